Source: an optimization exercise on an open RTL-to-GDS flow (aim: small area, a short achievable clock period and few clock cycles per item). Production flows keep margins and buffers that such runs may drop. At most, simulation tests tie the RTL to the original design; equivalence was not proved. The runs stand in the order in which they began. Some may have run side by side, so a run need not build on the results above it, and the first need not be the original design. Not every run is shown, and edits may drop behaviour that the tests do not exercise. For runs 2 to 10, 15 to 17, 22 to 27, 30, 36 and 37, only the layout was checked, not whether the RTL still works. Power figures rest on the tool's default switching activity, not on a simulated workload.

[flow/run.sh]
#!/bin/bash
# synth_recipe.tcl (not shown) runs the flow's synth.tcl, then flattens the netlist and writes it again
# the make line also repeats each setting of config.mk as NAME=value (left out here)
make -C /OpenROAD-flow-scripts/flow DESIGN_CONFIG=/design/flow/config.mk WORK_HOME=/design/flow/orfs CLKGATE_MAP_FILE= SYNTH_SCRIPT=/design/flow/synth_recipe.tcl finish
[flow/config.mk]
export PLATFORM = sky130hd
export DESIGN_NAME = madd_pipeline
export DESIGN_NICKNAME = madd_pipeline
export VERILOG_FILES = /design/flow/design.v
export SDC_FILE = /design/flow/constraint.sdc
export NUM_CORES = 4
export LEC_CHECK = 0
export CAP_MARGIN = 20
export CORE_MARGIN = 2
export CORE_UTILIZATION = 40
export SLEW_MARGIN = 20
[flow/constraint.sdc]
create_clock -name core_clock -period 7.5 [get_ports {clk}]
set_input_delay 1.5000 -clock core_clock [delete_from_list [all_inputs] [get_ports {clk}]]
set_output_delay 1.5000 -clock core_clock [all_outputs]
set_load 0.01 [all_outputs]
[flow/design.v]
`default_nettype none
module multiply_stage #(parameter data_width = 16, parameter n_blocks = 256, parameter full_width = 2 * data_width + 8, parameter n_channels = 16)
	(
		input wire clk,
		input wire reset,
		input wire enable,
		input  wire in_valid,
		output wire in_ready,
		output reg out_valid,
		input wire out_ready,
		input wire [$clog2(n_blocks) - 1 : 0] block_in,
		output reg [$clog2(n_blocks) - 1 : 0] block_out,
		input wire [4:0] shift_in,
		output reg [4:0] shift_out,
		input wire shift_disable_in,
		output reg shift_disable_out,
		input wire signedness_in,
		output reg signedness_out,
		input wire saturate_disable_in,
		output reg saturate_disable_out,
		input wire signed [	data_width - 1 : 0] arg_a_in,
		input wire signed [	data_width - 1 : 0] arg_b_in,
		output reg signed [full_width - 1 : 0] product_out,
		input wire signed [data_width - 1 : 0] arg_c_in,
		output reg signed [data_width - 1 : 0] arg_c_out,
		input wire [ch_addr_w - 1 : 0] dest_in,
		output reg [ch_addr_w - 1 : 0] dest_out,
		input wire [4 - 1 : 0] commit_id_in,
		output reg [4 - 1 : 0] commit_id_out,
		input wire commit_flag_in,
		output reg commit_flag_out
	);
	localparam ch_addr_w = $clog2(n_channels);
	assign in_ready = ~out_valid | out_ready;
	wire take_in  = in_ready & in_valid;
	wire take_out = out_valid & out_ready;
	wire signed [full_width - 1 : 0] product_signed   = $signed(arg_a_in)   * $signed(arg_b_in);
	wire 	    [full_width - 1 : 0] product_unsigned = $unsigned(arg_a_in) * $unsigned(arg_b_in);
	always @(posedge clk) begin
		out_valid <= out_valid;
		block_out <= block_out;
		shift_out <= shift_out;
		shift_disable_out <= shift_disable_out;
		signedness_out <= signedness_out;
		saturate_disable_out <= saturate_disable_out;
		product_out <= product_out;
		arg_c_out <= arg_c_out;
		dest_out <= dest_out;
		commit_id_out <= commit_id_out;
		commit_flag_out <= commit_flag_out;
		if (reset) begin
			out_valid 	<= 0;
		end else if (enable) begin
			if (take_in) begin
				out_valid <= 1;
				block_out <= block_in;
				shift_out 			 <= shift_in;
				shift_disable_out 	 <= shift_disable_in;
				saturate_disable_out <= saturate_disable_in;
				signedness_out 		 <= signedness_in;
				product_out 		 <= signedness_in ? product_signed : product_unsigned;
				arg_c_out 			 <= arg_c_in;
				dest_out 			 <= dest_in;
				commit_id_out		 <= commit_id_in;
				commit_flag_out 	 <= commit_flag_in;
			end else if (take_out) begin
				out_valid <= 0;
			end
		end
	end
endmodule
module shift_stage_1 #(parameter data_width = 16, parameter n_blocks = 256, parameter full_width = 2 * data_width + 8, parameter n_channels = 16, parameter bit shift_type = 0)
	(
		input wire clk,
		input wire reset,
		input wire enable,
		input  wire in_valid,
		output wire in_ready,
		output reg out_valid,
		input wire out_ready,
		input wire [$clog2(n_blocks) - 1 : 0] block_in,
		output reg [$clog2(n_blocks) - 1 : 0] block_out,
		input wire [4:0] shift_in,
		output reg [4:0] shift_out,
		input wire shift_disable_in,
		output reg shift_disable_out,
		input wire signedness_in,
		output reg signedness_out,
		input wire saturate_disable_in,
		output reg saturate_disable_out,
		input wire signed [full_width - 1 : 0] product_in,
		output reg signed [full_width - 1 : 0] product_out,
		output reg rounding_bit,
		input wire signed [data_width - 1 : 0] arg_c_in,
		output reg signed [data_width - 1 : 0] arg_c_out,
		input wire [ch_addr_w - 1 : 0] dest_in,
		output reg [ch_addr_w - 1 : 0] dest_out,
		input wire [4 - 1 : 0] commit_id_in,
		output reg [4 - 1 : 0] commit_id_out,
		input wire commit_flag_in,
		output reg commit_flag_out
	);
	localparam ch_addr_w = $clog2(n_channels);
	assign in_ready = ~out_valid | out_ready;
	wire take_in  = in_ready & in_valid;
	wire take_out = out_valid & out_ready;
	wire signed [full_width - 1 : 0] sh1;
	wire signed [full_width - 1 : 0] sh2;
	generate
		if (shift_type == 1) begin
			assign sh1 = shift_in[3] ? (product_in << 8) : product_in;
			assign sh2 = shift_in[2] ? (sh1 << 4) : sh1;
		end else begin
			assign sh1 = shift_in[3] ? (product_in >>> 8) : product_in;
			assign sh2 = shift_in[2] ? (sh1 >>> 4) : sh1;
		end
	endgenerate
	always @(posedge clk) begin
		if (reset) begin
			out_valid 	<= 0;
			block_out 			 <= 0;
			shift_out 			 <= 0;
			shift_disable_out 	 <= 0;
			signedness_out 		 <= 0;
			saturate_disable_out <= 0;
			product_out 		 <= 0;
			rounding_bit 		 <= 0;
			arg_c_out 			 <= 0;
			dest_out 			 <= 0;
			commit_id_out 		 <= 0;
			commit_flag_out 	 <= 0;
		end else if (enable) begin
			if (take_in) begin
				out_valid <= 1;
				block_out <= block_in;
				saturate_disable_out 	<= saturate_disable_in;
				signedness_out 			<= signedness_in;
				rounding_bit <= (shift_in == 0) ? 0 : (product_in[shift_in - 1] & ~shift_disable_in);
				if (shift_in > 15) 		   product_out <= 0;
				else if (shift_disable_in) product_out <= product_in;
				else 					   product_out <= sh2;
				shift_disable_out <= shift_disable_in;
				shift_out <= shift_in;
				arg_c_out 		<= arg_c_in;
				dest_out 		<= dest_in;
				commit_id_out	<= commit_id_in;
				commit_flag_out <= commit_flag_in;
			end else if (take_out) begin
				out_valid <= 0;
			end
		end
	end
endmodule
module shift_stage_2 #(parameter data_width = 16, parameter n_blocks = 256, parameter full_width = 2 * data_width + 8, parameter n_channels = 16, parameter bit shift_type = 0)
	(
		input wire clk,
		input wire reset,
		input wire enable,
		input  wire in_valid,
		output wire in_ready,
		output reg out_valid,
		input wire out_ready,
		input wire [$clog2(n_blocks) - 1 : 0] block_in,
		output reg [$clog2(n_blocks) - 1 : 0] block_out,
		input wire [4:0] shift_in,
		input wire shift_disable_in,
		input wire signedness_in,
		output reg signedness_out,
		input wire saturate_disable_in,
		output reg saturate_disable_out,
		input wire signed [full_width - 1 : 0] product_in,
		output reg signed [full_width - 1 : 0] product_out,
		input wire rounding_bit,
		input wire signed [data_width - 1 : 0] arg_c_in,
		output reg signed [data_width - 1 : 0] arg_c_out,
		input wire [ch_addr_w - 1 : 0] dest_in,
		output reg [ch_addr_w - 1 : 0] dest_out,
		input wire [4 - 1 : 0] commit_id_in,
		output reg [4 - 1 : 0] commit_id_out,
		input wire commit_flag_in,
		output reg commit_flag_out
	);
	localparam ch_addr_w = $clog2(n_channels);
	assign in_ready = ~out_valid | out_ready;
	wire take_in  = in_ready & in_valid;
	wire take_out = out_valid & out_ready;
	wire signed [full_width - 1 : 0] sh1;
	wire signed [full_width - 1 : 0] sh2;
	generate
		if (shift_type == 1) begin
			assign sh1 = shift_in[1] ? (product_in << 2) : product_in;
			assign sh2 = shift_in[0] ? (sh1 << 1) : sh1;
		end else begin
			assign sh1 = shift_in[1] ? (product_in >>> 2) : product_in;
			assign sh2 = shift_in[0] ? (sh1 >>> 1) : sh1;
		end
	endgenerate
	always @(posedge clk) begin
		if (reset) begin
			out_valid 	<= 0;
		end else if (enable) begin
			if (take_in) begin
				out_valid <= 1;
				block_out <= block_in;
				saturate_disable_out 	<= saturate_disable_in;
				signedness_out 			<= signedness_in;
				if (shift_disable_in)
					product_out <= product_in;
				else
					product_out <= sh2 + rounding_bit;
				arg_c_out 		<= arg_c_in;
				dest_out 		<= dest_in;
				commit_id_out	<= commit_id_in;
				commit_flag_out <= commit_flag_in;
			end else if (take_out) begin
				out_valid <= 0;
			end
		end
	end
endmodule
module add_stage #(parameter data_width = 16, parameter n_blocks = 256, parameter full_width = 2 * data_width + 8, parameter n_channels = 16)
	(
		input wire clk,
		input wire reset,
		input wire enable,
		input wire [$clog2(n_blocks) - 1 : 0] block_in,
		output reg [$clog2(n_blocks) - 1 : 0] block_out,
		input  wire in_valid,
		output wire in_ready,
		output reg out_valid,
		input wire out_ready,
		input wire saturate_disable_in,
		output reg saturate_disable_out,
		input wire signedness_in,
		input wire signed [full_width - 1 : 0] product_in,
		input wire signed [data_width - 1 : 0] arg_c_in,
		output reg signed [full_width - 1 : 0] result_out,
		input wire [ch_addr_w - 1 : 0] dest_in,
		output reg [ch_addr_w - 1 : 0] dest_out,
		input wire [4 - 1 : 0] commit_id_in,
		output reg [4 - 1 : 0] commit_id_out,
		input wire commit_flag_in,
		output reg commit_flag_out
	);
	localparam ch_addr_w = $clog2(n_channels);
	assign in_ready = ~out_valid | out_ready;
	wire take_in  =  in_ready & in_valid;
	wire take_out = out_valid & out_ready;
	wire signed [full_width - 1 : 0] arg_c_ext = {{(full_width - data_width){signedness_in & arg_c_in[data_width-1]}}, arg_c_in};
	wire signed [full_width - 1 : 0] result = product_in + arg_c_ext;
	always @(posedge clk) begin
		if (reset) begin
			out_valid 	<= 0;
		end else if (enable) begin
			if (take_in) begin
				out_valid <= 1;
				block_out <= block_in;
				saturate_disable_out 	<= saturate_disable_in;
				result_out		<= result;
				dest_out 		<= dest_in;
				commit_id_out	<= commit_id_in;
				commit_flag_out <= commit_flag_in;
			end else if (take_out) begin
				out_valid <= 0;
			end
		end
	end
endmodule
module saturate_stage #(parameter data_width = 16, parameter n_blocks = 256, parameter full_width = 2 * data_width + 8, parameter n_channels = 16)
	(
		input wire clk,
		input wire reset,
		input wire enable,
		input  wire in_valid,
		output wire in_ready,
		input wire [$clog2(n_blocks) - 1 : 0] block_in,
		output reg [$clog2(n_blocks) - 1 : 0] block_out,
		input wire saturate_disable_in,
		input wire signed [full_width - 1 : 0] result_in,
		output reg signed [full_width - 1 : 0] result_out,
		input wire [ch_addr_w - 1 : 0] dest_in,
		output reg [ch_addr_w - 1 : 0] dest_out,
		output reg out_valid,
		input wire out_ready,
		input wire [4 - 1 : 0] commit_id_in,
		output reg [4 - 1 : 0] commit_id_out,
		input wire commit_flag_in,
		output reg commit_flag_out
	);
	localparam ch_addr_w = $clog2(n_channels);
	assign in_ready = ~out_valid | out_ready;
	wire take_in  =  in_ready & in_valid;
	wire take_out = out_valid & out_ready;
	localparam signed [full_width - 1 : 0] sat_max = ( 1 << (data_width - 1)) - 1;
	localparam signed [full_width - 1 : 0] sat_min = (-1 << (data_width - 1));
	wire signed [full_width - 1 : 0] result_in_sat = (result_in > sat_max) ? sat_max : ((result_in < sat_min) ? sat_min : result_in);
	always @(posedge clk) begin
		if (reset) begin
			out_valid <= 0;
			block_out <= 0;
			result_out <= 0;
			dest_out <= 0;
			out_valid <= 0;
			commit_id_out <= 0;
			commit_flag_out <= 0;
		end else if (enable) begin
			if (take_in) begin
				out_valid <= 1;
				result_out <= (saturate_disable_in) ? result_in : result_in_sat;
				dest_out 	  	<= dest_in;
				block_out 	  	<= block_in;
				commit_id_out 	<= commit_id_in;
				commit_flag_out <= commit_flag_in;
			end else if (take_out) begin
				out_valid <= 0;
			end
		end
	end
endmodule
module mac_pipeline #(parameter data_width = 16, parameter n_blocks = 256, parameter full_width = 2 * data_width + 8, parameter n_channels = 16, parameter bit shift_type = 0)
	(
		input wire clk,
		input wire reset,
		input wire enable,
		input  wire in_valid,
		output wire in_ready,
		output wire out_valid,
		input  wire out_ready,
		input  wire [$clog2(n_blocks) - 1 : 0] block_in,
		output wire [$clog2(n_blocks) - 1 : 0] block_out,
		input  wire [4:0] shift,
		input  wire shift_disable,
		input  wire signedness_in,
		output wire signedness_out,
		input  wire saturate_disable_in,
		output wire saturate_disable_out,
		input  wire signed [data_width - 1 : 0] arg_a_in,
		input  wire signed [data_width - 1 : 0] arg_b_in,
		input  wire signed [data_width - 1 : 0] arg_c_in,
		output wire signed [data_width - 1 : 0] arg_c_out,
		output wire signed [full_width - 1 : 0] result_out,
		input  wire [ch_addr_w - 1 : 0] dest_in,
		output wire [ch_addr_w - 1 : 0] dest_out,
		input  wire [4 - 1 : 0] commit_id_in,
		output wire [4 - 1 : 0] commit_id_out,
		input  wire commit_flag_in,
		output wire commit_flag_out
	);
	localparam ch_addr_w = $clog2(n_channels);
	wire out_valid_muls;
	wire [$clog2(n_blocks) - 1 : 0] block_out_muls;
	wire [4:0] shift_out_muls;
	wire shift_disable_out_muls;
	wire saturate_disable_out_muls;
	wire signedness_out_muls;
	wire accumulator_needed_out_muls;
	wire subtract_out_muls;
	wire signed [data_width - 1 : 0] arg_a_out_muls;
	wire signed [data_width - 1 : 0] arg_b_out_muls;
	wire signed [data_width - 1 : 0] arg_c_out_muls;
	wire signed [full_width - 1 : 0] product_out_muls;
	wire signed [full_width - 1 : 0] accumulator_out_muls;
	wire [ch_addr_w - 1 : 0] dest_out_muls;
	wire writes_accumulator_out_muls;
	wire [4 - 1 : 0] commit_id_out_muls;
	wire commit_flag_out_muls;
	multiply_stage #(.data_width(data_width), .n_blocks(n_blocks), .full_width(full_width), .n_channels(n_channels)) multiply_stage
		(
			.clk(clk),
			.reset(reset),
			.enable(enable),
			.in_valid(in_valid),
			.in_ready(in_ready),
			.out_valid(out_valid_muls),
			.out_ready(in_ready_sh1),
			.block_in(block_in),
			.block_out(block_out_muls),
			.shift_in(shift),
			.shift_out(shift_out_muls),
			.shift_disable_in(shift_disable),
			.shift_disable_out(shift_disable_out_muls),
			.signedness_in(signedness_in),
			.signedness_out(signedness_out_muls),
			.saturate_disable_in(saturate_disable_in),
			.saturate_disable_out(saturate_disable_out_muls),
			.arg_a_in(arg_a_in),
			.arg_b_in(arg_b_in),
			.arg_c_in(arg_c_in),
			.product_out(product_out_muls),
			.arg_c_out(arg_c_out_muls),
			.dest_in(dest_in),
			.dest_out(dest_out_muls),
			.commit_id_in(commit_id_in),
			.commit_id_out(commit_id_out_muls),
			.commit_flag_in(commit_flag_in),
			.commit_flag_out(commit_flag_out_muls)
		);
	wire in_ready_sh1;
	wire out_valid_sh1;
	wire [$clog2(n_blocks) - 1 : 0] block_out_sh1;
	wire [4:0] shift_out_sh1;
	wire shift_disable_out_sh1;
	wire saturate_disable_out_sh1;
	wire signedness_out_sh1;
	wire accumulator_needed_out_sh1;
	wire subtract_out_sh1;
	wire signed [data_width - 1 : 0] arg_a_out_sh1;
	wire signed [data_width - 1 : 0] arg_b_out_sh1;
	wire signed [data_width - 1 : 0] arg_c_out_sh1;
	wire signed [full_width - 1 : 0] result_out_sh1;
	wire signed [full_width - 1 : 0] accumulator_out_sh1;
	wire [ch_addr_w - 1 : 0] dest_out_sh1;
	wire writes_accumulator_out_sh1;
	wire [4 - 1 : 0] commit_id_out_sh1;
	wire commit_flag_out_sh1;
	wire rounding_bit;
	shift_stage_1 #(.data_width(data_width), .n_blocks(n_blocks), .full_width(full_width), .shift_type(shift_type)) shift_1
		(
			.clk(clk),
			.reset(reset),
			.enable(enable),
			.in_valid(out_valid_muls),
			.in_ready(in_ready_sh1),
			.out_valid(out_valid_sh1),
			.out_ready(in_ready_sh2),
			.block_in(block_out_muls),
			.block_out(block_out_sh1),
			.shift_in(shift_out_muls),
			.shift_out(shift_out_sh1),
			.shift_disable_in(shift_disable_out_muls),
			.shift_disable_out(shift_disable_out_sh1),
			.saturate_disable_in(saturate_disable_out_muls),
			.saturate_disable_out(saturate_disable_out_sh1),
			.signedness_in(signedness_out_muls),
			.signedness_out(signedness_out_sh1),
			.product_in(product_out_muls),
			.product_out(result_out_sh1),
			.rounding_bit(rounding_bit),
			.arg_c_in(arg_c_out_muls),
			.arg_c_out(arg_c_out_sh1),
			.dest_in(dest_out_muls),
			.dest_out(dest_out_sh1),
			.commit_id_in(commit_id_out_muls),
			.commit_id_out(commit_id_out_sh1),
			.commit_flag_in(commit_flag_out_muls),
			.commit_flag_out(commit_flag_out_sh1)
		);
	wire in_ready_sh2;
	shift_stage_2 #(.data_width(data_width), .n_blocks(n_blocks), .full_width(full_width), .shift_type(shift_type)) shift_2
		(
			.clk(clk),
			.reset(reset),
			.enable(enable),
			.in_valid(out_valid_sh1),
			.in_ready(in_ready_sh2),
			.out_valid(out_valid),
			.out_ready(out_ready),
			.block_in(block_out_sh1),
			.block_out(block_out),
			.shift_in(shift_out_sh1),
			.shift_disable_in(shift_disable_out_sh1),
			.saturate_disable_in(saturate_disable_out_sh1),
			.saturate_disable_out(saturate_disable_out),
			.signedness_in(signedness_out_sh1),
			.signedness_out(signedness_out),
			.product_in(result_out_sh1),
			.product_out(result_out),
			.rounding_bit(rounding_bit),
			.arg_c_in(arg_c_out_sh1),
			.arg_c_out(arg_c_out),
			.dest_in(dest_out_sh1),
			.dest_out(dest_out),
			.commit_id_in(commit_id_out_sh1),
			.commit_id_out(commit_id_out),
			.commit_flag_in(commit_flag_out_sh1),
			.commit_flag_out(commit_flag_out)
		);
endmodule
module madd_pipeline #(parameter data_width = 16, parameter n_blocks = 256, parameter full_width = 2 * data_width + 8, parameter n_channels = 16)
	(
		input wire clk,
		input wire reset,
		input wire enable,
		input  wire in_valid,
		output wire in_ready,
		output wire out_valid,
		input  wire out_ready,
		input  wire [$clog2(n_blocks) - 1 : 0] block_in,
		output wire [$clog2(n_blocks) - 1 : 0] block_out,
		input wire [4:0] shift,
		input wire shift_disable,
		input wire signedness,
		input wire saturate_disable,
		input wire signed [data_width - 1 : 0] arg_a_in,
		input wire signed [data_width - 1 : 0] arg_b_in,
		input wire signed [data_width - 1 : 0] arg_c_in,
		output wire signed [full_width - 1 : 0] result_out,
		input  wire [ch_addr_w - 1 : 0] dest_in,
		output wire [ch_addr_w - 1 : 0] dest_out,
		input  wire [4 - 1 : 0] commit_id_in,
		output wire [4 - 1 : 0] commit_id_out,
		input wire commit_flag_in,
		output wire commit_flag_out
	);
	localparam ch_addr_w = $clog2(n_channels);
	wire [$clog2(n_blocks) - 1 : 0] block_out_mac;
	wire in_ready_mac;
	wire out_valid_mac;
	wire signedness_out_mac;
	wire saturate_disable_out_mac;
	wire signed [data_width - 1 : 0] arg_c_out_mac;
	wire signed [full_width - 1 : 0] accumulator_out_mac;
	wire signed [full_width - 1 : 0] result_out_mac;
	wire [4 - 1 : 0] commit_id_out_mac;
	wire [ch_addr_w - 1 : 0] dest_out_mac;
	wire commit_flag_out_mac;
	mac_pipeline #(.data_width(data_width), .n_blocks(n_blocks), .full_width(full_width), .n_channels(n_channels)) madd_main
	(
		.clk(clk),
		.reset(reset),
		.enable(enable),
		.in_valid(in_valid),
		.in_ready(in_ready),
		.out_valid(out_valid_mac),
		.out_ready(in_ready_add),
		.block_in(block_in),
		.block_out(block_out_mac),
		.shift(data_width - shift - 1),
		.shift_disable(shift_disable),
		.signedness_in(signedness),
		.signedness_out(signedness_out_mac),
		.saturate_disable_in(saturate_disable),
		.saturate_disable_out(saturate_disable_out_mac),
		.arg_a_in(arg_a_in),
		.arg_b_in(arg_b_in),
		.arg_c_in(arg_c_in),
		.arg_c_out(arg_c_out_mac),
		.result_out(result_out_mac),
		.dest_in(dest_in),
		.dest_out(dest_out_mac),
		.commit_id_in(commit_id_in),
		.commit_id_out(commit_id_out_mac),
		.commit_flag_in(commit_flag_in),
		.commit_flag_out(commit_flag_out_mac)
	);
	wire [$clog2(n_blocks) - 1 : 0] block_out_add;
	wire saturate_disable_out_add;
	wire in_ready_add;
	wire out_valid_add;
	wire [full_width - 1 : 0] result_out_add;
	wire [ch_addr_w - 1 : 0] dest_out_add;
	wire [4 - 1 : 0] commit_id_out_add;
	wire commit_flag_out_add;
	add_stage #(.data_width(data_width), .n_blocks(n_blocks), .full_width(full_width), .n_channels(n_channels)) add_stage
		(
			.clk(clk),
			.reset(reset),
			.enable(enable),
			.in_valid(out_valid_mac),
			.in_ready(in_ready_add),
			.out_valid(out_valid_add),
			.out_ready(in_ready_sats),
			.block_in(block_out_mac),
			.block_out(block_out_add),
			.signedness_in(signedness_out_mac),
			.saturate_disable_in(saturate_disable_out_mac),
			.saturate_disable_out(saturate_disable_out_add),
			.product_in(result_out_mac),
			.arg_c_in(arg_c_out_mac),
			.dest_in(dest_out_mac),
			.dest_out(dest_out_add),
			.result_out(result_out_add),
			.commit_id_in(commit_id_out_mac),
			.commit_id_out(commit_id_out_add),
			.commit_flag_in(commit_flag_out_mac),
			.commit_flag_out(commit_flag_out_add)
		);
	wire in_ready_sats;
	saturate_stage #(.data_width(data_width), .n_blocks(n_blocks), .full_width(full_width), .n_channels(n_channels)) saturate_stage
		(
			.clk(clk),
			.reset(reset),
			.enable(enable),
			.in_valid(out_valid_add),
			.in_ready(in_ready_sats),
			.out_valid(out_valid),
			.out_ready(out_ready),
			.block_in(block_out_add),
			.block_out(block_out),
			.saturate_disable_in(saturate_disable_out_add),
			.dest_in(dest_out_add),
			.dest_out(dest_out),
			.result_in(result_out_add),
			.result_out(result_out),
			.commit_id_in(commit_id_out_add),
			.commit_id_out(commit_id_out),
			.commit_flag_in(commit_flag_out_add),
			.commit_flag_out(commit_flag_out)
		);
endmodule
`default_nettype wire
==> impl_metrics.csv, run 1 <==
group,metric,value,unit
timing,max_slew_margin,0.275,
timing,setup_tns,0,ps
die,die_y,284,um
critical_path,r2r_end,"add_stage.result_out[38]",
critical_path,cpPeakStageDelay,570,ps
timing,hold_violations,0,
grt,grt_pass1_wl,120000,um
critical_path,cp_max_fo,7,
die,die_x,284,um
clocking,cts-buffers-inserted,36,
worst_hold_path,hold_start,"madd_main.shift_2.commit_flag_out",
finish,final_layout_size_suffix_gt1_frac,0.108,
clocking,root_buffer,"clkbuf_16",
timing,fmax,136,MHz
logic_synthesis,synthesis.nets,3874,
worst_hold_path,min_to,"add_stage.commit_flag_out",
timing,min_period_over_period,0.978,
timing,setup_ws,168,ps
logic_synthesis,syn_avg_cell_area,9.67,sq um
die,io_pins,137,
logic_synthesis,synth_top_area_share,0.235,
finish,seq_area,8940,sq um
finish,fin_nets,4157,
worst_hold_path,holdPathStages,0,
critical_path,worstPathArrival,7580,ps
logic_synthesis,ys_ff_latch,343,
drt,routed_wl,72000,um
finish,area_delta_synth_final,17.2,%
logic_synthesis,synth_area_leader_cell,"fa_1",
critical_path,slowest_stage,"fa_1",
placed_design,hpwl,58500,um
finish,fin_cells,4583,
die,core-area,77300,sq um
logic_synthesis,synth_ff_type,"edfxtp_1",
critical_path,cp.required,7750,ps
timing,worstMarginPinSlew,1090,ps
drt,num_vias,22569,
timing,slew_viol_final,0,
logic_synthesis,syn_inst,3232,
clocking,clkTransAtPathRegs,60,ps
die,dieArea,80400,sq um
clocking,insertion_delay,530,ps
clocking,cts_tree,"done",
timing,clock_skew,19.0,ps
logic_synthesis,ys_seq_area_frac,0.286,
drt,drt-pass1-iter-count,8,
die,start_util,0.404,
clocking,htreeDepth,2,
drt,drt_iter0_markers,1198,
grt,overflow,0,
worst_hold_path,min_path_type,"flop to flop",
timing,period_minus_slack,7330,ps
logic_synthesis,async_reset_ff_frac,0,
timing,setup_viol,0,
critical_path,critical_path.cell_chain,"clkdlybuf4s50_1 > buf_12 > and2_1 > fa_1 > inv_1 > fa_1 > fa_1 > inv_1 > fa_1 > fa_1 > inv_1 > fa_1 > inv_1 > ha_1 > a22o_1 > or4_1 > a21oi_2 > o21ai_2 > and4_1 > a211oi_1 > buf_4 > xor2_1 > o221ai_1",
clocking,cts_hold_buffers,0,
critical_path,crit_top_cell,"fa_1",
finish,final_cell_mix,"inv_1 (502), nand2_1 (410), fa_1 (366), a21oi_1 (245), buf_4 (232)",
finish,fillers,7419,
logic_synthesis,synth.distinct_cells,79,
drt,postRouteAntennaNets,0,
job,drv_cap,0,
finish,final_common_cell,"inv_1",
critical_path,rrSetupSlack,3520,ps
grt,groute.usage.overall,0.180,
grt,grt_pass1_vias,23330,
logic_synthesis,ys_warn_count,6,
grt,grt_max_degree,80,
critical_path,r2r_cells,11,
drt,vias_per_cell,4.92,
clocking,post-cts-setup-buffer-count,0,
placed_design,place.gp.congestion,0.848,
critical_path,startpoint_type,"input pin",
grt,grt_antenna_before_repair,1,
critical_path,r2r-start,"madd_main.shift_2.arg_c_out[15]",
critical_path,cp-end-kind,"flop",
clocking,clockBufferDepth,3,
placed_design,dp_slack,-631,ps
critical_path,worstSetupPathType,"input pin to flop",
logic_synthesis,synth_edf_count,207,
drt,drc,0,
logic_synthesis,synthTopCellsByArea,"fa_1 (24%), edfxtp_1 (20%), dfxtp_1 (8.7%), ha_1 (7.9%), inv_1 (6.0%)",
clocking,cts_sinks,343,
logic_synthesis,syn_area,31200,sq um
outcome,outcome,"finished clean",
drt,wl_per_cell,15.7,um
placed_design,dp.cells,4516,
die,rows,102,
finish,multiInputGateArea,20000,sq um
placed_design,io_buffers,136,
[worst max path at each step]
stage,slack [ps],from,to
2_1_floorplan,40,arg_b_in[15],madd_main.multiply_stage.product_out[29]
3_3_place_gp,-530,arg_b_in[4],madd_main.multiply_stage.product_out[31]
3_5_place_dp,-630,arg_a_in[14],madd_main.multiply_stage.product_out[31]
4_1_cts,50,arg_b_in[4],madd_main.multiply_stage.product_out[29]
5_1_grt,-20,arg_a_in[13],madd_main.multiply_stage.product_out[29]
6_report,170,arg_a_in[13],madd_main.multiply_stage.product_out[29]
[flip-flops by register name, summed over array words and instances (netlist names), 5 cells and up]
register / flops
add_stage.result_out: 40
madd_main.multiply_stage.arg_c_out: 16
add_stage.block_out: 8
saturate_stage.result_out: 40
madd_main.shift_1.product_out: 35
madd_main.shift_2.arg_c_out: 16
madd_main.multiply_stage.shift_out: 5
madd_main.shift_1.block_out: 8
saturate_stage.block_out: 8
madd_main.shift_2.product_out: 40
madd_main.multiply_stage.block_out: 8
madd_main.shift_2.block_out: 8
madd_main.shift_1.arg_c_out: 16
madd_main.multiply_stage.product_out: 33
[cell usage after synthesis, types with 8 or more instances]
cell and number:
and2_1 119, o21bai_1 14, nand4_1 24, nand2b_1 32
ha_1 197, xor2_1 44, nand2_1 411, nor2_1 170
o221ai_1 22, o21ai_0 131, a211oi_1 20, mux4_2 30
fa_1 367, a21o_1 40, clkbuf_1 122, a31oi_1 9
inv_1 502, mux2i_1 52, nor2b_1 8, xnor2_1 80
edfxtp_1 207, and3_1 15, a21oi_1 251, nand3_1 30
nor3_1 47, nor4_1 12, dfxtp_1 136, o211ai_1 15
[metal layers]
layer / share of wire / up-vias / wire length (um) / GRT usage
li1: - / 11232 / - / -
met1: 0.47 / 10877 / 33800 / 0.242
met2: 0.48 / 378 / 34700 / 0.313
met3: 0.031 / 82 / 2200 / 0.0182
met4: 0.019 / 0 / 1380 / 0.0402
met5: 0 / - / 0 / 0
[repair_timing]
action / in CTS / in global routing
setup endpoints to repair: 2 / 12
gates resized for setup: 2 / 26
pin swaps: 0 / 8
[critical path, delay by kind of cell]
family | cells | cell delay (ps)
compound gates | 5 | 770
xor+xnor | 1 | 170
fa+ha+maj | 7 | 3330
buf+inv | 7 | 1000
simple gates | 3 | 820
[through the flow]
stage	cell area (sq um)	util	hold slack (ps)
3_5_place_dp	35400	0.457	405
3_3_place_gp	35400	0.457	400
4_1_cts	36500	0.472	417
2_1_floorplan	31200	-	400
6_report	36600	0.473	414
5_1_grt	36600	0.473	425
[cells by family after synthesis]
group,share of synthesized area
simple gates,0.134
compound gates,0.107
fa+ha+maj,0.314
flops,0.286
mux,0.0455
xor+xnor,0.0348
buf+inv,0.0789
[layout make-up]
| cell class | instances | area share |
|---|---|---|
| multi-input combinational | 2249 | 0.546 |
| inverter | 503 | 0.0516 |
| antenna | 1 | 0.0000684 |
| clock buffer | 54 | 0.0281 |
| timing repair buffer | 382 | 0.0922 |
| clock inverter | 11 | 0.00215 |
| sequential | 343 | 0.244 |
| tap | 1040 | 0.0355 |
Testbench counts, summed over its fixed seeds: cycles 24,040, items 24,000.
Power of run 1 is not shown: the default activity estimate is doubtful for this run.
==> run 2, diff against run 1 <==
==> flow/design.v (replaced) <==
`default_nettype none
module madd_pipeline #(parameter data_width = 16, parameter n_blocks = 256, parameter full_width = 2 * data_width + 8, parameter n_channels = 16)
	(
		input wire clk,
		input wire reset,
		input wire enable,
		input  wire in_valid,
		output wire in_ready,
		output wire out_valid,
		input  wire out_ready,
		input  wire [$clog2(n_blocks) - 1 : 0] block_in,
		output wire [$clog2(n_blocks) - 1 : 0] block_out,
		input wire [4:0] shift,
		input wire shift_disable,
		input wire signedness,
		input wire saturate_disable,
		input wire signed [data_width - 1 : 0] arg_a_in,
		input wire signed [data_width - 1 : 0] arg_b_in,
		input wire signed [data_width - 1 : 0] arg_c_in,
		output wire signed [full_width - 1 : 0] result_out,
		input  wire [ch_addr_w - 1 : 0] dest_in,
		output wire [ch_addr_w - 1 : 0] dest_out,
		input  wire [4 - 1 : 0] commit_id_in,
		output wire [4 - 1 : 0] commit_id_out,
		input wire commit_flag_in,
		output wire commit_flag_out
	);
	localparam ch_addr_w = $clog2(n_channels);
	wire [3:0] s4  = ~shift[3:0];
	wire       big = shift[4];
	wire [3:0] sa  = (shift_disable | big) ? 4'd0 : s4;
	wire [16:0] a_ext = {signedness & arg_a_in[15], arg_a_in};
	wire [16:0] b_ext = {signedness & arg_b_in[15], arg_b_in};
	wire [33:0] c_ext = {{18{signedness & arg_c_in[15]}}, arg_c_in};
	wire [33:0] c_sh = c_ext << sa;
	wire [33:0] rnd  = (sa == 4'd0) ? 34'd0 : (34'd1 << (sa - 4'd1));
	wire [33:0] crow = big ? 34'd0 : (c_sh | rnd);
	wire pp1;
	wire pp2;
	wire pp3;
	wire pp4;
	wire pp5;
	wire pp6;
	wire pp7;
	wire pp8;
	wire pp9;
	wire pp10;
	wire pp11;
	wire pp12;
	wire pp13;
	wire pp14;
	wire pp15;
	wire pp16;
	wire pp17;
	wire pp18;
	wire pp19;
	wire pp20;
	wire pp21;
	wire pp22;
	wire pp23;
	wire pp24;
	wire pp25;
	wire pp26;
	wire pp27;
	wire pp28;
	wire pp29;
	wire pp30;
	wire pp31;
	wire pp32;
	wire pp33;
	wire pp34;
	wire pp35;
	wire pp36;
	wire pp37;
	wire pp38;
	wire pp39;
	wire pp40;
	wire pp41;
	wire pp42;
	wire pp43;
	wire pp44;
	wire pp45;
	wire pp46;
	wire pp47;
	wire pp48;
	wire pp49;
	wire pp50;
	wire pp51;
	wire pp52;
	wire pp53;
	wire pp54;
	wire pp55;
	wire pp56;
	wire pp57;
	wire pp58;
	wire pp59;
	wire pp60;
	wire pp61;
	wire pp62;
	wire pp63;
	wire pp64;
	wire pp65;
	wire pp66;
	wire pp67;
	wire pp68;
	wire pp69;
	wire pp70;
	wire pp71;
	wire pp72;
	wire pp73;
	wire pp74;
	wire pp75;
	wire pp76;
	wire pp77;
	wire pp78;
	wire pp79;
	wire pp80;
	wire pp81;
	wire pp82;
	wire pp83;
	wire pp84;
	wire pp85;
	wire pp86;
	wire pp87;
	wire pp88;
	wire pp89;
	wire pp90;
	wire pp91;
	wire pp92;
	wire pp93;
	wire pp94;
	wire pp95;
	wire pp96;
	wire pp97;
	wire pp98;
	wire pp99;
	wire pp100;
	wire pp101;
	wire pp102;
	wire pp103;
	wire pp104;
	wire pp105;
	wire pp106;
	wire pp107;
	wire pp108;
	wire pp109;
	wire pp110;
	wire pp111;
	wire pp112;
	wire pp113;
	wire pp114;
	wire pp115;
	wire pp116;
	wire pp117;
	wire pp118;
	wire pp119;
	wire pp120;
	wire pp121;
	wire pp122;
	wire pp123;
	wire pp124;
	wire pp125;
	wire pp126;
	wire pp127;
	wire pp128;
	wire pp129;
	wire pp130;
	wire pp131;
	wire pp132;
	wire pp133;
	wire pp134;
	wire pp135;
	wire pp136;
	wire pp137;
	wire pp138;
	wire pp139;
	wire pp140;
	wire pp141;
	wire pp142;
	wire pp143;
	wire pp144;
	wire pp145;
	wire pp146;
	wire pp147;
	wire pp148;
	wire pp149;
	wire pp150;
	wire pp151;
	wire pp152;
	wire pp153;
	wire pp154;
	wire pp155;
	wire pp156;
	wire pp157;
	wire pp158;
	wire pp159;
	wire pp160;
	wire pp161;
	wire pp162;
	wire s163;
	wire c164;
	wire s165;
	wire c166;
	wire s167;
	wire c168;
	wire s169;
	wire c170;
	wire s171;
	wire c172;
	wire s173;
	wire c174;
	wire s175;
	wire c176;
	wire s177;
	wire c178;
	wire s179;
	wire c180;
	wire s181;
	wire c182;
	wire s183;
	wire c184;
	wire s185;
	wire c186;
	wire s187;
	wire c188;
	wire s189;
	wire c190;
	wire s191;
	wire c192;
	wire s193;
	wire c194;
	wire s195;
	wire c196;
	wire s197;
	wire c198;
	wire s199;
	wire c200;
	wire s201;
	wire c202;
	wire s203;
	wire c204;
	wire s205;
	wire c206;
	wire s207;
	wire c208;
	wire s209;
	wire c210;
	wire s211;
	wire c212;
	wire s213;
	wire c214;
	wire s215;
	wire c216;
	wire s217;
	wire c218;
	wire s219;
	wire c220;
	wire s221;
	wire c222;
	wire s223;
	wire c224;
	wire s225;
	wire c226;
	wire s227;
	wire c228;
	wire s229;
	wire c230;
	wire s231;
	wire c232;
	wire s233;
	wire c234;
	wire s235;
	wire c236;
	wire s237;
	wire c238;
	wire s239;
	wire c240;
	wire s241;
	wire c242;
	wire s243;
	wire c244;
	wire s245;
	wire c246;
	wire s247;
	wire c248;
	wire s249;
	wire c250;
	wire s251;
	wire c252;
	wire s253;
	wire c254;
	wire s255;
	wire c256;
	wire s257;
	wire c258;
	wire s259;
	wire c260;
	wire s261;
	wire c262;
	wire s263;
	wire c264;
	wire s265;
	wire c266;
	wire s267;
	wire c268;
	wire s269;
	wire c270;
	wire s271;
	wire c272;
	wire s273;
	wire c274;
	wire s275;
	wire c276;
	wire s277;
	wire c278;
	wire s279;
	wire c280;
	wire s281;
	wire c282;
	wire s283;
	wire c284;
	wire s285;
	wire c286;
	wire s287;
	wire c288;
	wire s289;
	wire c290;
	wire s291;
	wire c292;
	wire s293;
	wire c294;
	wire s295;
	wire c296;
	wire s297;
	wire c298;
	wire s299;
	wire c300;
	wire s301;
	wire c302;
	wire s303;
	wire c304;
	wire s305;
	wire c306;
	wire s307;
	wire c308;
	wire s309;
	wire c310;
	wire s311;
	wire c312;
	wire s313;
	wire c314;
	wire s315;
	wire c316;
	wire s317;
	wire c318;
	wire s319;
	wire c320;
	wire s321;
	wire c322;
	wire s323;
	wire c324;
	wire s325;
	wire c326;
	wire s327;
	wire c328;
	wire s329;
	wire c330;
	wire s331;
	wire c332;
	wire s333;
	wire c334;
	wire s335;
	wire c336;
	wire s337;
	wire c338;
	wire s339;
	wire c340;
	wire s341;
	wire c342;
	wire s343;
	wire c344;
	wire s345;
	wire c346;
	wire s347;
	wire c348;
	wire s349;
	wire c350;
	wire s351;
	wire c352;
	wire s353;
	wire c354;
	wire s355;
	wire c356;
	wire s357;
	wire c358;
	wire s359;
	wire c360;
	wire s361;
	wire c362;
	wire s363;
	wire c364;
	wire s365;
	wire c366;
	wire s367;
	wire c368;
	wire s369;
	wire c370;
	wire s371;
	wire c372;
	wire s373;
	wire c374;
	wire s375;
	wire c376;
	wire s377;
	wire c378;
	wire s379;
	wire c380;
	wire s381;
	wire c382;
	wire s383;
	wire c384;
	wire s385;
	wire c386;
	wire s387;
	wire c388;
	wire s389;
	wire c390;
	wire s391;
	wire c392;
	wire s393;
	wire c394;
	wire s395;
	wire c396;
	wire s397;
	wire c398;
	wire s399;
	wire c400;
	wire s401;
	wire c402;
	wire s403;
	wire c404;
	wire s405;
	wire c406;
	wire s407;
	wire c408;
	wire s409;
	wire c410;
	wire s411;
	wire c412;
	wire s413;
	wire c414;
	wire s415;
	wire c416;
	wire s417;
	wire c418;
	wire s419;
	wire c420;
	wire s421;
	wire c422;
	wire s423;
	wire c424;
	wire s425;
	wire c426;
	wire s427;
	wire c428;
	wire s429;
	wire c430;
	wire s431;
	wire c432;
	wire s433;
	wire c434;
	wire s435;
	wire c436;
	wire s437;
	wire c438;
	wire s439;
	wire c440;
	wire s441;
	wire c442;
	wire s443;
	wire c444;
	wire s445;
	wire c446;
	wire s447;
	wire c448;
	wire s449;
	wire c450;
	wire s451;
	wire c452;
	wire s453;
	wire c454;
	wire s455;
	wire c456;
	wire s457;
	wire c458;
	wire s459;
	wire c460;
	wire s461;
	wire c462;
	wire s463;
	wire c464;
	wire s465;
	wire c466;
	wire s467;
	wire c468;
	wire s469;
	wire c470;
	wire s471;
	wire c472;
	wire s473;
	wire c474;
	wire s475;
	wire c476;
	wire s477;
	wire c478;
	wire s479;
	wire c480;
	wire s481;
	wire c482;
	wire s483;
	wire c484;
	wire s485;
	wire c486;
	wire s487;
	wire c488;
	wire s489;
	wire c490;
	wire s491;
	wire c492;
	wire s493;
	wire c494;
	wire s495;
	wire c496;
	wire s497;
	wire c498;
	wire s499;
	wire c500;
	wire s501;
	wire c502;
	wire bneg0 = b_ext[1];
	wire bone0 = b_ext[0] ^ 1'b0;
	wire btwo0 = (b_ext[1] & ~b_ext[0] & ~1'b0) | (~b_ext[1] & b_ext[0] & 1'b0);
	assign pp1 = (((bone0 & a_ext[0]) | (btwo0 & 1'b0)) ^ bneg0);
	assign pp2 = (((bone0 & a_ext[1]) | (btwo0 & a_ext[0])) ^ bneg0);
	assign pp3 = (((bone0 & a_ext[2]) | (btwo0 & a_ext[1])) ^ bneg0);
	assign pp4 = (((bone0 & a_ext[3]) | (btwo0 & a_ext[2])) ^ bneg0);
	assign pp5 = (((bone0 & a_ext[4]) | (btwo0 & a_ext[3])) ^ bneg0);
	assign pp6 = (((bone0 & a_ext[5]) | (btwo0 & a_ext[4])) ^ bneg0);
	assign pp7 = (((bone0 & a_ext[6]) | (btwo0 & a_ext[5])) ^ bneg0);
	assign pp8 = (((bone0 & a_ext[7]) | (btwo0 & a_ext[6])) ^ bneg0);
	assign pp9 = (((bone0 & a_ext[8]) | (btwo0 & a_ext[7])) ^ bneg0);
	assign pp10 = (((bone0 & a_ext[9]) | (btwo0 & a_ext[8])) ^ bneg0);
	assign pp11 = (((bone0 & a_ext[10]) | (btwo0 & a_ext[9])) ^ bneg0);
	assign pp12 = (((bone0 & a_ext[11]) | (btwo0 & a_ext[10])) ^ bneg0);
	assign pp13 = (((bone0 & a_ext[12]) | (btwo0 & a_ext[11])) ^ bneg0);
	assign pp14 = (((bone0 & a_ext[13]) | (btwo0 & a_ext[12])) ^ bneg0);
	assign pp15 = (((bone0 & a_ext[14]) | (btwo0 & a_ext[13])) ^ bneg0);
	assign pp16 = (((bone0 & a_ext[15]) | (btwo0 & a_ext[14])) ^ bneg0);
	assign pp17 = (((bone0 & a_ext[16]) | (btwo0 & a_ext[15])) ^ bneg0);
	assign pp18 = ~(((bone0 & a_ext[16]) | (btwo0 & a_ext[16])) ^ bneg0);
	wire bneg1 = b_ext[3];
	wire bone1 = b_ext[2] ^ b_ext[1];
	wire btwo1 = (b_ext[3] & ~b_ext[2] & ~b_ext[1]) | (~b_ext[3] & b_ext[2] & b_ext[1]);
	assign pp19 = (((bone1 & a_ext[0]) | (btwo1 & 1'b0)) ^ bneg1);
	assign pp20 = (((bone1 & a_ext[1]) | (btwo1 & a_ext[0])) ^ bneg1);
	assign pp21 = (((bone1 & a_ext[2]) | (btwo1 & a_ext[1])) ^ bneg1);
	assign pp22 = (((bone1 & a_ext[3]) | (btwo1 & a_ext[2])) ^ bneg1);
	assign pp23 = (((bone1 & a_ext[4]) | (btwo1 & a_ext[3])) ^ bneg1);
	assign pp24 = (((bone1 & a_ext[5]) | (btwo1 & a_ext[4])) ^ bneg1);
	assign pp25 = (((bone1 & a_ext[6]) | (btwo1 & a_ext[5])) ^ bneg1);
	assign pp26 = (((bone1 & a_ext[7]) | (btwo1 & a_ext[6])) ^ bneg1);
	assign pp27 = (((bone1 & a_ext[8]) | (btwo1 & a_ext[7])) ^ bneg1);
	assign pp28 = (((bone1 & a_ext[9]) | (btwo1 & a_ext[8])) ^ bneg1);
	assign pp29 = (((bone1 & a_ext[10]) | (btwo1 & a_ext[9])) ^ bneg1);
	assign pp30 = (((bone1 & a_ext[11]) | (btwo1 & a_ext[10])) ^ bneg1);
	assign pp31 = (((bone1 & a_ext[12]) | (btwo1 & a_ext[11])) ^ bneg1);
	assign pp32 = (((bone1 & a_ext[13]) | (btwo1 & a_ext[12])) ^ bneg1);
	assign pp33 = (((bone1 & a_ext[14]) | (btwo1 & a_ext[13])) ^ bneg1);
	assign pp34 = (((bone1 & a_ext[15]) | (btwo1 & a_ext[14])) ^ bneg1);
	assign pp35 = (((bone1 & a_ext[16]) | (btwo1 & a_ext[15])) ^ bneg1);
	assign pp36 = ~(((bone1 & a_ext[16]) | (btwo1 & a_ext[16])) ^ bneg1);
	wire bneg2 = b_ext[5];
	wire bone2 = b_ext[4] ^ b_ext[3];
	wire btwo2 = (b_ext[5] & ~b_ext[4] & ~b_ext[3]) | (~b_ext[5] & b_ext[4] & b_ext[3]);
	assign pp37 = (((bone2 & a_ext[0]) | (btwo2 & 1'b0)) ^ bneg2);
	assign pp38 = (((bone2 & a_ext[1]) | (btwo2 & a_ext[0])) ^ bneg2);
	assign pp39 = (((bone2 & a_ext[2]) | (btwo2 & a_ext[1])) ^ bneg2);
	assign pp40 = (((bone2 & a_ext[3]) | (btwo2 & a_ext[2])) ^ bneg2);
	assign pp41 = (((bone2 & a_ext[4]) | (btwo2 & a_ext[3])) ^ bneg2);
	assign pp42 = (((bone2 & a_ext[5]) | (btwo2 & a_ext[4])) ^ bneg2);
	assign pp43 = (((bone2 & a_ext[6]) | (btwo2 & a_ext[5])) ^ bneg2);
	assign pp44 = (((bone2 & a_ext[7]) | (btwo2 & a_ext[6])) ^ bneg2);
	assign pp45 = (((bone2 & a_ext[8]) | (btwo2 & a_ext[7])) ^ bneg2);
	assign pp46 = (((bone2 & a_ext[9]) | (btwo2 & a_ext[8])) ^ bneg2);
	assign pp47 = (((bone2 & a_ext[10]) | (btwo2 & a_ext[9])) ^ bneg2);
	assign pp48 = (((bone2 & a_ext[11]) | (btwo2 & a_ext[10])) ^ bneg2);
	assign pp49 = (((bone2 & a_ext[12]) | (btwo2 & a_ext[11])) ^ bneg2);
	assign pp50 = (((bone2 & a_ext[13]) | (btwo2 & a_ext[12])) ^ bneg2);
	assign pp51 = (((bone2 & a_ext[14]) | (btwo2 & a_ext[13])) ^ bneg2);
	assign pp52 = (((bone2 & a_ext[15]) | (btwo2 & a_ext[14])) ^ bneg2);
	assign pp53 = (((bone2 & a_ext[16]) | (btwo2 & a_ext[15])) ^ bneg2);
	assign pp54 = ~(((bone2 & a_ext[16]) | (btwo2 & a_ext[16])) ^ bneg2);
	wire bneg3 = b_ext[7];
	wire bone3 = b_ext[6] ^ b_ext[5];
	wire btwo3 = (b_ext[7] & ~b_ext[6] & ~b_ext[5]) | (~b_ext[7] & b_ext[6] & b_ext[5]);
	assign pp55 = (((bone3 & a_ext[0]) | (btwo3 & 1'b0)) ^ bneg3);
	assign pp56 = (((bone3 & a_ext[1]) | (btwo3 & a_ext[0])) ^ bneg3);
	assign pp57 = (((bone3 & a_ext[2]) | (btwo3 & a_ext[1])) ^ bneg3);
	assign pp58 = (((bone3 & a_ext[3]) | (btwo3 & a_ext[2])) ^ bneg3);
	assign pp59 = (((bone3 & a_ext[4]) | (btwo3 & a_ext[3])) ^ bneg3);
	assign pp60 = (((bone3 & a_ext[5]) | (btwo3 & a_ext[4])) ^ bneg3);
	assign pp61 = (((bone3 & a_ext[6]) | (btwo3 & a_ext[5])) ^ bneg3);
	assign pp62 = (((bone3 & a_ext[7]) | (btwo3 & a_ext[6])) ^ bneg3);
	assign pp63 = (((bone3 & a_ext[8]) | (btwo3 & a_ext[7])) ^ bneg3);
	assign pp64 = (((bone3 & a_ext[9]) | (btwo3 & a_ext[8])) ^ bneg3);
	assign pp65 = (((bone3 & a_ext[10]) | (btwo3 & a_ext[9])) ^ bneg3);
	assign pp66 = (((bone3 & a_ext[11]) | (btwo3 & a_ext[10])) ^ bneg3);
	assign pp67 = (((bone3 & a_ext[12]) | (btwo3 & a_ext[11])) ^ bneg3);
	assign pp68 = (((bone3 & a_ext[13]) | (btwo3 & a_ext[12])) ^ bneg3);
	assign pp69 = (((bone3 & a_ext[14]) | (btwo3 & a_ext[13])) ^ bneg3);
	assign pp70 = (((bone3 & a_ext[15]) | (btwo3 & a_ext[14])) ^ bneg3);
	assign pp71 = (((bone3 & a_ext[16]) | (btwo3 & a_ext[15])) ^ bneg3);
	assign pp72 = ~(((bone3 & a_ext[16]) | (btwo3 & a_ext[16])) ^ bneg3);
	wire bneg4 = b_ext[9];
	wire bone4 = b_ext[8] ^ b_ext[7];
	wire btwo4 = (b_ext[9] & ~b_ext[8] & ~b_ext[7]) | (~b_ext[9] & b_ext[8] & b_ext[7]);
	assign pp73 = (((bone4 & a_ext[0]) | (btwo4 & 1'b0)) ^ bneg4);
	assign pp74 = (((bone4 & a_ext[1]) | (btwo4 & a_ext[0])) ^ bneg4);
	assign pp75 = (((bone4 & a_ext[2]) | (btwo4 & a_ext[1])) ^ bneg4);
	assign pp76 = (((bone4 & a_ext[3]) | (btwo4 & a_ext[2])) ^ bneg4);
	assign pp77 = (((bone4 & a_ext[4]) | (btwo4 & a_ext[3])) ^ bneg4);
	assign pp78 = (((bone4 & a_ext[5]) | (btwo4 & a_ext[4])) ^ bneg4);
	assign pp79 = (((bone4 & a_ext[6]) | (btwo4 & a_ext[5])) ^ bneg4);
	assign pp80 = (((bone4 & a_ext[7]) | (btwo4 & a_ext[6])) ^ bneg4);
	assign pp81 = (((bone4 & a_ext[8]) | (btwo4 & a_ext[7])) ^ bneg4);
	assign pp82 = (((bone4 & a_ext[9]) | (btwo4 & a_ext[8])) ^ bneg4);
	assign pp83 = (((bone4 & a_ext[10]) | (btwo4 & a_ext[9])) ^ bneg4);
	assign pp84 = (((bone4 & a_ext[11]) | (btwo4 & a_ext[10])) ^ bneg4);
	assign pp85 = (((bone4 & a_ext[12]) | (btwo4 & a_ext[11])) ^ bneg4);
	assign pp86 = (((bone4 & a_ext[13]) | (btwo4 & a_ext[12])) ^ bneg4);
	assign pp87 = (((bone4 & a_ext[14]) | (btwo4 & a_ext[13])) ^ bneg4);
	assign pp88 = (((bone4 & a_ext[15]) | (btwo4 & a_ext[14])) ^ bneg4);
	assign pp89 = (((bone4 & a_ext[16]) | (btwo4 & a_ext[15])) ^ bneg4);
	assign pp90 = ~(((bone4 & a_ext[16]) | (btwo4 & a_ext[16])) ^ bneg4);
	wire bneg5 = b_ext[11];
	wire bone5 = b_ext[10] ^ b_ext[9];
	wire btwo5 = (b_ext[11] & ~b_ext[10] & ~b_ext[9]) | (~b_ext[11] & b_ext[10] & b_ext[9]);
	assign pp91 = (((bone5 & a_ext[0]) | (btwo5 & 1'b0)) ^ bneg5);
	assign pp92 = (((bone5 & a_ext[1]) | (btwo5 & a_ext[0])) ^ bneg5);
	assign pp93 = (((bone5 & a_ext[2]) | (btwo5 & a_ext[1])) ^ bneg5);
	assign pp94 = (((bone5 & a_ext[3]) | (btwo5 & a_ext[2])) ^ bneg5);
	assign pp95 = (((bone5 & a_ext[4]) | (btwo5 & a_ext[3])) ^ bneg5);
	assign pp96 = (((bone5 & a_ext[5]) | (btwo5 & a_ext[4])) ^ bneg5);
	assign pp97 = (((bone5 & a_ext[6]) | (btwo5 & a_ext[5])) ^ bneg5);
	assign pp98 = (((bone5 & a_ext[7]) | (btwo5 & a_ext[6])) ^ bneg5);
	assign pp99 = (((bone5 & a_ext[8]) | (btwo5 & a_ext[7])) ^ bneg5);
	assign pp100 = (((bone5 & a_ext[9]) | (btwo5 & a_ext[8])) ^ bneg5);
	assign pp101 = (((bone5 & a_ext[10]) | (btwo5 & a_ext[9])) ^ bneg5);
	assign pp102 = (((bone5 & a_ext[11]) | (btwo5 & a_ext[10])) ^ bneg5);
	assign pp103 = (((bone5 & a_ext[12]) | (btwo5 & a_ext[11])) ^ bneg5);
	assign pp104 = (((bone5 & a_ext[13]) | (btwo5 & a_ext[12])) ^ bneg5);
	assign pp105 = (((bone5 & a_ext[14]) | (btwo5 & a_ext[13])) ^ bneg5);
	assign pp106 = (((bone5 & a_ext[15]) | (btwo5 & a_ext[14])) ^ bneg5);
	assign pp107 = (((bone5 & a_ext[16]) | (btwo5 & a_ext[15])) ^ bneg5);
	assign pp108 = ~(((bone5 & a_ext[16]) | (btwo5 & a_ext[16])) ^ bneg5);
	wire bneg6 = b_ext[13];
	wire bone6 = b_ext[12] ^ b_ext[11];
	wire btwo6 = (b_ext[13] & ~b_ext[12] & ~b_ext[11]) | (~b_ext[13] & b_ext[12] & b_ext[11]);
	assign pp109 = (((bone6 & a_ext[0]) | (btwo6 & 1'b0)) ^ bneg6);
	assign pp110 = (((bone6 & a_ext[1]) | (btwo6 & a_ext[0])) ^ bneg6);
	assign pp111 = (((bone6 & a_ext[2]) | (btwo6 & a_ext[1])) ^ bneg6);
	assign pp112 = (((bone6 & a_ext[3]) | (btwo6 & a_ext[2])) ^ bneg6);
	assign pp113 = (((bone6 & a_ext[4]) | (btwo6 & a_ext[3])) ^ bneg6);
	assign pp114 = (((bone6 & a_ext[5]) | (btwo6 & a_ext[4])) ^ bneg6);
	assign pp115 = (((bone6 & a_ext[6]) | (btwo6 & a_ext[5])) ^ bneg6);
	assign pp116 = (((bone6 & a_ext[7]) | (btwo6 & a_ext[6])) ^ bneg6);
	assign pp117 = (((bone6 & a_ext[8]) | (btwo6 & a_ext[7])) ^ bneg6);
	assign pp118 = (((bone6 & a_ext[9]) | (btwo6 & a_ext[8])) ^ bneg6);
	assign pp119 = (((bone6 & a_ext[10]) | (btwo6 & a_ext[9])) ^ bneg6);
	assign pp120 = (((bone6 & a_ext[11]) | (btwo6 & a_ext[10])) ^ bneg6);
	assign pp121 = (((bone6 & a_ext[12]) | (btwo6 & a_ext[11])) ^ bneg6);
	assign pp122 = (((bone6 & a_ext[13]) | (btwo6 & a_ext[12])) ^ bneg6);
	assign pp123 = (((bone6 & a_ext[14]) | (btwo6 & a_ext[13])) ^ bneg6);
	assign pp124 = (((bone6 & a_ext[15]) | (btwo6 & a_ext[14])) ^ bneg6);
	assign pp125 = (((bone6 & a_ext[16]) | (btwo6 & a_ext[15])) ^ bneg6);
	assign pp126 = ~(((bone6 & a_ext[16]) | (btwo6 & a_ext[16])) ^ bneg6);
	wire bneg7 = b_ext[15];
	wire bone7 = b_ext[14] ^ b_ext[13];
	wire btwo7 = (b_ext[15] & ~b_ext[14] & ~b_ext[13]) | (~b_ext[15] & b_ext[14] & b_ext[13]);
	assign pp127 = (((bone7 & a_ext[0]) | (btwo7 & 1'b0)) ^ bneg7);
	assign pp128 = (((bone7 & a_ext[1]) | (btwo7 & a_ext[0])) ^ bneg7);
	assign pp129 = (((bone7 & a_ext[2]) | (btwo7 & a_ext[1])) ^ bneg7);
	assign pp130 = (((bone7 & a_ext[3]) | (btwo7 & a_ext[2])) ^ bneg7);
	assign pp131 = (((bone7 & a_ext[4]) | (btwo7 & a_ext[3])) ^ bneg7);
	assign pp132 = (((bone7 & a_ext[5]) | (btwo7 & a_ext[4])) ^ bneg7);
	assign pp133 = (((bone7 & a_ext[6]) | (btwo7 & a_ext[5])) ^ bneg7);
	assign pp134 = (((bone7 & a_ext[7]) | (btwo7 & a_ext[6])) ^ bneg7);
	assign pp135 = (((bone7 & a_ext[8]) | (btwo7 & a_ext[7])) ^ bneg7);
	assign pp136 = (((bone7 & a_ext[9]) | (btwo7 & a_ext[8])) ^ bneg7);
	assign pp137 = (((bone7 & a_ext[10]) | (btwo7 & a_ext[9])) ^ bneg7);
	assign pp138 = (((bone7 & a_ext[11]) | (btwo7 & a_ext[10])) ^ bneg7);
	assign pp139 = (((bone7 & a_ext[12]) | (btwo7 & a_ext[11])) ^ bneg7);
	assign pp140 = (((bone7 & a_ext[13]) | (btwo7 & a_ext[12])) ^ bneg7);
	assign pp141 = (((bone7 & a_ext[14]) | (btwo7 & a_ext[13])) ^ bneg7);
	assign pp142 = (((bone7 & a_ext[15]) | (btwo7 & a_ext[14])) ^ bneg7);
	assign pp143 = (((bone7 & a_ext[16]) | (btwo7 & a_ext[15])) ^ bneg7);
	assign pp144 = ~(((bone7 & a_ext[16]) | (btwo7 & a_ext[16])) ^ bneg7);
	wire bneg8 = b_ext[16];
	wire bone8 = b_ext[16] ^ b_ext[15];
	wire btwo8 = (b_ext[16] & ~b_ext[16] & ~b_ext[15]) | (~b_ext[16] & b_ext[16] & b_ext[15]);
	assign pp145 = (((bone8 & a_ext[0]) | (btwo8 & 1'b0)) ^ bneg8);
	assign pp146 = (((bone8 & a_ext[1]) | (btwo8 & a_ext[0])) ^ bneg8);
	assign pp147 = (((bone8 & a_ext[2]) | (btwo8 & a_ext[1])) ^ bneg8);
	assign pp148 = (((bone8 & a_ext[3]) | (btwo8 & a_ext[2])) ^ bneg8);
	assign pp149 = (((bone8 & a_ext[4]) | (btwo8 & a_ext[3])) ^ bneg8);
	assign pp150 = (((bone8 & a_ext[5]) | (btwo8 & a_ext[4])) ^ bneg8);
	assign pp151 = (((bone8 & a_ext[6]) | (btwo8 & a_ext[5])) ^ bneg8);
	assign pp152 = (((bone8 & a_ext[7]) | (btwo8 & a_ext[6])) ^ bneg8);
	assign pp153 = (((bone8 & a_ext[8]) | (btwo8 & a_ext[7])) ^ bneg8);
	assign pp154 = (((bone8 & a_ext[9]) | (btwo8 & a_ext[8])) ^ bneg8);
	assign pp155 = (((bone8 & a_ext[10]) | (btwo8 & a_ext[9])) ^ bneg8);
	assign pp156 = (((bone8 & a_ext[11]) | (btwo8 & a_ext[10])) ^ bneg8);
	assign pp157 = (((bone8 & a_ext[12]) | (btwo8 & a_ext[11])) ^ bneg8);
	assign pp158 = (((bone8 & a_ext[13]) | (btwo8 & a_ext[12])) ^ bneg8);
	assign pp159 = (((bone8 & a_ext[14]) | (btwo8 & a_ext[13])) ^ bneg8);
	assign pp160 = (((bone8 & a_ext[15]) | (btwo8 & a_ext[14])) ^ bneg8);
	assign pp161 = (((bone8 & a_ext[16]) | (btwo8 & a_ext[15])) ^ bneg8);
	assign pp162 = ~(((bone8 & a_ext[16]) | (btwo8 & a_ext[16])) ^ bneg8);
	assign s163 = bneg7 ^ pp111;
	assign c164 = bneg7 & pp111;
	assign s165 = pp112 ^ pp128;
	assign c166 = pp112 & pp128;
	assign s167 = bneg8 ^ pp113 ^ pp129;
	assign c168 = (bneg8 & pp113) | (bneg8 & pp129) | (pp113 & pp129);
	assign s169 = pp145 ^ pp17;
	assign c170 = pp145 & pp17;
	assign s171 = 1'b1 ^ pp114 ^ pp130;
	assign c172 = (1'b1 & pp114) | (1'b1 & pp130) | (pp114 & pp130);
	assign s173 = pp146 ^ pp18 ^ pp34;
	assign c174 = (pp146 & pp18) | (pp146 & pp34) | (pp18 & pp34);
	assign s175 = 1'b1 ^ pp115 ^ pp131;
	assign c176 = (1'b1 & pp115) | (1'b1 & pp131) | (pp115 & pp131);
	assign s177 = pp147 ^ pp35;
	assign c178 = pp147 & pp35;
	assign s179 = pp100 ^ pp116 ^ pp132;
	assign c180 = (pp100 & pp116) | (pp100 & pp132) | (pp116 & pp132);
	assign s181 = 1'b1 ^ pp101;
	assign c182 = 1'b1 & pp101;
	assign s183 = bneg4 ^ pp25;
	assign c184 = bneg4 & pp25;
	assign s185 = pp10 ^ pp26;
	assign c186 = pp10 & pp26;
	assign s187 = bneg5 ^ pp11 ^ pp27;
	assign c188 = (bneg5 & pp11) | (bneg5 & pp27) | (pp11 & pp27);
	assign s189 = pp43 ^ pp59;
	assign c190 = pp43 & pp59;
	assign s191 = pp12 ^ pp28 ^ pp44;
	assign c192 = (pp12 & pp28) | (pp12 & pp44) | (pp28 & pp44);
	assign s193 = pp60 ^ pp76;
	assign c194 = pp60 & pp76;
	assign s195 = bneg6 ^ pp109 ^ pp13;
	assign c196 = (bneg6 & pp109) | (bneg6 & pp13) | (pp109 & pp13);
	assign s197 = pp29 ^ pp45 ^ pp61;
	assign c198 = (pp29 & pp45) | (pp29 & pp61) | (pp45 & pp61);
	assign s199 = pp77 ^ pp93;
	assign c200 = pp77 & pp93;
	assign s201 = pp110 ^ pp14 ^ pp30;
	assign c202 = (pp110 & pp14) | (pp110 & pp30) | (pp14 & pp30);
	assign s203 = pp46 ^ pp62 ^ pp78;
	assign c204 = (pp46 & pp62) | (pp46 & pp78) | (pp62 & pp78);
	assign s205 = pp94 ^ crow[13];
	assign c206 = pp94 & crow[13];
	assign s207 = pp127 ^ pp15 ^ pp31;
	assign c208 = (pp127 & pp15) | (pp127 & pp31) | (pp15 & pp31);
	assign s209 = pp47 ^ pp63 ^ pp79;
	assign c210 = (pp47 & pp63) | (pp47 & pp79) | (pp63 & pp79);
	assign s211 = pp95 ^ crow[14] ^ s163;
	assign c212 = (pp95 & crow[14]) | (pp95 & s163) | (crow[14] & s163);
	assign s213 = pp16 ^ pp32 ^ pp48;
	assign c214 = (pp16 & pp32) | (pp16 & pp48) | (pp32 & pp48);
	assign s215 = pp64 ^ pp80 ^ pp96;
	assign c216 = (pp64 & pp80) | (pp64 & pp96) | (pp80 & pp96);
	assign s217 = c164 ^ crow[15] ^ s165;
	assign c218 = (c164 & crow[15]) | (c164 & s165) | (crow[15] & s165);
	assign s219 = pp33 ^ pp49 ^ pp65;
	assign c220 = (pp33 & pp49) | (pp33 & pp65) | (pp49 & pp65);
	assign s221 = pp81 ^ pp97 ^ c166;
	assign c222 = (pp81 & pp97) | (pp81 & c166) | (pp97 & c166);
	assign s223 = crow[16] ^ s169 ^ s167;
	assign c224 = (crow[16] & s169) | (crow[16] & s167) | (s169 & s167);
	assign s225 = pp50 ^ pp66 ^ pp82;
	assign c226 = (pp50 & pp66) | (pp50 & pp82) | (pp66 & pp82);
	assign s227 = pp98 ^ c170 ^ crow[17];
	assign c228 = (pp98 & c170) | (pp98 & crow[17]) | (c170 & crow[17]);
	assign s229 = c168 ^ s171 ^ s173;
	assign c230 = (c168 & s171) | (c168 & s173) | (s171 & s173);
	assign s231 = pp51 ^ pp67 ^ pp83;
	assign c232 = (pp51 & pp67) | (pp51 & pp83) | (pp67 & pp83);
	assign s233 = pp99 ^ crow[18] ^ s177;
	assign c234 = (pp99 & crow[18]) | (pp99 & s177) | (crow[18] & s177);
	assign s235 = c172 ^ c174 ^ s175;
	assign c236 = (c172 & c174) | (c172 & s175) | (c174 & s175);
	assign s237 = pp148 ^ pp36 ^ pp52;
	assign c238 = (pp148 & pp36) | (pp148 & pp52) | (pp36 & pp52);
	assign s239 = pp68 ^ pp84 ^ c178;
	assign c240 = (pp68 & pp84) | (pp68 & c178) | (pp84 & c178);
	assign s241 = crow[19] ^ c176 ^ s179;
	assign c242 = (crow[19] & c176) | (crow[19] & s179) | (c176 & s179);
	assign s243 = pp117 ^ pp133 ^ pp149;
	assign c244 = (pp117 & pp133) | (pp117 & pp149) | (pp133 & pp149);
	assign s245 = pp53 ^ pp69 ^ pp85;
	assign c246 = (pp53 & pp69) | (pp53 & pp85) | (pp69 & pp85);
	assign s247 = crow[20] ^ s181 ^ c180;
	assign c248 = (crow[20] & s181) | (crow[20] & c180) | (s181 & c180);
	assign s249 = pp102 ^ pp118 ^ pp134;
	assign c250 = (pp102 & pp118) | (pp102 & pp134) | (pp118 & pp134);
	assign s251 = pp150 ^ pp54 ^ pp70;
	assign c252 = (pp150 & pp54) | (pp150 & pp70) | (pp54 & pp70);
	assign s253 = pp86 ^ c182 ^ crow[21];
	assign c254 = (pp86 & c182) | (pp86 & crow[21]) | (c182 & crow[21]);
	assign s255 = 1'b1 ^ pp103 ^ pp119;
	assign c256 = (1'b1 & pp103) | (1'b1 & pp119) | (pp103 & pp119);
	assign s257 = pp135 ^ pp151 ^ pp71;
	assign c258 = (pp135 & pp151) | (pp135 & pp71) | (pp151 & pp71);
	assign s259 = pp87 ^ crow[22];
	assign c260 = pp87 & crow[22];
	assign s261 = pp104 ^ pp120 ^ pp136;
	assign c262 = (pp104 & pp120) | (pp104 & pp136) | (pp120 & pp136);
	assign s263 = pp152 ^ pp72 ^ pp88;
	assign c264 = (pp152 & pp72) | (pp152 & pp88) | (pp72 & pp88);
	assign s265 = 1'b1 ^ pp105 ^ pp121;
	assign c266 = (1'b1 & pp105) | (1'b1 & pp121) | (pp105 & pp121);
	assign s267 = pp137 ^ pp153;
	assign c268 = pp137 & pp153;
	assign s269 = pp106 ^ pp122 ^ pp138;
	assign c270 = (pp106 & pp122) | (pp106 & pp138) | (pp122 & pp138);
	assign s271 = 1'b1 ^ pp107;
	assign c272 = 1'b1 & pp107;
	assign s273 = bneg2 ^ pp21;
	assign c274 = bneg2 & pp21;
	assign s275 = pp22 ^ pp38;
	assign c276 = pp22 & pp38;
	assign s277 = bneg3 ^ pp23 ^ pp39;
	assign c278 = (bneg3 & pp23) | (bneg3 & pp39) | (pp23 & pp39);
	assign s279 = pp55 ^ pp7;
	assign c280 = pp55 & pp7;
	assign s281 = pp24 ^ pp40 ^ pp56;
	assign c282 = (pp24 & pp40) | (pp24 & pp56) | (pp40 & pp56);
	assign s283 = pp8 ^ crow[7];
	assign c284 = pp8 & crow[7];
	assign s285 = pp41 ^ pp57 ^ pp73;
	assign c286 = (pp41 & pp57) | (pp41 & pp73) | (pp57 & pp73);
	assign s287 = pp9 ^ crow[8] ^ s183;
	assign c288 = (pp9 & crow[8]) | (pp9 & s183) | (crow[8] & s183);
	assign s289 = pp42 ^ pp58 ^ pp74;
	assign c290 = (pp42 & pp58) | (pp42 & pp74) | (pp58 & pp74);
	assign s291 = c184 ^ crow[9] ^ s185;
	assign c292 = (c184 & crow[9]) | (c184 & s185) | (crow[9] & s185);
	assign s293 = pp75 ^ pp91 ^ c186;
	assign c294 = (pp75 & pp91) | (pp75 & c186) | (pp91 & c186);
	assign s295 = crow[10] ^ s189 ^ s187;
	assign c296 = (crow[10] & s189) | (crow[10] & s187) | (s189 & s187);
	assign s297 = pp92 ^ c190 ^ crow[11];
	assign c298 = (pp92 & c190) | (pp92 & crow[11]) | (c190 & crow[11]);
	assign s299 = s193 ^ c188 ^ s191;
	assign c300 = (s193 & c188) | (s193 & s191) | (c188 & s191);
	assign s301 = c194 ^ crow[12] ^ s199;
	assign c302 = (c194 & crow[12]) | (c194 & s199) | (crow[12] & s199);
	assign s303 = c192 ^ s195 ^ s197;
	assign c304 = (c192 & s195) | (c192 & s197) | (s195 & s197);
	assign s305 = c200 ^ c196 ^ c198;
	assign c306 = (c200 & c196) | (c200 & c198) | (c196 & c198);
	assign s307 = s201 ^ s203 ^ s205;
	assign c308 = (s201 & s203) | (s201 & s205) | (s203 & s205);
	assign s309 = c202 ^ c204 ^ s207;
	assign c310 = (c202 & c204) | (c202 & s207) | (c204 & s207);
	assign s311 = s209 ^ c206 ^ s211;
	assign c312 = (s209 & c206) | (s209 & s211) | (c206 & s211);
	assign s313 = c208 ^ c210 ^ s213;
	assign c314 = (c208 & c210) | (c208 & s213) | (c210 & s213);
	assign s315 = s215 ^ c212 ^ s217;
	assign c316 = (s215 & c212) | (s215 & s217) | (c212 & s217);
	assign s317 = c214 ^ c216 ^ s219;
	assign c318 = (c214 & c216) | (c214 & s219) | (c216 & s219);
	assign s319 = c218 ^ s221 ^ s223;
	assign c320 = (c218 & s221) | (c218 & s223) | (s221 & s223);
	assign s321 = c220 ^ s225 ^ c222;
	assign c322 = (c220 & s225) | (c220 & c222) | (s225 & c222);
	assign s323 = s227 ^ c224 ^ s229;
	assign c324 = (s227 & c224) | (s227 & s229) | (c224 & s229);
	assign s325 = c226 ^ s231 ^ c228;
	assign c326 = (c226 & s231) | (c226 & c228) | (s231 & c228);
	assign s327 = s233 ^ c230 ^ s235;
	assign c328 = (s233 & c230) | (s233 & s235) | (c230 & s235);
	assign s329 = c232 ^ s237 ^ c234;
	assign c330 = (c232 & s237) | (c232 & c234) | (s237 & c234);
	assign s331 = s239 ^ c236 ^ s241;
	assign c332 = (s239 & c236) | (s239 & s241) | (c236 & s241);
	assign s333 = c238 ^ s243 ^ s245;
	assign c334 = (c238 & s243) | (c238 & s245) | (s243 & s245);
	assign s335 = c240 ^ c242 ^ s247;
	assign c336 = (c240 & c242) | (c240 & s247) | (c242 & s247);
	assign s337 = c244 ^ c246 ^ s249;
	assign c338 = (c244 & c246) | (c244 & s249) | (c246 & s249);
	assign s339 = s251 ^ s253 ^ c248;
	assign c340 = (s251 & s253) | (s251 & c248) | (s253 & c248);
	assign s341 = c250 ^ c252 ^ s255;
	assign c342 = (c250 & c252) | (c250 & s255) | (c252 & s255);
	assign s343 = s257 ^ s259 ^ c254;
	assign c344 = (s257 & s259) | (s257 & c254) | (s259 & c254);
	assign s345 = crow[23] ^ c256 ^ c258;
	assign c346 = (crow[23] & c256) | (crow[23] & c258) | (c256 & c258);
	assign s347 = s261 ^ s263 ^ c260;
	assign c348 = (s261 & s263) | (s261 & c260) | (s263 & c260);
	assign s349 = pp89 ^ crow[24] ^ s267;
	assign c350 = (pp89 & crow[24]) | (pp89 & s267) | (crow[24] & s267);
	assign s351 = c262 ^ c264 ^ s265;
	assign c352 = (c262 & c264) | (c262 & s265) | (c264 & s265);
	assign s353 = pp154 ^ pp90 ^ c268;
	assign c354 = (pp154 & pp90) | (pp154 & c268) | (pp90 & c268);
	assign s355 = crow[25] ^ c266 ^ s269;
	assign c356 = (crow[25] & c266) | (crow[25] & s269) | (c266 & s269);
	assign s357 = pp123 ^ pp139 ^ pp155;
	assign c358 = (pp123 & pp139) | (pp123 & pp155) | (pp139 & pp155);
	assign s359 = crow[26] ^ s271 ^ c270;
	assign c360 = (crow[26] & s271) | (crow[26] & c270) | (s271 & c270);
	assign s361 = pp108 ^ pp124 ^ pp140;
	assign c362 = (pp108 & pp124) | (pp108 & pp140) | (pp124 & pp140);
	assign s363 = pp156 ^ c272 ^ crow[27];
	assign c364 = (pp156 & c272) | (pp156 & crow[27]) | (c272 & crow[27]);
	assign s365 = 1'b1 ^ pp125 ^ pp141;
	assign c366 = (1'b1 & pp125) | (1'b1 & pp141) | (pp125 & pp141);
	assign s367 = pp157 ^ crow[28];
	assign c368 = pp157 & crow[28];
	assign s369 = pp126 ^ pp142 ^ pp158;
	assign c370 = (pp126 & pp142) | (pp126 & pp158) | (pp142 & pp158);
	assign s371 = 1'b1 ^ pp143;
	assign c372 = 1'b1 & pp143;
	assign s373 = bneg1 ^ pp19;
	assign c374 = bneg1 & pp19;
	assign s375 = pp20 ^ pp4;
	assign c376 = pp20 & pp4;
	assign s377 = pp37 ^ pp5 ^ crow[4];
	assign c378 = (pp37 & pp5) | (pp37 & crow[4]) | (pp5 & crow[4]);
	assign s379 = pp6 ^ c274 ^ crow[5];
	assign c380 = (pp6 & c274) | (pp6 & crow[5]) | (c274 & crow[5]);
	assign s381 = c276 ^ crow[6] ^ s279;
	assign c382 = (c276 & crow[6]) | (c276 & s279) | (crow[6] & s279);
	assign s383 = c280 ^ c278 ^ s281;
	assign c384 = (c280 & c278) | (c280 & s281) | (c278 & s281);
	assign s385 = c282 ^ s285 ^ c284;
	assign c386 = (c282 & s285) | (c282 & c284) | (s285 & c284);
	assign s387 = c286 ^ s289 ^ c288;
	assign c388 = (c286 & s289) | (c286 & c288) | (s289 & c288);
	assign s389 = c290 ^ c292 ^ s293;
	assign c390 = (c290 & c292) | (c290 & s293) | (c292 & s293);
	assign s391 = c294 ^ s297 ^ c296;
	assign c392 = (c294 & s297) | (c294 & c296) | (s297 & c296);
	assign s393 = c298 ^ s301 ^ c300;
	assign c394 = (c298 & s301) | (c298 & c300) | (s301 & c300);
	assign s395 = c302 ^ c304 ^ s305;
	assign c396 = (c302 & c304) | (c302 & s305) | (c304 & s305);
	assign s397 = c306 ^ s309 ^ c308;
	assign c398 = (c306 & s309) | (c306 & c308) | (s309 & c308);
	assign s399 = c310 ^ s313 ^ c312;
	assign c400 = (c310 & s313) | (c310 & c312) | (s313 & c312);
	assign s401 = c314 ^ s317 ^ c316;
	assign c402 = (c314 & s317) | (c314 & c316) | (s317 & c316);
	assign s403 = c318 ^ s321 ^ c320;
	assign c404 = (c318 & s321) | (c318 & c320) | (s321 & c320);
	assign s405 = c322 ^ s325 ^ c324;
	assign c406 = (c322 & s325) | (c322 & c324) | (s325 & c324);
	assign s407 = c326 ^ s329 ^ c328;
	assign c408 = (c326 & s329) | (c326 & c328) | (s329 & c328);
	assign s409 = s333 ^ c330 ^ c332;
	assign c410 = (s333 & c330) | (s333 & c332) | (c330 & c332);
	assign s411 = c334 ^ s337 ^ s339;
	assign c412 = (c334 & s337) | (c334 & s339) | (s337 & s339);
	assign s413 = c338 ^ s341 ^ s343;
	assign c414 = (c338 & s341) | (c338 & s343) | (s341 & s343);
	assign s415 = c342 ^ s345 ^ s347;
	assign c416 = (c342 & s345) | (c342 & s347) | (s345 & s347);
	assign s417 = s349 ^ c346 ^ s351;
	assign c418 = (s349 & c346) | (s349 & s351) | (c346 & s351);
	assign s419 = c350 ^ s353 ^ c352;
	assign c420 = (c350 & s353) | (c350 & c352) | (s353 & c352);
	assign s421 = s357 ^ c354 ^ c356;
	assign c422 = (s357 & c354) | (s357 & c356) | (c354 & c356);
	assign s423 = c358 ^ s361 ^ s363;
	assign c424 = (c358 & s361) | (c358 & s363) | (s361 & s363);
	assign s425 = c362 ^ s365 ^ s367;
	assign c426 = (c362 & s365) | (c362 & s367) | (s365 & s367);
	assign s427 = crow[29] ^ c366 ^ s369;
	assign c428 = (crow[29] & c366) | (crow[29] & s369) | (c366 & s369);
	assign s429 = pp159 ^ crow[30] ^ s371;
	assign c430 = (pp159 & crow[30]) | (pp159 & s371) | (crow[30] & s371);
	assign s431 = pp144 ^ pp160 ^ c372;
	assign c432 = (pp144 & pp160) | (pp144 & c372) | (pp160 & c372);
	assign s433 = 1'b1 ^ pp161;
	assign c434 = 1'b1 & pp161;
	assign s435 = bneg0 ^ pp1;
	assign c436 = bneg0 & pp1;
	assign s437 = pp2 ^ crow[1];
	assign c438 = pp2 & crow[1];
	assign s439 = pp3 ^ crow[2] ^ s373;
	assign c440 = (pp3 & crow[2]) | (pp3 & s373) | (crow[2] & s373);
	assign s441 = c374 ^ crow[3] ^ s375;
	assign c442 = (c374 & crow[3]) | (c374 & s375) | (crow[3] & s375);
	assign s443 = c376 ^ s273 ^ s377;
	assign c444 = (c376 & s273) | (c376 & s377) | (s273 & s377);
	assign s445 = s275 ^ c378 ^ s379;
	assign c446 = (s275 & c378) | (s275 & s379) | (c378 & s379);
	assign s447 = s277 ^ c380 ^ s381;
	assign c448 = (s277 & c380) | (s277 & s381) | (c380 & s381);
	assign s449 = s283 ^ c382 ^ s383;
	assign c450 = (s283 & c382) | (s283 & s383) | (c382 & s383);
	assign s451 = s287 ^ c384 ^ s385;
	assign c452 = (s287 & c384) | (s287 & s385) | (c384 & s385);
	assign s453 = s291 ^ c386 ^ s387;
	assign c454 = (s291 & c386) | (s291 & s387) | (c386 & s387);
	assign s455 = s295 ^ c388 ^ s389;
	assign c456 = (s295 & c388) | (s295 & s389) | (c388 & s389);
	assign s457 = s299 ^ c390 ^ s391;
	assign c458 = (s299 & c390) | (s299 & s391) | (c390 & s391);
	assign s459 = s303 ^ c392 ^ s393;
	assign c460 = (s303 & c392) | (s303 & s393) | (c392 & s393);
	assign s461 = s307 ^ c394 ^ s395;
	assign c462 = (s307 & c394) | (s307 & s395) | (c394 & s395);
	assign s463 = s311 ^ c396 ^ s397;
	assign c464 = (s311 & c396) | (s311 & s397) | (c396 & s397);
	assign s465 = s315 ^ c398 ^ s399;
	assign c466 = (s315 & c398) | (s315 & s399) | (c398 & s399);
	assign s467 = s319 ^ c400 ^ s401;
	assign c468 = (s319 & c400) | (s319 & s401) | (c400 & s401);
	assign s469 = s323 ^ c402 ^ s403;
	assign c470 = (s323 & c402) | (s323 & s403) | (c402 & s403);
	assign s471 = s327 ^ c404 ^ s405;
	assign c472 = (s327 & c404) | (s327 & s405) | (c404 & s405);
	assign s473 = s331 ^ c406 ^ s407;
	assign c474 = (s331 & c406) | (s331 & s407) | (c406 & s407);
	assign s475 = s335 ^ c408 ^ s409;
	assign c476 = (s335 & c408) | (s335 & s409) | (c408 & s409);
	assign s477 = c336 ^ c410 ^ s411;
	assign c478 = (c336 & c410) | (c336 & s411) | (c410 & s411);
	assign s479 = c340 ^ s413 ^ c412;
	assign c480 = (c340 & s413) | (c340 & c412) | (s413 & c412);
	assign s481 = c344 ^ s415 ^ c414;
	assign c482 = (c344 & s415) | (c344 & c414) | (s415 & c414);
	assign s483 = c348 ^ s417 ^ c416;
	assign c484 = (c348 & s417) | (c348 & c416) | (s417 & c416);
	assign s485 = s355 ^ s419 ^ c418;
	assign c486 = (s355 & s419) | (s355 & c418) | (s419 & c418);
	assign s487 = s359 ^ c420 ^ s421;
	assign c488 = (s359 & c420) | (s359 & s421) | (c420 & s421);
	assign s489 = c360 ^ s423 ^ c422;
	assign c490 = (c360 & s423) | (c360 & c422) | (s423 & c422);
	assign s491 = c364 ^ s425 ^ c424;
	assign c492 = (c364 & s425) | (c364 & c424) | (s425 & c424);
	assign s493 = c368 ^ s427 ^ c426;
	assign c494 = (c368 & s427) | (c368 & c426) | (s427 & c426);
	assign s495 = c370 ^ s429 ^ c428;
	assign c496 = (c370 & s429) | (c370 & c428) | (s429 & c428);
	assign s497 = crow[31] ^ c430 ^ s431;
	assign c498 = (crow[31] & c430) | (crow[31] & s431) | (c430 & s431);
	assign s499 = crow[32] ^ s433 ^ c432;
	assign c500 = (crow[32] & s433) | (crow[32] & c432) | (s433 & c432);
	assign s501 = pp162 ^ c434 ^ crow[33];
	assign c502 = (pp162 & c434) | (pp162 & crow[33]) | (c434 & crow[33]);
	wire [33:0] row0 = {s501, c498, s497, s495, s493, s491, c488, c486, s485, s483, s481, c478, c476, c474, c472, c470, c468, c466, c464, c462, c460, c458, c456, c454, c452, c450, c448, c446, c444, c442, c440, c438, c436, crow[0]};
	wire [33:0] row1 = {c500, s499, c496, c494, c492, c490, s489, s487, c484, c482, c480, s479, s477, s475, s473, s471, s469, s467, s465, s463, s461, s459, s457, s455, s453, s451, s449, s447, s445, s443, s441, s439, s437, s435};
	wire [17:0] sum_lo = row0[16:0] + row1[16:0];
	reg        v_q;
	reg [3:0]  sh_q;
	reg        big_q, rb_en_q, satd_q, sg_q;
	reg [15:0] c_q;
	reg [7:0]  block_q;
	reg [3:0]  dest_q, cid_q;
	reg        cf_q;
	reg [17:0] lo_q;
	reg [33:17] h0_q;
	reg [33:17] h1_q;
	assign in_ready  = ~v_q | out_ready;
	assign out_valid = v_q;
	wire take_in  = in_valid & in_ready;
	wire take_out = v_q & out_ready;
	always @(posedge clk) begin
		if (reset)
			v_q <= 1'b0;
		else if (enable) begin
			if (take_in)
				v_q <= 1'b1;
			else if (take_out)
				v_q <= 1'b0;
		end
	end
	always @(posedge clk) begin
		if (enable & take_in) begin
			lo_q <= sum_lo;
			h0_q <= row0[33:17];
			h1_q <= row1[33:17];
			sh_q    <= (shift_disable & ~big) ? 4'd0 : s4;
			big_q   <= big;
			rb_en_q <= big & ~shift_disable;
			satd_q  <= saturate_disable;
			sg_q    <= signedness;
			c_q     <= arg_c_in;
			block_q <= block_in;
			dest_q  <= dest_in;
			cid_q   <= commit_id_in;
			cf_q    <= commit_flag_in;
		end
	end
	wire [33:0] x = {h0_q + h1_q + lo_q[17], lo_q[16:0]};
	wire signed [33:0] y = $signed(x) >>> sh_q;
	wire [32:0] xd = x[33:1] ^ x[32:0];
	reg  [32:0] ovf_mask;
	integer k;
	always @(*)
		for (k = 0; k < 33; k = k + 1)
			ovf_mask[k] = (k >= 15 + sh_q);
	wire ovf_y = |(xd & ovf_mask);
	wire [17:0] c18   = {{2{sg_q & c_q[15]}}, c_q};
	wire [17:0] c18p  = c18 + 18'd1;
	wire [17:0] r_big = (rb_en_q & y[15]) ? c18p : c18;
	wire ovf_big = ~r_big[17] & (r_big[16] | r_big[15]);
	wire        neg = big_q ? r_big[17] : x[33];
	wire        ovf = big_q ? ovf_big : ovf_y;
	wire [15:0] lo  = big_q ? r_big[15:0] : y[15:0];
	wire [23:0] hi  = big_q ? {{22{r_big[17]}}, r_big[17:16]} : {{6{y[33]}}, y[33:16]};
	assign result_out = satd_q ? {hi, lo} :
	                    ovf    ? {{25{neg}}, {15{~neg}}} :
	                             {{24{lo[15]}}, lo};
	assign block_out       = block_q;
	assign dest_out        = dest_q;
	assign commit_id_out   = cid_q;
	assign commit_flag_out = cf_q;
endmodule
`default_nettype wire
--- a/flow/config.mk
+++ b/flow/config.mk
@@ -6,4 +6,5 @@
 export NUM_CORES = 4
 export LEC_CHECK = 0
+export ABC_AREA = 1
 export CAP_MARGIN = 20
 export CORE_MARGIN = 2
==> impl_metrics.csv, run 2 <==
group,metric,value,unit
critical_path,startpoint_type,"input pin",
die,io_pins,137,
job,drv_cap,0,
die,dieArea,40300,sq um
clocking,cts_hold_buffers,0,
timing,fmax,143,MHz
clocking,cts_sinks,94,
logic_synthesis,synthTopCellsByCount,"nand2_1 (438), inv_1 (309), o21ai_0 (159)",
clocking,cts_tree,"done",
finish,n_antenna_cell,0,
clocking,clkTransAtPathRegs,60,ps
logic_synthesis,synth_top_area_share,0.182,
worst_hold_path,min_path_type,"flop to flop",
clocking,cts-buffers-inserted,9,
logic_synthesis,synth_area_leader_cell,"fa_1",
finish,fin_nets,2443,
clocking,post-cts-setup-buffer-count,0,
grt,gr-max-usage-layer,"met2",
clocking,cts_resized,0,
finish,finalInstanceArea,17700,sq um
drt,routed_wl,48000,um
die,rows,72,
timing,clock_skew,11.2,ps
logic_synthesis,synth.distinct_cells,55,
clocking,insertion_delay,350,ps
grt,gr-usage-met2,0.410,
clocking,root_buffer,"clkbuf_16",
logic_synthesis,syn_inst,2074,
grt,overflow,0,
logic_synthesis,ys_ff_latch,94,
logic_synthesis,async_reset_ff_frac,0,
worst_hold_path,holdPathStages,2,
grt,grt_pass1_wl,77100,um
critical_path,cp_num_buf_inv,7,
grt,met3_usage,0.0221,
critical_path,cp-end-kind,"flop",
logic_synthesis,synthesis.nets,2355,
timing,rsz0062_at_grt,"false",
timing,hold_violations,0,
finish,area_delta_synth_final,14.1,%
logic_synthesis,synth_ff_type,"edfxtp_1",
logic_synthesis,syn_area,15500,sq um
timing,setup_tns,0,ps
clocking,htreeDepth,3,
timing,worstMarginPinSlew,942,ps
critical_path,r2r_cells,4,
logic_synthesis,ys_seq_area_frac,0.181,
critical_path,worstSetupPathDepth,23,
die,core-area,38500,sq um
critical_path,cp_max_fo,27,
drt,wl_per_cell,17.9,um
placed_design,hpwl,39200,um
critical_path,slowest_stage,"fa_1",
critical_path,cpPeakStageDelay,560,ps
timing,max_slew_margin,0.371,
outcome,outcome,"finished clean",
grt,grt_antenna_before_repair,0,
grt,grtUsageMet1,0.316,
finish,final_layout_size_suffix_gt1_frac,0.0683,
power,cellLeakagePower,8.22,nW
drt,drt-pass1-iter-count,5,
grt,grt_max_degree,77,
drt,postRouteAntennaNets,0,
finish,largestRegisters,"lo_q (18), h0_q (17), h1_q (17)",
placed_design,io_buffers,136,
grt,groute.usage.overall,0.238,
timing,period_minus_slack,6980,ps
timing,min_period_over_period,0.930,
logic_synthesis,ys_warn_count,1,
logic_synthesis,yosysMostFrequentCell,"nand2_1",
grt,grt_pass1_vias,14385,
timing,setup_viol,0,
die,start_util,0.403,
power,p_per_area,364,nW/um^2
critical_path,worstSetupPathType,"input pin to flop",
critical_path,cp.required,7580,ps
placed_design,placedInstanceArea,17400,sq um
finish,regMostFlops,"lo_q",
finish,final_common_cell,"nand2_1",
finish,post-route-util,0.460,
placed_design,place.gp.congestion,0.948,
critical_path,critical_path.cell_chain,"clkdlybuf4s50_1 > nor2_1 > inv_1 > nor2_1 > clkinv_1 > a22oi_1 > o21ai_0 > o21ai_0 > o21ai_0 > fa_1 > inv_1 > fa_1 > inv_1 > fa_1 > inv_1 > fa_1 > inv_1 > ha_1 > a21oi_1 > o21ai_0 > a21oi_1 > o21ai_0 > xor2_1",
finish,largest_register_ff_count,18,
die,die_x,201,um
power,peakVddDrop,340,uV
drt,drt_iter0_markers,1078,
drt,vias_per_cell,5.32,
clocking,clockBufferDepth,2,
critical_path,worstPathArrival,7060,ps
finish,final_cell_mix,"nand2_1 (438), inv_1 (308), o21ai_0 (159), xor2_1 (157), fa_1 (141)",
drt,drc,0,
critical_path,crit_family,"adder cells",
logic_synthesis,syn_avg_cell_area,7.47,sq um
logic_synthesis,synthTopCellsByArea,"fa_1 (18%), edfxtp_1 (18%), nand2_1 (11%), xor2_1 (8.9%), inv_1 (7.5%)",
logic_synthesis,synth_edf_count,93,
drt,num_vias,14292,
timing,whs,492,ps
placed_design,dp.cells,2669,
die,die_y,201,um
finish,fin_cells,2684,
timing,slew_viol_final,0,
run 2: cell count changes after synthesis, moves of 95 or more:
cell,delta
a21oi_1,-184
inv_1,-193
edfxtp_1,-114
xor2_1,+113
o22ai_1,+132
ha_1,-135
and2_1,-116
nor2_1,-95
fa_1,-226
dfxtp_1,-135
run 2: stage by stage:
step	setup slack (ps)	power, mW
CTS	678	6.41
global placement	478	5.87
floorplan	1350	4.59
detailed placement	340	5.96
global route	272	7.13
finish	522	6.43
run 2: cell type report:
| type | instances | area [sq um] |
|---|---|---|
| fillers | 3856 | 20800 |
| multi-input cells | 1533 | 10900 |
| flip-flops and latches | 94 | 2810 |
| repair buffers | 188 | 1750 |
| inverters | 336 | 1270 |
| well taps | 518 | 648 |
| clock buffers | 9 | 225 |
| clock inverters | 6 | 46.3 |
run 2: final timing paths:
path / end / from / slack (ps)
setup / recovery: lo_q[16] / shift[4] / 520
hold / removal: v_q / v_q / 490
setup reg to reg: sh_q[2] / v_q / 5490
hold reg to reg: v_q / v_q / 490
run 2: power by group:
part           internal [mW]  switching, mW
clock network          0.225          0.193
registers              0.945         0.0746
logic                   1.95           3.05
total                   3.12           3.31
run 2: per-layer routing:
metal,vias to the layer above,part of all wire
met5,-,0
met4,0,0.031
met3,83,0.055
met2,454,0.48
met1,6802,0.43
li1,6953,-
run 2: logic make-up (layout without fill, tap and decap cells):
logic type / count (synthesis) / in the layout / synth area share
AND/OR/NAND/NOR: 719 / 719 / 0.208
adder cells (fa/ha/maj): 203 / 203 / 0.232
multiplexers: 15 / 15 / 0.00969
XOR/XNOR: 173 / 173 / 0.0992
buffers and inverters: 447 / 539 / 0.113
AO/OA/AOI/OAI: 423 / 423 / 0.156
flip-flops: 94 / 94 / 0.181
run 2: worst register-to-register path: cells and delay by family, from the launching register on:
kind / cells / cell delay, ps
buffers and inverters: 2 / 990
DFF: 1 / 320
and+or+nand+nor: 2 / 230
==> run 3, diff against run 2 <==
--- a/flow/design.v
+++ b/flow/design.v
@@ -1069,5 +1069,4 @@
 	wire [33:0] row0 = {s501, c498, s497, s495, s493, s491, c488, c486, s485, s483, s481, c478, c476, c474, c472, c470, c468, c466, c464, c462, c460, c458, c456, c454, c452, c450, c448, c446, c444, c442, c440, c438, c436, crow[0]};
 	wire [33:0] row1 = {c500, s499, c496, c494, c492, c490, s489, s487, c484, c482, c480, s479, s477, s475, s473, s471, s469, s467, s465, s463, s461, s459, s457, s455, s453, s451, s449, s447, s445, s443, s441, s439, s437, s435};
-	wire [17:0] sum_lo = row0[16:0] + row1[16:0];
 	reg        v_q;
 	reg [3:0]  sh_q;
@@ -1077,7 +1076,6 @@
 	reg [3:0]  dest_q, cid_q;
 	reg        cf_q;
-	reg [17:0] lo_q;
-	reg [33:17] h0_q;
-	reg [33:17] h1_q;
+	reg [33:0] r0_q;
+	reg [33:0] r1_q;
 	assign in_ready  = ~v_q | out_ready;
 	assign out_valid = v_q;
@@ -1096,7 +1094,6 @@
 	always @(posedge clk) begin
 		if (enable & take_in) begin
-			lo_q <= sum_lo;
-			h0_q <= row0[33:17];
-			h1_q <= row1[33:17];
+			r0_q <= row0;
+			r1_q <= row1;
 			sh_q    <= (shift_disable & ~big) ? 4'd0 : s4;
 			big_q   <= big;
@@ -1111,5 +1108,5 @@
 		end
 	end
-	wire [33:0] x = {h0_q + h1_q + lo_q[17], lo_q[16:0]};
+	wire [33:0] x = r0_q + r1_q;
 	wire signed [33:0] y = $signed(x) >>> sh_q;
 	wire [32:0] xd = x[33:1] ^ x[32:0];
==> impl_metrics.csv, run 3 <==
group,metric,value,unit
drt,num_vias,15698,
timing,setup_tns,0,ps
clocking,clkTransAtPathRegs,70,ps
critical_path,worstSetupPathDepth,25,
critical_path,r2r-start,"v_q",
clocking,cts_sinks,110,
placed_design,dp_slack,1220,ps
grt,overflow,0,
outcome,outcome,"finished clean",
logic_synthesis,synth.distinct_cells,52,
die,die_x,208,um
logic_synthesis,ys_ff_latch,110,
drt,dr_wl_met2,26100,um
critical_path,worstSetupPathType,"flop to output pin",
grt,groute.usage.overall,0.252,
finish,largestRegisters,"r0_q (34), r1_q (34), c_q (16)",
power,p_per_area,329,nW/um^2
power,peakVddDrop,145,uV
critical_path,crit_top_cell,"nand2_1",
placed_design,place.gp.congestion,0.942,
logic_synthesis,ys_warn_count,1,
clocking,cts_tree,"done",
logic_synthesis,synth_top_area_share,0.196,
timing,min_period_over_period,0.865,
timing,worstMarginPinSlew,1010,ps
power,cellLeakagePower,9.06,nW
grt,grt_pass1_vias,15357,
critical_path,cpPeakStageDelay,580,ps
placed_design,io_buffers,136,
timing,setup_ws,1020,ps
critical_path,cp_num_buf_inv,4,
logic_synthesis,synthTopCellsByCount,"nand2_1 (605), inv_1 (414), o21ai_0 (149)",
critical_path,cp-end-kind,"output pin",
critical_path,crit_start,"r0_q[0]",
worst_hold_path,hold_start,"v_q",
timing,period_minus_slack,6480,ps
critical_path,cp.required,6000,ps
drt,wl_met3,2740,um
finish,fin_cells,2959,
job,drv_cap,0,
timing,fmax,154,MHz
drt,postRouteAntennaNets,0,
drt,vias_per_cell,5.31,
drt,drt_iter0_markers,1306,
die,rows,74,
drt,dr.max_layer_used,"met4",
drt,m1WireLength,23800,um
logic_synthesis,yosysMostFrequentCell,"nand2_1",
placed_design,placedInstanceArea,18500,sq um
timing,whs,489,ps
critical_path,worstPathArrival,4980,ps
die,start_util,0.407,
finish,finalInstanceArea,18800,sq um
logic_synthesis,synth_edf_count,109,
clocking,post-cts-setup-buffer-count,0,
finish,final_cell_mix,"nand2_1 (605), inv_1 (413), o21ai_0 (149), xor2_1 (148), fa_1 (139)",
logic_synthesis,syn_inst,2352,
die,dieArea,43300,sq um
timing,max_slew_margin,0.328,
placed_design,hpwl,44400,um
finish,final_layout_size_suffix_gt1_frac,0.0396,
finish,n_antenna_cell,0,
timing,setup_viol,0,
grt,grt_pass1_wl,85500,um
critical_path,startpoint_type,"flop",
clocking,cts_hold_buffers,0,
logic_synthesis,synth_ff_type,"edfxtp_1",
clocking,insertion_delay,380,ps
finish,final_common_cell,"nand2_1",
die,die_y,208,um
logic_synthesis,synth_area_leader_cell,"edfxtp_1",
die,io_pins,137,
drt,routed_wl,54300,um
clocking,cts-buffers-inserted,9,
clocking,clockBufferDepth,2,
logic_synthesis,syn_avg_cell_area,7.09,sq um
clocking,htreeDepth,3,
placed_design,dp.cells,2943,
grt,grt_antenna_before_repair,0,
timing,hold_violations,0,
timing,slew_viol_final,0,
finish,post-route-util,0.459,
clocking,root_buffer,"clkbuf_16",
logic_synthesis,synthTopCellsByArea,"edfxtp_1 (20%), fa_1 (17%), nand2_1 (14%), inv_1 (9.3%), xor2_1 (7.8%)",
worst_hold_path,holdPathStages,2,
drt,wl_per_cell,18.3,um
timing,clock_skew,7.43,ps
worst_hold_path,min_path_type,"flop to flop",
critical_path,cp_max_fo,18,
critical_path,r2r_cells,4,
drt,drc,0,
power,total_power,6.20,mW
logic_synthesis,syn_area,16700,sq um
clocking,cts_resized,0,
drt,drt-pass1-iter-count,6,
logic_synthesis,ys_seq_area_frac,0.198,
die,core-area,41000,sq um
finish,area_delta_synth_final,13.0,%
timing,rsz0062_at_grt,"false",
grt,grt_max_degree,61,
critical_path,slowest_stage,"clkdlybuf4s50_1",
finish,fin_nets,2703,
logic_synthesis,async_reset_ff_frac,0,
critical_path,crit_family,"simple AND/OR/NAND/NOR gates",
logic_synthesis,synthesis.nets,2633,
==> run 3: power breakdown <==
| part | total [mW] | internal [mW] | switching (mW) | leakage (nW) |
|---|---|---|---|---|
| Combinational | 4.61 | 1.61 | 3.00 | 7.86 |
| Clock | 0.560 | 0.329 | 0.230 | 0.168 |
| Sequential | 1.03 | 0.981 | 0.0492 | 1.03 |
==> run 3: path summary, 6_finish.rpt <==
check / endpoint / slack (ps)
worst max-delay path: result_out[39] / 1020
worst min-delay path: v_q / 490
worst max register to register: r0_q[0] / 5290
worst min register to register: v_q / 490
==> run 3: cells by family (layout without fill, tap and decap cells) <==
group,after synthesis,after routing,share of synthesized area
AO/OA/AOI/OAI,414,414,0.143
XOR/XNOR,157,157,0.0829
adder cells (fa/ha/maj),203,203,0.215
buffers and inverters,541,616,0.124
flip-flops,110,110,0.198
multiplexers,8,8,0.00495
AND/OR/NAND/NOR,919,919,0.232
==> run 3: worst min-delay path, stage by stage (launching register included) <==
cell and delay (ps):
dfxtp_1 330, nand2_1 70, a21oi_1 50
==> run 3: metal layers <==
metal / vias up / global-route usage
li1: 7683 / -
met1: 7409 / 0.334
met2: 526 / 0.431
met3: 80 / 0.0273
met4: 0 / 0.0821
met5: - / 0
==> run 3: layout make-up <==
type / instances / area [sq um]
well taps: 532 / 666
flip-flops and latches: 110 / 3290
clock buffers: 10 / 229
repair buffers: 168 / 1600
clock inverters: 6 / 116
inverters: 432 / 1620
multi-input cells: 1701 / 11300
fillers: 4268 / 22200
==> run 4, diff against run 3 <==
--- a/flow/config.mk
+++ b/flow/config.mk
@@ -10,3 +10,4 @@
 export CORE_MARGIN = 2
 export CORE_UTILIZATION = 40
+export SETUP_SLACK_MARGIN = 1.0
 export SLEW_MARGIN = 20
==> impl_metrics.csv, run 4 <==
group,metric,value,unit
grt,grt_pass1_wl,85500,um
timing,fmax,164,MHz
grt,grt_max_degree,61,
critical_path,worstSetupPathType,"flop to output pin",
drt,postRouteAntennaNets,0,
timing,slew_viol_final,0,
placed_design,place.gp.congestion,0.942,
clocking,cts_tree,"done",
placed_design,dp_slack,1220,ps
finish,largestRegisters,"r0_q (34), r1_q (34), c_q (16)",
timing,whs,489,ps
clocking,cts-buffers-inserted,9,
power,p_per_area,329,nW/um^2
drt,drt-pass1-iter-count,6,
drt,wl_met3,2850,um
logic_synthesis,synthTopCellsByCount,"nand2_1 (605), inv_1 (414), o21ai_0 (149)",
drt,dr_wl_met2,26100,um
finish,fillers,4261,
worst_hold_path,hold_start,"v_q",
finish,finalInstanceArea,18900,sq um
logic_synthesis,ys_warn_count,1,
logic_synthesis,syn_avg_cell_area,7.09,sq um
critical_path,rrSetupSlack,5290,ps
clocking,clockBufferDepth,2,
logic_synthesis,synthTopCellsByArea,"edfxtp_1 (20%), fa_1 (17%), nand2_1 (14%), inv_1 (9.3%), xor2_1 (7.8%)",
logic_synthesis,synth.distinct_cells,52,
finish,final_layout_size_suffix_gt1_frac,0.0415,
grt,grt_antenna_before_repair,0,
timing,max_slew_margin,0.329,
die,die_x,208,um
critical_path,r2r_end,"r0_q[0]",
grt,grt_pass1_vias,15357,
logic_synthesis,synth_edf_count,109,
timing,clock_skew,9.27,ps
drt,drc,0,
job,drv_cap,0,
finish,final_cell_mix,"nand2_1 (604), inv_1 (413), o21ai_0 (149), xor2_1 (148), fa_1 (139)",
power,total_power,6.21,mW
drt,num_vias,15731,
drt,routed_wl,54200,um
clocking,clkTransAtPathRegs,70,ps
critical_path,r2r-start,"v_q",
drt,m1WireLength,23700,um
logic_synthesis,yosysMostFrequentCell,"nand2_1",
grt,groute.usage.overall,0.252,
die,start_util,0.407,
clocking,cts_sinks,110,
die,core-area,41000,sq um
critical_path,r2r_cells,4,
placed_design,dp.cells,2943,
logic_synthesis,syn_inst,2352,
critical_path,startpoint_type,"flop",
outcome,outcome,"finished clean",
power,cellLeakagePower,9.08,nW
placed_design,io_buffers,136,
logic_synthesis,synth_area_leader_cell,"edfxtp_1",
finish,area_delta_synth_final,13.3,%
power,peakVddDrop,144,uV
placed_design,hpwl,44400,um
logic_synthesis,async_reset_ff_frac,0,
grt,overflow,0,
clocking,insertion_delay,380,ps
worst_hold_path,min_to,"v_q",
die,dieArea,43300,sq um
logic_synthesis,synth_top_area_share,0.196,
timing,period_minus_slack,6110,ps
logic_synthesis,synthesis.nets,2633,
finish,fin_cells,2963,
timing,setup_ws,1390,ps
die,die_y,208,um
finish,n_antenna_cell,0,
die,io_pins,137,
clocking,htreeDepth,3,
timing,rsz0062_at_grt,"false",
timing,hold_violations,0,
drt,drt_iter0_markers,1425,
timing,setup_viol,0,
finish,fin_nets,2707,
logic_synthesis,synth_ff_type,"edfxtp_1",
drt,dr.max_layer_used,"met4",
logic_synthesis,syn_area,16700,sq um
logic_synthesis,ys_seq_area_frac,0.198,
critical_path,worstPathArrival,4610,ps
critical_path,cp_max_fo,16,
timing,worstMarginPinSlew,1000,ps
critical_path,cp-end-kind,"output pin",
placed_design,placedInstanceArea,18500,sq um
worst_hold_path,holdPathStages,2,
finish,final_common_cell,"nand2_1",
clocking,root_buffer,"clkbuf_16",
timing,min_period_over_period,0.814,
drt,vias_per_cell,5.31,
timing,setup_tns,0,ps
logic_synthesis,ys_ff_latch,110,
die,rows,74,
finish,post-route-util,0.461,
drt,wl_per_cell,18.3,um
worst_hold_path,min_path_type,"flop to flop",
critical_path,cp.required,6000,ps
[run 4: cell counts after synthesis]
Identical to the previous run, type by type.
[run 4: report_power, final]
group	switching, mW	internal (mW)	total (mW)
clock	0.230	0.329	0.560
sequential	0.0491	0.981	1.03
combinational	3.00	1.62	4.62
total	3.28	2.93	6.21
[run 4: critical path, stage by stage (launching register included)]
cell             delay [ps]
edfxtp_1                410
ha_1                    240
inv_1                    70
fa_1                    400
inv_1                   120
nand3_1                  70
nand2_1                 130
nand2_1                  70
nand2_1                 130
nand3_1                 120
nand2_1                 120
nand4_1                 120
nand3_1                 100
nand2_1                 180
xor2_1                  220
nor2_1                  170
nand2_1                  70
nor2_1                   90
nand3_1                 130
nand2_1                 150
nand2_4                 100
nand2_2                 230
o21ai_0                 150
nand2_1                  90
clkdlybuf4s50_1         550
[run 4: worst max-delay path by stage]
stage	startpoint	endpoint	cells after the start
after floorplan	arg_b_in[13]	r1_q[17]	13
after global placement	arg_b_in[13]	r1_q[17]	14
after detailed placement	arg_b_in[13]	r1_q[20]	15
after CTS	r0_q[0]	result_out[36]	25
after global routing	r0_q[0]	result_out[25]	26
final	r0_q[0]	result_out[11]	24
[run 4: cells by family (layout without fill, tap and decap cells)]
| group | count (synthesis) | in the layout | share of synthesized area |
|---|---|---|---|
| compound gates | 414 | 414 | 0.143 |
| flops | 110 | 110 | 0.198 |
| xor+xnor | 157 | 157 | 0.0829 |
| buf+inv | 541 | 620 | 0.124 |
| fa+ha+maj | 203 | 203 | 0.215 |
| simple gates | 919 | 919 | 0.232 |
| mux | 8 | 8 | 0.00495 |
[run 4: what timing repair did]
action / in CTS / in global routing
setup buffers: 0 / 4
hold buffers: 0 / 0
endpoints found under the setup margin: 0 / 31
resized for setup: 0 / 3
[run 4: area by class of cell]
cell class                 instances  area (sq um)  area share
clock buffer                      10           229      0.0121
timing repair buffer             172          1640      0.0870
inverter                         432          1620      0.0860
multi-input combinational       1701         11300       0.599
clock inverter                     6           116     0.00616
tap                              532           666      0.0352
sequential                       110          3290       0.174
[run 4: routing by layer]
layer	up-vias	track usage
met5	-	0
met4	0	0.0821
met3	78	0.0273
met2	530	0.431
met1	7438	0.334
li1	7685	-
==> run 5, diff against run 4 <==
--- a/flow/config.mk
+++ b/flow/config.mk
@@ -10,4 +10,4 @@
 export CORE_MARGIN = 2
 export CORE_UTILIZATION = 40
-export SETUP_SLACK_MARGIN = 1.0
+export SETUP_SLACK_MARGIN = 2.0
 export SLEW_MARGIN = 20
==> impl_metrics.csv, run 5 <==
group,metric,value,unit
outcome,outcome,"finished clean",
drt,drt_iter0_markers,1179,
placed_design,dp.cells,2943,
critical_path,rrSetupSlack,5280,ps
drt,drt-pass1-iter-count,8,
drt,wl_per_cell,18.6,um
placed_design,placedInstanceArea,18500,sq um
power,peakVddDrop,160,uV
finish,fillers,4154,
worst_hold_path,min_path_type,"flop to flop",
timing,setup_ws,2050,ps
placed_design,dp_slack,1220,ps
finish,n_antenna_cell,0,
die,start_util,0.407,
critical_path,r2r_end,"r0_q[0]",
drt,vias_per_cell,5.33,
grt,grt_antenna_before_repair,0,
finish,area_delta_synth_final,20.0,%
die,rows,74,
critical_path,r2r_cells,4,
power,cellLeakagePower,9.46,nW
power,total_power,6.69,mW
die,core-area,41000,sq um
critical_path,crit_start,"arg_a_in[14]",
logic_synthesis,synth.distinct_cells,52,
placed_design,hpwl,44400,um
finish,final_cell_mix,"nand2_1 (564), inv_1 (405), xor2_1 (146), o22ai_1 (138), fa_1 (138)",
timing,hold_violations,0,
logic_synthesis,ys_seq_area_frac,0.198,
logic_synthesis,ys_warn_count,1,
critical_path,cp_max_fo,17,
die,dieArea,43300,sq um
logic_synthesis,synth_edf_count,109,
finish,finalInstanceArea,20000,sq um
die,die_x,208,um
logic_synthesis,synthTopCellsByCount,"nand2_1 (605), inv_1 (414), o21ai_0 (149)",
drt,routed_wl,55900,um
logic_synthesis,ys_ff_latch,110,
finish,fin_nets,2744,
drt,num_vias,15998,
logic_synthesis,synth_top_area_share,0.196,
clocking,clockBufferDepth,2,
critical_path,worstPathArrival,5560,ps
timing,worstMarginPinSlew,1020,ps
timing,min_period_over_period,0.726,
timing,clock_skew,7.74,ps
drt,postRouteAntennaNets,0,
finish,final_layout_size_suffix_gt1_frac,0.130,
clocking,cts-buffers-inserted,9,
clocking,cts_tree,"done",
die,io_pins,137,
finish,seq_area,3290,sq um
logic_synthesis,synth_ff_type,"edfxtp_1",
timing,setup_viol,0,
timing,setup_tns,0,ps
clocking,clkTransAtPathRegs,70,ps
finish,multiInputGateArea,12100,sq um
critical_path,startpoint_type,"input pin",
critical_path,r2r-start,"v_q",
job,drv_cap,0,
logic_synthesis,yosysMostFrequentCell,"nand2_1",
finish,post-route-util,0.488,
finish,fin_cells,3000,
drt,drc,0,
critical_path,cp.required,7610,ps
timing,rsz0062_at_grt,"true",
logic_synthesis,syn_inst,2352,
placed_design,place.gp.congestion,0.942,
timing,period_minus_slack,5450,ps
grt,overflow,0,
worst_hold_path,hold_start,"v_q",
timing,max_slew_margin,0.320,
clocking,root_buffer,"clkbuf_16",
grt,groute.usage.overall,0.255,
grt,grt_pass1_wl,86500,um
worst_hold_path,min_to,"v_q",
logic_synthesis,async_reset_ff_frac,0,
critical_path,cp-end-kind,"flop",
logic_synthesis,syn_area,16700,sq um
grt,grt_max_degree,61,
critical_path,worstSetupPathType,"input pin to flop",
clocking,cts_hold_buffers,0,
logic_synthesis,synth_area_leader_cell,"edfxtp_1",
logic_synthesis,synthesis.nets,2633,
finish,final_common_cell,"nand2_1",
logic_synthesis,synthTopCellsByArea,"edfxtp_1 (20%), fa_1 (17%), nand2_1 (14%), inv_1 (9.3%), xor2_1 (7.8%)",
worst_hold_path,holdPathStages,2,
power,p_per_area,334,nW/um^2
clocking,htreeDepth,3,
clocking,insertion_delay,380,ps
grt,grt_pass1_vias,15512,
timing,slew_viol_final,0,
finish,largestRegisters,"r0_q (34), r1_q (34), c_q (16)",
placed_design,io_buffers,136,
die,die_y,208,um
logic_synthesis,syn_avg_cell_area,7.09,sq um
clocking,cts_sinks,110,
timing,whs,487,ps
timing,fmax,184,MHz
[run 5: cell count changes in the layout (fill, tap and decap cells not counted), sizes merged]
cell / delta
clkdlybuf4s15: +2
inv: -4
clkdlybuf4s50: -50
nand3: +1
clkinvlp: +8
clkbuf: +25
nand2: +1
dlygate4sd2: +1
dlymetal6s2s: +6
buf: +48
clkinv: -1
[run 5: worst max-delay path by stage]
stage	end	slack (ps)	depth (start not counted)
after CTS	result_out[36]	1780	24
final	r1_q[18]	2050	12
after global routing	result_out[18]	1890	26
after detailed placement	r1_q[20]	1220	15
after floorplan	r1_q[17]	2000	13
after global placement	r1_q[17]	1280	14
[run 5: kinds of logic (layout without fill, tap and decap cells)]
| kind of cell | count (synthesis) | count (layout) | synth area share |
|---|---|---|---|
| XOR/XNOR | 157 | 157 | 0.0829 |
| buffers and inverters | 541 | 655 | 0.124 |
| AO/OA/AOI/OAI | 414 | 414 | 0.143 |
| AND/OR/NAND/NOR | 919 | 921 | 0.232 |
| adder cells (fa/ha/maj) | 203 | 203 | 0.215 |
| multiplexers | 8 | 8 | 0.00495 |
| flip-flops | 110 | 110 | 0.198 |
[run 5: layout make-up]
type / instances / share of cell area
clock buffer: 10 / 0.0114
clock inverter: 6 / 0.00581
inverter: 432 / 0.0823
multi-input combinational: 1703 / 0.607
sequential: 110 / 0.165
tap: 532 / 0.0333
timing repair buffer: 204 / 0.0951
timing repair inverter: 3 / 0.000875
[run 5: timing repair]
action,in CTS,in global routing
pin swaps,11,30
gates resized for setup,91,300
buffers inserted,17,18
gates cloned,3,3
setup endpoints to repair,65,61
[run 5: layer usage]
layer  share of wire  vias to the layer above  global-route usage
li1                -                     7779                   -
met1            0.44                     7651               0.337
met2            0.48                      484               0.440
met3           0.047                       84              0.0270
met4           0.032                        0              0.0816
met5               0                        -                   0
[run 5: critical path, cell delays in order]
cell and delay [ps]:
clkdlybuf4s50_1 460, clkinv_1 530, o22ai_1 380, xor2_1 300
fa_1 510, fa_1 500, inv_1 50, fa_1 350
inv_1 70, fa_1 400, inv_1 80, fa_1 420
[run 5: power breakdown]
part           internal [mW]  switching, mW
clock                  0.329          0.229
sequential             0.983         0.0702
combinational           1.84           3.24
==> run 6, diff against run 5 <==
--- a/flow/config.mk
+++ b/flow/config.mk
@@ -10,4 +10,4 @@
 export CORE_MARGIN = 2
 export CORE_UTILIZATION = 40
-export SETUP_SLACK_MARGIN = 2.0
+export SETUP_SLACK_MARGIN = 3.0
 export SLEW_MARGIN = 20
==> impl_metrics.csv, run 6 <==
group,metric,value,unit
logic_synthesis,synth-adder-area-share,0.215,
placed_design,io_buffers,136,
logic_synthesis,yosysMostFrequentCell,"nand2_1",
logic_synthesis,synth.distinct_cells,52,
critical_path,cp.required,6000,ps
timing,max_slew_margin,0.336,
timing,min_period_over_period,0.703,
worst_hold_path,min_path_type,"flop to flop",
finish,final_common_cell,"nand2_1",
logic_synthesis,synthXorXnorAreaFrac,0.0829,
die,die_y,208,um
drt,dr.max_layer_used,"met5",
clocking,cts-buffers-inserted,9,
timing,whs,487,ps
power,clock_power_share,0.067,
critical_path,startpoint_type,"flop",
placed_design,dp.cells,2931,
die,start_util,0.407,
drt,postRouteAntennaNets,0,
die,core-area,41000,sq um
drt,dr_wl_met2,29900,um
drt,drt-pass1-iter-count,5,
outcome,outcome,"finished clean",
logic_synthesis,synth_top_family_by_area,"simple AND/OR/NAND/NOR gates",
logic_synthesis,ys_seq_area_frac,0.198,
drt,wl_met3,3900,um
timing,setup_tns,0,ps
drt,routed_wl,63500,um
logic_synthesis,synth_top_area_share,0.196,
die,io_pins,137,
power,cellLeakagePower,10.8,nW
clocking,htreeDepth,3,
logic_synthesis,ys_ff_latch,110,
finish,fin_nets,2925,
drt,drc,0,
critical_path,worstPathArrival,3770,ps
logic_synthesis,syn_inst,2352,
logic_synthesis,yosys.area_share.simple,0.232,
grt,groute.usage.overall,0.282,
grt,overflow,0,
critical_path,cp_max_fo,7,
drt,num_vias,17513,
power,peakVddDrop,189,uV
critical_path,cp-end-kind,"output pin",
logic_synthesis,ys_warn_count,1,
logic_synthesis,syn_area,16700,sq um
power,p_seq_frac,0.145,
clocking,cts_hold_buffers,0,
drt,m1WireLength,25600,um
die,dieArea,43300,sq um
clocking,cts_tree,"done",
logic_synthesis,synth_area_leader_cell,"edfxtp_1",
finish,largestRegisters,"r0_q (34), r1_q (34), c_q (16)",
timing,rsz0062_at_grt,"true",
placed_design,hpwl,44400,um
logic_synthesis,synthTopCellsByArea,"edfxtp_1 (20%), fa_1 (17%), nand2_1 (14%), inv_1 (9.3%), xor2_1 (7.8%)",
drt,drt_iter0_markers,1606,
die,rows,74,
grt,grt_max_degree,59,
power,power_switching,3.93,mW
logic_synthesis,synth_edf_count,109,
timing,slew_viol_final,0,
power,p_per_area,315,nW/um^2
logic_synthesis,synthTopCellsByCount,"nand2_1 (605), inv_1 (414), o21ai_0 (149)",
finish,fillers,3687,
power,total_power,7.50,mW
logic_synthesis,synthesis.nets,2633,
grt,grt_pass1_wl,95500,um
timing,clock_skew,6.45,ps
finish,area_delta_synth_final,42.6,%
power,power_frac_comb,0.788,
clocking,clkTransAtPathRegs,70,ps
finish,final_layout_size_suffix_gt1_frac,0.325,
clocking,cts_sinks,110,
finish,final_cell_mix,"nand2_1 (462), inv_1 (348), buf_4 (178), xor2_1 (134)",
job,drv_cap,0,
clocking,root_buffer,"clkbuf_16",
grt,grt_antenna_before_repair,2,
clocking,insertion_delay,360,ps
timing,setup_viol,0,
logic_synthesis,synthMuxAreaShare,0.00495,
drt,wl_per_cell,20.0,um
timing,period_minus_slack,5270,ps
logic_synthesis,synth_ff_type,"edfxtp_1",
timing,fmax,190,MHz
logic_synthesis,synth_compound_area_frac,0.143,
placed_design,placedInstanceArea,18700,sq um
logic_synthesis,syn_avg_cell_area,7.09,sq um
logic_synthesis,async_reset_ff_frac,0,
drt,vias_per_cell,5.50,
worst_hold_path,holdPathStages,2,
finish,finalInstanceArea,23800,sq um
placed_design,place.gp.congestion,0.940,
timing,worstMarginPinSlew,996,ps
timing,hold_violations,0,
power,netSwitchingFraction,0.525,
clocking,clockBufferDepth,2,
grt,grt_pass1_vias,17153,
die,die_x,208,um
critical_path,r2r_cells,4,
finish,fin_cells,3182,
power,p_int,3.56,mW
critical_path,worstSetupPathType,"flop to output pin",
## run 6: cell counts after synthesis
No cell type changed its count.
## run 6: layout make-up
type | instances | area (sq um) | area share
antenna | 1 | 2.50 | 0.000105
clock buffer | 9 | 225 | 0.00947
clock inverter | 7 | 80.1 | 0.00337
inverter | 432 | 1770 | 0.0744
multi-input combinational | 1705 | 14000 | 0.587
sequential | 110 | 3290 | 0.138
tap | 532 | 666 | 0.0280
timing repair buffer | 382 | 3750 | 0.158
timing repair inverter | 4 | 28.8 | 0.00121
## run 6: path summary, 6_finish.rpt
kind / from / end / slack (ps)
max reg2reg: v_q / c_q[13] / 5290
max: r0_q[22] / result_out[38] / 2230
min reg2reg: v_q / v_q / 490
min: v_q / v_q / 490
## run 6: what timing repair did
item                                    CTS  global route
cloned                                   10             2
gates resized for setup                 682           341
hold endpoints to repair                  0             0
endpoints found under the setup margin   94            77
buffers inserted                        152            70
pin swaps                               119           170
## run 6: kinds of logic after synthesis
kind of cell | after synthesis
adder cells (fa/ha/maj) | 203
AND/OR/NAND/NOR | 919
flip-flops | 110
buffers and inverters | 541
XOR/XNOR | 157
AO/OA/AOI/OAI | 414
multiplexers | 8
## run 6: power by group through the flow
| stage | Clock [mW] | Sequential [mW] | Combinational (mW) |
|---|---|---|---|
| 2_1_floorplan | 0 | 1.03 | 3.24 |
| 4_1_cts | 0.513 | 1.07 | 5.17 |
| 6_report | 0.500 | 1.09 | 5.91 |
| 5_1_grt | 0.535 | 1.10 | 6.54 |
| 3_5_place_dp | 0 | 1.05 | 4.62 |
| 3_3_place_gp | 0 | 1.04 | 4.54 |
## run 6: per-layer routing
metal / up-vias / GRT usage
li1: 8148 / -
met1: 8371 / 0.356
met2: 769 / 0.477
met3: 223 / 0.0315
met4: 2 / 0.147
met5: - / 0
## run 6: worst max-delay path: stages (launching register included)
cell      delay [ps]
edfxtp_1         440
ha_4             340
nand2_2           90
nor2_2           170
inv_1             90
nor3_2           180
nand2_2           80
nand4_1          190
buf_4            170
nand2_2           70
xor2_1           160
o21ai_0           90
nand4_1          140
nor2_2           170
nand3_2          130
nand2_2          110
nand2_4           80
buf_6            120
nand2_4           50
nand3_4          130
buf_12           210
nand2_8           80
buf_6            110
## run 6: through the flow
stage               utilization  setup WS (ps)
floorplan                     -           2700
global placement          0.457           1270
detailed placement        0.457           1190
CTS                       0.536           2190
global route              0.580           2030
finish                    0.580           2230
==> run 7, diff against run 6 <==
==> flow/flow/run.sh (new file) <==
#!/bin/bash
# Own layout flow: the standard flow (standard.sh, unchanged synthesis),
# with the port buffers that buffer_ports inserts made plain sky130 buffers
# (buffer_ports otherwise picks clkdlybuf4s50_1, a slow 10 um2 delay cell).
# The full output of the flow goes to flow_standard.log in this folder.
set -euo pipefail
cd "$(dirname "$0")/.."
EXTRA=()
if [[ -f flow/extra.mk ]]; then
  while IFS= read -r line; do
    [[ -z "$line" || "$line" == \#* ]] && continue
    EXTRA+=("$line")
  done < flow/extra.mk
fi
bash standard.sh "BUFFER_PORTS_ARGS=-buffer_cell sky130_fd_sc_hd__buf_2" ${EXTRA[@]+"${EXTRA[@]}"} finish > flow_standard.log 2>&1
==> flow/standard.sh (new file) <==
#!/bin/bash
# synth_recipe.tcl (not shown) runs the flow's synth.tcl, then flattens the netlist and writes it again
# the make line also repeats each setting of config.mk as NAME=value (left out here)
make -C /OpenROAD-flow-scripts/flow DESIGN_CONFIG=/design/flow/config.mk WORK_HOME=/design/flow/orfs CLKGATE_MAP_FILE= SYNTH_SCRIPT=/design/flow/synth_recipe.tcl "${@:-finish}"
--- a/flow/config.mk
+++ b/flow/config.mk
@@ -10,4 +10,4 @@
 export CORE_MARGIN = 2
 export CORE_UTILIZATION = 40
-export SETUP_SLACK_MARGIN = 3.0
+export SETUP_SLACK_MARGIN = 2.0
 export SLEW_MARGIN = 20
removed: flow/run.sh
==> impl_metrics.csv, run 7 <==
group,metric,value,unit
power,peakVddDrop,158,uV
critical_path,rrSetupSlack,5300,ps
clocking,clkTransAtPathRegs,70,ps
grt,gr-usage-met2,0.406,
critical_path,cp.required,7620,ps
logic_synthesis,synth_ff_type,"edfxtp_1",
critical_path,r2r_cells,4,
critical_path,cp_max_fo,12,
drt,wl_per_cell,18.1,um
power,cellLeakagePower,9.14,nW
clocking,htreeDepth,3,
clocking,clockBufferDepth,2,
power,power_switching,3.34,mW
logic_synthesis,synth_area_leader_cell,"edfxtp_1",
critical_path,worstPathArrival,5440,ps
die,dieArea,43300,sq um
drt,drt-pass1-iter-count,6,
clocking,cts_sinks,110,
logic_synthesis,syn_avg_cell_area,7.09,sq um
finish,area_delta_synth_final,11.8,%
placed_design,dp_slack,1450,ps
power,p_per_area,334,nW/um^2
logic_synthesis,ys_seq_area_frac,0.198,
logic_synthesis,synthTopCellsByCount,"nand2_1 (605), inv_1 (414), o21ai_0 (149)",
logic_synthesis,synthesis.nets,2633,
grt,grt_pass1_vias,15153,
logic_synthesis,syn_inst,2352,
finish,largestRegisters,"r0_q (34), r1_q (34), c_q (16)",
critical_path,r2r-start,"v_q",
power,netSwitchingFraction,0.537,
finish,fin_nets,2709,
power,clock_power_share,0.077,
drt,vias_per_cell,5.34,
timing,rsz0062_at_grt,"false",
finish,final_layout_size_suffix_gt1_frac,0.129,
grt,grt_pass1_wl,83900,um
logic_synthesis,ys_ff_latch,110,
critical_path,cp-end-kind,"flop",
clocking,cts-buffers-inserted,9,
placed_design,io_buffers,136,
worst_hold_path,holdPathStages,2,
finish,fin_cells,2965,
die,die_x,208,um
logic_synthesis,yosysMostFrequentCell,"nand2_1",
clocking,cts_hold_buffers,0,
timing,hold_violations,0,
logic_synthesis,async_reset_ff_frac,0,
grt,overflow,0,
timing,setup_tns,0,ps
power,p_int,2.88,mW
grt,grt_antenna_before_repair,0,
logic_synthesis,synth_edf_count,109,
drt,num_vias,15841,
worst_hold_path,min_path_type,"flop to flop",
timing,min_period_over_period,0.710,
drt,drt_iter0_markers,1462,
die,rows,74,
job,drv_cap,0,
logic_synthesis,syn_area,16700,sq um
logic_synthesis,synth_top_area_share,0.196,
grt,groute.usage.overall,0.247,
timing,setup_viol,0,
timing,setup_ws,2170,ps
outcome,outcome,"finished clean",
drt,drc,0,
clocking,insertion_delay,370,ps
die,io_pins,137,
clocking,cts_tree,"done",
critical_path,startpoint_type,"input pin",
power,p_seq_frac,0.168,
drt,routed_wl,53700,um
logic_synthesis,synth.distinct_cells,52,
die,core-area,41000,sq um
timing,fmax,188,MHz
timing,worstMarginPinSlew,974,ps
finish,fillers,4278,
grt,met3_usage,0.0287,
drt,postRouteAntennaNets,0,
timing,max_slew_margin,0.350,
placed_design,hpwl,43100,um
finish,final_cell_mix,"nand2_1 (588), inv_1 (411), o21ai_0 (149), xor2_1 (147)",
placed_design,dp.cells,2934,
worst_hold_path,min_to,"v_q",
clocking,root_buffer,"clkbuf_16",
timing,clock_skew,7.20,ps
critical_path,worstSetupPathType,"input pin to flop",
logic_synthesis,synthTopCellsByArea,"edfxtp_1 (20%), fa_1 (17%), nand2_1 (14%), inv_1 (9.3%), xor2_1 (7.8%)",
finish,final_common_cell,"nand2_1",
grt,grt_max_degree,66,
grt,grtUsageMet1,0.331,
grt,gr-max-usage-layer,"met2",
die,start_util,0.407,
timing,period_minus_slack,5330,ps
power,power_frac_comb,0.755,
critical_path,r2r_end,"sh_q[0]",
timing,slew_viol_final,0,
placed_design,place.gp.congestion,0.949,
worst_hold_path,hold_start,"v_q",
logic_synthesis,ys_warn_count,1,
die,die_y,208,um
-- run 7: cell count changes in the layout (fill, tap and decap cells not counted), moves of 33 or more --
cell             previous run  this run
fa_1                       99       138
buf_6                      59         1
inv_2                      48         6
o21ai_0                   100       149
fa_2                       40         1
buf_2                      20       135
nand3_1                    74       107
buf_4                     178        30
inv_1                     348       411
o22ai_1                   103       138
nand2_4                    49         1
clkdlybuf4s50_1            56         0
nand2_1                   462       588
nand2_2                   109        34
-- run 7: layout make-up --
type	instances	area (sq um)	share of cell area
Clock buffer	9	225	0.0121
Sequential cell	110	3290	0.177
Inverter	432	1640	0.0879
Timing Repair Buffer	174	1070	0.0577
Clock inverter	6	61.3	0.00329
Tap cell	532	666	0.0357
Antenna cell	1	2.50	0.000134
Multi-Input combinational cell	1701	11700	0.627
-- run 7: worst max path at each step --
stage / startpoint / end / slack, ps / cells after the start
3_5_place_dp: arg_b_in[13] / r1_q[17] / 1450 / 12
2_1_floorplan: arg_b_in[13] / r1_q[17] / 2000 / 13
4_1_cts: r1_q[0] / result_out[25] / 2020 / 27
5_1_grt: r0_q[7] / result_out[25] / 1970 / 24
6_report: signedness / r1_q[18] / 2170 / 13
3_3_place_gp: arg_b_in[13] / r1_q[17] / 1510 / 12
-- run 7: stage by stage --
step | power (mW) | utilization | area, sq um | hold WS, ps
after floorplan | 4.21 | - | 16700 | 488
after global placement | 5.43 | 0.433 | 17700 | 459
after detailed placement | 5.50 | 0.433 | 17700 | 469
after CTS | 6.02 | 0.442 | 18100 | 478
after global routing | 6.99 | 0.454 | 18600 | 520
final | 6.22 | 0.454 | 18600 | 478
-- run 7: logic make-up (layout without fill, tap and decap cells) --
| group | count (synthesis) | after routing | synth area share |
|---|---|---|---|
| compound gates | 414 | 414 | 0.143 |
| xor+xnor | 157 | 157 | 0.0829 |
| fa+ha+maj | 203 | 203 | 0.215 |
| buf+inv | 541 | 621 | 0.124 |
| flops | 110 | 110 | 0.198 |
| mux | 8 | 8 | 0.00495 |
| other cells | 0 | 1 | 0 |
| simple gates | 919 | 919 | 0.232 |
-- run 7: repair_timing --
action                                  in CTS  in global routing
pin swaps                                    2                  6
gates cloned                                 0                  3
endpoints found under the setup margin      45                 45
resized for setup                           14                 93
buffers inserted                             5                  7
-- run 7: power groups by stage --
stage | clock network, mW | registers, mW | logic (mW)
after floorplan | 0 | 1.03 | 3.18
after global placement | 0 | 1.04 | 4.39
after detailed placement | 0 | 1.04 | 4.46
after CTS | 0.496 | 1.03 | 4.50
after global routing | 0.519 | 1.06 | 5.41
final | 0.481 | 1.04 | 4.70
-- run 7: critical path: stages --
cell	delay, ps
buf_2	260
nand2_1	410
inv_1	510
a21oi_1	160
a21oi_1	260
fa_1	490
fa_1	490
inv_1	50
fa_1	350
inv_1	80
fa_1	400
inv_1	80
fa_1	400
-- run 7: routing by layer --
metal	wire length, um	vias to the layer above
met4	2140	0
li1	-	7697
met2	25000	581
met5	0	-
met3	3070	104
met1	23500	7459
==> run 8, diff against run 7 <==
--- a/flow/design.v
+++ b/flow/design.v
@@ -33,7 +33,7 @@
 	wire [16:0] b_ext = {signedness & arg_b_in[15], arg_b_in};
 	wire [33:0] c_ext = {{18{signedness & arg_c_in[15]}}, arg_c_in};
-	wire [33:0] c_sh = c_ext << sa;
-	wire [33:0] rnd  = (sa == 4'd0) ? 34'd0 : (34'd1 << (sa - 4'd1));
-	wire [33:0] crow = big ? 34'd0 : (c_sh | rnd);
+	wire [33:0] c_sh  = c_ext << sa;
+	wire [33:0] rnd   = (sa == 4'd0) ? 34'd0 : (34'd1 << (sa - 4'd1));
+	wire [33:0] crow  = big ? 34'd0 : (c_sh | rnd);
 	wire pp1;
 	wire pp2;
@@ -1067,6 +1067,7 @@
 	assign s501 = pp162 ^ c434 ^ crow[33];
 	assign c502 = (pp162 & c434) | (pp162 & crow[33]) | (c434 & crow[33]);
-	wire [33:0] row0 = {s501, c498, s497, s495, s493, s491, c488, c486, s485, s483, s481, c478, c476, c474, c472, c470, c468, c466, c464, c462, c460, c458, c456, c454, c452, c450, c448, c446, c444, c442, c440, c438, c436, crow[0]};
-	wire [33:0] row1 = {c500, s499, c496, c494, c492, c490, s489, s487, c484, c482, c480, s479, s477, s475, s473, s471, s469, s467, s465, s463, s461, s459, s457, s455, s453, s451, s449, s447, s445, s443, s441, s439, s437, s435};
+	wire [33:0] row0 = {s501, s499, s497, s495, s493, s491, c488, c486, s485, s483, s481, c478, c476, c474, c472, c470, c468, c466, c464, c462, c460, c458, c456, c454, c452, c450, c448, c446, c444, c442, c440, c438, c436, crow[0]};
+	wire [33:0] row1 = {c500, c498, c496, c494, c492, c490, s489, s487, c484, c482, c480, s479, s477, s475, s473, s471, s469, s467, s465, s463, s461, s459, s457, s455, s453, s451, s449, s447, s445, s443, s441, s439, s437, s435};
+	wire [10:0] sum_lo = row0[9:0] + row1[9:0];
 	reg        v_q;
 	reg [3:0]  sh_q;
@@ -1076,6 +1077,7 @@
 	reg [3:0]  dest_q, cid_q;
 	reg        cf_q;
-	reg [33:0] r0_q;
-	reg [33:0] r1_q;
+	reg [10:0] lo_q;
+	reg [33:10] h0_q;
+	reg [33:10] h1_q;
 	assign in_ready  = ~v_q | out_ready;
 	assign out_valid = v_q;
@@ -1094,6 +1096,7 @@
 	always @(posedge clk) begin
 		if (enable & take_in) begin
-			r0_q <= row0;
-			r1_q <= row1;
+			lo_q <= sum_lo;
+			h0_q <= row0[33:10];
+			h1_q <= row1[33:10];
 			sh_q    <= (shift_disable & ~big) ? 4'd0 : s4;
 			big_q   <= big;
@@ -1108,5 +1111,5 @@
 		end
 	end
-	wire [33:0] x = r0_q + r1_q;
+	wire [33:0] x = {h0_q + h1_q + lo_q[10], lo_q[9:0]};
 	wire signed [33:0] y = $signed(x) >>> sh_q;
 	wire [32:0] xd = x[33:1] ^ x[32:0];
==> impl_metrics.csv, run 8 <==
group,metric,value,unit
outcome,outcome,"finished clean",
power,p_per_area,347,nW/um^2
drt,wl_met3,2410,um
placed_design,io_buffers,136,
logic_synthesis,synth_ff_type,"edfxtp_1",
critical_path,startpoint_type,"input pin",
clocking,htreeDepth,3,
clocking,cts_tree,"done",
die,io_pins,137,
drt,wl_per_cell,17.8,um
grt,overflow,0,
drt,drt_iter0_markers,1042,
logic_synthesis,ys_ff_latch,101,
worst_hold_path,min_path_type,"flop to flop",
logic_synthesis,synthesis.nets,2446,
clocking,cts-buffers-inserted,9,
timing,hold_violations,0,
finish,area_delta_synth_final,12.0,%
drt,m1WireLength,22300,um
finish,final_layout_size_suffix_gt1_frac,0.126,
logic_synthesis,synthTopCellsByArea,"edfxtp_1 (19%), fa_1 (18%), nand2_1 (12%), xor2_1 (8.8%), inv_1 (7.9%)",
die,start_util,0.406,
clocking,insertion_delay,370,ps
timing,worstMarginPinSlew,942,ps
timing,slew_viol_final,0,
die,die_x,202,um
logic_synthesis,syn_avg_cell_area,7.27,sq um
die,core-area,38700,sq um
timing,setup_viol,0,
die,rows,72,
timing,max_slew_margin,0.372,
drt,num_vias,14640,
clocking,root_buffer,"clkbuf_16",
timing,setup_tns,0,ps
clocking,clockBufferDepth,2,
grt,grt_antenna_before_repair,0,
finish,post-route-util,0.455,
logic_synthesis,synth_top_area_share,0.191,
timing,fmax,187,MHz
clocking,clkTransAtPathRegs,70,ps
grt,grt_pass1_vias,13935,
critical_path,cp-end-kind,"flop",
logic_synthesis,synthTopCellsByCount,"nand2_1 (516), inv_1 (332), xor2_1 (158)",
finish,final_common_cell,"nand2_1",
logic_synthesis,synth_area_leader_cell,"edfxtp_1",
drt,vias_per_cell,5.30,
finish,largestRegisters,"h0_q (24), h1_q (24), c_q (16)",
drt,postRouteAntennaNets,0,
power,cellLeakagePower,8.45,nW
finish,fin_nets,2521,
timing,rsz0062_at_grt,"true",
critical_path,worstPathArrival,5460,ps
drt,drc,0,
grt,grt_pass1_wl,76700,um
clocking,cts_sinks,101,
logic_synthesis,ys_seq_area_frac,0.192,
job,drv_cap,0,
logic_synthesis,syn_area,15700,sq um
logic_synthesis,synth_edf_count,100,
worst_hold_path,holdPathStages,2,
grt,groute.usage.overall,0.237,
placed_design,dp_slack,1500,ps
critical_path,cp_max_fo,13,
timing,setup_ws,2150,ps
drt,drt-pass1-iter-count,5,
finish,n_antenna_cell,0,
logic_synthesis,syn_inst,2165,
die,dieArea,40900,sq um
finish,final_cell_mix,"nand2_1 (495), inv_1 (329), xor2_1 (157), o22ai_1 (139), fa_1 (139)",
drt,routed_wl,49100,um
timing,min_period_over_period,0.713,
die,die_y,202,um
timing,clock_skew,10.6,ps
critical_path,r2r_cells,4,
critical_path,worstSetupPathType,"input pin to flop",
logic_synthesis,async_reset_ff_frac,0,
drt,dr.max_layer_used,"met4",
placed_design,hpwl,39200,um
logic_synthesis,synth.distinct_cells,50,
placed_design,place.gp.congestion,0.937,
critical_path,cp.required,7610,ps
timing,period_minus_slack,5350,ps
power,peakVddDrop,179,uV
logic_synthesis,ys_warn_count,1,
grt,grt_max_degree,75,
logic_synthesis,yosysMostFrequentCell,"nand2_1",
drt,dr_wl_met2,23100,um
[run 8: cell count changes after synthesis, moves of 6 or more]
| cell | before | now |
|---|---|---|
| nand2_1 | 605 | 516 |
| xnor2_1 | 8 | 15 |
| nor2_1 | 117 | 107 |
| inv_1 | 414 | 332 |
| edfxtp_1 | 109 | 100 |
| nand2_2 | 18 | 5 |
| nand4_1 | 18 | 12 |
| nor3_1 | 12 | 20 |
| xor2_1 | 148 | 158 |
| o211ai_1 | 22 | 11 |
[run 8: cell type report]
cell class                 count  area (sq um)
fill                        4070         21100
multi-input combinational   1607         11400
sequential                   101          3020
inverter                     349          1320
timing repair buffer         172           991
tap                          518           648
clock buffer                   9           225
clock inverter                 7          68.8
[run 8: timing repair]
item | in CTS | in global routing
endpoints found under the setup margin | 45 | 57
setup buffers | 5 | 13
pin swaps | 5 | 14
cloned | 3 | 3
gates resized for setup | 19 | 86
hold endpoints to repair | 0 | 0
hold buffers | 0 | 0
[run 8: metrics by stage]
step           total power, mW  area [sq um]  std cells  hold WS [ps]
2_1_floorplan             4.19         15700       2165           488
3_3_place_gp              5.37         16700       2723           456
3_5_place_dp              5.45         16700       2723           462
4_1_cts                   5.95         17200       2747           473
5_1_grt                   6.82         17600       2763           495
6_report                  6.11         17600       2763           468
[run 8: where the power goes]
| part | internal [mW] | switching [mW] |
|---|---|---|
| registers | 0.948 | 0.0796 |
| logic | 1.68 | 2.95 |
| clock network | 0.234 | 0.223 |
| total | 2.86 | 3.25 |
[run 8: final timing paths]
check	start	to	slack, ps
setup / recovery	arg_b_in[7]	lo_q[9]	2150
hold / removal	v_q	v_q	470
setup reg to reg	v_q	c_q[9]	5410
hold reg to reg	v_q	v_q	470
[run 8: per-layer routing]
layer | vias up | GRT usage
li1 | 7182 | -
met1 | 6964 | 0.328
met2 | 425 | 0.398
met3 | 69 | 0.0216
met4 | 0 | 0.0594
met5 | - | 0
[run 8: worst max-delay path, stage by stage]
cell and delay [ps]:
buf_2 320, inv_1 410, o21ai_2 370, buf_4 260
o22ai_1 100, xor2_1 210, fa_1 460, fa_1 540
fa_1 440, ha_1 300, inv_1 80, nor2_1 50
nor2_1 130, nor2_1 50, nor2_1 120, xnor2_1 80
[run 8: logic make-up (layout without fill, tap and decap cells)]
logic type | Yosys count | after routing | synth area share
AND/OR/NAND/NOR | 812 | 818 | 0.216
buffers and inverters | 463 | 537 | 0.113
AO/OA/AOI/OAI | 403 | 403 | 0.146
adder cells (fa/ha/maj) | 203 | 203 | 0.229
XOR/XNOR | 175 | 175 | 0.0984
flip-flops | 101 | 101 | 0.192
multiplexers | 8 | 8 | 0.00517
==> run 9, diff against run 8 <==
--- a/flow/design.v
+++ b/flow/design.v
@@ -1069,5 +1069,4 @@
 	wire [33:0] row0 = {s501, s499, s497, s495, s493, s491, c488, c486, s485, s483, s481, c478, c476, c474, c472, c470, c468, c466, c464, c462, c460, c458, c456, c454, c452, c450, c448, c446, c444, c442, c440, c438, c436, crow[0]};
 	wire [33:0] row1 = {c500, c498, c496, c494, c492, c490, s489, s487, c484, c482, c480, s479, s477, s475, s473, s471, s469, s467, s465, s463, s461, s459, s457, s455, s453, s451, s449, s447, s445, s443, s441, s439, s437, s435};
-	wire [10:0] sum_lo = row0[9:0] + row1[9:0];
 	reg        v_q;
 	reg [3:0]  sh_q;
@@ -1077,7 +1076,6 @@
 	reg [3:0]  dest_q, cid_q;
 	reg        cf_q;
-	reg [10:0] lo_q;
-	reg [33:10] h0_q;
-	reg [33:10] h1_q;
+	reg [33:0] r0_q;
+	reg [33:0] r1_q;
 	assign in_ready  = ~v_q | out_ready;
 	assign out_valid = v_q;
@@ -1096,7 +1094,6 @@
 	always @(posedge clk) begin
 		if (enable & take_in) begin
-			lo_q <= sum_lo;
-			h0_q <= row0[33:10];
-			h1_q <= row1[33:10];
+			r0_q <= row0;
+			r1_q <= row1;
 			sh_q    <= (shift_disable & ~big) ? 4'd0 : s4;
 			big_q   <= big;
@@ -1111,5 +1108,5 @@
 		end
 	end
-	wire [33:0] x = {h0_q + h1_q + lo_q[10], lo_q[9:0]};
+	wire [33:0] x = r0_q + r1_q;
 	wire signed [33:0] y = $signed(x) >>> sh_q;
 	wire [32:0] xd = x[33:1] ^ x[32:0];
--- a/flow/config.mk
+++ b/flow/config.mk
@@ -10,4 +10,4 @@
 export CORE_MARGIN = 2
 export CORE_UTILIZATION = 40
-export SETUP_SLACK_MARGIN = 2.0
+export SETUP_SLACK_MARGIN = 2.5
 export SLEW_MARGIN = 20
==> impl_metrics.csv, run 9 <==
group,metric,value,unit
logic_synthesis,async_reset_ff_frac,0,
logic_synthesis,synth_area_leader_cell,"edfxtp_1",
clocking,cts-buffers-inserted,9,
grt,overflow,0,
timing,hold_violations,0,
power,cellLeakagePower,10.0,nW
drt,drt_iter0_markers,1418,
die,io_pins,137,
die,die_y,208,um
logic_synthesis,syn_area,16700,sq um
placed_design,hpwl,43300,um
outcome,outcome,"finished clean",
logic_synthesis,ys_ff_latch,110,
critical_path,crit_family,"simple AND/OR/NAND/NOR gates",
drt,postRouteAntennaNets,0,
clocking,clockBufferDepth,2,
logic_synthesis,synth.distinct_cells,52,
drt,dr.max_layer_used,"met4",
logic_synthesis,synthTopCellsByCount,"nand2_1 (605), inv_1 (414), o21ai_0 (149)",
die,core-area,41000,sq um
timing,period_minus_slack,5220,ps
logic_synthesis,syn_avg_cell_area,7.09,sq um
logic_synthesis,synthesis.nets,2633,
clocking,cts_tree,"done",
die,start_util,0.407,
die,die_x,208,um
finish,area_delta_synth_final,26.2,%
finish,fin_cells,3064,
critical_path,cp.required,6000,ps
timing,max_slew_margin,0.328,
finish,final_layout_size_suffix_gt1_frac,0.242,
grt,grt_antenna_before_repair,0,
finish,finalInstanceArea,21000,sq um
clocking,htreeDepth,3,
timing,setup_tns,0,ps
grt,grt_pass1_vias,16286,
placed_design,io_buffers,136,
grt,grt_pass1_wl,89200,um
logic_synthesis,synth_edf_count,109,
timing,setup_ws,2280,ps
finish,fin_nets,2808,
clocking,insertion_delay,390,ps
critical_path,worstPathArrival,3720,ps
drt,num_vias,16744,
timing,setup_viol,0,
critical_path,slowest_stage,"edfxtp_1",
critical_path,cpPeakStageDelay,400,ps
clocking,root_buffer,"clkbuf_16",
placed_design,place.gp.congestion,0.962,
drt,drc,0,
finish,fillers,3990,
critical_path,worstSetupPathType,"flop to output pin",
logic_synthesis,ys_warn_count,1,
logic_synthesis,yosysMostFrequentCell,"nand2_1",
placed_design,dp_slack,1430,ps
critical_path,cp-end-kind,"output pin",
critical_path,cp_max_fo,7,
drt,drt-pass1-iter-count,5,
power,p_per_area,350,nW/um^2
timing,fmax,192,MHz
finish,largestRegisters,"r0_q (34), r1_q (34), c_q (16)",
power,peakVddDrop,210,uV
grt,grt_max_degree,66,
job,drv_cap,0,
timing,rsz0062_at_grt,"true",
drt,m1WireLength,24300,um
drt,vias_per_cell,5.46,
placed_design,placedInstanceArea,17700,sq um
finish,post-route-util,0.513,
finish,n_antenna_cell,0,
clocking,clkTransAtPathRegs,70,ps
grt,groute.usage.overall,0.262,
timing,worstMarginPinSlew,1010,ps
drt,wl_met3,3450,um
finish,final_common_cell,"nand2_1",
timing,slew_viol_final,0,
drt,wl_per_cell,18.9,um
worst_hold_path,min_path_type,"flop to flop",
timing,clock_skew,22.6,ps
logic_synthesis,syn_inst,2352,
logic_synthesis,ys_seq_area_frac,0.198,
placed_design,dp.cells,2927,
critical_path,startpoint_type,"flop",
critical_path,cp_num_buf_inv,4,
clocking,cts_sinks,110,
finish,final_cell_mix,"nand2_1 (502), inv_1 (391), xor2_1 (144), fa_1 (137), o22ai_1 (134)",
logic_synthesis,synthTopCellsByArea,"edfxtp_1 (20%), fa_1 (17%), nand2_1 (14%), inv_1 (9.3%), xor2_1 (7.8%)",
die,rows,74,
die,dieArea,43300,sq um
drt,routed_wl,58000,um
critical_path,crit_top_cell,"nand2_4",
drt,dr_wl_met2,27400,um
logic_synthesis,synth_ff_type,"edfxtp_1",
timing,min_period_over_period,0.696,
logic_synthesis,synth_top_area_share,0.196,
[run 9: cell types whose count changed after synthesis, moves of 9 or more]
cell      change
edfxtp_1      +9
inv_1        +82
nand2_1      +89
nand2_2      +13
nor2_1       +10
o211ai_1     +11
xor2_1       -10
[run 9: path summary, 6_finish.rpt]
path / startpoint / end / slack, ps / depth (start not counted)
worst min-delay path: v_q / v_q / 470 / 2
worst min register to register: v_q / v_q / 470 / 2
worst max-delay path: r1_q[0] / result_out[26] / 2280 / 25
worst max register to register: v_q / r0_q[27] / 5300 / 4
[run 9: timing repair]
action,CTS,global route
gates resized for setup,256,220
gates cloned,8,4
buffers inserted,47,62
hold buffers,0,0
endpoints found under the setup margin,73,63
pin swaps,39,85
[run 9: cells by family (layout without fill, tap and decap cells)]
kind of cell / count (synthesis) / count (layout) / synth area share
and+or+nand+nor: 919 / 921 / 0.232
xor gates and xnor gates: 157 / 157 / 0.0829
AOI/OAI and AO/OA: 414 / 414 / 0.143
muxes: 8 / 8 / 0.00495
adders and majority gates: 203 / 203 / 0.215
buffers and inverters: 541 / 719 / 0.124
DFF: 110 / 110 / 0.198
[run 9: worst min-delay path, stage by stage, from the launching register on]
cell	delay (ps)
dfxtp_1	320
nand2_1	60
a21oi_1	50
[run 9: cell type report]
class | count | area, sq um | share of cell area
repair buffers | 268 | 2080 | 0.0990
repair inverters | 3 | 21.3 | 0.00101
clock inverters | 6 | 92.6 | 0.00440
flip-flops and latches | 110 | 3290 | 0.157
clock buffers | 10 | 229 | 0.0109
multi-input cells | 1703 | 13000 | 0.616
inverters | 432 | 1690 | 0.0802
well taps | 532 | 666 | 0.0316
[run 9: metrics by stage]
stage | hold slack (ps) | total power [mW]
finish | 468 | 7.35
global route | 496 | 8.04
floorplan | 488 | 4.21
detailed placement | 460 | 5.54
global placement | 456 | 5.45
CTS | 473 | 6.69
[run 9: power breakdown]
group	internal [mW]	total, mW	leakage (nW)	switching, mW
Combinational	2.19	5.72	8.82	3.53
Sequential	0.988	1.10	1.03	0.116
Clock	0.296	0.533	0.157	0.237
[run 9: per-layer routing]
layer	global-route usage	vias to the layer above
met3	0.0264	159
met1	0.340	7968
li1	-	7915
met5	0	-
met4	0.118	0
met2	0.441	702
==> run 10, diff against run 9 <==
--- a/flow/design.v
+++ b/flow/design.v
@@ -1069,4 +1069,66 @@
 	wire [33:0] row0 = {s501, s499, s497, s495, s493, s491, c488, c486, s485, s483, s481, c478, c476, c474, c472, c470, c468, c466, c464, c462, c460, c458, c456, c454, c452, c450, c448, c446, c444, c442, c440, c438, c436, crow[0]};
 	wire [33:0] row1 = {c500, c498, c496, c494, c492, c490, s489, s487, c484, c482, c480, s479, s477, s475, s473, s471, s469, s467, s465, s463, s461, s459, s457, s455, s453, s451, s449, s447, s445, s443, s441, s439, s437, s435};
+	wire [10:0] sum_lo;
+	wire [9:0] fl_p, fl_g;
+	assign fl_p[0] = row0[0] ^ row1[0];
+	assign fl_g[0] = row0[0] & row1[0];
+	assign fl_p[1] = row0[1] ^ row1[1];
+	assign fl_g[1] = row0[1] & row1[1];
+	assign fl_p[2] = row0[2] ^ row1[2];
+	assign fl_g[2] = row0[2] & row1[2];
+	assign fl_p[3] = row0[3] ^ row1[3];
+	assign fl_g[3] = row0[3] & row1[3];
+	assign fl_p[4] = row0[4] ^ row1[4];
+	assign fl_g[4] = row0[4] & row1[4];
+	assign fl_p[5] = row0[5] ^ row1[5];
+	assign fl_g[5] = row0[5] & row1[5];
+	assign fl_p[6] = row0[6] ^ row1[6];
+	assign fl_g[6] = row0[6] & row1[6];
+	assign fl_p[7] = row0[7] ^ row1[7];
+	assign fl_g[7] = row0[7] & row1[7];
+	assign fl_p[8] = row0[8] ^ row1[8];
+	assign fl_g[8] = row0[8] & row1[8];
+	assign fl_p[9] = row0[9] ^ row1[9];
+	assign fl_g[9] = row0[9] & row1[9];
+	wire fl_G1 = fl_g[1] | (fl_p[1] & fl_g[0]);
+	wire fl_P1 = fl_p[1] & fl_p[0];
+	wire fl_G2 = fl_g[3] | (fl_p[3] & fl_g[2]);
+	wire fl_P2 = fl_p[3] & fl_p[2];
+	wire fl_G3 = fl_g[5] | (fl_p[5] & fl_g[4]);
+	wire fl_P3 = fl_p[5] & fl_p[4];
+	wire fl_G4 = fl_g[7] | (fl_p[7] & fl_g[6]);
+	wire fl_P4 = fl_p[7] & fl_p[6];
+	wire fl_G5 = fl_g[9] | (fl_p[9] & fl_g[8]);
+	wire fl_P5 = fl_p[9] & fl_p[8];
+	wire fl_G6 = fl_G2 | (fl_P2 & fl_G1);
+	wire fl_P6 = fl_P2 & fl_P1;
+	wire fl_G7 = fl_G4 | (fl_P4 & fl_G3);
+	wire fl_P7 = fl_P4 & fl_P3;
+	wire fl_G8 = fl_G7 | (fl_P7 & fl_G6);
+	wire fl_P8 = fl_P7 & fl_P6;
+	wire fl_G9 = fl_G3 | (fl_P3 & fl_G6);
+	wire fl_P9 = fl_P3 & fl_P6;
+	wire fl_G10 = fl_G5 | (fl_P5 & fl_G8);
+	wire fl_P10 = fl_P5 & fl_P8;
+	wire fl_G11 = fl_g[2] | (fl_p[2] & fl_G1);
+	wire fl_P11 = fl_p[2] & fl_P1;
+	wire fl_G12 = fl_g[4] | (fl_p[4] & fl_G6);
+	wire fl_P12 = fl_p[4] & fl_P6;
+	wire fl_G13 = fl_g[6] | (fl_p[6] & fl_G9);
+	wire fl_P13 = fl_p[6] & fl_P9;
+	wire fl_G14 = fl_g[8] | (fl_p[8] & fl_G8);
+	wire fl_P14 = fl_p[8] & fl_P8;
+	assign sum_lo[0] = fl_p[0];
+	assign sum_lo[1] = fl_p[1] ^ fl_g[0];
+	assign sum_lo[2] = fl_p[2] ^ fl_G1;
+	assign sum_lo[3] = fl_p[3] ^ fl_G11;
+	assign sum_lo[4] = fl_p[4] ^ fl_G6;
+	assign sum_lo[5] = fl_p[5] ^ fl_G12;
+	assign sum_lo[6] = fl_p[6] ^ fl_G9;
+	assign sum_lo[7] = fl_p[7] ^ fl_G13;
+	assign sum_lo[8] = fl_p[8] ^ fl_G8;
+	assign sum_lo[9] = fl_p[9] ^ fl_G14;
+	wire fl_cout = fl_G10;
+	assign sum_lo[10] = fl_cout;
 	reg        v_q;
 	reg [3:0]  sh_q;
@@ -1076,6 +1138,7 @@
 	reg [3:0]  dest_q, cid_q;
 	reg        cf_q;
-	reg [33:0] r0_q;
-	reg [33:0] r1_q;
+	reg [10:0] lo_q;
+	reg [33:10] h0_q;
+	reg [33:10] h1_q;
 	assign in_ready  = ~v_q | out_ready;
 	assign out_valid = v_q;
@@ -1094,6 +1157,7 @@
 	always @(posedge clk) begin
 		if (enable & take_in) begin
-			r0_q <= row0;
-			r1_q <= row1;
+			lo_q <= sum_lo;
+			h0_q <= row0[33:10];
+			h1_q <= row1[33:10];
 			sh_q    <= (shift_disable & ~big) ? 4'd0 : s4;
 			big_q   <= big;
@@ -1108,5 +1172,163 @@
 		end
 	end
-	wire [33:0] x = r0_q + r1_q;
+	wire [23:0] xh;
+	wire [23:0] fh_p, fh_g;
+	assign fh_p[0] = h0_q[10] ^ h1_q[10];
+	assign fh_g[0] = h0_q[10] & h1_q[10];
+	assign fh_p[1] = h0_q[11] ^ h1_q[11];
+	assign fh_g[1] = h0_q[11] & h1_q[11];
+	assign fh_p[2] = h0_q[12] ^ h1_q[12];
+	assign fh_g[2] = h0_q[12] & h1_q[12];
+	assign fh_p[3] = h0_q[13] ^ h1_q[13];
+	assign fh_g[3] = h0_q[13] & h1_q[13];
+	assign fh_p[4] = h0_q[14] ^ h1_q[14];
+	assign fh_g[4] = h0_q[14] & h1_q[14];
+	assign fh_p[5] = h0_q[15] ^ h1_q[15];
+	assign fh_g[5] = h0_q[15] & h1_q[15];
+	assign fh_p[6] = h0_q[16] ^ h1_q[16];
+	assign fh_g[6] = h0_q[16] & h1_q[16];
+	assign fh_p[7] = h0_q[17] ^ h1_q[17];
+	assign fh_g[7] = h0_q[17] & h1_q[17];
+	assign fh_p[8] = h0_q[18] ^ h1_q[18];
+	assign fh_g[8] = h0_q[18] & h1_q[18];
+	assign fh_p[9] = h0_q[19] ^ h1_q[19];
+	assign fh_g[9] = h0_q[19] & h1_q[19];
+	assign fh_p[10] = h0_q[20] ^ h1_q[20];
+	assign fh_g[10] = h0_q[20] & h1_q[20];
+	assign fh_p[11] = h0_q[21] ^ h1_q[21];
+	assign fh_g[11] = h0_q[21] & h1_q[21];
+	assign fh_p[12] = h0_q[22] ^ h1_q[22];
+	assign fh_g[12] = h0_q[22] & h1_q[22];
+	assign fh_p[13] = h0_q[23] ^ h1_q[23];
+	assign fh_g[13] = h0_q[23] & h1_q[23];
+	assign fh_p[14] = h0_q[24] ^ h1_q[24];
+	assign fh_g[14] = h0_q[24] & h1_q[24];
+	assign fh_p[15] = h0_q[25] ^ h1_q[25];
+	assign fh_g[15] = h0_q[25] & h1_q[25];
+	assign fh_p[16] = h0_q[26] ^ h1_q[26];
+	assign fh_g[16] = h0_q[26] & h1_q[26];
+	assign fh_p[17] = h0_q[27] ^ h1_q[27];
+	assign fh_g[17] = h0_q[27] & h1_q[27];
+	assign fh_p[18] = h0_q[28] ^ h1_q[28];
+	assign fh_g[18] = h0_q[28] & h1_q[28];
+	assign fh_p[19] = h0_q[29] ^ h1_q[29];
+	assign fh_g[19] = h0_q[29] & h1_q[29];
+	assign fh_p[20] = h0_q[30] ^ h1_q[30];
+	assign fh_g[20] = h0_q[30] & h1_q[30];
+	assign fh_p[21] = h0_q[31] ^ h1_q[31];
+	assign fh_g[21] = h0_q[31] & h1_q[31];
+	assign fh_p[22] = h0_q[32] ^ h1_q[32];
+	assign fh_g[22] = h0_q[32] & h1_q[32];
+	assign fh_p[23] = h0_q[33] ^ h1_q[33];
+	assign fh_g[23] = h0_q[33] & h1_q[33];
+	wire fh_g0c = fh_g[0] | (fh_p[0] & lo_q[10]);
+	wire fh_G1 = fh_g[1] | (fh_p[1] & fh_g0c);
+	wire fh_P1 = fh_p[1] & fh_p[0];
+	wire fh_G2 = fh_g[3] | (fh_p[3] & fh_g[2]);
+	wire fh_P2 = fh_p[3] & fh_p[2];
+	wire fh_G3 = fh_g[5] | (fh_p[5] & fh_g[4]);
+	wire fh_P3 = fh_p[5] & fh_p[4];
+	wire fh_G4 = fh_g[7] | (fh_p[7] & fh_g[6]);
+	wire fh_P4 = fh_p[7] & fh_p[6];
+	wire fh_G5 = fh_g[9] | (fh_p[9] & fh_g[8]);
+	wire fh_P5 = fh_p[9] & fh_p[8];
+	wire fh_G6 = fh_g[11] | (fh_p[11] & fh_g[10]);
+	wire fh_P6 = fh_p[11] & fh_p[10];
+	wire fh_G7 = fh_g[13] | (fh_p[13] & fh_g[12]);
+	wire fh_P7 = fh_p[13] & fh_p[12];
+	wire fh_G8 = fh_g[15] | (fh_p[15] & fh_g[14]);
+	wire fh_P8 = fh_p[15] & fh_p[14];
+	wire fh_G9 = fh_g[17] | (fh_p[17] & fh_g[16]);
+	wire fh_P9 = fh_p[17] & fh_p[16];
+	wire fh_G10 = fh_g[19] | (fh_p[19] & fh_g[18]);
+	wire fh_P10 = fh_p[19] & fh_p[18];
+	wire fh_G11 = fh_g[21] | (fh_p[21] & fh_g[20]);
+	wire fh_P11 = fh_p[21] & fh_p[20];
+	wire fh_G12 = fh_g[23] | (fh_p[23] & fh_g[22]);
+	wire fh_P12 = fh_p[23] & fh_p[22];
+	wire fh_G13 = fh_G2 | (fh_P2 & fh_G1);
+	wire fh_P13 = fh_P2 & fh_P1;
+	wire fh_G14 = fh_G4 | (fh_P4 & fh_G3);
+	wire fh_P14 = fh_P4 & fh_P3;
+	wire fh_G15 = fh_G6 | (fh_P6 & fh_G5);
+	wire fh_P15 = fh_P6 & fh_P5;
+	wire fh_G16 = fh_G8 | (fh_P8 & fh_G7);
+	wire fh_P16 = fh_P8 & fh_P7;
+	wire fh_G17 = fh_G10 | (fh_P10 & fh_G9);
+	wire fh_P17 = fh_P10 & fh_P9;
+	wire fh_G18 = fh_G12 | (fh_P12 & fh_G11);
+	wire fh_P18 = fh_P12 & fh_P11;
+	wire fh_G19 = fh_G14 | (fh_P14 & fh_G13);
+	wire fh_P19 = fh_P14 & fh_P13;
+	wire fh_G20 = fh_G16 | (fh_P16 & fh_G15);
+	wire fh_P20 = fh_P16 & fh_P15;
+	wire fh_G21 = fh_G18 | (fh_P18 & fh_G17);
+	wire fh_P21 = fh_P18 & fh_P17;
+	wire fh_G22 = fh_G20 | (fh_P20 & fh_G19);
+	wire fh_P22 = fh_P20 & fh_P19;
+	wire fh_G23 = fh_G21 | (fh_P21 & fh_G22);
+	wire fh_P23 = fh_P21 & fh_P22;
+	wire fh_G24 = fh_G15 | (fh_P15 & fh_G19);
+	wire fh_P24 = fh_P15 & fh_P19;
+	wire fh_G25 = fh_G17 | (fh_P17 & fh_G22);
+	wire fh_P25 = fh_P17 & fh_P22;
+	wire fh_G26 = fh_G3 | (fh_P3 & fh_G13);
+	wire fh_P26 = fh_P3 & fh_P13;
+	wire fh_G27 = fh_G5 | (fh_P5 & fh_G19);
+	wire fh_P27 = fh_P5 & fh_P19;
+	wire fh_G28 = fh_G7 | (fh_P7 & fh_G24);
+	wire fh_P28 = fh_P7 & fh_P24;
+	wire fh_G29 = fh_G9 | (fh_P9 & fh_G22);
+	wire fh_P29 = fh_P9 & fh_P22;
+	wire fh_G30 = fh_G11 | (fh_P11 & fh_G25);
+	wire fh_P30 = fh_P11 & fh_P25;
+	wire fh_G31 = fh_g[2] | (fh_p[2] & fh_G1);
+	wire fh_P31 = fh_p[2] & fh_P1;
+	wire fh_G32 = fh_g[4] | (fh_p[4] & fh_G13);
+	wire fh_P32 = fh_p[4] & fh_P13;
+	wire fh_G33 = fh_g[6] | (fh_p[6] & fh_G26);
+	wire fh_P33 = fh_p[6] & fh_P26;
+	wire fh_G34 = fh_g[8] | (fh_p[8] & fh_G19);
+	wire fh_P34 = fh_p[8] & fh_P19;
+	wire fh_G35 = fh_g[10] | (fh_p[10] & fh_G27);
+	wire fh_P35 = fh_p[10] & fh_P27;
+	wire fh_G36 = fh_g[12] | (fh_p[12] & fh_G24);
+	wire fh_P36 = fh_p[12] & fh_P24;
+	wire fh_G37 = fh_g[14] | (fh_p[14] & fh_G28);
+	wire fh_P37 = fh_p[14] & fh_P28;
+	wire fh_G38 = fh_g[16] | (fh_p[16] & fh_G22);
+	wire fh_P38 = fh_p[16] & fh_P22;
+	wire fh_G39 = fh_g[18] | (fh_p[18] & fh_G29);
+	wire fh_P39 = fh_p[18] & fh_P29;
+	wire fh_G40 = fh_g[20] | (fh_p[20] & fh_G25);
+	wire fh_P40 = fh_p[20] & fh_P25;
+	wire fh_G41 = fh_g[22] | (fh_p[22] & fh_G30);
+	wire fh_P41 = fh_p[22] & fh_P30;
+	assign xh[0] = fh_p[0] ^ lo_q[10];
+	assign xh[1] = fh_p[1] ^ fh_g0c;
+	assign xh[2] = fh_p[2] ^ fh_G1;
+	assign xh[3] = fh_p[3] ^ fh_G31;
+	assign xh[4] = fh_p[4] ^ fh_G13;
+	assign xh[5] = fh_p[5] ^ fh_G32;
+	assign xh[6] = fh_p[6] ^ fh_G26;
+	assign xh[7] = fh_p[7] ^ fh_G33;
+	assign xh[8] = fh_p[8] ^ fh_G19;
+	assign xh[9] = fh_p[9] ^ fh_G34;
+	assign xh[10] = fh_p[10] ^ fh_G27;
+	assign xh[11] = fh_p[11] ^ fh_G35;
+	assign xh[12] = fh_p[12] ^ fh_G24;
+	assign xh[13] = fh_p[13] ^ fh_G36;
+	assign xh[14] = fh_p[14] ^ fh_G28;
+	assign xh[15] = fh_p[15] ^ fh_G37;
+	assign xh[16] = fh_p[16] ^ fh_G22;
+	assign xh[17] = fh_p[17] ^ fh_G38;
+	assign xh[18] = fh_p[18] ^ fh_G29;
+	assign xh[19] = fh_p[19] ^ fh_G39;
+	assign xh[20] = fh_p[20] ^ fh_G25;
+	assign xh[21] = fh_p[21] ^ fh_G40;
+	assign xh[22] = fh_p[22] ^ fh_G30;
+	assign xh[23] = fh_p[23] ^ fh_G41;
+	wire fh_cout = fh_G23;
+	wire [33:0] x = {xh, lo_q[9:0]};
 	wire signed [33:0] y = $signed(x) >>> sh_q;
 	wire [32:0] xd = x[33:1] ^ x[32:0];
--- a/flow/config.mk
+++ b/flow/config.mk
@@ -10,4 +10,4 @@
 export CORE_MARGIN = 2
 export CORE_UTILIZATION = 40
-export SETUP_SLACK_MARGIN = 2.5
+export SETUP_SLACK_MARGIN = 2.0
 export SLEW_MARGIN = 20
==> impl_metrics.csv, run 10 <==
group,metric,value,unit
outcome,outcome,"finished clean",
logic_synthesis,ys_ff_latch,101,
worst_hold_path,min_path_type,"flop to flop",
die,dieArea,40400,sq um
finish,largestRegisters,"h0_q (24), h1_q (24), c_q (16)",
critical_path,worstPathArrival,4760,ps
placed_design,dp.cells,2620,
critical_path,cp_max_fo,7,
grt,grt_max_degree,73,
logic_synthesis,synth.distinct_cells,46,
logic_synthesis,syn_area,15500,sq um
clocking,root_buffer,"clkbuf_16",
die,die_x,201,um
timing,setup_viol,0,
logic_synthesis,synth_top_area_share,0.201,
power,peakVddDrop,151,uV
logic_synthesis,synthTopCellsByArea,"fa_1 (20%), edfxtp_1 (19%), nand2_1 (11%), xor2_1 (8.9%), inv_1 (8.0%)",
finish,fin_nets,2440,
grt,grt_pass1_vias,13799,
grt,grtUsageMet1,0.316,
placed_design,placedInstanceArea,16500,sq um
drt,wl_per_cell,18.3,um
grt,overflow,0,
die,core-area,38500,sq um
grt,gr-max-usage-layer,"met2",
power,p_per_area,332,nW/um^2
die,die_y,201,um
timing,clock_skew,7.64,ps
logic_synthesis,ys_warn_count,1,
drt,routed_wl,48900,um
grt,groute.usage.overall,0.241,
logic_synthesis,synth_edf_count,100,
critical_path,cpPeakStageDelay,560,ps
grt,grt_antenna_before_repair,0,
die,rows,72,
timing,period_minus_slack,6260,ps
timing,slew_viol_final,0,
clocking,cts-buffers-inserted,9,
drt,postRouteAntennaNets,0,
finish,fin_cells,2670,
drt,drc,0,
logic_synthesis,synthTopCellsByCount,"nand2_1 (448), inv_1 (331), o21ai_0 (168)",
clocking,cts_sinks,101,
critical_path,cp.required,6000,ps
timing,rsz0062_at_grt,"true",
power,cellLeakagePower,8.37,nW
finish,final_common_cell,"nand2_1",
clocking,insertion_delay,370,ps
logic_synthesis,syn_inst,2062,
timing,min_period_over_period,0.834,
placed_design,io_buffers,136,
clocking,cts_hold_buffers,0,
critical_path,slowest_stage,"fa_2",
finish,final_layout_size_suffix_gt1_frac,0.140,
finish,n_antenna_cell,0,
timing,hold_violations,0,
clocking,clkTransAtPathRegs,70,ps
die,start_util,0.403,
die,io_pins,137,
timing,setup_tns,0,ps
clocking,cts_tree,"done",
clocking,clockBufferDepth,2,
grt,met3_usage,0.0263,
logic_synthesis,syn_avg_cell_area,7.52,sq um
logic_synthesis,synth_area_leader_cell,"fa_1",
timing,max_slew_margin,0.365,
drt,vias_per_cell,5.32,
logic_synthesis,async_reset_ff_frac,0,
clocking,htreeDepth,3,
finish,final_cell_mix,"nand2_1 (437), inv_1 (319), o21ai_0 (162), xor2_1 (157), fa_1 (152)",
critical_path,worstSetupPathType,"flop to output pin",
critical_path,cp-end-kind,"output pin",
timing,fmax,160,MHz
grt,grt_pass1_wl,76400,um
logic_synthesis,synth_ff_type,"edfxtp_1",
placed_design,place.gp.congestion,0.939,
drt,drt-pass1-iter-count,6,
logic_synthesis,synthesis.nets,2355,
logic_synthesis,yosysMostFrequentCell,"nand2_1",
power,total_power,5.79,mW
job,drv_cap,0,
placed_design,hpwl,37600,um
drt,drt_iter0_markers,1160,
drt,num_vias,14213,
critical_path,startpoint_type,"flop",
finish,area_delta_synth_final,12.5,%
logic_synthesis,ys_seq_area_frac,0.195,
finish,finalInstanceArea,17400,sq um
placed_design,dp_slack,892,ps
timing,setup_ws,1240,ps
timing,worstMarginPinSlew,952,ps
grt,gr-usage-met2,0.405,
-- run 10: kinds of logic (layout without fill, tap and decap cells) --
kind of cell / Yosys count / after routing / synth area share
AO/OA/AOI/OAI: 418 / 418 / 0.151
XOR/XNOR: 164 / 164 / 0.0926
adder cells (fa/ha/maj): 215 / 215 / 0.249
buffers and inverters: 470 / 556 / 0.119
flip-flops: 101 / 101 / 0.195
multiplexers: 9 / 9 / 0.00581
AND/OR/NAND/NOR: 685 / 689 / 0.187
-- run 10: final cells by class --
class / instances / area (sq um)
repair buffers: 181 / 1130
clock inverters: 7 / 72.6
multi-input cells: 1495 / 11000
well taps: 518 / 648
repair inverters: 4 / 20.0
flip-flops and latches: 101 / 3020
fillers: 3875 / 21000
inverters: 355 / 1360
clock buffers: 9 / 225
-- run 10: through the flow --
step	hold WS, ps	utilization
3_3_place_gp	457	0.429
6_report	483	0.454
4_1_cts	491	0.446
3_5_place_dp	480	0.429
2_1_floorplan	488	-
5_1_grt	518	0.454
-- run 10: where the power goes --
| part | switching [mW] | internal (mW) | total (mW) |
|---|---|---|---|
| Clock | 0.219 | 0.260 | 0.479 |
| Combinational | 2.64 | 1.63 | 4.28 |
| Sequential | 0.0842 | 0.949 | 1.03 |
-- run 10: path summary, 6_finish.rpt --
kind                  from             end  slack, ps  cells past startpoint
setup / recovery  lo_q[10]  result_out[35]       1240                     27
hold / removal         v_q             v_q        480                      2
setup reg to reg       v_q          c_q[3]       5390                      4
hold reg to reg        v_q             v_q        480                      2
-- run 10: what timing repair did --
action	4_1_cts	5_1_grt
pin swaps	24	23
endpoints found under the setup margin	47	45
buffers inserted	9	17
gates cloned	5	3
gates resized for setup	60	38
-- run 10: layer usage --
| metal | part of all wire | vias up | routed length [um] |
|---|---|---|---|
| met1 | 0.43 | 6746 | 21000 |
| met2 | 0.48 | 563 | 23500 |
| met3 | 0.052 | 81 | 2570 |
| met5 | 0 | - | 0 |
| met4 | 0.038 | 0 | 1870 |
| li1 | - | 6823 | - |
-- run 10: worst max-delay path: cells and delay by family (launching register included) --
kind            cells  cell delay [ps]
xor+xnor            1              160
fa+ha+maj           3             1100
buf+inv             5              360
compound gates      6              810
flops               1              360
simple gates       12             1590
==> run 11, diff against run 10 <==
--- a/flow/design.v
+++ b/flow/design.v
@@ -1091,43 +1091,65 @@
 	assign fl_p[9] = row0[9] ^ row1[9];
 	assign fl_g[9] = row0[9] & row1[9];
-	wire fl_G1 = fl_g[1] | (fl_p[1] & fl_g[0]);
-	wire fl_P1 = fl_p[1] & fl_p[0];
-	wire fl_G2 = fl_g[3] | (fl_p[3] & fl_g[2]);
-	wire fl_P2 = fl_p[3] & fl_p[2];
-	wire fl_G3 = fl_g[5] | (fl_p[5] & fl_g[4]);
-	wire fl_P3 = fl_p[5] & fl_p[4];
-	wire fl_G4 = fl_g[7] | (fl_p[7] & fl_g[6]);
-	wire fl_P4 = fl_p[7] & fl_p[6];
-	wire fl_G5 = fl_g[9] | (fl_p[9] & fl_g[8]);
-	wire fl_P5 = fl_p[9] & fl_p[8];
-	wire fl_G6 = fl_G2 | (fl_P2 & fl_G1);
-	wire fl_P6 = fl_P2 & fl_P1;
-	wire fl_G7 = fl_G4 | (fl_P4 & fl_G3);
-	wire fl_P7 = fl_P4 & fl_P3;
-	wire fl_G8 = fl_G7 | (fl_P7 & fl_G6);
-	wire fl_P8 = fl_P7 & fl_P6;
-	wire fl_G9 = fl_G3 | (fl_P3 & fl_G6);
-	wire fl_P9 = fl_P3 & fl_P6;
-	wire fl_G10 = fl_G5 | (fl_P5 & fl_G8);
-	wire fl_P10 = fl_P5 & fl_P8;
-	wire fl_G11 = fl_g[2] | (fl_p[2] & fl_G1);
-	wire fl_P11 = fl_p[2] & fl_P1;
-	wire fl_G12 = fl_g[4] | (fl_p[4] & fl_G6);
-	wire fl_P12 = fl_p[4] & fl_P6;
-	wire fl_G13 = fl_g[6] | (fl_p[6] & fl_G9);
-	wire fl_P13 = fl_p[6] & fl_P9;
-	wire fl_G14 = fl_g[8] | (fl_p[8] & fl_G8);
-	wire fl_P14 = fl_p[8] & fl_P8;
+	wire fl_G1 = fl_g[9] | (fl_p[9] & fl_g[8]);
+	wire fl_P1 = fl_p[9] & fl_p[8];
+	wire fl_G2 = fl_g[8] | (fl_p[8] & fl_g[7]);
+	wire fl_P2 = fl_p[8] & fl_p[7];
+	wire fl_G3 = fl_g[7] | (fl_p[7] & fl_g[6]);
+	wire fl_P3 = fl_p[7] & fl_p[6];
+	wire fl_G4 = fl_g[6] | (fl_p[6] & fl_g[5]);
+	wire fl_P4 = fl_p[6] & fl_p[5];
+	wire fl_G5 = fl_g[5] | (fl_p[5] & fl_g[4]);
+	wire fl_P5 = fl_p[5] & fl_p[4];
+	wire fl_G6 = fl_g[4] | (fl_p[4] & fl_g[3]);
+	wire fl_P6 = fl_p[4] & fl_p[3];
+	wire fl_G7 = fl_g[3] | (fl_p[3] & fl_g[2]);
+	wire fl_P7 = fl_p[3] & fl_p[2];
+	wire fl_G8 = fl_g[2] | (fl_p[2] & fl_g[1]);
+	wire fl_P8 = fl_p[2] & fl_p[1];
+	wire fl_G9 = fl_g[1] | (fl_p[1] & fl_g[0]);
+	wire fl_P9 = fl_p[1] & fl_p[0];
+	wire fl_G10 = fl_G1 | (fl_P1 & fl_G3);
+	wire fl_P10 = fl_P1 & fl_P3;
+	wire fl_G11 = fl_G2 | (fl_P2 & fl_G4);
+	wire fl_P11 = fl_P2 & fl_P4;
+	wire fl_G12 = fl_G3 | (fl_P3 & fl_G5);
+	wire fl_P12 = fl_P3 & fl_P5;
+	wire fl_G13 = fl_G4 | (fl_P4 & fl_G6);
+	wire fl_P13 = fl_P4 & fl_P6;
+	wire fl_G14 = fl_G5 | (fl_P5 & fl_G7);
+	wire fl_P14 = fl_P5 & fl_P7;
+	wire fl_G15 = fl_G6 | (fl_P6 & fl_G8);
+	wire fl_P15 = fl_P6 & fl_P8;
+	wire fl_G16 = fl_G7 | (fl_P7 & fl_G9);
+	wire fl_P16 = fl_P7 & fl_P9;
+	wire fl_G17 = fl_G8 | (fl_P8 & fl_g[0]);
+	wire fl_P17 = fl_P8 & fl_p[0];
+	wire fl_G18 = fl_G10 | (fl_P10 & fl_G14);
+	wire fl_P18 = fl_P10 & fl_P14;
+	wire fl_G19 = fl_G11 | (fl_P11 & fl_G15);
+	wire fl_P19 = fl_P11 & fl_P15;
+	wire fl_G20 = fl_G12 | (fl_P12 & fl_G16);
+	wire fl_P20 = fl_P12 & fl_P16;
+	wire fl_G21 = fl_G13 | (fl_P13 & fl_G17);
+	wire fl_P21 = fl_P13 & fl_P17;
+	wire fl_G22 = fl_G14 | (fl_P14 & fl_G9);
+	wire fl_P22 = fl_P14 & fl_P9;
+	wire fl_G23 = fl_G15 | (fl_P15 & fl_g[0]);
+	wire fl_P23 = fl_P15 & fl_p[0];
+	wire fl_G24 = fl_G18 | (fl_P18 & fl_G9);
+	wire fl_P24 = fl_P18 & fl_P9;
+	wire fl_G25 = fl_G19 | (fl_P19 & fl_g[0]);
+	wire fl_P25 = fl_P19 & fl_p[0];
 	assign sum_lo[0] = fl_p[0];
 	assign sum_lo[1] = fl_p[1] ^ fl_g[0];
-	assign sum_lo[2] = fl_p[2] ^ fl_G1;
-	assign sum_lo[3] = fl_p[3] ^ fl_G11;
-	assign sum_lo[4] = fl_p[4] ^ fl_G6;
-	assign sum_lo[5] = fl_p[5] ^ fl_G12;
-	assign sum_lo[6] = fl_p[6] ^ fl_G9;
-	assign sum_lo[7] = fl_p[7] ^ fl_G13;
-	assign sum_lo[8] = fl_p[8] ^ fl_G8;
-	assign sum_lo[9] = fl_p[9] ^ fl_G14;
-	wire fl_cout = fl_G10;
+	assign sum_lo[2] = fl_p[2] ^ fl_G9;
+	assign sum_lo[3] = fl_p[3] ^ fl_G17;
+	assign sum_lo[4] = fl_p[4] ^ fl_G16;
+	assign sum_lo[5] = fl_p[5] ^ fl_G23;
+	assign sum_lo[6] = fl_p[6] ^ fl_G22;
+	assign sum_lo[7] = fl_p[7] ^ fl_G21;
+	assign sum_lo[8] = fl_p[8] ^ fl_G20;
+	assign sum_lo[9] = fl_p[9] ^ fl_G25;
+	wire fl_cout = fl_G24;
 	assign sum_lo[10] = fl_cout;
 	reg        v_q;
@@ -1223,111 +1245,207 @@
 	assign fh_g[23] = h0_q[33] & h1_q[33];
 	wire fh_g0c = fh_g[0] | (fh_p[0] & lo_q[10]);
-	wire fh_G1 = fh_g[1] | (fh_p[1] & fh_g0c);
-	wire fh_P1 = fh_p[1] & fh_p[0];
-	wire fh_G2 = fh_g[3] | (fh_p[3] & fh_g[2]);
-	wire fh_P2 = fh_p[3] & fh_p[2];
-	wire fh_G3 = fh_g[5] | (fh_p[5] & fh_g[4]);
-	wire fh_P3 = fh_p[5] & fh_p[4];
-	wire fh_G4 = fh_g[7] | (fh_p[7] & fh_g[6]);
-	wire fh_P4 = fh_p[7] & fh_p[6];
-	wire fh_G5 = fh_g[9] | (fh_p[9] & fh_g[8]);
-	wire fh_P5 = fh_p[9] & fh_p[8];
-	wire fh_G6 = fh_g[11] | (fh_p[11] & fh_g[10]);
-	wire fh_P6 = fh_p[11] & fh_p[10];
-	wire fh_G7 = fh_g[13] | (fh_p[13] & fh_g[12]);
-	wire fh_P7 = fh_p[13] & fh_p[12];
-	wire fh_G8 = fh_g[15] | (fh_p[15] & fh_g[14]);
-	wire fh_P8 = fh_p[15] & fh_p[14];
-	wire fh_G9 = fh_g[17] | (fh_p[17] & fh_g[16]);
-	wire fh_P9 = fh_p[17] & fh_p[16];
-	wire fh_G10 = fh_g[19] | (fh_p[19] & fh_g[18]);
-	wire fh_P10 = fh_p[19] & fh_p[18];
-	wire fh_G11 = fh_g[21] | (fh_p[21] & fh_g[20]);
-	wire fh_P11 = fh_p[21] & fh_p[20];
-	wire fh_G12 = fh_g[23] | (fh_p[23] & fh_g[22]);
-	wire fh_P12 = fh_p[23] & fh_p[22];
-	wire fh_G13 = fh_G2 | (fh_P2 & fh_G1);
-	wire fh_P13 = fh_P2 & fh_P1;
-	wire fh_G14 = fh_G4 | (fh_P4 & fh_G3);
-	wire fh_P14 = fh_P4 & fh_P3;
-	wire fh_G15 = fh_G6 | (fh_P6 & fh_G5);
-	wire fh_P15 = fh_P6 & fh_P5;
-	wire fh_G16 = fh_G8 | (fh_P8 & fh_G7);
-	wire fh_P16 = fh_P8 & fh_P7;
-	wire fh_G17 = fh_G10 | (fh_P10 & fh_G9);
-	wire fh_P17 = fh_P10 & fh_P9;
-	wire fh_G18 = fh_G12 | (fh_P12 & fh_G11);
-	wire fh_P18 = fh_P12 & fh_P11;
-	wire fh_G19 = fh_G14 | (fh_P14 & fh_G13);
-	wire fh_P19 = fh_P14 & fh_P13;
-	wire fh_G20 = fh_G16 | (fh_P16 & fh_G15);
-	wire fh_P20 = fh_P16 & fh_P15;
-	wire fh_G21 = fh_G18 | (fh_P18 & fh_G17);
-	wire fh_P21 = fh_P18 & fh_P17;
-	wire fh_G22 = fh_G20 | (fh_P20 & fh_G19);
-	wire fh_P22 = fh_P20 & fh_P19;
-	wire fh_G23 = fh_G21 | (fh_P21 & fh_G22);
-	wire fh_P23 = fh_P21 & fh_P22;
-	wire fh_G24 = fh_G15 | (fh_P15 & fh_G19);
-	wire fh_P24 = fh_P15 & fh_P19;
-	wire fh_G25 = fh_G17 | (fh_P17 & fh_G22);
-	wire fh_P25 = fh_P17 & fh_P22;
-	wire fh_G26 = fh_G3 | (fh_P3 & fh_G13);
-	wire fh_P26 = fh_P3 & fh_P13;
-	wire fh_G27 = fh_G5 | (fh_P5 & fh_G19);
-	wire fh_P27 = fh_P5 & fh_P19;
-	wire fh_G28 = fh_G7 | (fh_P7 & fh_G24);
-	wire fh_P28 = fh_P7 & fh_P24;
-	wire fh_G29 = fh_G9 | (fh_P9 & fh_G22);
-	wire fh_P29 = fh_P9 & fh_P22;
-	wire fh_G30 = fh_G11 | (fh_P11 & fh_G25);
-	wire fh_P30 = fh_P11 & fh_P25;
-	wire fh_G31 = fh_g[2] | (fh_p[2] & fh_G1);
-	wire fh_P31 = fh_p[2] & fh_P1;
-	wire fh_G32 = fh_g[4] | (fh_p[4] & fh_G13);
-	wire fh_P32 = fh_p[4] & fh_P13;
-	wire fh_G33 = fh_g[6] | (fh_p[6] & fh_G26);
-	wire fh_P33 = fh_p[6] & fh_P26;
-	wire fh_G34 = fh_g[8] | (fh_p[8] & fh_G19);
-	wire fh_P34 = fh_p[8] & fh_P19;
-	wire fh_G35 = fh_g[10] | (fh_p[10] & fh_G27);
-	wire fh_P35 = fh_p[10] & fh_P27;
-	wire fh_G36 = fh_g[12] | (fh_p[12] & fh_G24);
-	wire fh_P36 = fh_p[12] & fh_P24;
-	wire fh_G37 = fh_g[14] | (fh_p[14] & fh_G28);
-	wire fh_P37 = fh_p[14] & fh_P28;
-	wire fh_G38 = fh_g[16] | (fh_p[16] & fh_G22);
-	wire fh_P38 = fh_p[16] & fh_P22;
-	wire fh_G39 = fh_g[18] | (fh_p[18] & fh_G29);
-	wire fh_P39 = fh_p[18] & fh_P29;
-	wire fh_G40 = fh_g[20] | (fh_p[20] & fh_G25);
-	wire fh_P40 = fh_p[20] & fh_P25;
-	wire fh_G41 = fh_g[22] | (fh_p[22] & fh_G30);
-	wire fh_P41 = fh_p[22] & fh_P30;
+	wire fh_G1 = fh_g[23] | (fh_p[23] & fh_g[22]);
+	wire fh_P1 = fh_p[23] & fh_p[22];
+	wire fh_G2 = fh_g[22] | (fh_p[22] & fh_g[21]);
+	wire fh_P2 = fh_p[22] & fh_p[21];
+	wire fh_G3 = fh_g[21] | (fh_p[21] & fh_g[20]);
+	wire fh_P3 = fh_p[21] & fh_p[20];
+	wire fh_G4 = fh_g[20] | (fh_p[20] & fh_g[19]);
+	wire fh_P4 = fh_p[20] & fh_p[19];
+	wire fh_G5 = fh_g[19] | (fh_p[19] & fh_g[18]);
+	wire fh_P5 = fh_p[19] & fh_p[18];
+	wire fh_G6 = fh_g[18] | (fh_p[18] & fh_g[17]);
+	wire fh_P6 = fh_p[18] & fh_p[17];
+	wire fh_G7 = fh_g[17] | (fh_p[17] & fh_g[16]);
+	wire fh_P7 = fh_p[17] & fh_p[16];
+	wire fh_G8 = fh_g[16] | (fh_p[16] & fh_g[15]);
+	wire fh_P8 = fh_p[16] & fh_p[15];
+	wire fh_G9 = fh_g[15] | (fh_p[15] & fh_g[14]);
+	wire fh_P9 = fh_p[15] & fh_p[14];
+	wire fh_G10 = fh_g[14] | (fh_p[14] & fh_g[13]);
+	wire fh_P10 = fh_p[14] & fh_p[13];
+	wire fh_G11 = fh_g[13] | (fh_p[13] & fh_g[12]);
+	wire fh_P11 = fh_p[13] & fh_p[12];
+	wire fh_G12 = fh_g[12] | (fh_p[12] & fh_g[11]);
+	wire fh_P12 = fh_p[12] & fh_p[11];
+	wire fh_G13 = fh_g[11] | (fh_p[11] & fh_g[10]);
+	wire fh_P13 = fh_p[11] & fh_p[10];
+	wire fh_G14 = fh_g[10] | (fh_p[10] & fh_g[9]);
+	wire fh_P14 = fh_p[10] & fh_p[9];
+	wire fh_G15 = fh_g[9] | (fh_p[9] & fh_g[8]);
+	wire fh_P15 = fh_p[9] & fh_p[8];
+	wire fh_G16 = fh_g[8] | (fh_p[8] & fh_g[7]);
+	wire fh_P16 = fh_p[8] & fh_p[7];
+	wire fh_G17 = fh_g[7] | (fh_p[7] & fh_g[6]);
+	wire fh_P17 = fh_p[7] & fh_p[6];
+	wire fh_G18 = fh_g[6] | (fh_p[6] & fh_g[5]);
+	wire fh_P18 = fh_p[6] & fh_p[5];
+	wire fh_G19 = fh_g[5] | (fh_p[5] & fh_g[4]);
+	wire fh_P19 = fh_p[5] & fh_p[4];
+	wire fh_G20 = fh_g[4] | (fh_p[4] & fh_g[3]);
+	wire fh_P20 = fh_p[4] & fh_p[3];
+	wire fh_G21 = fh_g[3] | (fh_p[3] & fh_g[2]);
+	wire fh_P21 = fh_p[3] & fh_p[2];
+	wire fh_G22 = fh_g[2] | (fh_p[2] & fh_g[1]);
+	wire fh_P22 = fh_p[2] & fh_p[1];
+	wire fh_G23 = fh_g[1] | (fh_p[1] & fh_g0c);
+	wire fh_P23 = fh_p[1] & fh_p[0];
+	wire fh_G24 = fh_G1 | (fh_P1 & fh_G3);
+	wire fh_P24 = fh_P1 & fh_P3;
+	wire fh_G25 = fh_G2 | (fh_P2 & fh_G4);
+	wire fh_P25 = fh_P2 & fh_P4;
+	wire fh_G26 = fh_G3 | (fh_P3 & fh_G5);
+	wire fh_P26 = fh_P3 & fh_P5;
+	wire fh_G27 = fh_G4 | (fh_P4 & fh_G6);
+	wire fh_P27 = fh_P4 & fh_P6;
+	wire fh_G28 = fh_G5 | (fh_P5 & fh_G7);
+	wire fh_P28 = fh_P5 & fh_P7;
+	wire fh_G29 = fh_G6 | (fh_P6 & fh_G8);
+	wire fh_P29 = fh_P6 & fh_P8;
+	wire fh_G30 = fh_G7 | (fh_P7 & fh_G9);
+	wire fh_P30 = fh_P7 & fh_P9;
+	wire fh_G31 = fh_G8 | (fh_P8 & fh_G10);
+	wire fh_P31 = fh_P8 & fh_P10;
+	wire fh_G32 = fh_G9 | (fh_P9 & fh_G11);
+	wire fh_P32 = fh_P9 & fh_P11;
+	wire fh_G33 = fh_G10 | (fh_P10 & fh_G12);
+	wire fh_P33 = fh_P10 & fh_P12;
+	wire fh_G34 = fh_G11 | (fh_P11 & fh_G13);
+	wire fh_P34 = fh_P11 & fh_P13;
+	wire fh_G35 = fh_G12 | (fh_P12 & fh_G14);
+	wire fh_P35 = fh_P12 & fh_P14;
+	wire fh_G36 = fh_G13 | (fh_P13 & fh_G15);
+	wire fh_P36 = fh_P13 & fh_P15;
+	wire fh_G37 = fh_G14 | (fh_P14 & fh_G16);
+	wire fh_P37 = fh_P14 & fh_P16;
+	wire fh_G38 = fh_G15 | (fh_P15 & fh_G17);
+	wire fh_P38 = fh_P15 & fh_P17;
+	wire fh_G39 = fh_G16 | (fh_P16 & fh_G18);
+	wire fh_P39 = fh_P16 & fh_P18;
+	wire fh_G40 = fh_G17 | (fh_P17 & fh_G19);
+	wire fh_P40 = fh_P17 & fh_P19;
+	wire fh_G41 = fh_G18 | (fh_P18 & fh_G20);
+	wire fh_P41 = fh_P18 & fh_P20;
+	wire fh_G42 = fh_G19 | (fh_P19 & fh_G21);
+	wire fh_P42 = fh_P19 & fh_P21;
+	wire fh_G43 = fh_G20 | (fh_P20 & fh_G22);
+	wire fh_P43 = fh_P20 & fh_P22;
+	wire fh_G44 = fh_G21 | (fh_P21 & fh_G23);
+	wire fh_P44 = fh_P21 & fh_P23;
+	wire fh_G45 = fh_G22 | (fh_P22 & fh_g0c);
+	wire fh_P45 = fh_P22 & fh_p[0];
+	wire fh_G46 = fh_G24 | (fh_P24 & fh_G28);
+	wire fh_P46 = fh_P24 & fh_P28;
+	wire fh_G47 = fh_G25 | (fh_P25 & fh_G29);
+	wire fh_P47 = fh_P25 & fh_P29;
+	wire fh_G48 = fh_G26 | (fh_P26 & fh_G30);
+	wire fh_P48 = fh_P26 & fh_P30;
+	wire fh_G49 = fh_G27 | (fh_P27 & fh_G31);
+	wire fh_P49 = fh_P27 & fh_P31;
+	wire fh_G50 = fh_G28 | (fh_P28 & fh_G32);
+	wire fh_P50 = fh_P28 & fh_P32;
+	wire fh_G51 = fh_G29 | (fh_P29 & fh_G33);
+	wire fh_P51 = fh_P29 & fh_P33;
+	wire fh_G52 = fh_G30 | (fh_P30 & fh_G34);
+	wire fh_P52 = fh_P30 & fh_P34;
+	wire fh_G53 = fh_G31 | (fh_P31 & fh_G35);
+	wire fh_P53 = fh_P31 & fh_P35;
+	wire fh_G54 = fh_G32 | (fh_P32 & fh_G36);
+	wire fh_P54 = fh_P32 & fh_P36;
+	wire fh_G55 = fh_G33 | (fh_P33 & fh_G37);
+	wire fh_P55 = fh_P33 & fh_P37;
+	wire fh_G56 = fh_G34 | (fh_P34 & fh_G38);
+	wire fh_P56 = fh_P34 & fh_P38;
+	wire fh_G57 = fh_G35 | (fh_P35 & fh_G39);
+	wire fh_P57 = fh_P35 & fh_P39;
+	wire fh_G58 = fh_G36 | (fh_P36 & fh_G40);
+	wire fh_P58 = fh_P36 & fh_P40;
+	wire fh_G59 = fh_G37 | (fh_P37 & fh_G41);
+	wire fh_P59 = fh_P37 & fh_P41;
+	wire fh_G60 = fh_G38 | (fh_P38 & fh_G42);
+	wire fh_P60 = fh_P38 & fh_P42;
+	wire fh_G61 = fh_G39 | (fh_P39 & fh_G43);
+	wire fh_P61 = fh_P39 & fh_P43;
+	wire fh_G62 = fh_G40 | (fh_P40 & fh_G44);
+	wire fh_P62 = fh_P40 & fh_P44;
+	wire fh_G63 = fh_G41 | (fh_P41 & fh_G45);
+	wire fh_P63 = fh_P41 & fh_P45;
+	wire fh_G64 = fh_G42 | (fh_P42 & fh_G23);
+	wire fh_P64 = fh_P42 & fh_P23;
+	wire fh_G65 = fh_G43 | (fh_P43 & fh_g0c);
+	wire fh_P65 = fh_P43 & fh_p[0];
+	wire fh_G66 = fh_G46 | (fh_P46 & fh_G54);
+	wire fh_P66 = fh_P46 & fh_P54;
+	wire fh_G67 = fh_G47 | (fh_P47 & fh_G55);
+	wire fh_P67 = fh_P47 & fh_P55;
+	wire fh_G68 = fh_G48 | (fh_P48 & fh_G56);
+	wire fh_P68 = fh_P48 & fh_P56;
+	wire fh_G69 = fh_G49 | (fh_P49 & fh_G57);
+	wire fh_P69 = fh_P49 & fh_P57;
+	wire fh_G70 = fh_G50 | (fh_P50 & fh_G58);
+	wire fh_P70 = fh_P50 & fh_P58;
+	wire fh_G71 = fh_G51 | (fh_P51 & fh_G59);
+	wire fh_P71 = fh_P51 & fh_P59;
+	wire fh_G72 = fh_G52 | (fh_P52 & fh_G60);
+	wire fh_P72 = fh_P52 & fh_P60;
+	wire fh_G73 = fh_G53 | (fh_P53 & fh_G61);
+	wire fh_P73 = fh_P53 & fh_P61;
+	wire fh_G74 = fh_G54 | (fh_P54 & fh_G62);
+	wire fh_P74 = fh_P54 & fh_P62;
+	wire fh_G75 = fh_G55 | (fh_P55 & fh_G63);
+	wire fh_P75 = fh_P55 & fh_P63;
+	wire fh_G76 = fh_G56 | (fh_P56 & fh_G64);
+	wire fh_P76 = fh_P56 & fh_P64;
+	wire fh_G77 = fh_G57 | (fh_P57 & fh_G65);
+	wire fh_P77 = fh_P57 & fh_P65;
+	wire fh_G78 = fh_G58 | (fh_P58 & fh_G44);
+	wire fh_P78 = fh_P58 & fh_P44;
+	wire fh_G79 = fh_G59 | (fh_P59 & fh_G45);
+	wire fh_P79 = fh_P59 & fh_P45;
+	wire fh_G80 = fh_G60 | (fh_P60 & fh_G23);
+	wire fh_P80 = fh_P60 & fh_P23;
+	wire fh_G81 = fh_G61 | (fh_P61 & fh_g0c);
+	wire fh_P81 = fh_P61 & fh_p[0];
+	wire fh_G82 = fh_G66 | (fh_P66 & fh_G62);
+	wire fh_P82 = fh_P66 & fh_P62;
+	wire fh_G83 = fh_G67 | (fh_P67 & fh_G63);
+	wire fh_P83 = fh_P67 & fh_P63;
+	wire fh_G84 = fh_G68 | (fh_P68 & fh_G64);
+	wire fh_P84 = fh_P68 & fh_P64;
+	wire fh_G85 = fh_G69 | (fh_P69 & fh_G65);
+	wire fh_P85 = fh_P69 & fh_P65;
+	wire fh_G86 = fh_G70 | (fh_P70 & fh_G44);
+	wire fh_P86 = fh_P70 & fh_P44;
+	wire fh_G87 = fh_G71 | (fh_P71 & fh_G45);
+	wire fh_P87 = fh_P71 & fh_P45;
+	wire fh_G88 = fh_G72 | (fh_P72 & fh_G23);
+	wire fh_P88 = fh_P72 & fh_P23;
+	wire fh_G89 = fh_G73 | (fh_P73 & fh_g0c);
+	wire fh_P89 = fh_P73 & fh_p[0];
 	assign xh[0] = fh_p[0] ^ lo_q[10];
 	assign xh[1] = fh_p[1] ^ fh_g0c;
-	assign xh[2] = fh_p[2] ^ fh_G1;
-	assign xh[3] = fh_p[3] ^ fh_G31;
-	assign xh[4] = fh_p[4] ^ fh_G13;
-	assign xh[5] = fh_p[5] ^ fh_G32;
-	assign xh[6] = fh_p[6] ^ fh_G26;
-	assign xh[7] = fh_p[7] ^ fh_G33;
-	assign xh[8] = fh_p[8] ^ fh_G19;
-	assign xh[9] = fh_p[9] ^ fh_G34;
-	assign xh[10] = fh_p[10] ^ fh_G27;
-	assign xh[11] = fh_p[11] ^ fh_G35;
-	assign xh[12] = fh_p[12] ^ fh_G24;
-	assign xh[13] = fh_p[13] ^ fh_G36;
-	assign xh[14] = fh_p[14] ^ fh_G28;
-	assign xh[15] = fh_p[15] ^ fh_G37;
-	assign xh[16] = fh_p[16] ^ fh_G22;
-	assign xh[17] = fh_p[17] ^ fh_G38;
-	assign xh[18] = fh_p[18] ^ fh_G29;
-	assign xh[19] = fh_p[19] ^ fh_G39;
-	assign xh[20] = fh_p[20] ^ fh_G25;
-	assign xh[21] = fh_p[21] ^ fh_G40;
-	assign xh[22] = fh_p[22] ^ fh_G30;
-	assign xh[23] = fh_p[23] ^ fh_G41;
-	wire fh_cout = fh_G23;
+	assign xh[2] = fh_p[2] ^ fh_G23;
+	assign xh[3] = fh_p[3] ^ fh_G45;
+	assign xh[4] = fh_p[4] ^ fh_G44;
+	assign xh[5] = fh_p[5] ^ fh_G65;
+	assign xh[6] = fh_p[6] ^ fh_G64;
+	assign xh[7] = fh_p[7] ^ fh_G63;
+	assign xh[8] = fh_p[8] ^ fh_G62;
+	assign xh[9] = fh_p[9] ^ fh_G81;
+	assign xh[10] = fh_p[10] ^ fh_G80;
+	assign xh[11] = fh_p[11] ^ fh_G79;
+	assign xh[12] = fh_p[12] ^ fh_G78;
+	assign xh[13] = fh_p[13] ^ fh_G77;
+	assign xh[14] = fh_p[14] ^ fh_G76;
+	assign xh[15] = fh_p[15] ^ fh_G75;
+	assign xh[16] = fh_p[16] ^ fh_G74;
+	assign xh[17] = fh_p[17] ^ fh_G89;
+	assign xh[18] = fh_p[18] ^ fh_G88;
+	assign xh[19] = fh_p[19] ^ fh_G87;
+	assign xh[20] = fh_p[20] ^ fh_G86;
+	assign xh[21] = fh_p[21] ^ fh_G85;
+	assign xh[22] = fh_p[22] ^ fh_G84;
+	assign xh[23] = fh_p[23] ^ fh_G83;
+	wire fh_cout = fh_G82;
 	wire [33:0] x = {xh, lo_q[9:0]};
 	wire signed [33:0] y = $signed(x) >>> sh_q;
==> impl_metrics.csv, run 11 <==
group,metric,value,unit
outcome,outcome,"finished clean",
clocking,cts-buffers-inserted,9,
logic_synthesis,yosysMostFrequentCell,"nand2_1",
critical_path,cp-end-kind,"flop",
die,start_util,0.403,
critical_path,worstSetupPathType,"input pin to flop",
drt,drt-pass1-iter-count,6,
timing,min_period_over_period,0.703,
logic_synthesis,synthMuxAreaShare,0.00441,
logic_synthesis,ys_warn_count,1,
logic_synthesis,synth_compound_area_frac,0.151,
timing,setup_ws,2230,ps
placed_design,place.gp.congestion,0.923,
critical_path,cp.required,7600,ps
timing,period_minus_slack,5270,ps
timing,worstMarginPinSlew,986,ps
finish,fin_cells,2787,
clocking,clkTransAtPathRegs,70,ps
critical_path,critical_path.cell_chain,"buf_2 > nand2_1 > inv_1 > o21ai_0 > fa_1 > inv_1 > fa_1 > inv_1 > fa_1 > inv_1 > fa_1 > inv_1 > fa_1",
logic_synthesis,syn_inst,2180,
critical_path,cp_max_fo,16,
logic_synthesis,synth_ff_type,"edfxtp_1",
logic_synthesis,syn_area,15900,sq um
placed_design,dp_slack,1470,ps
clocking,cts_tree,"done",
grt,groute.usage.overall,0.245,
drt,drc,0,
logic_synthesis,syn_avg_cell_area,7.29,sq um
drt,dr.max_layer_used,"met4",
finish,n_antenna_cell,0,
drt,vias_per_cell,5.33,
die,io_pins,137,
die,die_y,203,um
critical_path,cpPeakStageDelay,530,ps
critical_path,slowest_stage,"inv_1",
die,dieArea,41300,sq um
logic_synthesis,ys_ff_latch,101,
logic_synthesis,async_reset_ff_frac,0,
logic_synthesis,synth_top_area_share,0.189,
die,core-area,39500,sq um
critical_path,startpoint_type,"input pin",
drt,drt_iter0_markers,1347,
clocking,clockBufferDepth,2,
job,drv_cap,0,
logic_synthesis,synthTopCellsByArea,"edfxtp_1 (19%), fa_1 (18%), nand2_1 (12%), xor2_1 (8.4%), inv_1 (8.0%)",
placed_design,hpwl,40700,um
logic_synthesis,synth_area_leader_cell,"edfxtp_1",
clocking,root_buffer,"clkbuf_16",
logic_synthesis,synth_edf_count,100,
logic_synthesis,synthesis.nets,2461,
critical_path,worstPathArrival,5370,ps
logic_synthesis,ys_seq_area_frac,0.190,
grt,grt_antenna_before_repair,0,
timing,setup_tns,0,ps
power,total_power,6.27,mW
finish,final_layout_size_suffix_gt1_frac,0.137,
power,p_per_area,352,nW/um^2
grt,grt_max_degree,66,
placed_design,io_buffers,136,
clocking,insertion_delay,360,ps
placed_design,dp.cells,2751,
logic_synthesis,synth_top_family_by_area,"adder cells",
drt,num_vias,14855,
drt,postRouteAntennaNets,0,
worst_hold_path,min_path_type,"flop to flop",
drt,routed_wl,50500,um
timing,slew_viol_final,0,
clocking,cts_hold_buffers,0,
die,die_x,203,um
timing,hold_violations,0,
logic_synthesis,synth-adder-area-share,0.226,
die,rows,73,
drt,wl_per_cell,18.1,um
drt,m1WireLength,23200,um
logic_synthesis,synth.distinct_cells,50,
logic_synthesis,synthXorXnorAreaFrac,0.0925,
finish,area_delta_synth_final,12.0,%
logic_synthesis,yosys.area_share.simple,0.221,
clocking,htreeDepth,3,
timing,setup_viol,0,
clocking,cts_sinks,101,
finish,largestRegisters,"h0_q (24), h1_q (24), c_q (16)",
timing,fmax,190,MHz
timing,rsz0062_at_grt,"false",
grt,grt_pass1_wl,79700,um
power,cellLeakagePower,8.58,nW
finish,fillers,4088,
critical_path,cp_num_buf_inv,6,
finish,fin_nets,2538,
logic_synthesis,synthTopCellsByCount,"nand2_1 (516), inv_1 (339), o21ai_0 (170)",
power,peakVddDrop,224,uV
critical_path,crit_family,"adder cells",
drt,dr_wl_met2,23700,um
timing,max_slew_margin,0.342,
grt,grt_pass1_vias,14635,
finish,final_common_cell,"nand2_1",
drt,wl_met3,2440,um
finish,final_cell_mix,"nand2_1 (499), inv_1 (333), o21ai_0 (161), xor2_1 (150), o22ai_1 (140)",
grt,overflow,0,
timing,clock_skew,8.89,ps
[run 11: changes by cell type in the layout (fill, tap and decap cells not counted), sizes merged, moves of 9 or more]
cell	change
fa	-15
nand2	+67
nor2	+9
nand3	+9
nor3	+18
[run 11: path summary, 6_finish.rpt]
kind / depth (start not counted) / endpoint / from / slack [ps]
worst max-delay path: 13 / h1_q[18] / signedness / 2230
worst min-delay path: 2 / v_q / v_q / 470
worst max register to register: 4 / sh_q[3] / v_q / 5390
worst min register to register: 2 / v_q / v_q / 470
[run 11: through the flow]
step	instance area, sq um	utilization	hold slack [ps]
finish	17800	0.451	472
global route	17800	0.451	506
CTS	17400	0.441	477
detailed placement	16900	0.429	466
global placement	16900	0.429	456
floorplan	15900	-	488
[run 11: final cells by class]
type | instances | area (sq um) | area share
clock inverter | 7 | 81.3 | 0.00457
clock buffer | 9 | 225 | 0.0127
tap | 525 | 657 | 0.0369
multi-input combinational | 1611 | 11400 | 0.642
timing repair inverter | 1 | 7.51 | 0.000422
inverter | 359 | 1370 | 0.0768
sequential | 101 | 3020 | 0.170
timing repair buffer | 174 | 1010 | 0.0569
[run 11: cells by family after synthesis]
family,Yosys count
and+or+nand+nor,810
buffers and inverters,469
AOI/OAI and AO/OA,423
adders and majority gates,203
xor gates and xnor gates,167
DFF,101
muxes,7
[run 11: worst min-delay path: stages, from the launching register on]
cell and delay, ps:
dfxtp_1 320, nand2_1 60, a21oi_1 50
[run 11: routing by layer]
layer | vias to the layer above | GRT usage
li1 | 7239 | -
met1 | 7058 | 0.344
met2 | 493 | 0.406
met3 | 65 | 0.0155
met4 | 0 | 0.0764
met5 | - | 0
[run 11: what timing repair did]
item,4_1_cts,5_1_grt
endpoints found under the setup margin,48,56
setup buffers,8,9
cloned,1,2
resized for setup,16,80
pin swaps,4,19
[run 11: report_power, final]
group          switching [mW]  total [mW]  internal [mW]
logic                    3.02        4.76           1.74
clock network           0.226       0.490          0.264
registers              0.0741        1.02          0.948
total                    3.32        6.27           2.95
Testbench counts for the RTL of run 11, summed over its fixed seeds: cycles 24,008, items 24,000.
==> run 12, diff against run 11 <==
--- a/flow/config.mk
+++ b/flow/config.mk
@@ -9,5 +9,5 @@
 export CAP_MARGIN = 20
 export CORE_MARGIN = 2
-export CORE_UTILIZATION = 40
+export CORE_UTILIZATION = 60
 export SETUP_SLACK_MARGIN = 2.0
 export SLEW_MARGIN = 20
==> impl_metrics.csv, run 12 <==
group,metric,value,unit
outcome,outcome,"finished clean",
job,drv_cap,0,
critical_path,worstPathArrival,5450,ps
worst_hold_path,hold_start,"v_q",
timing,setup_tns,0,ps
finish,largestRegisters,"h0_q (24), h1_q (24), c_q (16)",
logic_synthesis,syn_avg_cell_area,7.29,sq um
finish,final_common_cell,"nand2_1",
clocking,htreeDepth,3,
clocking,cts-buffers-inserted,9,
power,p_int,2.90,mW
timing,period_minus_slack,5370,ps
finish,final_cell_mix,"nand2_1 (508), inv_1 (330), o21ai_0 (163), xor2_1 (150)",
grt,grt_max_degree,81,
clocking,clkTransAtPathRegs,90,ps
power,netSwitchingFraction,0.528,
logic_synthesis,ys_ff_latch,101,
logic_synthesis,async_reset_ff_frac,0,
critical_path,r2r_end,"c_q[14]",
grt,grt_pass1_wl,76600,um
clocking,cts_sinks,101,
power,power_switching,3.24,mW
drt,num_vias,15404,
critical_path,cp.required,7580,ps
timing,clock_skew,21.2,ps
power,total_power,6.14,mW
critical_path,cp_max_fo,16,
critical_path,worstSetupPathType,"input pin to flop",
drt,vias_per_cell,5.90,
grt,grt_pass1_vias,14315,
timing,hold_violations,0,
finish,fin_nets,2554,
timing,setup_viol,0,
finish,area_delta_synth_final,10.4,%
timing,min_period_over_period,0.716,
drt,routed_wl,49300,um
worst_hold_path,holdPathStages,2,
critical_path,startpoint_type,"input pin",
clocking,clockBufferDepth,2,
finish,final_layout_size_suffix_gt1_frac,0.135,
drt,wl_per_cell,18.8,um
logic_synthesis,syn_inst,2180,
drt,drc,0,
die,io_pins,137,
logic_synthesis,synthesis.nets,2461,
drt,postRouteAntennaNets,0,
logic_synthesis,synth_ff_type,"edfxtp_1",
placed_design,place.gp.congestion,1.00,
logic_synthesis,syn_area,15900,sq um
timing,fmax,186,MHz
power,power_frac_comb,0.749,
die,start_util,0.610,
placed_design,io_buffers,136,
critical_path,cp-end-kind,"flop",
power,clock_power_share,0.084,
logic_synthesis,yosysMostFrequentCell,"nand2_1",
logic_synthesis,synthTopCellsByArea,"edfxtp_1 (19%), fa_1 (18%), nand2_1 (12%), xor2_1 (8.4%), inv_1 (8.0%)",
power,cellLeakagePower,8.61,nW
worst_hold_path,min_path_type,"flop to flop",
timing,worstMarginPinSlew,988,ps
timing,slew_viol_final,0,
critical_path,r2r-start,"v_q",
power,p_per_area,350,nW/um^2
timing,rsz0062_at_grt,"true",
critical_path,r2r_cells,4,
die,die_y,167,um
logic_synthesis,synth_area_leader_cell,"edfxtp_1",
worst_hold_path,min_to,"v_q",
logic_synthesis,synth.distinct_cells,50,
power,p_seq_frac,0.167,
drt,drt_iter0_markers,1703,
logic_synthesis,synth_edf_count,100,
die,dieArea,27800,sq um
finish,n_antenna_cell,0,
critical_path,rrSetupSlack,5400,ps
die,die_x,167,um
logic_synthesis,synthTopCellsByCount,"nand2_1 (516), inv_1 (339), o21ai_0 (170)",
logic_synthesis,ys_warn_count,1,
grt,groute.usage.overall,0.347,
die,core-area,26100,sq um
power,peakVddDrop,178,uV
grt,grt_antenna_before_repair,0,
grt,overflow,0,
clocking,cts_tree,"done",
logic_synthesis,synth_top_area_share,0.189,
clocking,cts_hold_buffers,0,
die,rows,59,
drt,drt-pass1-iter-count,9,
clocking,root_buffer,"clkbuf_16",
timing,max_slew_margin,0.341,
placed_design,hpwl,38100,um
clocking,insertion_delay,360,ps
logic_synthesis,ys_seq_area_frac,0.190,
-- run 12: changes by cell type in the layout (fill, tap and decap cells not counted), moves of 4 or more --
cell / before / now
buf_4: 33 / 45
nand2_1: 499 / 508
nand2_2: 32 / 27
nand2_4: 8 / 4
nand3_1: 84 / 89
nand3_2: 15 / 19
nand3_4: 16 / 7
-- run 12: final cells by class --
class | count | area (sq um)
clock buffers | 9 | 225
clock inverters | 7 | 103
fillers | 2347 | 8510
inverters | 359 | 1380
multi-input cells | 1611 | 11200
flip-flops and latches | 101 | 3020
well taps | 335 | 419
repair buffers | 189 | 1150
repair inverters | 2 | 12.5
-- run 12: how the worst max path moves through the flow --
stage                       startpoint              to  depth (start not counted)
after floorplan            arg_b_in[3]        h1_q[18]                         15
after global placement    arg_b_in[15]        h1_q[17]                         13
after detailed placement      shift[4]        h1_q[18]                         19
after CTS                      sh_q[2]  result_out[24]                         22
after global routing          h1_q[10]  result_out[16]                         27
final                       signedness        h1_q[18]                         13
-- run 12: routing by layer --
metal,up-vias,share of wire,GRT usage
li1,7261,-,-
met1,7141,0.42,0.485
met2,859,0.45,0.545
met3,143,0.088,0.0518
met4,0,0.046,0.142
met5,-,0,0
-- run 12: power by group through the flow --
stage               Clock [mW]  Combinational (mW)  Sequential, mW
floorplan                    0                3.18            1.01
global placement             0                4.18            1.03
detailed placement           0                4.32            1.03
CTS                      0.520                4.39            1.02
global route             0.543                5.17            1.03
finish                   0.517                4.60            1.02
-- run 12: through the flow --
stage               hold slack, ps   util  instance area [sq um]  cells  setup WS [ps]
floorplan                      488      -                  15900   2180           2060
CTS                            475  0.656                  17100   2585           2000
global route                   532  0.673                  17500   2613           1980
finish                         477  0.673                  17500   2613           2130
detailed placement             462  0.639                  16700   2558           1570
global placement               453  0.639                  16700   2558           1620
-- run 12: cells by family after synthesis --
| group | Yosys count | share of synthesized area |
|---|---|---|
| muxes | 7 | 0.00441 |
| and+or+nand+nor | 810 | 0.221 |
| buffers and inverters | 469 | 0.114 |
| xor gates and xnor gates | 167 | 0.0925 |
| DFF | 101 | 0.190 |
| adders and majority gates | 203 | 0.226 |
| AOI/OAI and AO/OA | 423 | 0.151 |
-- run 12: what timing repair did --
item                                    in CTS  in global routing
buffers inserted                             9                 26
pin swaps                                    4                 12
endpoints found under the setup margin      47                 54
endpoints found under the hold margin        0                  0
gates resized for setup                      7                 59
cloned                                       2                  2
-- run 12: critical path: stages --
cell	delay [ps]
buf_2	280
nand2_1	390
inv_1	600
o21ai_0	210
fa_1	540
inv_1	50
fa_1	470
inv_1	50
fa_1	350
inv_1	80
fa_1	400
inv_1	80
fa_1	420
==> run 13, diff against run 12 <==
==> flow/flow/extra.mk (new file) <==
SYNTH_ARGS=-noabc
--- a/flow/config.mk
+++ b/flow/config.mk
@@ -9,5 +9,5 @@
 export CAP_MARGIN = 20
 export CORE_MARGIN = 2
-export CORE_UTILIZATION = 60
+export CORE_UTILIZATION = 40
 export SETUP_SLACK_MARGIN = 2.0
 export SLEW_MARGIN = 20
==> impl_metrics.csv, run 13 <==
group,metric,value,unit
outcome,outcome,"finished clean",
critical_path,startpoint_type,"flop",
placed_design,hpwl,38200,um
clocking,cts_hold_buffers,0,
finish,n_antenna_cell,0,
logic_synthesis,yosys.area_share.simple,0.214,
logic_synthesis,synthTopCellsByCount,"nand2_1 (466), xor2_1 (176), inv_1 (173)",
logic_synthesis,ys_seq_area_frac,0.196,
die,rows,71,
worst_hold_path,min_path_type,"flop to flop",
power,cellLeakagePower,7.93,nW
finish,fillers,3849,
timing,hold_violations,0,
grt,gr-max-usage-layer,"met2",
timing,max_slew_margin,0.369,
grt,grt_max_degree,71,
job,drv_cap,0,
logic_synthesis,syn_area,15400,sq um
logic_synthesis,synth_area_leader_cell,"edfxtp_1",
timing,slew_viol_final,0,
logic_synthesis,synth_edf_count,100,
drt,routed_wl,48800,um
timing,rsz0062_at_grt,"true",
die,die_y,200,um
die,core-area,37800,sq um
critical_path,worstSetupPathType,"flop to output pin",
drt,wl_per_cell,18.8,um
logic_synthesis,yosysMostFrequentCell,"nand2_1",
critical_path,critical_path.cell_chain,"fa_2 > fa_2 > nand3_2 > nand3_4 > nand3_2 > nand2_4 > nand2_2 > nand3b_1 > nand3_2 > nand3_2 > nand3_4 > nand3_4 > buf_6 > nand4_1 > nand2_1 > inv_2 > nand2_2 > nand2_4 > nand2_4 > nand2_4 > nand3_4 > clkbuf_16 > nand2_4 > buf_6",
logic_synthesis,synth_ff_type,"edfxtp_1",
finish,final_cell_mix,"nand2_1 (444), inv_1 (171), xor2_1 (171), o21ai_0 (147), fa_1 (140)",
timing,fmax,184,MHz
logic_synthesis,synth_top_family_by_area,"adder cells",
drt,drt_iter0_markers,1174,
logic_synthesis,syn_avg_cell_area,7.73,sq um
logic_synthesis,synthesis.nets,2279,
logic_synthesis,async_reset_ff_frac,0,
placed_design,io_buffers,136,
logic_synthesis,synthXorXnorAreaFrac,0.110,
finish,final_layout_size_suffix_gt1_frac,0.159,
finish,seq_area,3020,sq um
logic_synthesis,synthTopCellsByArea,"edfxtp_1 (19%), fa_1 (18%), nand2_1 (11%), xor2_1 (10%), o22ai_1 (5.4%)",
critical_path,cpPeakStageDelay,460,ps
drt,drc,0,
finish,fin_nets,2370,
clocking,clockBufferDepth,2,
clocking,cts_tree,"done",
drt,vias_per_cell,5.48,
logic_synthesis,synth_top_area_share,0.195,
timing,min_period_over_period,0.724,
die,start_util,0.407,
power,peakVddDrop,188,uV
grt,met3_usage,0.0203,
timing,period_minus_slack,5430,ps
clocking,root_buffer,"clkbuf_16",
finish,area_delta_synth_final,14.6,%
critical_path,worstPathArrival,3930,ps
grt,grtUsageMet1,0.334,
die,die_x,200,um
die,io_pins,137,
power,total_power,6.45,mW
critical_path,crit_top_cell,"nand2_4",
critical_path,cp_num_buf_inv,4,
logic_synthesis,ys_warn_count,1,
finish,final_common_cell,"nand2_1",
critical_path,cp_max_fo,6,
critical_path,slowest_stage,"fa_2",
critical_path,cp.required,6000,ps
logic_synthesis,ys_ff_latch,101,
clocking,clkTransAtPathRegs,70,ps
clocking,insertion_delay,380,ps
logic_synthesis,synth-adder-area-share,0.238,
logic_synthesis,synth_compound_area_frac,0.151,
timing,worstMarginPinSlew,946,ps
grt,gr-usage-met2,0.396,
finish,multiInputGateArea,11600,sq um
grt,groute.usage.overall,0.238,
critical_path,cp-end-kind,"output pin",
logic_synthesis,synth.distinct_cells,55,
logic_synthesis,syn_inst,1993,
timing,clock_skew,19.7,ps
grt,grt_pass1_wl,76400,um
clocking,cts-buffers-inserted,9,
timing,setup_viol,0,
drt,drt-pass1-iter-count,7,
grt,grt_antenna_before_repair,0,
power,p_per_area,365,nW/um^2
clocking,cts_sinks,101,
timing,setup_tns,0,ps
logic_synthesis,synthMuxAreaShare,0.0131,
placed_design,place.gp.congestion,0.947,
drt,postRouteAntennaNets,0,
grt,grt_pass1_vias,13639,
finish,largestRegisters,"h0_q (24), h1_q (24), c_q (16)",
drt,num_vias,14241,
die,dieArea,40100,sq um
grt,overflow,0,
clocking,htreeDepth,3,
critical_path,crit_family,"simple AND/OR/NAND/NOR gates",
-- run 13: changes by cell type after synthesis, moves of 12 or more --
cell | previous run | this run
inv_1 | 339 | 173
mux2i_1 | 7 | 19
nand2_1 | 516 | 466
nor2_1 | 94 | 113
o21ai_0 | 170 | 153
xor2_1 | 152 | 176
-- run 13: per-stage QoR --
stage / cell area (sq um) / std cells / worst slack (ps) / util / hold slack [ps]
global placement: 16500 / 2558 / 1250 / 0.435 / 512
detailed placement: 16500 / 2558 / 1090 / 0.435 / 534
finish: 17700 / 2600 / 2070 / 0.467 / 535
global route: 17700 / 2600 / 1860 / 0.467 / 567
CTS: 17000 / 2582 / 2000 / 0.449 / 545
floorplan: 15400 / 1993 / 2010 / - / 513
-- run 13: per-layer routing --
metal  routed length [um]  part of all wire
met3                 2460             0.050
met2                23100              0.47
met4                 1060             0.022
met5                    0                 0
met1                22200              0.45
-- run 13: report_power, final --
part	internal [mW]	switching, mW
logic	1.88	3.04
registers	0.962	0.0776
clock network	0.264	0.225
-- run 13: cells by family (layout without fill, tap and decap cells) --
family,after synthesis,after routing
xor+xnor,190,190
fa+ha+maj,208,208
flops,101,101
buf+inv,310,405
compound gates,403,403
mux,20,20
simple gates,761,762
-- run 13: what timing repair did --
item / in CTS / in global routing
pin swaps: 5 / 18
gates resized for setup: 32 / 114
gates cloned: 1 / 3
buffers inserted: 7 / 15
endpoints found under the setup margin: 74 / 55
-- run 13: final timing paths --
| path | end | slack [ps] | from | depth (start not counted) |
|---|---|---|---|---|
| worst max register to register | sh_q[2] | 5390 | v_q | 3 |
| worst min register to register | v_q | 540 | v_q | 2 |
| worst max-delay path | result_out[23] | 2070 | h0_q[10] | 24 |
| worst min-delay path | v_q | 540 | v_q | 2 |
-- run 13: final cells by class --
cell class	count	area share
multi-input combinational	1583	0.659
inverter	208	0.0459
timing repair buffer	180	0.0700
clock inverter	7	0.00475
clock buffer	9	0.0128
sequential	101	0.171
timing repair inverter	1	0.000283
tap	511	0.0362
-- run 13: worst register-to-register path: stages (launching register included) --
cell and delay [ps]:
dfxtp_1 360, a21oi_4 150, buf_4 370, buf_4 760
==> run 14, diff against run 13 <==
==> flow/flow/run.sh (replaced) <==
#!/bin/bash
# Own layout flow: the standard flow (standard.sh) with a few extra ORFS
# make variables, read one per line from flow/extra.mk. By default the port
# buffers that buffer_ports inserts are plain buf_2 cells (buffer_ports
# otherwise picks clkdlybuf4s50_1, a slow 10 um2 delay cell).
# The full output of the flow goes to flow_standard.log in this folder; each
# ORFS step keeps its own log under orfs/logs/.
set -euo pipefail
cd "$(dirname "$0")/.."
EXTRA=()
PORTBUF="BUFFER_PORTS_ARGS=-buffer_cell sky130_fd_sc_hd__buf_2"
if [[ -f flow/extra.mk ]]; then
  while IFS= read -r line; do
    [[ -z "$line" || "$line" == \#* ]] && continue
    if [[ "$line" == BUFFER_PORTS_ARGS=* ]]; then PORTBUF="$line"; continue; fi
    EXTRA+=("$line")
  done < flow/extra.mk
fi
bash standard.sh "$PORTBUF" ${EXTRA[@]+"${EXTRA[@]}"} finish > flow_standard.log 2>&1
--- a/flow/config.mk
+++ b/flow/config.mk
@@ -10,4 +10,5 @@
 export CORE_MARGIN = 2
 export CORE_UTILIZATION = 40
+export CTS_BUF_LIST = sky130_fd_sc_hd__clkbuf_4 sky130_fd_sc_hd__clkbuf_8
 export SETUP_SLACK_MARGIN = 2.0
 export SLEW_MARGIN = 20
removed: flow/flow/extra.mk
==> impl_metrics.csv, run 14 <==
group,metric,value,unit
logic_synthesis,syn_inst,2180,
clocking,clockBufferDepth,2,
clocking,root_buffer,"clkbuf_8",
clocking,cts_tree,"done",
logic_synthesis,yosysMostFrequentCell,"nand2_1",
drt,drc,0,
drt,wl_per_cell,18.1,um
die,die_x,203,um
clocking,htreeDepth,3,
logic_synthesis,ys_seq_area_frac,0.190,
logic_synthesis,synthTopCellsByArea,"edfxtp_1 (19%), fa_1 (18%), nand2_1 (12%), xor2_1 (8.4%), inv_1 (8.0%)",
placed_design,place.gp.congestion,0.923,
die,dieArea,41300,sq um
power,cellLeakagePower,8.58,nW
finish,area_delta_synth_final,12.4,%
clocking,cts_hold_buffers,0,
timing,min_period_over_period,0.717,
drt,num_vias,14796,
placed_design,dp.cells,2751,
clocking,insertion_delay,410,ps
critical_path,cp_max_fo,6,
power,p_per_area,348,nW/um^2
timing,fmax,186,MHz
critical_path,cp-end-kind,"output pin",
logic_synthesis,synth_ff_type,"edfxtp_1",
logic_synthesis,synth.distinct_cells,50,
placed_design,hpwl,40700,um
drt,drt-pass1-iter-count,6,
worst_hold_path,holdPathStages,2,
clocking,cts-buffers-inserted,9,
timing,worstMarginPinSlew,969,ps
die,start_util,0.403,
logic_synthesis,ys_warn_count,1,
timing,setup_viol,0,
drt,drt_iter0_markers,1272,
timing,rsz0062_at_grt,"true",
worst_hold_path,min_path_type,"flop to flop",
critical_path,cp.required,6000,ps
finish,largestRegisters,"h0_q (24), h1_q (24), c_q (16)",
finish,final_common_cell,"nand2_1",
logic_synthesis,syn_area,15900,sq um
critical_path,startpoint_type,"flop",
finish,fillers,4082,
die,rows,73,
critical_path,r2r_cells,4,
finish,fin_nets,2539,
logic_synthesis,synth_edf_count,100,
outcome,outcome,"finished clean",
critical_path,worstPathArrival,3880,ps
placed_design,io_buffers,136,
logic_synthesis,async_reset_ff_frac,0,
timing,setup_tns,0,ps
die,core-area,39500,sq um
clocking,cts_sinks,101,
finish,seq_area,3020,sq um
finish,fin_cells,2788,
logic_synthesis,synth_top_area_share,0.189,
logic_synthesis,ys_ff_latch,101,
timing,hold_violations,0,
power,peakVddDrop,179,uV
logic_synthesis,syn_avg_cell_area,7.29,sq um
drt,vias_per_cell,5.31,
finish,multiInputGateArea,11500,sq um
drt,postRouteAntennaNets,0,
finish,final_layout_size_suffix_gt1_frac,0.141,
grt,grt_max_degree,66,
finish,n_antenna_cell,0,
timing,period_minus_slack,5380,ps
die,io_pins,137,
grt,grt_antenna_before_repair,0,
job,drv_cap,0,
logic_synthesis,synthesis.nets,2461,
grt,groute.usage.overall,0.245,
logic_synthesis,synth_area_leader_cell,"edfxtp_1",
timing,clock_skew,15.0,ps
clocking,clkTransAtPathRegs,100,ps
grt,overflow,0,
finish,final_cell_mix,"nand2_1 (491), inv_1 (333), o21ai_0 (160), xor2_1 (150), o22ai_1 (140)",
critical_path,worstSetupPathType,"flop to output pin",
grt,grt_pass1_wl,79500,um
grt,grt_pass1_vias,14608,
die,die_y,203,um
logic_synthesis,synthTopCellsByCount,"nand2_1 (516), inv_1 (339), o21ai_0 (170)",
drt,routed_wl,50400,um
timing,slew_viol_final,0,
timing,max_slew_margin,0.353,
run 14: logic make-up after synthesis:
kind of cell | count (synthesis) | synth area share
compound gates | 423 | 0.151
fa+ha+maj | 203 | 0.226
mux | 7 | 0.00441
simple gates | 810 | 0.221
buf+inv | 469 | 0.114
flops | 101 | 0.190
xor+xnor | 167 | 0.0925
run 14: area by class of cell:
type	count	area share
multi-input combinational	1611	0.642
sequential	101	0.169
inverter	359	0.0765
timing repair buffer	175	0.0635
tap	525	0.0368
clock buffer	9	0.00693
clock inverter	7	0.00455
timing repair inverter	1	0.000280
run 14: power breakdown:
group          switching, mW  internal, mW  leakage [nW]
clock network          0.210         0.160         0.106
registers             0.0738         0.948         0.946
logic                   3.05          1.78          7.53
total                   3.33          2.88          8.58
run 14: worst max-delay path, cell delays in order (launching register included):
cell and delay [ps]:
edfxtp_1 440, fa_2 430, inv_2 70, fa_2 210, inv_2 50, nand3_2 80, nand3_4 130, buf_6 160
xor2_4 160, xnor2_1 170, o21ai_1 80, a21oi_1 140, nand3b_1 100, nor2_2 130, nand2_1 70, nor2_1 130
nand3_2 150, nand2_2 130, nand2_4 100, nand2_4 90, nand3_4 110, clkbuf_16 190, nand2_2 60, buf_6 100
run 14: path summary, 6_finish.rpt:
check,from,to,slack (ps)
worst max-delay path,lo_q[10],result_out[25],2120
worst min-delay path,v_q,v_q,480
worst max register to register,v_q,h0_q[12],5390
worst min register to register,v_q,v_q,480
run 14: timing repair:
| item | in CTS | in global routing |
|---|---|---|
| pin swaps | 5 | 26 |
| setup buffers | 8 | 10 |
| gates resized for setup | 17 | 112 |
| gates cloned | 1 | 2 |
| setup endpoints to repair | 45 | 52 |
run 14: metal layers:
metal / vias to the layer above / track usage / part of all wire
li1: 7251 / - / -
met1: 6999 / 0.344 / 0.46
met2: 482 / 0.405 / 0.47
met3: 64 / 0.0155 / 0.047
met4: 0 / 0.0740 / 0.022
met5: - / 0 / 0
run 14: metrics by stage:
stage          setup slack (ps)  cell area [sq um]  power [mW]  hold WS [ps]  utilization
2_1_floorplan              2060              15900        4.19           488            -
6_report                   2120              17900        6.21           476        0.453
5_1_grt                    1910              17900        6.91           511        0.453
3_3_place_gp               1540              16900        5.37           456        0.429
3_5_place_dp               1470              16900        5.47           466        0.429
4_1_cts                    2030              17300        5.91           482        0.438
--- run 15: outline of the changes from run 14 ---
flow/design.v: 1475 -> 1455 lines; modules unchanged: 0
  madd_pipeline: edited, 1473 -> 1453 lines, shown in part
==> module madd_pipeline as of run 15, first 31 of 1453 lines <==
module madd_pipeline #(parameter data_width = 16, parameter n_blocks = 256, parameter full_width = 2 * data_width + 8, parameter n_channels = 16)
	(
		input wire clk,
		input wire reset,
		input wire enable,
		input  wire in_valid,
		output wire in_ready,
		output wire out_valid,
		input  wire out_ready,
		input  wire [$clog2(n_blocks) - 1 : 0] block_in,
		output wire [$clog2(n_blocks) - 1 : 0] block_out,
		input wire [4:0] shift,
		input wire shift_disable,
		input wire signedness,
		input wire saturate_disable,
		input wire signed [data_width - 1 : 0] arg_a_in,
		input wire signed [data_width - 1 : 0] arg_b_in,
		input wire signed [data_width - 1 : 0] arg_c_in,
		output wire signed [full_width - 1 : 0] result_out,
		input  wire [ch_addr_w - 1 : 0] dest_in,
		output wire [ch_addr_w - 1 : 0] dest_out,
		input  wire [4 - 1 : 0] commit_id_in,
		output wire [4 - 1 : 0] commit_id_out,
		input wire commit_flag_in,
		output wire commit_flag_out
	);
	localparam ch_addr_w = $clog2(n_channels);
	wire [3:0] s4  = ~shift[3:0];
	wire       big = shift[4];
	wire [3:0] sa  = (shift_disable | big) ? 4'd0 : s4;
	wire [16:0] a_ext = {signedness & arg_a_in[15], arg_a_in};
--- a/flow/config.mk
+++ b/flow/config.mk
@@ -10,5 +10,4 @@
 export CORE_MARGIN = 2
 export CORE_UTILIZATION = 40
-export CTS_BUF_LIST = sky130_fd_sc_hd__clkbuf_4 sky130_fd_sc_hd__clkbuf_8
 export SETUP_SLACK_MARGIN = 2.0
 export SLEW_MARGIN = 20
==> impl_metrics.csv, run 15 <==
group,metric,value,unit
finish,largestRegisters,"h0_q (24), h1_q (24), c_q (16)",
clocking,cts_tree,"done",
critical_path,crit_start,"arg_b_in[9]",
finish,fin_cells,2754,
placed_design,io_buffers,136,
power,power_switching,3.16,mW
timing,worstMarginPinSlew,951,ps
logic_synthesis,yosysMostFrequentCell,"nand2_1",
placed_design,place.gp.congestion,0.963,
critical_path,r2r-start,"v_q",
timing,min_period_over_period,0.716,
critical_path,worstSetupPathType,"input pin to flop",
worst_hold_path,min_path_type,"flop to flop",
critical_path,slowest_stage,"o21ai_4",
power,p_seq_frac,0.169,
logic_synthesis,synthesis.nets,2420,
clocking,root_buffer,"clkbuf_16",
logic_synthesis,syn_area,15500,sq um
logic_synthesis,async_reset_ff_frac,0,
finish,multiInputGateArea,11200,sq um
timing,setup_ws,2130,ps
critical_path,worstPathArrival,5480,ps
logic_synthesis,syn_avg_cell_area,7.26,sq um
drt,wl_per_cell,18.0,um
logic_synthesis,synth_edf_count,100,
drt,drt_iter0_markers,1038,
power,peakVddDrop,196,uV
logic_synthesis,synthTopCellsByCount,"nand2_1 (500), inv_1 (338), o21ai_0 (165)",
timing,rsz0062_at_grt,"false",
power,clock_power_share,0.081,
clocking,cts-buffers-inserted,9,
logic_synthesis,syn_inst,2142,
critical_path,cpPeakStageDelay,600,ps
logic_synthesis,ys_seq_area_frac,0.194,
finish,area_delta_synth_final,13.2,%
timing,setup_tns,0,ps
outcome,outcome,"finished clean",
critical_path,cp_max_fo,16,
timing,period_minus_slack,5370,ps
timing,fmax,186,MHz
critical_path,cp.required,7600,ps
critical_path,crit_top_cell,"fa_1",
placed_design,hpwl,39400,um
drt,vias_per_cell,5.29,
timing,max_slew_margin,0.365,
clocking,cts_hold_buffers,0,
finish,final_common_cell,"nand2_1",
job,drv_cap,0,
grt,grt_antenna_before_repair,1,
clocking,clockBufferDepth,2,
grt,grt_pass1_wl,76800,um
power,power_frac_comb,0.750,
grt,grt_max_degree,71,
clocking,htreeDepth,3,
clocking,insertion_delay,370,ps
logic_synthesis,synth_top_area_share,0.193,
clocking,cts_sinks,101,
logic_synthesis,synth_area_leader_cell,"edfxtp_1",
logic_synthesis,synth.distinct_cells,51,
die,die_x,201,um
logic_synthesis,ys_warn_count,1,
timing,setup_viol,0,
drt,drt-pass1-iter-count,7,
timing,slew_viol_final,0,
power,cellLeakagePower,8.49,nW
grt,groute.usage.overall,0.240,
worst_hold_path,hold_start,"v_q",
drt,routed_wl,49600,um
clocking,clkTransAtPathRegs,70,ps
timing,hold_violations,0,
finish,fillers,3901,
power,p_int,2.85,mW
placed_design,dp.cells,2705,
grt,overflow,0,
finish,seq_area,3020,sq um
logic_synthesis,ys_ff_latch,101,
drt,drc,0,
finish,final_cell_mix,"nand2_1 (489), inv_1 (331), o21ai_0 (157), xor2_1 (151), o22ai_1 (140)",
die,rows,72,
grt,grt_pass1_vias,13937,
die,start_util,0.404,
finish,fin_nets,2509,
logic_synthesis,synthTopCellsByArea,"edfxtp_1 (19%), fa_1 (18%), nand2_1 (12%), xor2_1 (8.7%), inv_1 (8.2%)",
power,total_power,6.01,mW
timing,clock_skew,11.6,ps
logic_synthesis,synth_ff_type,"edfxtp_1",
critical_path,startpoint_type,"input pin",
die,die_y,201,um
die,core-area,38500,sq um
drt,num_vias,14572,
placed_design,dp_slack,1330,ps
drt,postRouteAntennaNets,0,
finish,final_layout_size_suffix_gt1_frac,0.132,
die,io_pins,137,
critical_path,cp-end-kind,"flop",
critical_path,critical_path.cell_chain,"buf_2 > clkinv_1 > o21ai_4 > o22ai_1 > xor2_1 > fa_1 > inv_1 > fa_1 > inv_1 > fa_1 > inv_1 > fa_1",
power,netSwitchingFraction,0.526,
die,dieArea,40500,sq um
finish,n_antenna_cell,0,
power,p_per_area,342,nW/um^2
## run 15: cell count changes after synthesis, sizes merged, moves of 4 or more
cell / change
nand2: -30
nor2: +15
nand3: +11
nor3: -9
o21ai: -8
buf: -6
xnor2: -6
nand3b: -5
nand4: -5
clkinv: +4
## run 15: layout make-up
type / instances / area share
Multi-Input combinational cell: 1582 / 0.636
Sequential cell: 101 / 0.172
Inverter: 360 / 0.0788
Timing Repair Buffer: 176 / 0.0588
Tap cell: 518 / 0.0368
Clock buffer: 9 / 0.0128
Clock inverter: 7 / 0.00455
Timing Repair inverter: 1 / 0.000284
## run 15: per-stage QoR
| stage | hold slack, ps | instance area, sq um | util |
|---|---|---|---|
| 2_1_floorplan | 488 | 15600 | - |
| 3_3_place_gp | 454 | 16500 | 0.430 |
| 3_5_place_dp | 485 | 16500 | 0.430 |
| 4_1_cts | 495 | 17100 | 0.443 |
| 5_1_grt | 540 | 17600 | 0.458 |
| 6_report | 492 | 17600 | 0.458 |
## run 15: kinds of logic (layout without fill, tap and decap cells)
kind of cell    after synthesis  after routing  share of synthesized area
compound gates              417            417                      0.152
mux                           7              7                    0.00451
buf+inv                     464            553                      0.115
simple gates                789            794                      0.212
xor+xnor                    164            164                     0.0933
fa+ha+maj                   200            200                      0.229
flops                       101            101                      0.194
## run 15: critical path: cells and delay by family
kind / cells / cell delay (ps)
xor gates and xnor gates: 1 / 190
AOI/OAI and AO/OA: 2 / 750
adders and majority gates: 4 / 1980
buffers and inverters: 5 / 1030
## run 15: timing repair
item                                   in CTS  in global routing
endpoints found under the hold margin       0                  0
buffers inserted                            7                 19
gates resized for setup                    30                 86
cloned                                      1                  6
setup endpoints to repair                  60                 58
pin swaps                                   5                 12
## run 15: final timing paths
check                           endpoint  slack (ps)  depth (start not counted)
worst max register to register    c_q[0]        5410                          4
worst min register to register       v_q         490                          2
worst min-delay path                 v_q         490                          2
worst max-delay path            h1_q[23]        2130                         12
## run 15: per-layer routing
layer	part of all wire	vias up	GRT usage
met5	0.00026	-	0
met4	0.024	2	0.0722
met2	0.47	437	0.398
met1	0.46	6911	0.331
met3	0.047	77	0.0245
li1	-	7145	-
## run 15: power by group through the flow
stage          Clock [mW]  Combinational [mW]  Sequential (mW)
6_report            0.486                4.51             1.02
3_3_place_gp            0                4.19             1.03
4_1_cts             0.497                4.35             1.02
2_1_floorplan           0                3.09             1.00
3_5_place_dp            0                4.27             1.03
5_1_grt             0.520                5.16             1.03
## Run 16: large edit since run 15, in outline
flow/design.v: 1455 -> 1366 lines; modules unchanged: 0
  madd_pipeline: edited, 1453 -> 1364 lines, shown in part
==> module madd_pipeline as of run 16, first 44 of 1364 lines <==
module madd_pipeline #(parameter data_width = 16, parameter n_blocks = 256, parameter full_width = 2 * data_width + 8, parameter n_channels = 16)
	(
		input wire clk,
		input wire reset,
		input wire enable,
		input  wire in_valid,
		output wire in_ready,
		output wire out_valid,
		input  wire out_ready,
		input  wire [$clog2(n_blocks) - 1 : 0] block_in,
		output wire [$clog2(n_blocks) - 1 : 0] block_out,
		input wire [4:0] shift,
		input wire shift_disable,
		input wire signedness,
		input wire saturate_disable,
		input wire signed [data_width - 1 : 0] arg_a_in,
		input wire signed [data_width - 1 : 0] arg_b_in,
		input wire signed [data_width - 1 : 0] arg_c_in,
		output wire signed [full_width - 1 : 0] result_out,
		input  wire [ch_addr_w - 1 : 0] dest_in,
		output wire [ch_addr_w - 1 : 0] dest_out,
		input  wire [4 - 1 : 0] commit_id_in,
		output wire [4 - 1 : 0] commit_id_out,
		input wire commit_flag_in,
		output wire commit_flag_out
	);
	localparam ch_addr_w = $clog2(n_channels);
	wire [3:0] s4  = ~shift[3:0];
	wire       big = shift[4];
	wire [3:0] sa  = (shift_disable | big) ? 4'd0 : s4;
	wire [16:0] a_ext = {signedness & arg_a_in[15], arg_a_in};
	wire [16:0] b_ext = {signedness & arg_b_in[15], arg_b_in};
	wire [14:0] crow = (sa == 4'd0) ? 15'd0 : (15'd1 << (sa - 4'd1));
	wire pp1;
	wire pp2;
	wire pp3;
	wire pp4;
	wire pp5;
	wire pp6;
	wire pp7;
	wire pp8;
	wire pp9;
	wire pp10;
	wire pp11;
==> impl_metrics.csv, run 16 <==
group,metric,value,unit
outcome,outcome,"finished clean",
power,total_power,5.62,mW
die,rows,71,
die,die_y,199,um
die,io_pins,137,
grt,grt_antenna_before_repair,0,
timing,clock_skew,7.27,ps
clocking,htreeDepth,3,
clocking,cts-buffers-inserted,9,
placed_design,place.gp.congestion,0.981,
finish,finalInstanceArea,18700,sq um
grt,groute.usage.overall,0.242,
grt,grt_max_degree,65,
logic_synthesis,async_reset_ff_frac,0,
finish,multiInputGateArea,12200,sq um
drt,vias_per_cell,5.35,
drt,drt-pass1-iter-count,5,
logic_synthesis,syn_area,15300,sq um
drt,postRouteAntennaNets,0,
finish,final_layout_size_suffix_gt1_frac,0.241,
critical_path,cp_max_fo,38,
logic_synthesis,synthXorXnorAreaFrac,0.0964,
clocking,clockBufferDepth,2,
timing,hold_violations,0,
finish,regMostFlops,"h1_q",
logic_synthesis,ys_seq_area_frac,0.192,
power,cellLeakagePower,8.96,nW
die,dieArea,39700,sq um
die,start_util,0.406,
worst_hold_path,min_path_type,"flop to flop",
logic_synthesis,yosys.area_share.simple,0.247,
logic_synthesis,ys_ff_latch,98,
drt,wl_per_cell,17.5,um
timing,period_minus_slack,6480,ps
finish,n_antenna_cell,0,
finish,largest_register_ff_count,23,
logic_synthesis,synth_top_area_share,0.191,
drt,drt_iter0_markers,1035,
clocking,cts_sinks,98,
logic_synthesis,synth_edf_count,97,
placed_design,hpwl,37400,um
die,core-area,37600,sq um
finish,final_common_cell,"nand2_1",
clocking,cts_hold_buffers,0,
critical_path,worstSetupPathType,"flop to output pin",
critical_path,r2r_cells,4,
finish,largestRegisters,"h1_q (23), h0_q (22), c_q (16)",
timing,worstMarginPinSlew,1270,ps
timing,fmax,154,MHz
finish,final_cell_mix,"nand2_1 (431), inv_1 (330), xor2_1 (160), o22ai_1 (128)",
clocking,root_buffer,"clkbuf_16",
clocking,cts_tree,"done",
die,die_x,199,um
timing,slew_viol_final,0,
finish,fin_nets,2548,
logic_synthesis,synth.distinct_cells,44,
grt,grt_pass1_wl,75100,um
critical_path,cp-end-kind,"output pin",
logic_synthesis,synthTopCellsByArea,"edfxtp_1 (19%), fa_1 (17%), nand2_1 (13%), xor2_1 (9.4%), inv_1 (8.3%)",
grt,grt_pass1_vias,14310,
finish,seq_area,2930,sq um
critical_path,worstPathArrival,4980,ps
critical_path,r2r_end,"c_q[15]",
critical_path,startpoint_type,"flop",
critical_path,r2r-start,"v_q",
logic_synthesis,yosysMostFrequentCell,"nand2_1",
power,p_per_area,300,nW/um^2
finish,fillers,3693,
logic_synthesis,synthTopCellsByCount,"nand2_1 (546), inv_1 (339), xor2_1 (163)",
clocking,clkTransAtPathRegs,70,ps
job,drv_cap,0,
finish,area_delta_synth_final,22.8,%
logic_synthesis,syn_avg_cell_area,7.20,sq um
logic_synthesis,synth_ff_type,"edfxtp_1",
power,peakVddDrop,123,uV
logic_synthesis,synthesis.nets,2409,
critical_path,cp.required,6000,ps
logic_synthesis,synthMuxAreaShare,0.00328,
timing,rsz0062_at_grt,"true",
timing,whs,474,ps
logic_synthesis,syn_inst,2120,
logic_synthesis,synth-adder-area-share,0.235,
critical_path,crit_start,"sh_q[0]",
drt,num_vias,14848,
grt,overflow,0,
clocking,insertion_delay,360,ps
timing,max_slew_margin,0.153,
placed_design,io_buffers,136,
timing,setup_viol,0,
drt,drc,0,
critical_path,cp-endpoint,"result_out[5]",
logic_synthesis,synth_top_family_by_area,"simple AND/OR/NAND/NOR gates",
logic_synthesis,ys_warn_count,1,
placed_design,placedInstanceArea,16500,sq um
logic_synthesis,synth_compound_area_frac,0.113,
timing,setup_tns,0,ps
logic_synthesis,synth_area_leader_cell,"edfxtp_1",
timing,min_period_over_period,0.865,
drt,routed_wl,48500,um
critical_path,rrSetupSlack,5480,ps
[run 16: what timing repair did]
item | CTS | global route
setup buffers | 31 | 21
cloned | 3 | 1
endpoints found under the setup margin | 42 | 42
endpoints found under the hold margin | 0 | 0
gates resized for setup | 198 | 191
pin swaps | 68 | 75
[run 16: worst min path at each step]
stage / from / endpoint / slack, ps / cells after the start
6_report: v_q / v_q / 470 / 2
5_1_grt: v_q / v_q / 520 / 2
4_1_cts: v_q / v_q / 480 / 2
3_5_place_dp: v_q / v_q / 470 / 2
3_3_place_gp: v_q / v_q / 460 / 2
2_1_floorplan: v_q / v_q / 490 / 2
[run 16: layout make-up]
class,count,share of cell area
tap,511,0.0341
clock buffer,9,0.0120
multi-input combinational,1578,0.650
clock inverter,6,0.00361
timing repair buffer,208,0.0697
inverter,362,0.0739
sequential,98,0.157
timing repair inverter,2,0.000601
[run 16: through the flow]
step / setup WS [ps] / instances / utilization
after floorplan: 2010 / 2120 / -
after global placement: 1120 / 2703 / 0.438
after detailed placement: 1060 / 2703 / 0.438
after CTS: 1040 / 2752 / 0.472
after global routing: 754 / 2774 / 0.499
final: 1020 / 2774 / 0.499
[run 16: cells by family after synthesis]
group,Yosys count
and+or+nand+nor,892
buffers and inverters,446
adders and majority gates,211
DFF,98
xor gates and xnor gates,167
muxes,5
AOI/OAI and AO/OA,301
[run 16: critical path, stage by stage (launching register included)]
cell and delay (ps):
edfxtp_1 320, buf_4 400, clkinvlp_2 780, nand3_1 450, nand3_4 130, nand3_4 110, nand3_4 90, nand3_4 100
nand2_4 60, ha_4 160, fa_2 440, nand3_2 110, nand3_4 100, nand2_4 80, nand2_4 80, nand2_4 90
nand3_4 80, nand2_2 100, nand2_4 70, nor2_4 80, nand2_1 70, nor2_2 120, nand3_4 140, nand3_4 170
nand2_2 90, nand2_2 80, buf_6 100
[run 16: per-layer routing]
layer | vias to the layer above | global-route usage | part of all wire
met1 | 7016 | 0.312 | 0.43
met5 | - | 0 | 0
li1 | 7112 | - | -
met2 | 609 | 0.410 | 0.47
met3 | 111 | 0.0334 | 0.065
met4 | 0 | 0.0934 | 0.035
[run 16: power breakdown]
part	total (mW)	internal (mW)	switching, mW
Sequential	0.919	0.872	0.0473
Clock	0.471	0.258	0.213
Combinational	4.23	1.62	2.61
Total	5.62	2.75	2.87
==> run 17: too many edits to list; what changed since run 16 <==
flow/design.v: 1366 -> 1457 lines; modules unchanged: 0
  madd_pipeline: edited, 1364 -> 1455 lines, shown in part
==> module madd_pipeline, changes in run 17, first 63 of 720 lines <==
@@ -31,5 +31,8 @@
 	wire [16:0] a_ext = {signedness & arg_a_in[15], arg_a_in};
 	wire [16:0] b_ext = {signedness & arg_b_in[15], arg_b_in};
-	wire [14:0] crow = (sa == 4'd0) ? 15'd0 : (15'd1 << (sa - 4'd1));
+	wire [33:0] c_ext = {{18{signedness & arg_c_in[15]}}, arg_c_in};
+	wire [33:0] c_sh  = c_ext << sa;
+	wire [33:0] rnd   = (sa == 4'd0) ? 34'd0 : (34'd1 << (sa - 4'd1));
+	wire [33:0] crow  = big ? 34'd0 : (c_sh | rnd);
 	wire pp1;
 	wire pp2;
@@ -487,4 +490,42 @@
 	wire s454;
 	wire c455;
+	wire s456;
+	wire c457;
+	wire s458;
+	wire c459;
+	wire s460;
+	wire c461;
+	wire s462;
+	wire c463;
+	wire s464;
+	wire c465;
+	wire s466;
+	wire c467;
+	wire s468;
+	wire c469;
+	wire s470;
+	wire c471;
+	wire s472;
+	wire c473;
+	wire s474;
+	wire c475;
+	wire s476;
+	wire c477;
+	wire s478;
+	wire c479;
+	wire s480;
+	wire c481;
+	wire s482;
+	wire c483;
+	wire s484;
+	wire c485;
+	wire s486;
+	wire c487;
+	wire s488;
+	wire c489;
+	wire s490;
+	wire c491;
+	wire s492;
+	wire c493;
 	wire bneg0 = b_ext[1];
 	wire bone0 = b_ext[0] ^ 1'b0;
@@ -673,300 +714,338 @@
 	assign pp160 = arg_a_in[14] & row8_en;
 	assign pp161 = arg_a_in[15] & row8_en;
-	assign s162 = bneg7 ^ crow[14];
-	assign c163 = bneg7 & crow[14];
-	assign s164 = bneg4 ^ crow[8];
-	assign c165 = bneg4 & crow[8];
-	assign s166 = crow[9] ^ pp10;
-	assign c167 = crow[9] & pp10;
-	assign s168 = bneg5 ^ crow[10] ^ pp11;
==> impl_metrics.csv, run 17 <==
group,metric,value,unit
power,power_switching,3.09,mW
worst_hold_path,min_to,"v_q",
finish,final_layout_size_suffix_gt1_frac,0.134,
grt,overflow,0,
logic_synthesis,ys_warn_count,1,
finish,final_cell_mix,"nand2_1 (470), inv_1 (333), xor2_1 (151), o21ai_0 (140)",
grt,grt_max_degree,65,
timing,rsz0062_at_grt,"true",
timing,slew_viol_final,0,
critical_path,r2r-start,"v_q",
grt,groute.usage.overall,0.236,
logic_synthesis,yosysMostFrequentCell,"nand2_1",
logic_synthesis,synth_area_leader_cell,"edfxtp_1",
timing,clock_skew,19.6,ps
drt,vias_per_cell,5.22,
critical_path,slowest_stage,"edfxtp_1",
logic_synthesis,synthXorXnorAreaFrac,0.0946,
logic_synthesis,synth_edf_count,100,
clocking,cts_sinks,101,
critical_path,r2r_end,"c_q[12]",
die,rows,71,
logic_synthesis,syn_avg_cell_area,7.33,sq um
finish,multiInputGateArea,10900,sq um
die,io_pins,137,
placed_design,placedInstanceArea,16300,sq um
power,peakVddDrop,176,uV
die,dieArea,40000,sq um
placed_design,io_buffers,136,
critical_path,crit_top_cell,"nand3_4",
drt,postRouteAntennaNets,0,
critical_path,startpoint_type,"flop",
logic_synthesis,syn_area,15400,sq um
logic_synthesis,ys_seq_area_frac,0.197,
timing,setup_tns,0,ps
die,start_util,0.407,
logic_synthesis,yosys.area_share.simple,0.207,
power,clock_power_share,0.077,
finish,area_delta_synth_final,12.4,%
logic_synthesis,synthTopCellsByArea,"edfxtp_1 (20%), fa_1 (18%), nand2_1 (12%), xor2_1 (8.7%), inv_1 (8.3%)",
clocking,cts_hold_buffers,0,
logic_synthesis,synth.distinct_cells,48,
power,netSwitchingFraction,0.527,
timing,period_minus_slack,5320,ps
die,die_y,200,um
clocking,clkTransAtPathRegs,70,ps
job,drv_cap,0,
clocking,clockBufferDepth,2,
timing,hold_violations,0,
worst_hold_path,min_path_type,"flop to flop",
power,cellLeakagePower,8.26,nW
clocking,cts-buffers-inserted,9,
grt,grt_pass1_wl,73100,um
power,total_power,5.87,mW
critical_path,cp-end-kind,"output pin",
drt,wl_per_cell,17.5,um
finish,final_common_cell,"nand2_1",
timing,worstMarginPinSlew,1150,ps
logic_synthesis,ys_ff_latch,101,
placed_design,hpwl,38100,um
critical_path,worstPathArrival,3820,ps
finish,n_antenna_cell,0,
logic_synthesis,synthTopCellsByCount,"nand2_1 (482), inv_1 (340), o21ai_0 (156)",
drt,num_vias,14044,
power,p_int,2.77,mW
timing,min_period_over_period,0.709,
critical_path,cp_max_fo,6,
critical_path,cpPeakStageDelay,420,ps
power,p_seq_frac,0.171,
logic_synthesis,synth_top_family_by_area,"adder cells",
finish,fillers,3849,
grt,grt_pass1_vias,13404,
finish,post-route-util,0.457,
clocking,insertion_delay,370,ps
clocking,htreeDepth,3,
finish,finalInstanceArea,17200,sq um
power,power_frac_comb,0.753,
finish,largestRegisters,"h0_q (24), h1_q (24), c_q (16)",
drt,drt_iter0_markers,1113,
logic_synthesis,synth_compound_area_frac,0.145,
logic_synthesis,syn_inst,2094,
worst_hold_path,hold_start,"v_q",
logic_synthesis,async_reset_ff_frac,0,
grt,grt_antenna_before_repair,0,
drt,drt-pass1-iter-count,6,
logic_synthesis,synthesis.nets,2369,
finish,fin_nets,2452,
critical_path,critical_path.cell_chain,"inv_2 > fa_2 > inv_2 > fa_2 > nand3_2 > nand3_4 > nand2_2 > nand2_4 > nand3_4 > nand2_2 > nand2_2 > nand3_2 > nand3_4 > nand3_4 > nand3_4 > nand3_4 > o21ai_4 > nor2_4 > a21oi_4 > clkinv_4 > nand2_4 > o21ai_0 > buf_2",
clocking,cts_tree,"done",
critical_path,worstSetupPathType,"flop to output pin",
clocking,root_buffer,"clkbuf_16",
outcome,outcome,"finished clean",
finish,seq_area,3020,sq um
logic_synthesis,synthMuxAreaShare,0.00848,
logic_synthesis,synth_top_area_share,0.196,
placed_design,place.gp.congestion,0.984,
timing,max_slew_margin,0.231,
logic_synthesis,synth_ff_type,"edfxtp_1",
drt,routed_wl,47200,um
timing,fmax,188,MHz
critical_path,r2r_cells,4,
power,p_per_area,340,nW/um^2
critical_path,cp.required,6000,ps
logic_synthesis,synth-adder-area-share,0.230,
die,core-area,37800,sq um
die,die_x,200,um
timing,setup_viol,0,
worst_hold_path,holdPathStages,2,
critical_path,rrSetupSlack,5420,ps
drt,drc,0,
## run 17: cell types whose count changed in the layout (fill, tap and decap cells not counted), sizes merged, moves of 10 or more
cell,change
buf,-36
ha,-29
nor2,-12
o21ai,+77
o22ai,+12
a21oi,-10
xor2,-10
fa,+15
nand3,-46
clkinv,-10
nand2,-61
## run 17: cell families after synthesis
| kind of cell | Yosys count |
|---|---|
| buffers and inverters | 470 |
| adder cells (fa/ha/maj) | 197 |
| AND/OR/NAND/NOR | 757 |
| flip-flops | 101 |
| multiplexers | 13 |
| XOR/XNOR | 165 |
| AO/OA/AOI/OAI | 391 |
## run 17: metal layers
metal  vias to the layer above  GRT usage  share of wire  wire, um
met5                         -          0              0         0
met4                         0     0.0842          0.035      1640
met3                        87     0.0267          0.054      2560
met2                       435      0.389           0.46     21600
met1                      6598      0.322           0.45     21400
li1                       6924          -              -         -
## run 17: critical path: cells and delay by family (launching register included)
family          cells  cell delay (ps)
compound gates      3              500
buf+inv             4              490
flops               1              420
fa+ha+maj           2              590
simple gates       14             1450
## run 17: stage by stage
step                worst slack, ps  instances  hold slack, ps
floorplan                      2060       2094             488
global placement               1400       2647             453
detailed placement             1390       2647             463
CTS                            2030       2669             472
global route                   1960       2693             517
finish                         2180       2693             472
## run 17: final cells by class
type | count | area share
inverters | 362 | 0.0807
multi-input cells | 1527 | 0.633
well taps | 511 | 0.0371
flip-flops and latches | 101 | 0.175
repair inverters | 2 | 0.000725
clock buffers | 9 | 0.0131
clock inverters | 7 | 0.00326
repair buffers | 174 | 0.0564
## run 17: worst max path at each step
stage | from | to | cells past startpoint
6_report | lo_q[10] | result_out[28] | 23
5_1_grt | h0_q[19] | result_out[29] | 20
4_1_cts | lo_q[10] | result_out[16] | 22
3_5_place_dp | arg_b_in[15] | h1_q[19] | 14
3_3_place_gp | arg_b_in[15] | h1_q[19] | 14
2_1_floorplan | arg_b_in[13] | h1_q[19] | 15
## run 17: repair_timing
| action | 4_1_cts | 5_1_grt |
|---|---|---|
| pin swaps | 5 | 18 |
| cloned | 2 | 4 |
| buffers inserted | 4 | 20 |
| endpoints found under the setup margin | 49 | 56 |
| gates resized for setup | 17 | 87 |
| hold endpoints to repair | 0 | 0 |
## run 17: power by group through the flow
stage	logic, mW	registers, mW	clock network, mW
finish	4.42	1.00	0.450
global route	5.06	1.01	0.478
CTS	4.18	1.00	0.459
detailed placement	4.11	1.01	0
global placement	4.03	1.01	0
floorplan	3.05	0.991	0
--- run 18: outline of the changes from run 17 ---
flow/design.v: 1457 -> 1449 lines; modules unchanged: 0
  madd_pipeline: edited, 1455 -> 1447 lines, not shown
==> flow/flow/extra.mk (new file) <==
SYNTH_ARGS=-noabc
==> impl_metrics.csv, run 18 <==
group,metric,value,unit
clocking,cts-buffers-inserted,9,
logic_synthesis,synth-adder-area-share,0.246,
clocking,htreeDepth,3,
worst_hold_path,holdPathStages,2,
finish,fin_nets,2287,
critical_path,startpoint_type,"input pin",
critical_path,worstSetupPathType,"input pin to flop",
logic_synthesis,synth_edf_count,96,
logic_synthesis,synth_top_area_share,0.198,
timing,period_minus_slack,5370,ps
logic_synthesis,syn_inst,1886,
power,cellLeakagePower,7.70,nW
critical_path,r2r_end,"sh_q[1]",
drt,wl_per_cell,18.2,um
die,die_y,195,um
die,rows,69,
critical_path,cp-end-kind,"flop",
critical_path,r2r_cells,4,
clocking,cts_tree,"done",
die,dieArea,38000,sq um
worst_hold_path,hold_start,"v_q",
logic_synthesis,synthXorXnorAreaFrac,0.101,
critical_path,worstPathArrival,5490,ps
logic_synthesis,syn_avg_cell_area,7.74,sq um
clocking,cts_sinks,97,
clocking,clkTransAtPathRegs,70,ps
grt,grt_pass1_vias,13094,
placed_design,place.gp.congestion,0.940,
power,peakVddDrop,216,uV
finish,n_antenna_cell,0,
finish,final_cell_mix,"nand2_1 (402), inv_1 (165), xor2_1 (154), fa_1 (138), o22ai_1 (133)",
finish,post-route-util,0.476,
grt,grt_max_degree,75,
clocking,insertion_delay,360,ps
logic_synthesis,synth_top_family_by_area,"adder cells",
logic_synthesis,syn_area,14600,sq um
critical_path,r2r-start,"v_q",
placed_design,hpwl,35100,um
logic_synthesis,async_reset_ff_frac,0,
timing,min_period_over_period,0.716,
placed_design,io_buffers,136,
grt,overflow,0,
logic_synthesis,synth_area_leader_cell,"edfxtp_1",
grt,grt_pass1_wl,70900,um
logic_synthesis,synth_compound_area_frac,0.152,
finish,final_layout_size_suffix_gt1_frac,0.179,
critical_path,rrSetupSlack,5510,ps
drt,num_vias,13597,
logic_synthesis,yosysMostFrequentCell,"nand2_1",
drt,drc,0,
timing,rsz0062_at_grt,"true",
die,io_pins,137,
clocking,root_buffer,"clkbuf_16",
grt,groute.usage.overall,0.233,
job,drv_cap,0,
timing,max_slew_margin,0.309,
logic_synthesis,yosys.area_share.simple,0.208,
logic_synthesis,ys_ff_latch,97,
timing,setup_tns,0,ps
die,die_x,195,um
outcome,outcome,"finished clean",
logic_synthesis,synthMuxAreaShare,0.0137,
finish,area_delta_synth_final,16.7,%
timing,setup_viol,0,
logic_synthesis,synthTopCellsByCount,"nand2_1 (432), inv_1 (172), xor2_1 (160)",
timing,fmax,186,MHz
clocking,clockBufferDepth,2,
power,p_per_area,362,nW/um^2
drt,routed_wl,44900,um
timing,slew_viol_final,0,
logic_synthesis,synthTopCellsByArea,"edfxtp_1 (20%), fa_1 (19%), nand2_1 (11%), xor2_1 (9.6%), o22ai_1 (5.7%)",
grt,grt_antenna_before_repair,0,
drt,postRouteAntennaNets,0,
logic_synthesis,ys_warn_count,1,
drt,drt-pass1-iter-count,7,
critical_path,cp_max_fo,8,
logic_synthesis,synth.distinct_cells,52,
timing,clock_skew,9.09,ps
timing,worstMarginPinSlew,1030,ps
critical_path,cp.required,7620,ps
worst_hold_path,min_to,"v_q",
logic_synthesis,ys_seq_area_frac,0.199,
worst_hold_path,min_path_type,"flop to flop",
drt,drt_iter0_markers,1134,
finish,largestRegisters,"h0_q (20), h1_q (20), c_q (16)",
finish,final_common_cell,"nand2_1",
timing,hold_violations,0,
drt,vias_per_cell,5.50,
die,start_util,0.408,
logic_synthesis,synthesis.nets,2166,
die,core-area,35700,sq um
logic_synthesis,synth_ff_type,"edfxtp_1",
run 18: worst max path at each step:
stage,start,end,slack [ps]
final,shift[4],lo_q[14],2130
after global placement,shift[4],lo_q[14],1180
after detailed placement,shift[4],lo_q[14],1060
after global routing,shift[4],lo_q[14],1900
after floorplan,arg_b_in[7],lo_q[14],1950
after CTS,shift[4],lo_q[14],1990
run 18: cells by family after synthesis:
logic type / count (synthesis)
AOI/OAI and AO/OA: 388
xor gates and xnor gates: 166
adders and majority gates: 202
buffers and inverters: 302
DFF: 97
muxes: 20
and+or+nand+nor: 711
run 18: cell type report:
| type | count | area (sq um) |
|---|---|---|
| fill | 3579 | 18700 |
| multi-input combinational | 1491 | 11100 |
| sequential | 97 | 2900 |
| timing repair buffer | 210 | 1350 |
| inverter | 198 | 782 |
| tap | 461 | 577 |
| clock buffer | 9 | 225 |
| clock inverter | 7 | 47.5 |
run 18: through the flow:
step / hold WS (ps) / cell area [sq um] / total power, mW / std cells / worst slack [ps]
final: 475 / 17000 / 6.17 / 2473 / 2130
after detailed placement: 475 / 15700 / 5.32 / 2408 / 1060
after global routing: 541 / 17000 / 6.87 / 2473 / 1900
after floorplan: 488 / 14700 / 4.20 / 1886 / 1950
after global placement: 453 / 15700 / 5.24 / 2408 / 1180
after CTS: 485 / 16200 / 5.81 / 2438 / 1990
run 18: repair_timing:
item	4_1_cts	5_1_grt
pin swaps	3	30
setup endpoints to repair	55	44
cloned	2	2
resized for setup	26	136
endpoints found under the hold margin	0	0
hold buffers	0	0
setup buffers	12	33
run 18: report_power, final:
part	internal (mW)	total (mW)	switching [mW]	leakage, nW
Clock	0.224	0.421	0.198	0.134
Sequential	0.949	1.01	0.0578	0.908
Combinational	1.86	4.74	2.88	6.65
run 18: worst max-delay path, stage by stage:
cell,delay [ps]
buf_2,170
nor2_2,140
inv_2,90
nor2_4,160
clkinvlp_4,190
ha_4,220
xor2_4,150
nand2_1,140
nor3_2,210
nand2_1,90
o21ai_1,130
ha_1,210
fa_1,430
fa_1,450
ha_1,320
inv_1,110
nor2_1,60
o21ai_1,130
nand2_1,100
nand2_1,70
nand2_1,60
a21oi_2,170
o21bai_1,80
nand2_1,60
nand2_1,40
run 18: per-layer routing:
layer  vias to the layer above  GRT usage  wire [um]
li1                       6542          -          -
met1                      6509      0.321      20100
met2                       484      0.386      21200
met3                        62     0.0245       2450
met4                         0     0.0777       1130
met5                         -          0          0
Testbench counts for the RTL of run 18, summed over its fixed seeds: cycles 24,008, items 24,000.
==> run 19, diff against run 18 <==
--- a/flow/config.mk
+++ b/flow/config.mk
@@ -9,5 +9,5 @@
 export CAP_MARGIN = 20
 export CORE_MARGIN = 2
-export CORE_UTILIZATION = 40
+export CORE_UTILIZATION = 42
 export SETUP_SLACK_MARGIN = 2.0
 export SLEW_MARGIN = 20
removed: flow/flow/extra.mk
==> impl_metrics.csv, run 19 <==
group,metric,value,unit
critical_path,worstSetupPathType,"input pin to flop",
logic_synthesis,syn_inst,2048,
logic_synthesis,syn_area,15100,sq um
placed_design,place.gp.congestion,0.932,
finish,area_delta_synth_final,12.5,%
clocking,htreeDepth,3,
finish,finalInstanceArea,17000,sq um
worst_hold_path,min_path_type,"flop to flop",
timing,fmax,188,MHz
grt,grt_pass1_vias,13257,
clocking,cts_sinks,97,
clocking,clockBufferDepth,2,
critical_path,critical_path.cell_chain,"buf_2 > inv_2 > o21ai_1 > buf_4 > o22ai_1 > xor2_1 > fa_1 > inv_1 > fa_1 > inv_1 > fa_1 > inv_1 > fa_1 > inv_1 > fa_1",
drt,drt-pass1-iter-count,5,
grt,grt_antenna_before_repair,1,
placed_design,dp_slack,1270,ps
logic_synthesis,synth_top_area_share,0.191,
logic_synthesis,ys_ff_latch,97,
power,total_power,6.20,mW
logic_synthesis,syn_avg_cell_area,7.37,sq um
drt,drt_iter0_markers,1058,
timing,hold_violations,0,
die,io_pins,137,
finish,final_cell_mix,"nand2_1 (459), inv_1 (341), xor2_1 (150), o22ai_1 (145), fa_1 (138)",
job,drv_cap,0,
timing,max_slew_margin,0.379,
grt,grt_max_degree,71,
finish,fin_nets,2424,
critical_path,cp_num_buf_inv,7,
critical_path,startpoint_type,"input pin",
logic_synthesis,ys_warn_count,1,
logic_synthesis,synth_ff_type,"edfxtp_1",
power,p_seq_frac,0.160,
drt,routed_wl,45000,um
logic_synthesis,synthTopCellsByCount,"nand2_1 (469), inv_1 (350), xor2_1 (151)",
critical_path,cp-end-kind,"flop",
power,cellLeakagePower,8.24,nW
timing,period_minus_slack,5320,ps
critical_path,cpPeakStageDelay,520,ps
grt,grt_pass1_wl,71600,um
logic_synthesis,yosysMostFrequentCell,"nand2_1",
clocking,cts_tree,"done",
finish,final_common_cell,"nand2_1",
timing,rsz0062_at_grt,"true",
timing,setup_viol,0,
drt,wl_per_cell,17.2,um
critical_path,worstPathArrival,5400,ps
placed_design,placedInstanceArea,16200,sq um
finish,largestRegisters,"h0_q (20), h1_q (20), c_q (16)",
finish,n_antenna_cell,0,
die,rows,69,
placed_design,io_buffers,136,
logic_synthesis,synthMuxAreaShare,0.00530,
timing,setup_ws,2180,ps
grt,overflow,0,
die,die_y,194,um
timing,worstMarginPinSlew,930,ps
finish,final_layout_size_suffix_gt1_frac,0.139,
grt,groute.usage.overall,0.238,
logic_synthesis,synth_compound_area_frac,0.146,
drt,postRouteAntennaNets,0,
logic_synthesis,synth_area_leader_cell,"edfxtp_1",
clocking,cts-buffers-inserted,9,
drt,drc,0,
die,core-area,35500,sq um
clocking,root_buffer,"clkbuf_16",
power,p_int,2.99,mW
critical_path,crit_family,"adder cells",
critical_path,cp.required,7580,ps
power,clock_power_share,0.075,
placed_design,hpwl,36700,um
outcome,outcome,"finished clean",
critical_path,cp_max_fo,15,
logic_synthesis,synth-adder-area-share,0.233,
power,p_per_area,365,nW/um^2
logic_synthesis,yosys.area_share.simple,0.206,
timing,slew_viol_final,0,
power,power_frac_comb,0.765,
power,netSwitchingFraction,0.517,
drt,num_vias,13970,
timing,setup_tns,0,ps
timing,whs,477,ps
die,dieArea,37500,sq um
clocking,insertion_delay,340,ps
timing,clock_skew,5.98,ps
logic_synthesis,ys_seq_area_frac,0.192,
die,die_x,194,um
critical_path,crit_top_cell,"fa_1",
die,start_util,0.426,
logic_synthesis,synth_top_family_by_area,"adder cells",
drt,vias_per_cell,5.34,
clocking,clkTransAtPathRegs,70,ps
logic_synthesis,synthXorXnorAreaFrac,0.0955,
power,peakVddDrop,277,uV
logic_synthesis,async_reset_ff_frac,0,
logic_synthesis,synth.distinct_cells,52,
logic_synthesis,synthesis.nets,2323,
logic_synthesis,synthTopCellsByArea,"edfxtp_1 (19%), fa_1 (19%), nand2_1 (12%), xor2_1 (8.8%), inv_1 (8.7%)",
power,power_switching,3.21,mW
critical_path,slowest_stage,"fa_1",
logic_synthesis,synth_edf_count,96,
timing,min_period_over_period,0.710,
[run 19: metrics by stage]
step | instances | util
3_3_place_gp | 2568 | 0.456
4_1_cts | 2591 | 0.467
3_5_place_dp | 2568 | 0.456
6_report | 2615 | 0.479
5_1_grt | 2615 | 0.479
2_1_floorplan | 2048 | -
[run 19: layout make-up]
class | count | area [sq um]
multi-input combinational | 1475 | 10600
tap | 461 | 577
clock buffer | 9 | 225
timing repair buffer | 187 | 1110
sequential | 97 | 2900
clock inverter | 7 | 77.6
fill | 3548 | 18500
inverter | 379 | 1490
[run 19: path summary, 6_finish.rpt]
path | startpoint | to | slack (ps) | cells after the start
hold / removal | v_q | v_q | 480 | 2
setup / recovery | arg_b_in[13] | h1_q[19] | 2180 | 15
setup reg to reg | v_q | c_q[8] | 5450 | 4
hold reg to reg | v_q | v_q | 480 | 2
[run 19: cell families after synthesis]
| group | count (synthesis) |
|---|---|
| and+or+nand+nor | 723 |
| buffers and inverters | 477 |
| AOI/OAI and AO/OA | 383 |
| adders and majority gates | 197 |
| xor gates and xnor gates | 163 |
| DFF | 97 |
| muxes | 8 |
[run 19: what timing repair did]
| item | in CTS | in global routing |
|---|---|---|
| hold endpoints to repair | 0 | 0 |
| pin swaps | 3 | 9 |
| endpoints found under the setup margin | 40 | 46 |
| gates resized for setup | 14 | 60 |
| setup buffers | 6 | 23 |
| hold buffers | 0 | 0 |
| gates cloned | 1 | 1 |
[run 19: per-layer routing]
metal | global-route usage | share of wire | up-vias
met5 | 0 | 0.00016 | -
met4 | 0.0707 | 0.023 | 2
met3 | 0.0173 | 0.053 | 68
met2 | 0.390 | 0.47 | 468
met1 | 0.337 | 0.46 | 6614
li1 | - | - | 6818
[run 19: power groups by stage]
| stage | clock, mW | sequential [mW] | combinational [mW] |
|---|---|---|---|
| after floorplan | 0 | 0.987 | 3.27 |
| after global placement | 0 | 1.00 | 4.41 |
| after detailed placement | 0 | 1.00 | 4.48 |
| after CTS | 0.477 | 0.993 | 4.53 |
| after global routing | 0.496 | 1.01 | 5.43 |
| final | 0.465 | 0.991 | 4.74 |
[run 19: worst min-delay path, cell delays in order, from the launching register on]
cell     delay (ps)
dfxtp_1         320
nand2_1          70
a21oi_1          50
==> run 20, diff against run 19 <==
--- a/flow/config.mk
+++ b/flow/config.mk
@@ -9,5 +9,5 @@
 export CAP_MARGIN = 20
 export CORE_MARGIN = 2
-export CORE_UTILIZATION = 42
+export CORE_UTILIZATION = 40
 export SETUP_SLACK_MARGIN = 2.0
 export SLEW_MARGIN = 20
==> impl_metrics.csv, run 20 <==
group,metric,value,unit
logic_synthesis,syn_inst,2048,
finish,multiInputGateArea,10600,sq um
finish,seq_area,2900,sq um
finish,final_common_cell,"nand2_1",
finish,fin_nets,2415,
clocking,cts-buffers-inserted,9,
grt,overflow,0,
clocking,cts_sinks,97,
grt,grt_pass1_vias,13352,
finish,final_cell_mix,"nand2_1 (460), inv_1 (340), xor2_1 (150), o22ai_1 (143), fa_1 (138)",
critical_path,r2r_end,"c_q[7]",
power,p_per_area,359,nW/um^2
placed_design,place.gp.congestion,0.948,
timing,fmax,186,MHz
die,start_util,0.404,
timing,hold_violations,0,
logic_synthesis,ys_seq_area_frac,0.192,
die,dieArea,39300,sq um
grt,met3_usage,0.0242,
timing,setup_viol,0,
timing,worstMarginPinSlew,953,ps
grt,gr-usage-met2,0.393,
clocking,htreeDepth,3,
timing,slew_viol_final,0,
timing,rsz0062_at_grt,"true",
timing,setup_ws,2120,ps
finish,area_delta_synth_final,12.7,%
critical_path,cp.required,7600,ps
critical_path,worstSetupPathType,"input pin to flop",
clocking,cts_tree,"done",
logic_synthesis,synthesis.nets,2323,
grt,grt_pass1_wl,72300,um
clocking,root_buffer,"clkbuf_16",
worst_hold_path,holdPathStages,2,
logic_synthesis,synth.distinct_cells,52,
power,total_power,6.10,mW
timing,setup_tns,0,ps
die,die_y,198,um
die,die_x,198,um
logic_synthesis,synthTopCellsByArea,"edfxtp_1 (19%), fa_1 (19%), nand2_1 (12%), xor2_1 (8.8%), inv_1 (8.7%)",
worst_hold_path,hold_start,"v_q",
critical_path,cp_max_fo,13,
timing,min_period_over_period,0.717,
placed_design,dp.cells,2616,
finish,fillers,3835,
critical_path,startpoint_type,"input pin",
grt,grt_antenna_before_repair,0,
drt,postRouteAntennaNets,0,
power,peakVddDrop,259,uV
drt,vias_per_cell,5.24,
logic_synthesis,synth_edf_count,96,
die,io_pins,137,
finish,largestRegisters,"h0_q (20), h1_q (20), c_q (16)",
logic_synthesis,synthTopCellsByCount,"nand2_1 (469), inv_1 (350), xor2_1 (151)",
placed_design,dp_slack,950,ps
grt,grt_max_degree,73,
critical_path,worstPathArrival,5480,ps
critical_path,r2r-start,"v_q",
critical_path,r2r_cells,4,
finish,final_layout_size_suffix_gt1_frac,0.137,
timing,period_minus_slack,5380,ps
clocking,clockBufferDepth,2,
logic_synthesis,synth_ff_type,"edfxtp_1",
worst_hold_path,min_to,"v_q",
logic_synthesis,ys_ff_latch,97,
logic_synthesis,syn_area,15100,sq um
die,rows,71,
logic_synthesis,yosysMostFrequentCell,"nand2_1",
placed_design,io_buffers,136,
logic_synthesis,ys_warn_count,1,
drt,drt_iter0_markers,1055,
grt,gr-max-usage-layer,"met2",
grt,groute.usage.overall,0.234,
drt,drt-pass1-iter-count,5,
outcome,outcome,"finished clean",
finish,fin_cells,2656,
finish,n_antenna_cell,0,
logic_synthesis,async_reset_ff_frac,0,
worst_hold_path,min_path_type,"flop to flop",
drt,routed_wl,45800,um
drt,num_vias,13907,
grt,grtUsageMet1,0.322,
clocking,insertion_delay,350,ps
clocking,clkTransAtPathRegs,60,ps
critical_path,rrSetupSlack,5440,ps
power,cellLeakagePower,8.22,nW
die,core-area,37400,sq um
placed_design,hpwl,36700,um
logic_synthesis,synth_area_leader_cell,"edfxtp_1",
drt,drc,0,
job,drv_cap,0,
critical_path,cp-end-kind,"flop",
timing,clock_skew,8.39,ps
timing,whs,480,ps
drt,wl_per_cell,17.2,um
logic_synthesis,syn_avg_cell_area,7.37,sq um
logic_synthesis,synth_top_area_share,0.191,
timing,max_slew_margin,0.364,
-- run 20: cell counts after synthesis --
Identical to the previous run, type by type.
-- run 20: through the flow --
stage	util	cell area, sq um
floorplan	-	15200
global placement	0.434	16200
detailed placement	0.434	16200
CTS	0.448	16700
global route	0.455	17000
finish	0.455	17000
-- run 20: worst max-delay path, stage by stage --
cell and delay [ps]:
buf_8 140, inv_1 70, buf_6 190, nand2_1 130, o21ai_4 120, buf_6 190
o22ai_1 90, xor2_1 190, fa_1 500, fa_1 500, inv_1 60, fa_1 450
ha_1 340, inv_2 90, o21ai_1 100, a21oi_1 170, o21ai_1 110, nand2_1 70
nand2_1 60, a21oi_2 160, o21bai_1 80, a21o_1 150
-- run 20: how the worst max path moves through the flow --
stage                   from  endpoint  cells past startpoint
2_1_floorplan    arg_b_in[1]  lo_q[13]                     20
3_3_place_gp    arg_b_in[11]  lo_q[13]                     19
3_5_place_dp   shift_disable  lo_q[14]                     26
4_1_cts          arg_b_in[7]  lo_q[14]                     22
5_1_grt        shift_disable  lo_q[14]                     26
6_report         arg_b_in[7]  lo_q[14]                     22
-- run 20: cells by family after synthesis --
family,count (synthesis),share of synthesized area
xor gates and xnor gates,163,0.0955
AOI/OAI and AO/OA,383,0.146
muxes,8,0.00530
adders and majority gates,197,0.233
DFF,97,0.192
and+or+nand+nor,723,0.206
buffers and inverters,477,0.122
-- run 20: per-layer routing --
metal,vias to the layer above,part of all wire
li1,6797,-
met1,6570,0.45
met2,458,0.47
met3,82,0.057
met4,0,0.024
met5,-,0
-- run 20: what timing repair did --
item,CTS,global route
endpoints found under the setup margin,64,45
resized for setup,25,56
buffers inserted,13,10
gates cloned,1,0
pin swaps,5,9
hold buffers,0,0
-- run 20: cell type report --
type / instances / share of cell area
inverters: 379 / 0.0869
well taps: 511 / 0.0376
repair buffers: 178 / 0.0623
clock inverters: 7 / 0.00581
clock buffers: 9 / 0.0132
multi-input cells: 1475 / 0.624
flip-flops and latches: 97 / 0.171
-- run 20: power breakdown --
group / switching (mW) / internal, mW / leakage (nW)
Sequential: 0.0545 / 0.936 / 0.908
Combinational: 2.90 / 1.71 / 7.15
Clock: 0.203 / 0.295 / 0.157
==> run 21, diff against run 20 <==
==> flow/flow/extra.mk (new file) <==
BUFFER_PORTS_ARGS=-buffer_cell sky130_fd_sc_hd__buf_1
==> impl_metrics.csv, run 21 <==
group,metric,value,unit
outcome,outcome,"finished clean",
finish,fin_cells,2686,
clocking,clkTransAtPathRegs,70,ps
logic_synthesis,async_reset_ff_frac,0,
logic_synthesis,ys_ff_latch,97,
logic_synthesis,synthTopCellsByCount,"nand2_1 (469), inv_1 (350), xor2_1 (151)",
critical_path,cp_num_buf_inv,2,
logic_synthesis,syn_area,15100,sq um
critical_path,cp.required,7610,ps
logic_synthesis,synth_area_leader_cell,"edfxtp_1",
timing,slew_viol_final,0,
timing,setup_tns,0,ps
finish,area_delta_synth_final,12.9,%
die,dieArea,39300,sq um
finish,post-route-util,0.456,
logic_synthesis,yosysMostFrequentCell,"nand2_1",
clocking,root_buffer,"clkbuf_16",
die,die_y,198,um
timing,rsz0062_at_grt,"false",
timing,clock_skew,9.20,ps
critical_path,crit_family,"adder cells",
drt,wl_per_cell,16.8,um
placed_design,hpwl,36600,um
power,cellLeakagePower,8.02,nW
grt,groute.usage.overall,0.231,
finish,n_antenna_cell,0,
critical_path,startpoint_type,"input pin",
finish,fin_nets,2445,
logic_synthesis,syn_inst,2048,
drt,vias_per_cell,5.20,
timing,max_slew_margin,0.381,
finish,final_layout_size_suffix_gt1_frac,0.0933,
timing,whs,487,ps
job,drv_cap,0,
critical_path,slowest_stage,"fa_1",
grt,grt_pass1_vias,13389,
logic_synthesis,ys_warn_count,1,
critical_path,worstSetupPathType,"input pin to flop",
grt,grt_pass1_wl,71300,um
critical_path,cpPeakStageDelay,510,ps
logic_synthesis,synthesis.nets,2323,
timing,setup_viol,0,
logic_synthesis,synth_ff_type,"edfxtp_1",
drt,routed_wl,45200,um
die,rows,71,
finish,largestRegisters,"h0_q (20), h1_q (20), c_q (16)",
timing,hold_violations,0,
logic_synthesis,synth_edf_count,96,
placed_design,io_buffers,136,
clocking,cts-buffers-inserted,9,
clocking,cts_tree,"done",
grt,overflow,0,
clocking,clockBufferDepth,2,
power,p_per_area,357,nW/um^2
critical_path,cp_max_fo,16,
power,total_power,6.08,mW
clocking,insertion_delay,360,ps
drt,drt_iter0_markers,877,
finish,final_common_cell,"nand2_1",
placed_design,dp.cells,2630,
die,start_util,0.404,
drt,num_vias,13964,
placed_design,place.gp.congestion,0.941,
grt,grt_max_degree,72,
logic_synthesis,syn_avg_cell_area,7.37,sq um
drt,drc,0,
finish,final_cell_mix,"nand2_1 (457), inv_1 (345), xor2_1 (150), o22ai_1 (144), fa_1 (138)",
logic_synthesis,synthTopCellsByArea,"edfxtp_1 (19%), fa_1 (19%), nand2_1 (12%), xor2_1 (8.8%), inv_1 (8.7%)",
clocking,cts_sinks,97,
die,core-area,37400,sq um
grt,grt_antenna_before_repair,0,
timing,period_minus_slack,5360,ps
placed_design,placedInstanceArea,16200,sq um
timing,worstMarginPinSlew,928,ps
power,peakVddDrop,248,uV
drt,drt-pass1-iter-count,5,
timing,fmax,187,MHz
clocking,htreeDepth,3,
worst_hold_path,min_path_type,"flop to flop",
die,die_x,198,um
die,io_pins,137,
timing,setup_ws,2140,ps
critical_path,critical_path.cell_chain,"buf_1 > inv_1 > o22ai_1 > xor2_1 > ha_1 > fa_1 > fa_1 > ha_1 > a21oi_1 > o21ai_1 > a21oi_1 > o21ai_1 > a21oi_1 > o21ai_1 > nand2_1 > nand2_1 > a21oi_2 > o21bai_1 > a21o_1",
finish,finalInstanceArea,17000,sq um
logic_synthesis,ys_seq_area_frac,0.192,
logic_synthesis,synth_top_area_share,0.191,
critical_path,worstPathArrival,5470,ps
critical_path,cp-end-kind,"flop",
logic_synthesis,synth.distinct_cells,52,
placed_design,dp_slack,1000,ps
clocking,cts_hold_buffers,0,
timing,min_period_over_period,0.714,
drt,postRouteAntennaNets,0,
==> run 21: cell counts after synthesis <==
Identical to the previous run, type by type.
==> run 21: what timing repair did <==
action / 4_1_cts / 5_1_grt
pin swaps: 5 / 10
resized for setup: 22 / 71
setup endpoints to repair: 44 / 43
buffers inserted: 9 / 30
cloned: 1 / 0
==> run 21: final cells by class <==
| class | count | area, sq um |
|---|---|---|
| Fill cell | 3810 | 20400 |
| Clock buffer | 9 | 225 |
| Tap cell | 511 | 639 |
| Clock inverter | 7 | 68.8 |
| Sequential cell | 97 | 2900 |
| Inverter | 379 | 1460 |
| Multi-Input combinational cell | 1475 | 10600 |
| Timing Repair Buffer | 208 | 1110 |
==> run 21: worst paths after layout <==
check                    from  endpoint  slack, ps  depth (start not counted)
setup / recovery  arg_a_in[2]  lo_q[14]       2140                         19
hold / removal            v_q       v_q        490                          2
setup reg to reg          v_q    c_q[3]       5420                          4
hold reg to reg           v_q       v_q        490                          2
==> run 21: layer usage <==
metal | global-route usage | part of all wire | up-vias
li1 | - | - | 6851
met1 | 0.314 | 0.45 | 6575
met2 | 0.379 | 0.47 | 467
met3 | 0.0264 | 0.058 | 71
met4 | 0.0813 | 0.028 | 0
met5 | 0 | 0 | -
==> run 21: power breakdown <==
part | switching [mW] | internal [mW]
registers | 0.0547 | 0.936
clock network | 0.201 | 0.258
logic | 2.90 | 1.73
==> run 21: cells by family (layout without fill, tap and decap cells) <==
| family | after synthesis | count (layout) | synth area share |
|---|---|---|---|
| simple gates | 723 | 724 | 0.206 |
| mux | 8 | 8 | 0.00530 |
| xor+xnor | 163 | 163 | 0.0955 |
| buf+inv | 477 | 603 | 0.122 |
| fa+ha+maj | 197 | 197 | 0.233 |
| flops | 97 | 97 | 0.192 |
| compound gates | 383 | 383 | 0.146 |
==> run 21: worst min-delay path: stages, from the launching register on <==
cell	delay, ps
dfxtp_1	330
nand2_1	70
a21oi_1	50
==> run 22, diff against run 21 <==
--- a/flow/design.v
+++ b/flow/design.v
@@ -32,8 +32,9 @@
 	wire [16:0] a_ext = {signedness & arg_a_in[15], arg_a_in};
 	wire [16:0] b_ext = {signedness & arg_b_in[15], arg_b_in};
-	wire [33:0] c_ext = {{18{signedness & arg_c_in[15]}}, arg_c_in};
+	wire [15:0]   c_g   = arg_c_in & {16{~big}};
+	wire [33:0] c_ext = {{18{signedness & c_g[15]}}, c_g};
 	wire [33:0] c_sh  = c_ext << sa;
 	wire [33:0] rnd   = (sa == 4'd0) ? 34'd0 : (34'd1 << (sa - 4'd1));
-	wire [33:0] crow  = big ? 34'd0 : (c_sh | rnd);
+	wire [33:0] crow  = c_sh | rnd;
 	wire pp1;
 	wire pp2;
removed: flow/flow/extra.mk
==> impl_metrics.csv, run 22 <==
group,metric,value,unit
timing,hold_violations,0,
grt,overflow,0,
drt,vias_per_cell,5.22,
logic_synthesis,synth_top_family_by_area,"adder cells",
timing,min_period_over_period,0.714,
logic_synthesis,synth_compound_area_frac,0.150,
drt,drt-pass1-iter-count,5,
clocking,root_buffer,"clkbuf_16",
placed_design,place.gp.congestion,0.969,
placed_design,placedInstanceArea,16300,sq um
power,peakVddDrop,271,uV
power,power_switching,3.22,mW
grt,grt_antenna_before_repair,0,
power,p_int,2.97,mW
finish,largestRegisters,"h0_q (20), h1_q (20), c_q (16)",
critical_path,cp_max_fo,15,
grt,grt_pass1_vias,13445,
placed_design,hpwl,37400,um
timing,slew_viol_final,0,
critical_path,slowest_stage,"fa_1",
logic_synthesis,synth.distinct_cells,50,
timing,fmax,187,MHz
logic_synthesis,ys_warn_count,1,
die,start_util,0.406,
finish,seq_area,2900,sq um
power,cellLeakagePower,8.35,nW
drt,postRouteAntennaNets,0,
power,netSwitchingFraction,0.520,
die,die_x,199,um
die,core-area,37600,sq um
clocking,insertion_delay,370,ps
finish,post-route-util,0.462,
die,die_y,199,um
finish,n_antenna_cell,0,
logic_synthesis,synth_top_area_share,0.189,
finish,final_layout_size_suffix_gt1_frac,0.158,
critical_path,crit_start,"shift[4]",
logic_synthesis,syn_inst,2066,
critical_path,crit_top_cell,"inv_1",
logic_synthesis,synthTopCellsByArea,"edfxtp_1 (19%), fa_1 (19%), nand2_1 (11%), xor2_1 (9.1%), inv_1 (8.0%)",
timing,rsz0062_at_grt,"true",
drt,drc,0,
drt,wl_per_cell,17.2,um
logic_synthesis,synthXorXnorAreaFrac,0.0964,
grt,groute.usage.overall,0.233,
placed_design,dp.cells,2620,
clocking,htreeDepth,3,
job,drv_cap,0,
critical_path,cpPeakStageDelay,530,ps
timing,clock_skew,16.3,ps
logic_synthesis,syn_area,15200,sq um
grt,grt_max_degree,80,
critical_path,cp-end-kind,"flop",
logic_synthesis,synthesis.nets,2341,
timing,worstMarginPinSlew,999,ps
logic_synthesis,async_reset_ff_frac,0,
placed_design,io_buffers,136,
critical_path,cp_num_buf_inv,9,
outcome,outcome,"finished clean",
drt,drt_iter0_markers,1121,
critical_path,cp.required,7610,ps
power,power_frac_comb,0.767,
finish,final_common_cell,"nand2_1",
logic_synthesis,synth_edf_count,96,
finish,finalInstanceArea,17300,sq um
clocking,cts-buffers-inserted,9,
logic_synthesis,syn_avg_cell_area,7.38,sq um
timing,setup_tns,0,ps
worst_hold_path,hold_start,"v_q",
critical_path,critical_path.cell_chain,"buf_4 > nor2_2 > inv_2 > nor2_2 > buf_6 > clkinvlp_4 > buf_4 > a21oi_1 > o21ai_0 > nand2_1 > nand2_1 > o21ai_1 > fa_1 > inv_1 > fa_1 > inv_1 > fa_1 > inv_1 > ha_1 > inv_1 > nor3_2 > nand3_1 > nand2_1 > xor2_1",
critical_path,worstSetupPathType,"input pin to flop",
logic_synthesis,yosys.area_share.simple,0.199,
drt,num_vias,14064,
die,dieArea,39700,sq um
critical_path,r2r-start,"v_q",
worst_hold_path,min_path_type,"flop to flop",
critical_path,startpoint_type,"input pin",
die,rows,71,
finish,multiInputGateArea,10900,sq um
grt,grt_pass1_wl,72200,um
logic_synthesis,synth_area_leader_cell,"edfxtp_1",
finish,area_delta_synth_final,13.8,%
power,clock_power_share,0.073,
logic_synthesis,yosysMostFrequentCell,"nand2_1",
finish,fillers,3779,
critical_path,crit_family,"adder cells",
die,io_pins,137,
logic_synthesis,ys_seq_area_frac,0.190,
clocking,cts_tree,"done",
clocking,clkTransAtPathRegs,70,ps
logic_synthesis,ys_ff_latch,97,
logic_synthesis,synthTopCellsByCount,"nand2_1 (432), inv_1 (325), o21ai_0 (161)",
finish,final_cell_mix,"nand2_1 (419), inv_1 (312), xor2_1 (157), o21ai_0 (150), fa_1 (137)",
critical_path,worstPathArrival,5460,ps
drt,routed_wl,46300,um
finish,fin_nets,2453,
finish,fin_cells,2694,
logic_synthesis,synth-adder-area-share,0.231,
power,p_seq_frac,0.160,
timing,setup_viol,0,
clocking,cts_sinks,97,
clocking,clockBufferDepth,2,
logic_synthesis,synthMuxAreaShare,0.0151,
logic_synthesis,synth_ff_type,"edfxtp_1",
power,p_per_area,357,nW/um^2
timing,period_minus_slack,5350,ps
timing,max_slew_margin,0.333,
run 22: changes by cell type in the layout (fill, tap and decap cells not counted), moves of 14 or more:
cell / previous run / this run
buf_2: 1 / 130
buf_1: 127 / 0
nand2_1: 457 / 419
inv_1: 345 / 312
a21oi_1: 49 / 80
o21ai_0: 122 / 150
nor2_1: 86 / 106
mux2i_1: 8 / 23
o22ai_1: 144 / 129
clkinvlp_4: 4 / 18
run 22: worst min-delay path: cells and delay by family, from the launching register on:
family / cells / cell delay, ps
DFF: 1 / 330
AOI/OAI and AO/OA: 1 / 60
and+or+nand+nor: 1 / 70
run 22: power groups by stage:
stage / clock [mW] / sequential, mW / combinational (mW)
CTS: 0.463 / 0.994 / 4.56
detailed placement: 0 / 1.01 / 4.49
global placement: 0 / 1.00 / 4.41
finish: 0.449 / 0.992 / 4.75
floorplan: 0 / 0.991 / 3.34
global route: 0.479 / 1.01 / 5.44
run 22: cell type report:
| class | count | share of cell area |
|---|---|---|
| Clock buffer | 9 | 0.0130 |
| Clock inverter | 7 | 0.00353 |
| Inverter | 349 | 0.0788 |
| Multi-Input combinational cell | 1512 | 0.627 |
| Sequential cell | 97 | 0.167 |
| Tap cell | 511 | 0.0369 |
| Timing Repair Buffer | 206 | 0.0718 |
| Timing Repair inverter | 3 | 0.00130 |
run 22: logic make-up (layout without fill, tap and decap cells):
family                     after synthesis  after routing
xor gates and xnor gates               167            167
buffers and inverters                  460            574
muxes                                   23             23
DFF                                     97             97
adders and majority gates              197            197
and+or+nand+nor                        714            717
AOI/OAI and AO/OA                      408            408
run 22: timing repair:
item                                    CTS  global route
hold buffers                              0             0
cloned                                    4             3
pin swaps                                 8            17
endpoints found under the setup margin   54            51
resized for setup                        22            74
buffers inserted                         16            35
run 22: worst paths after layout:
path                   end  slack (ps)  depth (start not counted)
setup / recovery  lo_q[13]        2150                         24
setup reg to reg    c_q[5]        5460                          4
hold reg to reg        v_q         500                          2
hold / removal         v_q         500                          2
run 22: metal layers:
| metal | share of wire | up-vias | wire length [um] | track usage |
|---|---|---|---|---|
| li1 | - | 6900 | - | - |
| met1 | 0.44 | 6646 | 20600 | 0.309 |
| met2 | 0.48 | 448 | 22100 | 0.397 |
| met3 | 0.052 | 70 | 2430 | 0.0275 |
| met4 | 0.027 | 0 | 1230 | 0.0724 |
| met5 | 0 | - | 0 | 0 |
run 22: through the flow:
stage / hold slack, ps / worst slack (ps) / power (mW)
2_1_floorplan: 488 / 1960 / 4.33
3_3_place_gp: 453 / 1350 / 5.41
3_5_place_dp: 490 / 1250 / 5.49
4_1_cts: 499 / 1940 / 6.02
5_1_grt: 527 / 1920 / 6.92
6_report: 500 / 2150 / 6.19
==> run 23, diff against run 22 <==
--- a/flow/config.mk
+++ b/flow/config.mk
@@ -10,4 +10,4 @@
 export CORE_MARGIN = 2
 export CORE_UTILIZATION = 40
-export SETUP_SLACK_MARGIN = 2.0
+export SETUP_SLACK_MARGIN = 2.2
 export SLEW_MARGIN = 20
==> impl_metrics.csv, run 23 <==
group,metric,value,unit
drt,drc,0,
critical_path,worstSetupPathType,"input pin to flop",
drt,vias_per_cell,5.32,
die,start_util,0.406,
power,total_power,6.77,mW
clocking,root_buffer,"clkbuf_16",
grt,groute.usage.overall,0.239,
placed_design,placedInstanceArea,16300,sq um
timing,hold_violations,0,
die,die_x,199,um
logic_synthesis,ys_seq_area_frac,0.190,
clocking,cts_sinks,97,
critical_path,r2r_cells,4,
drt,postRouteAntennaNets,0,
outcome,outcome,"finished clean",
logic_synthesis,synthesis.nets,2341,
logic_synthesis,synth_ff_type,"edfxtp_1",
placed_design,io_buffers,136,
job,drv_cap,0,
finish,fin_nets,2483,
critical_path,worstPathArrival,5340,ps
logic_synthesis,ys_warn_count,1,
timing,period_minus_slack,5240,ps
logic_synthesis,syn_inst,2066,
logic_synthesis,synth_area_leader_cell,"edfxtp_1",
critical_path,worstSetupPathDepth,23,
logic_synthesis,ys_ff_latch,97,
drt,wl_per_cell,17.5,um
clocking,cts-buffers-inserted,9,
drt,num_vias,14500,
drt,dr.max_layer_used,"met4",
power,power_frac_comb,0.786,
finish,multiInputGateArea,11200,sq um
timing,clock_skew,8.77,ps
critical_path,crit_top_cell,"inv_2",
critical_path,slowest_stage,"fa_2",
timing,fmax,191,MHz
logic_synthesis,synthTopCellsByCount,"nand2_1 (432), inv_1 (325), o21ai_0 (161)",
finish,post-route-util,0.480,
logic_synthesis,synth_top_area_share,0.189,
critical_path,cp-end-kind,"flop",
logic_synthesis,synthMuxAreaShare,0.0151,
finish,final_common_cell,"nand2_1",
timing,min_period_over_period,0.698,
timing,setup_tns,0,ps
clocking,insertion_delay,360,ps
drt,wl_met3,2470,um
grt,grt_max_degree,70,
critical_path,crit_family,"adder cells",
critical_path,cp_max_fo,7,
logic_synthesis,synth_compound_area_frac,0.150,
timing,setup_viol,0,
critical_path,r2r_end,"sh_q[2]",
grt,grt_antenna_before_repair,0,
drt,routed_wl,47700,um
critical_path,cp-endpoint,"lo_q[13]",
timing,whs,476,ps
placed_design,hpwl,37500,um
power,peakVddDrop,271,uV
clocking,clkTransAtPathRegs,70,ps
grt,grt_pass1_vias,13774,
logic_synthesis,synth.distinct_cells,50,
logic_synthesis,syn_area,15200,sq um
logic_synthesis,syn_avg_cell_area,7.38,sq um
timing,slew_viol_final,0,
die,io_pins,137,
critical_path,critical_path.cell_chain,"buf_12 > nor2_4 > inv_2 > nor2_2 > buf_6 > clkinvlp_4 > buf_6 > o21ai_2 > o21ai_1 > mux2i_1 > mux2i_1 > o32ai_2 > ha_2 > inv_2 > fa_1 > inv_2 > fa_2 > ha_4 > a21oi_2 > o21ai_2 > a21oi_1 > nand2_1 > xor2_1",
logic_synthesis,synth_edf_count,96,
finish,final_cell_mix,"nand2_1 (395), inv_1 (298), xor2_1 (157), o21ai_0 (141), fa_1 (136)",
die,core-area,37600,sq um
worst_hold_path,min_path_type,"flop to flop",
clocking,clockBufferDepth,2,
drt,m1WireLength,20700,um
finish,area_delta_synth_final,18.2,%
die,die_y,199,um
critical_path,rrSetupSlack,5410,ps
logic_synthesis,synth_top_family_by_area,"adder cells",
finish,final_layout_size_suffix_gt1_frac,0.203,
power,clock_power_share,0.066,
critical_path,cp_num_buf_inv,7,
logic_synthesis,synthTopCellsByArea,"edfxtp_1 (19%), fa_1 (19%), nand2_1 (11%), xor2_1 (9.1%), inv_1 (8.0%)",
grt,overflow,0,
critical_path,r2r-start,"v_q",
clocking,htreeDepth,3,
timing,max_slew_margin,0.305,
logic_synthesis,synth-adder-area-share,0.231,
power,netSwitchingFraction,0.514,
finish,seq_area,2900,sq um
placed_design,place.gp.congestion,0.922,
power,power_switching,3.48,mW
critical_path,startpoint_type,"input pin",
grt,grt_pass1_wl,74100,um
drt,dr_wl_met2,23100,um
logic_synthesis,yosys.area_share.simple,0.199,
die,dieArea,39700,sq um
power,p_seq_frac,0.148,
power,cellLeakagePower,8.56,nW
power,p_per_area,375,nW/um^2
critical_path,cp.required,7600,ps
clocking,cts_tree,"done",
timing,worstMarginPinSlew,1040,ps
critical_path,crit_start,"shift[4]",
timing,rsz0062_at_grt,"true",
finish,largestRegisters,"h0_q (20), h1_q (20), c_q (16)",
finish,n_antenna_cell,0,
drt,drt_iter0_markers,1153,
logic_synthesis,async_reset_ff_frac,0,
finish,fillers,3739,
critical_path,cpPeakStageDelay,560,ps
finish,finalInstanceArea,18000,sq um
logic_synthesis,yosysMostFrequentCell,"nand2_1",
power,p_int,3.29,mW
drt,drt-pass1-iter-count,6,
logic_synthesis,synthXorXnorAreaFrac,0.0964,
clocking,cts_hold_buffers,0,
die,rows,71,
-- run 23: cell counts after synthesis --
No cell type changed its count.
-- run 23: area by class of cell --
cell class,instances,area share
well taps,511,0.0355
clock inverters,7,0.00326
repair buffers,233,0.0867
repair inverters,5,0.00167
inverters,349,0.0763
multi-input cells,1513,0.623
clock buffers,9,0.0125
flip-flops and latches,97,0.161
-- run 23: worst min-delay path by stage --
| stage | from | end | cells past startpoint |
|---|---|---|---|
| after floorplan | v_q | v_q | 2 |
| after global placement | v_q | v_q | 2 |
| after detailed placement | v_q | v_q | 2 |
| after CTS | v_q | v_q | 2 |
| after global routing | v_q | v_q | 2 |
| final | v_q | v_q | 2 |
-- run 23: timing repair --
item,CTS,global route
gates resized for setup,46,158
cloned,3,6
setup endpoints to repair,64,62
setup buffers,37,41
pin swaps,17,51
-- run 23: logic make-up after synthesis --
logic type / after synthesis
adders and majority gates: 197
muxes: 23
and+or+nand+nor: 714
AOI/OAI and AO/OA: 408
xor gates and xnor gates: 167
buffers and inverters: 460
DFF: 97
-- run 23: metrics by stage --
step                instances  setup WS (ps)
finish                   2724           2260
global route             2724           2080
CTS                      2677           2200
detailed placement       2621           1350
global placement         2621           1370
floorplan                2066           2130
-- run 23: worst reg2reg max path, stage by stage (launching register included) --
cell,delay [ps]
dfxtp_1,320
nand2_1,110
nand3_1,110
clkinv_2,350
buf_4,730
-- run 23: power groups by stage --
stage               combinational (mW)  clock, mW  sequential, mW
finish                            5.32      0.449            1.00
global route                      6.03      0.480            1.02
CTS                               4.73      0.459           0.999
detailed placement                4.56          0            1.01
global placement                  4.44          0            1.01
floorplan                         3.38          0           0.991
-- run 23: per-layer routing --
metal / GRT usage / up-vias
met3: 0.0209 / 84
met4: 0.0774 / 0
met5: 0 / -
met1: 0.322 / 6963
li1: - / 6986
met2: 0.407 / 467
--- run 24: outline of the changes from run 23 ---
flow/design.v: 1450 -> 1456 lines; modules unchanged: 0
  madd_pipeline: edited, 1448 -> 1454 lines, shown in part
==> module madd_pipeline, changes in run 24, first 22 of 674 lines <==
@@ -31,9 +31,8 @@
 	wire [16:0] a_ext = {signedness & arg_a_in[15], arg_a_in};
 	wire [16:0] b_ext = {signedness & arg_b_in[15], arg_b_in};
-	wire [15:0]   c_g   = arg_c_in & {16{~big}};
-	wire [33:0] c_ext = {{18{signedness & c_g[15]}}, c_g};
+	wire [33:0] c_ext = {{18{signedness & arg_c_in[15]}}, arg_c_in};
 	wire [33:0] c_sh  = c_ext << sa;
 	wire [33:0] rnd   = (sa == 4'd0) ? 34'd0 : (34'd1 << (sa - 4'd1));
-	wire [33:0] crow  = c_sh | rnd;
+	wire [33:0] crow  = big ? 34'd0 : (c_sh | rnd);
 	wire pp1;
 	wire pp2;
@@ -1049,6 +1048,6 @@
 	wire [33:0] row0 = {s492, s490, s488, s486, s484, c481, c479, s478, s476, s474, c471, c469, c467, c465, c463, c461, c459, c457, c455, c453, c451, c449, c447, c445, c443, c441, c439, c437, c435, c433, c431, c429, c427, s426};
 	wire [33:0] row1 = {c491, c489, c487, c485, c483, s482, s480, c477, c475, c473, s472, s470, s468, s466, s464, s462, s460, s458, s456, s454, s452, s450, s448, s446, s444, s442, s440, s438, s436, s434, s432, s430, s428, crow[0]};
-	wire [14:0] sum_lo;
-	wire [13:0] fl_p, fl_g;
+	wire [10:0] sum_lo;
+	wire [9:0] fl_p, fl_g;
 	assign fl_p[0] = row0[0] ^ row1[0];
 	assign fl_g[0] = row0[0] & row1[0];
@@ -1071,110 +1070,66 @@
--- a/flow/config.mk
+++ b/flow/config.mk
@@ -10,4 +10,4 @@
 export CORE_MARGIN = 2
 export CORE_UTILIZATION = 40
-export SETUP_SLACK_MARGIN = 2.2
+export SETUP_SLACK_MARGIN = 2.0
 export SLEW_MARGIN = 20
==> impl_metrics.csv, run 24 <==
group,metric,value,unit
outcome,outcome,"finished clean",
power,p_per_area,349,nW/um^2
die,dieArea,40100,sq um
placed_design,place.gp.congestion,0.941,
timing,rsz0062_at_grt,"true",
grt,grt_antenna_before_repair,0,
drt,wl_per_cell,17.1,um
drt,drt_iter0_markers,972,
drt,drt-pass1-iter-count,7,
grt,grt_max_degree,74,
power,cellLeakagePower,8.38,nW
critical_path,crit_top_cell,"nand2_1",
clocking,insertion_delay,370,ps
die,rows,71,
critical_path,cp.required,6000,ps
drt,num_vias,14203,
timing,period_minus_slack,5330,ps
finish,n_antenna_cell,0,
grt,grt_pass1_vias,13632,
power,peakVddDrop,191,uV
critical_path,worstPathArrival,3830,ps
clocking,clkTransAtPathRegs,70,ps
finish,area_delta_synth_final,12.8,%
placed_design,dp.cells,2681,
clocking,clockBufferDepth,2,
clocking,root_buffer,"clkbuf_16",
critical_path,worstSetupPathType,"flop to output pin",
finish,fin_cells,2728,
logic_synthesis,ys_ff_latch,101,
finish,final_layout_size_suffix_gt1_frac,0.132,
logic_synthesis,yosysMostFrequentCell,"nand2_1",
critical_path,cp_max_fo,7,
timing,setup_ws,2170,ps
drt,postRouteAntennaNets,0,
timing,min_period_over_period,0.711,
clocking,htreeDepth,3,
timing,setup_tns,0,ps
logic_synthesis,async_reset_ff_frac,0,
drt,drc,0,
finish,seq_area,3020,sq um
timing,worstMarginPinSlew,1080,ps
logic_synthesis,synth.distinct_cells,47,
finish,final_cell_mix,"nand2_1 (501), inv_1 (350), xor2_1 (155), o21ai_0 (148), fa_1 (140)",
logic_synthesis,synthesis.nets,2398,
grt,groute.usage.overall,0.229,
logic_synthesis,syn_avg_cell_area,7.26,sq um
critical_path,startpoint_type,"flop",
logic_synthesis,synth_top_area_share,0.195,
logic_synthesis,syn_area,15400,sq um
worst_hold_path,min_path_type,"flop to flop",
placed_design,dp_slack,1450,ps
die,io_pins,137,
logic_synthesis,ys_seq_area_frac,0.196,
timing,clock_skew,6.61,ps
die,core-area,37800,sq um
logic_synthesis,syn_inst,2123,
timing,hold_violations,0,
finish,final_common_cell,"nand2_1",
finish,fillers,3971,
grt,overflow,0,
drt,routed_wl,46800,um
finish,fin_nets,2487,
finish,largestRegisters,"h0_q (24), h1_q (24), c_q (16)",
die,start_util,0.407,
logic_synthesis,synth_area_leader_cell,"edfxtp_1",
die,die_x,200,um
critical_path,cpPeakStageDelay,430,ps
logic_synthesis,synthTopCellsByCount,"nand2_1 (509), inv_1 (353), xor2_1 (158)",
finish,post-route-util,0.459,
critical_path,rrSetupSlack,5400,ps
finish,multiInputGateArea,11000,sq um
clocking,cts-buffers-inserted,9,
timing,fmax,188,MHz
timing,slew_viol_final,0,
timing,max_slew_margin,0.281,
logic_synthesis,synth_ff_type,"edfxtp_1",
placed_design,hpwl,37500,um
logic_synthesis,synth_edf_count,100,
job,drv_cap,0,
critical_path,cp_num_buf_inv,2,
clocking,cts_sinks,101,
placed_design,io_buffers,136,
clocking,cts_tree,"done",
critical_path,critical_path.cell_chain,"ha_4 > nand2_1 > nand2_1 > nand3_1 > nand2_1 > nand3_1 > nand2_2 > nand2_1 > nand3_1 > nand3_1 > nand3_2 > nand3_2 > nand3_4 > nand3_4 > o21ai_4 > nor2_4 > a21oi_4 > buf_12 > nand3_2 > nand2_1 > buf_2",
timing,setup_viol,0,
critical_path,cp-end-kind,"output pin",
critical_path,slowest_stage,"edfxtp_1",
critical_path,crit_family,"simple AND/OR/NAND/NOR gates",
grt,grt_pass1_wl,73800,um
die,die_y,200,um
drt,vias_per_cell,5.21,
logic_synthesis,ys_warn_count,1,
logic_synthesis,synthTopCellsByArea,"edfxtp_1 (19%), fa_1 (18%), nand2_1 (12%), xor2_1 (9.0%), inv_1 (8.6%)",
run 24: worst paths after layout:
path	start	depth (start not counted)	end
hold / removal	v_q	2	v_q
setup reg to reg	v_q	4	c_q[1]
setup / recovery	h0_q[10]	21	result_out[3]
hold reg to reg	v_q	2	v_q
run 24: layout make-up:
cell class,instances,share of cell area
clock inverter,7,0.00374
inverter,372,0.0811
tap,511,0.0368
clock buffer,9,0.0130
timing repair inverter,2,0.000720
timing repair buffer,180,0.0592
multi-input combinational,1546,0.632
sequential,101,0.174
run 24: logic make-up (layout without fill, tap and decap cells):
kind of cell | count (synthesis) | after routing | synth area share
adders and majority gates | 197 | 197 | 0.228
and+or+nand+nor | 773 | 776 | 0.206
muxes | 10 | 10 | 0.00650
buffers and inverters | 479 | 570 | 0.120
DFF | 101 | 101 | 0.196
xor gates and xnor gates | 173 | 173 | 0.0998
AOI/OAI and AO/OA | 390 | 390 | 0.144
run 24: worst reg2reg max path, stage by stage, from the launching register on:
cell and delay, ps:
dfxtp_1 320, nand2_1 90, nand3_1 130, inv_4 310, buf_4 790
run 24: stage by stage:
stage	power [mW]	area, sq um	hold WS [ps]
after floorplan	4.06	15400	488
after global placement	5.14	16400	453
after detailed placement	5.25	16400	465
after CTS	5.75	16800	476
after global routing	6.76	17400	513
final	6.06	17400	474
run 24: power breakdown:
| group | switching, mW | internal (mW) | total, mW |
|---|---|---|---|
| Combinational | 2.84 | 1.72 | 4.56 |
| Sequential | 0.0853 | 0.944 | 1.03 |
| Clock | 0.237 | 0.234 | 0.471 |
| Total | 3.16 | 2.90 | 6.06 |
run 24: timing repair:
action,CTS,global route
setup endpoints to repair,44,57
buffers inserted,0,25
pin swaps,0,11
resized for setup,7,79
gates cloned,1,5
hold buffers,0,0
run 24: routing by layer:
metal / global-route usage / routed length [um]
met3: 0.0265 / 2560
met1: 0.309 / 20900
met5: 0 / 0
met4: 0.0516 / 673
met2: 0.394 / 22600
## Run 25: large edit since run 24, in outline
flow/design.v: 1456 -> 1452 lines; modules unchanged: 0
  madd_pipeline: edited, 1454 -> 1450 lines, not shown
==> impl_metrics.csv, run 25 <==
group,metric,value,unit
clocking,htreeDepth,3,
timing,hold_violations,0,
die,die_x,200,um
die,die_y,200,um
die,dieArea,39900,sq um
clocking,cts_sinks,99,
logic_synthesis,synth_area_leader_cell,"edfxtp_1",
critical_path,cp.required,7600,ps
placed_design,place.gp.congestion,0.957,
clocking,root_buffer,"clkbuf_16",
logic_synthesis,synth_compound_area_frac,0.158,
drt,drt-pass1-iter-count,7,
logic_synthesis,synthXorXnorAreaFrac,0.0929,
grt,grt_antenna_before_repair,0,
worst_hold_path,min_path_type,"flop to flop",
timing,whs,496,ps
logic_synthesis,ys_warn_count,1,
clocking,cts_tree,"done",
timing,setup_viol,0,
drt,drc,0,
finish,n_antenna_cell,0,
power,peakVddDrop,152,uV
clocking,clockBufferDepth,2,
drt,drt_iter0_markers,973,
power,cellLeakagePower,8.16,nW
logic_synthesis,yosysMostFrequentCell,"nand2_1",
logic_synthesis,synth-adder-area-share,0.231,
job,drv_cap,0,
die,io_pins,137,
clocking,insertion_delay,370,ps
critical_path,worstSetupPathType,"input pin to flop",
finish,final_common_cell,"nand2_1",
finish,fin_nets,2459,
grt,groute.usage.overall,0.236,
finish,post-route-util,0.458,
timing,period_minus_slack,5380,ps
critical_path,critical_path.cell_chain,"buf_2 > nor2_1 > inv_1 > nor2_1 > buf_6 > clkinvlp_4 > ha_2 > inv_1 > nor3_1 > o311ai_1 > fa_1 > inv_1 > fa_1 > fa_1 > ha_1 > inv_1 > o21bai_1 > and2_1 > nor2_1 > xor2_1",
critical_path,startpoint_type,"input pin",
timing,clock_skew,12.1,ps
logic_synthesis,syn_inst,2091,
critical_path,cpPeakStageDelay,440,ps
timing,slew_viol_final,0,
clocking,cts-buffers-inserted,9,
logic_synthesis,ys_seq_area_frac,0.193,
critical_path,cp_max_fo,23,
drt,postRouteAntennaNets,0,
logic_synthesis,synth_ff_type,"edfxtp_1",
placed_design,io_buffers,136,
drt,num_vias,14208,
finish,final_layout_size_suffix_gt1_frac,0.139,
finish,area_delta_synth_final,12.4,%
critical_path,slowest_stage,"fa_1",
critical_path,worstPathArrival,5480,ps
power,total_power,5.92,mW
die,rows,71,
finish,largestRegisters,"h0_q (22), h1_q (22), c_q (16)",
logic_synthesis,synthTopCellsByArea,"edfxtp_1 (19%), fa_1 (18%), nand2_1 (11%), xor2_1 (8.7%), inv_1 (8.2%)",
logic_synthesis,synthMuxAreaShare,0.00588,
drt,vias_per_cell,5.27,
logic_synthesis,synth_edf_count,98,
drt,routed_wl,46900,um
critical_path,crit_top_cell,"inv_1",
logic_synthesis,synth_top_area_share,0.192,
logic_synthesis,syn_avg_cell_area,7.33,sq um
critical_path,cp-end-kind,"flop",
timing,max_slew_margin,0.413,
logic_synthesis,async_reset_ff_frac,0,
grt,grt_pass1_wl,73300,um
logic_synthesis,synth.distinct_cells,52,
clocking,clkTransAtPathRegs,60,ps
timing,worstMarginPinSlew,879,ps
timing,setup_tns,0,ps
grt,overflow,0,
grt,grt_max_degree,71,
drt,wl_per_cell,17.4,um
logic_synthesis,ys_ff_latch,99,
grt,grt_pass1_vias,13705,
logic_synthesis,synthTopCellsByCount,"nand2_1 (461), inv_1 (335), o21ai_0 (168)",
timing,fmax,186,MHz
logic_synthesis,syn_area,15300,sq um
logic_synthesis,synth_top_family_by_area,"adder cells",
placed_design,hpwl,37600,um
finish,final_cell_mix,"nand2_1 (450), inv_1 (328), o21ai_0 (165), xor2_1 (151), fa_1 (140)",
outcome,outcome,"finished clean",
logic_synthesis,yosys.area_share.simple,0.201,
timing,min_period_over_period,0.717,
power,p_per_area,344,nW/um^2
die,core-area,37700,sq um
timing,rsz0062_at_grt,"true",
logic_synthesis,synthesis.nets,2368,
die,start_util,0.407,
-- run 25: metal layers --
metal,share of wire,GRT usage,wire length [um]
met5,0,0,0
met4,0.026,0.0818,1240
met3,0.062,0.0291,2890
met2,0.47,0.398,22200
met1,0.44,0.313,20600
-- run 25: kinds of logic after synthesis --
| family | Yosys count |
|---|---|
| simple gates | 728 |
| buf+inv | 468 |
| compound gates | 427 |
| fa+ha+maj | 199 |
| xor+xnor | 161 |
| flops | 99 |
| mux | 9 |
-- run 25: layout make-up --
type / instances / area, sq um
Timing Repair inverter: 3 / 17.5
Multi-Input combinational cell: 1525 / 10900
Inverter: 360 / 1400
Clock inverter: 6 / 48.8
Clock buffer: 10 / 229
Tap cell: 511 / 639
Timing Repair Buffer: 184 / 1070
Sequential cell: 99 / 2960
Fill cell: 3920 / 20400
-- run 25: path summary, 6_finish.rpt --
kind,depth (start not counted),slack (ps),from,end
worst max-delay path,20,2120,shift_disable,lo_q[11]
worst min-delay path,2,500,v_q,v_q
worst max register to register,4,5430,v_q,c_q[9]
worst min register to register,2,500,v_q,v_q
-- run 25: power breakdown --
group	leakage, nW	internal [mW]	switching (mW)	total, mW
Combinational	7.10	1.66	2.82	4.48
Clock	0.126	0.228	0.208	0.436
Sequential	0.927	0.938	0.0695	1.01
Total	8.16	2.83	3.10	5.92
-- run 25: worst max-delay path: cells and delay by family --
family | cells | cell delay (ps)
adders and majority gates | 5 | 1960
xor gates and xnor gates | 1 | 140
and+or+nand+nor | 5 | 710
buffers and inverters | 7 | 840
AOI/OAI and AO/OA | 2 | 320
-- run 25: repair_timing --
item	CTS	global route
setup endpoints to repair	42	54
hold buffers	0	0
gates resized for setup	12	73
pin swaps	2	6
buffers inserted	3	18
cloned	0	4
-- run 25: stage by stage --
stage	cells	area [sq um]	setup slack, ps
3_3_place_gp	2657	16400	1270
2_1_floorplan	2091	15400	2000
3_5_place_dp	2657	16400	1200
6_report	2698	17200	2120
5_1_grt	2698	17200	1870
4_1_cts	2676	16800	1890
==> run 26: too many edits to list; what changed since run 25 <==
flow/design.v: 1452 -> 1504 lines; modules unchanged: 0
  madd_pipeline: edited, 1450 -> 1502 lines, shown in part
==> module madd_pipeline, changes in run 26, first 28 of 752 lines <==
@@ -1048,110 +1048,4 @@
 	wire [33:0] row0 = {s492, s490, s488, s486, s484, c481, c479, s478, s476, s474, c471, c469, c467, c465, c463, c461, c459, c457, c455, c453, c451, c449, c447, c445, c443, c441, c439, c437, c435, c433, c431, c429, c427, s426};
 	wire [33:0] row1 = {c491, c489, c487, c485, c483, s482, s480, c477, c475, c473, s472, s470, s468, s466, s464, s462, s460, s458, s456, s454, s452, s450, s448, s446, s444, s442, s440, s438, s436, s434, s432, s430, s428, crow[0]};
-	wire [12:0] sum_lo;
-	wire [11:0] fl_p, fl_g;
-	assign fl_p[0] = row0[0] ^ row1[0];
-	assign fl_g[0] = row0[0] & row1[0];
-	assign fl_p[1] = row0[1] ^ row1[1];
-	assign fl_g[1] = row0[1] & row1[1];
-	assign fl_p[2] = row0[2] ^ row1[2];
-	assign fl_g[2] = row0[2] & row1[2];
-	assign fl_p[3] = row0[3] ^ row1[3];
-	assign fl_g[3] = row0[3] & row1[3];
-	assign fl_p[4] = row0[4] ^ row1[4];
-	assign fl_g[4] = row0[4] & row1[4];
-	assign fl_p[5] = row0[5] ^ row1[5];
-	assign fl_g[5] = row0[5] & row1[5];
-	assign fl_p[6] = row0[6] ^ row1[6];
-	assign fl_g[6] = row0[6] & row1[6];
-	assign fl_p[7] = row0[7] ^ row1[7];
-	assign fl_g[7] = row0[7] & row1[7];
-	assign fl_p[8] = row0[8] ^ row1[8];
-	assign fl_g[8] = row0[8] & row1[8];
-	assign fl_p[9] = row0[9] ^ row1[9];
-	assign fl_g[9] = row0[9] & row1[9];
-	assign fl_p[10] = row0[10] ^ row1[10];
-	assign fl_g[10] = row0[10] & row1[10];
-	assign fl_p[11] = row0[11] ^ row1[11];
==> impl_metrics.csv, run 26 <==
group,metric,value,unit
critical_path,worstPathArrival,5470,ps
logic_synthesis,synth_edf_count,109,
finish,fillers,4166,
job,drv_cap,0,
logic_synthesis,synthTopCellsByCount,"nand2_1 (631), inv_1 (386), o21ai_0 (155)",
critical_path,r2r_cells,4,
power,total_power,6.02,mW
critical_path,rrSetupSlack,5280,ps
die,die_y,207,um
grt,overflow,0,
die,rows,74,
placed_design,io_buffers,136,
drt,drt-pass1-iter-count,6,
critical_path,cp.required,7610,ps
clocking,cts-buffers-inserted,9,
timing,whs,473,ps
timing,clock_skew,11.8,ps
critical_path,worstSetupPathType,"input pin to flop",
power,cellLeakagePower,9.05,nW
finish,largestRegisters,"r0_q (34), r1_q (34), c_q (16)",
finish,final_layout_size_suffix_gt1_frac,0.129,
logic_synthesis,synth.distinct_cells,46,
timing,setup_ws,2130,ps
die,dieArea,42900,sq um
power,peakVddDrop,151,uV
grt,grt_antenna_before_repair,0,
finish,final_cell_mix,"nand2_1 (616), inv_1 (383), o21ai_0 (150), xor2_1 (145), o22ai_1 (142)",
placed_design,dp_slack,1430,ps
grt,groute.usage.overall,0.237,
timing,setup_tns,0,ps
finish,final_common_cell,"nand2_1",
drt,drt_iter0_markers,999,
drt,routed_wl,52200,um
clocking,cts_tree,"done",
logic_synthesis,synthTopCellsByArea,"edfxtp_1 (20%), fa_1 (17%), nand2_1 (14%), inv_1 (8.8%), xor2_1 (7.7%)",
logic_synthesis,syn_inst,2335,
clocking,cts_sinks,110,
logic_synthesis,yosysMostFrequentCell,"nand2_1",
clocking,insertion_delay,370,ps
clocking,root_buffer,"clkbuf_16",
die,start_util,0.405,
drt,wl_per_cell,17.7,um
drt,postRouteAntennaNets,0,
logic_synthesis,synth_ff_type,"edfxtp_1",
timing,period_minus_slack,5370,ps
logic_synthesis,ys_warn_count,1,
critical_path,cp_max_fo,17,
worst_hold_path,min_path_type,"flop to flop",
critical_path,r2r-start,"v_q",
finish,n_antenna_cell,0,
die,io_pins,137,
critical_path,r2r_end,"c_q[10]",
logic_synthesis,synth_top_area_share,0.198,
timing,max_slew_margin,0.316,
timing,worstMarginPinSlew,1020,ps
grt,grt_max_degree,65,
placed_design,hpwl,42300,um
worst_hold_path,min_to,"v_q",
critical_path,startpoint_type,"input pin",
logic_synthesis,ys_ff_latch,110,
timing,fmax,186,MHz
clocking,clockBufferDepth,2,
worst_hold_path,holdPathStages,2,
logic_synthesis,ys_seq_area_frac,0.199,
logic_synthesis,synthesis.nets,2609,
timing,slew_viol_final,0,
timing,setup_viol,0,
drt,drc,0,
logic_synthesis,async_reset_ff_frac,0,
timing,min_period_over_period,0.715,
worst_hold_path,hold_start,"v_q",
logic_synthesis,synth_area_leader_cell,"edfxtp_1",
timing,rsz0062_at_grt,"true",
outcome,outcome,"finished clean",
finish,fin_nets,2693,
drt,vias_per_cell,5.25,
critical_path,cp-end-kind,"flop",
grt,grt_pass1_vias,14871,
die,core-area,40800,sq um
clocking,htreeDepth,3,
drt,num_vias,15512,
logic_synthesis,syn_avg_cell_area,7.07,sq um
power,p_per_area,328,nW/um^2
finish,post-route-util,0.450,
timing,hold_violations,0,
die,die_x,207,um
finish,area_delta_synth_final,11.3,%
logic_synthesis,syn_area,16500,sq um
placed_design,place.gp.congestion,0.934,
grt,grt_pass1_wl,80900,um
clocking,clkTransAtPathRegs,80,ps
run 26: cells by family (layout without fill, tap and decap cells):
| group | after synthesis | after routing | share of synthesized area |
|---|---|---|---|
| multiplexers | 13 | 13 | 0.00788 |
| AO/OA/AOI/OAI | 383 | 383 | 0.132 |
| XOR/XNOR | 160 | 160 | 0.0848 |
| buffers and inverters | 528 | 612 | 0.123 |
| AND/OR/NAND/NOR | 945 | 949 | 0.241 |
| adder cells (fa/ha/maj) | 196 | 196 | 0.212 |
| flip-flops | 110 | 110 | 0.199 |
run 26: what timing repair did:
| action | 4_1_cts | 5_1_grt |
|---|---|---|
| pin swaps | 4 | 20 |
| setup buffers | 3 | 17 |
| resized for setup | 12 | 72 |
| gates cloned | 1 | 5 |
| hold buffers | 0 | 0 |
| setup endpoints to repair | 48 | 60 |
run 26: cell type report:
class | count | area [sq um] | area share
inverters | 420 | 1600 | 0.0869
repair buffers | 175 | 1000 | 0.0545
multi-input cells | 1701 | 11500 | 0.627
repair inverters | 2 | 10.0 | 0.000544
well taps | 532 | 666 | 0.0362
flip-flops and latches | 110 | 3290 | 0.179
clock inverters | 6 | 71.3 | 0.00388
clock buffers | 9 | 225 | 0.0123
run 26: worst max-delay path, stage by stage:
cell,delay (ps)
buf_2,340
nor2_1,160
inv_1,80
nand2_1,360
o22ai_1,350
xor2_1,290
fa_1,480
fa_1,530
inv_1,60
fa_1,400
inv_1,80
fa_1,380
inv_1,90
fa_1,380
run 26: metrics by stage:
step / cell area (sq um) / cells
CTS: 17900 / 2933
detailed placement: 17500 / 2914
global placement: 17500 / 2914
finish: 18400 / 2955
floorplan: 16500 / 2335
global route: 18400 / 2955
run 26: per-layer routing:
metal | vias up | track usage | wire length (um)
met5 | - | 0 | 0
met4 | 0 | 0.0943 | 2050
met3 | 91 | 0.0248 | 2710
met2 | 545 | 0.403 | 25100
met1 | 7245 | 0.309 | 22400
li1 | 7631 | - | -
run 26: power by group:
group	internal [mW]	switching [mW]	leakage (nW)
Sequential	0.977	0.0642	1.03
Clock	0.260	0.230	0.145
Combinational	1.58	2.91	7.87
Total	2.82	3.21	9.05
run 26: worst max-delay path by stage:
stage                       startpoint             to  slack, ps  cells past startpoint
final                     arg_b_in[13]       r1_q[20]       2130                     14
after global routing           r0_q[7]  result_out[9]       1930                     20
after CTS                 arg_b_in[15]       r1_q[17]       2010                     12
after detailed placement  arg_b_in[11]       r1_q[20]       1430                     13
after global placement    arg_b_in[11]       r1_q[19]       1540                     14
after floorplan           arg_b_in[15]       r1_q[19]       2030                     15
==> run 27: too many edits to list; what changed since run 26 <==
flow/design.v: 1504 -> 1472 lines; modules unchanged: 0
  madd_pipeline: edited, 1502 -> 1470 lines, not shown
==> impl_metrics.csv, run 27 <==
group,metric,value,unit
logic_synthesis,synth_ff_type,"edfxtp_1",
clocking,cts_hold_buffers,0,
drt,drt_iter0_markers,1447,
timing,hold_violations,0,
logic_synthesis,syn_avg_cell_area,7.17,sq um
drt,drt-pass1-iter-count,8,
logic_synthesis,async_reset_ff_frac,0,
critical_path,cp_max_fo,16,
timing,setup_viol,0,
critical_path,cp.required,7620,ps
finish,largestRegisters,"h0_q (29), h1_q (29), c_q (16)",
grt,grt_pass1_vias,14774,
finish,fin_nets,2595,
grt,grt_max_degree,54,
clocking,root_buffer,"clkbuf_16",
power,cellLeakagePower,8.71,nW
timing,min_period_over_period,0.722,
drt,num_vias,15278,
timing,whs,479,ps
drt,postRouteAntennaNets,0,
clocking,clkTransAtPathRegs,80,ps
finish,final_common_cell,"nand2_1",
critical_path,cp-end-kind,"flop",
clocking,htreeDepth,3,
logic_synthesis,ys_seq_area_frac,0.197,
die,die_x,205,um
critical_path,crit_family,"adder cells",
drt,vias_per_cell,5.36,
finish,area_delta_synth_final,13.3,%
job,drv_cap,0,
finish,final_layout_size_suffix_gt1_frac,0.141,
drt,routed_wl,52600,um
critical_path,critical_path.cell_chain,"clkbuf_4 > nor2_1 > inv_1 > nand2_1 > o22ai_1 > xor2_1 > fa_1 > inv_1 > fa_1 > inv_1 > fa_1 > inv_1 > fa_1 > inv_1 > fa_1",
grt,grt_pass1_wl,81400,um
timing,max_slew_margin,0.325,
logic_synthesis,syn_inst,2246,
logic_synthesis,synth_edf_count,105,
grt,groute.usage.overall,0.251,
logic_synthesis,synth.distinct_cells,51,
power,total_power,6.42,mW
clocking,cts-buffers-inserted,9,
placed_design,place.gp.congestion,0.950,
power,peakVddDrop,183,uV
timing,rsz0062_at_grt,"false",
worst_hold_path,min_path_type,"flop to flop",
logic_synthesis,synth_top_area_share,0.196,
critical_path,worstPathArrival,5530,ps
critical_path,cpPeakStageDelay,550,ps
die,rows,73,
logic_synthesis,synthesis.nets,2521,
logic_synthesis,yosysMostFrequentCell,"nand2_1",
clocking,cts_tree,"done",
logic_synthesis,synth_area_leader_cell,"edfxtp_1",
finish,final_cell_mix,"nand2_1 (535), inv_1 (382), o21ai_0 (154), xor2_1 (148), o22ai_1 (141)",
finish,fin_cells,2850,
critical_path,slowest_stage,"fa_1",
critical_path,rrSetupSlack,5310,ps
clocking,clockBufferDepth,2,
critical_path,cp_num_buf_inv,6,
timing,period_minus_slack,5410,ps
timing,fmax,185,MHz
drt,drc,0,
placed_design,hpwl,41700,um
grt,grt_antenna_before_repair,0,
drt,wl_per_cell,18.4,um
grt,overflow,0,
die,io_pins,137,
placed_design,io_buffers,136,
logic_synthesis,synthTopCellsByCount,"nand2_1 (550), inv_1 (386), o21ai_0 (159)",
die,core-area,39700,sq um
timing,clock_skew,10.6,ps
logic_synthesis,synthTopCellsByArea,"edfxtp_1 (20%), fa_1 (17%), nand2_1 (13%), inv_1 (9.0%), xor2_1 (8.2%)",
timing,slew_viol_final,0,
clocking,cts_sinks,106,
power,p_per_area,352,nW/um^2
placed_design,dp.cells,2812,
outcome,outcome,"finished clean",
die,start_util,0.405,
logic_synthesis,syn_area,16100,sq um
die,die_y,205,um
logic_synthesis,ys_ff_latch,106,
clocking,insertion_delay,380,ps
critical_path,startpoint_type,"input pin",
die,dieArea,41900,sq um
timing,worstMarginPinSlew,1010,ps
critical_path,worstSetupPathType,"input pin to flop",
finish,fillers,4125,
logic_synthesis,ys_warn_count,1,
finish,n_antenna_cell,0,
timing,setup_tns,0,ps
## run 27: changes by cell type in the layout (fill, tap and decap cells not counted), sizes merged, moves of 5 or more
cell,previous run,this run
and2,10,4
clkinv,22,12
a21oi,48,60
nand2,652,562
nand3,126,102
a31oi,13,6
nor2,119,124
xor2,145,153
buf,175,168
## run 27: routing by layer
| layer | track usage | part of all wire | vias up |
|---|---|---|---|
| met2 | 0.414 | 0.47 | 508 |
| met5 | 0 | 0 | - |
| met4 | 0.0955 | 0.036 | 0 |
| li1 | - | - | 7359 |
| met1 | 0.338 | 0.43 | 7306 |
| met3 | 0.0262 | 0.058 | 105 |
## run 27: path summary, 6_finish.rpt
path | startpoint | depth (start not counted) | end
max | arg_b_in[11] | 15 | h1_q[19]
min | v_q | 2 | v_q
max reg2reg | v_q | 4 | c_q[1]
min reg2reg | v_q | 2 | v_q
## run 27: logic make-up (layout without fill, tap and decap cells)
kind of cell	count (synthesis)	count (layout)	synth area share
buffers and inverters	520	597	0.125
DFF	106	106	0.197
xor gates and xnor gates	170	170	0.0939
and+or+nand+nor	837	839	0.216
AOI/OAI and AO/OA	407	407	0.144
muxes	9	9	0.00559
adders and majority gates	197	197	0.218
## run 27: tightest hold or removal path: stages (launching register included)
cell and delay, ps:
dfxtp_1 330, nand2_1 60, a21oi_1 50
## run 27: what timing repair did
action	CTS	global route
setup buffers	2	16
pin swaps	1	23
endpoints found under the setup margin	68	62
cloned	2	2
gates resized for setup	18	126
## run 27: per-stage QoR
stage | cell area, sq um | util | setup WS, ps
finish | 18200 | 0.459 | 2090
global route | 18200 | 0.459 | 2000
CTS | 17500 | 0.440 | 1980
detailed placement | 17100 | 0.430 | 1140
global placement | 17100 | 0.430 | 1190
floorplan | 16100 | - | 2020
## run 27: where the power goes
group | switching [mW] | total [mW] | internal (mW)
Sequential | 0.109 | 1.07 | 0.960
Clock | 0.251 | 0.489 | 0.238
Combinational | 3.07 | 4.86 | 1.79
## run 27: area by class of cell
| type | count | area (sq um) | share of cell area |
|---|---|---|---|
| timing repair buffer | 170 | 941 | 0.0516 |
| sequential | 106 | 3170 | 0.174 |
| tap | 525 | 657 | 0.0360 |
| inverter | 409 | 1560 | 0.0857 |
| multi-input combinational | 1622 | 11600 | 0.635 |
| timing repair inverter | 2 | 12.5 | 0.000686 |
| clock buffer | 9 | 225 | 0.0123 |
| clock inverter | 7 | 78.8 | 0.00432 |
## Run 28: large edit since run 27, in outline
flow/design.v: 1472 -> 1448 lines; modules unchanged: 0
  madd_pipeline: edited, 1470 -> 1446 lines, not shown
==> impl_metrics.csv, run 28 <==
group,metric,value,unit
critical_path,worstSetupPathType,"input pin to flop",
clocking,clockBufferDepth,2,
die,die_x,199,um
grt,grt_max_degree,70,
clocking,root_buffer,"clkbuf_16",
finish,final_layout_size_suffix_gt1_frac,0.139,
finish,n_antenna_cell,0,
timing,min_period_over_period,0.712,
critical_path,cp.required,7690,ps
placed_design,io_buffers,136,
logic_synthesis,synthesis.nets,2372,
critical_path,crit_top_cell,"inv_1",
drt,drt-pass1-iter-count,5,
timing,rsz0062_at_grt,"true",
drt,wl_per_cell,17.1,um
drt,vias_per_cell,5.22,
drt,drt_iter0_markers,968,
drt,postRouteAntennaNets,0,
power,peakVddDrop,267,uV
drt,drc,0,
placed_design,hpwl,37500,um
critical_path,slowest_stage,"fa_1",
logic_synthesis,synth_top_area_share,0.189,
drt,num_vias,14126,
die,core-area,37600,sq um
outcome,outcome,"finished clean",
clocking,cts-buffers-inserted,9,
critical_path,cp_max_fo,17,
logic_synthesis,synth_edf_count,96,
worst_hold_path,min_path_type,"flop to flop",
die,dieArea,39700,sq um
finish,largestRegisters,"h0_q (20), h1_q (20), c_q (16)",
clocking,cts_hold_buffers,0,
timing,max_slew_margin,0.286,
timing,slew_viol_final,0,
grt,overflow,0,
grt,grt_pass1_vias,13348,
logic_synthesis,synthTopCellsByArea,"edfxtp_1 (19%), fa_1 (18%), nand2_1 (12%), xor2_1 (8.8%), inv_1 (8.5%)",
finish,post-route-util,0.457,
grt,groute.usage.overall,0.235,
clocking,htreeDepth,3,
power,cellLeakagePower,8.30,nW
clocking,clkTransAtPathRegs,60,ps
logic_synthesis,synth.distinct_cells,47,
finish,final_common_cell,"nand2_1",
logic_synthesis,synthTopCellsByCount,"nand2_1 (489), inv_1 (344), xor2_1 (153)",
finish,fillers,3911,
logic_synthesis,synth_area_leader_cell,"edfxtp_1",
clocking,cts_sinks,97,
logic_synthesis,synth_ff_type,"edfxtp_1",
logic_synthesis,ys_seq_area_frac,0.191,
critical_path,critical_path.cell_chain,"buf_6 > inv_4 > o21ai_4 > buf_4 > o22ai_1 > xor2_1 > fa_2 > fa_1 > inv_1 > fa_1 > inv_1 > fa_1 > inv_1 > ha_4 > inv_1 > o31ai_2 > a21oi_1 > nand2_1 > xor2_1",
grt,grt_pass1_wl,72600,um
die,start_util,0.405,
logic_synthesis,syn_area,15200,sq um
critical_path,startpoint_type,"input pin",
logic_synthesis,async_reset_ff_frac,0,
logic_synthesis,syn_avg_cell_area,7.26,sq um
timing,period_minus_slack,5340,ps
logic_synthesis,yosysMostFrequentCell,"nand2_1",
die,die_y,199,um
timing,fmax,187,MHz
die,rows,71,
clocking,insertion_delay,360,ps
finish,final_cell_mix,"nand2_1 (481), inv_1 (337), xor2_1 (152), o21ai_0 (146), o22ai_1 (141)",
power,p_per_area,363,nW/um^2
placed_design,place.gp.congestion,0.936,
timing,setup_tns,0,ps
timing,worstMarginPinSlew,1070,ps
timing,clock_skew,12.8,ps
logic_synthesis,ys_ff_latch,97,
critical_path,worstPathArrival,5530,ps
timing,setup_viol,0,
critical_path,cpPeakStageDelay,530,ps
finish,fin_nets,2464,
logic_synthesis,syn_inst,2097,
clocking,cts_tree,"done",
finish,area_delta_synth_final,12.7,%
timing,hold_violations,0,
grt,grt_antenna_before_repair,0,
drt,routed_wl,46200,um
die,io_pins,137,
critical_path,cp-end-kind,"flop",
job,drv_cap,0,
logic_synthesis,ys_warn_count,1,
==> run 28: timing repair <==
item,4_1_cts,5_1_grt
gates resized for setup,17,65
setup endpoints to repair,25,51
pin swaps,2,10
cloned,1,1
buffers inserted,4,23
==> run 28: area by class of cell <==
cell class	instances	area, sq um	share of cell area
Clock inverter	7	52.6	0.00306
Inverter	368	1450	0.0843
Timing Repair Buffer	184	1080	0.0631
Multi-Input combinational cell	1529	10800	0.630
Tap cell	511	639	0.0372
Sequential cell	97	2900	0.169
Clock buffer	9	225	0.0131
==> run 28: kinds of logic after synthesis <==
kind of cell / count (synthesis) / share of synthesized area
AOI/OAI and AO/OA: 403 / 0.150
xor gates and xnor gates: 168 / 0.0981
adders and majority gates: 197 / 0.231
buffers and inverters: 473 / 0.120
DFF: 97 / 0.191
muxes: 9 / 0.00591
and+or+nand+nor: 750 / 0.205
==> run 28: worst paths after layout <==
path / to / cells past startpoint / slack, ps / startpoint
worst max-delay path: lo_q[13] / 19 / 2160 / arg_b_in[3]
worst min-delay path: v_q / 2 / 480 / v_q
worst max register to register: c_q[1] / 4 / 5470 / v_q
worst min register to register: v_q / 2 / 480 / v_q
==> run 28: routing by layer <==
layer  vias up  wire (um)  global-route usage
met5         -          0                   0
met4         0       1310              0.0774
li1       6946          -                   -
met3        62       2460              0.0257
met2       482      21700               0.391
met1      6636      20700               0.319
==> run 28: critical path: cells and delay by family <==
kind                       cells  cell delay, ps
and+or+nand+nor                1              80
AOI/OAI and AO/OA              4             640
buffers and inverters          7             720
xor gates and xnor gates       2             370
adders and majority gates      5            2190
==> run 28: where the power goes <==
group / switching, mW / total [mW] / internal, mW
combinational: 3.00 / 4.80 / 1.81
sequential: 0.0675 / 1.00 / 0.935
clock: 0.206 / 0.433 / 0.227
total: 3.27 / 6.24 / 2.97
==> run 28: metrics by stage <==
stage               instances  worst slack, ps  instance area (sq um)  hold WS (ps)  power [mW]
floorplan                2097             2010                  15400           488        4.32
global placement         2660             1340                  16300           454        5.45
detailed placement       2660             1340                  16300           462        5.53
CTS                      2681             2010                  16700           472        6.00
global route             2705             1960                  17200           508        6.98
finish                   2705             2160                  17200           477        6.24
Testbench counts for the RTL of run 28, summed over its fixed seeds: cycles 24,008, items 24,000.
==> run 29, diff against run 28 <==
--- a/flow/config.mk
+++ b/flow/config.mk
@@ -10,4 +10,4 @@
 export CORE_MARGIN = 2
 export CORE_UTILIZATION = 40
-export SETUP_SLACK_MARGIN = 2.0
+export SETUP_SLACK_MARGIN = 2.3
 export SLEW_MARGIN = 20
==> impl_metrics.csv, run 29 <==
group,metric,value,unit
logic_synthesis,synth_area_leader_cell,"edfxtp_1",
worst_hold_path,min_path_type,"flop to flop",
timing,hold_violations,0,
clocking,clockBufferDepth,2,
grt,grt_max_degree,67,
critical_path,r2r_cells,4,
critical_path,rrSetupSlack,5410,ps
job,drv_cap,0,
logic_synthesis,yosys.area_share.simple,0.205,
logic_synthesis,synth_top_family_by_area,"adder cells",
critical_path,r2r-start,"v_q",
die,rows,71,
logic_synthesis,ys_warn_count,1,
logic_synthesis,synthTopCellsByArea,"edfxtp_1 (19%), fa_1 (18%), nand2_1 (12%), xor2_1 (8.8%), inv_1 (8.5%)",
timing,clock_skew,13.7,ps
timing,period_minus_slack,5200,ps
power,clock_power_share,0.065,
worst_hold_path,min_to,"v_q",
die,die_y,199,um
clocking,cts_tree,"done",
timing,slew_viol_final,0,
outcome,outcome,"finished clean",
power,p_per_area,372,nW/um^2
drt,drt_iter0_markers,1039,
critical_path,cp.required,7600,ps
drt,vias_per_cell,5.27,
timing,rsz0062_at_grt,"true",
power,cellLeakagePower,8.81,nW
critical_path,cp-end-kind,"flop",
logic_synthesis,synth_edf_count,96,
drt,postRouteAntennaNets,0,
finish,n_antenna_cell,0,
logic_synthesis,syn_avg_cell_area,7.26,sq um
die,io_pins,137,
logic_synthesis,synth_compound_area_frac,0.150,
die,dieArea,39700,sq um
logic_synthesis,synth_top_area_share,0.189,
critical_path,worstPathArrival,5300,ps
finish,fin_nets,2541,
drt,routed_wl,48000,um
placed_design,place.gp.congestion,0.923,
finish,area_delta_synth_final,21.6,%
logic_synthesis,syn_area,15200,sq um
clocking,cts_sinks,97,
die,start_util,0.405,
critical_path,worstSetupPathType,"input pin to flop",
logic_synthesis,synth_ff_type,"edfxtp_1",
timing,min_period_over_period,0.693,
placed_design,hpwl,37100,um
clocking,insertion_delay,370,ps
logic_synthesis,synth-adder-area-share,0.231,
clocking,root_buffer,"clkbuf_16",
logic_synthesis,syn_inst,2097,
die,die_x,199,um
drt,drc,0,
power,peakVddDrop,276,uV
grt,groute.usage.overall,0.232,
timing,worstMarginPinSlew,983,ps
grt,overflow,0,
finish,final_cell_mix,"nand2_1 (470), inv_1 (321), xor2_1 (151), o22ai_1 (136), fa_1 (136)",
placed_design,placedInstanceArea,16400,sq um
logic_synthesis,synthTopCellsByCount,"nand2_1 (489), inv_1 (344), xor2_1 (153)",
placed_design,io_buffers,136,
logic_synthesis,yosysMostFrequentCell,"nand2_1",
finish,finalInstanceArea,18500,sq um
clocking,cts_hold_buffers,0,
logic_synthesis,synth.distinct_cells,47,
logic_synthesis,ys_seq_area_frac,0.191,
finish,post-route-util,0.493,
timing,fmax,192,MHz
clocking,htreeDepth,3,
clocking,clkTransAtPathRegs,70,ps
power,p_seq_frac,0.148,
die,core-area,37600,sq um
worst_hold_path,hold_start,"v_q",
logic_synthesis,synthMuxAreaShare,0.00591,
grt,grt_pass1_vias,13450,
finish,final_layout_size_suffix_gt1_frac,0.207,
timing,setup_viol,0,
drt,drt-pass1-iter-count,5,
timing,setup_tns,0,ps
drt,wl_per_cell,17.3,um
drt,num_vias,14657,
power,power_frac_comb,0.787,
grt,grt_pass1_wl,71500,um
power,netSwitchingFraction,0.513,
logic_synthesis,synthXorXnorAreaFrac,0.0981,
finish,largestRegisters,"h0_q (20), h1_q (20), c_q (16)",
grt,grt_antenna_before_repair,0,
finish,final_common_cell,"nand2_1",
timing,max_slew_margin,0.344,
worst_hold_path,holdPathStages,2,
logic_synthesis,ys_ff_latch,97,
power,p_int,3.35,mW
critical_path,startpoint_type,"input pin",
power,power_switching,3.54,mW
clocking,cts-buffers-inserted,9,
critical_path,cp_max_fo,11,
logic_synthesis,async_reset_ff_frac,0,
logic_synthesis,synthesis.nets,2372,
critical_path,r2r_end,"c_q[14]",
-- run 29: stage by stage --
stage	setup WS, ps	hold slack (ps)	total power [mW]	instances
final	2300	476	6.89	2782
after global routing	2170	499	7.61	2782
after CTS	2290	475	6.21	2696
after detailed placement	1250	465	5.63	2652
after global placement	1390	456	5.55	2652
after floorplan	2280	488	4.40	2097
-- run 29: kinds of logic after synthesis --
kind of cell,count (synthesis)
AO/OA/AOI/OAI,403
adder cells (fa/ha/maj),197
buffers and inverters,473
AND/OR/NAND/NOR,750
flip-flops,97
multiplexers,9
XOR/XNOR,168
-- run 29: how the worst max path moves through the flow --
stage	end	cells past startpoint	slack (ps)	startpoint
2_1_floorplan	lo_q[13]	19	2280	arg_b_in[5]
3_5_place_dp	lo_q[14]	18	1250	arg_b_in[7]
4_1_cts	lo_q[14]	19	2290	arg_b_in[5]
6_report	lo_q[13]	19	2300	arg_b_in[5]
5_1_grt	lo_q[13]	20	2170	shift[4]
3_3_place_gp	lo_q[14]	18	1390	arg_b_in[7]
-- run 29: routing by layer --
layer	vias up	wire length, um	GRT usage
met5	-	0	0
met4	0	1170	0.0697
met3	82	2610	0.0208
met2	470	23300	0.396
met1	6999	21000	0.313
li1	7106	-	-
-- run 29: power by group through the flow --
stage / Clock, mW / Combinational (mW) / Sequential (mW)
global route: 0.473 / 6.10 / 1.04
detailed placement: 0 / 4.63 / 1.00
CTS: 0.458 / 4.75 / 0.994
global placement: 0 / 4.55 / 1.00
finish: 0.446 / 5.42 / 1.02
floorplan: 0 / 3.42 / 0.983
-- run 29: layout make-up --
cell class,instances,area (sq um)
fillers,3739,19100
multi-input cells,1528,11400
flip-flops and latches,97,2900
repair buffers,260,1800
inverters,368,1480
well taps,511,639
clock buffers,9,225
clock inverters,7,58.8
repair inverters,2,11.3
-- run 29: repair_timing --
action,CTS,global route
cloned,1,4
pin swaps,12,52
endpoints found under the setup margin,67,55
buffers inserted,27,82
resized for setup,63,171
-- run 29: critical path, cell delays in order --
cell and delay [ps]:
buf_8 160, clkinv_8 80, o21ai_4 240, buf_6 170
o22ai_1 90, xor2_1 180, fa_2 370, fa_1 490
inv_1 50, fa_1 520, inv_2 40, fa_1 510
inv_2 50, ha_4 250, a21oi_2 150, o31ai_2 80
a21oi_1 120, nand2_1 80, xor2_1 140
==> run 30, diff against run 29 <==
--- a/flow/design.v
+++ b/flow/design.v
@@ -719,14 +719,14 @@
 	assign s164 = pp113 ^ pp129;
 	assign c165 = pp113 & pp129;
-	assign s166 = pp114 ^ pp130 ^ pp146;
-	assign c167 = (pp114 & pp130) | (pp114 & pp146) | (pp130 & pp146);
-	assign s168 = pp115 ^ pp131 ^ pp147;
-	assign c169 = (pp115 & pp131) | (pp115 & pp147) | (pp131 & pp147);
-	assign s170 = pp100 ^ pp116 ^ pp132;
-	assign c171 = (pp100 & pp116) | (pp100 & pp132) | (pp116 & pp132);
-	assign s172 = pp101 ^ pp117 ^ pp133;
-	assign c173 = (pp101 & pp117) | (pp101 & pp133) | (pp117 & pp133);
-	assign s174 = 1'b1 ^ pp102;
-	assign c175 = 1'b1 & pp102;
+	assign s166 = pp146 ^ pp114 ^ pp130;
+	assign c167 = (pp146 & pp114) | (pp146 & pp130) | (pp114 & pp130);
+	assign s168 = pp147 ^ pp115 ^ pp131;
+	assign c169 = (pp147 & pp115) | (pp147 & pp131) | (pp115 & pp131);
+	assign s170 = pp148 ^ pp100 ^ pp116;
+	assign c171 = (pp148 & pp100) | (pp148 & pp116) | (pp100 & pp116);
+	assign s172 = pp149 ^ pp101 ^ pp117;
+	assign c173 = (pp149 & pp101) | (pp149 & pp117) | (pp101 & pp117);
+	assign s174 = 1'b1 ^ pp150;
+	assign c175 = 1'b1 & pp150;
 	assign s176 = bneg4 ^ pp26;
 	assign c177 = bneg4 & pp26;
@@ -757,66 +757,66 @@
 	assign s202 = pp48 ^ pp64 ^ pp80;
 	assign c203 = (pp48 & pp64) | (pp48 & pp80) | (pp64 & pp80);
-	assign s204 = pp96 ^ s162 ^ crow[14];
-	assign c205 = (pp96 & s162) | (pp96 & crow[14]) | (s162 & crow[14]);
+	assign s204 = pp96 ^ crow[14] ^ s162;
+	assign c205 = (pp96 & crow[14]) | (pp96 & s162) | (crow[14] & s162);
 	assign s206 = pp16 ^ pp33 ^ pp49;
 	assign c207 = (pp16 & pp33) | (pp16 & pp49) | (pp33 & pp49);
 	assign s208 = pp65 ^ pp81 ^ pp97;
 	assign c209 = (pp65 & pp81) | (pp65 & pp97) | (pp81 & pp97);
-	assign s210 = c163 ^ s164 ^ crow[15];
-	assign c211 = (c163 & s164) | (c163 & crow[15]) | (s164 & crow[15]);
+	assign s210 = crow[15] ^ c163 ^ s164;
+	assign c211 = (crow[15] & c163) | (crow[15] & s164) | (c163 & s164);
 	assign s212 = pp34 ^ pp50 ^ pp66;
 	assign c213 = (pp34 & pp50) | (pp34 & pp66) | (pp50 & pp66);
-	assign s214 = pp82 ^ pp98 ^ c165;
-	assign c215 = (pp82 & pp98) | (pp82 & c165) | (pp98 & c165);
-	assign s216 = pp17 ^ s166 ^ crow[16];
-	assign c217 = (pp17 & s166) | (pp17 & crow[16]) | (s166 & crow[16]);
+	assign s214 = pp82 ^ pp98 ^ crow[16];
+	assign c215 = (pp82 & pp98) | (pp82 & crow[16]) | (pp98 & crow[16]);
+	assign s216 = pp17 ^ c165 ^ s166;
+	assign c217 = (pp17 & c165) | (pp17 & s166) | (c165 & s166);
 	assign s218 = pp35 ^ pp51 ^ pp67;
 	assign c219 = (pp35 & pp51) | (pp35 & pp67) | (pp51 & pp67);
-	assign s220 = pp83 ^ pp99 ^ pp18;
-	assign c221 = (pp83 & pp99) | (pp83 & pp18) | (pp99 & pp18);
-	assign s222 = c167 ^ s168 ^ crow[17];
-	assign c223 = (c167 & s168) | (c167 & crow[17]) | (s168 & crow[17]);
-	assign s224 = pp148 ^ pp52 ^ pp68;
-	assign c225 = (pp148 & pp52) | (pp148 & pp68) | (pp52 & pp68);
-	assign s226 = pp84 ^ pp18 ^ pp36;
-	assign c227 = (pp84 & pp18) | (pp84 & pp36) | (pp18 & pp36);
-	assign s228 = c169 ^ s170 ^ crow[18];
-	assign c229 = (c169 & s170) | (c169 & crow[18]) | (s170 & crow[18]);
-	assign s230 = pp149 ^ pp53 ^ pp69;
-	assign c231 = (pp149 & pp53) | (pp149 & pp69) | (pp53 & pp69);
-	assign s232 = pp85 ^ pp19 ^ pp37;
-	assign c233 = (pp85 & pp19) | (pp85 & pp37) | (pp19 & pp37);
-	assign s234 = c171 ^ s172 ^ crow[19];
-	assign c235 = (c171 & s172) | (c171 & crow[19]) | (s172 & crow[19]);
-	assign s236 = pp118 ^ pp134 ^ pp150;
-	assign c237 = (pp118 & pp134) | (pp118 & pp150) | (pp134 & pp150);
-	assign s238 = pp70 ^ pp86 ^ pp54;
-	assign c239 = (pp70 & pp86) | (pp70 & pp54) | (pp86 & pp54);
-	assign s240 = s174 ^ c173 ^ crow[20];
-	assign c241 = (s174 & c173) | (s174 & crow[20]) | (c173 & crow[20]);
-	assign s242 = pp103 ^ pp119 ^ pp135;
-	assign c243 = (pp103 & pp119) | (pp103 & pp135) | (pp119 & pp135);
-	assign s244 = pp151 ^ pp71 ^ pp87;
-	assign c245 = (pp151 & pp71) | (pp151 & pp87) | (pp71 & pp87);
-	assign s246 = c175 ^ pp55 ^ crow[21];
-	assign c247 = (c175 & pp55) | (c175 & crow[21]) | (pp55 & crow[21]);
-	assign s248 = 1'b1 ^ pp104 ^ pp120;
-	assign c249 = (1'b1 & pp104) | (1'b1 & pp120) | (pp104 & pp120);
-	assign s250 = pp136 ^ pp152 ^ pp88;
-	assign c251 = (pp136 & pp152) | (pp136 & pp88) | (pp152 & pp88);
-	assign s252 = pp72 ^ crow[22];
-	assign c253 = pp72 & crow[22];
-	assign s254 = pp105 ^ pp121 ^ pp137;
-	assign c255 = (pp105 & pp121) | (pp105 & pp137) | (pp121 & pp137);
-	assign s256 = pp153 ^ pp89 ^ pp73;
-	assign c257 = (pp153 & pp89) | (pp153 & pp73) | (pp89 & pp73);
-	assign s258 = 1'b1 ^ pp106 ^ pp122;
-	assign c259 = (1'b1 & pp106) | (1'b1 & pp122) | (pp106 & pp122);
-	assign s260 = pp138 ^ pp154;
-	assign c261 = pp138 & pp154;
-	assign s262 = pp107 ^ pp123 ^ pp139;
-	assign c263 = (pp107 & pp123) | (pp107 & pp139) | (pp123 & pp139);
-	assign s264 = 1'b1 ^ pp124;
-	assign c265 = 1'b1 & pp124;
+	assign s220 = pp83 ^ pp99 ^ crow[17];
+	assign c221 = (pp83 & pp99) | (pp83 & crow[17]) | (pp99 & crow[17]);
+	assign s222 = pp18 ^ c167 ^ s168;
+	assign c223 = (pp18 & c167) | (pp18 & s168) | (c167 & s168);
+	assign s224 = pp132 ^ pp52 ^ pp68;
+	assign c225 = (pp132 & pp52) | (pp132 & pp68) | (pp52 & pp68);
+	assign s226 = pp84 ^ crow[18] ^ pp18;
+	assign c227 = (pp84 & crow[18]) | (pp84 & pp18) | (crow[18] & pp18);
+	assign s228 = pp36 ^ c169 ^ s170;
+	assign c229 = (pp36 & c169) | (pp36 & s170) | (c169 & s170);
+	assign s230 = pp133 ^ pp53 ^ pp69;
+	assign c231 = (pp133 & pp53) | (pp133 & pp69) | (pp53 & pp69);
+	assign s232 = pp85 ^ crow[19] ^ pp19;
+	assign c233 = (pp85 & crow[19]) | (pp85 & pp19) | (crow[19] & pp19);
+	assign s234 = pp37 ^ c171 ^ s172;
+	assign c235 = (pp37 & c171) | (pp37 & s172) | (c171 & s172);
+	assign s236 = s174 ^ pp102 ^ pp118;
+	assign c237 = (s174 & pp102) | (s174 & pp118) | (pp102 & pp118);
+	assign s238 = pp134 ^ pp70 ^ pp86;
+	assign c239 = (pp134 & pp70) | (pp134 & pp86) | (pp70 & pp86);
+	assign s240 = crow[20] ^ pp54 ^ c173;
+	assign c241 = (crow[20] & pp54) | (crow[20] & c173) | (pp54 & c173);
+	assign s242 = pp151 ^ c175 ^ pp103;
+	assign c243 = (pp151 & c175) | (pp151 & pp103) | (c175 & pp103);
+	assign s244 = pp119 ^ pp135 ^ pp71;
+	assign c245 = (pp119 & pp135) | (pp119 & pp71) | (pp135 & pp71);
+	assign s246 = pp87 ^ crow[21] ^ pp55;
+	assign c247 = (pp87 & crow[21]) | (pp87 & pp55) | (crow[21] & pp55);
+	assign s248 = 1'b1 ^ pp152 ^ pp104;
+	assign c249 = (1'b1 & pp152) | (1'b1 & pp104) | (pp152 & pp104);
+	assign s250 = pp120 ^ pp136 ^ pp88;
+	assign c251 = (pp120 & pp136) | (pp120 & pp88) | (pp136 & pp88);
+	assign s252 = crow[22] ^ pp72;
+	assign c253 = crow[22] & pp72;
+	assign s254 = pp153 ^ pp105 ^ pp121;
+	assign c255 = (pp153 & pp105) | (pp153 & pp121) | (pp105 & pp121);
+	assign s256 = pp137 ^ pp89 ^ crow[23];
+	assign c257 = (pp137 & pp89) | (pp137 & crow[23]) | (pp89 & crow[23]);
+	assign s258 = 1'b1 ^ pp154 ^ pp106;
+	assign c259 = (1'b1 & pp154) | (1'b1 & pp106) | (pp154 & pp106);
+	assign s260 = pp122 ^ pp138;
+	assign c261 = pp122 & pp138;
+	assign s262 = pp155 ^ pp107 ^ pp123;
+	assign c263 = (pp155 & pp107) | (pp155 & pp123) | (pp107 & pp123);
+	assign s264 = 1'b1 ^ pp156;
+	assign c265 = 1'b1 & pp156;
 	assign s266 = bneg2 ^ pp22;
 	assign c267 = bneg2 & pp22;
@@ -833,30 +833,30 @@
 	assign s278 = pp42 ^ pp58 ^ pp74;
 	assign c279 = (pp42 & pp58) | (pp42 & pp74) | (pp58 & pp74);
-	assign s280 = pp9 ^ s176 ^ crow[8];
-	assign c281 = (pp9 & s176) | (pp9 & crow[8]) | (s176 & crow[8]);
+	assign s280 = pp9 ^ crow[8] ^ s176;
+	assign c281 = (pp9 & crow[8]) | (pp9 & s176) | (crow[8] & s176);
 	assign s282 = pp43 ^ pp59 ^ pp75;
 	assign c283 = (pp43 & pp59) | (pp43 & pp75) | (pp59 & pp75);
-	assign s284 = c177 ^ s178 ^ crow[9];
-	assign c285 = (c177 & s178) | (c177 & crow[9]) | (s178 & crow[9]);
-	assign s286 = pp76 ^ pp92 ^ c179;
-	assign c287 = (pp76 & pp92) | (pp76 & c179) | (pp92 & c179);
-	assign s288 = s182 ^ s180 ^ crow[10];
-	assign c289 = (s182 & s180) | (s182 & crow[10]) | (s180 & crow[10]);
-	assign s290 = pp93 ^ c183 ^ s186;
-	assign c291 = (pp93 & c183) | (pp93 & s186) | (c183 & s186);
-	assign s292 = c181 ^ s184 ^ crow[11];
-	assign c293 = (c181 & s184) | (c181 & crow[11]) | (s184 & crow[11]);
-	assign s294 = c187 ^ s192 ^ c185;
-	assign c295 = (c187 & s192) | (c187 & c185) | (s192 & c185);
-	assign s296 = s188 ^ s190 ^ crow[12];
-	assign c297 = (s188 & s190) | (s188 & crow[12]) | (s190 & crow[12]);
-	assign s298 = c193 ^ c189 ^ c191;
-	assign c299 = (c193 & c189) | (c193 & c191) | (c189 & c191);
-	assign s300 = s194 ^ s196 ^ s198;
-	assign c301 = (s194 & s196) | (s194 & s198) | (s196 & s198);
-	assign s302 = c195 ^ c197 ^ s200;
-	assign c303 = (c195 & c197) | (c195 & s200) | (c197 & s200);
-	assign s304 = s202 ^ c199 ^ s204;
-	assign c305 = (s202 & c199) | (s202 & s204) | (c199 & s204);
+	assign s284 = crow[9] ^ c177 ^ s178;
+	assign c285 = (crow[9] & c177) | (crow[9] & s178) | (c177 & s178);
+	assign s286 = pp76 ^ pp92 ^ crow[10];
+	assign c287 = (pp76 & pp92) | (pp76 & crow[10]) | (pp92 & crow[10]);
+	assign s288 = c179 ^ s182 ^ s180;
+	assign c289 = (c179 & s182) | (c179 & s180) | (s182 & s180);
+	assign s290 = pp93 ^ crow[11] ^ c183;
+	assign c291 = (pp93 & crow[11]) | (pp93 & c183) | (crow[11] & c183);
+	assign s292 = s186 ^ c181 ^ s184;
+	assign c293 = (s186 & c181) | (s186 & s184) | (c181 & s184);
+	assign s294 = crow[12] ^ c187 ^ s192;
+	assign c295 = (crow[12] & c187) | (crow[12] & s192) | (c187 & s192);
+	assign s296 = c185 ^ s188 ^ s190;
+	assign c297 = (c185 & s188) | (c185 & s190) | (s188 & s190);
+	assign s298 = c193 ^ s198 ^ c189;
+	assign c299 = (c193 & s198) | (c193 & c189) | (s198 & c189);
+	assign s300 = c191 ^ s194 ^ s196;
+	assign c301 = (c191 & s194) | (c191 & s196) | (s194 & s196);
+	assign s302 = c199 ^ c195 ^ c197;
+	assign c303 = (c199 & c195) | (c199 & c197) | (c195 & c197);
+	assign s304 = s200 ^ s202 ^ s204;
+	assign c305 = (s200 & s202) | (s200 & s204) | (s202 & s204);
 	assign s306 = c201 ^ c203 ^ s206;
 	assign c307 = (c201 & c203) | (c201 & s206) | (c203 & s206);
@@ -867,10 +867,10 @@
 	assign s312 = s214 ^ c211 ^ s216;
 	assign c313 = (s214 & c211) | (s214 & s216) | (c211 & s216);
-	assign s314 = c213 ^ s218 ^ c215;
-	assign c315 = (c213 & s218) | (c213 & c215) | (s218 & c215);
+	assign s314 = c213 ^ c215 ^ s218;
+	assign c315 = (c213 & c215) | (c213 & s218) | (c215 & s218);
 	assign s316 = s220 ^ c217 ^ s222;
 	assign c317 = (s220 & c217) | (s220 & s222) | (c217 & s222);
-	assign s318 = c219 ^ s224 ^ c221;
-	assign c319 = (c219 & s224) | (c219 & c221) | (s224 & c221);
+	assign s318 = c219 ^ c221 ^ s224;
+	assign c319 = (c219 & c221) | (c219 & s224) | (c221 & s224);
 	assign s320 = s226 ^ c223 ^ s228;
 	assign c321 = (s226 & c223) | (s226 & s228) | (c223 & s228);
@@ -879,42 +879,42 @@
 	assign s324 = s232 ^ c229 ^ s234;
 	assign c325 = (s232 & c229) | (s232 & s234) | (c229 & s234);
-	assign s326 = c231 ^ s236 ^ c233;
-	assign c327 = (c231 & s236) | (c231 & c233) | (s236 & c233);
-	assign s328 = s238 ^ c235 ^ s240;
-	assign c329 = (s238 & c235) | (s238 & s240) | (c235 & s240);
-	assign s330 = c237 ^ s242 ^ s244;
-	assign c331 = (c237 & s242) | (c237 & s244) | (s242 & s244);
-	assign s332 = c239 ^ c241 ^ s246;
-	assign c333 = (c239 & c241) | (c239 & s246) | (c241 & s246);
+	assign s326 = c231 ^ s236 ^ s238;
+	assign c327 = (c231 & s236) | (c231 & s238) | (s236 & s238);
+	assign s328 = c233 ^ c235 ^ s240;
+	assign c329 = (c233 & c235) | (c233 & s240) | (c235 & s240);
+	assign s330 = c237 ^ c239 ^ s242;
+	assign c331 = (c237 & c239) | (c237 & s242) | (c239 & s242);
+	assign s332 = s244 ^ s246 ^ c241;
+	assign c333 = (s244 & s246) | (s244 & c241) | (s246 & c241);
 	assign s334 = c243 ^ c245 ^ s248;
 	assign c335 = (c243 & c245) | (c243 & s248) | (c245 & s248);
 	assign s336 = s250 ^ s252 ^ c247;
 	assign c337 = (s250 & s252) | (s250 & c247) | (s252 & c247);
-	assign s338 = c249 ^ c251 ^ s254;
-	assign c339 = (c249 & c251) | (c249 & s254) | (c251 & s254);
-	assign s340 = crow[23] ^ s256 ^ c253;
-	assign c341 = (crow[23] & s256) | (crow[23] & c253) | (s256 & c253);
-	assign s342 = pp90 ^ s260 ^ c255;
-	assign c343 = (pp90 & s260) | (pp90 & c255) | (s260 & c255);
-	assign s344 = s258 ^ crow[24] ^ c257;
-	assign c345 = (s258 & crow[24]) | (s258 & c257) | (crow[24] & c257);
-	assign s346 = pp155 ^ c261 ^ pp91;
-	assign c347 = (pp155 & c261) | (pp155 & pp91) | (c261 & pp91);
-	assign s348 = c259 ^ s262 ^ crow[25];
-	assign c349 = (c259 & s262) | (c259 & crow[25]) | (s262 & crow[25]);
-	assign s350 = pp140 ^ pp156 ^ pp108;
-	assign c351 = (pp140 & pp156) | (pp140 & pp108) | (pp156 & pp108);
-	assign s352 = s264 ^ c263 ^ crow[26];
-	assign c353 = (s264 & c263) | (s264 & crow[26]) | (c263 & crow[26]);
-	assign s354 = pp125 ^ pp141 ^ pp157;
-	assign c355 = (pp125 & pp141) | (pp125 & pp157) | (pp141 & pp157);
-	assign s356 = c265 ^ pp109 ^ crow[27];
-	assign c357 = (c265 & pp109) | (c265 & crow[27]) | (pp109 & crow[27]);
-	assign s358 = 1'b1 ^ pp142 ^ pp158;
-	assign c359 = (1'b1 & pp142) | (1'b1 & pp158) | (pp142 & pp158);
-	assign s360 = pp126 ^ crow[28];
-	assign c361 = pp126 & crow[28];
-	assign s362 = pp143 ^ pp159 ^ pp127;
-	assign c363 = (pp143 & pp159) | (pp143 & pp127) | (pp159 & pp127);
+	assign s338 = pp73 ^ c249 ^ c251;
+	assign c339 = (pp73 & c249) | (pp73 & c251) | (c249 & c251);
+	assign s340 = s254 ^ c253 ^ s256;
+	assign c341 = (s254 & c253) | (s254 & s256) | (c253 & s256);
+	assign s342 = crow[24] ^ pp90 ^ s260;
+	assign c343 = (crow[24] & pp90) | (crow[24] & s260) | (pp90 & s260);
+	assign s344 = c255 ^ c257 ^ s258;
+	assign c345 = (c255 & c257) | (c255 & s258) | (c257 & s258);
+	assign s346 = pp139 ^ crow[25] ^ pp91;
+	assign c347 = (pp139 & crow[25]) | (pp139 & pp91) | (crow[25] & pp91);
+	assign s348 = c261 ^ c259 ^ s262;
+	assign c349 = (c261 & c259) | (c261 & s262) | (c259 & s262);
+	assign s350 = s264 ^ pp124 ^ pp140;
+	assign c351 = (s264 & pp124) | (s264 & pp140) | (pp124 & pp140);
+	assign s352 = crow[26] ^ pp108 ^ c263;
+	assign c353 = (crow[26] & pp108) | (crow[26] & c263) | (pp108 & c263);
+	assign s354 = pp157 ^ c265 ^ pp125;
+	assign c355 = (pp157 & c265) | (pp157 & pp125) | (c265 & pp125);
+	assign s356 = pp141 ^ crow[27] ^ pp109;
+	assign c357 = (pp141 & crow[27]) | (pp141 & pp109) | (crow[27] & pp109);
+	assign s358 = 1'b1 ^ pp158 ^ pp142;
+	assign c359 = (1'b1 & pp158) | (1'b1 & pp142) | (pp158 & pp142);
+	assign s360 = crow[28] ^ pp126;
+	assign c361 = crow[28] & pp126;
+	assign s362 = pp159 ^ pp143 ^ crow[29];
+	assign c363 = (pp159 & pp143) | (pp159 & crow[29]) | (pp143 & crow[29]);
 	assign s364 = 1'b1 ^ pp160;
 	assign c365 = 1'b1 & pp160;
@@ -923,14 +923,14 @@
 	assign s368 = pp21 ^ pp4;
 	assign c369 = pp21 & pp4;
-	assign s370 = pp38 ^ pp5 ^ s266;
-	assign c371 = (pp38 & pp5) | (pp38 & s266) | (pp5 & s266);
-	assign s372 = pp6 ^ c267 ^ s268;
-	assign c373 = (pp6 & c267) | (pp6 & s268) | (c267 & s268);
-	assign s374 = c269 ^ s272 ^ s270;
-	assign c375 = (c269 & s272) | (c269 & s270) | (s272 & s270);
-	assign s376 = c273 ^ c271 ^ s274;
-	assign c377 = (c273 & c271) | (c273 & s274) | (c271 & s274);
-	assign s378 = c275 ^ s278 ^ c277;
-	assign c379 = (c275 & s278) | (c275 & c277) | (s278 & c277);
+	assign s370 = pp38 ^ pp5 ^ crow[4];
+	assign c371 = (pp38 & pp5) | (pp38 & crow[4]) | (pp5 & crow[4]);
+	assign s372 = pp6 ^ crow[5] ^ c267;
+	assign c373 = (pp6 & crow[5]) | (pp6 & c267) | (crow[5] & c267);
+	assign s374 = crow[6] ^ c269 ^ s272;
+	assign c375 = (crow[6] & c269) | (crow[6] & s272) | (c269 & s272);
+	assign s376 = c273 ^ s276 ^ c271;
+	assign c377 = (c273 & s276) | (c273 & c271) | (s276 & c271);
+	assign s378 = c277 ^ c275 ^ s278;
+	assign c379 = (c277 & c275) | (c277 & s278) | (c275 & s278);
 	assign s380 = c279 ^ s282 ^ c281;
 	assign c381 = (c279 & s282) | (c279 & c281) | (s282 & c281);
@@ -941,8 +941,8 @@
 	assign s386 = c291 ^ s294 ^ c293;
 	assign c387 = (c291 & s294) | (c291 & c293) | (s294 & c293);
-	assign s388 = c295 ^ s298 ^ c297;
-	assign c389 = (c295 & s298) | (c295 & c297) | (s298 & c297);
-	assign s390 = c299 ^ s302 ^ c301;
-	assign c391 = (c299 & s302) | (c299 & c301) | (s302 & c301);
+	assign s388 = c295 ^ c297 ^ s298;
+	assign c389 = (c295 & c297) | (c295 & s298) | (c297 & s298);
+	assign s390 = c299 ^ c301 ^ s302;
+	assign c391 = (c299 & c301) | (c299 & s302) | (c301 & s302);
 	assign s392 = c303 ^ s306 ^ c305;
 	assign c393 = (c303 & s306) | (c303 & c305) | (s306 & c305);
@@ -955,46 +955,46 @@
 	assign s400 = c319 ^ s322 ^ c321;
 	assign c401 = (c319 & s322) | (c319 & c321) | (s322 & c321);
-	assign s402 = c323 ^ s326 ^ c325;
-	assign c403 = (c323 & s326) | (c323 & c325) | (s326 & c325);
-	assign s404 = s330 ^ c327 ^ c329;
-	assign c405 = (s330 & c327) | (s330 & c329) | (c327 & c329);
-	assign s406 = c331 ^ s334 ^ c333;
-	assign c407 = (c331 & s334) | (c331 & c333) | (s334 & c333);
-	assign s408 = c335 ^ s338 ^ s340;
-	assign c409 = (c335 & s338) | (c335 & s340) | (s338 & s340);
-	assign s410 = c339 ^ s342 ^ s344;
-	assign c411 = (c339 & s342) | (c339 & s344) | (s342 & s344);
-	assign s412 = s346 ^ c343 ^ s348;
-	assign c413 = (s346 & c343) | (s346 & s348) | (c343 & s348);
-	assign s414 = c347 ^ s350 ^ c349;
-	assign c415 = (c347 & s350) | (c347 & c349) | (s350 & c349);
-	assign s416 = s354 ^ c351 ^ c353;
-	assign c417 = (s354 & c351) | (s354 & c353) | (c351 & c353);
+	assign s402 = s326 ^ c323 ^ c325;
+	assign c403 = (s326 & c323) | (s326 & c325) | (c323 & c325);
+	assign s404 = c327 ^ s330 ^ c329;
+	assign c405 = (c327 & s330) | (c327 & c329) | (s330 & c329);
+	assign s406 = c331 ^ s334 ^ s336;
+	assign c407 = (c331 & s334) | (c331 & s336) | (s334 & s336);
+	assign s408 = c335 ^ s338 ^ c337;
+	assign c409 = (c335 & s338) | (c335 & c337) | (s338 & c337);
+	assign s410 = s342 ^ c339 ^ c341;
+	assign c411 = (s342 & c339) | (s342 & c341) | (c339 & c341);
+	assign s412 = s346 ^ c343 ^ c345;
+	assign c413 = (s346 & c343) | (s346 & c345) | (c343 & c345);
+	assign s414 = s350 ^ c347 ^ c349;
+	assign c415 = (s350 & c347) | (s350 & c349) | (c347 & c349);
+	assign s416 = c351 ^ s354 ^ s356;
+	assign c417 = (c351 & s354) | (c351 & s356) | (s354 & s356);
 	assign s418 = c355 ^ s358 ^ s360;
 	assign c419 = (c355 & s358) | (c355 & s360) | (s358 & s360);
-	assign s420 = c359 ^ crow[29] ^ s362;
-	assign c421 = (c359 & crow[29]) | (c359 & s362) | (crow[29] & s362);
-	assign s422 = pp144 ^ s364 ^ crow[30];
-	assign c423 = (pp144 & s364) | (pp144 & crow[30]) | (s364 & crow[30]);
-	assign s424 = pp161 ^ c365 ^ pp145;
-	assign c425 = (pp161 & c365) | (pp161 & pp145) | (c365 & pp145);
+	assign s420 = pp127 ^ c359 ^ c361;
+	assign c421 = (pp127 & c359) | (pp127 & c361) | (c359 & c361);
+	assign s422 = s364 ^ crow[30] ^ pp144;
+	assign c423 = (s364 & crow[30]) | (s364 & pp144) | (crow[30] & pp144);
+	assign s424 = pp161 ^ c365 ^ crow[31];
+	assign c425 = (pp161 & c365) | (pp161 & crow[31]) | (c365 & crow[31]);
 	assign s426 = bneg0 ^ pp1;
 	assign c427 = bneg0 & pp1;
 	assign s428 = pp2 ^ crow[1];
 	assign c429 = pp2 & crow[1];
-	assign s430 = pp3 ^ s366 ^ crow[2];
-	assign c431 = (pp3 & s366) | (pp3 & crow[2]) | (s366 & crow[2]);
-	assign s432 = c367 ^ s368 ^ crow[3];
-	assign c433 = (c367 & s368) | (c367 & crow[3]) | (s368 & crow[3]);
-	assign s434 = c369 ^ crow[4] ^ s370;
-	assign c435 = (c369 & crow[4]) | (c369 & s370) | (crow[4] & s370);
-	assign s436 = crow[5] ^ c371 ^ s372;
-	assign c437 = (crow[5] & c371) | (crow[5] & s372) | (c371 & s372);
-	assign s438 = crow[6] ^ c373 ^ s374;
-	assign c439 = (crow[6] & c373) | (crow[6] & s374) | (c373 & s374);
-	assign s440 = c375 ^ s376 ^ s276;
-	assign c441 = (c375 & s376) | (c375 & s276) | (s376 & s276);
-	assign s442 = c377 ^ s280 ^ s378;
-	assign c443 = (c377 & s280) | (c377 & s378) | (s280 & s378);
+	assign s430 = pp3 ^ crow[2] ^ s366;
+	assign c431 = (pp3 & crow[2]) | (pp3 & s366) | (crow[2] & s366);
+	assign s432 = crow[3] ^ c367 ^ s368;
+	assign c433 = (crow[3] & c367) | (crow[3] & s368) | (c367 & s368);
+	assign s434 = c369 ^ s266 ^ s370;
+	assign c435 = (c369 & s266) | (c369 & s370) | (s266 & s370);
+	assign s436 = s268 ^ c371 ^ s372;
+	assign c437 = (s268 & c371) | (s268 & s372) | (c371 & s372);
+	assign s438 = s270 ^ c373 ^ s374;
+	assign c439 = (s270 & c373) | (s270 & s374) | (c373 & s374);
+	assign s440 = s274 ^ c375 ^ s376;
+	assign c441 = (s274 & c375) | (s274 & s376) | (c375 & s376);
+	assign s442 = s280 ^ c377 ^ s378;
+	assign c443 = (s280 & c377) | (s280 & s378) | (c377 & s378);
 	assign s444 = s284 ^ c379 ^ s380;
 	assign c445 = (s284 & c379) | (s284 & s380) | (c379 & s380);
@@ -1007,6 +1007,6 @@
 	assign s452 = s300 ^ c387 ^ s388;
 	assign c453 = (s300 & c387) | (s300 & s388) | (c387 & s388);
-	assign s454 = c389 ^ s304 ^ s390;
-	assign c455 = (c389 & s304) | (c389 & s390) | (s304 & s390);
+	assign s454 = s304 ^ c389 ^ s390;
+	assign c455 = (s304 & c389) | (s304 & s390) | (c389 & s390);
 	assign s456 = s308 ^ c391 ^ s392;
 	assign c457 = (s308 & c391) | (s308 & s392) | (c391 & s392);
@@ -1023,30 +1023,30 @@
 	assign s468 = s332 ^ c403 ^ s404;
 	assign c469 = (s332 & c403) | (s332 & s404) | (c403 & s404);
-	assign s470 = s336 ^ c405 ^ s406;
-	assign c471 = (s336 & c405) | (s336 & s406) | (c405 & s406);
-	assign s472 = c337 ^ s408 ^ c407;
-	assign c473 = (c337 & s408) | (c337 & c407) | (s408 & c407);
-	assign s474 = c341 ^ s410 ^ c409;
-	assign c475 = (c341 & s410) | (c341 & c409) | (s410 & c409);
-	assign s476 = c345 ^ s412 ^ c411;
-	assign c477 = (c345 & s412) | (c345 & c411) | (s412 & c411);
+	assign s470 = c333 ^ s406 ^ c405;
+	assign c471 = (c333 & s406) | (c333 & c405) | (s406 & c405);
+	assign s472 = s340 ^ c407 ^ s408;
+	assign c473 = (s340 & c407) | (s340 & s408) | (c407 & s408);
+	assign s474 = s344 ^ c409 ^ s410;
+	assign c475 = (s344 & c409) | (s344 & s410) | (c409 & s410);
+	assign s476 = s348 ^ c411 ^ s412;
+	assign c477 = (s348 & c411) | (s348 & s412) | (c411 & s412);
 	assign s478 = s352 ^ c413 ^ s414;
 	assign c479 = (s352 & c413) | (s352 & s414) | (c413 & s414);
-	assign s480 = s356 ^ c415 ^ s416;
-	assign c481 = (s356 & c415) | (s356 & s416) | (c415 & s416);
+	assign s480 = c353 ^ s416 ^ c415;
+	assign c481 = (c353 & s416) | (c353 & c415) | (s416 & c415);
 	assign s482 = c357 ^ s418 ^ c417;
 	assign c483 = (c357 & s418) | (c357 & c417) | (s418 & c417);
-	assign s484 = c361 ^ s420 ^ c419;
-	assign c485 = (c361 & s420) | (c361 & c419) | (s420 & c419);
+	assign s484 = s362 ^ c419 ^ s420;
+	assign c485 = (s362 & c419) | (s362 & s420) | (c419 & s420);
 	assign s486 = c363 ^ s422 ^ c421;
 	assign c487 = (c363 & s422) | (c363 & c421) | (s422 & c421);
-	assign s488 = crow[31] ^ s424 ^ c423;
-	assign c489 = (crow[31] & s424) | (crow[31] & c423) | (s424 & c423);
+	assign s488 = pp145 ^ s424 ^ c423;
+	assign c489 = (pp145 & s424) | (pp145 & c423) | (s424 & c423);
 	assign s490 = 1'b1 ^ crow[32] ^ c425;
 	assign c491 = (1'b1 & crow[32]) | (1'b1 & c425) | (crow[32] & c425);
 	assign s492 = 1'b1 ^ crow[33];
 	assign c493 = 1'b1 & crow[33];
-	wire [33:0] row0 = {s492, s490, s488, s486, s484, c481, c479, s478, s476, s474, c471, c469, c467, c465, c463, c461, c459, c457, c455, c453, c451, c449, c447, c445, c443, c441, c439, c437, c435, c433, c431, c429, c427, s426};
-	wire [33:0] row1 = {c491, c489, c487, c485, c483, s482, s480, c477, c475, c473, s472, s470, s468, s466, s464, s462, s460, s458, s456, s454, s452, s450, s448, s446, s444, s442, s440, s438, s436, s434, s432, s430, s428, crow[0]};
+	wire [33:0] row0 = {s492, s490, s488, c485, s484, s482, c479, c477, c475, c473, s472, c469, c467, c465, c463, c461, c459, c457, c455, c453, c451, c449, c447, c445, c443, c441, c439, c437, c435, c433, c431, c429, c427, crow[0]};
+	wire [33:0] row1 = {c491, c489, c487, s486, c483, c481, s480, s478, s476, s474, c471, s470, s468, s466, s464, s462, s460, s458, s456, s454, s452, s450, s448, s446, s444, s442, s440, s438, s436, s434, s432, s430, s428, s426};
 	wire [14:0] sum_lo;
 	wire [13:0] fl_p, fl_g;
--- a/flow/config.mk
+++ b/flow/config.mk
@@ -10,4 +10,4 @@
 export CORE_MARGIN = 2
 export CORE_UTILIZATION = 40
-export SETUP_SLACK_MARGIN = 2.3
+export SETUP_SLACK_MARGIN = 2.0
 export SLEW_MARGIN = 20
==> impl_metrics.csv, run 30 <==
group,metric,value,unit
critical_path,cp.required,7580,ps
finish,final_common_cell,"nand2_1",
finish,final_cell_mix,"nand2_1 (505), inv_1 (312), xor2_1 (153), o22ai_1 (138), fa_1 (138)",
die,core-area,37700,sq um
logic_synthesis,syn_avg_cell_area,7.29,sq um
critical_path,cp-end-kind,"flop",
timing,clock_skew,9.69,ps
die,dieArea,39900,sq um
grt,groute.usage.overall,0.233,
logic_synthesis,syn_area,15300,sq um
power,peakVddDrop,292,uV
logic_synthesis,ys_seq_area_frac,0.190,
critical_path,r2r_end,"c_q[12]",
drt,drt_iter0_markers,1093,
critical_path,worstPathArrival,5500,ps
drt,drc,0,
die,rows,71,
grt,grt_max_degree,74,
logic_synthesis,synth_compound_area_frac,0.146,
clocking,cts_hold_buffers,0,
logic_synthesis,synth-adder-area-share,0.231,
clocking,clockBufferDepth,2,
clocking,root_buffer,"clkbuf_16",
grt,overflow,0,
finish,final_layout_size_suffix_gt1_frac,0.163,
logic_synthesis,synthTopCellsByArea,"edfxtp_1 (19%), fa_1 (18%), nand2_1 (13%), xor2_1 (8.7%), inv_1 (7.9%)",
timing,min_period_over_period,0.723,
timing,fmax,185,MHz
placed_design,place.gp.congestion,0.942,
power,p_per_area,362,nW/um^2
logic_synthesis,syn_inst,2101,
die,die_x,200,um
timing,hold_violations,0,
logic_synthesis,synth_top_family_by_area,"adder cells",
logic_synthesis,synth_area_leader_cell,"edfxtp_1",
timing,setup_viol,0,
logic_synthesis,synth.distinct_cells,50,
logic_synthesis,ys_ff_latch,97,
logic_synthesis,yosysMostFrequentCell,"nand2_1",
worst_hold_path,min_path_type,"flop to flop",
worst_hold_path,min_to,"v_q",
critical_path,startpoint_type,"input pin",
drt,wl_per_cell,17.3,um
clocking,cts_tree,"done",
logic_synthesis,synth_top_area_share,0.188,
timing,setup_tns,0,ps
die,die_y,200,um
finish,area_delta_synth_final,14.1,%
power,cellLeakagePower,8.41,nW
job,drv_cap,0,
drt,drt-pass1-iter-count,6,
finish,n_antenna_cell,0,
critical_path,cp_max_fo,17,
drt,vias_per_cell,5.25,
timing,slew_viol_final,0,
logic_synthesis,synth_edf_count,96,
timing,period_minus_slack,5420,ps
logic_synthesis,yosys.area_share.simple,0.214,
logic_synthesis,synthXorXnorAreaFrac,0.0969,
worst_hold_path,hold_start,"v_q",
die,io_pins,137,
placed_design,hpwl,36900,um
outcome,outcome,"finished clean",
clocking,htreeDepth,3,
logic_synthesis,ys_warn_count,1,
drt,routed_wl,47100,um
grt,grt_antenna_before_repair,0,
critical_path,r2r-start,"v_q",
finish,fin_nets,2477,
critical_path,rrSetupSlack,5480,ps
logic_synthesis,synthMuxAreaShare,0.00523,
clocking,cts-buffers-inserted,9,
timing,worstMarginPinSlew,1010,ps
clocking,clkTransAtPathRegs,60,ps
critical_path,worstSetupPathType,"input pin to flop",
critical_path,r2r_cells,4,
logic_synthesis,synthTopCellsByCount,"nand2_1 (511), inv_1 (323), o21ai_0 (155)",
drt,postRouteAntennaNets,0,
timing,rsz0062_at_grt,"true",
logic_synthesis,synth_ff_type,"edfxtp_1",
timing,max_slew_margin,0.325,
grt,grt_pass1_vias,13614,
placed_design,io_buffers,136,
grt,grt_pass1_wl,72500,um
finish,post-route-util,0.464,
finish,largestRegisters,"h0_q (20), h1_q (20), c_q (16)",
drt,num_vias,14263,
timing,whs,466,ps
clocking,cts_sinks,97,
die,start_util,0.407,
worst_hold_path,holdPathStages,2,
clocking,insertion_delay,350,ps
logic_synthesis,synthesis.nets,2378,
logic_synthesis,async_reset_ff_frac,0,
run 30: changes by cell type in the layout (fill, tap and decap cells not counted), moves of 7 or more:
cell | previous run | this run
buf_4 | 111 | 56
nand2_1 | 470 | 505
nand3_1 | 89 | 105
o21ai_2 | 8 | 23
ha_4 | 19 | 7
ha_1 | 33 | 42
inv_1 | 321 | 312
o22ai_2 | 8 | 1
run 30: what timing repair did:
action / CTS / global route
setup endpoints to repair: 55 / 62
hold endpoints to repair: 0 / 0
pin swaps: 8 / 42
gates resized for setup: 46 / 111
setup buffers: 10 / 27
gates cloned: 5 / 1
run 30: cells by family (layout without fill, tap and decap cells):
family | after synthesis | after routing
compound gates | 392 | 392
mux | 8 | 8
simple gates | 778 | 779
fa+ha+maj | 199 | 199
xor+xnor | 166 | 166
flops | 97 | 97
buf+inv | 461 | 563
run 30: worst max path at each step:
stage,start,to,slack [ps],cells past startpoint
after global routing,shift[4],lo_q[13],1900,24
after global placement,shift_disable,lo_q[11],1180,26
final,arg_b_in[13],h1_q[19],2080,15
after CTS,arg_b_in[5],lo_q[13],1870,20
after detailed placement,shift_disable,lo_q[14],1140,24
after floorplan,arg_b_in[7],lo_q[13],1940,18
run 30: power by group:
part	internal (mW)	switching (mW)	leakage, nW	total (mW)
clock	0.258	0.194	0.138	0.452
sequential	0.929	0.0648	0.907	0.994
combinational	1.90	2.98	7.37	4.88
run 30: stage by stage:
stage / power [mW] / instances / worst slack (ps) / instance area (sq um)
floorplan: 4.20 / 2101 / 1940 / 15400
global route: 7.03 / 2715 / 1900 / 17500
CTS: 5.92 / 2687 / 1870 / 16900
detailed placement: 5.38 / 2657 / 1140 / 16400
global placement: 5.31 / 2657 / 1180 / 16400
finish: 6.33 / 2715 / 2080 / 17500
run 30: final cells by class:
type	count	area, sq um
clock inverters	6	67.6
fillers	3858	20200
well taps	511	639
repair inverters	4	27.5
repair buffers	195	1170
inverters	349	1340
clock buffers	9	225
multi-input cells	1544	11100
flip-flops and latches	97	2900
run 30: metal layers:
layer,GRT usage,vias up,wire (um)
met4,0.0763,0,1200
met3,0.0282,68,2790
met5,0,-,0
met1,0.316,6728,21000
li1,-,6990,-
met2,0.388,477,22100
run 30: worst max-delay path: stages:
cell      delay, ps
buf_2           430
clkinv_2        350
nand2_1         220
o21ai_4         110
o22ai_1         160
xor2_1          150
fa_1            570
inv_1            60
fa_1            520
inv_1            50
fa_1            410
inv_1            90
fa_1            380
inv_1            80
fa_1            400
==> run 31, diff against run 30 <==
==> flow/design.v: back to that of run 28 <==
--- a/flow/config.mk
+++ b/flow/config.mk
@@ -10,4 +10,4 @@
 export CORE_MARGIN = 2
 export CORE_UTILIZATION = 40
-export SETUP_SLACK_MARGIN = 2.0
+export SETUP_SLACK_MARGIN = 1.8
 export SLEW_MARGIN = 20
==> impl_metrics.csv, run 31 <==
group,metric,value,unit
outcome,outcome,"finished clean",
logic_synthesis,async_reset_ff_frac,0,
logic_synthesis,synth.distinct_cells,47,
die,start_util,0.405,
die,core-area,37600,sq um
critical_path,cp-endpoint,"h1_q[19]",
critical_path,worstSetupPathDepth,15,
critical_path,cp_num_buf_inv,7,
timing,max_slew_margin,0.320,
logic_synthesis,synth_compound_area_frac,0.150,
timing,hold_violations,0,
critical_path,cp.required,7590,ps
logic_synthesis,ys_seq_area_frac,0.191,
power,peakVddDrop,216,uV
logic_synthesis,synthTopCellsByCount,"nand2_1 (489), inv_1 (344), xor2_1 (153)",
logic_synthesis,synth_top_area_share,0.189,
logic_synthesis,yosysMostFrequentCell,"nand2_1",
placed_design,place.gp.congestion,0.948,
placed_design,io_buffers,136,
job,drv_cap,0,
finish,fillers,3861,
critical_path,cpPeakStageDelay,560,ps
timing,worstMarginPinSlew,1020,ps
drt,postRouteAntennaNets,0,
clocking,clockBufferDepth,2,
finish,final_common_cell,"nand2_1",
critical_path,crit_family,"adder cells",
die,die_y,199,um
critical_path,r2r-start,"v_q",
logic_synthesis,yosys.area_share.simple,0.205,
critical_path,crit_top_cell,"fa_1",
critical_path,cp_max_fo,15,
drt,wl_per_cell,17.1,um
critical_path,cp-end-kind,"flop",
logic_synthesis,synth_ff_type,"edfxtp_1",
die,die_x,199,um
timing,fmax,180,MHz
finish,n_antenna_cell,0,
critical_path,worstSetupPathType,"input pin to flop",
finish,post-route-util,0.449,
clocking,cts_tree,"done",
timing,setup_tns,0,ps
timing,clock_skew,17.2,ps
critical_path,slowest_stage,"fa_1",
critical_path,worstPathArrival,5650,ps
timing,setup_viol,0,
grt,grt_antenna_before_repair,0,
finish,final_layout_size_suffix_gt1_frac,0.119,
placed_design,dp.cells,2659,
logic_synthesis,synthesis.nets,2372,
power,p_per_area,355,nW/um^2
power,cellLeakagePower,8.25,nW
clocking,clkTransAtPathRegs,70,ps
clocking,insertion_delay,370,ps
clocking,cts_sinks,97,
drt,num_vias,14061,
finish,final_cell_mix,"nand2_1 (483), inv_1 (341), xor2_1 (153), o21ai_0 (150), o22ai_1 (144)",
logic_synthesis,syn_area,15200,sq um
timing,rsz0062_at_grt,"true",
timing,period_minus_slack,5550,ps
critical_path,r2r_cells,4,
clocking,root_buffer,"clkbuf_16",
timing,setup_ws,1950,ps
logic_synthesis,syn_avg_cell_area,7.26,sq um
grt,grt_pass1_wl,72700,um
logic_synthesis,ys_warn_count,1,
logic_synthesis,synth_area_leader_cell,"edfxtp_1",
worst_hold_path,min_path_type,"flop to flop",
finish,fin_nets,2454,
logic_synthesis,synth_edf_count,96,
drt,routed_wl,46000,um
grt,overflow,0,
finish,fin_cells,2695,
grt,grt_max_degree,69,
die,io_pins,137,
critical_path,startpoint_type,"input pin",
drt,vias_per_cell,5.22,
clocking,cts-buffers-inserted,9,
logic_synthesis,synthTopCellsByArea,"edfxtp_1 (19%), fa_1 (18%), nand2_1 (12%), xor2_1 (8.8%), inv_1 (8.5%)",
placed_design,dp_slack,1190,ps
timing,slew_viol_final,0,
clocking,htreeDepth,3,
critical_path,crit_start,"arg_b_in[15]",
die,rows,71,
critical_path,critical_path.cell_chain,"buf_2 > inv_2 > o21ai_1 > buf_4 > o22ai_1 > xor2_1 > fa_1 > inv_1 > fa_1 > inv_1 > fa_1 > inv_1 > fa_1 > inv_1 > fa_1",
critical_path,rrSetupSlack,5470,ps
grt,grt_pass1_vias,13514,
drt,drc,0,
logic_synthesis,synthXorXnorAreaFrac,0.0981,
grt,groute.usage.overall,0.234,
logic_synthesis,syn_inst,2097,
drt,drt_iter0_markers,1009,
logic_synthesis,ys_ff_latch,97,
logic_synthesis,synth-adder-area-share,0.231,
die,dieArea,39700,sq um
timing,min_period_over_period,0.741,
drt,drt-pass1-iter-count,8,
logic_synthesis,synth_top_family_by_area,"adder cells",
critical_path,r2r_end,"sh_q[0]",
placed_design,hpwl,37700,um
finish,largestRegisters,"h0_q (20), h1_q (20), c_q (16)",
logic_synthesis,synthMuxAreaShare,0.00591,
finish,area_delta_synth_final,10.6,%
## run 31: changes by cell type after synthesis, moves of 5 or more
cell and delta:
a21oi_1 +11, nor2_1 +9, nand2_1 -22, inv_1 +21, nand3_1 -9, o22ai_1 +5
## run 31: report_power, final
part / internal (mW) / switching (mW)
clock network: 0.231 / 0.213
registers: 0.934 / 0.0595
logic: 1.66 / 2.89
## run 31: worst min path at each step
stage / from / endpoint / slack, ps / depth (start not counted)
after floorplan: v_q / v_q / 490 / 2
after global placement: v_q / v_q / 450 / 2
after detailed placement: v_q / v_q / 470 / 2
after CTS: v_q / v_q / 480 / 2
after global routing: v_q / v_q / 520 / 2
final: v_q / v_q / 480 / 2
## run 31: area by class of cell
type                       instances  area [sq um]  share of cell area
multi-input combinational       1528         10600               0.630
sequential                        97          2900               0.172
timing repair buffer             174           986              0.0585
clock inverter                     7          60.1             0.00356
tap                              511           639              0.0379
inverter                         368          1410              0.0838
timing repair inverter             1          5.00            0.000297
clock buffer                       9           225              0.0134
## run 31: logic make-up after synthesis
family                   Yosys count
AO/OA/AOI/OAI                    403
adder cells (fa/ha/maj)          197
multiplexers                       9
flip-flops                        97
XOR/XNOR                         168
buffers and inverters            473
AND/OR/NAND/NOR                  750
## run 31: what timing repair did
item                                    CTS  global route
gates cloned                              0             2
endpoints found under the hold margin     0             0
hold buffers                              0             0
setup buffers                             5            13
endpoints found under the setup margin    4            41
gates resized for setup                   8            32
pin swaps                                 1             1
## run 31: metal layers
metal | up-vias | global-route usage | wire length [um]
li1 | 6920 | - | -
met1 | 6628 | 0.320 | 20600
met2 | 433 | 0.391 | 21500
met3 | 80 | 0.0197 | 2390
met4 | 0 | 0.0818 | 1500
met5 | - | 0 | 0
## run 31: tightest hold or removal path: stages (launching register included)
cell	delay (ps)
dfxtp_1	320
nand2_1	60
a21oi_1	50
## run 31: metrics by stage
stage	instance area (sq um)	hold WS (ps)	total power [mW]
after floorplan	15300	488	4.31
after global placement	16300	454	5.40
after detailed placement	16300	469	5.47
after CTS	16600	480	5.94
after global routing	16900	518	6.73
final	16900	479	5.99
Testbench counts for the RTL of run 31, summed over its fixed seeds: cycles 24,008, items 24,000.
==> run 32, diff against run 31 <==
--- a/flow/config.mk
+++ b/flow/config.mk
@@ -9,5 +9,6 @@
 export CAP_MARGIN = 20
 export CORE_MARGIN = 2
-export CORE_UTILIZATION = 40
-export SETUP_SLACK_MARGIN = 1.8
+export CORE_UTILIZATION = 55
+export PLACE_DENSITY = 0.75
+export SETUP_SLACK_MARGIN = 2.0
 export SLEW_MARGIN = 20
==> impl_metrics.csv, run 32 <==
group,metric,value,unit
die,dieArea,29000,sq um
timing,setup_tns,0,ps
timing,rsz0062_at_grt,"false",
grt,groute.usage.overall,0.308,
logic_synthesis,syn_inst,2097,
clocking,clockBufferDepth,2,
drt,routed_wl,44300,um
timing,setup_viol,0,
finish,largestRegisters,"h0_q (20), h1_q (20), c_q (16)",
critical_path,cp.required,7600,ps
timing,period_minus_slack,5420,ps
finish,fin_nets,2452,
timing,max_slew_margin,0.336,
placed_design,placedInstanceArea,16100,sq um
grt,overflow,0,
critical_path,worstSetupPathType,"input pin to flop",
drt,drc,0,
placed_design,io_buffers,136,
critical_path,r2r_cells,4,
timing,min_period_over_period,0.723,
critical_path,startpoint_type,"input pin",
logic_synthesis,yosysMostFrequentCell,"nand2_1",
grt,grt_antenna_before_repair,0,
die,rows,60,
critical_path,critical_path.cell_chain,"buf_2 > inv_1 > o22ai_1 > xor2_1 > fa_1 > inv_1 > fa_1 > inv_1 > fa_1 > ha_1 > a21oi_2 > nor2_1 > o21ai_0 > nand2_1 > nand2_1 > inv_1 > o21ai_0 > nand2_1 > xor2_1",
drt,postRouteAntennaNets,0,
logic_synthesis,synth_ff_type,"edfxtp_1",
clocking,cts-buffers-inserted,9,
clocking,clkTransAtPathRegs,70,ps
drt,num_vias,14419,
power,peakVddDrop,263,uV
timing,hold_violations,0,
placed_design,place.gp.congestion,0.975,
die,core-area,27100,sq um
finish,seq_area,2900,sq um
logic_synthesis,ys_warn_count,1,
critical_path,rrSetupSlack,5450,ps
clocking,cts_tree,"done",
drt,vias_per_cell,5.65,
finish,fillers,2489,
timing,setup_ws,2080,ps
logic_synthesis,ys_seq_area_frac,0.191,
clocking,cts_sinks,97,
drt,drt_iter0_markers,1418,
worst_hold_path,hold_start,"v_q",
logic_synthesis,synth.distinct_cells,47,
clocking,root_buffer,"clkbuf_16",
grt,grt_pass1_wl,70600,um
logic_synthesis,syn_avg_cell_area,7.26,sq um
critical_path,cp_max_fo,16,
timing,slew_viol_final,0,
worst_hold_path,holdPathStages,2,
finish,multiInputGateArea,10800,sq um
logic_synthesis,synth_edf_count,96,
finish,area_delta_synth_final,11.3,%
finish,final_layout_size_suffix_gt1_frac,0.134,
logic_synthesis,async_reset_ff_frac,0,
worst_hold_path,min_to,"v_q",
die,die_y,170,um
finish,final_common_cell,"nand2_1",
timing,worstMarginPinSlew,995,ps
logic_synthesis,syn_area,15200,sq um
drt,drt-pass1-iter-count,6,
clocking,htreeDepth,3,
logic_synthesis,synthTopCellsByArea,"edfxtp_1 (19%), fa_1 (18%), nand2_1 (12%), xor2_1 (8.8%), inv_1 (8.5%)",
finish,finalInstanceArea,17000,sq um
timing,fmax,184,MHz
logic_synthesis,ys_ff_latch,97,
logic_synthesis,synth_top_area_share,0.189,
placed_design,hpwl,35100,um
critical_path,cpPeakStageDelay,540,ps
worst_hold_path,min_path_type,"flop to flop",
clocking,insertion_delay,360,ps
die,io_pins,137,
finish,n_antenna_cell,0,
grt,grt_pass1_vias,13814,
power,total_power,6.28,mW
placed_design,dp_slack,787,ps
critical_path,r2r-start,"v_q",
critical_path,cp-end-kind,"flop",
logic_synthesis,synth_area_leader_cell,"edfxtp_1",
critical_path,crit_top_cell,"inv_1",
critical_path,worstPathArrival,5530,ps
die,start_util,0.562,
logic_synthesis,synthTopCellsByCount,"nand2_1 (489), inv_1 (344), xor2_1 (153)",
power,p_per_area,371,nW/um^2
logic_synthesis,synthesis.nets,2372,
die,die_x,170,um
drt,wl_per_cell,17.3,um
finish,final_cell_mix,"nand2_1 (479), inv_1 (339), xor2_1 (153), o21ai_0 (145), o22ai_1 (144)",
outcome,outcome,"finished clean",
critical_path,slowest_stage,"fa_1",
grt,grt_max_degree,73,
timing,clock_skew,19.7,ps
job,drv_cap,0,
critical_path,r2r_end,"c_q[2]",
power,cellLeakagePower,8.30,nW
[run 32: cell counts after synthesis]
No cell type changed its count.
[run 32: cells by family after synthesis]
kind of cell | Yosys count | synth area share
xor gates and xnor gates | 168 | 0.0981
adders and majority gates | 197 | 0.231
buffers and inverters | 473 | 0.120
muxes | 9 | 0.00591
AOI/OAI and AO/OA | 403 | 0.150
DFF | 97 | 0.191
and+or+nand+nor | 750 | 0.205
[run 32: repair_timing]
item | CTS | global route
pin swaps | 3 | 3
resized for setup | 26 | 57
endpoints found under the hold margin | 0 | 0
endpoints found under the setup margin | 14 | 54
buffers inserted | 10 | 11
hold buffers | 0 | 0
cloned | 0 | 1
[run 32: power by group]
group | total, mW | switching (mW) | internal (mW)
sequential | 0.998 | 0.0635 | 0.934
clock | 0.523 | 0.224 | 0.299
combinational | 4.76 | 2.96 | 1.80
total | 6.28 | 3.25 | 3.04
[run 32: worst max-delay path, delay by kind of cell]
family                   cells  cell delay (ps)
adder cells (fa/ha/maj)      4             1840
buffers and inverters        5              770
AO/OA/AOI/OAI                4              760
XOR/XNOR                     2              340
AND/OR/NAND/NOR              4              300
[run 32: final cells by class]
class	count	share of cell area
sequential	97	0.171
multi-input combinational	1528	0.637
tap	372	0.0275
inverter	368	0.0849
clock inverter	7	0.00627
timing repair buffer	173	0.0604
clock buffer	9	0.0133
[run 32: worst max-delay path by stage]
stage	from	endpoint	depth (start not counted)
floorplan	arg_b_in[3]	lo_q[13]	20
global placement	arg_b_in[7]	lo_q[14]	18
detailed placement	arg_b_in[7]	lo_q[14]	18
CTS	arg_b_in[1]	lo_q[11]	24
global route	shift_disable	lo_q[13]	22
finish	arg_a_in[4]	lo_q[11]	19
[run 32: metrics by stage]
| step | hold slack [ps] | std cells | utilization |
|---|---|---|---|
| 2_1_floorplan | 488 | 2097 | - |
| 4_1_cts | 487 | 2542 | 0.614 |
| 6_report | 488 | 2554 | 0.626 |
| 3_5_place_dp | 480 | 2516 | 0.595 |
| 3_3_place_gp | 450 | 2515 | 0.595 |
| 5_1_grt | 526 | 2554 | 0.626 |
[run 32: per-layer routing]
layer,share of wire,vias to the layer above,GRT usage
li1,-,6928,-
met1,0.42,6679,0.411
met2,0.47,695,0.516
met3,0.083,117,0.0428
met4,0.036,0,0.109
met5,0,-,0
==> run 33, diff against run 32 <==
==> flow/flow/extra.mk (new file) <==
SYNTH_ARGS=-noabc
--- a/flow/config.mk
+++ b/flow/config.mk
@@ -9,6 +9,5 @@
 export CAP_MARGIN = 20
 export CORE_MARGIN = 2
-export CORE_UTILIZATION = 55
-export PLACE_DENSITY = 0.75
+export CORE_UTILIZATION = 40
 export SETUP_SLACK_MARGIN = 2.0
 export SLEW_MARGIN = 20
==> impl_metrics.csv, run 33 <==
group,metric,value,unit
logic_synthesis,synth.distinct_cells,50,
timing,setup_tns,0,ps
drt,postRouteAntennaNets,0,
critical_path,critical_path.cell_chain,"buf_2 > xnor2_2 > buf_4 > o21ai_1 > buf_4 > o22ai_1 > xor2_1 > fa_1 > fa_1 > fa_1 > fa_1 > fa_1",
die,core-area,36600,sq um
clocking,cts_tree,"done",
timing,hold_violations,0,
clocking,clkTransAtPathRegs,60,ps
clocking,htreeDepth,3,
critical_path,cpPeakStageDelay,530,ps
finish,post-route-util,0.467,
die,die_x,197,um
power,total_power,6.32,mW
worst_hold_path,holdPathStages,2,
logic_synthesis,synthTopCellsByArea,"edfxtp_1 (19%), fa_1 (19%), nand2_1 (11%), xor2_1 (9.4%), o22ai_1 (5.7%)",
drt,drt_iter0_markers,1074,
logic_synthesis,ys_warn_count,1,
drt,routed_wl,44800,um
timing,clock_skew,9.17,ps
logic_synthesis,yosysMostFrequentCell,"nand2_1",
placed_design,hpwl,35400,um
outcome,outcome,"finished clean",
logic_synthesis,async_reset_ff_frac,0,
logic_synthesis,ys_seq_area_frac,0.195,
logic_synthesis,synth_edf_count,96,
critical_path,cp-end-kind,"flop",
job,drv_cap,0,
finish,final_common_cell,"nand2_1",
power,p_per_area,369,nW/um^2
worst_hold_path,min_path_type,"flop to flop",
critical_path,worstPathArrival,5420,ps
drt,drc,0,
finish,final_layout_size_suffix_gt1_frac,0.165,
finish,final_cell_mix,"nand2_1 (448), inv_1 (178), xor2_1 (156), o21ai_0 (148), fa_1 (140)",
timing,worstMarginPinSlew,985,ps
logic_synthesis,synth_ff_type,"edfxtp_1",
timing,slew_viol_final,0,
clocking,root_buffer,"clkbuf_16",
grt,grt_antenna_before_repair,0,
timing,whs,476,ps
critical_path,slowest_stage,"buf_2",
clocking,cts_sinks,97,
die,rows,70,
finish,area_delta_synth_final,15.1,%
timing,period_minus_slack,5340,ps
finish,n_antenna_cell,0,
logic_synthesis,syn_area,14900,sq um
grt,gr-max-usage-layer,"met2",
clocking,cts-buffers-inserted,9,
timing,max_slew_margin,0.336,
grt,overflow,0,
logic_synthesis,synth_area_leader_cell,"edfxtp_1",
drt,drt-pass1-iter-count,6,
grt,grt_max_degree,74,
timing,setup_viol,0,
logic_synthesis,synthesis.nets,2230,
logic_synthesis,ys_ff_latch,97,
critical_path,r2r_end,"c_q[14]",
critical_path,startpoint_type,"input pin",
clocking,clockBufferDepth,2,
die,io_pins,137,
finish,fin_nets,2341,
drt,wl_per_cell,17.7,um
critical_path,cp.required,7580,ps
logic_synthesis,syn_avg_cell_area,7.62,sq um
drt,vias_per_cell,5.44,
critical_path,r2r_cells,4,
critical_path,crit_top_cell,"fa_1",
critical_path,rrSetupSlack,5470,ps
critical_path,r2r-start,"v_q",
clocking,insertion_delay,350,ps
timing,fmax,187,MHz
drt,num_vias,13786,
finish,largestRegisters,"h0_q (20), h1_q (20), c_q (16)",
critical_path,worstSetupPathType,"input pin to flop",
power,peakVddDrop,279,uV
clocking,cts_hold_buffers,0,
critical_path,cp_max_fo,21,
die,start_util,0.406,
placed_design,io_buffers,136,
timing,min_period_over_period,0.712,
logic_synthesis,synthTopCellsByCount,"nand2_1 (453), inv_1 (185), xor2_1 (159)",
grt,grt_pass1_wl,71000,um
grt,gr-usage-met2,0.368,
placed_design,place.gp.congestion,0.907,
grt,grt_pass1_vias,13073,
die,die_y,197,um
worst_hold_path,min_to,"v_q",
die,dieArea,38700,sq um
grt,met3_usage,0.0252,
grt,grtUsageMet1,0.321,
logic_synthesis,syn_inst,1950,
grt,groute.usage.overall,0.231,
worst_hold_path,hold_start,"v_q",
timing,rsz0062_at_grt,"true",
power,cellLeakagePower,7.73,nW
logic_synthesis,synth_top_area_share,0.194,
run 33: cell types whose count changed after synthesis, moves of 9 or more:
cell / change
inv_1: -159
nand2_1: -36
a21oi_1: -9
mux2i_1: +15
nor3_1: +20
o22ai_1: -9
run 33: logic make-up (layout without fill, tap and decap cells):
family	after synthesis	count (layout)	synth area share
compound gates	399	399	0.154
xor+xnor	170	170	0.101
fa+ha+maj	202	202	0.241
buf+inv	322	437	0.0854
flops	97	97	0.195
mux	24	24	0.0162
simple gates	736	737	0.208
run 33: worst max-delay path by stage:
stage / cells past startpoint / to / startpoint
CTS: 22 / lo_q[14] / arg_b_in[1]
global placement: 22 / lo_q[14] / arg_b_in[1]
floorplan: 22 / lo_q[14] / shift[4]
global route: 21 / lo_q[14] / arg_b_in[3]
finish: 12 / h1_q[18] / arg_b_in[13]
detailed placement: 20 / lo_q[14] / arg_b_in[1]
run 33: critical path: cells and delay by family:
kind | cells | cell delay, ps
buf+inv | 3 | 980
compound gates | 2 | 240
xor+xnor | 2 | 400
fa+ha+maj | 5 | 2280
run 33: where the power goes:
group	leakage, nW	internal (mW)	switching [mW]
Sequential	0.908	0.948	0.0636
Combinational	6.67	1.91	2.88
Clock	0.160	0.324	0.187
Total	7.73	3.19	3.13
run 33: repair_timing:
action / 4_1_cts / 5_1_grt
pin swaps: 6 / 27
resized for setup: 27 / 89
cloned: 2 / 1
endpoints found under the setup margin: 64 / 48
buffers inserted: 14 / 29
run 33: through the flow:
step / setup WS, ps / cells / instance area (sq um)
finish: 2160 / 2534 / 17100
floorplan: 1970 / 1950 / 15000
global placement: 1020 / 2472 / 16000
detailed placement: 874 / 2472 / 16000
global route: 1980 / 2534 / 17100
CTS: 1960 / 2504 / 16500
run 33: metal layers:
| layer | vias up | share of wire |
|---|---|---|
| li1 | 6728 | - |
| met1 | 6557 | 0.45 |
| met2 | 428 | 0.45 |
| met3 | 73 | 0.051 |
| met4 | 0 | 0.040 |
| met5 | - | 0 |
run 33: layout make-up:
class	count	area, sq um
clock buffer	10	229
timing repair inverter	1	5.00
sequential	97	2900
fill	3688	19500
inverter	214	857
tap	468	586
multi-input combinational	1532	11100
timing repair buffer	206	1300
clock inverter	6	106
==> run 34, diff against run 33 <==
--- a/flow/flow/run.sh
+++ b/flow/flow/run.sh
@@ -4,6 +4,9 @@
 # buffers that buffer_ports inserts are plain buf_2 cells (buffer_ports
 # otherwise picks clkdlybuf4s50_1, a slow 10 um2 delay cell).
-# The full output of the flow goes to flow_standard.log in this folder; each
-# ORFS step keeps its own log under orfs/logs/.
+# Between synthesis and floorplan, flow/fixinv.py re-chooses the polarity of
+# the full adders to drop the inverters that Yosys leaves between them; it
+# changes no register and no other cell.
+# Logs: flow_synth.log (synthesis), fixinv.log, flow_standard.log (the rest);
+# each ORFS step also keeps its own log under orfs/logs/.
 set -euo pipefail
 cd "$(dirname "$0")/.."
@@ -17,3 +20,8 @@
   done < flow/extra.mk
 fi
+RES="$PWD/orfs/results/${FLOW_PLATFORM:-sky130hd}/madd_pipeline/base"
+bash standard.sh "$PORTBUF" ${EXTRA[@]+"${EXTRA[@]}"} "$RES/1_2_yosys.v" > flow_synth.log 2>&1
+python3 flow/fixinv.py "$RES/1_2_yosys.v" "$RES/1_2_yosys.fixinv.v" > fixinv.log 2>&1
+cp "$RES/1_2_yosys.v" "$RES/1_2_yosys.orig.v"
+mv "$RES/1_2_yosys.fixinv.v" "$RES/1_2_yosys.v"
 bash standard.sh "$PORTBUF" ${EXTRA[@]+"${EXTRA[@]}"} finish > flow_standard.log 2>&1
==> flow/flow/fixinv.py (new file) <==
#!/usr/bin/env python3
"""Re-choose the polarity of the full adders in a flat sky130 gate netlist.

A full adder is self-dual: FA(~a, ~b, ~c) = (~sum, ~cout). Yosys' extract_fa
often leaves an inverter between two full adders; flipping a full adder (feeding
it the complements of its inputs, so that its outputs carry the complements of
their old values) can remove such inverters. This picks, greedily, the flips
that need the fewest inverters, then rebuilds the inverters: one per signal whose
loads need its complement. Only sky130_fd_sc_hd__inv_1 cells whose nets are not
ports and not named in assign statements are rebuilt; every other cell, and
every register, is left as it is.

usage: fixinv.py IN.v OUT.v
"""
import re
import sys

src = open(sys.argv[1]).read()
cell_re = re.compile(r'^(\s+)(sky130_fd_sc_hd__\w+)\s+(\S+)\s*\((.*?)\);\n', re.S | re.M)
pin_re = re.compile(r'\.(\w+)\(([^()]*)\)')
OUTS = {'X', 'Y', 'Q', 'Q_N', 'SUM', 'COUT', 'HI', 'LO'}
INV = 'sky130_fd_sc_hd__inv_1'
FA = 'sky130_fd_sc_hd__fa_1'

cells = []
for m in cell_re.finditer(src):
    pins = [(p, n.strip()) for p, n in pin_re.findall(m.group(4))]
    cells.append(dict(span=m.span(), ind=m.group(1), typ=m.group(2), name=m.group(3), pins=pins))

protected = set()
hdr = src[:cells[0]['span'][0]] if cells else src
ports = re.search(r'module\s+\w+\s*\((.*?)\);', src, re.S).group(1)
for decl in re.finditer(r'^\s*(input|output|inout)\s*(\[[^\]]*\])?\s*([^;]*);', src, re.M):
    for nm in decl.group(3).split(','):
        nm = nm.strip()
        if decl.group(2):
            hi, lo = [int(x) for x in decl.group(2)[1:-1].split(':')]
            for i in range(min(hi, lo), max(hi, lo) + 1):
                protected.add(f'{nm}[{i}]')
        protected.add(nm)
for a in re.finditer(r'^\s*assign\s+(.*?);', src, re.M | re.S):
    for tok in re.findall(r'\\\S+|[A-Za-z_][\w$]*(?:\s*\[\d+\])?', a.group(1)):
        protected.add(tok.replace(' ', ''))

driver = {}
for c in cells:
    for p, n in c['pins']:
        if p in OUTS:
            driver[n] = (c, p)

def is_free_inv(c):
    if c['typ'] != INV:
        return False
    d = dict(c['pins'])
    return d['A'] not in protected and d['Y'] not in protected

free_inv = [c for c in cells if is_free_inv(c)]
free_ids = set(id(c) for c in free_inv)

root_cache = {}
def root(n):
    """(root net, parity) of net n through free inverters."""
    if n in root_cache:
        return root_cache[n]
    d = driver.get(n)
    if d and id(d[0]) in free_ids:
        r, par = root(dict(d[0]['pins'])['A'])
        res = (r, par ^ 1)
    else:
        res = (n, 0)
    root_cache[n] = res
    return res

# loads: (cell, pin, root, parity) for every input pin of a kept cell
fas = [c for c in cells if c['typ'] == FA]
fa_idx = {id(c): i for i, c in enumerate(fas)}
loads = {}      # root -> list of [cell, pin, parity]
for c in cells:
    if id(c) in free_ids:
        continue
    for p, n in c['pins']:
        if p in OUTS:
            continue
        r, par = root(n)
        loads.setdefault(r, []).append((c, p, par))
# protected nets driven through free inverters are not possible (excluded above)

fa_out_root = {}  # root net -> fa index (its driver)
for i, c in enumerate(fas):
    for p, n in c['pins']:
        if p in ('SUM', 'COUT'):
            fa_out_root[n] = i

flip = [0] * len(fas)
frozen = set(i for i, c in enumerate(fas)
             if any(p in OUTS and n in protected for p, n in c['pins']))

def phase(r):
    i = fa_out_root.get(r)
    return flip[i] if i is not None else 0

def need_inv(r):
    ph = phase(r)
    for c, p, par in loads.get(r, []):
        q = par ^ (flip[fa_idx[id(c)]] if id(c) in fa_idx else 0)
        if q != ph:
            return 1
    return 0

def roots_of_fa(i):
    c = fas[i]
    rs = set()
    for p, n in c['pins']:
        if p in OUTS:
            rs.add(n)
        else:
            rs.add(root(n)[0])
    return rs

before = sum(need_inv(r) for r in loads)
improved = True
rounds = 0
while improved and rounds < 20:
    improved = False
    rounds += 1
    for i in range(len(fas)):
        if i in frozen:
            continue
        rs = roots_of_fa(i)
        old = sum(need_inv(r) for r in rs)
        flip[i] ^= 1
        new = sum(need_inv(r) for r in rs)
        if new < old:
            improved = True
        else:
            flip[i] ^= 1
after = sum(need_inv(r) for r in loads)

# rebuild
def esc(n):
    # escaped identifiers end at white space
    return n + ' ' if n.startswith('\\') else n

inv_net = {}
new_cells = []
new_wires = []
k = [0]
def inv_of(r):
    if r not in inv_net:
        k[0] += 1
        y = f'fixinv_{k[0]}_y'
        inv_net[r] = y
        new_wires.append(y)
        new_cells.append(f'  {INV} fixinv_{k[0]} (\n    .A({esc(r)}),\n    .Y({y})\n  );\n')
    return inv_net[r]

out = []
pos = 0
for c in cells:
    s, e = c['span']
    out.append(src[pos:s])
    pos = e
    if id(c) in free_ids:
        continue
    f = flip[fa_idx[id(c)]] if id(c) in fa_idx else 0
    pins = []
    for p, n in c['pins']:
        if p in OUTS:
            pins.append((p, n))
            continue
        r, par = root(n)
        q = par ^ f
        ph = phase(r)
        pins.append((p, r if q == ph else inv_of(r)))
    body = ',\n'.join(f'{c["ind"]}  .{p}({esc(n)})' for p, n in pins)
    out.append(f'{c["ind"]}{c["typ"]} {c["name"]} (\n{body}\n{c["ind"]});\n')
rest = src[pos:]
i = rest.rfind('endmodule')
out.append(rest[:i] + ''.join(new_cells) + rest[i:])
text = ''.join(out)
# declare the new wires after the module header
j = text.index(');', text.index('module')) + 2
text = text[:j] + '\n' + ''.join(f'  wire {w};\n' for w in new_wires) + text[j:]
open(sys.argv[2], 'w').write(text)
print(f'fixinv: {len(fas)} full adders, {sum(flip)} flipped; inverters rebuilt: '
      f'{len(free_inv)} -> {len(new_cells)} (cost {before} -> {after})', file=sys.stderr)
removed: flow/flow/extra.mk
==> impl_metrics.csv, run 34 <==
group,metric,value,unit
critical_path,cp_num_buf_inv,5,
critical_path,cp_max_fo,19,
drt,postRouteAntennaNets,0,
grt,groute.usage.overall,0.236,
power,p_int,3.03,mW
finish,fin_nets,2319,
grt,grt_max_degree,71,
timing,whs,469,ps
timing,fmax,188,MHz
outcome,outcome,"finished clean",
placed_design,dp_slack,1300,ps
timing,hold_violations,0,
die,core-area,36400,sq um
drt,drc,0,
logic_synthesis,synthesis.nets,2242,
worst_hold_path,min_to,"v_q",
timing,worstMarginPinSlew,1030,ps
drt,drt_iter0_markers,940,
placed_design,hpwl,36100,um
timing,slew_viol_final,0,
grt,grt_pass1_vias,13286,
grt,overflow,0,
placed_design,placedInstanceArea,15800,sq um
power,p_per_area,372,nW/um^2
timing,setup_tns,0,ps
die,io_pins,137,
logic_synthesis,syn_avg_cell_area,7.50,sq um
placed_design,place.gp.congestion,0.928,
finish,largestRegisters,"h0_q (20), h1_q (20), c_q (16)",
power,cellLeakagePower,7.63,nW
die,die_x,196,um
finish,n_antenna_cell,0,
grt,grt_pass1_wl,71600,um
critical_path,slowest_stage,"fa_1",
timing,min_period_over_period,0.710,
power,power_frac_comb,0.758,
critical_path,crit_family,"adder cells",
critical_path,cpPeakStageDelay,530,ps
clocking,insertion_delay,350,ps
logic_synthesis,ys_warn_count,1,
critical_path,cp-end-kind,"flop",
power,netSwitchingFraction,0.508,
critical_path,r2r_cells,4,
worst_hold_path,holdPathStages,2,
clocking,htreeDepth,3,
logic_synthesis,syn_inst,1967,
critical_path,crit_top_cell,"fa_1",
clocking,cts-buffers-inserted,9,
die,start_util,0.405,
drt,vias_per_cell,5.41,
critical_path,rrSetupSlack,5440,ps
timing,rsz0062_at_grt,"false",
timing,max_slew_margin,0.312,
drt,drt-pass1-iter-count,7,
die,dieArea,38400,sq um
clocking,clkTransAtPathRegs,70,ps
critical_path,critical_path.cell_chain,"buf_2 > nor2_1 > inv_1 > nor2_2 > buf_6 > clkinv_4 > o21ai_0 > o21ai_0 > o21ai_1 > o22ai_1 > fa_1 > fa_1 > fa_1 > ha_4 > inv_1 > o21bai_2 > a21oi_1 > o21bai_1 > a21oi_1 > o21bai_1",
clocking,cts_sinks,97,
worst_hold_path,min_path_type,"flop to flop",
clocking,cts_hold_buffers,0,
clocking,root_buffer,"clkbuf_16",
finish,final_cell_mix,"nand2_1 (480), inv_1 (208), xor2_1 (152), o21ai_0 (143), o22ai_1 (141)",
timing,setup_ws,2180,ps
die,rows,70,
clocking,clockBufferDepth,2,
finish,final_layout_size_suffix_gt1_frac,0.137,
critical_path,r2r-start,"v_q",
placed_design,io_buffers,136,
drt,wl_per_cell,17.9,um
grt,grt_antenna_before_repair,0,
drt,routed_wl,45000,um
die,die_y,196,um
power,p_seq_frac,0.163,
critical_path,cp.required,7690,ps
critical_path,worstPathArrival,5510,ps
finish,finalInstanceArea,16500,sq um
finish,area_delta_synth_final,12.1,%
critical_path,worstSetupPathType,"input pin to flop",
power,clock_power_share,0.080,
power,power_switching,3.12,mW
power,peakVddDrop,202,uV
critical_path,startpoint_type,"input pin",
clocking,cts_tree,"done",
job,drv_cap,0,
timing,setup_viol,0,
critical_path,r2r_end,"lo_q[4]",
drt,num_vias,13627,
timing,period_minus_slack,5320,ps
worst_hold_path,hold_start,"v_q",
timing,clock_skew,6.87,ps
finish,final_common_cell,"nand2_1",
logic_synthesis,syn_area,14700,sq um
[run 34: cell type report]
type	count	area (sq um)
fillers	3708	19900
multi-input cells	1528	10800
flip-flops and latches	97	2900
repair buffers	170	985
inverters	238	941
well taps	468	586
clock buffers	10	229
clock inverters	6	91.3
[run 34: timing repair]
action | in CTS | in global routing
endpoints found under the setup margin | 36 | 56
pin swaps | 2 | 4
resized for setup | 13 | 66
setup buffers | 8 | 3
gates cloned | 1 | 0
[run 34: power groups by stage]
stage	clock network, mW	logic, mW	registers (mW)
after floorplan	0	3.32	0.985
after global placement	0	4.40	1.01
after detailed placement	0	4.48	1.01
after CTS	0.499	4.51	0.998
after global routing	0.519	5.31	1.01
final	0.490	4.65	0.999
[run 34: tightest hold or removal path, delay by kind of cell (launching register included)]
kind / cells / cell delay (ps)
flops: 1 / 320
simple gates: 1 / 60
compound gates: 1 / 50
[run 34: through the flow]
stage                     total power, mW  utilization  std cells
after detailed placement             5.48        0.434       2489
after floorplan                      4.31            -       1967
after global routing                 6.84        0.454       2517
after global placement               5.41        0.434       2489
final                                6.14        0.454       2517
after CTS                            6.01        0.446       2514
[run 34: how the worst max path moves through the flow]
stage	depth (start not counted)	start	endpoint
final	20	shift_disable	lo_q[14]
after global routing	19	h1_q[28]	result_out[29]
after CTS	10	arg_b_in[15]	h1_q[17]
after detailed placement	20	shift_disable	lo_q[14]
after global placement	23	shift_disable	lo_q[13]
after floorplan	17	arg_b_in[5]	lo_q[13]
[run 34: per-layer routing]
| layer | part of all wire | GRT usage | vias up |
|---|---|---|---|
| met4 | 0.028 | 0.0766 | 0 |
| met5 | 0 | 0 | - |
| met1 | 0.44 | 0.317 | 6483 |
| met2 | 0.48 | 0.400 | 436 |
| li1 | - | - | 6646 |
| met3 | 0.051 | 0.0242 | 62 |
==> run 35, diff against run 34 <==
--- a/flow/config.mk
+++ b/flow/config.mk
@@ -10,4 +10,4 @@
 export CORE_MARGIN = 2
 export CORE_UTILIZATION = 40
-export SETUP_SLACK_MARGIN = 2.0
+export SETUP_SLACK_MARGIN = 2.2
 export SLEW_MARGIN = 20
==> impl_metrics.csv, run 35 <==
group,metric,value,unit
outcome,outcome,"finished clean",
worst_hold_path,min_path_type,"flop to flop",
critical_path,crit_top_cell,"fa_1",
drt,routed_wl,45700,um
grt,grt_pass1_wl,70700,um
critical_path,slowest_stage,"fa_1",
timing,period_minus_slack,5190,ps
power,p_per_area,383,nW/um^2
die,rows,70,
timing,clock_skew,12.8,ps
drt,wl_per_cell,18.0,um
power,cellLeakagePower,7.81,nW
placed_design,place.gp.congestion,0.915,
grt,groute.usage.overall,0.234,
timing,rsz0062_at_grt,"true",
finish,final_cell_mix,"nand2_1 (474), inv_1 (206), xor2_1 (151), o21ai_0 (141), o22ai_1 (139)",
grt,grt_pass1_vias,13086,
drt,drc,0,
critical_path,r2r-start,"v_q",
clocking,cts-buffers-inserted,9,
critical_path,critical_path.cell_chain,"buf_2 > inv_1 > o22ai_1 > xor2_1 > fa_1 > inv_1 > fa_1 > fa_1 > fa_1 > ha_4 > inv_1 > o31ai_1 > a21oi_1 > nand2_1 > xor2_1",
die,die_x,196,um
job,drv_cap,0,
timing,max_slew_margin,0.342,
clocking,cts_tree,"done",
clocking,clockBufferDepth,2,
critical_path,r2r_cells,4,
die,start_util,0.405,
drt,num_vias,13766,
logic_synthesis,syn_inst,1967,
drt,vias_per_cell,5.43,
logic_synthesis,synthesis.nets,2242,
critical_path,worstPathArrival,5290,ps
clocking,cts_sinks,97,
timing,setup_tns,0,ps
timing,fmax,193,MHz
placed_design,hpwl,36300,um
finish,finalInstanceArea,17200,sq um
finish,largestRegisters,"h0_q (20), h1_q (20), c_q (16)",
critical_path,cp_max_fo,16,
die,io_pins,137,
logic_synthesis,syn_avg_cell_area,7.50,sq um
critical_path,cp.required,7600,ps
finish,final_common_cell,"nand2_1",
critical_path,rrSetupSlack,5480,ps
critical_path,cp-end-kind,"flop",
timing,hold_violations,0,
critical_path,startpoint_type,"input pin",
clocking,clkTransAtPathRegs,60,ps
finish,area_delta_synth_final,16.7,%
critical_path,cpPeakStageDelay,540,ps
timing,slew_viol_final,0,
critical_path,cp_num_buf_inv,4,
grt,grt_antenna_before_repair,0,
timing,setup_viol,0,
worst_hold_path,holdPathStages,2,
finish,fin_nets,2339,
critical_path,worstSetupPathType,"input pin to flop",
grt,overflow,0,
clocking,root_buffer,"clkbuf_16",
drt,drt_iter0_markers,1059,
drt,drt-pass1-iter-count,6,
finish,n_antenna_cell,0,
worst_hold_path,min_to,"v_q",
finish,fin_cells,2537,
clocking,htreeDepth,3,
placed_design,placedInstanceArea,15800,sq um
placed_design,dp.cells,2482,
power,peakVddDrop,253,uV
placed_design,io_buffers,136,
clocking,cts_hold_buffers,0,
die,core-area,36400,sq um
timing,worstMarginPinSlew,985,ps
logic_synthesis,syn_area,14700,sq um
clocking,insertion_delay,360,ps
finish,final_layout_size_suffix_gt1_frac,0.175,
worst_hold_path,hold_start,"v_q",
drt,postRouteAntennaNets,0,
logic_synthesis,ys_warn_count,1,
timing,min_period_over_period,0.692,
grt,grt_max_degree,73,
die,die_y,196,um
die,dieArea,38400,sq um
critical_path,r2r_end,"c_q[14]",
critical_path,crit_family,"adder cells",
[run 35: report_power, final]
group,internal [mW],switching (mW),leakage [nW]
Combinational,2.08,3.02,6.76
Sequential,0.938,0.0920,0.908
Clock,0.262,0.206,0.142
[run 35: stage by stage]
step | power [mW] | util | hold slack (ps) | setup slack [ps]
2_1_floorplan | 4.33 | - | 488 | 2200
3_3_place_gp | 5.40 | 0.434 | 458 | 1400
3_5_place_dp | 5.47 | 0.434 | 478 | 1340
4_1_cts | 6.04 | 0.450 | 489 | 2200
5_1_grt | 7.30 | 0.472 | 513 | 2160
6_report | 6.60 | 0.472 | 483 | 2310
[run 35: layout make-up]
type | instances | area [sq um]
Inverter | 238 | 952
Multi-Input combinational cell | 1530 | 11300
Tap cell | 468 | 586
Clock inverter | 7 | 77.6
Clock buffer | 9 | 225
Fill cell | 3673 | 19200
Timing Repair Buffer | 188 | 1140
Sequential cell | 97 | 2900
[run 35: timing repair]
| item | 4_1_cts | 5_1_grt |
|---|---|---|
| hold endpoints to repair | 0 | 0 |
| pin swaps | 7 | 31 |
| gates resized for setup | 52 | 123 |
| setup buffers | 13 | 23 |
| gates cloned | 1 | 2 |
| endpoints found under the setup margin | 56 | 56 |
[run 35: worst max path at each step]
| stage | start | end | slack [ps] | cells after the start |
|---|---|---|---|---|
| after global placement | arg_b_in[9] | lo_q[13] | 1400 | 16 |
| after detailed placement | arg_b_in[9] | lo_q[13] | 1340 | 16 |
| after floorplan | arg_b_in[1] | lo_q[11] | 2200 | 23 |
| final | arg_a_in[6] | lo_q[13] | 2310 | 15 |
| after CTS | arg_b_in[5] | lo_q[14] | 2200 | 19 |
| after global routing | arg_b_in[1] | lo_q[11] | 2160 | 22 |
[run 35: routing by layer]
| metal | GRT usage | wire (um) | up-vias | share of wire |
|---|---|---|---|---|
| li1 | - | - | 6694 | - |
| met1 | 0.318 | 20000 | 6536 | 0.44 |
| met2 | 0.394 | 21900 | 461 | 0.48 |
| met3 | 0.0225 | 2340 | 75 | 0.051 |
| met4 | 0.0769 | 1420 | 0 | 0.031 |
| met5 | 0 | 0 | - | 0 |
[run 35: worst register-to-register path: stages (launching register included)]
cell and delay (ps):
dfxtp_1 320, nand2_1 100, nand3_1 130, inv_4 280
buf_4 750
==> run 36, diff against run 35 <==
==> flow/design.v: back to that of run 24 <==
--- a/flow/config.mk
+++ b/flow/config.mk
@@ -10,4 +10,4 @@
 export CORE_MARGIN = 2
 export CORE_UTILIZATION = 40
-export SETUP_SLACK_MARGIN = 2.2
+export SETUP_SLACK_MARGIN = 2.0
 export SLEW_MARGIN = 20
==> impl_metrics.csv, run 36 <==
group,metric,value,unit
outcome,outcome,"finished clean",
critical_path,crit_family,"adder cells",
placed_design,dp.cells,2500,
grt,overflow,0,
logic_synthesis,syn_area,14900,sq um
timing,min_period_over_period,0.713,
clocking,cts-buffers-inserted,9,
die,die_y,197,um
critical_path,cp_max_fo,10,
critical_path,crit_top_cell,"fa_1",
grt,grt_pass1_vias,13526,
die,start_util,0.406,
finish,fin_nets,2357,
critical_path,r2r_end,"sg_q",
placed_design,io_buffers,136,
timing,clock_skew,16.9,ps
die,dieArea,38800,sq um
drt,postRouteAntennaNets,0,
critical_path,slowest_stage,"fa_1",
timing,worstMarginPinSlew,1050,ps
critical_path,cp_num_buf_inv,5,
placed_design,hpwl,37200,um
placed_design,place.gp.congestion,0.965,
critical_path,cpPeakStageDelay,530,ps
critical_path,worstSetupPathType,"input pin to flop",
timing,max_slew_margin,0.302,
finish,n_antenna_cell,0,
power,cellLeakagePower,7.77,nW
drt,routed_wl,46300,um
timing,hold_violations,0,
drt,drt-pass1-iter-count,5,
job,drv_cap,0,
die,die_x,197,um
finish,fillers,3717,
timing,setup_viol,0,
power,p_per_area,357,nW/um^2
finish,final_common_cell,"nand2_1",
critical_path,startpoint_type,"input pin",
power,netSwitchingFraction,0.509,
grt,grt_antenna_before_repair,0,
power,p_int,2.95,mW
power,peakVddDrop,188,uV
power,total_power,6.02,mW
power,power_frac_comb,0.754,
drt,drc,0,
timing,setup_tns,0,ps
critical_path,rrSetupSlack,5370,ps
clocking,clockBufferDepth,2,
drt,num_vias,13812,
power,clock_power_share,0.076,
critical_path,worstPathArrival,5430,ps
grt,groute.usage.overall,0.240,
clocking,clkTransAtPathRegs,70,ps
drt,wl_per_cell,18.1,um
finish,fin_cells,2555,
clocking,root_buffer,"clkbuf_16",
grt,grt_max_degree,75,
logic_synthesis,synthesis.nets,2265,
critical_path,worstSetupPathDepth,17,
timing,period_minus_slack,5340,ps
critical_path,cp-end-kind,"flop",
die,core-area,36700,sq um
timing,fmax,187,MHz
logic_synthesis,syn_avg_cell_area,7.49,sq um
clocking,cts_hold_buffers,0,
finish,seq_area,3020,sq um
drt,drt_iter0_markers,1045,
critical_path,crit_start,"shift_disable",
logic_synthesis,syn_inst,1990,
critical_path,cp-endpoint,"h1_q[19]",
drt,vias_per_cell,5.41,
power,p_seq_frac,0.169,
critical_path,cp.required,7590,ps
clocking,htreeDepth,3,
clocking,insertion_delay,370,ps
power,power_switching,3.07,mW
logic_synthesis,ys_warn_count,1,
clocking,cts_sinks,101,
finish,area_delta_synth_final,13.1,%
critical_path,critical_path.cell_chain,"buf_2 > nor2_1 > inv_1 > nor2_1 > buf_6 > clkinvlp_4 > buf_4 > nand2_1 > o21ai_0 > nand2_1 > o21ai_0 > o21ai_0 > o22ai_2 > fa_1 > fa_1 > fa_1 > fa_1",
finish,multiInputGateArea,11000,sq um
timing,rsz0062_at_grt,"false",
die,io_pins,137,
finish,final_layout_size_suffix_gt1_frac,0.143,
critical_path,r2r-start,"v_q",
timing,slew_viol_final,0,
critical_path,r2r_cells,4,
worst_hold_path,min_path_type,"flop to flop",
grt,grt_pass1_wl,73200,um
finish,largestRegisters,"h0_q (24), h1_q (24), c_q (16)",
clocking,cts_tree,"done",
finish,final_cell_mix,"nand2_1 (497), inv_1 (216), xor2_1 (154), o21ai_0 (147), fa_1 (140)",
die,rows,70,
[run 36: per-stage QoR]
step	hold slack [ps]	setup slack, ps	cell area [sq um]	utilization
3_3_place_gp	459	1470	15800	0.431
2_1_floorplan	488	1990	14900	-
4_1_cts	521	2010	16200	0.442
3_5_place_dp	510	1440	15800	0.431
5_1_grt	542	1980	16900	0.459
6_report	513	2160	16900	0.459
[run 36: how the worst min path moves through the flow]
stage               cells after the start   to  slack (ps)  start
floorplan                               2  v_q         490    v_q
global placement                        2  v_q         460    v_q
detailed placement                      2  v_q         510    v_q
CTS                                     2  v_q         520    v_q
global route                            2  v_q         540    v_q
finish                                  2  v_q         510    v_q
[run 36: power by group through the flow]
| stage | Sequential, mW | Clock [mW] | Combinational, mW |
|---|---|---|---|
| 2_1_floorplan | 0.995 | 0 | 3.04 |
| 3_3_place_gp | 1.02 | 0 | 4.06 |
| 3_5_place_dp | 1.02 | 0 | 4.15 |
| 4_1_cts | 1.01 | 0.469 | 4.22 |
| 5_1_grt | 1.03 | 0.493 | 5.20 |
| 6_report | 1.02 | 0.459 | 4.54 |
[run 36: layout make-up]
type / count / share of cell area
Multi-Input combinational cell: 1545 / 0.651
Sequential cell: 101 / 0.179
Inverter: 239 / 0.0547
Tap cell: 468 / 0.0347
Timing Repair Buffer: 185 / 0.0627
Timing Repair inverter: 1 / 0.000445
Clock inverter: 7 / 0.00401
Clock buffer: 9 / 0.0134
[run 36: worst register-to-register path, cell delays in order, from the launching register on]
cell	delay (ps)
dfxtp_1	330
nand2_1	100
nand3_1	140
inv_4	300
buf_4	760
[run 36: what timing repair did]
item,CTS,global route
endpoints found under the hold margin,0,0
setup endpoints to repair,55,62
setup buffers,3,33
gates cloned,1,2
pin swaps,1,7
resized for setup,13,80
[run 36: routing by layer]
| metal | GRT usage | vias up | part of all wire |
|---|---|---|---|
| met5 | 0 | - | 0 |
| met4 | 0.0766 | 0 | 0.027 |
| met3 | 0.0266 | 74 | 0.054 |
| met2 | 0.398 | 431 | 0.47 |
| met1 | 0.329 | 6578 | 0.45 |
| li1 | - | 6729 | - |
--- run 37: outline of the changes from run 36 ---
flow/design.v: 1456 -> 1444 lines; modules unchanged: 0
  madd_pipeline: edited, 1454 -> 1442 lines, not shown
==> impl_metrics.csv, run 37 <==
group,metric,value,unit
die,core-area,35700,sq um
critical_path,cp_max_fo,11,
finish,final_cell_mix,"nand2_1 (437), inv_1 (180), xor2_1 (146), fa_1 (138), o21ai_0 (135)",
finish,area_delta_synth_final,18.9,%
clocking,clockBufferDepth,2,
critical_path,crit_start,"shift_disable",
critical_path,rrSetupSlack,5440,ps
critical_path,worstSetupPathType,"input pin to flop",
clocking,cts-buffers-inserted,9,
power,peakVddDrop,316,uV
die,start_util,0.407,
clocking,cts_tree,"done",
logic_synthesis,syn_avg_cell_area,7.58,sq um
grt,grt_max_degree,69,
finish,fin_nets,2338,
finish,largestRegisters,"lo_q (18), h0_q (17), h1_q (17)",
critical_path,r2r-start,"v_q",
job,drv_cap,0,
critical_path,cp.required,7600,ps
clocking,htreeDepth,3,
grt,grt_pass1_wl,71000,um
finish,final_common_cell,"nand2_1",
die,dieArea,37800,sq um
timing,max_slew_margin,0.422,
power,p_per_area,382,nW/um^2
drt,vias_per_cell,5.48,
timing,period_minus_slack,5470,ps
clocking,root_buffer,"clkbuf_16",
grt,overflow,0,
clocking,insertion_delay,350,ps
worst_hold_path,hold_start,"v_q",
timing,setup_tns,0,ps
timing,clock_skew,10.1,ps
critical_path,r2r_cells,4,
placed_design,io_buffers,136,
finish,fillers,3483,
critical_path,r2r_end,"sh_q[2]",
timing,min_period_over_period,0.729,
drt,num_vias,13852,
timing,setup_viol,0,
clocking,cts_sinks,94,
drt,drt_iter0_markers,1249,
drt,postRouteAntennaNets,0,
critical_path,cp-end-kind,"flop",
timing,setup_ws,2030,ps
drt,wl_per_cell,18.1,um
die,rows,69,
finish,final_layout_size_suffix_gt1_frac,0.191,
placed_design,dp_slack,897,ps
drt,drc,0,
clocking,clkTransAtPathRegs,70,ps
finish,regMostFlops,"lo_q",
critical_path,worstPathArrival,5560,ps
finish,n_antenna_cell,0,
drt,drt-pass1-iter-count,24,
placed_design,place.gp.congestion,0.931,
die,io_pins,137,
logic_synthesis,syn_area,14500,sq um
logic_synthesis,syn_inst,1913,
placed_design,hpwl,35200,um
grt,grt_pass1_vias,13023,
timing,rsz0062_at_grt,"true",
timing,worstMarginPinSlew,867,ps
logic_synthesis,ys_warn_count,1,
critical_path,startpoint_type,"input pin",
die,die_x,194,um
critical_path,cp-endpoint,"lo_q[16]",
grt,grt_antenna_before_repair,0,
die,die_y,194,um
drt,routed_wl,45800,um
timing,hold_violations,0,
power,cellLeakagePower,7.85,nW
finish,largest_register_ff_count,18,
grt,groute.usage.overall,0.235,
worst_hold_path,min_path_type,"flop to flop",
logic_synthesis,synthesis.nets,2190,
timing,slew_viol_final,0,
timing,fmax,183,MHz
outcome,outcome,"finished clean",
## run 37: metrics by stage
stage,instance area (sq um),util,cells,hold WS [ps],power (mW)
after floorplan,14800,-,1913,488,4.55
after global placement,15600,0.439,2422,454,5.60
after detailed placement,15600,0.439,2422,468,5.69
after CTS,16400,0.459,2466,479,6.32
after global routing,17200,0.484,2527,512,7.30
final,17200,0.484,2527,477,6.59
## run 37: critical path, cell delays in order
cell      delay (ps)
buf_8            110
nor2_4           100
inv_2             70
nor2_4           130
buf_4            140
buf_6            140
mux2i_4          280
o21ai_0          130
mux2i_1          220
o221ai_2         150
fa_1             520
fa_2             410
fa_1             460
fa_1             600
ha_4             230
a21oi_2          140
o21ai_2           70
xor2_1           150
## run 37: area by class of cell
class	instances	area, sq um	share of cell area
Multi-Input combinational cell	1493	11000	0.637
Sequential cell	94	2810	0.163
Timing Repair Buffer	241	1660	0.0963
Inverter	221	916	0.0531
Tap cell	461	577	0.0334
Clock buffer	10	229	0.0133
Clock inverter	6	67.6	0.00392
Timing Repair inverter	1	5.00	0.000290
## run 37: how the worst min path moves through the flow
| stage | end | slack [ps] | cells after the start |
|---|---|---|---|
| floorplan | v_q | 490 | 2 |
| global placement | v_q | 450 | 2 |
| detailed placement | v_q | 470 | 2 |
| CTS | v_q | 480 | 2 |
| global route | v_q | 510 | 2 |
| finish | v_q | 480 | 2 |
## run 37: report_power, final
part           internal, mW  switching (mW)
clock network         0.260           0.200
logic                  2.15            2.97
registers             0.942          0.0641
## run 37: layer usage
layer  vias up  share of wire  global-route usage
met5         -              0                   0
met4         0          0.030              0.0741
met3        98          0.061              0.0226
met2       558           0.47               0.391
met1      6507           0.44               0.323
li1       6689              -                   -
## run 37: repair_timing
item / 4_1_cts / 5_1_grt
endpoints found under the hold margin: 0 / 0
pin swaps: 22 / 45
gates resized for setup: 66 / 108
setup buffers: 28 / 57
gates cloned: 0 / 3
setup endpoints to repair: 16 / 41
hold buffers: 0 / 0

## what the ideal ports hide
How much do the figures lean on ideal ports? The routed layouts below were timed once more, with nothing changed but the port constraints. Step 1 sets driving cells, clkbuf_16 on the clock port and buf_2 on the other inputs (assumed; they add their load-dependent delay and slew). Step 2 moves the port delays by t, midway between the first and last clock arrival at a register: inputs arrive t later, outputs are due t later. That takes back most of the time a late clock gives input paths. a / b / c = ideal / step 1 / step 2; a / b = the first two.
run	shift t [ns]	setup slack, ns	worst setup path after step 2
run 1	0.573	0.168 / 0.195 / -0.378	input to register
run 2	0.389	0.522 / 0.545 / 0.156	input to register
run 3	0.430	1.016 / 0.962 / 1.166	input to register
run 4	0.431	1.394 / 1.340 / 1.155	input to register
run 5	0.430	2.055 / 2.055 / 1.656	input to register
run 6	0.405	2.228 / 2.183 / 2.248	input to register
run 7	0.421	2.171 / 2.158 / 1.778	input to register
run 8	0.405	2.155 / 2.111 / 1.775	input to register
run 9	0.424	2.279 / 2.228 / 2.158	input to register
run 10	0.413	1.242 / 1.187 / 1.600	register to output
run 11	0.411	2.230 / 2.194 / 1.836	input to register
run 12	0.400	2.132 / 2.162 / 1.762	input to register
run 13	0.411	2.073 / 2.024 / 1.735	input to register
run 14	0.439	2.121 / 2.080 / 1.705	input to register
run 15	0.400	2.127 / 2.130 / 1.729	input to register
run 16	0.405	1.015 / 0.967 / 1.372	register to output
run 17	0.404	2.182 / 2.134 / 1.794	input to register
run 18	0.408	2.128 / 2.131 / 1.733	input to register
run 19	0.390	2.175 / 2.185 / 1.796	input to register
run 20	0.390	2.121 / 2.129 / 1.739	input to register
run 21	0.399	2.143 / 2.166 / 1.767	input to register
run 22	0.407	2.147 / 2.167 / 1.759	input to register
run 23	0.400	2.261 / 2.248 / 1.848	input to register
run 24	0.409	2.168 / 2.123 / 1.769	input to register
run 25	0.405	2.124 / 2.132 / 1.727	input to register
run 26	0.416	2.135 / 2.133 / 1.744	input to register
run 27	0.422	2.088 / 2.112 / 1.690	input to register
run 28	0.398	2.161 / 2.167 / 1.769	input to register
run 29	0.405	2.302 / 2.298 / 1.893	input to register
run 30	0.390	2.081 / 2.103 / 1.713	input to register
run 31	0.400	1.946 / 1.963 / 1.563	input to register
run 32	0.399	2.075 / 2.104 / 1.705	input to register
run 33	0.394	2.161 / 2.179 / 1.786	input to register
run 34	0.390	2.177 / 2.190 / 1.800	input to register
run 35	0.401	2.310 / 2.337 / 1.935	input to register
run 36	0.400	2.155 / 2.182 / 1.781	input to register
run 37	0.392	2.034 / 2.040 / 1.648	input to register
Met with ideal ports but missed after step 2: setup timing in run 1. The setup slack of run 1, which loses most, moves by +0.027 ns with the drivers and by -0.546 ns with both steps.
